What follows belongs to an exercise in optimizing a design on an open flow for small area, a short achievable clock period and few clock cycles per item; a production flow would make more cautious choices.
RTL that was checked went through simulation tests only; none was proved equivalent to the original.
Runs are listed by start time; runs that overlapped did not see each other's results, and the first one shown may already differ from the original design.
Not every run is shown, and edits may drop behaviour that the tests do not exercise.
The RTL of runs 2, 5 to 12, 14, 15, 25, 30 and 38 was laid out without a check of its function.

$ cat flow/config.mk
export PLATFORM = sky130hd
export DESIGN_NAME = MD5
export DESIGN_NICKNAME = MD5
export VERILOG_FILES = /design/flow/design.v
export SDC_FILE = /design/flow/constraint.sdc
export NUM_CORES = 8
export LEC_CHECK = 0
export CAP_MARGIN = 20
export CORE_MARGIN = 2
export CORE_UTILIZATION = 40
export SLEW_MARGIN = 20
$ cat flow/run.sh
#!/bin/bash
# synth_recipe.tcl (not shown) runs the flow's synth.tcl, then flattens the netlist and writes it again
# the make line also repeats each setting of config.mk as NAME=value (left out here)
make -C /OpenROAD-flow-scripts/flow DESIGN_CONFIG=/design/flow/config.mk WORK_HOME=/design/flow/orfs CLKGATE_MAP_FILE= SYNTH_SCRIPT=/design/flow/synth_recipe.tcl finish
$ cat flow/design.v
module MD5_core(
    input wire clk,
    input wire reset_n,
    input wire init,
    input wire next,
    input wire [511:0] block,
    output wire [127:0] digest,
    output wire ready
);
localparam A0 = 32'h67452301;
localparam B0 = 32'hefcdab89;
localparam C0 = 32'h98badcfe;
localparam D0 = 32'h10325476;
localparam CTRL_IDLE = 3'h0;
localparam CTRL_PIPE = 3'h1;
localparam CTRL_LOOP = 3'h2;
localparam CTRL_FINISH = 3'h3;
localparam NUM_ROUNDS = 64;
reg [31:0] h0_reg;
reg [31:0] h0_new;
reg [31:0] h1_reg;
reg [31:0] h1_new;
reg [31:0] h2_reg;
reg [31:0] h2_new;
reg [31:0] h3_reg;
reg [31:0] h3_new;
reg h_we;
reg [31:0] a_reg;
reg [31:0] a_new;
reg [31:0] b_reg;
reg [31:0] b_new;
reg [31:0] c_reg;
reg [31:0] c_new;
reg [31:0] d_reg;
reg [31:0] d_new;
reg a_d_we;
reg [31:0] pipe_b_reg;
reg [31:0] pipe_b_new;
reg ready_reg;
reg ready_new;
reg ready_we;
reg [31:0] block_reg [0:15];
reg block_we;
reg [6:0] round_ctr_reg;
reg [6:0] round_ctr_new;
reg round_ctr_inc;
reg round_ctr_rst;
reg round_ctr_we;
reg [2:0] MD5_core_ctrl_reg;
reg [2:0] MD5_core_ctrl_new;
reg MD5_core_ctrl_we;
reg init_state;
reg update_state;
reg init_round;
reg update_round;
function [31:0] F(
    input [31:0] b,
    input [31:0] c,
    input [31:0] d,
    input [5:0] round
);
    begin
        if (round < 16)
            F = (b & c) | ((~b) & d);
        else if ((round >= 16) && (round < 32))
            F = (d & b) | ((~d) & c);
        else if ((round >= 32) && (round < 48))
            F = b ^ c ^ d;
        else  
            F = c ^ (b | (~d));
    end
endfunction
function [31:0] K(
    input [5:0] round
);
    begin
        case (round)
            6'h00: K = 32'hd76aa478;
            6'h01: K = 32'he8c7b756;
            6'h02: K = 32'h242070db;
            6'h03: K = 32'hc1bdceee;
            6'h04: K = 32'hf57c0faf;
            6'h05: K = 32'h4787c62a;
            6'h06: K = 32'ha8304613;
            6'h07: K = 32'hfd469501;
            6'h08: K = 32'h698098d8;
            6'h09: K = 32'h8b44f7af;
            6'h0a: K = 32'hffff5bb1;
            6'h0b: K = 32'h895cd7be;
            6'h0c: K = 32'h6b901122;
            6'h0d: K = 32'hfd987193;
            6'h0e: K = 32'ha679438e;
            6'h0f: K = 32'h49b40821;
            6'h10: K = 32'hf61e2562;
            6'h11: K = 32'hc040b340;
            6'h12: K = 32'h265e5a51;
            6'h13: K = 32'he9b6c7aa;
            6'h14: K = 32'hd62f105d;
            6'h15: K = 32'h02441453;
            6'h16: K = 32'hd8a1e681;
            6'h17: K = 32'he7d3fbc8;
            6'h18: K = 32'h21e1cde6;
            6'h19: K = 32'hc33707d6;
            6'h1a: K = 32'hf4d50d87;
            6'h1b: K = 32'h455a14ed;
            6'h1c: K = 32'ha9e3e905;
            6'h1d: K = 32'hfcefa3f8;
            6'h1e: K = 32'h676f02d9;
            6'h1f: K = 32'h8d2a4c8a;
            6'h20: K = 32'hfffa3942;
            6'h21: K = 32'h8771f681;
            6'h22: K = 32'h6d9d6122;
            6'h23: K = 32'hfde5380c;
            6'h24: K = 32'ha4beea44;
            6'h25: K = 32'h4bdecfa9;
            6'h26: K = 32'hf6bb4b60;
            6'h27: K = 32'hbebfbc70;
            6'h28: K = 32'h289b7ec6;
            6'h29: K = 32'heaa127fa;
            6'h2a: K = 32'hd4ef3085;
            6'h2b: K = 32'h04881d05;
            6'h2c: K = 32'hd9d4d039;
            6'h2d: K = 32'he6db99e5;
            6'h2e: K = 32'h1fa27cf8;
            6'h2f: K = 32'hc4ac5665;
            6'h30: K = 32'hf4292244;
            6'h31: K = 32'h432aff97;
            6'h32: K = 32'hab9423a7;
            6'h33: K = 32'hfc93a039;
            6'h34: K = 32'h655b59c3;
            6'h35: K = 32'h8f0ccc92;
            6'h36: K = 32'hffeff47d;
            6'h37: K = 32'h85845dd1;
            6'h38: K = 32'h6fa87e4f;
            6'h39: K = 32'hfe2ce6e0;
            6'h3a: K = 32'ha3014314;
            6'h3b: K = 32'h4e0811a1;
            6'h3c: K = 32'hf7537e82;
            6'h3d: K = 32'hbd3af235;
            6'h3e: K = 32'h2ad7d2bb;
            6'h3f: K = 32'heb86d391;
        endcase
    end
endfunction
function [31:0] rotate(
    input [31:0] x,
    input [5:0] round
);
    begin
        if (round < 16)
            case (round[1:0])
                0: rotate = {x[24:0], x[31:25]};     
                1: rotate = {x[19:0], x[31:20]};     
                2: rotate = {x[14:0], x[31:15]};     
                3: rotate = {x[09:0], x[31:10]};     
            endcase
        else if ((round >= 16) && (round < 32))
            case (round[1:0])
                0: rotate = {x[26:0], x[31:27]};     
                1: rotate = {x[22:0], x[31:23]};     
                2: rotate = {x[17:0], x[31:18]};     
                3: rotate = {x[11:0], x[31:12]};     
            endcase
        else if ((round >= 32) && (round < 48))
            case (round[1:0])
                0: rotate = {x[27:0], x[31:28]};     
                1: rotate = {x[20:0], x[31:21]};     
                2: rotate = {x[15:0], x[31:16]};     
                3: rotate = {x[08:0], x[31:09]};     
            endcase
        else   
            case (round[1:0])
                0: rotate = {x[25:0], x[31:26]};     
                1: rotate = {x[21:0], x[31:22]};     
                2: rotate = {x[16:0], x[31:17]};     
                3: rotate = {x[10:0], x[31:11]};     
            endcase
    end
endfunction
function [3:0] G(
    input [5:0] round
);
    begin
        case (round)
            6'h00: G = 0;
            6'h01: G = 1;
            6'h02: G = 2;
            6'h03: G = 3;
            6'h04: G = 4;
            6'h05: G = 5;
            6'h06: G = 6;
            6'h07: G = 7;
            6'h08: G = 8;
            6'h09: G = 9;
            6'h0a: G = 10;
            6'h0b: G = 11;
            6'h0c: G = 12;
            6'h0d: G = 13;
            6'h0e: G = 14;
            6'h0f: G = 15;
            6'h10: G = 1;
            6'h11: G = 6;
            6'h12: G = 11;
            6'h13: G = 0;
            6'h14: G = 5;
            6'h15: G = 10;
            6'h16: G = 15;
            6'h17: G = 4;
            6'h18: G = 9;
            6'h19: G = 14;
            6'h1a: G = 3;
            6'h1b: G = 8;
            6'h1c: G = 13;
            6'h1d: G = 2;
            6'h1e: G = 7;
            6'h1f: G = 12;
            6'h20: G = 5;
            6'h21: G = 8;
            6'h22: G = 11;
            6'h23: G = 14;
            6'h24: G = 1;
            6'h25: G = 4;
            6'h26: G = 7;
            6'h27: G = 10;
            6'h28: G = 13;
            6'h29: G = 0;
            6'h2a: G = 3;
            6'h2b: G = 6;
            6'h2c: G = 9;
            6'h2d: G = 12;
            6'h2e: G = 15;
            6'h2f: G = 2;
            6'h30: G = 0;
            6'h31: G = 7;
            6'h32: G = 14;
            6'h33: G = 5;
            6'h34: G = 12;
            6'h35: G = 3;
            6'h36: G = 10;
            6'h37: G = 1;
            6'h38: G = 8;
            6'h39: G = 15;
            6'h3a: G = 6;
            6'h3b: G = 13;
            6'h3c: G = 4;
            6'h3d: G = 11;
            6'h3e: G = 2;
            6'h3f: G = 9;
        endcase
    end
endfunction
function [31:0] byteflip(
    input [31:0] w
);
    begin
        byteflip = {w[7:0], w[15:8], w[23:16], w[31:24]};
    end
endfunction
assign ready = ready_reg;
assign digest = {byteflip(h0_reg), byteflip(h1_reg),
                 byteflip(h2_reg), byteflip(h3_reg)};
always @(posedge clk or negedge reset_n) begin: reg_update
    integer i;
    if (!reset_n) begin
        for (i = 0; i < 16; i = i + 1) 
            block_reg[i] <= 32'h0;
        h0_reg <= 32'h0;
        h1_reg <= 32'h0;
        h2_reg <= 32'h0;
        h3_reg <= 32'h0;
        a_reg <= 32'h0;
        b_reg <= 32'h0;
        c_reg <= 32'h0;
        d_reg <= 32'h0;
        pipe_b_reg <= 32'h0;
        ready_reg <= 1'h1;
        round_ctr_reg <= 7'h0;
        MD5_core_ctrl_reg <= CTRL_IDLE;
    end
    else begin
        pipe_b_reg <= pipe_b_new;
        if (ready_we)
            ready_reg <= ready_new;
        if (block_we) begin
            block_reg[00] <= block[511:480];
            block_reg[01] <= block[479:448];
            block_reg[02] <= block[447:416];
            block_reg[03] <= block[415:384];
            block_reg[04] <= block[383:352];
            block_reg[05] <= block[351:320];
            block_reg[06] <= block[319:288];
            block_reg[07] <= block[287:256];
            block_reg[08] <= block[255:224];
            block_reg[09] <= block[223:192];
            block_reg[10] <= block[191:160];
            block_reg[11] <= block[159:128];
            block_reg[12] <= block[127:096];
            block_reg[13] <= block[095:064];
            block_reg[14] <= block[063:032];
            block_reg[15] <= block[031:000];
        end
        if (h_we) begin
            h0_reg <= h0_new;
            h1_reg <= h1_new;
            h2_reg <= h2_new;
            h3_reg <= h3_new;
        end
        if (a_d_we) begin
            a_reg <= a_new;
            b_reg <= b_new;
            c_reg <= c_new;
            d_reg <= d_new;
        end
        if (round_ctr_we)
            round_ctr_reg <= round_ctr_new;
        if (MD5_core_ctrl_we)
            MD5_core_ctrl_reg <= MD5_core_ctrl_new;
    end
end
always @(*) begin: MD5_dp
    reg [31:0] f;
    reg [31:0] k;
    reg [3:0] g;
    reg [31:0] w;
    reg [31:0] tmp_b0;
    reg [31:0] lr;
    reg [31:0] tmp_b2;
    h0_new = 32'h0;
    h1_new = 32'h0;
    h2_new = 32'h0;
    h3_new = 32'h0;
    h_we = 1'h0;
    a_new = 32'h0;
    b_new = 32'h0;
    c_new = 32'h0;
    d_new = 32'h0;
    a_d_we = 1'h0;
    f = F(b_reg, c_reg, d_reg, round_ctr_reg[5:0]);
    g = G(round_ctr_reg[5:0]);
    w = block_reg[g];
    k = K(round_ctr_reg[5:0]);
    tmp_b0 = a_reg + f + w + k;
    pipe_b_new = tmp_b0;
    lr = rotate(pipe_b_reg, round_ctr_reg[5:0]);
    tmp_b2 = lr + b_reg;
    if (init_state) begin
        h0_new = A0;
        h1_new = B0;
        h2_new = C0;
        h3_new = D0;
        h_we = 1'h1;
    end
    if (update_state) begin
        h0_new = h0_reg + a_reg;
        h1_new = h1_reg + b_reg;
        h2_new = h2_reg + c_reg;
        h3_new = h3_reg + d_reg;
        h_we = 1'h1;
    end
    if (init_round) begin
        a_new = h0_reg;
        b_new = h1_reg;
        c_new = h2_reg;
        d_new = h3_reg;
        a_d_we = 1'h1;
    end
    if (update_round) begin
        a_new = d_reg;
        b_new = tmp_b2;
        c_new = b_reg;
        d_new = c_reg;
        a_d_we = 1'h1;
    end
end
always @(*) begin: round_ctr
    round_ctr_new = 7'h0;
    round_ctr_we = 1'h0;
    if (round_ctr_rst) begin
        round_ctr_new = 7'h0;
        round_ctr_we = 1'h1;
    end
    if (round_ctr_inc) begin
        round_ctr_new = round_ctr_reg + 1'h1;
        round_ctr_we = 1'h1;
    end
end
always @(*) begin: MD5_core_ctrl
    ready_new = 1'h0;
    ready_we = 1'h0;
    block_we = 1'h0;
    round_ctr_inc = 1'h0;
    round_ctr_rst = 1'h0;
    init_state = 1'h0;
    update_state = 1'h0;
    init_round = 1'h0;
    update_round = 1'h0;
    MD5_core_ctrl_new = CTRL_IDLE;
    MD5_core_ctrl_we = 1'h0;
    case (MD5_core_ctrl_reg) 
        CTRL_IDLE: begin
            if (init) begin
                init_state = 1'h1;
            end
            if (next) begin
                init_round = 1'h1;
                block_we = 1'h1;
                round_ctr_rst = 1'h1;
                ready_new = 1'h0;
                ready_we = 1'h1;
                MD5_core_ctrl_new = CTRL_PIPE;
                MD5_core_ctrl_we = 1'h1;
            end
        end
        CTRL_PIPE: begin
            MD5_core_ctrl_new = CTRL_LOOP;
            MD5_core_ctrl_we = 1'h1;
        end
        CTRL_LOOP: begin
            if (round_ctr_reg < 64) begin
                update_round = 1'h1;
                round_ctr_inc = 1'h1;
                MD5_core_ctrl_new = CTRL_PIPE;
                MD5_core_ctrl_we = 1'h1;
            end
            else begin
                update_state = 1'h1;
                ready_new = 1'h1;
                ready_we = 1'h1;
                MD5_core_ctrl_new = CTRL_IDLE;
                MD5_core_ctrl_we = 1'h1;
            end
        end
        default: begin
        end
    endcase
end
endmodule
module MD5(
    input wire clk,
    input wire reset_n,
    input wire cs,
    input wire we,
    input wire [7:0] address,
    input wire [31:0] write_data,
    output wire [31:0] read_data
);
localparam ADDR_NAME0 = 8'h00;
localparam ADDR_NAME1 = 8'h01;
localparam ADDR_VERSION = 8'h02;
localparam ADDR_CTRL = 8'h08;
localparam CTRL_INIT_BIT = 0;
localparam CTRL_NEXT_BIT = 1;
localparam ADDR_STATUS = 8'h09;
localparam STATUS_READY_BIT = 0;
localparam ADDR_BLOCK0 = 8'h20;
localparam ADDR_BLOCK15 = 8'h2f;
localparam ADDR_DIGEST0 = 8'h40;
localparam ADDR_DIGEST3 = 8'h43;
localparam CORE_NAME0 = 32'h6d643520;    
localparam CORE_NAME1 = 32'h68617368;    
localparam CORE_VERSION = 32'h302e3120;  
reg init_reg;
reg init_new;
reg next_reg;
reg next_new;
reg [31:0] block_reg [0:15];
reg block_we;
reg [31:0] tmp_read_data;
wire core_ready;
wire [511:0] core_block;
wire [127:0] core_digest;
assign read_data = tmp_read_data;
assign core_block = {block_reg[0],  block_reg[1],  block_reg[2],  block_reg[3],
                     block_reg[4],  block_reg[5],  block_reg[6],  block_reg[7],
                     block_reg[8],  block_reg[9],  block_reg[10], block_reg[11],
                     block_reg[12], block_reg[13], block_reg[14], block_reg[15]};
MD5_core core(
    .clk(clk),
    .reset_n(reset_n),
    .init(init_reg),
    .next(next_reg),
    .block(core_block),
    .digest(core_digest),
    .ready(core_ready)
);
always @(posedge clk or negedge reset_n) begin: reg_update
    integer i;
    if (!reset_n) begin
        for (i = 0; i < 16; i = i + 1) 
            block_reg[i] <= 32'h0;
        init_reg <= 1'h0;
        next_reg <= 1'h0;
    end
    else begin
        init_reg <= init_new;
        next_reg <= next_new;
        if (block_we)
            block_reg[address[3:0]] <= write_data;
    end
end  
always @(*) begin: api
    init_new = 1'h0;
    next_new = 1'h0;
    block_we = 1'h0;
    tmp_read_data = 32'h0;
    if (cs) begin
        if (we) begin
            if (core_ready) begin
                if (address == ADDR_CTRL) begin
                    init_new = write_data[CTRL_INIT_BIT];
                    next_new = write_data[CTRL_NEXT_BIT];
                end
                if ((address >= ADDR_BLOCK0) && (address <= ADDR_BLOCK15))
                    block_we = 1'h1;
            end
        end
        else begin
            case (address)
                ADDR_NAME0: tmp_read_data = CORE_NAME0;
                ADDR_NAME1: tmp_read_data = CORE_NAME1;
                ADDR_VERSION: tmp_read_data = CORE_VERSION;
                ADDR_STATUS: tmp_read_data = {31'h0, core_ready};
                default: begin
                end
            endcase  
            if ((address >= ADDR_DIGEST0) && (address <= ADDR_DIGEST3))
                tmp_read_data = core_digest[(3 - (address - ADDR_DIGEST0))*32 +: 32];
        end
    end
end  
endmodule    
$ cat flow/constraint.sdc
create_clock -name core_clock -period 9.0 [get_ports {clk}]
set_input_delay 1.8000 -clock core_clock [delete_from_list [all_inputs] [get_ports {clk}]]
set_output_delay 1.8000 -clock core_clock [all_outputs]
set_load 0.01 [all_outputs]
==> flow_summary_export.csv, run 1 <==
group,metric,value,unit
finish,drive_gt1_share,13.4,%
route,top_layer_used,"met5",
placed_design,portBuffers,75,
timing,fin_crit_sh,95.1,%
setup_path,arrival,9.24,ns
logic_synthesis,syn_area,70700,µm²
route,drt_wl_total,249000,µm
finish,final_util,44.8,%
grt,grt_usage,27.3,%
grt,grt_first_pass_wirelength,374000,µm
floorplan,core,176000,µm²
finish,areaGrowthSynthToFinish,11.6,%
setup_path,slowest_delay,0.82,ns
grt,antenna_found_initial,5,
setup_path,crit_top_cell,"buf_4",
setup_path,worstPathRequired,9.68,ns
hold_path,hold_path_class,"reg2reg",
clock_network,clk_pin_slew,0.06,ns
timing,grt_setup_unrepaired,"no",
logic_synthesis,synth_top_area_share,46.8,%
logic_synthesis,yosysWarnings,4,
logic_synthesis,ys_top_cells_by_area,"dfrtp_1 47%, nand2_1 11%, mux2_2 8.2%, ha_1 3.8%, a21oi_1 2.6%",
placed_design,dp_hpwl,161000,µm
grt,gr-total-overflow,0,
clock_network,cts_setup_buffers,0,
grt,grt_pass1_vias,56800,
status,outcome,"no timing/DRC/antenna violations",
floorplan,dieArea,180000,µm²
finish,fill_cells,16800,
timing,holdWs,0.410,ns
logic_synthesis,yosysUniqueCellTypes,94,
clock_network,root_buffer,"clkbuf_16",
grt,grt_max_degree,211,
timing,min_period,8.56,ns
setup_path,cpMaxStageDelayCell,"nor3_4",
route,wl_met1,106000,µm
logic_synthesis,synth-main-ff-cell,"dfrtp_1",
finish,regArea,33100,µm²
logic_synthesis,async_flop_share,100,%
logic_synthesis,seq_area_frac_synth,46.9,%
route,drc,0,
timing,slew_viol_final,0,
route,ant_nets,0,
clock_network,cts_resized,0,
floorplan,die_x,424,µm
logic_synthesis,ys_ff_latch,1324,
route,avgRoutedWirePerCell,25.1,µm
timing,skew,0.0725,ns
logic_synthesis,synthTopCellsByCount,"2140 x nand2_1, 1323 x dfrtp_1, 513 x mux2_2, 434 x nor2_1, 369 x clkbuf_1",
route,dr_total_vias,58300,
floorplan,ioPinCount,76,
finish,layout.nets,7761,
logic_synthesis,synth_top_cell_by_area,"dfrtp_1",
run,maxCapViolCount,0,
clock_network,cts_hold_buf,0,
timing,worstMarginPinSlew,1.24,ns
logic_synthesis,syn_avg_cell_area,9.34,µm²
placed_design,gp_routability_congestion,0.969,
logic_synthesis,synthesis.nets,7889,
logic_synthesis,synth_most_common_cell,"nand2_1",
route,drt_iter0_drc,6880,
floorplan,initial_core_util,40.2,%
route,wl_met2,116000,µm
clock_network,cts.sinks,1324,
finish,multi_input_area,35400,µm²
clock_network,cts_buffers,147,
clock_network,cts.path.max_buffers,3,
setup_path,worstSetupPathType,"reg2reg",
route,vias_per_cell,5.89,
timing,tns,0,ns
clock_network,cts_tree,"built",
setup_path,startpoint_type,"flip-flop",
floorplan,rows,154,
floorplan,die_h,424,µm
route,met3_length,16400,µm
clock_network,htreeDepth,4,
route,dr.pass1.iters,10,
setup_path,crit_path_end_kind,"flip-flop",
setup_path,path_max_fanout,14,
timing,fmax,0.117,GHz
clock_network,clock_latency,0.82,ns
logic_synthesis,synth_cells,7564,
timing,hold_viol,0,
logic_synthesis,synth_edf_count,0,
timing,relSlewSlack,17.1,%
timing,setup_viol,0,
-- placed cells by master (no fill, tap or decap), types with 149 or more instances in the layout --
master / count
ha_1: 214
a21oi_1: 362
inv_1: 152
o21ai_0: 297
nand2_1: 2125
dfrtp_1: 1319
mux2_2: 513
a31oi_1: 175
nor2_1: 421
clkbuf_16: 149
-- worst paths after layout --
path / startpoint / endpoint / slack (ns) / cells past startpoint
min: block_reg[12][7] / core.block_reg[12][7] / 0.41 / 2
min reg2reg: block_reg[12][7] / core.block_reg[12][7] / 0.41 / 2
max reg2reg: core.round_ctr_reg[1] / core.pipe_b_reg[28] / 0.44 / 28
min in group asynchronous: reset_n / core.h3_reg[18] / 0.88 / 1
max: core.round_ctr_reg[1] / core.pipe_b_reg[28] / 0.44 / 28
max in group asynchronous: reset_n / core.block_reg[10][22] / 5.88 / 3
-- metrics by stage --
step	worst slack, ns	cells	area (µm²)
2_1_floorplan	2.00	7564	70700
3_3_place_gp	0.852	9624	73800
3_5_place_dp	0.724	9625	73800
4_1_cts	0.666	9886	78900
5_1_grt	0.138	9889	78900
6_report	0.441	9892	78900
-- critical path, delay by kind of cell, from the launching register on --
family | cells | cell delay [ns]
adder cells (fa/ha/maj) | 4 | 2.05
AO/OA/AOI/OAI | 10 | 2.39
flip-flops | 1 | 0.34
buffers and inverters | 5 | 1.02
AND/OR/NAND/NOR | 9 | 2.66
-- per-layer routing --
| layer | GRT usage, % | vias to the layer above |
|---|---|---|
| met5 | 0 | - |
| met4 | 11.1 | 4 |
| met3 | 4.21 | 508 |
| met2 | 43.5 | 2261 |
| met1 | 37.2 | 29400 |
| li1 | - | 26100 |
-- layout make-up --
class                   count  share of cell area, %
diodes                      4                 0.0127
clock buffers             215                   5.47
clock inverters            46                  0.899
inverters                 156                  0.742
multi-input cells        5609                   44.9
flip-flops and latches   1324                   42.0
well taps                2340                   3.71
repair buffers            198                   2.30
-- logic make-up after synthesis --
kind of cell,Yosys count,synth area share [%]
and+or+nand+nor,3003,17.3
DFF,1324,46.9
buffers and inverters,631,3.39
AOI/OAI and AO/OA,1559,14.6
xor gates and xnor gates,192,2.38
muxes,571,9.70
adders and majority gates,284,5.73
Testbench counts, summed over its fixed seeds: cycles 29,631, blocks 192.
Power of run 1 is not shown: the default activity estimate is doubtful for this run.
==> run 2: changes to the inputs <==
==> flow/design.v (replaced) <==
module MD5_core(
    input wire clk,
    input wire reset_n,
    input wire init,
    input wire next,
    input wire block_wr,
    input wire block_sel,
    input wire [3:0] block_addr,
    input wire [31:0] block_data,
    output wire [127:0] digest,
    output wire ready
);
localparam A0 = 32'h67452301;
localparam B0 = 32'hefcdab89;
localparam C0 = 32'h98badcfe;
localparam D0 = 32'h10325476;
function [31:0] K(input [5:0] i);
    begin
        case (i)
            6'd0: K = 32'hd76aa478;
            6'd1: K = 32'he8c7b756;
            6'd2: K = 32'h242070db;
            6'd3: K = 32'hc1bdceee;
            6'd4: K = 32'hf57c0faf;
            6'd5: K = 32'h4787c62a;
            6'd6: K = 32'ha8304613;
            6'd7: K = 32'hfd469501;
            6'd8: K = 32'h698098d8;
            6'd9: K = 32'h8b44f7af;
            6'd10: K = 32'hffff5bb1;
            6'd11: K = 32'h895cd7be;
            6'd12: K = 32'h6b901122;
            6'd13: K = 32'hfd987193;
            6'd14: K = 32'ha679438e;
            6'd15: K = 32'h49b40821;
            6'd16: K = 32'hf61e2562;
            6'd17: K = 32'hc040b340;
            6'd18: K = 32'h265e5a51;
            6'd19: K = 32'he9b6c7aa;
            6'd20: K = 32'hd62f105d;
            6'd21: K = 32'h02441453;
            6'd22: K = 32'hd8a1e681;
            6'd23: K = 32'he7d3fbc8;
            6'd24: K = 32'h21e1cde6;
            6'd25: K = 32'hc33707d6;
            6'd26: K = 32'hf4d50d87;
            6'd27: K = 32'h455a14ed;
            6'd28: K = 32'ha9e3e905;
            6'd29: K = 32'hfcefa3f8;
            6'd30: K = 32'h676f02d9;
            6'd31: K = 32'h8d2a4c8a;
            6'd32: K = 32'hfffa3942;
            6'd33: K = 32'h8771f681;
            6'd34: K = 32'h6d9d6122;
            6'd35: K = 32'hfde5380c;
            6'd36: K = 32'ha4beea44;
            6'd37: K = 32'h4bdecfa9;
            6'd38: K = 32'hf6bb4b60;
            6'd39: K = 32'hbebfbc70;
            6'd40: K = 32'h289b7ec6;
            6'd41: K = 32'heaa127fa;
            6'd42: K = 32'hd4ef3085;
            6'd43: K = 32'h04881d05;
            6'd44: K = 32'hd9d4d039;
            6'd45: K = 32'he6db99e5;
            6'd46: K = 32'h1fa27cf8;
            6'd47: K = 32'hc4ac5665;
            6'd48: K = 32'hf4292244;
            6'd49: K = 32'h432aff97;
            6'd50: K = 32'hab9423a7;
            6'd51: K = 32'hfc93a039;
            6'd52: K = 32'h655b59c3;
            6'd53: K = 32'h8f0ccc92;
            6'd54: K = 32'hffeff47d;
            6'd55: K = 32'h85845dd1;
            6'd56: K = 32'h6fa87e4f;
            6'd57: K = 32'hfe2ce6e0;
            6'd58: K = 32'ha3014314;
            6'd59: K = 32'h4e0811a1;
            6'd60: K = 32'hf7537e82;
            6'd61: K = 32'hbd3af235;
            6'd62: K = 32'h2ad7d2bb;
            6'd63: K = 32'heb86d391;
        endcase
    end
endfunction
function [3:0] G(input [5:0] i);
    begin
        case (i)
            6'd0: G = 4'd0;
            6'd1: G = 4'd1;
            6'd2: G = 4'd2;
            6'd3: G = 4'd3;
            6'd4: G = 4'd4;
            6'd5: G = 4'd5;
            6'd6: G = 4'd6;
            6'd7: G = 4'd7;
            6'd8: G = 4'd8;
            6'd9: G = 4'd9;
            6'd10: G = 4'd10;
            6'd11: G = 4'd11;
            6'd12: G = 4'd12;
            6'd13: G = 4'd13;
            6'd14: G = 4'd14;
            6'd15: G = 4'd15;
            6'd16: G = 4'd1;
            6'd17: G = 4'd6;
            6'd18: G = 4'd11;
            6'd19: G = 4'd0;
            6'd20: G = 4'd5;
            6'd21: G = 4'd10;
            6'd22: G = 4'd15;
            6'd23: G = 4'd4;
            6'd24: G = 4'd9;
            6'd25: G = 4'd14;
            6'd26: G = 4'd3;
            6'd27: G = 4'd8;
            6'd28: G = 4'd13;
            6'd29: G = 4'd2;
            6'd30: G = 4'd7;
            6'd31: G = 4'd12;
            6'd32: G = 4'd5;
            6'd33: G = 4'd8;
            6'd34: G = 4'd11;
            6'd35: G = 4'd14;
            6'd36: G = 4'd1;
            6'd37: G = 4'd4;
            6'd38: G = 4'd7;
            6'd39: G = 4'd10;
            6'd40: G = 4'd13;
            6'd41: G = 4'd0;
            6'd42: G = 4'd3;
            6'd43: G = 4'd6;
            6'd44: G = 4'd9;
            6'd45: G = 4'd12;
            6'd46: G = 4'd15;
            6'd47: G = 4'd2;
            6'd48: G = 4'd0;
            6'd49: G = 4'd7;
            6'd50: G = 4'd14;
            6'd51: G = 4'd5;
            6'd52: G = 4'd12;
            6'd53: G = 4'd3;
            6'd54: G = 4'd10;
            6'd55: G = 4'd1;
            6'd56: G = 4'd8;
            6'd57: G = 4'd15;
            6'd58: G = 4'd6;
            6'd59: G = 4'd13;
            6'd60: G = 4'd4;
            6'd61: G = 4'd11;
            6'd62: G = 4'd2;
            6'd63: G = 4'd9;
        endcase
    end
endfunction
function [31:0] rotl(input [31:0] x, input [3:0] j);
    begin
        case (j)
            4'd0: rotl = {x[24:0], x[31:25]};    
            4'd1: rotl = {x[19:0], x[31:20]};    
            4'd2: rotl = {x[14:0], x[31:15]};    
            4'd3: rotl = {x[9:0], x[31:10]};    
            4'd4: rotl = {x[26:0], x[31:27]};    
            4'd5: rotl = {x[22:0], x[31:23]};    
            4'd6: rotl = {x[17:0], x[31:18]};    
            4'd7: rotl = {x[11:0], x[31:12]};    
            4'd8: rotl = {x[27:0], x[31:28]};    
            4'd9: rotl = {x[20:0], x[31:21]};    
            4'd10: rotl = {x[15:0], x[31:16]};    
            4'd11: rotl = {x[8:0], x[31:9]};    
            4'd12: rotl = {x[25:0], x[31:26]};    
            4'd13: rotl = {x[21:0], x[31:22]};    
            4'd14: rotl = {x[16:0], x[31:17]};    
            4'd15: rotl = {x[10:0], x[31:11]};    
        endcase
    end
endfunction
function [31:0] F(input [31:0] b, input [31:0] c, input [31:0] d, input [1:0] t);
    begin
        case (t)
            2'd0: F = d ^ (b & (c ^ d));
            2'd1: F = c ^ (d & (b ^ c));
            2'd2: F = b ^ c ^ d;
            2'd3: F = c ^ (b | ~d);
        endcase
    end
endfunction
function [31:0] bswap(input [31:0] w);
    begin
        bswap = {w[7:0], w[15:8], w[23:16], w[31:24]};
    end
endfunction
reg [31:0] blk [0:15];
reg [31:0] h0_reg, h1_reg, h2_reg, h3_reg;   
reg [31:0] a_reg, b_reg, c_reg, d_reg;
reg [31:0] pre_reg;      
reg [5:0]  ri_reg;
reg        pstep_reg;    
reg        plast_reg;    
reg        pv_reg;       
reg [6:0]  cnt_reg;      
reg        busy_reg;
reg        fin_reg;      
reg        reload_reg;   
wire idle    = ~busy_reg;
wire go      = next & idle;
wire do_init = init & idle;
wire bwe     = block_wr & idle;
wire cnt_lo  = ~cnt_reg[6] & ~cnt_reg[5] & ~cnt_reg[4];    
wire match   = bwe & cnt_lo & ~reload_reg & (block_addr == cnt_reg[3:0]);
wire inval   = bwe & (cnt_reg[4] | (cnt_lo & (block_addr < cnt_reg[3:0])));
wire prep    = match | ((busy_reg | go) & ~cnt_reg[6] & ~reload_reg);
wire step    = (pv_reg & pstep_reg) | fin_reg;
wire [31:0] w_sel  = (block_sel & idle) ? block_data : blk[G(cnt_reg[5:0])];
wire [31:0] pre_new = (pv_reg ? d_reg : a_reg) + K(cnt_reg[5:0]) + w_sel;
wire [31:0] f_val  = F(b_reg, c_reg, d_reg, ri_reg[5:4]);
wire [31:0] b_new  = b_reg + rotl(pre_reg + f_val, {ri_reg[5:4], ri_reg[1:0]});
wire [31:0] h_sum  = h0_reg + b_reg;
assign ready  = idle;
assign digest = {bswap(h0_reg), bswap(h1_reg), bswap(h2_reg), bswap(h3_reg)};
always @(posedge clk or negedge reset_n) begin
    if (!reset_n) begin
        busy_reg   <= 1'b0;
        pv_reg     <= 1'b0;
        cnt_reg    <= 7'd0;
        fin_reg    <= 1'b0;
        reload_reg <= 1'b0;
    end
    else begin
        fin_reg    <= pv_reg & plast_reg;
        reload_reg <= fin_reg | do_init | inval;
        if (go)
            busy_reg <= 1'b1;
        else if (pv_reg & plast_reg)
            busy_reg <= 1'b0;
        if (do_init | inval | reload_reg) begin
            cnt_reg <= 7'd0;
            pv_reg  <= 1'b0;
        end
        else begin
            pv_reg <= prep;
            if (prep)
                cnt_reg <= cnt_reg + 7'd1;
        end
    end
end
always @(posedge clk) begin
    if (bwe)
        blk[block_addr] <= block_data;
    if (prep) begin
        pre_reg   <= pre_new;
        ri_reg    <= cnt_reg[5:0];
        pstep_reg <= (cnt_reg[5:0] >= 6'd61);
        plast_reg <= (cnt_reg[5:0] == 6'd63);
    end
    if (reload_reg) begin
        a_reg <= h0_reg;
        b_reg <= h1_reg;
        c_reg <= h2_reg;
        d_reg <= h3_reg;
    end
    else if (pv_reg) begin
        a_reg <= d_reg;
        b_reg <= b_new;
        c_reg <= b_reg;
        d_reg <= c_reg;
    end
    if (do_init) begin
        h0_reg <= A0;
        h1_reg <= B0;
        h2_reg <= C0;
        h3_reg <= D0;
    end
    else if (step) begin
        h0_reg <= h3_reg;
        h1_reg <= h_sum;
        h2_reg <= h1_reg;
        h3_reg <= h2_reg;
    end
end
endmodule
module MD5(
    input wire clk,
    input wire reset_n,
    input wire cs,
    input wire we,
    input wire [7:0] address,
    input wire [31:0] write_data,
    output wire [31:0] read_data
);
localparam CORE_NAME0   = 32'h6d643520;    
localparam CORE_NAME1   = 32'h68617368;    
localparam CORE_VERSION = 32'h302e3120;    
wire         ready;
wire [127:0] digest;
wire wr       = cs & we;
wire ctrl_wr  = wr & (address == 8'h08);
wire block_wr = wr & (address[7:4] == 4'h2);
MD5_core core(
    .clk(clk),
    .reset_n(reset_n),
    .init(ctrl_wr & write_data[0] & ~write_data[1]),
    .next(ctrl_wr & write_data[1] & ~write_data[0]),
    .block_wr(block_wr),
    .block_sel(address[5]),
    .block_addr(address[3:0]),
    .block_data(write_data),
    .digest(digest),
    .ready(ready)
);
reg [31:0] rd;
always @(*) begin
    rd = 32'h0;
    case (address)
        8'h00: rd = CORE_NAME0;
        8'h01: rd = CORE_NAME1;
        8'h02: rd = CORE_VERSION;
        8'h09: rd = {31'h0, ready};
        8'h40: rd = digest[127:96];
        8'h41: rd = digest[95:64];
        8'h42: rd = digest[63:32];
        8'h43: rd = digest[31:0];
        default: rd = 32'h0;
    endcase
end
assign read_data = rd;
endmodule
==> flow_summary_export.csv, run 2 <==
group,metric,value,unit
finish,final_cell_mix,"745 x nand2_1, 646 x edfxtp_1, 394 x a21oi_1",
route,avgRoutedWirePerCell,25.2,µm
floorplan,core,120000,µm²
logic_synthesis,yosysWarnings,2,
floorplan,ioPinCount,76,
clock_network,clock_latency,0.68,ns
route,met3_length,12900,µm
logic_synthesis,synth-main-ff-cell,"edfxtp_1",
setup_path,worstSetupPathType,"reg2reg",
finish,layout.nets,5092,
logic_synthesis,ys_top_cells_by_area,"edfxtp_1 40%, dfxtp_1 6.7%, nand2_1 5.8%, a21oi_1 4.1%, ha_1 4.0%",
floorplan,die_h,351,µm
timing,setup_viol,0,
timing,slew_viol_final,0,
floorplan,dieArea,123000,µm²
clock_network,root_buffer,"clkbuf_16",
logic_synthesis,synth_most_common_cell,"nand2_1",
timing,relSlewSlack,13.7,%
logic_synthesis,synthesis.nets,5145,
route,wl_met1,71300,µm
finish,drive_gt1_share,9.29,%
timing,worstMarginPinSlew,1.28,ns
logic_synthesis,async_flop_share,1.35,%
logic_synthesis,synth_edf_count,646,
clock_network,htreeDepth,3,
timing,tns,0,ns
finish,areaGrowthSynthToFinish,12.0,%
setup_path,crit_top_cell,"o21ai_0",
logic_synthesis,seq_area_frac_synth,47.5,%
clock_network,cts.sinks,817,
clock_network,cts_hold_buf,0,
route,ant_nets,0,
logic_synthesis,yosysUniqueCellTypes,89,
placed_design,gp_routability_congestion,0.976,
hold_path,hold_path_class,"reg2reg",
logic_synthesis,syn_avg_cell_area,9.81,µm²
grt,grt_usage,26.3,%
logic_synthesis,synth_cells,4911,
run,maxCapViolCount,0,
timing,fmax,0.120,GHz
route,wl_met2,73200,µm
route,dr_total_vias,40000,
grt,gr-total-overflow,0,
grt,antenna_found_initial,13,
floorplan,initial_core_util,40.3,%
setup_path,worstPathRequired,9.39,ns
floorplan,rows,127,
route,drt_iter0_drc,4795,
timing,grt_setup_unrepaired,"no",
setup_path,slowest_delay,0.66,ns
placed_design,portBuffers,75,
clock_network,clk_pin_slew,0.06,ns
timing,fin_crit_sh,92.8,%
timing,hold_viol,0,
route,drc,0,
finish,largest_reg_flops,512,
route,dr.pass1.iters,9,
placed_design,dp_hpwl,111000,µm
finish,top_register,"core.blk",
logic_synthesis,synth_top_area_share,40.3,%
setup_path,cpMaxStageDelayCell,"edfxtp_1",
setup_path,arrival,8.74,ns
logic_synthesis,synth_top_cell_by_area,"edfxtp_1",
setup_path,startpoint_type,"flip-flop",
route,vias_per_cell,6.12,
clock_network,cts_resized,0,
setup_path,crit_path_end_kind,"flip-flop",
logic_synthesis,syn_area,48200,µm²
logic_synthesis,synthTopCellsByCount,"745 x nand2_1, 646 x edfxtp_1, 396 x a21oi_1, 300 x clkbuf_1, 277 x o21ai_0",
clock_network,cts_setup_buffers,0,
timing,skew,0.0333,ns
clock_network,cts_tree,"built",
status,outcome,"no timing/DRC/antenna violations",
clock_network,cts.path.max_buffers,3,
route,top_layer_used,"met5",
route,drt_wl_total,165000,µm
grt,grt_pass1_vias,37300,
setup_path,path_max_fanout,28,
finish,final_common_cell,"nand2_1",
clock_network,cts_buffers,87,
grt,grt_first_pass_wirelength,246000,µm
timing,min_period,8.35,ns
logic_synthesis,ys_ff_latch,817,
grt,grt_max_degree,100,
floorplan,die_x,351,µm
## run 2: changes by cell type after synthesis, moves of 59 or more
cell	previous run	this run
nand2_1	2140	745
dfrtp_1	1323	11
edfxtp_1	0	646
mux2_2	513	75
nor2_1	434	257
dfxtp_1	0	160
a211oi_1	82	236
and2_1	16	146
clkbuf_1	369	300
mux2i_1	17	85
a222oi_1	71	8
a311oi_1	14	75
ha_1	214	155
## run 2: cell type report
cell class                      count  area (µm²)
Fill cell                       11400       65700
Multi-Input combinational cell   3592       23600
Sequential cell                   817       22900
Clock buffer                      112        2360
Tap cell                         1612        2020
Timing Repair Buffer              220        1870
Clock inverter                     51         634
Inverter                          140         526
Antenna cell                        2        5.00
## run 2: worst max-delay path, delay by kind of cell (launching register included)
| kind | cells | cell delay, ns |
|---|---|---|
| xor+xnor | 3 | 0.60 |
| simple gates | 3 | 0.36 |
| flops | 1 | 0.66 |
| compound gates | 19 | 4.55 |
| fa+ha+maj | 2 | 0.75 |
| buf+inv | 3 | 1.13 |
## run 2: path summary, 6_finish.rpt
check                                from  cells after the start  slack (ns)         endpoint
max                        core.ri_reg[4]                     30        0.65   core.b_reg[30]
max reg2reg                core.ri_reg[4]                     30        0.65   core.b_reg[30]
min reg2reg                core.h0_reg[6]                      2        0.48   core.h0_reg[6]
min                        core.h0_reg[6]                      2        0.48   core.h0_reg[6]
min in group asynchronous         reset_n                      1        1.53    core.busy_reg
max in group asynchronous         reset_n                      1        7.01  core.cnt_reg[2]
## run 2: metrics by stage
stage / utilization (%) / setup slack, ns / hold slack, ns / std cells / cell area [µm²]
global route: 45.1 / 0.113 / 0.496 / 6546 / 53900
finish: 45.1 / 0.647 / 0.482 / 6546 / 53900
CTS: 45.1 / 0.823 / 0.471 / 6544 / 53900
global placement: 42.5 / 0.957 / 0.465 / 6380 / 50900
detailed placement: 42.6 / 0.850 / 0.469 / 6381 / 50900
floorplan: - / 1.10 / 0.449 / 4911 / 48200
## run 2: cell families (layout without fill, tap and decap cells)
logic type | Yosys count | in the layout | synth area share [%]
compound gates | 1566 | 1566 | 21.6
buf+inv | 502 | 523 | 4.02
fa+ha+maj | 192 | 192 | 5.52
other cells | 0 | 2 | 0
mux | 177 | 177 | 4.31
flops | 817 | 817 | 47.5
xor+xnor | 188 | 188 | 3.47
simple gates | 1469 | 1469 | 13.6
## run 2: per-layer routing
metal | vias to the layer above | global-route usage (%)
met5 | - | 0
met2 | 1855 | 40.7
met4 | 14 | 10.0
met3 | 347 | 4.31
met1 | 19600 | 36.8
li1 | 18300 | -
Power of run 2 is not shown: the default activity estimate is doubtful for this run.
==> run 3: changes to the inputs <==
--- a/flow/design.v
+++ b/flow/design.v
@@ -85,104 +85,92 @@
     end
 endfunction
-function [3:0] G(input [5:0] i);
+function [15:0] G1H(input [5:0] i);
     begin
         case (i)
-            6'd0: G = 4'd0;
-            6'd1: G = 4'd1;
-            6'd2: G = 4'd2;
-            6'd3: G = 4'd3;
-            6'd4: G = 4'd4;
-            6'd5: G = 4'd5;
-            6'd6: G = 4'd6;
-            6'd7: G = 4'd7;
-            6'd8: G = 4'd8;
-            6'd9: G = 4'd9;
-            6'd10: G = 4'd10;
-            6'd11: G = 4'd11;
-            6'd12: G = 4'd12;
-            6'd13: G = 4'd13;
-            6'd14: G = 4'd14;
-            6'd15: G = 4'd15;
-            6'd16: G = 4'd1;
-            6'd17: G = 4'd6;
-            6'd18: G = 4'd11;
-            6'd19: G = 4'd0;
-            6'd20: G = 4'd5;
-            6'd21: G = 4'd10;
-            6'd22: G = 4'd15;
-            6'd23: G = 4'd4;
-            6'd24: G = 4'd9;
-            6'd25: G = 4'd14;
-            6'd26: G = 4'd3;
-            6'd27: G = 4'd8;
-            6'd28: G = 4'd13;
-            6'd29: G = 4'd2;
-            6'd30: G = 4'd7;
-            6'd31: G = 4'd12;
-            6'd32: G = 4'd5;
-            6'd33: G = 4'd8;
-            6'd34: G = 4'd11;
-            6'd35: G = 4'd14;
-            6'd36: G = 4'd1;
-            6'd37: G = 4'd4;
-            6'd38: G = 4'd7;
-            6'd39: G = 4'd10;
-            6'd40: G = 4'd13;
-            6'd41: G = 4'd0;
-            6'd42: G = 4'd3;
-            6'd43: G = 4'd6;
-            6'd44: G = 4'd9;
-            6'd45: G = 4'd12;
-            6'd46: G = 4'd15;
-            6'd47: G = 4'd2;
-            6'd48: G = 4'd0;
-            6'd49: G = 4'd7;
-            6'd50: G = 4'd14;
-            6'd51: G = 4'd5;
-            6'd52: G = 4'd12;
-            6'd53: G = 4'd3;
-            6'd54: G = 4'd10;
-            6'd55: G = 4'd1;
-            6'd56: G = 4'd8;
-            6'd57: G = 4'd15;
-            6'd58: G = 4'd6;
-            6'd59: G = 4'd13;
-            6'd60: G = 4'd4;
-            6'd61: G = 4'd11;
-            6'd62: G = 4'd2;
-            6'd63: G = 4'd9;
+            6'd0: G1H = 16'h0001;
+            6'd1: G1H = 16'h0002;
+            6'd2: G1H = 16'h0004;
+            6'd3: G1H = 16'h0008;
+            6'd4: G1H = 16'h0010;
+            6'd5: G1H = 16'h0020;
+            6'd6: G1H = 16'h0040;
+            6'd7: G1H = 16'h0080;
+            6'd8: G1H = 16'h0100;
+            6'd9: G1H = 16'h0200;
+            6'd10: G1H = 16'h0400;
+            6'd11: G1H = 16'h0800;
+            6'd12: G1H = 16'h1000;
+            6'd13: G1H = 16'h2000;
+            6'd14: G1H = 16'h4000;
+            6'd15: G1H = 16'h8000;
+            6'd16: G1H = 16'h0002;
+            6'd17: G1H = 16'h0040;
+            6'd18: G1H = 16'h0800;
+            6'd19: G1H = 16'h0001;
+            6'd20: G1H = 16'h0020;
+            6'd21: G1H = 16'h0400;
+            6'd22: G1H = 16'h8000;
+            6'd23: G1H = 16'h0010;
+            6'd24: G1H = 16'h0200;
+            6'd25: G1H = 16'h4000;
+            6'd26: G1H = 16'h0008;
+            6'd27: G1H = 16'h0100;
+            6'd28: G1H = 16'h2000;
+            6'd29: G1H = 16'h0004;
+            6'd30: G1H = 16'h0080;
+            6'd31: G1H = 16'h1000;
+            6'd32: G1H = 16'h0020;
+            6'd33: G1H = 16'h0100;
+            6'd34: G1H = 16'h0800;
+            6'd35: G1H = 16'h4000;
+            6'd36: G1H = 16'h0002;
+            6'd37: G1H = 16'h0010;
+            6'd38: G1H = 16'h0080;
+            6'd39: G1H = 16'h0400;
+            6'd40: G1H = 16'h2000;
+            6'd41: G1H = 16'h0001;
+            6'd42: G1H = 16'h0008;
+            6'd43: G1H = 16'h0040;
+            6'd44: G1H = 16'h0200;
+            6'd45: G1H = 16'h1000;
+            6'd46: G1H = 16'h8000;
+            6'd47: G1H = 16'h0004;
+            6'd48: G1H = 16'h0001;
+            6'd49: G1H = 16'h0080;
+            6'd50: G1H = 16'h4000;
+            6'd51: G1H = 16'h0020;
+            6'd52: G1H = 16'h1000;
+            6'd53: G1H = 16'h0008;
+            6'd54: G1H = 16'h0400;
+            6'd55: G1H = 16'h0002;
+            6'd56: G1H = 16'h0100;
+            6'd57: G1H = 16'h8000;
+            6'd58: G1H = 16'h0040;
+            6'd59: G1H = 16'h2000;
+            6'd60: G1H = 16'h0010;
+            6'd61: G1H = 16'h0800;
+            6'd62: G1H = 16'h0004;
+            6'd63: G1H = 16'h0200;
         endcase
     end
 endfunction
-function [31:0] rotl(input [31:0] x, input [3:0] j);
+function [31:0] rotl(input [31:0] x, input [15:0] s);
     begin
-        case (j)
-            4'd0: rotl = {x[24:0], x[31:25]};    
-            4'd1: rotl = {x[19:0], x[31:20]};    
-            4'd2: rotl = {x[14:0], x[31:15]};    
-            4'd3: rotl = {x[9:0], x[31:10]};    
-            4'd4: rotl = {x[26:0], x[31:27]};    
-            4'd5: rotl = {x[22:0], x[31:23]};    
-            4'd6: rotl = {x[17:0], x[31:18]};    
-            4'd7: rotl = {x[11:0], x[31:12]};    
-            4'd8: rotl = {x[27:0], x[31:28]};    
-            4'd9: rotl = {x[20:0], x[31:21]};    
-            4'd10: rotl = {x[15:0], x[31:16]};    
-            4'd11: rotl = {x[8:0], x[31:9]};    
-            4'd12: rotl = {x[25:0], x[31:26]};    
-            4'd13: rotl = {x[21:0], x[31:22]};    
-            4'd14: rotl = {x[16:0], x[31:17]};    
-            4'd15: rotl = {x[10:0], x[31:11]};    
-        endcase
-    end
-endfunction
-function [31:0] F(input [31:0] b, input [31:0] c, input [31:0] d, input [1:0] t);
-    begin
-        case (t)
-            2'd0: F = d ^ (b & (c ^ d));
-            2'd1: F = c ^ (d & (b ^ c));
-            2'd2: F = b ^ c ^ d;
-            2'd3: F = c ^ (b | ~d);
-        endcase
+        rotl = ({32{s[0]}} & {x[24:0], x[31:25]}) |
+        ({32{s[1]}} & {x[19:0], x[31:20]}) |
+        ({32{s[2]}} & {x[14:0], x[31:15]}) |
+        ({32{s[3]}} & {x[9:0], x[31:10]}) |
+        ({32{s[4]}} & {x[26:0], x[31:27]}) |
+        ({32{s[5]}} & {x[22:0], x[31:23]}) |
+        ({32{s[6]}} & {x[17:0], x[31:18]}) |
+        ({32{s[7]}} & {x[11:0], x[31:12]}) |
+        ({32{s[8]}} & {x[27:0], x[31:28]}) |
+        ({32{s[9]}} & {x[20:0], x[31:21]}) |
+        ({32{s[10]}} & {x[15:0], x[31:16]}) |
+        ({32{s[11]}} & {x[8:0], x[31:9]}) |
+        ({32{s[12]}} & {x[25:0], x[31:26]}) |
+        ({32{s[13]}} & {x[21:0], x[31:22]}) |
+        ({32{s[14]}} & {x[16:0], x[31:17]}) |
+        ({32{s[15]}} & {x[10:0], x[31:11]});
     end
 endfunction
@@ -195,8 +183,10 @@
 reg [31:0] h0_reg, h1_reg, h2_reg, h3_reg;   
 reg [31:0] a_reg, b_reg, c_reg, d_reg;
+reg [31:0] x1_reg, x0_reg;   
 reg [31:0] pre_reg;      
-reg [5:0]  ri_reg;
+reg [15:0] rsel_reg;     
 reg        pstep_reg;    
 reg        plast_reg;    
+reg [15:0] gsel_reg;     
 reg        pv_reg;       
 reg [6:0]  cnt_reg;      
@@ -212,10 +202,30 @@
 wire inval   = bwe & (cnt_reg[4] | (cnt_lo & (block_addr < cnt_reg[3:0])));
 wire prep    = match | ((busy_reg | go) & ~cnt_reg[6] & ~reload_reg);
+wire clear   = do_init | inval | reload_reg;
 wire step    = (pv_reg & pstep_reg) | fin_reg;
-wire [31:0] w_sel  = (block_sel & idle) ? block_data : blk[G(cnt_reg[5:0])];
+wire [6:0] cnt_inc = cnt_reg + 7'd1;
+reg [31:0] w_mem;
+integer i;
+always @(*) begin
+    w_mem = 32'h0;
+    for (i = 0; i < 16; i = i + 1)
+        w_mem = w_mem | ({32{gsel_reg[i]}} & blk[i]);
+end
+wire [31:0] w_sel   = (block_sel & idle) ? block_data : w_mem;
 wire [31:0] pre_new = (pv_reg ? d_reg : a_reg) + K(cnt_reg[5:0]) + w_sel;
-wire [31:0] f_val  = F(b_reg, c_reg, d_reg, ri_reg[5:4]);
-wire [31:0] b_new  = b_reg + rotl(pre_reg + f_val, {ri_reg[5:4], ri_reg[1:0]});
-wire [31:0] h_sum  = h0_reg + b_reg;
+wire [31:0] f_val   = (b_reg & x1_reg) | (~b_reg & x0_reg);
+wire [31:0] b_new   = b_reg + rotl(pre_reg + f_val, rsel_reg);
+wire [31:0] h_sum   = h0_reg + b_reg;
+wire [31:0] c_nx = reload_reg ? h2_reg : (pv_reg ? b_reg : c_reg);
+wire [31:0] d_nx = reload_reg ? h3_reg : (pv_reg ? c_reg : d_reg);
+reg  [31:0] x1_new, x0_new;
+always @(*) begin
+    case (cnt_reg[5:4])
+        2'd0: begin x1_new = c_nx;           x0_new = d_nx;          end
+        2'd1: begin x1_new = c_nx | d_nx;    x0_new = c_nx & ~d_nx;  end
+        2'd2: begin x1_new = ~(c_nx ^ d_nx); x0_new = c_nx ^ d_nx;   end
+        2'd3: begin x1_new = ~c_nx;          x0_new = ~(c_nx ^ d_nx); end
+    endcase
+end
 assign ready  = idle;
 assign digest = {bswap(h0_reg), bswap(h1_reg), bswap(h2_reg), bswap(h3_reg)};
@@ -225,4 +235,5 @@
         pv_reg     <= 1'b0;
         cnt_reg    <= 7'd0;
+        gsel_reg   <= 16'h0001;
         fin_reg    <= 1'b0;
         reload_reg <= 1'b0;
@@ -235,12 +246,15 @@
         else if (pv_reg & plast_reg)
             busy_reg <= 1'b0;
-        if (do_init | inval | reload_reg) begin
-            cnt_reg <= 7'd0;
-            pv_reg  <= 1'b0;
+        if (clear) begin
+            cnt_reg  <= 7'd0;
+            gsel_reg <= 16'h0001;
+            pv_reg   <= 1'b0;
         end
         else begin
             pv_reg <= prep;
-            if (prep)
-                cnt_reg <= cnt_reg + 7'd1;
+            if (prep) begin
+                cnt_reg  <= cnt_inc;
+                gsel_reg <= G1H(cnt_inc[5:0]);
+            end
         end
     end
@@ -251,8 +265,10 @@
     if (prep) begin
         pre_reg   <= pre_new;
-        ri_reg    <= cnt_reg[5:0];
+        rsel_reg  <= 16'h0001 << {cnt_reg[5:4], cnt_reg[1:0]};
         pstep_reg <= (cnt_reg[5:0] >= 6'd61);
         plast_reg <= (cnt_reg[5:0] == 6'd63);
     end
+    x1_reg <= x1_new;
+    x0_reg <= x0_new;
     if (reload_reg) begin
         a_reg <= h0_reg;
==> flow_summary_export.csv, run 3 <==
group,metric,value,unit
finish,areaGrowthSynthToFinish,12.3,%
timing,setup_viol,0,
hold_path,holdPathStages,2,
floorplan,rows,128,
finish,fill_cells,11500,
placed_design,dp_hpwl,111000,µm
finish,final_cell_mix,"597 x nand2_1, 594 x edfxtp_1, 378 x o21ai_0",
clock_network,cts_buffers,100,
placed_design,portBuffers,75,
grt,grt_use_met1,36.9,%
clock_network,cts_resized,0,
clock_network,cts.sinks,909,
timing,skew,0.0869,ns
setup_path,startpoint_type,"flip-flop",
logic_synthesis,ys_ff_latch,909,
logic_synthesis,synth_top_area_share,36.2,%
floorplan,die_h,355,µm
setup_path,path_max_fanout,8,
logic_synthesis,yosysUniqueCellTypes,86,
logic_synthesis,synth-main-ff-cell,"edfxtp_1",
hold_path,hold_path_startpoint,"core.h3_reg[0]",
logic_synthesis,async_flop_share,2.97,%
setup_path,critPathBufInv,0,
logic_synthesis,syn_area,49300,µm²
setup_path,crit_family,"compound AO/OA/AOI/OAI gates",
floorplan,dieArea,126000,µm²
floorplan,core,122000,µm²
logic_synthesis,synthTopCellsByCount,"597 x nand2_1, 594 x edfxtp_1, 379 x o21ai_0, 318 x clkbuf_1, 293 x a21oi_1",
clock_network,htreeDepth,3,
logic_synthesis,synth_most_common_cell,"nand2_1",
logic_synthesis,synth_cells,4822,
route,dr_total_vias,39800,
clock_network,cts.path.max_buffers,3,
clock_network,cts_hold_buf,0,
setup_path,crit_path_cell_trace,"mux2_2 > ha_1 > a211oi_2 > o211ai_1 > and4bb_1 > a21bo_2 > a2111oi_0 > or3b_1 > a21oi_1 > o21a_1 > nor2_1 > xor2_1 > o2111ai_1 > ha_1 > nor3_1 > o21ai_0 > a311oi_1 > o31ai_1 > a311oi_1 > o2111ai_1 > a21boi_0 > o21bai_1 > mux2i_1 > o21ai_0",
timing,relSlewSlack,22.1,%
setup_path,path_depth,24,
grt,met3_usage,4.10,%
setup_path,slowest_delay,0.79,ns
clock_network,clk_pin_slew,0.06,ns
setup_path,cpMaxStageDelayCell,"a311oi_1",
grt,antenna_found_initial,7,
route,drc,0,
setup_path,timing.rr.start,"core.b_reg[1]",
route,vias_per_cell,6.14,
grt,grtUsageMet2,42.4,%
clock_network,cts_tree,"built",
route,dr.pass1.iters,9,
logic_synthesis,yosysWarnings,2,
logic_synthesis,synth_edf_count,594,
setup_path,worstPathRequired,9.45,ns
floorplan,die_x,355,µm
status,outcome,"no timing/DRC/antenna violations",
grt,grt_pass1_vias,37300,
finish,drive_gt1_share,8.47,%
grt,grt_first_pass_wirelength,251000,µm
grt,gr-total-overflow,0,
floorplan,ioPinCount,76,
setup_path,crit_path_start,"core.b_reg[1]",
clock_network,cts_setup_buffers,0,
floorplan,initial_core_util,40.4,%
logic_synthesis,synth_top_cell_by_area,"edfxtp_1",
finish,regArea,24300,µm²
logic_synthesis,syn_avg_cell_area,10.2,µm²
timing,slew_viol_final,0,
timing,worstMarginPinSlew,1.16,ns
finish,stdcell_area,55400,µm²
setup_path,reg2regPathDepth,24,
run,maxCapViolCount,0,
route,drt_wl_total,171000,µm
clock_network,root_buffer,"clkbuf_16",
timing,min_period,8.22,ns
route,ant_nets,0,
finish,layout.nets,5057,
setup_path,arrival,8.68,ns
logic_synthesis,ys_top_cells_by_area,"edfxtp_1 36%, dfxtp_1 12%, ha_1 5.4%, nand2_1 4.5%, o21ai_0 3.8%",
logic_synthesis,seq_area_frac_synth,49.2,%
timing,grt_setup_unrepaired,"no",
grt,grt_busiest_layer,"met2",
finish,top_register,"core.blk",
placed_design,gp_routability_congestion,0.957,
finish,largest_reg_flops,512,
clock_network,clock_latency,0.77,ns
timing,hold_viol,0,
logic_synthesis,synthesis.nets,5115,
timing,fmax,0.122,GHz
placed_design,dpl_cell_area,51900,µm²
finish,multi_input_area,23100,µm²
grt,grt_max_degree,191,
setup_path,crit_path_end_kind,"flip-flop",
route,drt_iter0_drc,4625,
hold_path,hold_path_class,"reg2reg",
timing,tns,0,ns
timing,fin_crit_sh,91.4,%
route,avgRoutedWirePerCell,26.4,µm
finish,final_common_cell,"nand2_1",
grt,grt_usage,26.5,%
setup_path,worstSetupPathType,"reg2reg",
## run 3: cell types whose count changed after synthesis, moves of 102 or more
cell,previous run,this run
a211oi_1,236,27
nand2_1,745,597
dfxtp_1,160,288
and2_1,146,26
a22oi_1,35,147
a21oi_1,396,293
o21ai_0,277,379
## run 3: area by class of cell
cell class	instances	area share, %
diodes	2	0.00904
clock buffers	133	4.91
clock inverters	57	1.34
inverters	206	1.40
multi-input cells	3344	41.7
flip-flops and latches	909	43.9
well taps	1625	3.67
repair buffers	203	3.13
## run 3: path summary, 6_finish.rpt
check,to,slack (ns)
setup / recovery,core.b_reg[30],0.78
hold / removal,core.h3_reg[0],0.49
setup reg to reg,core.b_reg[30],0.78
hold reg to reg,core.h3_reg[0],0.49
max in group asynchronous,core.reload_reg,7.13
min in group asynchronous,core.gsel_reg[12],1.44
## run 3: logic make-up after synthesis
logic type | synth area share [%]
AOI/OAI and AO/OA | 20.8
xor gates and xnor gates | 2.05
adders and majority gates | 6.85
buffers and inverters | 4.35
DFF | 49.2
muxes | 5.31
and+or+nand+nor | 11.4
## run 3: worst register-to-register path, delay by kind of cell (launching register included)
family	cells	cell delay, ns
XOR/XNOR	1	0.68
flip-flops	1	0.50
adder cells (fa/ha/maj)	2	0.61
AND/OR/NAND/NOR	4	1.15
AO/OA/AOI/OAI	15	4.46
multiplexers	2	0.56
## run 3: metrics by stage
step	utilization (%)	std cells	setup slack (ns)	hold WS, ns
floorplan	-	4822	2.26	0.455
global placement	42.5	6286	0.814	0.460
detailed placement	42.5	6286	0.886	0.476
CTS	45.3	6476	0.880	0.486
global route	45.4	6477	0.217	0.511
finish	45.4	6479	0.776	0.489
## run 3: routing by layer
layer / routed length, µm / vias up
met5: 48 / -
met4: 5190 / 8
met3: 12200 / 266
met2: 79000 / 1679
met1: 74200 / 19800
li1: - / 18000
Testbench counts for the RTL of run 3, summed over its fixed seeds: cycles 13,695, blocks 192.
Power of run 3 is not shown: the default activity estimate is doubtful for this run.
==> run 4: changes to the inputs <==
--- a/flow/config.mk
+++ b/flow/config.mk
@@ -9,3 +9,4 @@
 export CORE_MARGIN = 2
 export CORE_UTILIZATION = 40
+export SETUP_SLACK_MARGIN = 3.5
 export SLEW_MARGIN = 20
==> flow_summary_export.csv, run 4 <==
group,metric,value,unit
clock_network,cts.sinks,909,
floorplan,initial_core_util,40.4,%
finish,final_common_cell,"edfxtp_1",
finish,top_register,"core.blk",
finish,drive_gt1_share,13.8,%
timing,hold_viol,0,
finish,largest_reg_flops,512,
route,drt_wl_total,170000,µm
floorplan,dieArea,126000,µm²
run,maxCapViolCount,0,
logic_synthesis,synth_edf_count,594,
logic_synthesis,synth_top_area_share,36.2,%
timing,fin_crit_sh,74.5,%
timing,fmax,0.149,GHz
timing,skew,0.0279,ns
grt,grt_max_degree,131,
setup_path,crit_path_start,"core.b_reg[0]",
route,avgRoutedWirePerCell,25.8,µm
logic_synthesis,yosysUniqueCellTypes,86,
setup_path,startpoint_type,"flip-flop",
placed_design,place_ws,1.71,ns
floorplan,die_x,355,µm
logic_synthesis,synth_cells,4822,
logic_synthesis,ys_top_cells_by_area,"edfxtp_1 36%, dfxtp_1 12%, ha_1 5.4%, nand2_1 4.5%, o21ai_0 3.8%",
setup_path,crit_family,"compound AO/OA/AOI/OAI gates",
logic_synthesis,syn_area,49300,µm²
finish,fill_cells,11200,
logic_synthesis,seq_area_frac_synth,49.2,%
grt,gr-total-overflow,0,
route,ant_nets,0,
clock_network,cts.path.max_buffers,3,
hold_path,hold_path_startpoint,"core.plast_reg",
timing,slew_viol_final,0,
route,drc,0,
grt,grt_busiest_layer,"met2",
finish,areaGrowthSynthToFinish,16.6,%
finish,layout.nets,5182,
finish,final_cell_mix,"594 x edfxtp_1, 589 x nand2_1, 341 x o21ai_0",
clock_network,clk_pin_slew,0.06,ns
clock_network,clock_latency,0.71,ns
setup_path,arrival,7.13,ns
timing,fin_ws,2.30,ns
grt,grt_first_pass_wirelength,249000,µm
grt,grt_pass1_vias,37500,
finish,multi_input_area,24200,µm²
grt,met3_usage,4.47,%
setup_path,worstSetupPathType,"reg2reg",
setup_path,crit_path_end_kind,"flip-flop",
logic_synthesis,yosysWarnings,2,
timing,relSlewSlack,17.9,%
route,dr.pass1.iters,10,
status,outcome,"no timing/DRC/antenna violations",
placed_design,dp_hpwl,107000,µm
clock_network,htreeDepth,3,
clock_network,cts_tree,"built",
logic_synthesis,synth_most_common_cell,"nand2_1",
clock_network,root_buffer,"clkbuf_16",
timing,tns,0,ns
placed_design,gp_routability_congestion,0.968,
logic_synthesis,synthTopCellsByCount,"597 x nand2_1, 594 x edfxtp_1, 379 x o21ai_0, 318 x clkbuf_1, 293 x a21oi_1",
setup_path,critPathBufInv,3,
grt,grt_use_met1,35.8,%
floorplan,die_h,355,µm
floorplan,rows,128,
grt,antenna_found_initial,9,
logic_synthesis,synth-main-ff-cell,"edfxtp_1",
setup_path,timing.rr.start,"core.b_reg[0]",
setup_path,worstPathRequired,9.43,ns
route,vias_per_cell,6.14,
floorplan,core,122000,µm²
clock_network,cts_hold_buf,0,
grt,grt_usage,26.0,%
timing,grt_setup_unrepaired,"yes",
logic_synthesis,async_flop_share,2.97,%
logic_synthesis,ys_ff_latch,909,
route,dr_total_vias,40500,
finish,regArea,24300,µm²
placed_design,portBuffers,75,
floorplan,ioPinCount,76,
logic_synthesis,synthesis.nets,5115,
setup_path,cpMaxStageDelayCell,"edfxtp_1",
hold_path,hold_path_class,"reg2reg",
timing,setup_viol,0,
timing,min_period,6.70,ns
clock_network,cts_buffers,99,
setup_path,path_max_fanout,6,
setup_path,slowest_delay,0.45,ns
logic_synthesis,synth_top_cell_by_area,"edfxtp_1",
grt,grtUsageMet2,41.0,%
logic_synthesis,syn_avg_cell_area,10.2,µm²
route,drt_iter0_drc,4967,
timing,worstMarginPinSlew,1.20,ns
run 4: cell count changes in the layout (fill, tap and decap cells not counted), moves of 12 or more:
cell             change
ha_2                +12
o21ai_1             +31
ha_1                -30
buf_4               +93
a21oi_2             +16
a21oi_1             -21
ha_4                +18
o21ai_0             -37
dlygate4sd2_1       +21
buf_6               +18
clkdlybuf4s50_1     -35
run 4: per-stage QoR:
stage / util [%] / area, µm² / instances / hold slack, ns
3_3_place_gp: 42.6 / 52000 / 6283 / 0.462
2_1_floorplan: - / 49500 / 4822 / 0.455
3_5_place_dp: 42.6 / 52000 / 6283 / 0.467
4_1_cts: 46.4 / 56600 / 6540 / 0.481
5_1_grt: 47.1 / 57500 / 6597 / 0.500
6_report: 47.1 / 57500 / 6599 / 0.480
run 4: cell type report:
class	instances	share of cell area (%)
clock inverter	54	0.899
multi-input combinational	3345	42.1
clock buffer	130	4.75
tap	1625	3.54
antenna	2	0.00871
sequential	909	42.3
timing repair buffer	328	5.08
inverter	206	1.37
run 4: kinds of logic (layout without fill, tap and decap cells):
kind of cell             after synthesis  count (layout)  share of synthesized area [%]
other                                  0               2                              0
XOR/XNOR                             113             113                           2.05
flip-flops                           909             909                           49.2
AO/OA/AOI/OAI                       1502            1502                           20.8
AND/OR/NAND/NOR                     1257            1258                           11.4
buffers and inverters                569             718                           4.35
multiplexers                         223             223                           5.31
adder cells (fa/ha/maj)              249             249                           6.85
run 4: what timing repair did:
action	4_1_cts	5_1_grt
pin swaps	62	53
setup buffers	70	55
setup endpoints to repair	96	46
gates cloned	3	2
gates resized for setup	225	105
run 4: final timing paths:
kind	to	slack, ns	depth (start not counted)
max reg2reg	core.b_reg[23]	2.30	28
max	core.b_reg[23]	2.30	28
min	core.fin_reg	0.48	1
min reg2reg	core.fin_reg	0.48	1
min in group asynchronous	core.gsel_reg[6]	1.53	2
max in group asynchronous	core.pv_reg	7.12	2
run 4: worst register-to-register path, delay by kind of cell (launching register included):
family,cells,cell delay (ns)
AND/OR/NAND/NOR,3,0.39
buffers and inverters,3,0.50
flip-flops,1,0.45
adder cells (fa/ha/maj),3,0.87
XOR/XNOR,2,0.24
multiplexers,1,0.35
AO/OA/AOI/OAI,16,3.61
run 4: per-layer routing:
layer	part of all wire, %	routed length (µm)
met1	43	72300
met2	45	76900
met3	7.9	13500
met4	4.3	7280
met5	0.052	88
Power of run 4 is not shown: the default activity estimate is doubtful for this run.
==> run 5: changes to the inputs <==
--- a/flow/design.v
+++ b/flow/design.v
@@ -5,5 +5,4 @@
     input wire next,
     input wire block_wr,
-    input wire block_sel,
     input wire [3:0] block_addr,
     input wire [31:0] block_data,
@@ -201,5 +200,5 @@
 wire match   = bwe & cnt_lo & ~reload_reg & (block_addr == cnt_reg[3:0]);
 wire inval   = bwe & (cnt_reg[4] | (cnt_lo & (block_addr < cnt_reg[3:0])));
-wire prep    = match | ((busy_reg | go) & ~cnt_reg[6] & ~reload_reg);
+wire prep    = match | ((busy_reg | (go & ~cnt_lo)) & ~cnt_reg[6] & ~reload_reg);
 wire clear   = do_init | inval | reload_reg;
 wire step    = (pv_reg & pstep_reg) | fin_reg;
@@ -212,5 +211,6 @@
         w_mem = w_mem | ({32{gsel_reg[i]}} & blk[i]);
 end
-wire [31:0] w_sel   = (block_sel & idle) ? block_data : w_mem;
+wire        w_bus   = idle & cnt_lo;
+wire [31:0] w_sel   = w_bus ? block_data : w_mem;
 wire [31:0] pre_new = (pv_reg ? d_reg : a_reg) + K(cnt_reg[5:0]) + w_sel;
 wire [31:0] f_val   = (b_reg & x1_reg) | (~b_reg & x0_reg);
@@ -320,5 +320,4 @@
     .next(ctrl_wr & write_data[1] & ~write_data[0]),
     .block_wr(block_wr),
-    .block_sel(address[5]),
     .block_addr(address[3:0]),
     .block_data(write_data),
--- a/flow/config.mk
+++ b/flow/config.mk
@@ -6,7 +6,8 @@
 export NUM_CORES = 8
 export LEC_CHECK = 0
+export ABC_AREA = 1
 export CAP_MARGIN = 20
 export CORE_MARGIN = 2
 export CORE_UTILIZATION = 40
-export SETUP_SLACK_MARGIN = 3.5
+export SETUP_SLACK_MARGIN = 4.0
 export SLEW_MARGIN = 20
==> flow_summary_export.csv, run 5 <==
group,metric,value,unit
finish,areaGrowthSynthToFinish,24.2,%
clock_network,cts.path.max_buffers,3,
logic_synthesis,synthTopCellsByCount,"1295 x nand2_1, 594 x edfxtp_1, 526 x inv_1, 392 x a21oi_1, 344 x o21ai_0",
timing,setup_viol,0,
placed_design,gp_routability_congestion,1.03,
clock_network,cts_buffers,99,
logic_synthesis,synth-xor-area-share,1.00,%
floorplan,rows,129,
route,drt_iter0_drc,5459,
logic_synthesis,synth_cells,5649,
hold_path,holdPathStages,2,
grt,antenna_found_initial,10,
clock_network,cts_hold_buf,0,
finish,fill_cells,11500,
timing,relSlewSlack,25.7,%
floorplan,initial_core_util,40.3,%
logic_synthesis,synth_compound_area_share,17.2,%
timing,skew,0.0519,ns
route,ant_nets,0,
timing,slew_viol_final,0,
timing,min_period,5.32,ns
run,maxCapViolCount,0,
logic_synthesis,seq_area_frac_synth,48.7,%
logic_synthesis,synthMuxAreaShare,1.56,%
clock_network,clock_latency,0.73,ns
logic_synthesis,syn_avg_cell_area,8.83,µm²
finish,final_cell_mix,"1190 x nand2_1, 594 x edfxtp_1, 468 x inv_1",
timing,grt_setup_unrepaired,"yes",
clock_network,cts.sinks,909,
floorplan,ioPinCount,76,
logic_synthesis,yosysWarnings,2,
timing,fmax,0.188,GHz
floorplan,die_x,357,µm
finish,multi_input_area,25700,µm²
grt,grt_first_pass_wirelength,286000,µm
timing,tns,0,ns
setup_path,crit_path_end_kind,"output pin",
logic_synthesis,synth-main-ff-cell,"edfxtp_1",
logic_synthesis,synth_top_cell_by_area,"edfxtp_1",
route,vias_per_cell,5.96,
placed_design,dp_hpwl,130000,µm
logic_synthesis,ys_ff_latch,909,
floorplan,die_h,357,µm
setup_path,startpoint_type,"input pin",
clock_network,clk_pin_slew,0.06,ns
clock_network,cts_tree,"built",
route,drt_wl_total,201000,µm
route,avgRoutedWirePerCell,26.3,µm
clock_network,root_buffer,"clkbuf_16",
logic_synthesis,synth_top_family_by_area,"simple AND/OR/NAND/NOR gates",
setup_path,arrival,3.52,ns
logic_synthesis,ys_top_cells_by_area,"edfxtp_1 36%, dfxtp_1 12%, nand2_1 9.7%, ha_1 5.4%, inv_1 4.0%",
logic_synthesis,async_flop_share,2.97,%
setup_path,reg2regPathDepth,28,
grt,grt_max_degree,87,
clock_network,htreeDepth,3,
grt,grt_usage,30.3,%
finish,layout.nets,6242,
grt,grt_pass1_vias,42100,
logic_synthesis,syn_area,49900,µm²
logic_synthesis,synth_top_area_share,35.8,%
setup_path,path_max_fanout,5,
logic_synthesis,synth-simple-area-share,18.2,%
status,outcome,"no timing/DRC/antenna violations",
placed_design,portBuffers,75,
grt,gr-total-overflow,0,
logic_synthesis,synth_edf_count,594,
floorplan,dieArea,128000,µm²
floorplan,core,124000,µm²
route,dr_total_vias,45700,
timing,fin_crit_sh,59.1,%
logic_synthesis,yosysUniqueCellTypes,77,
logic_synthesis,synthesis.nets,5942,
timing,hold_viol,0,
hold_path,hold_path_class,"reg2reg",
route,drc,0,
finish,drive_gt1_share,21.5,%
setup_path,worstSetupPathType,"in2out",
finish,largest_reg_flops,512,
finish,top_register,"core.blk",
finish,final_common_cell,"nand2_1",
finish,regArea,24300,µm²
route,dr.pass1.iters,7,
setup_path,worstPathRequired,7.20,ns
logic_synthesis,synthAdderAreaFrac,6.77,%
timing,worstMarginPinSlew,1.08,ns
logic_synthesis,synth_most_common_cell,"nand2_1",
-- run 5: layout make-up --
cell class,instances,area share [%]
antenna,2,0.00808
clock buffer,134,4.55
clock inverter,50,0.752
inverter,560,3.59
multi-input combinational,3892,41.4
sequential,909,39.2
tap,1637,3.31
timing repair buffer,483,7.08
timing repair inverter,4,0.0525
-- run 5: kinds of logic (layout without fill, tap and decap cells) --
logic type      after synthesis  in the layout
simple gates               2145           2147
compound gates             1365           1365
fa+ha+maj                   249            249
other cells                   0              2
buf+inv                     850           1231
xor+xnor                     57             57
flops                       909            909
mux                          74             74
-- run 5: worst max-delay path: stages --
cell and delay (ns):
buf_8 0.10, nor2_4 0.18, clkinv_4 0.10, nor2_4 0.09, inv_2 0.06, buf_6 0.11
nor2_4 0.10, buf_12 0.13, clkinvlp_4 0.18, buf_12 0.19, o22ai_2 0.15, a21oi_1 0.06
o211ai_1 0.10, buf_2 0.16
-- run 5: final timing paths --
kind,startpoint,end,slack (ns)
worst max-delay path,address[3],read_data[5],3.68
worst min-delay path,core.h2_reg[31],core.h3_reg[31],0.46
worst max register to register,core.b_reg[7],core.b_reg[18],3.80
worst min register to register,core.h2_reg[31],core.h3_reg[31],0.46
max in group asynchronous,reset_n,core.pv_reg,7.19
min in group asynchronous,reset_n,core.cnt_reg[0],1.48
-- run 5: per-stage QoR --
| step | hold slack [ns] | cells | cell area, µm² | setup slack (ns) | utilization (%) |
|---|---|---|---|---|---|
| 2_1_floorplan | 0.426 | 5649 | 49900 | 4.04 | - |
| 3_3_place_gp | 0.444 | 7167 | 52400 | 1.58 | 42.3 |
| 3_5_place_dp | 0.457 | 7167 | 52400 | 1.39 | 42.3 |
| 4_1_cts | 0.465 | 7541 | 58900 | 3.76 | 47.6 |
| 5_1_grt | 0.489 | 7669 | 61900 | 3.60 | 50.1 |
| 6_report | 0.460 | 7671 | 61900 | 3.68 | 50.1 |
-- run 5: metal layers --
layer,wire (µm),part of all wire [%],GRT usage [%],vias to the layer above
met5,80,0.040,0,-
met4,11700,5.8,14.3,14
met3,18600,9.2,6.18,635
met2,91300,45,48.5,2364
met1,79700,40,39.3,22200
li1,-,-,-,20500
-- run 5: what timing repair did --
item                       CTS  global route
setup endpoints to repair   91            67
gates resized for setup    555           533
pin swaps                  101           226
gates cloned                10             5
setup buffers              180           123
Power of run 5 is not shown: the default activity estimate is doubtful for this run.
==> run 6: changes to the inputs <==
--- a/flow/design.v
+++ b/flow/design.v
@@ -154,4 +154,14 @@
     end
 endfunction
+function [31:0] rot2(input [31:0] x, input [3:0] sr, input [4:0] sq);
+    reg [31:0] t;
+    begin
+        t = ({32{sr[0]}} & x) | ({32{sr[1]}} & {x[30:0], x[31]}) |
+            ({32{sr[2]}} & {x[29:0], x[31:30]}) | ({32{sr[3]}} & {x[28:0], x[31:29]});
+        rot2 = ({32{sq[0]}} & {t[27:0], t[31:28]}) | ({32{sq[1]}} & {t[23:0], t[31:24]}) |
+               ({32{sq[2]}} & {t[19:0], t[31:20]}) | ({32{sq[3]}} & {t[15:0], t[31:16]}) |
+               ({32{sq[4]}} & {t[11:0], t[31:12]});
+    end
+endfunction
 function [31:0] rotl(input [31:0] x, input [15:0] s);
     begin
@@ -174,4 +184,26 @@
     end
 endfunction
+function [4:0] rot_amt(input [5:0] i);
+    begin
+        case ({i[5:4], i[1:0]})
+            4'd0: rot_amt = 5'd7;
+            4'd1: rot_amt = 5'd12;
+            4'd2: rot_amt = 5'd17;
+            4'd3: rot_amt = 5'd22;
+            4'd4: rot_amt = 5'd5;
+            4'd5: rot_amt = 5'd9;
+            4'd6: rot_amt = 5'd14;
+            4'd7: rot_amt = 5'd20;
+            4'd8: rot_amt = 5'd4;
+            4'd9: rot_amt = 5'd11;
+            4'd10: rot_amt = 5'd16;
+            4'd11: rot_amt = 5'd23;
+            4'd12: rot_amt = 5'd6;
+            4'd13: rot_amt = 5'd10;
+            4'd14: rot_amt = 5'd15;
+            4'd15: rot_amt = 5'd21;
+        endcase
+    end
+endfunction
 function [31:0] bswap(input [31:0] w);
     begin
@@ -182,7 +214,8 @@
 reg [31:0] h0_reg, h1_reg, h2_reg, h3_reg;   
 reg [31:0] a_reg, b_reg, c_reg, d_reg;
-reg [31:0] x1_reg, x0_reg;   
+reg [3:0]  fsel_reg;     
 reg [31:0] pre_reg;      
-reg [15:0] rsel_reg;     
+reg [3:0]  rlo_reg;      
+reg [4:0]  rhi_reg;      
 reg        pstep_reg;    
 reg        plast_reg;    
@@ -214,18 +247,10 @@
 wire [31:0] w_sel   = w_bus ? block_data : w_mem;
 wire [31:0] pre_new = (pv_reg ? d_reg : a_reg) + K(cnt_reg[5:0]) + w_sel;
-wire [31:0] f_val   = (b_reg & x1_reg) | (~b_reg & x0_reg);
-wire [31:0] b_new   = b_reg + rotl(pre_reg + f_val, rsel_reg);
+wire [31:0] f_val   = ({32{fsel_reg[0]}} & (d_reg ^ (b_reg & (c_reg ^ d_reg)))) |
+                      ({32{fsel_reg[1]}} & (c_reg ^ (d_reg & (b_reg ^ c_reg)))) |
+                      ({32{fsel_reg[2]}} & (b_reg ^ c_reg ^ d_reg)) |
+                      ({32{fsel_reg[3]}} & (c_reg ^ (b_reg | ~d_reg)));
+wire [31:0] b_new   = b_reg + rot2(pre_reg + f_val, rlo_reg, rhi_reg);
 wire [31:0] h_sum   = h0_reg + b_reg;
-wire [31:0] c_nx = reload_reg ? h2_reg : (pv_reg ? b_reg : c_reg);
-wire [31:0] d_nx = reload_reg ? h3_reg : (pv_reg ? c_reg : d_reg);
-reg  [31:0] x1_new, x0_new;
-always @(*) begin
-    case (cnt_reg[5:4])
-        2'd0: begin x1_new = c_nx;           x0_new = d_nx;          end
-        2'd1: begin x1_new = c_nx | d_nx;    x0_new = c_nx & ~d_nx;  end
-        2'd2: begin x1_new = ~(c_nx ^ d_nx); x0_new = c_nx ^ d_nx;   end
-        2'd3: begin x1_new = ~c_nx;          x0_new = ~(c_nx ^ d_nx); end
-    endcase
-end
 assign ready  = idle;
 assign digest = {bswap(h0_reg), bswap(h1_reg), bswap(h2_reg), bswap(h3_reg)};
@@ -265,10 +290,10 @@
     if (prep) begin
         pre_reg   <= pre_new;
-        rsel_reg  <= 16'h0001 << {cnt_reg[5:4], cnt_reg[1:0]};
+        fsel_reg  <= 4'h1 << cnt_reg[5:4];
+        rlo_reg   <= 4'h1 << (rot_amt(cnt_reg[5:0]) & 5'd3);
+        rhi_reg   <= 5'h1 << ((rot_amt(cnt_reg[5:0]) >> 2) - 5'd1);
         pstep_reg <= (cnt_reg[5:0] >= 6'd61);
         plast_reg <= (cnt_reg[5:0] == 6'd63);
     end
-    x1_reg <= x1_new;
-    x0_reg <= x0_new;
     if (reload_reg) begin
         a_reg <= h0_reg;
==> flow_summary_export.csv, run 6 <==
group,metric,value,unit
finish,areaGrowthSynthToFinish,24.6,%
clock_network,htreeDepth,3,
timing,skew,0.0517,ns
clock_network,cts_tree,"built",
logic_synthesis,async_flop_share,3.21,%
grt,grt_usage,30.1,%
setup_path,cpMaxStageDelayCell,"edfxtp_1",
run,maxCapViolCount,0,
route,dr_total_vias,43100,
clock_network,cts.sinks,842,
finish,largest_reg_flops,512,
floorplan,core,118000,µm²
grt,grt_max_degree,96,
floorplan,die_h,348,µm
logic_synthesis,ys_ff_latch,842,
timing,fin_ws,3.38,ns
setup_path,worstSetupPathType,"reg2reg",
timing,relSlewSlack,16.6,%
logic_synthesis,synth_top_cell_by_area,"edfxtp_1",
grt,gr-total-overflow,0,
setup_path,arrival,6.04,ns
timing,setup_viol,0,
floorplan,initial_core_util,40.2,%
finish,final_util,50.0,%
setup_path,worstPathRequired,9.41,ns
logic_synthesis,synthesis.nets,5708,
floorplan,rows,126,
placed_design,place_ws,1.32,ns
setup_path,startpoint_type,"flip-flop",
finish,layout.nets,6031,
logic_synthesis,synth_most_common_cell,"nand2_1",
route,avgRoutedWirePerCell,25.4,µm
timing,hold_viol,0,
finish,top_register,"core.blk",
clock_network,root_buffer,"clkbuf_16",
logic_synthesis,synth_cells,5475,
finish,final_cell_mix,"1430 x nand2_1, 655 x edfxtp_1, 571 x inv_1",
placed_design,dp_hpwl,124000,µm
floorplan,die_x,348,µm
timing,tns,0,ns
clock_network,cts_buffers,90,
route,drt_wl_total,189000,µm
hold_path,hold_path_class,"reg2reg",
timing,grt_setup_unrepaired,"yes",
setup_path,crit_top_cell,"nand2_2",
logic_synthesis,yosysWarnings,2,
route,drc,0,
logic_synthesis,seq_area_frac_synth,49.8,%
timing,slew_viol_final,0,
floorplan,ioPinCount,76,
finish,drive_gt1_share,19.9,%
logic_synthesis,synthTopCellsByCount,"1515 x nand2_1, 655 x edfxtp_1, 610 x inv_1, 352 x a21oi_1, 350 x o21ai_0",
status,outcome,"no timing/DRC/antenna violations",
setup_path,critPathBufInv,6,
timing,min_period,5.62,ns
floorplan,dieArea,121000,µm²
grt,grt_pass1_vias,39900,
logic_synthesis,synth_edf_count,655,
setup_path,path_max_fanout,4,
placed_design,portBuffers,75,
setup_path,crit_path_end_kind,"flip-flop",
logic_synthesis,syn_avg_cell_area,8.63,µm²
logic_synthesis,synth_top_area_share,41.6,%
finish,final_common_cell,"nand2_1",
clock_network,clock_latency,0.70,ns
route,dr.pass1.iters,8,
route,drt_iter0_drc,5057,
logic_synthesis,synth-main-ff-cell,"edfxtp_1",
logic_synthesis,yosysUniqueCellTypes,77,
clock_network,cts.path.max_buffers,3,
setup_path,crit_family,"simple AND/OR/NAND/NOR gates",
timing,fin_crit_sh,62.5,%
placed_design,gp_routability_congestion,0.962,
clock_network,cts_hold_buf,0,
setup_path,slowest_delay,0.49,ns
route,vias_per_cell,5.81,
route,ant_nets,0,
clock_network,clk_pin_slew,0.07,ns
timing,worstMarginPinSlew,1.24,ns
logic_synthesis,ys_top_cells_by_area,"edfxtp_1 42%, nand2_1 12%, dfxtp_1 6.8%, inv_1 4.8%, ha_1 4.1%",
grt,antenna_found_initial,8,
timing,fmax,0.178,GHz
finish,fill_cells,10900,
grt,grt_first_pass_wirelength,270000,µm
logic_synthesis,syn_area,47200,µm²
[run 6: changes by cell type in the layout (fill, tap and decap cells not counted), sizes merged, moves of 55 or more]
cell / change
nand2: +211
edfxtp: +61
o22ai: -55
dfxtp: -128
ha: -60
inv: +95
[run 6: layout make-up]
type                    count  area [µm²]  share of cell area, %
repair inverters            4        50.0                 0.0850
multi-input cells        3782       23600                   40.1
clock buffers             126        2500                   4.25
inverters                 631        2450                   4.17
well taps                1536        1920                   3.27
clock inverters            39         480                  0.816
diodes                      4        10.0                 0.0170
repair buffers            447        4230                   7.20
flip-flops and latches    842       23600                   40.1
[run 6: final timing paths]
check                           startpoint                end  slack (ns)  depth (start not counted)
hold / removal             core.h1_reg[13]    core.h2_reg[13]        0.47                          2
setup reg to reg             core.d_reg[0]     core.b_reg[30]        3.38                         39
hold reg to reg            core.h1_reg[13]    core.h2_reg[13]        0.47                          2
max in group asynchronous          reset_n   core.gsel_reg[9]        7.11                          2
min in group asynchronous          reset_n  core.gsel_reg[12]        1.52                          2
setup / recovery             core.d_reg[0]     core.b_reg[30]        3.38                         39
[run 6: cell families (layout without fill, tap and decap cells)]
logic type	Yosys count	in the layout	synth area share, %
simple gates	2312	2312	20.6
mux	14	14	0.299
buf+inv	851	1247	6.85
flops	842	842	49.8
compound gates	1210	1210	15.8
fa+ha+maj	189	189	5.56
xor+xnor	57	57	1.06
other cells	0	4	0
[run 6: metrics by stage]
stage | area (µm²) | std cells | hold WS, ns
final | 58800 | 7411 | 0.473
after global routing | 58800 | 7408 | 0.488
after CTS | 57000 | 7334 | 0.467
after detailed placement | 49800 | 6950 | 0.454
after global placement | 49800 | 6950 | 0.447
after floorplan | 47300 | 5475 | 0.426
[run 6: metal layers]
layer | GRT usage, % | routed length (µm) | vias to the layer above
met4 | 15.1 | 10800 | 12
met5 | 0 | 78 | -
met3 | 6.38 | 18300 | 463
li1 | - | - | 19600
met2 | 46.6 | 83500 | 2155
met1 | 40.0 | 76000 | 20800
[run 6: worst register-to-register path, delay by kind of cell (launching register included)]
family	cells	cell delay (ns)
simple gates	20	1.96
fa+ha+maj	4	1.17
compound gates	8	0.98
buf+inv	6	0.55
flops	1	0.49
xor+xnor	1	0.20
[run 6: repair_timing]
action | CTS | global route
gates resized for setup | 706 | 289
pin swaps | 139 | 125
gates cloned | 10 | 3
buffers inserted | 209 | 70
endpoints found under the setup margin | 90 | 74
Power of run 6 is not shown: the default activity estimate is doubtful for this run.
==> run 7: changes to the inputs <==
--- a/flow/design.v
+++ b/flow/design.v
@@ -214,5 +214,5 @@
 reg [31:0] h0_reg, h1_reg, h2_reg, h3_reg;   
 reg [31:0] a_reg, b_reg, c_reg, d_reg;
-reg [3:0]  fsel_reg;     
+reg [31:0] x1_reg, x0_reg;   
 reg [31:0] pre_reg;      
 reg [3:0]  rlo_reg;      
@@ -247,10 +247,18 @@
 wire [31:0] w_sel   = w_bus ? block_data : w_mem;
 wire [31:0] pre_new = (pv_reg ? d_reg : a_reg) + K(cnt_reg[5:0]) + w_sel;
-wire [31:0] f_val   = ({32{fsel_reg[0]}} & (d_reg ^ (b_reg & (c_reg ^ d_reg)))) |
-                      ({32{fsel_reg[1]}} & (c_reg ^ (d_reg & (b_reg ^ c_reg)))) |
-                      ({32{fsel_reg[2]}} & (b_reg ^ c_reg ^ d_reg)) |
-                      ({32{fsel_reg[3]}} & (c_reg ^ (b_reg | ~d_reg)));
+wire [31:0] f_val   = (b_reg & x1_reg) | (~b_reg & x0_reg);
 wire [31:0] b_new   = b_reg + rot2(pre_reg + f_val, rlo_reg, rhi_reg);
 wire [31:0] h_sum   = h0_reg + b_reg;
+wire [31:0] c_nx = reload_reg ? h2_reg : (pv_reg ? b_reg : c_reg);
+wire [31:0] d_nx = reload_reg ? h3_reg : (pv_reg ? c_reg : d_reg);
+reg  [31:0] x1_new, x0_new;
+always @(*) begin
+    case (cnt_reg[5:4])
+        2'd0: begin x1_new = c_nx;           x0_new = d_nx;          end
+        2'd1: begin x1_new = c_nx | d_nx;    x0_new = c_nx & ~d_nx;  end
+        2'd2: begin x1_new = ~(c_nx ^ d_nx); x0_new = c_nx ^ d_nx;   end
+        2'd3: begin x1_new = ~c_nx;          x0_new = ~(c_nx ^ d_nx); end
+    endcase
+end
 assign ready  = idle;
 assign digest = {bswap(h0_reg), bswap(h1_reg), bswap(h2_reg), bswap(h3_reg)};
@@ -290,5 +298,4 @@
     if (prep) begin
         pre_reg   <= pre_new;
-        fsel_reg  <= 4'h1 << cnt_reg[5:4];
         rlo_reg   <= 4'h1 << (rot_amt(cnt_reg[5:0]) & 5'd3);
         rhi_reg   <= 5'h1 << ((rot_amt(cnt_reg[5:0]) >> 2) - 5'd1);
@@ -296,4 +303,6 @@
         plast_reg <= (cnt_reg[5:0] == 6'd63);
     end
+    x1_reg <= x1_new;
+    x0_reg <= x0_new;
     if (reload_reg) begin
         a_reg <= h0_reg;
==> flow_summary_export.csv, run 7 <==
group,metric,value,unit
setup_path,timing.rr.start,"core.b_reg[29]",
clock_network,clk_pin_slew,0.06,ns
setup_path,worstPathRequired,7.20,ns
hold_path,hold_path_class,"reg2reg",
logic_synthesis,seq_area_frac_synth,49.3,%
logic_synthesis,synth_top_area_share,36.1,%
logic_synthesis,synth-main-ff-cell,"edfxtp_1",
clock_network,cts_buffers,98,
floorplan,ioPinCount,76,
finish,drive_gt1_share,19.6,%
grt,grt_first_pass_wirelength,272000,µm
timing,min_period,5.29,ns
setup_path,r2r-end,"core.b_reg[2]",
logic_synthesis,synth_cells,5497,
finish,top_register,"core.blk",
timing,worstMarginPinSlew,1.17,ns
finish,largest_reg_flops,512,
placed_design,placed_cells,7035,
grt,grt_max_degree,90,
finish,regArea,24100,µm²
logic_synthesis,yosysUniqueCellTypes,79,
route,dr_total_vias,43000,
setup_path,crit_path_end_kind,"output pin",
status,outcome,"no timing/DRC/antenna violations",
logic_synthesis,synth_edf_count,587,
placed_design,dp_hpwl,128000,µm
finish,final_common_cell,"nand2_1",
finish,areaGrowthSynthToFinish,22.5,%
route,drc,0,
floorplan,dieArea,125000,µm²
setup_path,startpoint_type,"input pin",
logic_synthesis,synthesis.nets,5790,
clock_network,cts_tree,"built",
logic_synthesis,ys_top_cells_by_area,"edfxtp_1 36%, dfxtp_1 12%, nand2_1 10%, ha_1 5.5%, inv_1 4.7%",
route,drt_iter0_drc,4750,
hold_path,hold_path_startpoint,"core.plast_reg",
timing,skew,0.0630,ns
clock_network,cts.path.max_buffers,3,
clock_network,cts.sinks,902,
floorplan,die_h,353,µm
logic_synthesis,synthTopCellsByCount,"1313 x nand2_1, 607 x inv_1, 587 x edfxtp_1, 366 x o21ai_0, 292 x nor2_1",
finish,multi_input_area,24400,µm²
logic_synthesis,async_flop_share,2.99,%
clock_network,htreeDepth,3,
timing,fin_crit_sh,58.7,%
floorplan,core,121000,µm²
logic_synthesis,syn_area,48800,µm²
finish,layout.nets,6039,
placed_design,portBuffers,75,
floorplan,die_x,353,µm
setup_path,r2r_slack,3.77,ns
hold_path,holdPathStages,2,
timing,relSlewSlack,22.3,%
hold_path,whs_endpoint,"core.fin_reg",
route,dr.pass1.iters,6,
logic_synthesis,synth_most_common_cell,"nand2_1",
timing,fmax,0.189,GHz
route,vias_per_cell,5.77,
floorplan,rows,128,
grt,grt_pass1_vias,39900,
grt,gr-total-overflow,0,
setup_path,reg2regPathDepth,27,
logic_synthesis,ys_ff_latch,902,
grt,antenna_found_initial,7,
grt,grt_usage,29.4,%
setup_path,arrival,3.49,ns
setup_path,worstSetupPathType,"in2out",
setup_path,path_max_fanout,8,
finish,final_cell_mix,"1207 x nand2_1, 587 x edfxtp_1, 574 x inv_1",
finish,instances_no_fill,7460,
run,maxCapViolCount,0,
route,drt_wl_total,192000,µm
timing,grt_setup_unrepaired,"yes",
route,ant_nets,0,
placed_design,gp_routability_congestion,1.03,
timing,slew_viol_final,0,
route,avgRoutedWirePerCell,25.8,µm
clock_network,root_buffer,"clkbuf_16",
logic_synthesis,yosysWarnings,2,
timing,hold_viol,0,
timing,tns,0,ns
clock_network,clock_latency,0.72,ns
finish,fill_cells,11300,
floorplan,initial_core_util,40.2,%
timing,setup_viol,0,
logic_synthesis,syn_avg_cell_area,8.88,µm²
logic_synthesis,synth_top_cell_by_area,"edfxtp_1",
[run 7: cell types whose count changed after synthesis, moves of 22 or more]
cell / delta
nand2_1: -202
dfxtp_1: +128
a21oi_1: -78
edfxtp_1: -68
ha_1: +60
o2111ai_1: -36
o211ai_1: +34
a221oi_1: +31
mux2_2: +29
mux2i_1: +26
clkbuf_1: +24
o221ai_1: +22
[run 7: layout make-up]
type	count	share of cell area, %
multi-input combinational	3711	40.7
sequential	902	40.3
timing repair buffer	395	5.94
clock buffer	122	4.42
inverter	638	4.09
tap	1625	3.40
clock inverter	60	1.11
antenna	7	0.0293
[run 7: how the worst max path moves through the flow]
stage	start	to	slack, ns	cells past startpoint
detailed placement	address[3]	read_data[18]	1.99	9
global placement	address[3]	read_data[18]	2.05	9
global route	core.b_reg[23]	core.b_reg[22]	3.63	33
floorplan	address[5]	read_data[14]	4.01	7
CTS	core.b_reg[0]	core.b_reg[18]	3.73	32
finish	address[4]	read_data[11]	3.71	13
[run 7: what timing repair did]
item | CTS | global route
hold buffers | 0 | 0
gates cloned | 8 | 4
endpoints found under the setup margin | 85 | 74
pin swaps | 74 | 146
resized for setup | 522 | 409
buffers inserted | 134 | 90
[run 7: cell families (layout without fill, tap and decap cells)]
kind of cell	Yosys count	after routing	share of synthesized area [%]
buf+inv	888	1215	7.00
other cells	0	7	0
simple gates	2103	2107	18.3
compound gates	1225	1225	15.9
fa+ha+maj	249	249	6.92
mux	69	69	1.49
xor+xnor	61	61	1.14
flops	902	902	49.3
[run 7: metrics by stage]
step | hold slack, ns | worst slack [ns] | cell area [µm²] | util, %
after global routing | 0.486 | 3.63 | 59800 | 49.2
final | 0.470 | 3.71 | 59800 | 49.3
after CTS | 0.467 | 3.73 | 57300 | 47.2
after global placement | 0.466 | 2.05 | 51400 | 42.4
after floorplan | 0.426 | 4.01 | 48800 | -
after detailed placement | 0.464 | 1.99 | 51400 | 42.4
[run 7: layer usage]
metal	track usage [%]	vias to the layer above	share of wire (%)
met3	5.95	444	8.1
li1	-	19700	-
met1	37.1	21000	40
met4	14.7	2	5.5
met5	0	-	0.0068
met2	48.0	1897	47
[run 7: critical path, stage by stage]
cell,delay [ns]
buf_6,0.10
nor2_4,0.12
inv_2,0.05
nor3_4,0.13
buf_4,0.14
buf_6,0.08
buf_6,0.09
nand4_1,0.15
buf_6,0.19
buf_12,0.15
buf_4,0.15
o21ai_1,0.17
buf_2,0.17
Power of run 7 is not shown: the default activity estimate is doubtful for this run.
==> run 8: changes to the inputs <==
--- a/flow/config.mk
+++ b/flow/config.mk
@@ -10,4 +10,5 @@
 export CORE_MARGIN = 2
 export CORE_UTILIZATION = 40
+export CTS_BUF_LIST = sky130_fd_sc_hd__clkbuf_8
 export SETUP_SLACK_MARGIN = 4.0
 export SLEW_MARGIN = 20
==> flow_summary_export.csv, run 8 <==
group,metric,value,unit
finish,final_util,48.9,%
route,drt_wl_total,192000,µm
clock_network,cts_tree,"built",
route,met3_length,16400,µm
timing,min_period,5.33,ns
setup_path,arrival,3.53,ns
finish,final_common_cell,"nand2_1",
finish,top_register,"core.blk",
clock_network,cts.sinks,902,
timing,fin_crit_sh,59.2,%
setup_path,reg2regPathDepth,27,
setup_path,path_max_fanout,6,
setup_path,r2r_slack,3.76,ns
setup_path,worstSetupPathType,"in2out",
logic_synthesis,ys_ff_latch,902,
timing,skew,0.0669,ns
grt,grt_pass1_vias,40000,
setup_path,worstPathRequired,7.20,ns
route,drt_iter0_drc,4910,
floorplan,die_h,353,µm
logic_synthesis,ys_top_cells_by_area,"edfxtp_1 36%, dfxtp_1 12%, nand2_1 10%, ha_1 5.5%, inv_1 4.7%",
route,top_layer_used,"met5",
placed_design,portBuffers,75,
clock_network,cts_hold_buf,0,
floorplan,core,121000,µm²
route,vias_per_cell,5.74,
clock_network,cts_buffers,153,
hold_path,hold_path_startpoint,"core.plast_reg",
grt,grt_first_pass_wirelength,271000,µm
run,maxCapViolCount,0,
status,outcome,"no timing/DRC/antenna violations",
logic_synthesis,synth_top_area_share,36.1,%
route,avgRoutedWirePerCell,25.4,µm
logic_synthesis,syn_area,48800,µm²
timing,grt_setup_unrepaired,"yes",
placed_design,place_ws,1.99,ns
finish,layout.nets,6096,
timing,fin_ws,3.67,ns
route,wl_met2,89100,µm
timing,hold_viol,0,
logic_synthesis,syn_avg_cell_area,8.88,µm²
placed_design,gp_routability_congestion,1.03,
placed_design,dpl_cell_area,51400,µm²
logic_synthesis,synth_edf_count,587,
setup_path,crit_family,"buffers and inverters",
route,ant_nets,0,
logic_synthesis,async_flop_share,2.99,%
timing,relSlewSlack,25.4,%
clock_network,cts.path.max_buffers,3,
finish,areaGrowthSynthToFinish,21.5,%
placed_design,dp_hpwl,128000,µm
finish,fill_cells,11400,
setup_path,critPathBufInv,9,
finish,drive_gt1_share,20.1,%
setup_path,crit_top_cell,"buf_6",
finish,final_cell_mix,"1207 x nand2_1, 635 x inv_1, 587 x edfxtp_1",
timing,worstMarginPinSlew,1.09,ns
logic_synthesis,yosysWarnings,2,
logic_synthesis,synthesis.nets,5790,
timing,fmax,0.188,GHz
setup_path,r2r-end,"core.b_reg[2]",
route,wl_met1,75400,µm
finish,regArea,24100,µm²
finish,largest_reg_flops,512,
floorplan,ioPinCount,76,
finish,multi_input_area,24300,µm²
route,dr_total_vias,43300,
logic_synthesis,yosysUniqueCellTypes,79,
setup_path,crit_path_end_kind,"output pin",
logic_synthesis,synth_cells,5497,
timing,slew_viol_final,0,
setup_path,timing.rr.start,"core.b_reg[28]",
clock_network,root_buffer,"clkbuf_8",
hold_path,whs_endpoint,"core.fin_reg",
setup_path,slowest_delay,0.18,ns
grt,antenna_found_initial,9,
hold_path,hold_path_class,"reg2reg",
setup_path,cpMaxStageDelayCell,"buf_2",
logic_synthesis,synthTopCellsByCount,"1313 x nand2_1, 607 x inv_1, 587 x edfxtp_1, 366 x o21ai_0, 292 x nor2_1",
grt,grt_usage,29.4,%
setup_path,path_depth,14,
timing,tns,0,ns
finish,stdcell_area,59300,µm²
floorplan,dieArea,125000,µm²
floorplan,rows,128,
logic_synthesis,synth-main-ff-cell,"edfxtp_1",
setup_path,crit_path_cell_trace,"buf_8 > nor2_4 > inv_2 > nor3_4 > buf_6 > clkinvlp_4 > buf_8 > buf_6 > nor2_4 > buf_12 > buf_6 > a221oi_1 > o21ai_1 > buf_2",
setup_path,startpoint_type,"input pin",
route,dr.pass1.iters,6,
hold_path,holdPathStages,2,
floorplan,initial_core_util,40.2,%
clock_network,htreeDepth,4,
grt,gr-total-overflow,0,
logic_synthesis,synth_top_cell_by_area,"edfxtp_1",
floorplan,die_x,353,µm
clock_network,clk_pin_slew,0.06,ns
timing,setup_viol,0,
clock_network,clock_latency,0.88,ns
grt,grt_max_degree,90,
logic_synthesis,synth_most_common_cell,"nand2_1",
route,drc,0,
logic_synthesis,seq_area_frac_synth,49.3,%
run 8: cell type report:
cell class / instances / area share [%]
clock buffers: 168 / 3.90
flip-flops and latches: 902 / 40.6
multi-input cells: 3711 / 41.0
inverters: 638 / 4.13
clock inverters: 99 / 0.953
diodes: 3 / 0.0127
repair buffers: 397 / 5.96
well taps: 1625 / 3.43
run 8: worst max path at each step:
stage,from,endpoint,slack [ns]
floorplan,address[5],read_data[14],4.01
global placement,address[3],read_data[18],2.05
detailed placement,address[3],read_data[18],1.99
CTS,core.b_reg[0],core.b_reg[18],3.73
global route,core.b_reg[5],core.b_reg[26],3.57
finish,address[5],read_data[1],3.67
run 8: cell families after synthesis:
| logic type | share of synthesized area (%) |
|---|---|
| simple gates | 18.3 |
| mux | 1.49 |
| buf+inv | 7.00 |
| compound gates | 15.9 |
| fa+ha+maj | 6.92 |
| flops | 49.3 |
| xor+xnor | 1.14 |
run 8: per-layer routing:
metal / track usage [%] / vias to the layer above
met4: 15.2 / 6
met3: 6.08 / 447
met2: 47.6 / 1988
met5: 0 / -
li1: - / 19800
met1: 37.2 / 21100
run 8: worst reg2reg max path, cell delays in order, from the launching register on:
cell and delay, ns:
edfxtp_1 0.64, mux2_2 0.48, ha_1 0.38, nand3_1 0.18, o221ai_1 0.17, nor2_1 0.19, nand2_2 0.08, or2_4 0.29
nand3_1 0.09, nand2_2 0.09, o21ai_2 0.18, o2111ai_4 0.19, ha_4 0.33, nand2_2 0.07, buf_4 0.13, buf_4 0.12
buf_4 0.12, buf_4 0.12, buf_4 0.12, buf_4 0.13, buf_4 0.13, buf_4 0.12, buf_4 0.12, buf_4 0.12
buf_4 0.12, buf_4 0.12, nand2_1 0.05, o22ai_1 0.07
run 8: through the flow:
| stage | cells | hold WS, ns |
|---|---|---|
| floorplan | 5497 | 0.426 |
| global placement | 7035 | 0.466 |
| detailed placement | 7035 | 0.464 |
| CTS | 7442 | 0.479 |
| global route | 7541 | 0.499 |
| finish | 7543 | 0.480 |
run 8: timing repair:
item,4_1_cts,5_1_grt
cloned,8,2
buffers inserted,132,96
resized for setup,489,426
pin swaps,62,161
setup endpoints to repair,85,74
Power of run 8 is not shown: the default activity estimate is doubtful for this run.
==> run 9: changes to the inputs <==
==> flow/flow/run.sh (new file) <==
#!/bin/bash
# The standard layout (standard.sh), with one change to synthesis: Yosys does not map
# adders to the library's full/half-adder cells (ADDER_MAP_FILE is empty), so ABC maps the
# adders' logic together with the rest. Registers are mapped exactly as in the standard synthesis.
# make's full output goes to flow_make.log; ORFS keeps each step's log under orfs/logs/.
set -euo pipefail
bash standard.sh ADDER_MAP_FILE= finish > flow_make.log 2>&1
==> flow/standard.sh (new file) <==
#!/bin/bash
# synth_recipe.tcl (not shown) runs the flow's synth.tcl, then flattens the netlist and writes it again
# the make line also repeats each setting of config.mk as NAME=value (left out here)
make -C /OpenROAD-flow-scripts/flow DESIGN_CONFIG=/design/flow/config.mk WORK_HOME=/design/flow/orfs CLKGATE_MAP_FILE= SYNTH_SCRIPT=/design/flow/synth_recipe.tcl "${@:-finish}"
--- a/flow/config.mk
+++ b/flow/config.mk
@@ -10,5 +10,4 @@
 export CORE_MARGIN = 2
 export CORE_UTILIZATION = 40
-export CTS_BUF_LIST = sky130_fd_sc_hd__clkbuf_8
 export SETUP_SLACK_MARGIN = 4.0
 export SLEW_MARGIN = 20
removed: flow/run.sh
==> flow_summary_export.csv, run 9 <==
group,metric,value,unit
logic_synthesis,ys_ff_latch,902,
finish,final_cell_mix,"1977 x nand2_1, 623 x inv_1, 587 x edfxtp_1",
setup_path,path_max_fanout,6,
logic_synthesis,syn_area,49400,µm²
logic_synthesis,async_flop_share,2.99,%
floorplan,initial_core_util,40.4,%
timing,min_period,5.14,ns
setup_path,worstPathRequired,7.20,ns
route,avgRoutedWirePerCell,24.9,µm
timing,setup_viol,0,
logic_synthesis,synthTopCellsByCount,"2003 x nand2_1, 646 x inv_1, 587 x edfxtp_1, 554 x nor2_1, 447 x o21ai_0",
timing,fmax,0.195,GHz
route,drt_iter0_drc,5461,
grt,grt_usage,31.3,%
setup_path,timing.rr.start,"core.b_reg[2]",
setup_path,r2r-end,"core.b_reg[22]",
route,dr_total_vias,46900,
grt,antenna_found_initial,4,
clock_network,cts_tree,"built",
timing,holdWs,0.471,ns
logic_synthesis,yosysUniqueCellTypes,78,
status,outcome,"no timing/DRC/antenna violations",
logic_synthesis,synth_cells,6366,
hold_path,holdPathStages,2,
clock_network,htreeDepth,3,
floorplan,dieArea,126000,µm²
route,vias_per_cell,5.72,
hold_path,hold_path_class,"reg2reg",
floorplan,rows,128,
clock_network,cts_buffers,94,
timing,worstMarginPinSlew,1.09,ns
finish,areaGrowthSynthToFinish,15.4,%
finish,stdcell_area,57000,µm²
finish,largest_reg_flops,512,
floorplan,ioPinCount,76,
route,ant_nets,0,
placed_design,dpl_cell_area,52000,µm²
logic_synthesis,synth_edf_count,587,
clock_network,root_buffer,"clkbuf_16",
logic_synthesis,yosysWarnings,2,
floorplan,die_x,356,µm
timing,tns,0,ns
setup_path,worstSetupPathType,"in2out",
clock_network,cts_hold_buf,0,
route,dr.pass1.iters,7,
timing,grt_setup_unrepaired,"yes",
timing,fin_crit_sh,57.1,%
placed_design,portBuffers,75,
timing,skew,0.0548,ns
timing,relSlewSlack,26.4,%
timing,hold_viol,0,
run,maxCapViolCount,0,
setup_path,arrival,3.34,ns
logic_synthesis,ys_top_cells_by_area,"edfxtp_1 36%, nand2_1 15%, dfxtp_1 12%, inv_1 4.9%, o21ai_0 4.5%",
finish,layout.nets,6543,
grt,grt_pass1_vias,42500,
placed_design,gp_routability_congestion,1.06,
finish,drive_gt1_share,10.7,%
placed_design,dp_hpwl,144000,µm
floorplan,core,122000,µm²
logic_synthesis,synth_most_common_cell,"nand2_1",
logic_synthesis,synthesis.nets,6410,
finish,final_common_cell,"nand2_1",
clock_network,cts.path.max_buffers,3,
logic_synthesis,synth_top_area_share,35.7,%
logic_synthesis,syn_avg_cell_area,7.76,µm²
setup_path,startpoint_type,"input pin",
setup_path,r2r_slack,4.13,ns
timing,slew_viol_final,0,
grt,grt_first_pass_wirelength,290000,µm
setup_path,reg2regPathDepth,29,
hold_path,whs_endpoint,"core.fin_reg",
grt,grt_max_degree,102,
floorplan,die_h,356,µm
setup_path,crit_path_end_kind,"output pin",
route,drc,0,
clock_network,cts.sinks,902,
route,drt_wl_total,204000,µm
finish,top_register,"core.blk",
grt,gr-total-overflow,0,
hold_path,hold_path_startpoint,"core.plast_reg",
clock_network,clk_pin_slew,0.06,ns
logic_synthesis,synth-main-ff-cell,"edfxtp_1",
logic_synthesis,synth_top_cell_by_area,"edfxtp_1",
logic_synthesis,seq_area_frac_synth,48.7,%
clock_network,clock_latency,0.70,ns
run 9: changes by cell type after synthesis, moves of 30 or more:
cell and delta:
o21ai_0 +81, a21oi_1 -68, mux2_2 -30, xor2_1 +49
nand2_1 +690, inv_1 +39, fa_1 -35, mux2i_1 -39
o22ai_1 -36, ha_1 -214, nor2_1 +262, nand3_1 +199
run 9: worst max path at each step:
stage                    start            end  slack [ns]  cells past startpoint
detailed placement  address[5]  read_data[23]        1.77                     10
finish              address[5]  read_data[26]        3.86                     12
floorplan           address[5]  read_data[26]        4.01                      8
CTS                 address[4]  read_data[23]        3.86                     12
global placement    address[5]  read_data[10]        1.72                      6
global route        address[5]  read_data[26]        3.78                     12
run 9: logic make-up (layout without fill, tap and decap cells):
family          after synthesis  after routing  synth area share, %
compound gates             1149           1149                 14.4
flops                       902            902                 48.7
buf+inv                     915           1120                 7.10
fa+ha+maj                     1              1               0.0203
simple gates               3278           3282                 27.6
xor+xnor                    121            121                 2.21
other cells                   0              3                    0
run 9: layer usage:
metal | global-route usage [%] | part of all wire [%] | up-vias
met5 | 0 | 0.0064 | -
met4 | 16.2 | 5.7 | 2
met3 | 4.68 | 8.6 | 497
met2 | 50.4 | 46 | 2361
met1 | 40.9 | 40 | 22300
li1 | - | - | 21800
run 9: worst max-delay path, cell delays in order:
cell and delay [ns]:
buf_6 0.09, or2_4 0.25, nor3_4 0.17, buf_6 0.15, inv_8 0.04, nor2_4 0.20
buf_12 0.18, a21oi_2 0.05, o21ai_1 0.10, a21oi_1 0.07, o21ai_1 0.08, buf_2 0.14
run 9: through the flow:
stage / instances / worst slack (ns) / util (%)
after global placement: 7905 / 1.72 / 42.6
after CTS: 8137 / 3.86 / 45.8
final: 8203 / 3.86 / 46.7
after detailed placement: 7906 / 1.77 / 42.6
after floorplan: 6366 / 4.01 / -
after global routing: 8200 / 3.78 / 46.7
run 9: cell type report:
class	count	area [µm²]
inverters	681	2600
well taps	1625	2030
repair buffers	267	2340
diodes	3	7.51
flip-flops and latches	902	24100
multi-input cells	4553	22900
clock buffers	134	2660
clock inverters	38	400
fillers	12000	65200
run 9: repair_timing:
action / 4_1_cts / 5_1_grt
resized for setup: 280 / 156
cloned: 7 / 2
pin swaps: 32 / 26
setup endpoints to repair: 74 / 79
setup buffers: 52 / 61
Power of run 9 is not shown: the default activity estimate is doubtful for this run.
==> run 10: changes to the inputs <==
==> flow/run.sh (new file) <==
#!/bin/bash
# synth_recipe.tcl (not shown) runs the flow's synth.tcl, then flattens the netlist and writes it again
# the make line also repeats each setting of config.mk as NAME=value (left out here)
make -C /OpenROAD-flow-scripts/flow DESIGN_CONFIG=/design/flow/config.mk WORK_HOME=/design/flow/orfs CLKGATE_MAP_FILE= SYNTH_SCRIPT=/design/flow/synth_recipe.tcl finish
--- a/flow/config.mk
+++ b/flow/config.mk
@@ -10,4 +10,5 @@
 export CORE_MARGIN = 2
 export CORE_UTILIZATION = 40
-export SETUP_SLACK_MARGIN = 4.0
+export CTS_BUF_LIST = sky130_fd_sc_hd__clkbuf_8
+export SETUP_SLACK_MARGIN = 3.6
 export SLEW_MARGIN = 20
removed: flow/flow/run.sh
removed: flow/standard.sh
==> flow_summary_export.csv, run 10 <==
group,metric,value,unit
logic_synthesis,seq_area_frac_synth,49.3,%
route,drt_wl_total,186000,µm
logic_synthesis,async_flop_share,2.99,%
setup_path,worstSetupPathType,"reg2reg",
route,drc,0,
logic_synthesis,syn_avg_cell_area,8.88,µm²
clock_network,cts_buffers,153,
clock_network,clk_pin_slew,0.08,ns
timing,hold_viol,0,
logic_synthesis,synth_cells,5497,
logic_synthesis,synth-simple-area-share,18.3,%
floorplan,rows,128,
logic_synthesis,yosysWarnings,2,
floorplan,initial_core_util,40.2,%
finish,final_cell_mix,"1274 x nand2_1, 651 x inv_1, 587 x edfxtp_1",
logic_synthesis,synth_most_common_cell,"nand2_1",
setup_path,slowest_delay,0.58,ns
hold_path,hold_path_startpoint,"core.plast_reg",
finish,fill_cells,11700,
logic_synthesis,synthesis.nets,5790,
logic_synthesis,synth_top_family_by_area,"simple AND/OR/NAND/NOR gates",
clock_network,htreeDepth,4,
route,wl_met1,75300,µm
grt,antenna_found_initial,12,
placed_design,dp_hpwl,128000,µm
clock_network,cts.sinks,902,
grt,grt_usage,29.0,%
placed_design,portBuffers,75,
setup_path,crit_path_start,"core.cnt_reg[1]",
setup_path,arrival,5.92,ns
grt,grt_pass1_vias,39200,
status,outcome,"no timing/DRC/antenna violations",
setup_path,crit_path_end_kind,"flip-flop",
floorplan,die_x,353,µm
setup_path,path_max_fanout,16,
route,avgRoutedWirePerCell,25.2,µm
floorplan,dieArea,125000,µm²
logic_synthesis,yosysUniqueCellTypes,79,
clock_network,cts_tree,"built",
clock_network,root_buffer,"clkbuf_8",
route,drt_iter0_drc,4855,
setup_path,startpoint_type,"flip-flop",
logic_synthesis,synth_top_cell_by_area,"edfxtp_1",
setup_path,worstPathRequired,9.58,ns
timing,slew_viol_final,0,
hold_path,hold_path_class,"reg2reg",
clock_network,clock_latency,0.88,ns
logic_synthesis,synth-main-ff-cell,"edfxtp_1",
clock_network,cts.path.max_buffers,3,
grt,gr-total-overflow,0,
finish,layout.nets,5960,
grt,grt_max_degree,90,
timing,fin_crit_sh,59.4,%
route,dr_total_vias,42400,
setup_path,cpMaxStageDelayCell,"fa_1",
grt,grt_first_pass_wirelength,267000,µm
logic_synthesis,synthTopCellsByCount,"1313 x nand2_1, 607 x inv_1, 587 x edfxtp_1, 366 x o21ai_0, 292 x nor2_1",
route,met3_length,14300,µm
logic_synthesis,synthAdderAreaFrac,6.92,%
logic_synthesis,ys_top_cells_by_area,"edfxtp_1 36%, dfxtp_1 12%, nand2_1 10%, ha_1 5.5%, inv_1 4.7%",
timing,skew,0.0562,ns
floorplan,core,121000,µm²
finish,final_common_cell,"nand2_1",
timing,relSlewSlack,26.9,%
route,ant_nets,0,
timing,min_period,5.34,ns
logic_synthesis,synth_compound_area_share,15.9,%
route,top_layer_used,"met5",
logic_synthesis,synth-xor-area-share,1.14,%
route,wl_met2,86300,µm
timing,setup_viol,0,
floorplan,ioPinCount,76,
finish,drive_gt1_share,13.8,%
logic_synthesis,synthMuxAreaShare,1.49,%
logic_synthesis,synth_top_area_share,36.1,%
timing,worstMarginPinSlew,1.10,ns
placed_design,gp_routability_congestion,1.03,
setup_path,crit_top_cell,"nand2_1",
floorplan,die_h,353,µm
route,vias_per_cell,5.73,
timing,fmax,0.187,GHz
finish,largest_reg_flops,512,
timing,grt_setup_unrepaired,"yes",
finish,top_register,"core.blk",
timing,tns,0,ns
setup_path,timing.rr.start,"core.cnt_reg[1]",
logic_synthesis,synth_edf_count,587,
logic_synthesis,ys_ff_latch,902,
logic_synthesis,syn_area,48800,µm²
finish,areaGrowthSynthToFinish,15.5,%
route,dr.pass1.iters,9,
run,maxCapViolCount,0,
run 10: area by class of cell:
cell class | instances | area [µm²] | area share [%]
Sequential cell | 902 | 24100 | 42.7
Clock buffer | 168 | 2310 | 4.10
Inverter | 638 | 2420 | 4.30
Timing Repair inverter | 1 | 5.00 | 0.00888
Clock inverter | 99 | 566 | 1.00
Timing Repair Buffer | 262 | 2190 | 3.88
Multi-Input combinational cell | 3709 | 22800 | 40.4
Tap cell | 1625 | 2030 | 3.61
Antenna cell | 4 | 10.0 | 0.0178
run 10: path summary, 6_finish.rpt:
check	to	slack, ns	cells after the start
min	core.fin_reg	0.48	2
max reg2reg	core.pre_reg[26]	3.66	28
max in group asynchronous	core.gsel_reg[0]	7.36	2
max	core.pre_reg[26]	3.66	28
min in group asynchronous	core.cnt_reg[2]	1.31	2
min reg2reg	core.fin_reg	0.48	2
run 10: worst max-delay path, delay by kind of cell (launching register included):
kind                       cells  cell delay, ns
DFF                            1            0.38
AOI/OAI and AO/OA              6            1.11
adders and majority gates      3            1.23
buffers and inverters          7            0.87
and+or+nand+nor               12            1.44
run 10: routing by layer:
metal,GRT usage (%),up-vias
met2,47.1,1864
met5,0,-
li1,-,19500
met4,14.4,8
met3,5.74,418
met1,36.9,20600
run 10: cells by family after synthesis:
group / count (synthesis)
and+or+nand+nor: 2103
AOI/OAI and AO/OA: 1225
DFF: 902
buffers and inverters: 888
adders and majority gates: 249
muxes: 69
xor gates and xnor gates: 61
run 10: what timing repair did:
| action | in CTS | in global routing |
|---|---|---|
| gates cloned | 3 | 1 |
| hold buffers | 0 | 0 |
| setup endpoints to repair | 76 | 69 |
| buffers inserted | 68 | 30 |
| pin swaps | 21 | 49 |
| resized for setup | 238 | 175 |
run 10: through the flow:
step	hold WS [ns]	area, µm²	setup WS, ns	cells	utilization (%)
finish	0.476	56400	3.66	7408	46.4
global route	0.500	56400	3.44	7406	46.4
CTS	0.479	55500	3.59	7373	45.7
detailed placement	0.464	51400	1.99	7035	42.4
global placement	0.466	51400	2.05	7035	42.4
floorplan	0.426	48800	4.01	5497	-
Power of run 10 is not shown: the default activity estimate is doubtful for this run.
==> run 11: changes to the inputs <==
--- a/flow/config.mk
+++ b/flow/config.mk
@@ -9,6 +9,6 @@
 export CAP_MARGIN = 20
 export CORE_MARGIN = 2
-export CORE_UTILIZATION = 40
+export CORE_UTILIZATION = 55
 export CTS_BUF_LIST = sky130_fd_sc_hd__clkbuf_8
-export SETUP_SLACK_MARGIN = 3.6
+export SETUP_SLACK_MARGIN = 4.0
 export SLEW_MARGIN = 20
==> flow_summary_export.csv, run 11 <==
group,metric,value,unit
floorplan,rows,109,
floorplan,die_x,302,µm
route,drc,0,
floorplan,core,88200,µm²
timing,grt_setup_unrepaired,"yes",
grt,grt_usage,40.4,%
grt,grt_busiest_layer,"met2",
setup_path,worstPathRequired,9.60,ns
clock_network,clock_latency,0.87,ns
floorplan,die_h,302,µm
route,vias_per_cell,6.19,
finish,final_cell_mix,"1251 x nand2_1, 637 x inv_1, 587 x edfxtp_1",
timing,skew,0.0658,ns
setup_path,path_max_fanout,4,
logic_synthesis,synth_top_area_share,36.1,%
logic_synthesis,async_flop_share,2.99,%
placed_design,portBuffers,75,
finish,areaGrowthSynthToFinish,18.0,%
hold_path,hold_path_class,"reg2reg",
route,drt_iter0_drc,5196,
logic_synthesis,yosysWarnings,2,
logic_synthesis,seq_area_frac_synth,49.3,%
route,ant_nets,0,
setup_path,startpoint_type,"flip-flop",
timing,fmax,0.182,GHz
clock_network,clk_pin_slew,0.07,ns
route,drt_wl_total,188000,µm
logic_synthesis,synth-main-ff-cell,"edfxtp_1",
route,dr.pass1.iters,6,
finish,top_register,"core.blk",
setup_path,crit_path_end_kind,"flip-flop",
timing,fin_crit_sh,61.1,%
floorplan,ioPinCount,76,
finish,final_common_cell,"nand2_1",
timing,fin_ws,3.50,ns
logic_synthesis,ys_ff_latch,902,
setup_path,worstSetupPathType,"reg2reg",
grt,grt_pass1_vias,40500,
timing,slew_viol_final,0,
floorplan,initial_core_util,55.3,%
logic_synthesis,yosysUniqueCellTypes,79,
floorplan,dieArea,91200,µm²
placed_design,place_ws,2.15,ns
setup_path,cpMaxStageDelayCell,"edfxtp_1",
clock_network,cts.sinks,902,
finish,largest_reg_flops,512,
logic_synthesis,synthTopCellsByCount,"1313 x nand2_1, 607 x inv_1, 587 x edfxtp_1, 366 x o21ai_0, 292 x nor2_1",
finish,layout.nets,6036,
logic_synthesis,synth_top_cell_by_area,"edfxtp_1",
grt,grt_use_met1,49.5,%
timing,setup_viol,0,
logic_synthesis,synth_most_common_cell,"nand2_1",
logic_synthesis,synth_edf_count,587,
grt,grtUsageMet2,62.6,%
logic_synthesis,syn_avg_cell_area,8.88,µm²
logic_synthesis,ys_top_cells_by_area,"edfxtp_1 36%, dfxtp_1 12%, nand2_1 10%, ha_1 5.5%, inv_1 4.7%",
timing,min_period,5.50,ns
run,maxCapViolCount,0,
logic_synthesis,synth_cells,5497,
clock_network,cts.path.max_buffers,3,
timing,relSlewSlack,27.5,%
logic_synthesis,syn_area,48800,µm²
clock_network,cts_buffers,149,
grt,gr-total-overflow,0,
grt,grt_max_degree,90,
setup_path,slowest_delay,0.57,ns
grt,met3_usage,9.03,%
clock_network,cts_tree,"built",
setup_path,arrival,6.11,ns
grt,grt_first_pass_wirelength,267000,µm
placed_design,dp_hpwl,124000,µm
placed_design,gp_routability_congestion,1.03,
status,outcome,"no timing/DRC/antenna violations",
clock_network,root_buffer,"clkbuf_8",
timing,hold_viol,0,
finish,drive_gt1_share,17.6,%
grt,antenna_found_initial,6,
timing,worstMarginPinSlew,1.08,ns
logic_synthesis,synthesis.nets,5790,
timing,tns,0,ns
clock_network,htreeDepth,4,
route,avgRoutedWirePerCell,26.7,µm
route,dr_total_vias,43500,
[run 11: worst paths after layout]
check                                from                to  slack (ns)  cells past startpoint
setup reg to reg            core.b_reg[5]    core.b_reg[10]        3.50                     32
min in group asynchronous         reset_n  core.gsel_reg[5]        1.35                      2
max in group asynchronous         reset_n  core.gsel_reg[0]        7.33                      2
hold reg to reg            core.h2_reg[1]    core.h3_reg[1]        0.48                      2
hold / removal             core.h2_reg[1]    core.h3_reg[1]        0.48                      2
setup / recovery            core.b_reg[5]    core.b_reg[10]        3.50                     32
[run 11: kinds of logic after synthesis]
logic type / synth area share [%]
flip-flops: 49.3
buffers and inverters: 7.00
AO/OA/AOI/OAI: 15.9
adder cells (fa/ha/maj): 6.92
AND/OR/NAND/NOR: 18.3
XOR/XNOR: 1.14
multiplexers: 1.49
[run 11: metrics by stage]
step | hold slack [ns] | area [µm²] | instances | utilization (%)
4_1_cts | 0.489 | 56300 | 6957 | 63.8
2_1_floorplan | 0.426 | 48800 | 5497 | -
3_5_place_dp | 0.475 | 50700 | 6560 | 57.5
6_report | 0.483 | 57600 | 7027 | 65.3
5_1_grt | 0.508 | 57600 | 7023 | 65.3
3_3_place_gp | 0.464 | 50700 | 6560 | 57.5
[run 11: layer usage]
layer | up-vias | wire length [µm]
met3 | 688 | 17500
met5 | - | 26
met4 | 4 | 16200
met1 | 20700 | 70100
met2 | 2436 | 84000
li1 | 19700 | -
[run 11: layout make-up]
| cell class | count | area [µm²] |
|---|---|---|
| sequential | 902 | 24100 |
| multi-input combinational | 3710 | 23600 |
| antenna | 6 | 15.0 |
| fill | 7270 | 30600 |
| timing repair inverter | 2 | 17.5 |
| timing repair buffer | 340 | 3100 |
| clock buffer | 167 | 2300 |
| tap | 1165 | 1460 |
| inverter | 638 | 2440 |
| clock inverter | 97 | 613 |
[run 11: repair_timing]
action,CTS,global route
hold buffers,0,0
resized for setup,533,197
cloned,8,4
pin swaps,87,94
endpoints found under the setup margin,87,74
setup buffers,125,60
[run 11: worst max-delay path, delay by kind of cell (launching register included)]
family                     cells  cell delay, ns
buffers and inverters          3            0.23
AOI/OAI and AO/OA              4            0.51
and+or+nand+nor               21            2.54
adders and majority gates      3            0.99
muxes                          1            0.38
DFF                            1            0.57
Power of run 11 is not shown: the default activity estimate is doubtful for this run.
==> run 12: changes to the inputs <==
--- a/flow/design.v
+++ b/flow/design.v
@@ -84,4 +84,137 @@
     end
 endfunction
+function [31:0] rot2(input [31:0] x, input [3:0] sr, input [4:0] sq);
+    reg [31:0] t;
+    begin
+        t = ({32{sr[0]}} & x) | ({32{sr[1]}} & {x[30:0], x[31]}) |
+            ({32{sr[2]}} & {x[29:0], x[31:30]}) | ({32{sr[3]}} & {x[28:0], x[31:29]});
+        rot2 = ({32{sq[0]}} & {t[27:0], t[31:28]}) | ({32{sq[1]}} & {t[23:0], t[31:24]}) |
+               ({32{sq[2]}} & {t[19:0], t[31:20]}) | ({32{sq[3]}} & {t[15:0], t[31:16]}) |
+               ({32{sq[4]}} & {t[11:0], t[31:12]});
+    end
+endfunction
+function [31:0] rotl(input [31:0] x, input [15:0] s);
+    begin
+        rotl = ({32{s[0]}} & {x[24:0], x[31:25]}) |
+        ({32{s[1]}} & {x[19:0], x[31:20]}) |
+        ({32{s[2]}} & {x[14:0], x[31:15]}) |
+        ({32{s[3]}} & {x[9:0], x[31:10]}) |
+        ({32{s[4]}} & {x[26:0], x[31:27]}) |
+        ({32{s[5]}} & {x[22:0], x[31:23]}) |
+        ({32{s[6]}} & {x[17:0], x[31:18]}) |
+        ({32{s[7]}} & {x[11:0], x[31:12]}) |
+        ({32{s[8]}} & {x[27:0], x[31:28]}) |
+        ({32{s[9]}} & {x[20:0], x[31:21]}) |
+        ({32{s[10]}} & {x[15:0], x[31:16]}) |
+        ({32{s[11]}} & {x[8:0], x[31:9]}) |
+        ({32{s[12]}} & {x[25:0], x[31:26]}) |
+        ({32{s[13]}} & {x[21:0], x[31:22]}) |
+        ({32{s[14]}} & {x[16:0], x[31:17]}) |
+        ({32{s[15]}} & {x[10:0], x[31:11]});
+    end
+endfunction
+function [31:0] bswap(input [31:0] w);
+    begin
+        bswap = {w[7:0], w[15:8], w[23:16], w[31:24]};
+    end
+endfunction
+reg [31:0] blk [0:15];
+reg [31:0] h0_reg, h1_reg, h2_reg, h3_reg;   
+reg [31:0] a_reg, b_reg, c_reg, d_reg;
+reg [31:0] pre_reg;      
+wire        prep, pv, reload, step, do_init, bwe, w_bus;
+wire [5:0]  rnd;
+wire [15:0] gsel;
+wire [3:0]  fsel, rlo;
+wire [4:0]  rhi;
+md5_ctl ctl(
+    .clk(clk),
+    .reset_n(reset_n),
+    .init(init),
+    .next(next),
+    .block_wr(block_wr),
+    .block_addr(block_addr),
+    .ready(ready),
+    .prep(prep),
+    .pv(pv),
+    .reload(reload),
+    .step(step),
+    .do_init(do_init),
+    .bwe(bwe),
+    .w_bus(w_bus),
+    .rnd(rnd),
+    .gsel(gsel),
+    .fsel(fsel),
+    .rlo(rlo),
+    .rhi(rhi)
+);
+reg [31:0] w_mem;
+integer i;
+always @(*) begin
+    w_mem = 32'h0;
+    for (i = 0; i < 16; i = i + 1)
+        w_mem = w_mem | ({32{gsel[i]}} & blk[i]);
+end
+wire [31:0] w_sel   = w_bus ? block_data : w_mem;
+wire [31:0] pre_new = (pv ? d_reg : a_reg) + K(rnd) + w_sel;
+wire [31:0] f_val   = ({32{fsel[0]}} & (d_reg ^ (b_reg & (c_reg ^ d_reg)))) |
+                      ({32{fsel[1]}} & (c_reg ^ (d_reg & (b_reg ^ c_reg)))) |
+                      ({32{fsel[2]}} & (b_reg ^ c_reg ^ d_reg)) |
+                      ({32{fsel[3]}} & (c_reg ^ (b_reg | ~d_reg)));
+wire [31:0] b_new   = b_reg + rot2(pre_reg + f_val, rlo, rhi);
+wire [31:0] h_sum   = h0_reg + b_reg;
+assign digest = {bswap(h0_reg), bswap(h1_reg), bswap(h2_reg), bswap(h3_reg)};
+always @(posedge clk) begin
+    if (bwe)
+        blk[block_addr] <= block_data;
+    if (prep)
+        pre_reg <= pre_new;
+    if (reload) begin
+        a_reg <= h0_reg;
+        b_reg <= h1_reg;
+        c_reg <= h2_reg;
+        d_reg <= h3_reg;
+    end
+    else if (pv) begin
+        a_reg <= d_reg;
+        b_reg <= b_new;
+        c_reg <= b_reg;
+        d_reg <= c_reg;
+    end
+    if (do_init) begin
+        h0_reg <= A0;
+        h1_reg <= B0;
+        h2_reg <= C0;
+        h3_reg <= D0;
+    end
+    else if (step) begin
+        h0_reg <= h3_reg;
+        h1_reg <= h_sum;
+        h2_reg <= h1_reg;
+        h3_reg <= h2_reg;
+    end
+end
+endmodule
+module md5_ctl(
+    input wire clk,
+    input wire reset_n,
+    input wire init,
+    input wire next,
+    input wire block_wr,
+    input wire [3:0] block_addr,
+    output wire ready,
+    output wire prep,        
+    output wire pv,          
+    output wire reload,      
+    output wire step,        
+    output wire do_init,     
+    output wire bwe,         
+    output wire w_bus,       
+    output wire [5:0] rnd,   
+    output wire [15:0] gsel,
+    output wire [3:0] fsel,
+    output wire [3:0] rlo,
+    output wire [4:0] rhi
+);
 function [15:0] G1H(input [5:0] i);
     begin
@@ -154,34 +287,4 @@
     end
 endfunction
-function [31:0] rot2(input [31:0] x, input [3:0] sr, input [4:0] sq);
-    reg [31:0] t;
-    begin
-        t = ({32{sr[0]}} & x) | ({32{sr[1]}} & {x[30:0], x[31]}) |
-            ({32{sr[2]}} & {x[29:0], x[31:30]}) | ({32{sr[3]}} & {x[28:0], x[31:29]});
-        rot2 = ({32{sq[0]}} & {t[27:0], t[31:28]}) | ({32{sq[1]}} & {t[23:0], t[31:24]}) |
-               ({32{sq[2]}} & {t[19:0], t[31:20]}) | ({32{sq[3]}} & {t[15:0], t[31:16]}) |
-               ({32{sq[4]}} & {t[11:0], t[31:12]});
-    end
-endfunction
-function [31:0] rotl(input [31:0] x, input [15:0] s);
-    begin
-        rotl = ({32{s[0]}} & {x[24:0], x[31:25]}) |
-        ({32{s[1]}} & {x[19:0], x[31:20]}) |
-        ({32{s[2]}} & {x[14:0], x[31:15]}) |
-        ({32{s[3]}} & {x[9:0], x[31:10]}) |
-        ({32{s[4]}} & {x[26:0], x[31:27]}) |
-        ({32{s[5]}} & {x[22:0], x[31:23]}) |
-        ({32{s[6]}} & {x[17:0], x[31:18]}) |
-        ({32{s[7]}} & {x[11:0], x[31:12]}) |
-        ({32{s[8]}} & {x[27:0], x[31:28]}) |
-        ({32{s[9]}} & {x[20:0], x[31:21]}) |
-        ({32{s[10]}} & {x[15:0], x[31:16]}) |
-        ({32{s[11]}} & {x[8:0], x[31:9]}) |
-        ({32{s[12]}} & {x[25:0], x[31:26]}) |
-        ({32{s[13]}} & {x[21:0], x[31:22]}) |
-        ({32{s[14]}} & {x[16:0], x[31:17]}) |
-        ({32{s[15]}} & {x[10:0], x[31:11]});
-    end
-endfunction
 function [4:0] rot_amt(input [5:0] i);
     begin
@@ -206,14 +309,5 @@
     end
 endfunction
-function [31:0] bswap(input [31:0] w);
-    begin
-        bswap = {w[7:0], w[15:8], w[23:16], w[31:24]};
-    end
-endfunction
-reg [31:0] blk [0:15];
-reg [31:0] h0_reg, h1_reg, h2_reg, h3_reg;   
-reg [31:0] a_reg, b_reg, c_reg, d_reg;
-reg [31:0] x1_reg, x0_reg;   
-reg [31:0] pre_reg;      
+reg [3:0]  fsel_reg;     
 reg [3:0]  rlo_reg;      
 reg [4:0]  rhi_reg;      
@@ -225,42 +319,25 @@
 reg        busy_reg;
 reg        fin_reg;      
-reg        reload_reg;   
+reg        reload_reg;
 wire idle    = ~busy_reg;
 wire go      = next & idle;
-wire do_init = init & idle;
-wire bwe     = block_wr & idle;
 wire cnt_lo  = ~cnt_reg[6] & ~cnt_reg[5] & ~cnt_reg[4];    
 wire match   = bwe & cnt_lo & ~reload_reg & (block_addr == cnt_reg[3:0]);
 wire inval   = bwe & (cnt_reg[4] | (cnt_lo & (block_addr < cnt_reg[3:0])));
-wire prep    = match | ((busy_reg | (go & ~cnt_lo)) & ~cnt_reg[6] & ~reload_reg);
 wire clear   = do_init | inval | reload_reg;
-wire step    = (pv_reg & pstep_reg) | fin_reg;
 wire [6:0] cnt_inc = cnt_reg + 7'd1;
-reg [31:0] w_mem;
-integer i;
-always @(*) begin
-    w_mem = 32'h0;
-    for (i = 0; i < 16; i = i + 1)
-        w_mem = w_mem | ({32{gsel_reg[i]}} & blk[i]);
-end
-wire        w_bus   = idle & cnt_lo;
-wire [31:0] w_sel   = w_bus ? block_data : w_mem;
-wire [31:0] pre_new = (pv_reg ? d_reg : a_reg) + K(cnt_reg[5:0]) + w_sel;
-wire [31:0] f_val   = (b_reg & x1_reg) | (~b_reg & x0_reg);
-wire [31:0] b_new   = b_reg + rot2(pre_reg + f_val, rlo_reg, rhi_reg);
-wire [31:0] h_sum   = h0_reg + b_reg;
-wire [31:0] c_nx = reload_reg ? h2_reg : (pv_reg ? b_reg : c_reg);
-wire [31:0] d_nx = reload_reg ? h3_reg : (pv_reg ? c_reg : d_reg);
-reg  [31:0] x1_new, x0_new;
-always @(*) begin
-    case (cnt_reg[5:4])
-        2'd0: begin x1_new = c_nx;           x0_new = d_nx;          end
-        2'd1: begin x1_new = c_nx | d_nx;    x0_new = c_nx & ~d_nx;  end
-        2'd2: begin x1_new = ~(c_nx ^ d_nx); x0_new = c_nx ^ d_nx;   end
-        2'd3: begin x1_new = ~c_nx;          x0_new = ~(c_nx ^ d_nx); end
-    endcase
-end
-assign ready  = idle;
-assign digest = {bswap(h0_reg), bswap(h1_reg), bswap(h2_reg), bswap(h3_reg)};
+assign ready   = idle;
+assign do_init = init & idle;
+assign bwe     = block_wr & idle;
+assign prep    = match | ((busy_reg | (go & ~cnt_lo)) & ~cnt_reg[6] & ~reload_reg);
+assign step    = (pv_reg & pstep_reg) | fin_reg;
+assign w_bus   = idle & cnt_lo;
+assign pv      = pv_reg;
+assign reload  = reload_reg;
+assign rnd     = cnt_reg[5:0];
+assign gsel    = gsel_reg;
+assign fsel    = fsel_reg;
+assign rlo     = rlo_reg;
+assign rhi     = rhi_reg;
 always @(posedge clk or negedge reset_n) begin
     if (!reset_n) begin
@@ -294,8 +371,6 @@
 end
 always @(posedge clk) begin
-    if (bwe)
-        blk[block_addr] <= block_data;
     if (prep) begin
-        pre_reg   <= pre_new;
+        fsel_reg  <= 4'h1 << cnt_reg[5:4];
         rlo_reg   <= 4'h1 << (rot_amt(cnt_reg[5:0]) & 5'd3);
         rhi_reg   <= 5'h1 << ((rot_amt(cnt_reg[5:0]) >> 2) - 5'd1);
@@ -303,30 +378,4 @@
         plast_reg <= (cnt_reg[5:0] == 6'd63);
     end
-    x1_reg <= x1_new;
-    x0_reg <= x0_new;
-    if (reload_reg) begin
-        a_reg <= h0_reg;
-        b_reg <= h1_reg;
-        c_reg <= h2_reg;
-        d_reg <= h3_reg;
-    end
-    else if (pv_reg) begin
-        a_reg <= d_reg;
-        b_reg <= b_new;
-        c_reg <= b_reg;
-        d_reg <= c_reg;
-    end
-    if (do_init) begin
-        h0_reg <= A0;
-        h1_reg <= B0;
-        h2_reg <= C0;
-        h3_reg <= D0;
-    end
-    else if (step) begin
-        h0_reg <= h3_reg;
-        h1_reg <= h_sum;
-        h2_reg <= h1_reg;
-        h3_reg <= h2_reg;
-    end
 end
 endmodule
@@ -340,7 +389,4 @@
     output wire [31:0] read_data
 );
-localparam CORE_NAME0   = 32'h6d643520;    
-localparam CORE_NAME1   = 32'h68617368;    
-localparam CORE_VERSION = 32'h302e3120;    
 wire         ready;
 wire [127:0] digest;
@@ -359,19 +405,32 @@
     .ready(ready)
 );
-reg [31:0] rd;
+MD5_read rd_mux(
+    .address(address),
+    .ready(ready),
+    .digest(digest),
+    .read_data(read_data)
+);
+endmodule
+module MD5_read(
+    input wire [7:0] address,
+    input wire ready,
+    input wire [127:0] digest,
+    output reg [31:0] read_data
+);
+localparam CORE_NAME0   = 32'h6d643520;    
+localparam CORE_NAME1   = 32'h68617368;    
+localparam CORE_VERSION = 32'h302e3120;    
 always @(*) begin
-    rd = 32'h0;
     case (address)
-        8'h00: rd = CORE_NAME0;
-        8'h01: rd = CORE_NAME1;
-        8'h02: rd = CORE_VERSION;
-        8'h09: rd = {31'h0, ready};
-        8'h40: rd = digest[127:96];
-        8'h41: rd = digest[95:64];
-        8'h42: rd = digest[63:32];
-        8'h43: rd = digest[31:0];
-        default: rd = 32'h0;
+        8'h00: read_data = CORE_NAME0;
+        8'h01: read_data = CORE_NAME1;
+        8'h02: read_data = CORE_VERSION;
+        8'h09: read_data = {31'h0, ready};
+        8'h40: read_data = digest[127:96];
+        8'h41: read_data = digest[95:64];
+        8'h42: read_data = digest[63:32];
+        8'h43: read_data = digest[31:0];
+        default: read_data = 32'h0;
     endcase
 end
-assign read_data = rd;
 endmodule
==> flow/flow/run.sh (new file) <==
#!/bin/bash
# The standard layout (standard.sh), with one change to synthesis: Yosys does not map
# adders to the library's full/half-adder cells (ADDER_MAP_FILE is empty), so ABC maps the
# adders' logic together with the rest. Registers are mapped exactly as in the standard synthesis.
# make's full output goes to flow_make.log; ORFS keeps each step's log under orfs/logs/.
set -euo pipefail
bash standard.sh ADDER_MAP_FILE= finish > flow_make.log 2>&1
==> flow/standard.sh (new file) <==
#!/bin/bash
# synth_recipe.tcl (not shown) runs the flow's synth.tcl, then flattens the netlist and writes it again
# the make line also repeats each setting of config.mk as NAME=value (left out here)
make -C /OpenROAD-flow-scripts/flow DESIGN_CONFIG=/design/flow/config.mk WORK_HOME=/design/flow/orfs CLKGATE_MAP_FILE= SYNTH_SCRIPT=/design/flow/synth_recipe.tcl "${@:-finish}"
--- a/flow/config.mk
+++ b/flow/config.mk
@@ -9,6 +9,7 @@
 export CAP_MARGIN = 20
 export CORE_MARGIN = 2
-export CORE_UTILIZATION = 55
-export CTS_BUF_LIST = sky130_fd_sc_hd__clkbuf_8
+export CORE_UTILIZATION = 40
+export CTS_CLUSTER_SIZE = 20
 export SETUP_SLACK_MARGIN = 4.0
 export SLEW_MARGIN = 20
+export SYNTH_HIERARCHICAL = 1
removed: flow/run.sh
==> flow_summary_export.csv, run 12 <==
group,metric,value,unit
status,outcome,"no timing/DRC/antenna violations",
clock_network,cts.sinks,842,
timing,fin_ws,4.00,ns
logic_synthesis,ys_top_cells_by_area,"edfxtp_1 39%, nand2_1 16%, nand3_1 6.5%, dfxtp_1 6.4%, nor2_1 4.6%",
run,maxCapViolCount,0,
timing,fin_crit_sh,55.6,%
finish,top_register,"core.blk",
floorplan,dieArea,128000,µm²
timing,grt_setup_unrepaired,"yes",
logic_synthesis,seq_area_frac_synth,47.2,%
setup_path,crit_path_end_kind,"output pin",
setup_path,crit_path_cell_trace,"dlygate4sd2_1 > inv_2 > nand2_4 > nor2_4 > buf_8 > clkbuf_16 > nand3_1 > nand2_2 > nor2_2 > nand2_1 > buf_2",
timing,min_period,5.00,ns
finish,final_cell_mix,"2013 x nand2_1, 655 x edfxtp_1, 622 x nand3_1",
timing,setup_viol,0,
logic_synthesis,syn_avg_cell_area,7.68,µm²
logic_synthesis,synthesis.nets,6538,
floorplan,rows,129,
setup_path,worstSetupPathType,"in2out",
clock_network,cts_tree,"built",
setup_path,worstPathRequired,7.20,ns
clock_network,clock_latency,0.72,ns
logic_synthesis,yosysWarnings,9,
grt,antenna_found_initial,4,
timing,skew,0.0698,ns
route,vias_per_cell,5.66,
logic_synthesis,syn_area,49900,µm²
grt,grt_max_degree,183,
finish,largest_reg_flops,512,
floorplan,initial_core_util,40.3,%
clock_network,root_buffer,"clkbuf_16",
route,drc,0,
setup_path,path_max_fanout,6,
finish,layout.nets,6688,
route,dr.pass1.iters,8,
placed_design,gp_routability_congestion,1.02,
placed_design,placed_cells,8044,
placed_design,place_ws,2.23,ns
logic_synthesis,ys_ff_latch,842,
timing,hold_viol,0,
route,drt_iter0_drc,5349,
finish,final_util,46.4,%
setup_path,cpMaxStageDelayCell,"dlygate4sd2_1",
finish,final_common_cell,"nand2_1",
clock_network,cts.path.max_buffers,3,
clock_network,htreeDepth,3,
setup_path,slowest_delay,0.25,ns
clock_network,clk_pin_slew,0.05,ns
floorplan,die_x,357,µm
finish,drive_gt1_share,14.6,%
logic_synthesis,yosysUniqueCellTypes,77,
hold_path,hold_path_class,"reg2reg",
setup_path,startpoint_type,"input pin",
route,dr_total_vias,47300,
grt,grt_usage,31.3,%
logic_synthesis,synth_cells,6494,
timing,fmax,0.200,GHz
finish,instances_no_fill,8363,
finish,areaGrowthSynthToFinish,15.1,%
timing,worstMarginPinSlew,1.18,ns
timing,tns,0,ns
floorplan,die_h,357,µm
logic_synthesis,synth_top_area_share,39.4,%
floorplan,core,124000,µm²
floorplan,ioPinCount,76,
logic_synthesis,synth_top_cell_by_area,"edfxtp_1",
setup_path,arrival,3.20,ns
timing,slew_viol_final,0,
logic_synthesis,synth-main-ff-cell,"edfxtp_1",
placed_design,dp_hpwl,143000,µm
grt,gr-total-overflow,0,
route,drt_wl_total,204000,µm
placed_design,portBuffers,75,
logic_synthesis,synth_edf_count,655,
clock_network,cts_buffers,92,
logic_synthesis,async_flop_share,3.21,%
logic_synthesis,synth_most_common_cell,"nand2_1",
route,avgRoutedWirePerCell,24.4,µm
route,ant_nets,0,
logic_synthesis,synthTopCellsByCount,"2061 x nand2_1, 655 x edfxtp_1, 646 x nand3_1, 610 x nor2_1, 492 x inv_1",
grt,grt_pass1_vias,43200,
grt,grt_first_pass_wirelength,293000,µm
timing,relSlewSlack,20.5,%
==> run 12: cell types whose count changed in the layout (fill, tap and decap cells not counted), sizes merged, moves of 40 or more <==
cell    delta
nand2    +866
nand3    +407
nor2     +405
ha       -214
dfxtp    -128
inv      -112
o211ai   -105
edfxtp    +68
o21ai     +63
o22ai     -58
buf       -57
a21oi     -53
a221oi    -53
clkbuf    -40
==> run 12: worst paths after layout <==
check	startpoint	endpoint	slack (ns)	cells past startpoint
max	address[7]	read_data[5]	4.00	11
min in group asynchronous	reset_n	core.ctl.gsel_reg[4]	1.49	2
min reg2reg	core.ctl.plast_reg	core.ctl.fin_reg	0.49	2
max in group asynchronous	reset_n	core.ctl.gsel_reg[0]	7.15	2
min	core.ctl.plast_reg	core.ctl.fin_reg	0.49	2
max reg2reg	core.ctl.fsel_reg[2]	core.b_reg[31]	4.12	25
==> run 12: cell families (layout without fill, tap and decap cells) <==
family	after synthesis	after routing	synth area share (%)
AO/OA/AOI/OAI	954	954	11.4
adder cells (fa/ha/maj)	4	4	0.0802
flip-flops	842	842	47.2
XOR/XNOR	98	98	1.72
other	0	3	0
AND/OR/NAND/NOR	3773	3780	32.7
buffers and inverters	823	1045	6.84
==> run 12: critical path: cells and delay by family <==
family                 cells  cell delay [ns]
and+or+nand+nor            6             0.58
buffers and inverters      5             0.81
==> run 12: metal layers <==
| metal | wire length (µm) | global-route usage [%] |
|---|---|---|
| met5 | 25 | 0 |
| met4 | 12300 | 16.6 |
| met3 | 16800 | 4.40 |
| met2 | 92100 | 49.4 |
| met1 | 83100 | 41.8 |
==> run 12: what timing repair did <==
| item | in CTS | in global routing |
|---|---|---|
| gates cloned | 9 | 5 |
| setup endpoints to repair | 179 | 82 |
| pin swaps | 29 | 45 |
| gates resized for setup | 232 | 230 |
| buffers inserted | 78 | 50 |
| hold buffers | 0 | 0 |
==> run 12: metrics by stage <==
step	instance area (µm²)	hold WS (ns)
5_1_grt	57400	0.511
2_1_floorplan	49900	0.421
4_1_cts	56300	0.486
6_report	57400	0.490
3_5_place_dp	52200	0.477
3_3_place_gp	52200	0.469
==> run 12: final cells by class <==
class / instances / area [µm²]
Inverter: 582 / 2220
Antenna cell: 3 / 7.51
Timing Repair Buffer: 290 / 2610
Multi-Input combinational cell: 4836 / 24000
Clock inverter: 53 / 538
Tap cell: 1637 / 2050
Fill cell: 12300 / 66400
Sequential cell: 842 / 23600
Clock buffer: 120 / 2490
==> run 12: modules after synthesis (local to each module, per instance) <==
| module | cell area, µm² | cells | flops+latches |
|---|---|---|---|
| MD5 | 71.3 | 15 | 0 |
| md5_ctl | 2660 | 335 | 42 |
| MD5_read | 1490 | 314 | 0 |
| MD5_core | 45700 | 5830 | 800 |
Power of run 12 is not shown: the default activity estimate is doubtful for this run.
==> run 13: changes to the inputs <==
--- a/flow/design.v
+++ b/flow/design.v
@@ -84,137 +84,4 @@
     end
 endfunction
-function [31:0] rot2(input [31:0] x, input [3:0] sr, input [4:0] sq);
-    reg [31:0] t;
-    begin
-        t = ({32{sr[0]}} & x) | ({32{sr[1]}} & {x[30:0], x[31]}) |
-            ({32{sr[2]}} & {x[29:0], x[31:30]}) | ({32{sr[3]}} & {x[28:0], x[31:29]});
-        rot2 = ({32{sq[0]}} & {t[27:0], t[31:28]}) | ({32{sq[1]}} & {t[23:0], t[31:24]}) |
-               ({32{sq[2]}} & {t[19:0], t[31:20]}) | ({32{sq[3]}} & {t[15:0], t[31:16]}) |
-               ({32{sq[4]}} & {t[11:0], t[31:12]});
-    end
-endfunction
-function [31:0] rotl(input [31:0] x, input [15:0] s);
-    begin
-        rotl = ({32{s[0]}} & {x[24:0], x[31:25]}) |
-        ({32{s[1]}} & {x[19:0], x[31:20]}) |
-        ({32{s[2]}} & {x[14:0], x[31:15]}) |
-        ({32{s[3]}} & {x[9:0], x[31:10]}) |
-        ({32{s[4]}} & {x[26:0], x[31:27]}) |
-        ({32{s[5]}} & {x[22:0], x[31:23]}) |
-        ({32{s[6]}} & {x[17:0], x[31:18]}) |
-        ({32{s[7]}} & {x[11:0], x[31:12]}) |
-        ({32{s[8]}} & {x[27:0], x[31:28]}) |
-        ({32{s[9]}} & {x[20:0], x[31:21]}) |
-        ({32{s[10]}} & {x[15:0], x[31:16]}) |
-        ({32{s[11]}} & {x[8:0], x[31:9]}) |
-        ({32{s[12]}} & {x[25:0], x[31:26]}) |
-        ({32{s[13]}} & {x[21:0], x[31:22]}) |
-        ({32{s[14]}} & {x[16:0], x[31:17]}) |
-        ({32{s[15]}} & {x[10:0], x[31:11]});
-    end
-endfunction
-function [31:0] bswap(input [31:0] w);
-    begin
-        bswap = {w[7:0], w[15:8], w[23:16], w[31:24]};
-    end
-endfunction
-reg [31:0] blk [0:15];
-reg [31:0] h0_reg, h1_reg, h2_reg, h3_reg;   
-reg [31:0] a_reg, b_reg, c_reg, d_reg;
-reg [31:0] pre_reg;      
-wire        prep, pv, reload, step, do_init, bwe, w_bus;
-wire [5:0]  rnd;
-wire [15:0] gsel;
-wire [3:0]  fsel, rlo;
-wire [4:0]  rhi;
-md5_ctl ctl(
-    .clk(clk),
-    .reset_n(reset_n),
-    .init(init),
-    .next(next),
-    .block_wr(block_wr),
-    .block_addr(block_addr),
-    .ready(ready),
-    .prep(prep),
-    .pv(pv),
-    .reload(reload),
-    .step(step),
-    .do_init(do_init),
-    .bwe(bwe),
-    .w_bus(w_bus),
-    .rnd(rnd),
-    .gsel(gsel),
-    .fsel(fsel),
-    .rlo(rlo),
-    .rhi(rhi)
-);
-reg [31:0] w_mem;
-integer i;
-always @(*) begin
-    w_mem = 32'h0;
-    for (i = 0; i < 16; i = i + 1)
-        w_mem = w_mem | ({32{gsel[i]}} & blk[i]);
-end
-wire [31:0] w_sel   = w_bus ? block_data : w_mem;
-wire [31:0] pre_new = (pv ? d_reg : a_reg) + K(rnd) + w_sel;
-wire [31:0] f_val   = ({32{fsel[0]}} & (d_reg ^ (b_reg & (c_reg ^ d_reg)))) |
-                      ({32{fsel[1]}} & (c_reg ^ (d_reg & (b_reg ^ c_reg)))) |
-                      ({32{fsel[2]}} & (b_reg ^ c_reg ^ d_reg)) |
-                      ({32{fsel[3]}} & (c_reg ^ (b_reg | ~d_reg)));
-wire [31:0] b_new   = b_reg + rot2(pre_reg + f_val, rlo, rhi);
-wire [31:0] h_sum   = h0_reg + b_reg;
-assign digest = {bswap(h0_reg), bswap(h1_reg), bswap(h2_reg), bswap(h3_reg)};
-always @(posedge clk) begin
-    if (bwe)
-        blk[block_addr] <= block_data;
-    if (prep)
-        pre_reg <= pre_new;
-    if (reload) begin
-        a_reg <= h0_reg;
-        b_reg <= h1_reg;
-        c_reg <= h2_reg;
-        d_reg <= h3_reg;
-    end
-    else if (pv) begin
-        a_reg <= d_reg;
-        b_reg <= b_new;
-        c_reg <= b_reg;
-        d_reg <= c_reg;
-    end
-    if (do_init) begin
-        h0_reg <= A0;
-        h1_reg <= B0;
-        h2_reg <= C0;
-        h3_reg <= D0;
-    end
-    else if (step) begin
-        h0_reg <= h3_reg;
-        h1_reg <= h_sum;
-        h2_reg <= h1_reg;
-        h3_reg <= h2_reg;
-    end
-end
-endmodule
-module md5_ctl(
-    input wire clk,
-    input wire reset_n,
-    input wire init,
-    input wire next,
-    input wire block_wr,
-    input wire [3:0] block_addr,
-    output wire ready,
-    output wire prep,        
-    output wire pv,          
-    output wire reload,      
-    output wire step,        
-    output wire do_init,     
-    output wire bwe,         
-    output wire w_bus,       
-    output wire [5:0] rnd,   
-    output wire [15:0] gsel,
-    output wire [3:0] fsel,
-    output wire [3:0] rlo,
-    output wire [4:0] rhi
-);
 function [15:0] G1H(input [5:0] i);
     begin
@@ -287,4 +154,34 @@
     end
 endfunction
+function [31:0] rot2(input [31:0] x, input [3:0] sr, input [4:0] sq);
+    reg [31:0] t;
+    begin
+        t = ({32{sr[0]}} & x) | ({32{sr[1]}} & {x[30:0], x[31]}) |
+            ({32{sr[2]}} & {x[29:0], x[31:30]}) | ({32{sr[3]}} & {x[28:0], x[31:29]});
+        rot2 = ({32{sq[0]}} & {t[27:0], t[31:28]}) | ({32{sq[1]}} & {t[23:0], t[31:24]}) |
+               ({32{sq[2]}} & {t[19:0], t[31:20]}) | ({32{sq[3]}} & {t[15:0], t[31:16]}) |
+               ({32{sq[4]}} & {t[11:0], t[31:12]});
+    end
+endfunction
+function [31:0] rotl(input [31:0] x, input [15:0] s);
+    begin
+        rotl = ({32{s[0]}} & {x[24:0], x[31:25]}) |
+        ({32{s[1]}} & {x[19:0], x[31:20]}) |
+        ({32{s[2]}} & {x[14:0], x[31:15]}) |
+        ({32{s[3]}} & {x[9:0], x[31:10]}) |
+        ({32{s[4]}} & {x[26:0], x[31:27]}) |
+        ({32{s[5]}} & {x[22:0], x[31:23]}) |
+        ({32{s[6]}} & {x[17:0], x[31:18]}) |
+        ({32{s[7]}} & {x[11:0], x[31:12]}) |
+        ({32{s[8]}} & {x[27:0], x[31:28]}) |
+        ({32{s[9]}} & {x[20:0], x[31:21]}) |
+        ({32{s[10]}} & {x[15:0], x[31:16]}) |
+        ({32{s[11]}} & {x[8:0], x[31:9]}) |
+        ({32{s[12]}} & {x[25:0], x[31:26]}) |
+        ({32{s[13]}} & {x[21:0], x[31:22]}) |
+        ({32{s[14]}} & {x[16:0], x[31:17]}) |
+        ({32{s[15]}} & {x[10:0], x[31:11]});
+    end
+endfunction
 function [4:0] rot_amt(input [5:0] i);
     begin
@@ -309,5 +206,14 @@
     end
 endfunction
-reg [3:0]  fsel_reg;     
+function [31:0] bswap(input [31:0] w);
+    begin
+        bswap = {w[7:0], w[15:8], w[23:16], w[31:24]};
+    end
+endfunction
+reg [31:0] blk [0:15];
+reg [31:0] h0_reg, h1_reg, h2_reg, h3_reg;   
+reg [31:0] a_reg, b_reg, c_reg, d_reg;
+reg [31:0] x1_reg, x0_reg;   
+reg [31:0] pre_reg;      
 reg [3:0]  rlo_reg;      
 reg [4:0]  rhi_reg;      
@@ -319,25 +225,42 @@
 reg        busy_reg;
 reg        fin_reg;      
-reg        reload_reg;
+reg        reload_reg;   
 wire idle    = ~busy_reg;
 wire go      = next & idle;
+wire do_init = init & idle;
+wire bwe     = block_wr & idle;
 wire cnt_lo  = ~cnt_reg[6] & ~cnt_reg[5] & ~cnt_reg[4];    
 wire match   = bwe & cnt_lo & ~reload_reg & (block_addr == cnt_reg[3:0]);
 wire inval   = bwe & (cnt_reg[4] | (cnt_lo & (block_addr < cnt_reg[3:0])));
+wire prep    = match | ((busy_reg | (go & ~cnt_lo)) & ~cnt_reg[6] & ~reload_reg);
 wire clear   = do_init | inval | reload_reg;
+wire step    = (pv_reg & pstep_reg) | fin_reg;
 wire [6:0] cnt_inc = cnt_reg + 7'd1;
-assign ready   = idle;
-assign do_init = init & idle;
-assign bwe     = block_wr & idle;
-assign prep    = match | ((busy_reg | (go & ~cnt_lo)) & ~cnt_reg[6] & ~reload_reg);
-assign step    = (pv_reg & pstep_reg) | fin_reg;
-assign w_bus   = idle & cnt_lo;
-assign pv      = pv_reg;
-assign reload  = reload_reg;
-assign rnd     = cnt_reg[5:0];
-assign gsel    = gsel_reg;
-assign fsel    = fsel_reg;
-assign rlo     = rlo_reg;
-assign rhi     = rhi_reg;
+reg [31:0] w_mem;
+integer i;
+always @(*) begin
+    w_mem = 32'h0;
+    for (i = 0; i < 16; i = i + 1)
+        w_mem = w_mem | ({32{gsel_reg[i]}} & blk[i]);
+end
+wire        w_bus   = idle & cnt_lo;
+wire [31:0] w_sel   = w_bus ? block_data : w_mem;
+wire [31:0] pre_new = (pv_reg ? d_reg : a_reg) + K(cnt_reg[5:0]) + w_sel;
+wire [31:0] f_val   = (b_reg & x1_reg) | (~b_reg & x0_reg);
+wire [31:0] b_new   = b_reg + rot2(pre_reg + f_val, rlo_reg, rhi_reg);
+wire [31:0] h_sum   = h0_reg + b_reg;
+wire [31:0] c_nx = reload_reg ? h2_reg : (pv_reg ? b_reg : c_reg);
+wire [31:0] d_nx = reload_reg ? h3_reg : (pv_reg ? c_reg : d_reg);
+reg  [31:0] x1_new, x0_new;
+always @(*) begin
+    case (cnt_reg[5:4])
+        2'd0: begin x1_new = c_nx;           x0_new = d_nx;          end
+        2'd1: begin x1_new = c_nx | d_nx;    x0_new = c_nx & ~d_nx;  end
+        2'd2: begin x1_new = ~(c_nx ^ d_nx); x0_new = c_nx ^ d_nx;   end
+        2'd3: begin x1_new = ~c_nx;          x0_new = ~(c_nx ^ d_nx); end
+    endcase
+end
+assign ready  = idle;
+assign digest = {bswap(h0_reg), bswap(h1_reg), bswap(h2_reg), bswap(h3_reg)};
 always @(posedge clk or negedge reset_n) begin
     if (!reset_n) begin
@@ -371,6 +294,8 @@
 end
 always @(posedge clk) begin
+    if (bwe)
+        blk[block_addr] <= block_data;
     if (prep) begin
-        fsel_reg  <= 4'h1 << cnt_reg[5:4];
+        pre_reg   <= pre_new;
         rlo_reg   <= 4'h1 << (rot_amt(cnt_reg[5:0]) & 5'd3);
         rhi_reg   <= 5'h1 << ((rot_amt(cnt_reg[5:0]) >> 2) - 5'd1);
@@ -378,4 +303,30 @@
         plast_reg <= (cnt_reg[5:0] == 6'd63);
     end
+    x1_reg <= x1_new;
+    x0_reg <= x0_new;
+    if (reload_reg) begin
+        a_reg <= h0_reg;
+        b_reg <= h1_reg;
+        c_reg <= h2_reg;
+        d_reg <= h3_reg;
+    end
+    else if (pv_reg) begin
+        a_reg <= d_reg;
+        b_reg <= b_new;
+        c_reg <= b_reg;
+        d_reg <= c_reg;
+    end
+    if (do_init) begin
+        h0_reg <= A0;
+        h1_reg <= B0;
+        h2_reg <= C0;
+        h3_reg <= D0;
+    end
+    else if (step) begin
+        h0_reg <= h3_reg;
+        h1_reg <= h_sum;
+        h2_reg <= h1_reg;
+        h3_reg <= h2_reg;
+    end
 end
 endmodule
--- a/flow/config.mk
+++ b/flow/config.mk
@@ -10,5 +10,4 @@
 export CORE_MARGIN = 2
 export CORE_UTILIZATION = 40
-export CTS_CLUSTER_SIZE = 20
 export SETUP_SLACK_MARGIN = 4.0
 export SLEW_MARGIN = 20
==> flow_summary_export.csv, run 13 <==
group,metric,value,unit
status,outcome,"no timing/DRC/antenna violations",
finish,largest_reg_flops,512,
floorplan,ioPinCount,76,
setup_path,arrival,3.16,ns
placed_design,portBuffers,75,
finish,final_cell_mix,"1850 x nand2_1, 587 x edfxtp_1, 568 x inv_1",
finish,final_common_cell,"nand2_1",
setup_path,slowest_delay,0.30,ns
route,dr_total_vias,46400,
floorplan,die_h,359,µm
route,drt_iter0_drc,4957,
logic_synthesis,yosysWarnings,8,
setup_path,crit_path_cell_trace,"buf_2 > inv_2 > nand2_8 > nor2_4 > bufbuf_16 > buf_4 > nand3_1 > nand2_1 > inv_1 > nand2_1 > buf_2",
timing,setup_viol,0,
timing,fin_crit_sh,55.1,%
logic_synthesis,synth_most_common_cell,"nand2_1",
setup_path,worstSetupPathType,"in2out",
hold_path,holdPathStages,2,
setup_path,r2r_slack,4.22,ns
logic_synthesis,synth-simple-area-share,29.0,%
timing,min_period,4.96,ns
logic_synthesis,synthesis.nets,6488,
logic_synthesis,synth-xor-area-share,2.24,%
logic_synthesis,synth_top_area_share,35.0,%
finish,regArea,24100,µm²
placed_design,dp_hpwl,146000,µm
clock_network,cts_tree,"built",
setup_path,crit_family,"buffers and inverters",
clock_network,clock_latency,0.74,ns
clock_network,cts.sinks,902,
clock_network,cts_hold_buf,0,
setup_path,timing.rr.start,"core.b_reg[28]",
clock_network,clk_pin_slew,0.06,ns
route,drc,0,
setup_path,reg2regPathDepth,30,
logic_synthesis,syn_area,50400,µm²
timing,relSlewSlack,16.7,%
logic_synthesis,synthMuxAreaShare,0,%
logic_synthesis,synthAdderAreaFrac,0.0819,%
setup_path,critPathBufInv,6,
logic_synthesis,synth_top_cell_by_area,"edfxtp_1",
placed_design,gp_routability_congestion,1.02,
grt,grt_max_degree,98,
logic_synthesis,synth_top_family_by_area,"simple AND/OR/NAND/NOR gates",
grt,grt_usage,30.9,%
hold_path,hold_path_class,"reg2reg",
grt,gr-total-overflow,0,
setup_path,worstPathRequired,7.20,ns
timing,tns,0,ns
logic_synthesis,async_flop_share,2.99,%
clock_network,root_buffer,"clkbuf_16",
floorplan,core,125000,µm²
floorplan,dieArea,129000,µm²
logic_synthesis,synth_edf_count,587,
finish,layout.nets,6588,
finish,top_register,"core.blk",
logic_synthesis,synthTopCellsByCount,"1861 x nand2_1, 587 x edfxtp_1, 576 x inv_1, 539 x nand3_1, 528 x nor2_1",
timing,slew_viol_final,0,
logic_synthesis,ys_ff_latch,902,
run,maxCapViolCount,0,
grt,grt_first_pass_wirelength,293000,µm
timing,hold_viol,0,
hold_path,hold_path_startpoint,"core.plast_reg",
finish,areaGrowthSynthToFinish,13.7,%
floorplan,die_x,359,µm
route,vias_per_cell,5.60,
finish,fill_cells,12500,
floorplan,rows,130,
route,dr.pass1.iters,10,
timing,worstMarginPinSlew,1.24,ns
logic_synthesis,seq_area_frac_synth,47.7,%
timing,grt_setup_unrepaired,"yes",
clock_network,cts.path.max_buffers,3,
route,ant_nets,0,
grt,antenna_found_initial,6,
hold_path,whs_endpoint,"core.fin_reg",
logic_synthesis,synth_cells,6444,
route,avgRoutedWirePerCell,24.8,µm
logic_synthesis,synth_compound_area_share,13.7,%
clock_network,htreeDepth,3,
finish,drive_gt1_share,12.0,%
logic_synthesis,ys_top_cells_by_area,"edfxtp_1 35%, nand2_1 14%, dfxtp_1 11%, nand3_1 5.4%, o21ai_0 4.4%",
setup_path,crit_path_end_kind,"output pin",
logic_synthesis,yosysUniqueCellTypes,84,
setup_path,path_max_fanout,7,
timing,fmax,0.202,GHz
route,drt_wl_total,205000,µm
floorplan,initial_core_util,40.2,%
setup_path,startpoint_type,"input pin",
finish,multi_input_area,23200,µm²
setup_path,r2r-end,"core.b_reg[28]",
grt,grt_pass1_vias,42900,
timing,skew,0.0585,ns
setup_path,cpMaxStageDelayCell,"bufbuf_16",
logic_synthesis,syn_avg_cell_area,7.82,µm²
clock_network,cts_buffers,97,
logic_synthesis,synth-main-ff-cell,"edfxtp_1",
[run 13: changes by cell type after synthesis, sizes merged, moves of 29 or more]
cell	previous run	this run
nand2	2202	1981
dfxtp	160	288
nand3	657	558
nor2	705	617
inv	572	658
edfxtp	655	587
clkbuf	103	164
o211ai	32	91
buf	137	81
a21oi	227	271
xor2	59	93
o21ai	461	493
o22ai	19	48
[run 13: kinds of logic (layout without fill, tap and decap cells)]
group | Yosys count | in the layout
compound gates | 1143 | 1143
xor+xnor | 124 | 124
fa+ha+maj | 4 | 4
buf+inv | 916 | 1089
flops | 902 | 902
other cells | 0 | 2
simple gates | 3355 | 3363
[run 13: area by class of cell]
cell class,instances,area share [%]
Sequential cell,902,42.0
Multi-Input combinational cell,4634,40.4
Clock buffer,135,4.79
Inverter,670,4.43
Timing Repair Buffer,239,3.84
Tap cell,1650,3.60
Clock inverter,45,0.871
Antenna cell,2,0.00873
[run 13: how the worst max path moves through the flow]
stage          slack, ns             to       start  cells past startpoint
2_1_floorplan       4.64  read_data[15]  address[3]                      7
3_3_place_gp        2.54   read_data[0]  address[4]                     10
3_5_place_dp        2.56  read_data[24]  address[5]                     10
4_1_cts             3.97  read_data[24]  address[3]                     11
5_1_grt             3.99   read_data[8]  address[0]                     11
6_report            4.04  read_data[24]  address[2]                     11
[run 13: through the flow]
stage / instance area [µm²] / worst slack [ns] / utilization, % / hold WS [ns] / std cells
2_1_floorplan: 50400 / 4.64 / - / 0.426 / 6444
3_3_place_gp: 52800 / 2.54 / 42.1 / 0.473 / 7995
3_5_place_dp: 52800 / 2.56 / 42.1 / 0.488 / 7995
4_1_cts: 56700 / 3.97 / 45.2 / 0.478 / 8215
5_1_grt: 57300 / 3.99 / 45.7 / 0.525 / 8275
6_report: 57300 / 4.04 / 45.7 / 0.488 / 8277
[run 13: worst register-to-register path: cells and delay by family (launching register included)]
kind / cells / cell delay [ns]
and+or+nand+nor: 25 / 2.83
DFF: 1 / 0.77
AOI/OAI and AO/OA: 1 / 0.29
buffers and inverters: 4 / 0.63
[run 13: repair_timing]
action / in CTS / in global routing
hold endpoints to repair: 0 / 0
pin swaps: 23 / 14
setup buffers: 28 / 58
endpoints found under the setup margin: 54 / 89
cloned: 12 / 2
gates resized for setup: 181 / 59
[run 13: layer usage]
| layer | wire length, µm | vias up | GRT usage, % |
|---|---|---|---|
| met5 | 34 | - | 0 |
| met4 | 11300 | 4 | 15.5 |
| met3 | 14900 | 451 | 5.07 |
| met2 | 96100 | 2011 | 51.4 |
| met1 | 82700 | 22000 | 39.0 |
| li1 | - | 21900 | - |
[run 13: Yosys stat by module (local to each module, per instance)]
module    times used  flip-flops and latches
MD5_core           1                     902
MD5_read           1                       0
MD5                1                       0
Testbench counts for the RTL of run 13, summed over its fixed seeds: cycles 13,695, blocks 192.
Power of run 13 is not shown: the default activity estimate is doubtful for this run.
==> run 14: changes to the inputs <==
--- a/flow/design.v
+++ b/flow/design.v
@@ -84,4 +84,139 @@
     end
 endfunction
+function [31:0] rot2(input [31:0] x, input [3:0] sr, input [4:0] sq);
+    reg [31:0] t;
+    begin
+        t = ({32{sr[0]}} & x) | ({32{sr[1]}} & {x[30:0], x[31]}) |
+            ({32{sr[2]}} & {x[29:0], x[31:30]}) | ({32{sr[3]}} & {x[28:0], x[31:29]});
+        rot2 = ({32{sq[0]}} & {t[27:0], t[31:28]}) | ({32{sq[1]}} & {t[23:0], t[31:24]}) |
+               ({32{sq[2]}} & {t[19:0], t[31:20]}) | ({32{sq[3]}} & {t[15:0], t[31:16]}) |
+               ({32{sq[4]}} & {t[11:0], t[31:12]});
+    end
+endfunction
+function [31:0] rotl(input [31:0] x, input [15:0] s);
+    begin
+        rotl = ({32{s[0]}} & {x[24:0], x[31:25]}) |
+        ({32{s[1]}} & {x[19:0], x[31:20]}) |
+        ({32{s[2]}} & {x[14:0], x[31:15]}) |
+        ({32{s[3]}} & {x[9:0], x[31:10]}) |
+        ({32{s[4]}} & {x[26:0], x[31:27]}) |
+        ({32{s[5]}} & {x[22:0], x[31:23]}) |
+        ({32{s[6]}} & {x[17:0], x[31:18]}) |
+        ({32{s[7]}} & {x[11:0], x[31:12]}) |
+        ({32{s[8]}} & {x[27:0], x[31:28]}) |
+        ({32{s[9]}} & {x[20:0], x[31:21]}) |
+        ({32{s[10]}} & {x[15:0], x[31:16]}) |
+        ({32{s[11]}} & {x[8:0], x[31:9]}) |
+        ({32{s[12]}} & {x[25:0], x[31:26]}) |
+        ({32{s[13]}} & {x[21:0], x[31:22]}) |
+        ({32{s[14]}} & {x[16:0], x[31:17]}) |
+        ({32{s[15]}} & {x[10:0], x[31:11]});
+    end
+endfunction
+function [31:0] bswap(input [31:0] w);
+    begin
+        bswap = {w[7:0], w[15:8], w[23:16], w[31:24]};
+    end
+endfunction
+reg [31:0] blk [0:15];
+reg [31:0] h0_reg, h1_reg, h2_reg, h3_reg;   
+reg [31:0] b_reg, c_reg, d_reg;
+reg [31:0] pre_reg;
+wire        prep, pv, reload, step, do_init, bwe, w_bus;
+wire [5:0]  rnd;
+wire [15:0] gsel;
+wire [3:0]  fsel, rlo;
+wire [4:0]  rhi;
+md5_ctl ctl(
+    .clk(clk),
+    .reset_n(reset_n),
+    .init(init),
+    .next(next),
+    .block_wr(block_wr),
+    .block_addr(block_addr),
+    .ready(ready),
+    .prep(prep),
+    .pv(pv),
+    .reload(reload),
+    .step(step),
+    .do_init(do_init),
+    .bwe(bwe),
+    .w_bus(w_bus),
+    .rnd(rnd),
+    .gsel(gsel),
+    .fsel(fsel),
+    .rlo(rlo),
+    .rhi(rhi)
+);
+reg [31:0] w_mem;
+integer i;
+always @(*) begin
+    w_mem = 32'h0;
+    for (i = 0; i < 16; i = i + 1)
+        w_mem = w_mem | ({32{gsel[i]}} & blk[i]);
+end
+wire [31:0] w_sel   = w_bus ? block_data : w_mem;
+wire [31:0] pre_new = (pv ? d_reg : pre_reg) + K(rnd) + w_sel;
+wire [31:0] f_val   = ({32{fsel[0]}} & (d_reg ^ (b_reg & (c_reg ^ d_reg)))) |
+                      ({32{fsel[1]}} & (c_reg ^ (d_reg & (b_reg ^ c_reg)))) |
+                      ({32{fsel[2]}} & (b_reg ^ c_reg ^ d_reg)) |
+                      ({32{fsel[3]}} & (c_reg ^ (b_reg | ~d_reg)));
+wire [31:0] b_new   = b_reg + rot2(pre_reg + f_val, rlo, rhi);
+wire [31:0] h_sum   = h0_reg + b_reg;
+assign digest = {bswap(h0_reg), bswap(h1_reg), bswap(h2_reg), bswap(h3_reg)};
+always @(posedge clk) begin
+    if (bwe)
+        blk[block_addr] <= block_data;
+    if (reload)
+        pre_reg <= h0_reg;
+    else if (prep)
+        pre_reg <= pre_new;
+    else if (pv)
+        pre_reg <= d_reg;
+    if (reload) begin
+        b_reg <= h1_reg;
+        c_reg <= h2_reg;
+        d_reg <= h3_reg;
+    end
+    else if (pv) begin
+        b_reg <= b_new;
+        c_reg <= b_reg;
+        d_reg <= c_reg;
+    end
+    if (do_init) begin
+        h0_reg <= A0;
+        h1_reg <= B0;
+        h2_reg <= C0;
+        h3_reg <= D0;
+    end
+    else if (step) begin
+        h0_reg <= h3_reg;
+        h1_reg <= h_sum;
+        h2_reg <= h1_reg;
+        h3_reg <= h2_reg;
+    end
+end
+endmodule
+module md5_ctl(
+    input wire clk,
+    input wire reset_n,
+    input wire init,
+    input wire next,
+    input wire block_wr,
+    input wire [3:0] block_addr,
+    output wire ready,
+    output wire prep,        
+    output wire pv,          
+    output wire reload,      
+    output wire step,        
+    output wire do_init,     
+    output wire bwe,         
+    output wire w_bus,       
+    output wire [5:0] rnd,   
+    output wire [15:0] gsel,
+    output wire [3:0] fsel,
+    output wire [3:0] rlo,
+    output wire [4:0] rhi
+);
 function [15:0] G1H(input [5:0] i);
     begin
@@ -154,34 +289,4 @@
     end
 endfunction
-function [31:0] rot2(input [31:0] x, input [3:0] sr, input [4:0] sq);
-    reg [31:0] t;
-    begin
-        t = ({32{sr[0]}} & x) | ({32{sr[1]}} & {x[30:0], x[31]}) |
-            ({32{sr[2]}} & {x[29:0], x[31:30]}) | ({32{sr[3]}} & {x[28:0], x[31:29]});
-        rot2 = ({32{sq[0]}} & {t[27:0], t[31:28]}) | ({32{sq[1]}} & {t[23:0], t[31:24]}) |
-               ({32{sq[2]}} & {t[19:0], t[31:20]}) | ({32{sq[3]}} & {t[15:0], t[31:16]}) |
-               ({32{sq[4]}} & {t[11:0], t[31:12]});
-    end
-endfunction
-function [31:0] rotl(input [31:0] x, input [15:0] s);
-    begin
-        rotl = ({32{s[0]}} & {x[24:0], x[31:25]}) |
-        ({32{s[1]}} & {x[19:0], x[31:20]}) |
-        ({32{s[2]}} & {x[14:0], x[31:15]}) |
-        ({32{s[3]}} & {x[9:0], x[31:10]}) |
-        ({32{s[4]}} & {x[26:0], x[31:27]}) |
-        ({32{s[5]}} & {x[22:0], x[31:23]}) |
-        ({32{s[6]}} & {x[17:0], x[31:18]}) |
-        ({32{s[7]}} & {x[11:0], x[31:12]}) |
-        ({32{s[8]}} & {x[27:0], x[31:28]}) |
-        ({32{s[9]}} & {x[20:0], x[31:21]}) |
-        ({32{s[10]}} & {x[15:0], x[31:16]}) |
-        ({32{s[11]}} & {x[8:0], x[31:9]}) |
-        ({32{s[12]}} & {x[25:0], x[31:26]}) |
-        ({32{s[13]}} & {x[21:0], x[31:22]}) |
-        ({32{s[14]}} & {x[16:0], x[31:17]}) |
-        ({32{s[15]}} & {x[10:0], x[31:11]});
-    end
-endfunction
 function [4:0] rot_amt(input [5:0] i);
     begin
@@ -206,14 +311,5 @@
     end
 endfunction
-function [31:0] bswap(input [31:0] w);
-    begin
-        bswap = {w[7:0], w[15:8], w[23:16], w[31:24]};
-    end
-endfunction
-reg [31:0] blk [0:15];
-reg [31:0] h0_reg, h1_reg, h2_reg, h3_reg;   
-reg [31:0] a_reg, b_reg, c_reg, d_reg;
-reg [31:0] x1_reg, x0_reg;   
-reg [31:0] pre_reg;      
+reg [3:0]  fsel_reg;     
 reg [3:0]  rlo_reg;      
 reg [4:0]  rhi_reg;      
@@ -225,42 +321,25 @@
 reg        busy_reg;
 reg        fin_reg;      
-reg        reload_reg;   
+reg        reload_reg;
 wire idle    = ~busy_reg;
 wire go      = next & idle;
-wire do_init = init & idle;
-wire bwe     = block_wr & idle;
 wire cnt_lo  = ~cnt_reg[6] & ~cnt_reg[5] & ~cnt_reg[4];    
 wire match   = bwe & cnt_lo & ~reload_reg & (block_addr == cnt_reg[3:0]);
 wire inval   = bwe & (cnt_reg[4] | (cnt_lo & (block_addr < cnt_reg[3:0])));
-wire prep    = match | ((busy_reg | (go & ~cnt_lo)) & ~cnt_reg[6] & ~reload_reg);
 wire clear   = do_init | inval | reload_reg;
-wire step    = (pv_reg & pstep_reg) | fin_reg;
 wire [6:0] cnt_inc = cnt_reg + 7'd1;
-reg [31:0] w_mem;
-integer i;
-always @(*) begin
-    w_mem = 32'h0;
-    for (i = 0; i < 16; i = i + 1)
-        w_mem = w_mem | ({32{gsel_reg[i]}} & blk[i]);
-end
-wire        w_bus   = idle & cnt_lo;
-wire [31:0] w_sel   = w_bus ? block_data : w_mem;
-wire [31:0] pre_new = (pv_reg ? d_reg : a_reg) + K(cnt_reg[5:0]) + w_sel;
-wire [31:0] f_val   = (b_reg & x1_reg) | (~b_reg & x0_reg);
-wire [31:0] b_new   = b_reg + rot2(pre_reg + f_val, rlo_reg, rhi_reg);
-wire [31:0] h_sum   = h0_reg + b_reg;
-wire [31:0] c_nx = reload_reg ? h2_reg : (pv_reg ? b_reg : c_reg);
-wire [31:0] d_nx = reload_reg ? h3_reg : (pv_reg ? c_reg : d_reg);
-reg  [31:0] x1_new, x0_new;
-always @(*) begin
-    case (cnt_reg[5:4])
-        2'd0: begin x1_new = c_nx;           x0_new = d_nx;          end
-        2'd1: begin x1_new = c_nx | d_nx;    x0_new = c_nx & ~d_nx;  end
-        2'd2: begin x1_new = ~(c_nx ^ d_nx); x0_new = c_nx ^ d_nx;   end
-        2'd3: begin x1_new = ~c_nx;          x0_new = ~(c_nx ^ d_nx); end
-    endcase
-end
-assign ready  = idle;
-assign digest = {bswap(h0_reg), bswap(h1_reg), bswap(h2_reg), bswap(h3_reg)};
+assign ready   = idle;
+assign do_init = init & idle;
+assign bwe     = block_wr & idle;
+assign prep    = match | ((busy_reg | (go & ~cnt_lo)) & ~cnt_reg[6] & ~reload_reg);
+assign step    = (pv_reg & pstep_reg) | fin_reg;
+assign w_bus   = idle & cnt_lo;
+assign pv      = pv_reg;
+assign reload  = reload_reg;
+assign rnd     = cnt_reg[5:0];
+assign gsel    = gsel_reg;
+assign fsel    = fsel_reg;
+assign rlo     = rlo_reg;
+assign rhi     = rhi_reg;
 always @(posedge clk or negedge reset_n) begin
     if (!reset_n) begin
@@ -294,8 +373,6 @@
 end
 always @(posedge clk) begin
-    if (bwe)
-        blk[block_addr] <= block_data;
     if (prep) begin
-        pre_reg   <= pre_new;
+        fsel_reg  <= 4'h1 << cnt_reg[5:4];
         rlo_reg   <= 4'h1 << (rot_amt(cnt_reg[5:0]) & 5'd3);
         rhi_reg   <= 5'h1 << ((rot_amt(cnt_reg[5:0]) >> 2) - 5'd1);
@@ -303,30 +380,4 @@
         plast_reg <= (cnt_reg[5:0] == 6'd63);
     end
-    x1_reg <= x1_new;
-    x0_reg <= x0_new;
-    if (reload_reg) begin
-        a_reg <= h0_reg;
-        b_reg <= h1_reg;
-        c_reg <= h2_reg;
-        d_reg <= h3_reg;
-    end
-    else if (pv_reg) begin
-        a_reg <= d_reg;
-        b_reg <= b_new;
-        c_reg <= b_reg;
-        d_reg <= c_reg;
-    end
-    if (do_init) begin
-        h0_reg <= A0;
-        h1_reg <= B0;
-        h2_reg <= C0;
-        h3_reg <= D0;
-    end
-    else if (step) begin
-        h0_reg <= h3_reg;
-        h1_reg <= h_sum;
-        h2_reg <= h1_reg;
-        h3_reg <= h2_reg;
-    end
 end
 endmodule
==> flow_summary_export.csv, run 14 <==
group,metric,value,unit
logic_synthesis,synth_top_area_share,38.0,%
placed_design,gp_routability_congestion,0.991,
setup_path,arrival,3.19,ns
run,maxCapViolCount,0,
clock_network,cts_buffers,89,
finish,layout.nets,6750,
finish,areaGrowthSynthToFinish,15.4,%
clock_network,cts.sinks,810,
setup_path,crit_path_end_kind,"output pin",
placed_design,portBuffers,75,
clock_network,cts.path.max_buffers,3,
logic_synthesis,synth_edf_count,623,
logic_synthesis,seq_area_frac_synth,45.9,%
timing,setup_viol,0,
setup_path,cpMaxStageDelayCell,"nor2_4",
grt,grt_usage,30.9,%
grt,grt_pass1_vias,43800,
setup_path,startpoint_type,"input pin",
floorplan,core,122000,µm²
floorplan,ioPinCount,76,
timing,relSlewSlack,21.3,%
logic_synthesis,ys_ff_latch,810,
route,avgRoutedWirePerCell,23.8,µm
timing,hold_viol,0,
status,outcome,"no timing/DRC/antenna violations",
finish,largest_reg_flops,512,
clock_network,clock_latency,0.73,ns
finish,final_common_cell,"nand2_1",
setup_path,crit_family,"simple AND/OR/NAND/NOR gates",
grt,antenna_found_initial,6,
route,vias_per_cell,5.65,
logic_synthesis,yosysUniqueCellTypes,73,
route,dr.pass1.iters,7,
clock_network,cts_tree,"built",
logic_synthesis,async_flop_share,3.33,%
logic_synthesis,syn_area,49200,µm²
logic_synthesis,synth_most_common_cell,"nand2_1",
finish,final_cell_mix,"2001 x nand2_1, 638 x nand3_1, 623 x edfxtp_1",
timing,grt_setup_unrepaired,"yes",
setup_path,worstSetupPathType,"in2out",
logic_synthesis,ys_top_cells_by_area,"edfxtp_1 38%, nand2_1 16%, nand3_1 6.7%, dfxtp_1 6.5%, nor2_1 4.8%",
logic_synthesis,synth_cells,6565,
grt,gr-total-overflow,0,
route,drt_iter0_drc,5543,
grt,grt_first_pass_wirelength,289000,µm
finish,fill_cells,12200,
route,dr_total_vias,47500,
logic_synthesis,synth_top_cell_by_area,"edfxtp_1",
placed_design,dp_hpwl,140000,µm
logic_synthesis,synthTopCellsByCount,"2051 x nand2_1, 654 x nand3_1, 628 x nor2_1, 623 x edfxtp_1, 583 x inv_1",
finish,drive_gt1_share,13.9,%
hold_path,hold_path_class,"reg2reg",
timing,tns,0,ns
logic_synthesis,yosysWarnings,9,
floorplan,rows,128,
clock_network,root_buffer,"clkbuf_16",
clock_network,htreeDepth,3,
timing,min_period,4.99,ns
timing,skew,0.0521,ns
setup_path,slowest_delay,0.27,ns
clock_network,cts_hold_buf,0,
logic_synthesis,synth-main-ff-cell,"edfxtp_1",
floorplan,die_h,355,µm
grt,grt_max_degree,107,
finish,top_register,"core.blk",
clock_network,clk_pin_slew,0.06,ns
floorplan,initial_core_util,40.4,%
timing,fin_crit_sh,55.5,%
timing,worstMarginPinSlew,1.17,ns
timing,slew_viol_final,0,
setup_path,crit_path_cell_trace,"clkbuf_4 > inv_2 > nand2_2 > nor2_4 > nand2_1 > nand2_1 > inv_1 > nand3_1 > dlygate4sd2_1",
route,ant_nets,0,
floorplan,die_x,355,µm
timing,fmax,0.200,GHz
setup_path,crit_top_cell,"nand2_1",
setup_path,worstPathRequired,7.20,ns
floorplan,dieArea,126000,µm²
logic_synthesis,syn_avg_cell_area,7.49,µm²
logic_synthesis,synthesis.nets,6609,
setup_path,critPathBufInv,4,
setup_path,path_max_fanout,9,
route,drc,0,
route,drt_wl_total,200000,µm
-- run 14: cell types whose count changed after synthesis, moves of 42 or more --
cell      before   now
nand2_1     1861  2051
o21ai_0      445   403
o211ai_1      91    49
nand3_1      539   654
nor2_1       528   628
dfxtp_1      288   160
-- run 14: tightest hold or removal path: stages, from the launching register on --
cell and delay [ns]:
dfrtp_1 0.32, inv_1 0.06, nand2_1 0.07
-- run 14: per-layer routing --
metal | track usage [%] | vias up | routed length [µm] | share of wire, %
met3 | 4.20 | 430 | 15600 | 7.8
li1 | - | 22300 | - | -
met4 | 15.3 | 4 | 10700 | 5.3
met5 | 0 | - | 26 | 0.013
met2 | 49.9 | 2134 | 91600 | 46
met1 | 40.8 | 22600 | 82600 | 41
-- run 14: layout make-up --
class / count / area (µm²) / area share [%]
Antenna cell: 3 / 7.51 / 0.0132
Clock buffer: 113 / 2350 / 4.14
Clock inverter: 52 / 494 / 0.870
Inverter: 649 / 2470 / 4.36
Multi-Input combinational cell: 4861 / 24100 / 42.4
Sequential cell: 810 / 22600 / 39.8
Tap cell: 1625 / 2030 / 3.58
Timing Repair Buffer: 295 / 2760 / 4.86
-- run 14: what timing repair did --
action / CTS / global route
resized for setup: 198 / 309
pin swaps: 25 / 52
buffers inserted: 47 / 86
cloned: 11 / 4
setup endpoints to repair: 69 / 82
endpoints found under the hold margin: 0 / 0
-- run 14: metrics by stage --
stage          util, %  setup WS, ns  instance area (µm²)  instances  hold WS, ns
6_report          46.6          4.01                56800       8408        0.481
5_1_grt           46.6          3.88                56800       8407        0.490
4_1_cts           45.2          3.97                55100       8315        0.482
3_5_place_dp      42.2          2.79                51500       8092        0.463
3_3_place_gp      42.2          2.82                51500       8092        0.463
2_1_floorplan        -          3.56                49200       6565        0.421
-- run 14: cells by family after synthesis --
| logic type | after synthesis | share of synthesized area [%] |
|---|---|---|
| and+or+nand+nor | 3749 | 32.7 |
| AOI/OAI and AO/OA | 1019 | 12.4 |
| buffers and inverters | 898 | 7.43 |
| DFF | 810 | 45.9 |
| xor gates and xnor gates | 86 | 1.53 |
| adders and majority gates | 2 | 0.0407 |
| muxes | 1 | 0.0203 |
-- run 14: worst paths after layout --
kind	startpoint	to	slack [ns]	cells after the start
worst max-delay path	address[0]	read_data[28]	4.01	9
worst min-delay path	core.ctl.fin_reg	core.ctl.reload_reg	0.48	2
worst max register to register	core.ctl.cnt_reg[1]	core.pre_reg[28]	4.16	27
worst min register to register	core.ctl.fin_reg	core.ctl.reload_reg	0.48	2
max in group asynchronous	reset_n	core.ctl.gsel_reg[0]	7.19	2
min in group asynchronous	reset_n	core.ctl.busy_reg	1.49	2
-- run 14: per-module statistics from Yosys (local to each module, per instance) --
module	cell area (µm²)	cells inside
MD5_core	45000	5901
md5_ctl	2660	335
MD5_read	1490	314
MD5	71.3	15
Power of run 14 is not shown: the default activity estimate is doubtful for this run.
==> run 15: changes to the inputs <==
--- a/flow/config.mk
+++ b/flow/config.mk
@@ -10,5 +10,5 @@
 export CORE_MARGIN = 2
 export CORE_UTILIZATION = 40
-export SETUP_SLACK_MARGIN = 4.0
+export SETUP_SLACK_MARGIN = 4.3
 export SLEW_MARGIN = 20
 export SYNTH_HIERARCHICAL = 1
==> flow_summary_export.csv, run 15 <==
group,metric,value,unit
floorplan,die_x,355,µm
finish,layout.nets,6876,
timing,relSlewSlack,15.8,%
setup_path,crit_path_cell_trace,"buf_8 > inv_6 > nand2_4 > nor2_4 > buf_12 > buf_12 > buf_16 > nand3_2 > nand2_2 > inv_1 > nand2_1 > buf_2",
grt,gr-total-overflow,0,
timing,slew_viol_final,0,
route,dr_total_vias,48500,
finish,drive_gt1_share,22.8,%
logic_synthesis,synth_cells,6565,
route,drt_wl_total,207000,µm
finish,instances_no_fill,8533,
logic_synthesis,synth-main-ff-cell,"edfxtp_1",
floorplan,ioPinCount,76,
setup_path,cpMaxStageDelayCell,"buf_16",
clock_network,htreeDepth,3,
route,dr.pass1.iters,8,
floorplan,die_h,355,µm
clock_network,cts.sinks,810,
logic_synthesis,synthTopCellsByCount,"2051 x nand2_1, 654 x nand3_1, 628 x nor2_1, 623 x edfxtp_1, 583 x inv_1",
timing,setup_viol,0,
finish,final_common_cell,"nand2_1",
setup_path,crit_path_end_kind,"output pin",
setup_path,arrival,3.06,ns
timing,grt_setup_unrepaired,"yes",
placed_design,portBuffers,75,
route,drt_iter0_drc,5530,
logic_synthesis,synth_edf_count,623,
logic_synthesis,synthesis.nets,6609,
setup_path,crit_top_cell,"buf_12",
route,drc,0,
logic_synthesis,yosysUniqueCellTypes,73,
grt,grt_first_pass_wirelength,293000,µm
timing,tns,0,ns
timing,fmax,0.206,GHz
route,avgRoutedWirePerCell,24.2,µm
grt,grt_pass1_vias,44300,
floorplan,dieArea,126000,µm²
setup_path,worstSetupPathType,"in2out",
setup_path,startpoint_type,"input pin",
floorplan,core,122000,µm²
clock_network,clk_pin_slew,0.06,ns
grt,grt_usage,31.3,%
floorplan,rows,128,
timing,hold_viol,0,
clock_network,root_buffer,"clkbuf_16",
clock_network,cts_tree,"built",
logic_synthesis,async_flop_share,3.33,%
status,outcome,"no timing/DRC/antenna violations",
logic_synthesis,syn_area,49200,µm²
placed_design,placed_cells,8092,
clock_network,cts.path.max_buffers,3,
placed_design,place_ws,2.79,ns
clock_network,cts_hold_buf,0,
logic_synthesis,seq_area_frac_synth,45.9,%
timing,min_period,4.86,ns
logic_synthesis,ys_top_cells_by_area,"edfxtp_1 38%, nand2_1 16%, nand3_1 6.7%, dfxtp_1 6.5%, nor2_1 4.8%",
placed_design,gp_routability_congestion,0.991,
grt,antenna_found_initial,6,
floorplan,initial_core_util,40.4,%
finish,final_cell_mix,"1774 x nand2_1, 623 x edfxtp_1, 543 x inv_1",
finish,largest_reg_flops,512,
logic_synthesis,synth_top_area_share,38.0,%
setup_path,slowest_delay,0.16,ns
hold_path,hold_path_class,"reg2reg",
timing,fin_ws,4.14,ns
clock_network,clock_latency,0.73,ns
route,ant_nets,0,
finish,areaGrowthSynthToFinish,23.8,%
timing,fin_crit_sh,54.0,%
timing,worstMarginPinSlew,1.26,ns
grt,grt_max_degree,107,
logic_synthesis,yosysWarnings,9,
logic_synthesis,synth_most_common_cell,"nand2_1",
logic_synthesis,synth_top_cell_by_area,"edfxtp_1",
logic_synthesis,syn_avg_cell_area,7.49,µm²
finish,top_register,"core.blk",
timing,skew,0.0517,ns
clock_network,cts_buffers,89,
run,maxCapViolCount,0,
placed_design,dp_hpwl,140000,µm
setup_path,path_max_fanout,7,
logic_synthesis,ys_ff_latch,810,
setup_path,worstPathRequired,7.20,ns
route,vias_per_cell,5.68,
## run 15: changes by cell type in the layout (fill, tap and decap cells not counted), moves of 28 or more
cell,delta
nand3_1,-111
nand3_2,+100
nand2_1,-227
nor2_1,-80
nor2_4,+65
o21ai_0,-28
nand2_4,+93
nand2_2,+130
buf_4,+88
## run 15: cells by family (layout without fill, tap and decap cells)
group           Yosys count  count (layout)  synth area share, %
buf+inv                 898            1234                 7.43
xor+xnor                 86              86                 1.53
simple gates           3749            3754                 32.7
flops                   810             810                 45.9
compound gates         1019            1019                 12.4
fa+ha+maj                 2               2               0.0407
mux                       1               1               0.0203
other cells               0               2                    0
## run 15: worst paths after layout
kind / slack (ns) / cells after the start / endpoint / from
min reg2reg: 0.48 / 2 / core.ctl.reload_reg / core.ctl.fin_reg
min in group asynchronous: 1.48 / 2 / core.ctl.busy_reg / reset_n
max reg2reg: 4.30 / 36 / core.b_reg[27] / core.b_reg[15]
max in group asynchronous: 7.20 / 2 / core.ctl.gsel_reg[0] / reset_n
min: 0.48 / 2 / core.ctl.reload_reg / core.ctl.fin_reg
max: 4.14 / 12 / read_data[14] / address[7]
## run 15: worst max-delay path: cells and delay by family
kind / cells / cell delay (ns)
simple gates: 5 / 0.43
buf+inv: 7 / 0.80
## run 15: layer usage
| metal | wire length (µm) | global-route usage, % | vias up |
|---|---|---|---|
| met2 | 94700 | 50.6 | 2165 |
| met3 | 16100 | 4.12 | 489 |
| met1 | 83600 | 41.3 | 23300 |
| met5 | 26 | 0 | - |
| li1 | - | - | 22600 |
| met4 | 12400 | 15.8 | 4 |
## run 15: Yosys stat by module, one instance, submodules excluded
module | cell area, µm² | times used | flip-flops and latches
MD5 | 71.3 | 1 | 0
MD5_core | 45000 | 1 | 768
md5_ctl | 2660 | 1 | 42
MD5_read | 1490 | 1 | 0
## run 15: what timing repair did
| action | CTS | global route |
|---|---|---|
| gates cloned | 17 | 9 |
| endpoints found under the setup margin | 80 | 93 |
| pin swaps | 65 | 314 |
| buffers inserted | 98 | 150 |
| gates resized for setup | 438 | 909 |
## run 15: cell type report
| cell class | instances | area [µm²] |
|---|---|---|
| clock inverters | 52 | 494 |
| well taps | 1625 | 2030 |
| inverters | 649 | 2520 |
| repair buffers | 420 | 4110 |
| clock buffers | 113 | 2350 |
| diodes | 2 | 5.00 |
| multi-input cells | 4862 | 26800 |
| fillers | 11800 | 61000 |
| flip-flops and latches | 810 | 22600 |
## run 15: metrics by stage
stage               util [%]  area (µm²)  hold WS, ns
global placement        42.2       51500        0.463
detailed placement      42.2       51500        0.463
finish                  50.0       60900        0.481
floorplan                  -       49200        0.421
global route            50.0       60900        0.490
CTS                     46.2       56300        0.482
Power of run 15 is not shown: the default activity estimate is doubtful for this run.
==> run 16: changes to the inputs <==
--- a/flow/design.v
+++ b/flow/design.v
@@ -219,71 +219,71 @@
     output wire [4:0] rhi
 );
-function [15:0] G1H(input [5:0] i);
+function [3:0] GIX(input [5:0] i);
     begin
         case (i)
-            6'd0: G1H = 16'h0001;
-            6'd1: G1H = 16'h0002;
-            6'd2: G1H = 16'h0004;
-            6'd3: G1H = 16'h0008;
-            6'd4: G1H = 16'h0010;
-            6'd5: G1H = 16'h0020;
-            6'd6: G1H = 16'h0040;
-            6'd7: G1H = 16'h0080;
-            6'd8: G1H = 16'h0100;
-            6'd9: G1H = 16'h0200;
-            6'd10: G1H = 16'h0400;
-            6'd11: G1H = 16'h0800;
-            6'd12: G1H = 16'h1000;
-            6'd13: G1H = 16'h2000;
-            6'd14: G1H = 16'h4000;
-            6'd15: G1H = 16'h8000;
-            6'd16: G1H = 16'h0002;
-            6'd17: G1H = 16'h0040;
-            6'd18: G1H = 16'h0800;
-            6'd19: G1H = 16'h0001;
-            6'd20: G1H = 16'h0020;
-            6'd21: G1H = 16'h0400;
-            6'd22: G1H = 16'h8000;
-            6'd23: G1H = 16'h0010;
-            6'd24: G1H = 16'h0200;
-            6'd25: G1H = 16'h4000;
-            6'd26: G1H = 16'h0008;
-            6'd27: G1H = 16'h0100;
-            6'd28: G1H = 16'h2000;
-            6'd29: G1H = 16'h0004;
-            6'd30: G1H = 16'h0080;
-            6'd31: G1H = 16'h1000;
-            6'd32: G1H = 16'h0020;
-            6'd33: G1H = 16'h0100;
-            6'd34: G1H = 16'h0800;
-            6'd35: G1H = 16'h4000;
-            6'd36: G1H = 16'h0002;
-            6'd37: G1H = 16'h0010;
-            6'd38: G1H = 16'h0080;
-            6'd39: G1H = 16'h0400;
-            6'd40: G1H = 16'h2000;
-            6'd41: G1H = 16'h0001;
-            6'd42: G1H = 16'h0008;
-            6'd43: G1H = 16'h0040;
-            6'd44: G1H = 16'h0200;
-            6'd45: G1H = 16'h1000;
-            6'd46: G1H = 16'h8000;
-            6'd47: G1H = 16'h0004;
-            6'd48: G1H = 16'h0001;
-            6'd49: G1H = 16'h0080;
-            6'd50: G1H = 16'h4000;
-            6'd51: G1H = 16'h0020;
-            6'd52: G1H = 16'h1000;
-            6'd53: G1H = 16'h0008;
-            6'd54: G1H = 16'h0400;
-            6'd55: G1H = 16'h0002;
-            6'd56: G1H = 16'h0100;
-            6'd57: G1H = 16'h8000;
-            6'd58: G1H = 16'h0040;
-            6'd59: G1H = 16'h2000;
-            6'd60: G1H = 16'h0010;
-            6'd61: G1H = 16'h0800;
-            6'd62: G1H = 16'h0004;
-            6'd63: G1H = 16'h0200;
+            6'd0: GIX = 4'd0;
+            6'd1: GIX = 4'd1;
+            6'd2: GIX = 4'd2;
+            6'd3: GIX = 4'd3;
+            6'd4: GIX = 4'd4;
+            6'd5: GIX = 4'd5;
+            6'd6: GIX = 4'd6;
+            6'd7: GIX = 4'd7;
+            6'd8: GIX = 4'd8;
+            6'd9: GIX = 4'd9;
+            6'd10: GIX = 4'd10;
+            6'd11: GIX = 4'd11;
+            6'd12: GIX = 4'd12;
+            6'd13: GIX = 4'd13;
+            6'd14: GIX = 4'd14;
+            6'd15: GIX = 4'd15;
+            6'd16: GIX = 4'd1;
+            6'd17: GIX = 4'd6;
+            6'd18: GIX = 4'd11;
+            6'd19: GIX = 4'd0;
+            6'd20: GIX = 4'd5;
+            6'd21: GIX = 4'd10;
+            6'd22: GIX = 4'd15;
+            6'd23: GIX = 4'd4;
+            6'd24: GIX = 4'd9;
+            6'd25: GIX = 4'd14;
+            6'd26: GIX = 4'd3;
+            6'd27: GIX = 4'd8;
+            6'd28: GIX = 4'd13;
+            6'd29: GIX = 4'd2;
+            6'd30: GIX = 4'd7;
+            6'd31: GIX = 4'd12;
+            6'd32: GIX = 4'd5;
+            6'd33: GIX = 4'd8;
+            6'd34: GIX = 4'd11;
+            6'd35: GIX = 4'd14;
+            6'd36: GIX = 4'd1;
+            6'd37: GIX = 4'd4;
+            6'd38: GIX = 4'd7;
+            6'd39: GIX = 4'd10;
+            6'd40: GIX = 4'd13;
+            6'd41: GIX = 4'd0;
+            6'd42: GIX = 4'd3;
+            6'd43: GIX = 4'd6;
+            6'd44: GIX = 4'd9;
+            6'd45: GIX = 4'd12;
+            6'd46: GIX = 4'd15;
+            6'd47: GIX = 4'd2;
+            6'd48: GIX = 4'd0;
+            6'd49: GIX = 4'd7;
+            6'd50: GIX = 4'd14;
+            6'd51: GIX = 4'd5;
+            6'd52: GIX = 4'd12;
+            6'd53: GIX = 4'd3;
+            6'd54: GIX = 4'd10;
+            6'd55: GIX = 4'd1;
+            6'd56: GIX = 4'd8;
+            6'd57: GIX = 4'd15;
+            6'd58: GIX = 4'd6;
+            6'd59: GIX = 4'd13;
+            6'd60: GIX = 4'd4;
+            6'd61: GIX = 4'd11;
+            6'd62: GIX = 4'd2;
+            6'd63: GIX = 4'd9;
         endcase
     end
@@ -316,5 +316,5 @@
 reg        pstep_reg;    
 reg        plast_reg;    
-reg [15:0] gsel_reg;     
+reg [3:0]  gidx_reg;     
 reg        pv_reg;       
 reg [6:0]  cnt_reg;      
@@ -338,5 +338,5 @@
 assign reload  = reload_reg;
 assign rnd     = cnt_reg[5:0];
-assign gsel    = gsel_reg;
+assign gsel    = 16'h0001 << gidx_reg;
 assign fsel    = fsel_reg;
 assign rlo     = rlo_reg;
@@ -347,5 +347,5 @@
         pv_reg     <= 1'b0;
         cnt_reg    <= 7'd0;
-        gsel_reg   <= 16'h0001;
+        gidx_reg   <= 4'd0;
         fin_reg    <= 1'b0;
         reload_reg <= 1'b0;
@@ -360,5 +360,5 @@
         if (clear) begin
             cnt_reg  <= 7'd0;
-            gsel_reg <= 16'h0001;
+            gidx_reg <= 4'd0;
             pv_reg   <= 1'b0;
         end
@@ -367,5 +367,5 @@
             if (prep) begin
                 cnt_reg  <= cnt_inc;
-                gsel_reg <= G1H(cnt_inc[5:0]);
+                gidx_reg <= GIX(cnt_inc[5:0]);
             end
         end
--- a/flow/config.mk
+++ b/flow/config.mk
@@ -10,5 +10,5 @@
 export CORE_MARGIN = 2
 export CORE_UTILIZATION = 40
-export SETUP_SLACK_MARGIN = 4.3
+export SETUP_SLACK_MARGIN = 3.7
 export SLEW_MARGIN = 20
 export SYNTH_HIERARCHICAL = 1
==> flow_summary_export.csv, run 16 <==
group,metric,value,unit
status,outcome,"no timing/DRC/antenna violations",
grt,grt_pass1_vias,42800,
clock_network,cts.path.max_buffers,3,
setup_path,path_max_fanout,8,
logic_synthesis,synth_top_cell_by_area,"edfxtp_1",
route,drt_iter0_drc,5414,
setup_path,worstPathRequired,7.20,ns
clock_network,cts_buffers,87,
run,maxCapViolCount,0,
finish,largest_reg_flops,512,
floorplan,rows,127,
setup_path,worstSetupPathType,"in2out",
floorplan,die_h,351,µm
timing,worstMarginPinSlew,1.14,ns
floorplan,ioPinCount,76,
timing,hold_viol,0,
floorplan,core,120000,µm²
logic_synthesis,synth_most_common_cell,"nand2_1",
timing,fin_crit_sh,58.5,%
timing,skew,0.0789,ns
clock_network,root_buffer,"clkbuf_16",
clock_network,htreeDepth,3,
finish,top_register,"core.blk",
clock_network,clock_latency,0.71,ns
logic_synthesis,ys_ff_latch,798,
floorplan,dieArea,123000,µm²
placed_design,dpl_cell_area,50700,µm²
timing,min_period,5.27,ns
clock_network,clk_pin_slew,0.06,ns
logic_synthesis,yosysWarnings,9,
grt,grt_max_degree,102,
timing,fmax,0.190,GHz
logic_synthesis,synth_edf_count,623,
grt,antenna_found_initial,6,
logic_synthesis,synth_top_area_share,38.8,%
setup_path,startpoint_type,"input pin",
route,drt_wl_total,195000,µm
timing,setup_viol,0,
finish,layout.nets,6599,
logic_synthesis,synth_cells,6464,
setup_path,crit_path_end_kind,"output pin",
placed_design,dp_hpwl,138000,µm
hold_path,hold_path_class,"reg2reg",
route,vias_per_cell,5.64,
logic_synthesis,synthesis.nets,6508,
grt,grt_first_pass_wirelength,283000,µm
grt,gr-total-overflow,0,
route,drc,0,
timing,grt_setup_unrepaired,"yes",
finish,drive_gt1_share,10.4,%
logic_synthesis,syn_area,48300,µm²
finish,final_cell_mix,"2011 x nand2_1, 632 x nand3_1, 623 x edfxtp_1",
finish,final_common_cell,"nand2_1",
floorplan,die_x,351,µm
clock_network,cts.sinks,798,
finish,areaGrowthSynthToFinish,13.9,%
route,dr_total_vias,46500,
logic_synthesis,syn_avg_cell_area,7.47,µm²
logic_synthesis,async_flop_share,1.88,%
logic_synthesis,synthTopCellsByCount,"2018 x nand2_1, 643 x nor2_1, 633 x nand3_1, 623 x edfxtp_1, 586 x inv_1",
logic_synthesis,synth-main-ff-cell,"edfxtp_1",
clock_network,cts_tree,"built",
timing,tns,0,ns
timing,slew_viol_final,0,
logic_synthesis,ys_top_cells_by_area,"edfxtp_1 39%, nand2_1 16%, dfxtp_1 6.6%, nand3_1 6.6%, nor2_1 5.0%",
setup_path,arrival,3.47,ns
finish,stdcell_area,55000,µm²
timing,relSlewSlack,23.5,%
placed_design,place_ws,2.57,ns
placed_design,portBuffers,75,
route,dr.pass1.iters,6,
floorplan,initial_core_util,40.3,%
placed_design,gp_routability_congestion,1.02,
logic_synthesis,yosysUniqueCellTypes,66,
route,avgRoutedWirePerCell,23.6,µm
grt,grt_usage,31.0,%
route,ant_nets,0,
timing,fin_ws,3.73,ns
logic_synthesis,seq_area_frac_synth,46.2,%
[run 16: cell types whose count changed after synthesis, moves of 7 or more]
cell,delta
nand2_1,-33
nand3_1,-21
o21ai_2,-20
nor2_1,+15
dfrtp_1,-11
nand2_2,-7
[run 16: per-module statistics from Yosys (local to each module, per instance)]
module	area, µm²	cells inside	times used	flip-flops and latches
MD5_read	1490	314	1	0
MD5	71.3	15	1	0
md5_ctl	1730	234	1	30
MD5_core	45000	5901	1	768
[run 16: per-stage QoR]
stage	utilization, %	instances	hold slack, ns
CTS	45.4	8198	0.489
global placement	42.3	7985	0.473
global route	45.9	8242	0.516
finish	45.9	8245	0.483
detailed placement	42.3	7985	0.475
floorplan	-	6464	0.427
[run 16: repair_timing]
item | CTS | global route
cloned | 9 | 0
buffers inserted | 42 | 41
hold buffers | 0 | 0
pin swaps | 18 | 16
resized for setup | 123 | 92
setup endpoints to repair | 84 | 79
[run 16: logic make-up (layout without fill, tap and decap cells)]
kind of cell	count (synthesis)	after routing	synth area share (%)
compound gates	1001	1001	12.2
xor+xnor	87	87	1.58
fa+ha+maj	2	2	0.0415
buf+inv	885	1043	7.31
flops	798	798	46.2
mux	1	1	0.0207
other cells	0	5	0
simple gates	3690	3696	32.6
[run 16: path summary, 6_finish.rpt]
check                                     from                   end  slack, ns  cells after the start
hold / removal              core.ctl.plast_reg      core.ctl.fin_reg       0.48                      2
setup reg to reg           core.ctl.cnt_reg[4]      core.pre_reg[24]       3.75                     21
hold reg to reg             core.ctl.plast_reg      core.ctl.fin_reg       0.48                      2
setup / recovery                    address[1]         read_data[10]       3.73                     12
max in group asynchronous              reset_n   core.ctl.reload_reg       6.67                      1
min in group asynchronous              reset_n  core.ctl.gidx_reg[3]       1.63                      1
[run 16: critical path: stages]
cell,delay [ns]
clkdlybuf4s18_2,0.32
inv_1,0.21
nand2_4,0.13
nor2_4,0.15
buf_12,0.14
buf_4,0.11
buf_6,0.12
nand3_1,0.07
nand2_1,0.08
nor2_1,0.04
nand2_1,0.05
clkdlybuf4s15_1,0.23
[run 16: area by class of cell]
class                   instances  area [µm²]
fillers                     12000       64800
multi-input cells            4787       23100
flip-flops and latches        798       22300
inverters                     645        2430
clock buffers                 115        2390
repair buffers                236        2220
well taps                    1612        2020
clock inverters                47         549
diodes                          5        12.5
[run 16: layer usage]
metal | part of all wire (%) | GRT usage (%)
met1 | 41 | 40.8
met2 | 46 | 50.0
met3 | 8.3 | 4.79
met4 | 5.4 | 15.1
met5 | 0 | 0
Testbench counts for the RTL of run 16, summed over its fixed seeds: cycles 13,695, blocks 192.
Power of run 16 is not shown: the default activity estimate is doubtful for this run.
==> run 17: changes to the inputs <==
--- a/flow/config.mk
+++ b/flow/config.mk
@@ -10,5 +10,5 @@
 export CORE_MARGIN = 2
 export CORE_UTILIZATION = 40
-export SETUP_SLACK_MARGIN = 3.7
+export SETUP_SLACK_MARGIN = 4.0
 export SLEW_MARGIN = 20
 export SYNTH_HIERARCHICAL = 1
==> flow_summary_export.csv, run 17 <==
group,metric,value,unit
setup_path,critPathBufInv,7,
logic_synthesis,yosysWarnings,9,
setup_path,path_max_fanout,9,
clock_network,clk_pin_slew,0.06,ns
route,drc,0,
status,outcome,"no timing/DRC/antenna violations",
grt,grt_max_degree,102,
grt,gr-total-overflow,0,
finish,final_common_cell,"nand2_1",
grt,antenna_found_initial,9,
setup_path,crit_family,"buffers and inverters",
finish,fill_cells,11900,
route,dr.pass1.iters,10,
logic_synthesis,syn_avg_cell_area,7.47,µm²
route,avgRoutedWirePerCell,23.7,µm
setup_path,cpMaxStageDelayCell,"buf_4",
logic_synthesis,synth_top_area_share,38.8,%
logic_synthesis,synth_cells,6464,
logic_synthesis,syn_area,48300,µm²
timing,grt_setup_unrepaired,"yes",
setup_path,crit_path_cell_trace,"clkbuf_2 > inv_2 > nand2_8 > buf_4 > buf_4 > nor2_4 > buf_4 > buf_4 > nand3_1 > nand4_1 > buf_2",
timing,fin_crit_sh,54.8,%
setup_path,arrival,3.13,ns
logic_synthesis,synthTopCellsByCount,"2018 x nand2_1, 643 x nor2_1, 633 x nand3_1, 623 x edfxtp_1, 586 x inv_1",
logic_synthesis,async_flop_share,1.88,%
logic_synthesis,seq_area_frac_synth,46.2,%
logic_synthesis,ys_ff_latch,798,
finish,areaGrowthSynthToFinish,16.8,%
logic_synthesis,synth-main-ff-cell,"edfxtp_1",
logic_synthesis,synth_edf_count,623,
grt,grtUsageMet2,50.1,%
setup_path,worstPathRequired,7.20,ns
grt,grt_busiest_layer,"met2",
floorplan,dieArea,123000,µm²
clock_network,clock_latency,0.71,ns
floorplan,die_h,351,µm
route,drt_iter0_drc,5286,
route,dr_total_vias,46900,
finish,drive_gt1_share,13.4,%
finish,final_cell_mix,"1969 x nand2_1, 623 x edfxtp_1, 621 x nand3_1",
finish,layout.nets,6675,
floorplan,ioPinCount,76,
floorplan,rows,127,
placed_design,portBuffers,75,
run,maxCapViolCount,0,
floorplan,initial_core_util,40.3,%
placed_design,dp_hpwl,138000,µm
hold_path,hold_path_class,"reg2reg",
timing,setup_viol,0,
logic_synthesis,yosysUniqueCellTypes,66,
clock_network,cts.path.max_buffers,3,
clock_network,root_buffer,"clkbuf_16",
timing,fmax,0.203,GHz
timing,tns,0,ns
setup_path,crit_top_cell,"buf_4",
timing,worstMarginPinSlew,1.11,ns
floorplan,die_x,351,µm
logic_synthesis,synth_most_common_cell,"nand2_1",
route,vias_per_cell,5.64,
setup_path,worstSetupPathType,"in2out",
timing,hold_viol,0,
timing,skew,0.0780,ns
clock_network,cts_buffers,87,
logic_synthesis,synthesis.nets,6508,
timing,slew_viol_final,0,
finish,largest_reg_flops,512,
route,ant_nets,0,
grt,grt_use_met1,40.9,%
floorplan,core,120000,µm²
finish,top_register,"core.blk",
placed_design,gp_routability_congestion,1.02,
clock_network,cts.sinks,798,
grt,grt_pass1_vias,43100,
logic_synthesis,synth_top_cell_by_area,"edfxtp_1",
timing,min_period,4.93,ns
clock_network,htreeDepth,3,
grt,grt_usage,31.3,%
route,drt_wl_total,197000,µm
timing,relSlewSlack,26.2,%
grt,grt_first_pass_wirelength,286000,µm
setup_path,slowest_delay,0.17,ns
clock_network,cts_tree,"built",
grt,met3_usage,4.92,%
setup_path,startpoint_type,"input pin",
logic_synthesis,ys_top_cells_by_area,"edfxtp_1 39%, nand2_1 16%, dfxtp_1 6.6%, nand3_1 6.6%, nor2_1 5.0%",
setup_path,crit_path_end_kind,"output pin",
## run 17: cell counts after synthesis
No cell type changed its count.
## run 17: area by class of cell
class	instances	area, µm²	share of cell area, %
Clock buffer	115	2390	4.23
Tap cell	1612	2020	3.58
Sequential cell	798	22300	39.6
Inverter	645	2460	4.36
Antenna cell	4	10.0	0.0178
Clock inverter	47	549	0.975
Timing Repair Buffer	312	3000	5.33
Multi-Input combinational cell	4787	23600	41.9
## run 17: per-layer routing
metal	routed length (µm)	part of all wire [%]
met4	11900	6.0
met5	45	0.023
met2	89500	45
met1	79600	40
met3	16300	8.3
## run 17: cells by family (layout without fill, tap and decap cells)
group	after synthesis	after routing	synth area share, %
adder cells (fa/ha/maj)	2	2	0.0415
AND/OR/NAND/NOR	3690	3696	32.6
XOR/XNOR	87	87	1.58
buffers and inverters	885	1119	7.31
AO/OA/AOI/OAI	1001	1001	12.2
flip-flops	798	798	46.2
other	0	4	0
multiplexers	1	1	0.0207
## run 17: modules after synthesis, one instance, submodules excluded
module / times used / cells / flip-flops and latches / cell area [µm²]
MD5_core: 1 / 5901 / 768 / 45000
md5_ctl: 1 / 234 / 30 / 1730
MD5_read: 1 / 314 / 0 / 1490
MD5: 1 / 15 / 0 / 71.3
## run 17: tightest hold or removal path, cell delays in order, from the launching register on
cell and delay (ns):
edfxtp_1 0.33, nand2_1 0.07, inv_1 0.05
## run 17: path summary, 6_finish.rpt
kind	from	endpoint	slack (ns)	depth (start not counted)
worst max-delay path	address[5]	read_data[31]	4.07	11
worst min-delay path	core.ctl.plast_reg	core.ctl.fin_reg	0.48	2
worst max register to register	core.b_reg[18]	core.b_reg[25]	4.15	31
worst min register to register	core.ctl.plast_reg	core.ctl.fin_reg	0.48	2
max in group asynchronous	reset_n	core.ctl.reload_reg	6.66	1
min in group asynchronous	reset_n	core.ctl.gidx_reg[3]	1.63	1
## run 17: what timing repair did
action / in CTS / in global routing
gates resized for setup: 226 / 266
buffers inserted: 62 / 89
pin swaps: 28 / 46
endpoints found under the setup margin: 89 / 83
hold buffers: 0 / 0
gates cloned: 13 / 3
## run 17: metrics by stage
stage | cell area [µm²] | hold slack, ns | instances | utilization (%) | worst slack, ns
floorplan | 48300 | 0.427 | 6464 | - | 3.58
finish | 56400 | 0.480 | 8320 | 47.0 | 4.07
detailed placement | 50700 | 0.475 | 7985 | 42.3 | 2.57
global route | 56400 | 0.516 | 8318 | 47.0 | 3.96
CTS | 54700 | 0.489 | 8222 | 45.7 | 3.93
global placement | 50700 | 0.473 | 7985 | 42.3 | 2.64
Power of run 17 is not shown: the default activity estimate is doubtful for this run.
==> run 18: changes to the inputs <==
--- a/flow/config.mk
+++ b/flow/config.mk
@@ -10,4 +10,5 @@
 export CORE_MARGIN = 2
 export CORE_UTILIZATION = 40
+export PLACE_DENSITY = 0.72
 export SETUP_SLACK_MARGIN = 4.0
 export SLEW_MARGIN = 20
==> flow_summary_export.csv, run 18 <==
group,metric,value,unit
timing,min_period,4.95,ns
timing,worstMarginPinSlew,1.07,ns
floorplan,die_h,351,µm
clock_network,clock_latency,0.73,ns
finish,drive_gt1_share,13.3,%
grt,grt_first_pass_wirelength,277000,µm
timing,fin_crit_sh,55.0,%
route,avgRoutedWirePerCell,23.1,µm
route,wl_met1,73900,µm
logic_synthesis,syn_avg_cell_area,7.47,µm²
logic_synthesis,syn_area,48300,µm²
floorplan,dieArea,123000,µm²
finish,layout.nets,6640,
logic_synthesis,synth_top_family_by_area,"simple AND/OR/NAND/NOR gates",
floorplan,initial_core_util,40.3,%
grt,antenna_found_initial,5,
setup_path,cpMaxStageDelayCell,"clkdlybuf4s15_2",
setup_path,worstSetupPathType,"in2out",
grt,gr-total-overflow,0,
grt,grt_usage,30.2,%
route,drc,0,
setup_path,crit_family,"buffers and inverters",
route,ant_nets,0,
timing,skew,0.0382,ns
floorplan,die_x,351,µm
setup_path,arrival,3.15,ns
clock_network,clk_pin_slew,0.06,ns
setup_path,path_depth,10,
timing,hold_viol,0,
logic_synthesis,synth_cells,6464,
grt,grt_pass1_vias,43400,
setup_path,reg2regPathDepth,33,
logic_synthesis,synthMuxAreaShare,0.0207,%
finish,largest_reg_flops,512,
floorplan,ioPinCount,76,
placed_design,dp_hpwl,132000,µm
setup_path,critPathBufInv,6,
timing,fmax,0.202,GHz
clock_network,cts.sinks,798,
clock_network,cts_tree,"built",
finish,final_cell_mix,"1966 x nand2_1, 623 x edfxtp_1, 617 x nand3_1",
logic_synthesis,synth-main-ff-cell,"edfxtp_1",
timing,tns,0,ns
finish,top_register,"core.blk",
grt,grt_max_degree,106,
placed_design,gp_routability_congestion,1.03,
logic_synthesis,ys_top_cells_by_area,"edfxtp_1 39%, nand2_1 16%, dfxtp_1 6.6%, nand3_1 6.6%, nor2_1 5.0%",
clock_network,cts_buffers,85,
route,drt_wl_total,191000,µm
route,top_layer_used,"met5",
floorplan,rows,127,
setup_path,path_max_fanout,16,
setup_path,crit_path_cell_trace,"clkbuf_2 > inv_2 > nand2_8 > nor2_4 > buf_12 > buf_12 > buf_16 > nand3_1 > nand4_1 > clkdlybuf4s15_2",
hold_path,holdPathStages,2,
route,wl_met2,85400,µm
logic_synthesis,synthAdderAreaFrac,0.0415,%
setup_path,crit_top_cell,"buf_12",
finish,stdcell_area,55900,µm²
route,met3_length,20300,µm
route,dr_total_vias,47400,
timing,relSlewSlack,26.6,%
timing,setup_viol,0,
setup_path,startpoint_type,"input pin",
route,drt_iter0_drc,6589,
logic_synthesis,synthesis.nets,6508,
floorplan,core,120000,µm²
run,maxCapViolCount,0,
finish,areaGrowthSynthToFinish,15.9,%
logic_synthesis,yosysUniqueCellTypes,66,
clock_network,cts.path.max_buffers,3,
logic_synthesis,async_flop_share,1.88,%
route,vias_per_cell,5.73,
timing,grt_setup_unrepaired,"yes",
timing,slew_viol_final,0,
status,outcome,"no timing/DRC/antenna violations",
route,dr.pass1.iters,8,
placed_design,dpl_cell_area,50700,µm²
logic_synthesis,synth_compound_area_share,12.2,%
clock_network,root_buffer,"clkbuf_16",
logic_synthesis,ys_ff_latch,798,
setup_path,slowest_delay,0.24,ns
clock_network,htreeDepth,3,
finish,final_common_cell,"nand2_1",
logic_synthesis,synth-simple-area-share,32.6,%
setup_path,worstPathRequired,7.20,ns
logic_synthesis,synth_top_cell_by_area,"edfxtp_1",
logic_synthesis,synth_most_common_cell,"nand2_1",
logic_synthesis,seq_area_frac_synth,46.2,%
timing,fin_ws,4.05,ns
logic_synthesis,yosysWarnings,9,
hold_path,hold_path_class,"reg2reg",
placed_design,place_ws,2.68,ns
placed_design,portBuffers,75,
logic_synthesis,synthTopCellsByCount,"2018 x nand2_1, 643 x nor2_1, 633 x nand3_1, 623 x edfxtp_1, 586 x inv_1",
logic_synthesis,synth-xor-area-share,1.58,%
logic_synthesis,synth_top_area_share,38.8,%
setup_path,crit_path_end_kind,"output pin",
logic_synthesis,synth_edf_count,623,
run 18: cell counts after synthesis:
Identical to the previous run, type by type.
run 18: final timing paths:
| path | slack [ns] | startpoint | endpoint |
|---|---|---|---|
| max | 4.05 | address[7] | read_data[23] |
| min | 0.49 | core.ctl.plast_reg | core.ctl.fin_reg |
| max reg2reg | 4.12 | core.b_reg[19] | core.b_reg[28] |
| min reg2reg | 0.49 | core.ctl.plast_reg | core.ctl.fin_reg |
| max in group asynchronous | 6.91 | reset_n | core.ctl.cnt_reg[0] |
| min in group asynchronous | 1.54 | reset_n | core.ctl.reload_reg |
run 18: stage by stage:
step           hold WS, ns  instances  util (%)
2_1_floorplan        0.427       6464         -
6_report             0.491       8281      46.7
3_5_place_dp         0.478       7981      42.3
5_1_grt              0.516       8279      46.7
3_3_place_gp         0.460       7981      42.3
4_1_cts              0.493       8203      45.4
run 18: routing by layer:
layer,up-vias,global-route usage (%)
met5,-,0
met4,2,16.8
met3,542,6.11
met2,2677,47.2
met1,22300,39.0
li1,21900,-
run 18: cells by family after synthesis:
kind of cell	Yosys count
AOI/OAI and AO/OA	1001
muxes	1
adders and majority gates	2
and+or+nand+nor	3690
buffers and inverters	885
DFF	798
xor gates and xnor gates	87
run 18: what timing repair did:
action / in CTS / in global routing
endpoints found under the hold margin: 0 / 0
pin swaps: 26 / 35
hold buffers: 0 / 0
cloned: 10 / 3
gates resized for setup: 220 / 290
setup buffers: 56 / 71
endpoints found under the setup margin: 88 / 84
run 18: worst register-to-register path, delay by kind of cell, from the launching register on:
kind            cells  cell delay (ns)
flops               1             0.49
simple gates       26             3.24
buf+inv             5             0.55
compound gates      2             0.35
run 18: per-module statistics from Yosys (local to each module, per instance):
module	cell area [µm²]	cells	copies in the design
MD5_read	1490	314	1
MD5_core	45000	5901	1
md5_ctl	1730	234	1
MD5	71.3	15	1
run 18: area by class of cell:
type	count	area, µm²
clock inverters	49	517
well taps	1612	2020
flip-flops and latches	798	22300
inverters	645	2470
multi-input cells	4787	23700
clock buffers	107	2260
fillers	11800	63900
diodes	4	10.0
repair buffers	279	2640
Power of run 18 is not shown: the default activity estimate is doubtful for this run.
==> run 19: changes to the inputs <==
--- a/flow/config.mk
+++ b/flow/config.mk
@@ -7,9 +7,8 @@
 export LEC_CHECK = 0
 export ABC_AREA = 1
-export CAP_MARGIN = 20
+export CAP_MARGIN = 8
 export CORE_MARGIN = 2
 export CORE_UTILIZATION = 40
-export PLACE_DENSITY = 0.72
 export SETUP_SLACK_MARGIN = 4.0
-export SLEW_MARGIN = 20
+export SLEW_MARGIN = 8
 export SYNTH_HIERARCHICAL = 1
==> flow_summary_export.csv, run 19 <==
group,metric,value,unit
floorplan,dieArea,123000,µm²
setup_path,critPathBufInv,7,
floorplan,die_h,351,µm
logic_synthesis,ys_ff_latch,798,
grt,antenna_found_initial,10,
logic_synthesis,synth_cells,6464,
setup_path,slowest_delay,0.17,ns
timing,skew,0.0765,ns
route,drt_wl_total,198000,µm
route,ant_nets,0,
finish,layout.nets,6667,
setup_path,worstSetupPathType,"in2out",
clock_network,cts.sinks,798,
floorplan,die_x,351,µm
route,dr_total_vias,47100,
timing,relSlewSlack,16.8,%
placed_design,portBuffers,75,
route,dr.pass1.iters,9,
clock_network,cts_buffers,87,
logic_synthesis,syn_avg_cell_area,7.47,µm²
setup_path,path_max_fanout,9,
grt,grt_usage,31.3,%
clock_network,htreeDepth,3,
setup_path,startpoint_type,"input pin",
placed_design,dpl_cell_area,50700,µm²
logic_synthesis,yosysWarnings,9,
timing,worstMarginPinSlew,1.25,ns
timing,grt_setup_unrepaired,"yes",
timing,hold_viol,0,
placed_design,dp_hpwl,138000,µm
setup_path,cpMaxStageDelayCell,"buf_4",
logic_synthesis,synthTopCellsByCount,"2018 x nand2_1, 643 x nor2_1, 633 x nand3_1, 623 x edfxtp_1, 586 x inv_1",
setup_path,arrival,3.13,ns
logic_synthesis,synth_edf_count,623,
grt,grt_max_degree,102,
floorplan,rows,127,
grt,gr-total-overflow,0,
clock_network,clock_latency,0.71,ns
route,vias_per_cell,5.67,
timing,fmax,0.203,GHz
logic_synthesis,async_flop_share,1.88,%
floorplan,initial_core_util,40.3,%
finish,fill_cells,11900,
logic_synthesis,yosysUniqueCellTypes,66,
setup_path,crit_top_cell,"buf_4",
timing,setup_viol,0,
logic_synthesis,syn_area,48300,µm²
logic_synthesis,synth_top_cell_by_area,"edfxtp_1",
logic_synthesis,synth_most_common_cell,"nand2_1",
run,maxCapViolCount,0,
timing,fin_crit_sh,54.8,%
logic_synthesis,synthesis.nets,6508,
finish,areaGrowthSynthToFinish,16.6,%
grt,grt_pass1_vias,43100,
status,outcome,"no timing/DRC/antenna violations",
route,avgRoutedWirePerCell,23.8,µm
timing,min_period,4.93,ns
floorplan,core,120000,µm²
logic_synthesis,seq_area_frac_synth,46.2,%
logic_synthesis,synth-main-ff-cell,"edfxtp_1",
floorplan,ioPinCount,76,
clock_network,clk_pin_slew,0.06,ns
placed_design,gp_routability_congestion,1.02,
setup_path,worstPathRequired,7.20,ns
timing,slew_viol_final,0,
timing,tns,0,ns
finish,final_common_cell,"nand2_1",
clock_network,root_buffer,"clkbuf_16",
route,drt_iter0_drc,5228,
clock_network,cts_tree,"built",
clock_network,cts.path.max_buffers,3,
route,drc,0,
logic_synthesis,ys_top_cells_by_area,"edfxtp_1 39%, nand2_1 16%, dfxtp_1 6.6%, nand3_1 6.6%, nor2_1 5.0%",
finish,stdcell_area,56300,µm²
finish,drive_gt1_share,13.2,%
setup_path,crit_path_cell_trace,"clkbuf_2 > inv_2 > nand2_8 > buf_4 > buf_4 > nor2_4 > buf_4 > buf_4 > nand3_1 > nand4_1 > buf_2",
setup_path,crit_family,"buffers and inverters",
setup_path,crit_path_end_kind,"output pin",
hold_path,hold_path_class,"reg2reg",
finish,top_register,"core.blk",
grt,grt_first_pass_wirelength,286000,µm
logic_synthesis,synth_top_area_share,38.8,%
finish,final_cell_mix,"1974 x nand2_1, 623 x edfxtp_1, 622 x nand3_1",
finish,largest_reg_flops,512,
## run 19: per-module statistics from Yosys (local to each module, per instance)
module	cells inside	cell area [µm²]
MD5_core	5901	45000
md5_ctl	234	1730
MD5	15	71.3
MD5_read	314	1490
## run 19: worst min-delay path, delay by kind of cell (launching register included)
| family | cells | cell delay, ns |
|---|---|---|
| AND/OR/NAND/NOR | 1 | 0.07 |
| buffers and inverters | 1 | 0.05 |
| flip-flops | 1 | 0.33 |
## run 19: worst paths after layout
| check | cells past startpoint | to | slack [ns] | from |
|---|---|---|---|---|
| worst max register to register | 28 | core.b_reg[25] | 4.15 | core.ctl.fsel_reg[3] |
| min in group asynchronous | 1 | core.ctl.gidx_reg[3] | 1.64 | reset_n |
| worst min register to register | 2 | core.ctl.fin_reg | 0.48 | core.ctl.plast_reg |
| worst min-delay path | 2 | core.ctl.fin_reg | 0.48 | core.ctl.plast_reg |
| worst max-delay path | 11 | read_data[31] | 4.07 | address[5] |
| max in group asynchronous | 1 | core.ctl.reload_reg | 6.66 | reset_n |
## run 19: area by class of cell
class | instances | area [µm²] | area share, %
Tap cell | 1612 | 2020 | 3.58
Inverter | 645 | 2460 | 4.37
Sequential cell | 798 | 22300 | 39.6
Clock inverter | 47 | 549 | 0.976
Antenna cell | 6 | 15.0 | 0.0267
Timing Repair Buffer | 304 | 2940 | 5.22
Clock buffer | 115 | 2390 | 4.24
Multi-Input combinational cell | 4787 | 23600 | 42.0
## run 19: stage by stage
| step | util [%] | hold WS, ns | std cells | setup slack [ns] |
|---|---|---|---|---|
| floorplan | - | 0.427 | 6464 | 3.58 |
| global placement | 42.3 | 0.473 | 7985 | 2.64 |
| detailed placement | 42.3 | 0.475 | 7985 | 2.57 |
| CTS | 45.7 | 0.489 | 8222 | 3.93 |
| global route | 47.0 | 0.516 | 8310 | 3.97 |
| finish | 47.0 | 0.479 | 8314 | 4.07 |
## run 19: metal layers
| layer | track usage (%) | vias to the layer above | share of wire (%) |
|---|---|---|---|
| li1 | - | 22000 | - |
| met1 | 40.9 | 22500 | 40 |
| met2 | 50.1 | 2167 | 45 |
| met3 | 4.92 | 451 | 8.8 |
| met4 | 16.2 | 8 | 6.1 |
| met5 | 0 | - | 0.022 |
## run 19: cells by family (layout without fill, tap and decap cells)
logic type / count (synthesis) / in the layout / synth area share, %
XOR/XNOR: 87 / 87 / 1.58
AO/OA/AOI/OAI: 1001 / 1001 / 12.2
flip-flops: 798 / 798 / 46.2
AND/OR/NAND/NOR: 3690 / 3696 / 32.6
other: 0 / 6 / 0
multiplexers: 1 / 1 / 0.0207
buffers and inverters: 885 / 1111 / 7.31
adder cells (fa/ha/maj): 2 / 2 / 0.0415
## run 19: what timing repair did
action / 4_1_cts / 5_1_grt
pin swaps: 28 / 42
hold buffers: 0 / 0
endpoints found under the setup margin: 89 / 83
cloned: 13 / 3
buffers inserted: 62 / 83
resized for setup: 226 / 259
Power of run 19 is not shown: the default activity estimate is doubtful for this run.
==> run 20: changes to the inputs <==
--- a/flow/config.mk
+++ b/flow/config.mk
@@ -7,8 +7,10 @@
 export LEC_CHECK = 0
 export ABC_AREA = 1
-export CAP_MARGIN = 8
+export CAP_MARGIN = 20
 export CORE_MARGIN = 2
 export CORE_UTILIZATION = 40
+export CTS_CLUSTER_DIAMETER = 250
+export CTS_CLUSTER_SIZE = 16
 export SETUP_SLACK_MARGIN = 4.0
-export SLEW_MARGIN = 8
+export SLEW_MARGIN = 20
 export SYNTH_HIERARCHICAL = 1
==> flow_summary_export.csv, run 20 <==
group,metric,value,unit
status,outcome,"no timing/DRC/antenna violations",
clock_network,root_buffer,"clkbuf_16",
setup_path,reg2regPathDepth,31,
finish,layout.nets,6646,
route,ant_nets,0,
route,drt_wl_total,197000,µm
grt,grt_max_degree,102,
grt,gr-total-overflow,0,
timing,min_period,4.95,ns
setup_path,worstSetupPathType,"in2out",
logic_synthesis,synth_top_area_share,38.8,%
setup_path,timing.rr.start,"core.ctl.fsel_reg[3]",
setup_path,startpoint_type,"input pin",
hold_path,hold_path_startpoint,"core.ctl.plast_reg",
clock_network,clk_pin_slew,0.09,ns
setup_path,arrival,3.15,ns
timing,tns,0,ns
finish,areaGrowthSynthToFinish,14.0,%
clock_network,cts_hold_buf,0,
timing,relSlewSlack,25.7,%
timing,grt_setup_unrepaired,"yes",
grt,grt_pass1_vias,42700,
floorplan,die_x,351,µm
setup_path,crit_path_end_kind,"output pin",
route,avgRoutedWirePerCell,23.8,µm
run,maxCapViolCount,0,
timing,worstMarginPinSlew,1.11,ns
logic_synthesis,synth-main-ff-cell,"edfxtp_1",
floorplan,rows,127,
clock_network,cts.sinks,798,
clock_network,cts.path.max_buffers,3,
logic_synthesis,synthTopCellsByCount,"2018 x nand2_1, 643 x nor2_1, 633 x nand3_1, 623 x edfxtp_1, 586 x inv_1",
grt,antenna_found_initial,6,
route,dr.pass1.iters,6,
setup_path,path_max_fanout,5,
logic_synthesis,yosysWarnings,9,
logic_synthesis,synthesis.nets,6508,
placed_design,gp_routability_congestion,1.02,
setup_path,worstPathRequired,7.20,ns
logic_synthesis,syn_area,48300,µm²
clock_network,htreeDepth,2,
placed_design,dp_hpwl,138000,µm
logic_synthesis,ys_ff_latch,798,
logic_synthesis,ys_top_cells_by_area,"edfxtp_1 39%, nand2_1 16%, dfxtp_1 6.6%, nand3_1 6.6%, nor2_1 5.0%",
route,vias_per_cell,5.66,
floorplan,core,120000,µm²
finish,top_register,"core.blk",
logic_synthesis,synth_top_cell_by_area,"edfxtp_1",
logic_synthesis,synth_cells,6464,
hold_path,whs_endpoint,"core.ctl.fin_reg",
finish,final_common_cell,"nand2_1",
timing,slew_viol_final,0,
clock_network,cts_buffers,55,
grt,grt_usage,31.2,%
timing,fin_crit_sh,55.0,%
floorplan,ioPinCount,76,
clock_network,clock_latency,0.72,ns
finish,final_cell_mix,"1972 x nand2_1, 623 x edfxtp_1, 622 x nand3_1",
clock_network,cts_tree,"built",
logic_synthesis,syn_avg_cell_area,7.47,µm²
route,dr_total_vias,46800,
timing,fin_ws,4.05,ns
hold_path,holdPathStages,2,
setup_path,r2r_slack,4.12,ns
timing,setup_viol,0,
setup_path,r2r-end,"core.b_reg[28]",
finish,drive_gt1_share,12.7,%
logic_synthesis,synth_edf_count,623,
logic_synthesis,synth_most_common_cell,"nand2_1",
logic_synthesis,yosysUniqueCellTypes,66,
setup_path,crit_path_start,"address[4]",
hold_path,hold_path_class,"reg2reg",
floorplan,initial_core_util,40.3,%
timing,hold_viol,0,
finish,largest_reg_flops,512,
route,drt_iter0_drc,5427,
route,drc,0,
timing,fmax,0.202,GHz
floorplan,die_h,351,µm
logic_synthesis,async_flop_share,1.88,%
placed_design,place_ws,2.57,ns
floorplan,dieArea,123000,µm²
grt,grt_first_pass_wirelength,285000,µm
logic_synthesis,seq_area_frac_synth,46.2,%
timing,skew,0.0583,ns
placed_design,portBuffers,75,
==> run 20: routing by layer <==
metal / share of wire [%] / routed length [µm] / track usage [%]
met5: 0.0056 / 11 / 0
met3: 8.6 / 16800 / 5.21
met1: 40 / 79300 / 40.8
met4: 6.1 / 11900 / 15.5
met2: 45 / 88500 / 50.0
==> run 20: worst max-delay path by stage <==
stage	slack, ns	to
3_5_place_dp	2.57	core.pre_reg[24]
2_1_floorplan	3.58	core.blk[0][0]
5_1_grt	3.96	core.b_reg[26]
4_1_cts	3.90	read_data[1]
3_3_place_gp	2.64	core.pre_reg[24]
6_report	4.05	read_data[22]
==> run 20: kinds of logic after synthesis <==
logic type | after synthesis | share of synthesized area [%]
fa+ha+maj | 2 | 0.0415
simple gates | 3690 | 32.6
flops | 798 | 46.2
buf+inv | 885 | 7.31
compound gates | 1001 | 12.2
mux | 1 | 0.0207
xor+xnor | 87 | 1.58
==> run 20: timing repair <==
item / CTS / global route
resized for setup: 238 / 259
setup buffers: 65 / 90
endpoints found under the setup margin: 89 / 81
pin swaps: 32 / 52
gates cloned: 14 / 2
==> run 20: cell type report <==
cell class	instances	area, µm²
tap	1612	2020
clock buffer	101	1600
inverter	645	2450
sequential	798	22300
fill	12100	64800
timing repair buffer	315	2990
antenna	4	10.0
multi-input combinational	4787	23600
clock inverter	1	20.0
==> run 20: modules after synthesis, one instance, submodules excluded <==
module | cells | flip-flops and latches | copies in the design | area, µm²
md5_ctl | 234 | 30 | 1 | 1730
MD5_read | 314 | 0 | 1 | 1490
MD5_core | 5901 | 768 | 1 | 45000
MD5 | 15 | 0 | 1 | 71.3
==> run 20: critical path, cell delays in order <==
cell      delay, ns
clkbuf_2       0.11
inv_2          0.10
nand2_8        0.07
nor2_4         0.11
buf_12         0.15
buf_12         0.13
buf_12         0.11
buf_16         0.11
nand3_1        0.10
nand2_2        0.09
nor2_1         0.04
nand2_1        0.07
buf_2          0.13
==> run 20: per-stage QoR <==
step / hold slack (ns) / utilization (%) / instances / cell area, µm²
floorplan: 0.427 / - / 6464 / 48300
global placement: 0.473 / 42.3 / 7985 / 50700
detailed placement: 0.475 / 42.3 / 7985 / 50700
CTS: 0.481 / 44.6 / 8166 / 53500
global route: 0.526 / 45.9 / 8261 / 55000
finish: 0.469 / 45.9 / 8263 / 55000
Power of run 20 is not shown: the default activity estimate is doubtful for this run.
==> run 21: changes to the inputs <==
--- a/flow/config.mk
+++ b/flow/config.mk
@@ -12,5 +12,5 @@
 export CTS_CLUSTER_DIAMETER = 250
 export CTS_CLUSTER_SIZE = 16
-export SETUP_SLACK_MARGIN = 4.0
+export SETUP_SLACK_MARGIN = 4.1
 export SLEW_MARGIN = 20
 export SYNTH_HIERARCHICAL = 1
==> flow_summary_export.csv, run 21 <==
group,metric,value,unit
logic_synthesis,ys_ff_latch,798,
logic_synthesis,synthTopCellsByCount,"2018 x nand2_1, 643 x nor2_1, 633 x nand3_1, 623 x edfxtp_1, 586 x inv_1",
timing,worstMarginPinSlew,1.11,ns
logic_synthesis,async_flop_share,1.88,%
clock_network,cts.sinks,798,
logic_synthesis,synthAdderAreaFrac,0.0415,%
timing,fin_ws,4.16,ns
clock_network,cts_buffers,55,
placed_design,place_ws,2.57,ns
logic_synthesis,ys_top_cells_by_area,"edfxtp_1 39%, nand2_1 16%, dfxtp_1 6.6%, nand3_1 6.6%, nor2_1 5.0%",
floorplan,core,120000,µm²
logic_synthesis,synth_top_cell_by_area,"edfxtp_1",
logic_synthesis,yosysUniqueCellTypes,66,
setup_path,crit_path_cell_trace,"buf_6 > inv_4 > nand2_8 > nor2_4 > buf_12 > buf_12 > buf_12 > buf_16 > nand3_1 > nand2_1 > nor2_1 > nand2_1 > buf_2",
setup_path,path_max_fanout,8,
clock_network,clk_pin_slew,0.09,ns
setup_path,arrival,3.04,ns
finish,layout.nets,6664,
logic_synthesis,syn_area,48300,µm²
timing,holdWs,0.471,ns
logic_synthesis,synth_compound_area_share,12.2,%
finish,largest_reg_flops,512,
floorplan,initial_core_util,40.3,%
hold_path,hold_path_class,"reg2reg",
floorplan,rows,127,
clock_network,cts_tree,"built",
finish,drive_gt1_share,14.0,%
logic_synthesis,synth-main-ff-cell,"edfxtp_1",
route,vias_per_cell,5.68,
route,dr.pass1.iters,7,
timing,fin_crit_sh,53.8,%
logic_synthesis,synth_cells,6464,
grt,grt_first_pass_wirelength,285000,µm
floorplan,ioPinCount,76,
route,dr_total_vias,47100,
setup_path,crit_top_cell,"buf_12",
logic_synthesis,synth_most_common_cell,"nand2_1",
setup_path,cpMaxStageDelayCell,"buf_12",
grt,grt_max_degree,102,
clock_network,clock_latency,0.72,ns
logic_synthesis,synthMuxAreaShare,0.0207,%
grt,grt_usage,31.3,%
finish,areaGrowthSynthToFinish,15.4,%
clock_network,cts.path.max_buffers,3,
timing,fmax,0.207,GHz
logic_synthesis,yosysWarnings,9,
grt,grt_pass1_vias,42700,
timing,skew,0.0620,ns
setup_path,crit_path_end_kind,"output pin",
route,avgRoutedWirePerCell,23.9,µm
floorplan,die_x,351,µm
setup_path,worstPathRequired,7.20,ns
setup_path,critPathBufInv,7,
floorplan,die_h,351,µm
finish,top_register,"core.blk",
route,drc,0,
logic_synthesis,synthesis.nets,6508,
logic_synthesis,seq_area_frac_synth,46.2,%
timing,setup_viol,0,
timing,grt_setup_unrepaired,"yes",
finish,final_util,46.5,%
finish,final_cell_mix,"1942 x nand2_1, 623 x edfxtp_1, 603 x nand3_1",
clock_network,cts_hold_buf,0,
grt,antenna_found_initial,7,
setup_path,crit_family,"buffers and inverters",
floorplan,dieArea,123000,µm²
clock_network,root_buffer,"clkbuf_16",
setup_path,worstSetupPathType,"in2out",
grt,gr-total-overflow,0,
run,maxCapViolCount,0,
logic_synthesis,synth-xor-area-share,1.58,%
finish,final_common_cell,"nand2_1",
logic_synthesis,synth_top_family_by_area,"simple AND/OR/NAND/NOR gates",
logic_synthesis,synth-simple-area-share,32.6,%
clock_network,htreeDepth,2,
timing,relSlewSlack,25.9,%
route,drt_wl_total,198000,µm
timing,hold_viol,0,
timing,slew_viol_final,0,
timing,min_period,4.84,ns
status,outcome,"no timing/DRC/antenna violations",
logic_synthesis,syn_avg_cell_area,7.47,µm²
logic_synthesis,synth_edf_count,623,
placed_design,portBuffers,75,
placed_design,dp_hpwl,138000,µm
logic_synthesis,synth_top_area_share,38.8,%
setup_path,startpoint_type,"input pin",
placed_design,gp_routability_congestion,1.02,
route,ant_nets,0,
setup_path,slowest_delay,0.18,ns
timing,tns,0,ns
route,drt_iter0_drc,5267,
-- run 21: stage by stage --
step | std cells | instance area [µm²]
CTS | 8168 | 53600
global route | 8279 | 55700
finish | 8284 | 55700
detailed placement | 7985 | 50700
floorplan | 6464 | 48300
global placement | 7985 | 50700
-- run 21: cell families (layout without fill, tap and decap cells) --
| group | after synthesis | count (layout) |
|---|---|---|
| compound gates | 1001 | 1001 |
| xor+xnor | 87 | 87 |
| fa+ha+maj | 2 | 2 |
| buf+inv | 885 | 1080 |
| flops | 798 | 798 |
| mux | 1 | 1 |
| other cells | 0 | 7 |
| simple gates | 3690 | 3696 |
-- run 21: timing repair --
action	CTS	global route
endpoints found under the setup margin	90	81
gates resized for setup	266	373
cloned	14	3
buffers inserted	67	105
pin swaps	40	74
hold endpoints to repair	0	0
-- run 21: worst register-to-register path, delay by kind of cell (launching register included) --
kind | cells | cell delay [ns]
buffers and inverters | 4 | 0.54
AOI/OAI and AO/OA | 1 | 0.08
and+or+nand+nor | 26 | 3.55
DFF | 1 | 0.44
-- run 21: layer usage --
layer,up-vias,wire (µm),track usage [%]
met2,2240,89700,50.3
li1,22000,-,-
met4,2,11700,15.2
met1,22400,78600,40.8
met5,-,13,0
met3,446,18100,5.31
-- run 21: cell type report --
cell class	count	area, µm²
inverter	645	2470
sequential	798	22300
clock inverter	1	20.0
timing repair buffer	333	3230
tap	1612	2020
clock buffer	101	1600
antenna	7	17.5
fill	12000	64100
multi-input combinational	4787	24000
-- run 21: final timing paths --
| kind | depth (start not counted) | end | startpoint | slack (ns) |
|---|---|---|---|---|
| max in group asynchronous | 1 | core.ctl.gidx_reg[3] | reset_n | 6.69 |
| worst min register to register | 2 | core.ctl.fin_reg | core.ctl.plast_reg | 0.47 |
| worst max-delay path | 13 | read_data[8] | address[4] | 4.16 |
| min in group asynchronous | 1 | core.ctl.cnt_reg[4] | reset_n | 1.63 |
| worst min-delay path | 2 | core.ctl.fin_reg | core.ctl.plast_reg | 0.47 |
| worst max register to register | 31 | core.b_reg[28] | core.ctl.fsel_reg[3] | 4.17 |
-- run 21: modules after synthesis, one instance, submodules excluded --
| module | flip-flops and latches | copies in the design |
|---|---|---|
| MD5_read | 0 | 1 |
| MD5 | 0 | 1 |
| md5_ctl | 30 | 1 |
| MD5_core | 768 | 1 |
Power of run 21 is not shown: the default activity estimate is doubtful for this run.
==> run 22: changes to the inputs <==
--- a/flow/config.mk
+++ b/flow/config.mk
@@ -10,7 +10,7 @@
 export CORE_MARGIN = 2
 export CORE_UTILIZATION = 40
-export CTS_CLUSTER_DIAMETER = 250
-export CTS_CLUSTER_SIZE = 16
-export SETUP_SLACK_MARGIN = 4.1
+export CTS_CLUSTER_DIAMETER = 220
+export CTS_CLUSTER_SIZE = 18
+export SETUP_SLACK_MARGIN = 4.0
 export SLEW_MARGIN = 20
 export SYNTH_HIERARCHICAL = 1
==> flow_summary_export.csv, run 22 <==
group,metric,value,unit
grt,grt_first_pass_wirelength,284000,µm
placed_design,dp_hpwl,138000,µm
hold_path,holdPathStages,2,
timing,fmax,0.204,GHz
grt,grt_pass1_vias,42600,
grt,gr-total-overflow,0,
clock_network,htreeDepth,2,
clock_network,cts_tree,"built",
logic_synthesis,synth_top_area_share,38.8,%
route,avgRoutedWirePerCell,23.9,µm
finish,instances_no_fill,8249,
floorplan,die_x,351,µm
logic_synthesis,yosysWarnings,9,
setup_path,crit_path_end_kind,"output pin",
finish,layout.nets,6633,
clock_network,clock_latency,0.72,ns
finish,drive_gt1_share,12.9,%
logic_synthesis,synthTopCellsByCount,"2018 x nand2_1, 643 x nor2_1, 633 x nand3_1, 623 x edfxtp_1, 586 x inv_1",
setup_path,critPathBufInv,6,
clock_network,cts_hold_buf,0,
placed_design,placed_cells,7985,
finish,regArea,22300,µm²
finish,areaGrowthSynthToFinish,13.7,%
placed_design,gp_routability_congestion,1.02,
timing,min_period,4.91,ns
timing,fin_crit_sh,54.6,%
floorplan,initial_core_util,40.3,%
floorplan,ioPinCount,76,
timing,slew_viol_final,0,
setup_path,path_depth,11,
clock_network,cts.sinks,798,
route,dr.pass1.iters,7,
status,outcome,"no timing/DRC/antenna violations",
logic_synthesis,synth_top_cell_by_area,"edfxtp_1",
logic_synthesis,async_flop_share,1.88,%
setup_path,r2r_slack,4.14,ns
grt,grt_max_degree,102,
floorplan,dieArea,123000,µm²
floorplan,core,120000,µm²
logic_synthesis,syn_avg_cell_area,7.47,µm²
setup_path,path_max_fanout,8,
setup_path,worstSetupPathType,"in2out",
timing,setup_viol,0,
floorplan,rows,127,
finish,top_register,"core.blk",
finish,largest_reg_flops,512,
floorplan,die_h,351,µm
clock_network,cts.path.max_buffers,3,
setup_path,crit_path_cell_trace,"clkbuf_4 > inv_4 > nand2_8 > nor2_4 > buf_6 > buf_12 > nand3_1 > nand2_1 > inv_1 > nand2_1 > clkdlybuf4s15_2",
clock_network,cts_buffers,50,
logic_synthesis,synth_edf_count,623,
finish,multi_input_area,23700,µm²
setup_path,arrival,3.11,ns
finish,fill_cells,12100,
logic_synthesis,ys_top_cells_by_area,"edfxtp_1 39%, nand2_1 16%, dfxtp_1 6.6%, nand3_1 6.6%, nor2_1 5.0%",
grt,grt_usage,31.1,%
logic_synthesis,yosysUniqueCellTypes,66,
timing,grt_setup_unrepaired,"no",
route,vias_per_cell,5.67,
logic_synthesis,seq_area_frac_synth,46.2,%
timing,worstMarginPinSlew,1.14,ns
setup_path,worstPathRequired,7.20,ns
finish,final_cell_mix,"1952 x nand2_1, 623 x edfxtp_1, 614 x nand3_1",
placed_design,portBuffers,75,
timing,skew,0.0872,ns
timing,hold_viol,0,
clock_network,clk_pin_slew,0.08,ns
route,ant_nets,0,
setup_path,slowest_delay,0.22,ns
hold_path,hold_path_class,"reg2reg",
logic_synthesis,syn_area,48300,µm²
timing,tns,0,ns
setup_path,reg2regPathDepth,32,
setup_path,startpoint_type,"input pin",
logic_synthesis,synth-main-ff-cell,"edfxtp_1",
timing,relSlewSlack,24.1,%
logic_synthesis,synth_most_common_cell,"nand2_1",
finish,final_common_cell,"nand2_1",
setup_path,cpMaxStageDelayCell,"clkdlybuf4s15_2",
logic_synthesis,ys_ff_latch,798,
logic_synthesis,synthesis.nets,6508,
timing,holdWs,0.487,ns
route,drt_wl_total,197000,µm
clock_network,root_buffer,"clkbuf_16",
run,maxCapViolCount,0,
route,drt_iter0_drc,5568,
logic_synthesis,synth_cells,6464,
setup_path,crit_family,"buffers and inverters",
route,drc,0,
grt,antenna_found_initial,6,
setup_path,crit_top_cell,"nand2_1",
route,dr_total_vias,46800,
## run 22: repair_timing
item / 4_1_cts / 5_1_grt
setup buffers: 62 / 87
cloned: 12 / 2
pin swaps: 32 / 60
endpoints found under the setup margin: 89 / 79
gates resized for setup: 219 / 292
endpoints found under the hold margin: 0 / 0
## run 22: path summary, 6_finish.rpt
path,startpoint,endpoint
setup / recovery,address[3],read_data[10]
hold / removal,core.ctl.plast_reg,core.ctl.fin_reg
setup reg to reg,core.b_reg[21],core.b_reg[28]
hold reg to reg,core.ctl.plast_reg,core.ctl.fin_reg
max in group asynchronous,reset_n,core.ctl.cnt_reg[1]
min in group asynchronous,reset_n,core.ctl.reload_reg
## run 22: kinds of logic (layout without fill, tap and decap cells)
| group | count (synthesis) | after routing | share of synthesized area (%) |
|---|---|---|---|
| buf+inv | 885 | 1046 | 7.31 |
| xor+xnor | 87 | 87 | 1.58 |
| flops | 798 | 798 | 46.2 |
| other cells | 0 | 6 | 0 |
| fa+ha+maj | 2 | 2 | 0.0415 |
| simple gates | 3690 | 3696 | 32.6 |
| compound gates | 1001 | 1001 | 12.2 |
| mux | 1 | 1 | 0.0207 |
## run 22: worst min-delay path, cell delays in order (launching register included)
cell and delay (ns):
edfxtp_1 0.34, nand2_1 0.07, inv_1 0.05
## run 22: modules after synthesis, one instance, submodules excluded
module	times used	flip-flops and latches	cell area [µm²]	cells
md5_ctl	1	30	1730	234
MD5_read	1	0	1490	314
MD5	1	0	71.3	15
MD5_core	1	768	45000	5901
## run 22: final cells by class
type                    instances  share of cell area [%]
well taps                    1612                    3.67
inverters                     645                    4.45
clock inverters                 4                   0.175
multi-input cells            4787                    43.2
diodes                          6                  0.0273
repair buffers                307                    5.27
clock buffers                  90                    2.55
flip-flops and latches        798                    40.6
## run 22: stage by stage
step                worst slack, ns  cell area, µm²  utilization (%)
detailed placement             2.57           50700             42.3
global route                   3.93           54900             45.8
global placement               2.64           50700             42.3
floorplan                      3.58           48300                -
CTS                            3.96           53200             44.4
finish                         4.09           54900             45.8
## run 22: metal layers
layer	global-route usage, %	share of wire, %	vias to the layer above
met5	0	0	-
met2	50.0	46	2148
li1	-	-	21900
met3	5.40	8.7	403
met4	14.9	5.6	0
met1	40.5	40	22300
Power of run 22 is not shown: the default activity estimate is doubtful for this run.
==> run 23: changes to the inputs <==
==> flow/flow/run.sh (replaced) <==
#!/bin/bash
# The standard layout (standard.sh) with two changes to synthesis:
# - Yosys does not map adders to the library's full/half-adder cells
#   (ADDER_MAP_FILE is empty), so ABC maps the adders' logic with the rest;
# - flow/synth.tcl runs synth_recipe.tcl with ABC mapping MD5_core with
#   flow/core_abc.script.
# Registers are mapped exactly as in the standard synthesis.
# make's full output goes to flow_make.log; ORFS keeps each step's log under orfs/logs/.
set -euo pipefail
bash standard.sh ADDER_MAP_FILE= SYNTH_SCRIPT="$PWD/flow/synth.tcl" finish > flow_make.log 2>&1
==> flow/flow/core_abc.script (new file) <==
strash
dc2
dch
map -B 0.9
topo
stime -c
buffer -c
upsize -c
dnsize -c
==> flow/flow/synth.tcl (new file) <==
# The standard flow's synthesis (synth_recipe.tcl, run unchanged), with one change: ABC maps
# the module MD5_core with the script core_abc.script (logic rewriting for area
# with dc2 before the mapping of ORFS's area script). Every other module is
# mapped with the script that the flow settings choose. ABC maps only
# combinational logic; registers are mapped by synth.tcl as in the standard
# synthesis.
set flow_dir [file dirname [file normalize [info script]]]
proc abc {args} {
  global flow_dir
  set i [lsearch -exact $args -script]
  set core [lreplace $args [expr {$i + 1}] [expr {$i + 1}] $flow_dir/core_abc.script]
  yosys abc {*}$core MD5_core
  yosys abc {*}$args * MD5_core %d
}
source [file dirname $flow_dir]/synth_recipe.tcl
--- a/flow/config.mk
+++ b/flow/config.mk
@@ -10,6 +10,6 @@
 export CORE_MARGIN = 2
 export CORE_UTILIZATION = 40
-export CTS_CLUSTER_DIAMETER = 220
-export CTS_CLUSTER_SIZE = 18
+export CTS_CLUSTER_DIAMETER = 250
+export CTS_CLUSTER_SIZE = 16
 export SETUP_SLACK_MARGIN = 4.0
 export SLEW_MARGIN = 20
==> flow_summary_export.csv, run 23 <==
group,metric,value,unit
grt,grt_usage,29.3,%
logic_synthesis,seq_area_frac_synth,50.3,%
route,dr.pass1.iters,10,
grt,grt_pass1_vias,38700,
finish,layout.nets,5901,
timing,worstMarginPinSlew,1.15,ns
finish,largest_reg_flops,512,
setup_path,startpoint_type,"flip-flop",
route,drt_iter0_drc,4971,
finish,final_util,50.4,%
finish,top_register,"core.blk",
route,dr_total_vias,42500,
finish,stdcell_area,55600,µm²
setup_path,slowest_delay,0.46,ns
timing,skew,0.0798,ns
timing,min_period,6.90,ns
route,avgRoutedWirePerCell,23.8,µm
route,drt_wl_total,176000,µm
logic_synthesis,synth_top_area_share,42.2,%
setup_path,worstPathRequired,9.43,ns
clock_network,cts.path.max_buffers,3,
clock_network,cts.sinks,798,
timing,tns,0,ns
floorplan,initial_core_util,40.2,%
logic_synthesis,ys_top_cells_by_area,"edfxtp_1 42%, nand2_1 12%, dfxtp_1 7.2%, o21ai_0 5.1%, inv_1 4.6%",
floorplan,dieArea,113000,µm²
floorplan,rows,122,
grt,grt_first_pass_wirelength,250000,µm
logic_synthesis,synth_edf_count,623,
hold_path,hold_path_class,"reg2reg",
route,drc,0,
floorplan,die_x,337,µm
clock_network,htreeDepth,2,
logic_synthesis,yosysWarnings,9,
placed_design,portBuffers,75,
setup_path,reg2regPathDepth,63,
logic_synthesis,synth_most_common_cell,"nand2_1",
grt,grt_max_degree,88,
logic_synthesis,synth-main-ff-cell,"edfxtp_1",
timing,slew_viol_final,0,
logic_synthesis,synth_top_cell_by_area,"edfxtp_1",
hold_path,holdPathStages,2,
logic_synthesis,async_flop_share,1.88,%
grt,gr-total-overflow,0,
setup_path,path_depth,63,
timing,grt_setup_unrepaired,"yes",
placed_design,dpl_cell_area,46900,µm²
grt,antenna_found_initial,4,
clock_network,cts_buffers,55,
finish,final_common_cell,"nand2_1",
finish,areaGrowthSynthToFinish,25.4,%
setup_path,crit_top_cell,"nand2_2",
setup_path,worstSetupPathType,"reg2reg",
logic_synthesis,syn_area,44300,µm²
finish,final_cell_mix,"1268 x nand2_1, 623 x edfxtp_1, 516 x inv_1",
logic_synthesis,synthesis.nets,5395,
timing,fmax,0.145,GHz
setup_path,crit_path_end_kind,"flip-flop",
timing,relSlewSlack,23.4,%
setup_path,critPathBufInv,13,
clock_network,clock_latency,0.72,ns
placed_design,dp_hpwl,108000,µm
floorplan,die_h,337,µm
logic_synthesis,syn_avg_cell_area,8.28,µm²
logic_synthesis,synth_cells,5351,
timing,setup_viol,0,
floorplan,core,110000,µm²
logic_synthesis,synthTopCellsByCount,"1366 x nand2_1, 623 x edfxtp_1, 538 x inv_1, 449 x o21ai_0, 404 x nor2_1",
status,outcome,"no timing/DRC/antenna violations",
setup_path,arrival,7.33,ns
route,vias_per_cell,5.76,
floorplan,ioPinCount,76,
setup_path,cpMaxStageDelayCell,"edfxtp_1",
route,ant_nets,0,
logic_synthesis,ys_ff_latch,798,
logic_synthesis,yosysUniqueCellTypes,75,
timing,fin_crit_sh,76.7,%
run,maxCapViolCount,0,
finish,drive_gt1_share,23.0,%
clock_network,cts_tree,"built",
timing,hold_viol,0,
placed_design,gp_routability_congestion,0.979,
clock_network,root_buffer,"clkbuf_16",
setup_path,crit_family,"simple AND/OR/NAND/NOR gates",
clock_network,clk_pin_slew,0.10,ns
setup_path,path_max_fanout,5,
==> run 23: what timing repair did <==
item | in CTS | in global routing
gates cloned | 7 | 10
pin swaps | 126 | 207
setup buffers | 387 | 118
hold buffers | 0 | 0
setup endpoints to repair | 91 | 94
gates resized for setup | 421 | 445
==> run 23: worst paths after layout <==
| path | slack (ns) | startpoint | to |
|---|---|---|---|
| worst max-delay path | 2.10 | core.ctl.fsel_reg[3] | core.b_reg[7] |
| worst min-delay path | 0.48 | core.ctl.plast_reg | core.ctl.fin_reg |
| worst max register to register | 2.10 | core.ctl.fsel_reg[3] | core.b_reg[7] |
| worst min register to register | 0.48 | core.ctl.plast_reg | core.ctl.fin_reg |
| max in group asynchronous | 6.85 | reset_n | core.ctl.cnt_reg[4] |
| min in group asynchronous | 1.55 | reset_n | core.ctl.fin_reg |
==> run 23: layout make-up <==
cell class | count | area, µm²
fillers | 10200 | 54600
clock inverters | 4 | 93.8
multi-input cells | 3740 | 21200
flip-flops and latches | 798 | 22300
repair buffers | 689 | 6340
diodes | 1 | 2.50
well taps | 1488 | 1860
inverters | 573 | 2240
clock buffers | 83 | 1480
==> run 23: per-module statistics from Yosys (local to each module, per instance) <==
module	flip-flops and latches	copies in the design
md5_ctl	30	1
MD5_core	768	1
MD5_read	0	1
MD5	0	1
==> run 23: logic make-up (layout without fill, tap and decap cells) <==
logic type / Yosys count / count (layout) / share of synthesized area, %
AND/OR/NAND/NOR: 2462 / 2463 / 24.2
XOR/XNOR: 92 / 92 / 1.87
AO/OA/AOI/OAI: 1183 / 1183 / 16.2
flip-flops: 798 / 798 / 50.3
adder cells (fa/ha/maj): 2 / 2 / 0.0452
other: 0 / 1 / 0
buffers and inverters: 814 / 1349 / 7.43
==> run 23: per-layer routing <==
layer | part of all wire, % | track usage (%)
met3 | 8.6 | 4.30
met1 | 42 | 41.0
met4 | 3.8 | 9.77
met5 | 0.13 | 1.06
met2 | 45 | 46.4
==> run 23: worst reg2reg max path: cells and delay by family, from the launching register on <==
family | cells | cell delay (ns)
AO/OA/AOI/OAI | 6 | 0.90
buffers and inverters | 13 | 1.76
AND/OR/NAND/NOR | 43 | 3.31
XOR/XNOR | 1 | 0.18
flip-flops | 1 | 0.46
==> run 23: per-stage QoR <==
step | setup WS (ns) | hold slack, ns | cells
2_1_floorplan | 2.92 | 0.427 | 5351
3_3_place_gp | 1.59 | 0.443 | 6766
3_5_place_dp | 1.50 | 0.460 | 6766
4_1_cts | 2.32 | 0.468 | 7247
5_1_grt | 1.73 | 0.496 | 7375
6_report | 2.10 | 0.475 | 7376
Power of run 23 is not shown: the default activity estimate is doubtful for this run.
==> run 24: changes to the inputs <==
--- a/flow/design.v
+++ b/flow/design.v
@@ -94,24 +94,4 @@
     end
 endfunction
-function [31:0] rotl(input [31:0] x, input [15:0] s);
-    begin
-        rotl = ({32{s[0]}} & {x[24:0], x[31:25]}) |
-        ({32{s[1]}} & {x[19:0], x[31:20]}) |
-        ({32{s[2]}} & {x[14:0], x[31:15]}) |
-        ({32{s[3]}} & {x[9:0], x[31:10]}) |
-        ({32{s[4]}} & {x[26:0], x[31:27]}) |
-        ({32{s[5]}} & {x[22:0], x[31:23]}) |
-        ({32{s[6]}} & {x[17:0], x[31:18]}) |
-        ({32{s[7]}} & {x[11:0], x[31:12]}) |
-        ({32{s[8]}} & {x[27:0], x[31:28]}) |
-        ({32{s[9]}} & {x[20:0], x[31:21]}) |
-        ({32{s[10]}} & {x[15:0], x[31:16]}) |
-        ({32{s[11]}} & {x[8:0], x[31:9]}) |
-        ({32{s[12]}} & {x[25:0], x[31:26]}) |
-        ({32{s[13]}} & {x[21:0], x[31:22]}) |
-        ({32{s[14]}} & {x[16:0], x[31:17]}) |
-        ({32{s[15]}} & {x[10:0], x[31:11]});
-    end
-endfunction
 function [31:0] bswap(input [31:0] w);
     begin
==> flow/flow/run.sh (replaced) <==
#!/bin/bash
# The standard layout (standard.sh), with one change to synthesis: Yosys does not map
# adders to the library's full/half-adder cells (ADDER_MAP_FILE is empty), so ABC maps the
# adders' logic together with the rest. Registers are mapped exactly as in the standard synthesis.
# make's full output goes to flow_make.log; ORFS keeps each step's log under orfs/logs/.
set -euo pipefail
bash standard.sh ADDER_MAP_FILE= finish > flow_make.log 2>&1
--- a/flow/config.mk
+++ b/flow/config.mk
@@ -10,6 +10,7 @@
 export CORE_MARGIN = 2
 export CORE_UTILIZATION = 40
-export CTS_CLUSTER_DIAMETER = 250
-export CTS_CLUSTER_SIZE = 16
+export CTS_CLUSTER_DIAMETER = 220
+export CTS_CLUSTER_SIZE = 18
+export GPL_ROUTABILITY_DRIVEN = 0
 export SETUP_SLACK_MARGIN = 4.0
 export SLEW_MARGIN = 20
removed: flow/flow/core_abc.script
removed: flow/flow/synth.tcl
==> flow_summary_export.csv, run 24 <==
group,metric,value,unit
status,outcome,"no timing/DRC/antenna violations",
setup_path,slowest_delay,0.26,ns
floorplan,rows,127,
floorplan,die_x,351,µm
floorplan,dieArea,123000,µm²
logic_synthesis,synth_top_area_share,38.8,%
route,drc,0,
setup_path,critPathBufInv,5,
logic_synthesis,syn_avg_cell_area,7.47,µm²
finish,final_cell_mix,"1984 x nand2_1, 623 x edfxtp_1, 616 x nand3_1",
setup_path,crit_path_end_kind,"output pin",
timing,fmax,0.202,GHz
setup_path,path_max_fanout,8,
clock_network,cts_tree,"built",
logic_synthesis,async_flop_share,1.88,%
timing,worstMarginPinSlew,1.19,ns
finish,largest_reg_flops,512,
clock_network,root_buffer,"clkbuf_16",
setup_path,startpoint_type,"input pin",
route,drt_wl_total,189000,µm
hold_path,hold_path_class,"reg2reg",
route,dr.pass1.iters,11,
setup_path,crit_family,"buffers and inverters",
timing,slew_viol_final,0,
grt,grt_first_pass_wirelength,273000,µm
grt,gr-total-overflow,0,
placed_design,dp_hpwl,130000,µm
logic_synthesis,seq_area_frac_synth,46.2,%
setup_path,arrival,3.16,ns
grt,antenna_found_initial,7,
placed_design,place_ws,2.49,ns
setup_path,worstSetupPathType,"in2out",
logic_synthesis,syn_area,48300,µm²
setup_path,cpMaxStageDelayCell,"nor2_4",
clock_network,htreeDepth,2,
finish,fill_cells,11900,
clock_network,clk_pin_slew,0.09,ns
finish,instances_no_fill,8250,
clock_network,cts_buffers,50,
timing,fin_crit_sh,55.1,%
timing,min_period,4.96,ns
setup_path,crit_path_cell_trace,"buf_4 > inv_2 > nand2_4 > nor2_4 > buf_12 > nand2_8 > nand2_4 > a21oi_4 > buf_12 > nand2_1 > clkbuf_2",
timing,tns,0,ns
logic_synthesis,ys_top_cells_by_area,"edfxtp_1 39%, nand2_1 16%, dfxtp_1 6.6%, nand3_1 6.6%, nor2_1 5.0%",
clock_network,cts.sinks,798,
clock_network,cts.path.max_buffers,3,
logic_synthesis,ys_ff_latch,798,
timing,fin_ws,4.04,ns
route,drt_iter0_drc,6190,
logic_synthesis,synthTopCellsByCount,"2018 x nand2_1, 643 x nor2_1, 633 x nand3_1, 623 x edfxtp_1, 586 x inv_1",
logic_synthesis,synth_top_cell_by_area,"edfxtp_1",
route,ant_nets,0,
timing,setup_viol,0,
grt,grt_usage,29.6,%
timing,skew,0.0365,ns
logic_synthesis,synthesis.nets,6508,
floorplan,core,120000,µm²
logic_synthesis,yosysWarnings,9,
floorplan,ioPinCount,76,
route,avgRoutedWirePerCell,22.9,µm
logic_synthesis,yosysUniqueCellTypes,66,
finish,final_common_cell,"nand2_1",
clock_network,clock_latency,0.69,ns
logic_synthesis,synth_cells,6464,
grt,grt_max_degree,106,
timing,hold_viol,0,
finish,top_register,"core.blk",
logic_synthesis,synth_edf_count,623,
finish,areaGrowthSynthToFinish,13.5,%
floorplan,initial_core_util,40.3,%
route,vias_per_cell,5.70,
placed_design,placed_cells,7985,
placed_design,portBuffers,75,
finish,stdcell_area,54800,µm²
grt,grt_pass1_vias,42100,
finish,drive_gt1_share,12.3,%
finish,layout.nets,6637,
placed_design,dpl_cell_area,50700,µm²
run,maxCapViolCount,0,
timing,relSlewSlack,20.8,%
route,dr_total_vias,47100,
setup_path,worstPathRequired,7.20,ns
logic_synthesis,synth-main-ff-cell,"edfxtp_1",
floorplan,die_h,351,µm
timing,grt_setup_unrepaired,"yes",
logic_synthesis,synth_most_common_cell,"nand2_1",
clock_network,cts_hold_buf,0,
==> run 24: worst min-delay path, delay by kind of cell, from the launching register on <==
kind          cells  cell delay [ns]
simple gates      1             0.07
flops             1             0.34
buf+inv           1             0.05
==> run 24: worst paths after layout <==
path,startpoint,to,slack [ns],depth (start not counted)
setup / recovery,address[1],read_data[13],4.04,11
hold / removal,core.ctl.plast_reg,core.ctl.fin_reg,0.49,2
setup reg to reg,core.ctl.fsel_reg[3],core.b_reg[26],4.16,32
hold reg to reg,core.ctl.plast_reg,core.ctl.fin_reg,0.49,2
max in group asynchronous,reset_n,core.ctl.reload_reg,6.85,1
min in group asynchronous,reset_n,core.ctl.cnt_reg[3],1.57,1
==> run 24: area by class of cell <==
| type | count | area [µm²] | share of cell area (%) |
|---|---|---|---|
| antenna | 5 | 12.5 | 0.0228 |
| clock buffer | 88 | 1390 | 2.55 |
| clock inverter | 4 | 96.3 | 0.176 |
| inverter | 645 | 2460 | 4.49 |
| multi-input combinational | 4793 | 23600 | 43.1 |
| sequential | 798 | 22300 | 40.7 |
| tap | 1612 | 2020 | 3.68 |
| timing repair buffer | 304 | 2880 | 5.26 |
| timing repair inverter | 1 | 7.51 | 0.0137 |
==> run 24: per-stage QoR <==
stage / hold WS [ns] / utilization [%]
after CTS: 0.497 / 44.4
after floorplan: 0.427 / -
final: 0.490 / 45.7
after global placement: 0.475 / 42.3
after detailed placement: 0.476 / 42.3
after global routing: 0.507 / 45.7
==> run 24: Yosys stat by module, one instance, submodules excluded <==
module / cell area (µm²) / times used / cells
MD5_core: 45000 / 1 / 5901
MD5: 71.3 / 1 / 15
md5_ctl: 1730 / 1 / 234
MD5_read: 1490 / 1 / 314
==> run 24: cell families (layout without fill, tap and decap cells) <==
logic type / Yosys count / in the layout / share of synthesized area [%]
simple gates: 3690 / 3702 / 32.6
compound gates: 1001 / 1001 / 12.2
other cells: 0 / 5 / 0
flops: 798 / 798 / 46.2
xor+xnor: 87 / 87 / 1.58
buf+inv: 885 / 1042 / 7.31
mux: 1 / 1 / 0.0207
fa+ha+maj: 2 / 2 / 0.0415
==> run 24: per-layer routing <==
metal	part of all wire, %	GRT usage (%)	vias to the layer above
li1	-	-	21900
met2	44	46.7	2462
met4	5.9	14.7	4
met5	0.016	0	-
met3	9.7	5.30	482
met1	40	39.2	22200
==> run 24: repair_timing <==
action                                  CTS  global route
cloned                                   17             5
endpoints found under the setup margin   88            78
buffers inserted                         55            89
pin swaps                                27            45
resized for setup                       195           255
Testbench counts for the RTL of run 24, summed over its fixed seeds: cycles 13,695, blocks 192.
Power of run 24 is not shown: the default activity estimate is doubtful for this run.
==> run 25: changes to the inputs <==
--- a/flow/design.v
+++ b/flow/design.v
@@ -296,5 +296,6 @@
 reg        pstep_reg;    
 reg        plast_reg;    
-reg [3:0]  gidx_reg;     
+reg [3:0]  ghi_reg;      
+reg [3:0]  glo_reg;      
 reg        pv_reg;       
 reg [6:0]  cnt_reg;      
@@ -309,4 +310,5 @@
 wire clear   = do_init | inval | reload_reg;
 wire [6:0] cnt_inc = cnt_reg + 7'd1;
+wire [3:0] gix_inc = GIX(cnt_inc[5:0]);
 assign ready   = idle;
 assign do_init = init & idle;
@@ -318,5 +320,10 @@
 assign reload  = reload_reg;
 assign rnd     = cnt_reg[5:0];
-assign gsel    = 16'h0001 << gidx_reg;
+genvar gi;
+generate
+    for (gi = 0; gi < 16; gi = gi + 1) begin: g_sel
+        assign gsel[gi] = ghi_reg[gi / 4] & glo_reg[gi % 4];
+    end
+endgenerate
 assign fsel    = fsel_reg;
 assign rlo     = rlo_reg;
@@ -327,5 +334,6 @@
         pv_reg     <= 1'b0;
         cnt_reg    <= 7'd0;
-        gidx_reg   <= 4'd0;
+        ghi_reg    <= 4'h1;
+        glo_reg    <= 4'h1;
         fin_reg    <= 1'b0;
         reload_reg <= 1'b0;
@@ -340,5 +348,6 @@
         if (clear) begin
             cnt_reg  <= 7'd0;
-            gidx_reg <= 4'd0;
+            ghi_reg  <= 4'h1;
+            glo_reg  <= 4'h1;
             pv_reg   <= 1'b0;
         end
@@ -347,5 +356,6 @@
             if (prep) begin
                 cnt_reg  <= cnt_inc;
-                gidx_reg <= GIX(cnt_inc[5:0]);
+                ghi_reg  <= 4'h1 << gix_inc[3:2];
+                glo_reg  <= 4'h1 << gix_inc[1:0];
             end
         end
--- a/flow/config.mk
+++ b/flow/config.mk
@@ -9,8 +9,7 @@
 export CAP_MARGIN = 20
 export CORE_MARGIN = 2
-export CORE_UTILIZATION = 40
+export CORE_UTILIZATION = 45
 export CTS_CLUSTER_DIAMETER = 220
 export CTS_CLUSTER_SIZE = 18
-export GPL_ROUTABILITY_DRIVEN = 0
 export SETUP_SLACK_MARGIN = 4.0
 export SLEW_MARGIN = 20
==> flow_summary_export.csv, run 25 <==
group,metric,value,unit
logic_synthesis,synth_edf_count,623,
logic_synthesis,syn_area,48600,µm²
timing,relSlewSlack,19.1,%
clock_network,cts.sinks,802,
logic_synthesis,synthTopCellsByCount,"2036 x nand2_1, 641 x nand3_1, 625 x nor2_1, 623 x edfxtp_1, 592 x inv_1",
finish,drive_gt1_share,13.0,%
finish,final_cell_mix,"1965 x nand2_1, 623 x edfxtp_1, 618 x nand3_1",
grt,grt_usage,34.5,%
floorplan,die_h,333,µm
timing,fin_ws,4.07,ns
floorplan,initial_core_util,45.4,%
placed_design,dpl_cell_area,50600,µm²
timing,min_period,4.93,ns
logic_synthesis,ys_ff_latch,802,
logic_synthesis,seq_area_frac_synth,46.1,%
finish,top_register,"core.blk",
route,drc,0,
setup_path,crit_path_end_kind,"output pin",
setup_path,worstPathRequired,7.20,ns
setup_path,path_max_fanout,9,
hold_path,hold_path_class,"reg2reg",
finish,final_common_cell,"nand2_1",
finish,instances_no_fill,8043,
floorplan,ioPinCount,76,
setup_path,worstSetupPathType,"in2out",
setup_path,startpoint_type,"input pin",
clock_network,cts_buffers,50,
route,drt_iter0_drc,5290,
placed_design,placed_cells,7802,
placed_design,dp_hpwl,139000,µm
route,ant_nets,0,
placed_design,portBuffers,75,
floorplan,die_x,333,µm
logic_synthesis,yosysUniqueCellTypes,68,
floorplan,core,107000,µm²
finish,largest_reg_flops,512,
setup_path,crit_top_cell,"nor2_1",
grt,antenna_found_initial,3,
timing,fmax,0.203,GHz
route,avgRoutedWirePerCell,24.6,µm
timing,hold_viol,0,
logic_synthesis,synth_most_common_cell,"nand2_1",
clock_network,clk_pin_slew,0.08,ns
status,outcome,"no timing/DRC/antenna violations",
clock_network,cts_hold_buf,0,
timing,fin_crit_sh,54.7,%
timing,worstMarginPinSlew,1.20,ns
timing,tns,0,ns
finish,multi_input_area,24000,µm²
route,vias_per_cell,5.82,
logic_synthesis,synth_top_cell_by_area,"edfxtp_1",
route,dr_total_vias,46800,
timing,slew_viol_final,0,
clock_network,root_buffer,"clkbuf_16",
setup_path,critPathBufInv,5,
route,dr.pass1.iters,6,
logic_synthesis,yosysWarnings,9,
placed_design,place_ws,2.57,ns
finish,fill_cells,10500,
logic_synthesis,async_flop_share,2.37,%
timing,setup_viol,0,
finish,layout.nets,6640,
logic_synthesis,synth_cells,6500,
finish,stdcell_area,54800,µm²
logic_synthesis,ys_top_cells_by_area,"edfxtp_1 39%, nand2_1 16%, nand3_1 6.6%, dfxtp_1 6.6%, nor2_1 4.8%",
grt,grt_pass1_vias,42600,
grt,gr-total-overflow,0,
floorplan,dieArea,111000,µm²
clock_network,htreeDepth,2,
finish,regArea,22400,µm²
setup_path,crit_family,"buffers and inverters",
finish,areaGrowthSynthToFinish,12.8,%
run,maxCapViolCount,0,
setup_path,arrival,3.13,ns
clock_network,cts.path.max_buffers,3,
clock_network,cts_tree,"built",
logic_synthesis,synthesis.nets,6544,
route,drt_wl_total,198000,µm
timing,grt_setup_unrepaired,"yes",
grt,grt_max_degree,91,
logic_synthesis,syn_avg_cell_area,7.47,µm²
grt,grt_first_pass_wirelength,284000,µm
logic_synthesis,synth_top_area_share,38.5,%
floorplan,rows,120,
setup_path,crit_path_cell_trace,"dlygate4sd2_1 > inv_2 > nand2_4 > nor2_4 > buf_12 > buf_6 > nand2_8 > nor2_1 > nor2_1 > nand2_1 > clkdlybuf4s15_1",
setup_path,slowest_delay,0.25,ns
setup_path,cpMaxStageDelayCell,"dlygate4sd2_1",
placed_design,gp_routability_congestion,1.00,
clock_network,clock_latency,0.71,ns
logic_synthesis,synth-main-ff-cell,"edfxtp_1",
timing,skew,0.0600,ns
run 25: what timing repair did:
action | CTS | global route
resized for setup | 195 | 360
buffers inserted | 40 | 94
pin swaps | 17 | 66
cloned | 8 | 3
setup endpoints to repair | 83 | 80
run 25: cells by family (layout without fill, tap and decap cells):
family,after synthesis,count (layout),synth area share [%]
AO/OA/AOI/OAI,996,996,12.1
XOR/XNOR,88,88,1.59
adder cells (fa/ha/maj),2,2,0.0412
buffers and inverters,896,1027,7.39
flip-flops,802,802,46.1
multiplexers,1,1,0.0206
other,0,3,0
AND/OR/NAND/NOR,3715,3721,32.8
run 25: per-module statistics from Yosys (local to each module, per instance):
module | flops+latches | cells
MD5_core | 768 | 5901
MD5_read | 0 | 314
md5_ctl | 34 | 270
MD5 | 0 | 15
run 25: cell type report:
cell class / instances / area share (%)
Multi-Input combinational cell: 4808 / 43.8
Sequential cell: 802 / 40.9
Timing Repair Buffer: 278 / 4.82
Inverter: 656 / 4.56
Tap cell: 1403 / 3.20
Clock buffer: 89 / 2.55
Clock inverter: 4 / 0.162
Antenna cell: 3 / 0.0137
run 25: worst min-delay path, cell delays in order, from the launching register on:
cell and delay (ns):
edfxtp_1 0.33, nand2_1 0.06, inv_1 0.05
run 25: final timing paths:
| kind | cells after the start | startpoint | slack (ns) | endpoint |
|---|---|---|---|---|
| worst min register to register | 2 | core.ctl.plast_reg | 0.47 | core.ctl.fin_reg |
| max in group asynchronous | 1 | reset_n | 6.69 | core.ctl.reload_reg |
| worst max register to register | 30 | core.ctl.fsel_reg[2] | 4.17 | core.b_reg[28] |
| worst min-delay path | 2 | core.ctl.plast_reg | 0.47 | core.ctl.fin_reg |
| worst max-delay path | 11 | address[7] | 4.07 | read_data[26] |
| min in group asynchronous | 1 | reset_n | 1.64 | core.ctl.cnt_reg[5] |
run 25: routing by layer:
| layer | vias up | wire length, µm | global-route usage (%) | part of all wire, % |
|---|---|---|---|---|
| met3 | 453 | 14400 | 4.40 | 7.3 |
| met2 | 2025 | 92400 | 57.2 | 47 |
| met1 | 22400 | 77800 | 43.5 | 39 |
| met5 | - | 11 | 0 | 0.0056 |
| li1 | 21900 | - | - | - |
| met4 | 2 | 13400 | 19.7 | 6.8 |
run 25: stage by stage:
step	hold WS (ns)	utilization, %
after floorplan	0.427	-
after global placement	0.446	47.2
after detailed placement	0.451	47.2
after CTS	0.471	49.4
after global routing	0.480	51.2
final	0.470	51.2
Power of run 25 is not shown: the default activity estimate is doubtful for this run.
==> run 26: changes to the inputs <==
--- a/flow/design.v
+++ b/flow/design.v
@@ -296,6 +296,5 @@
 reg        pstep_reg;    
 reg        plast_reg;    
-reg [3:0]  ghi_reg;      
-reg [3:0]  glo_reg;      
+reg [3:0]  gidx_reg;     
 reg        pv_reg;       
 reg [6:0]  cnt_reg;      
@@ -310,5 +309,4 @@
 wire clear   = do_init | inval | reload_reg;
 wire [6:0] cnt_inc = cnt_reg + 7'd1;
-wire [3:0] gix_inc = GIX(cnt_inc[5:0]);
 assign ready   = idle;
 assign do_init = init & idle;
@@ -320,10 +318,5 @@
 assign reload  = reload_reg;
 assign rnd     = cnt_reg[5:0];
-genvar gi;
-generate
-    for (gi = 0; gi < 16; gi = gi + 1) begin: g_sel
-        assign gsel[gi] = ghi_reg[gi / 4] & glo_reg[gi % 4];
-    end
-endgenerate
+assign gsel    = 16'h0001 << gidx_reg;
 assign fsel    = fsel_reg;
 assign rlo     = rlo_reg;
@@ -334,6 +327,5 @@
         pv_reg     <= 1'b0;
         cnt_reg    <= 7'd0;
-        ghi_reg    <= 4'h1;
-        glo_reg    <= 4'h1;
+        gidx_reg   <= 4'd0;
         fin_reg    <= 1'b0;
         reload_reg <= 1'b0;
@@ -348,6 +340,5 @@
         if (clear) begin
             cnt_reg  <= 7'd0;
-            ghi_reg  <= 4'h1;
-            glo_reg  <= 4'h1;
+            gidx_reg <= 4'd0;
             pv_reg   <= 1'b0;
         end
@@ -356,6 +347,5 @@
             if (prep) begin
                 cnt_reg  <= cnt_inc;
-                ghi_reg  <= 4'h1 << gix_inc[3:2];
-                glo_reg  <= 4'h1 << gix_inc[1:0];
+                gidx_reg <= GIX(cnt_inc[5:0]);
             end
         end
--- a/flow/config.mk
+++ b/flow/config.mk
@@ -15,2 +15,3 @@
 export SLEW_MARGIN = 20
 export SYNTH_HIERARCHICAL = 1
+export TNS_END_PERCENT = 5
==> flow_summary_export.csv, run 26 <==
group,metric,value,unit
run,maxCapViolCount,0,
logic_synthesis,synth-main-ff-cell,"edfxtp_1",
route,dr.pass1.iters,6,
logic_synthesis,syn_area,48300,µm²
setup_path,cpMaxStageDelayCell,"dlygate4sd2_1",
timing,setup_viol,0,
timing,hold_viol,0,
logic_synthesis,ys_ff_latch,798,
setup_path,startpoint_type,"input pin",
logic_synthesis,synth_most_common_cell,"nand2_1",
route,drc,0,
route,avgRoutedWirePerCell,23.7,µm
status,outcome,"no timing/DRC/antenna violations",
logic_synthesis,synth_edf_count,623,
timing,fin_crit_sh,55.9,%
finish,top_register,"core.blk",
grt,antenna_found_initial,5,
setup_path,worstPathRequired,7.20,ns
grt,gr-total-overflow,0,
setup_path,reg2regPathDepth,31,
placed_design,portBuffers,75,
clock_network,cts_buffers,50,
grt,grt_first_pass_wirelength,273000,µm
floorplan,die_h,332,µm
floorplan,dieArea,110000,µm²
clock_network,cts_hold_buf,0,
floorplan,initial_core_util,45.2,%
route,dr_total_vias,45900,
finish,layout.nets,6574,
route,vias_per_cell,5.76,
floorplan,ioPinCount,76,
route,drt_iter0_drc,5200,
finish,final_cell_mix,"1993 x nand2_1, 625 x nand3_1, 623 x edfxtp_1",
floorplan,core,107000,µm²
logic_synthesis,synth_top_cell_by_area,"edfxtp_1",
logic_synthesis,syn_avg_cell_area,7.47,µm²
finish,regArea,22300,µm²
timing,grt_setup_unrepaired,"yes",
timing,worstMarginPinSlew,1.21,ns
logic_synthesis,synthMuxAreaShare,0.0207,%
finish,fill_cells,10400,
finish,final_common_cell,"nand2_1",
logic_synthesis,synth_top_area_share,38.8,%
logic_synthesis,synth-xor-area-share,1.58,%
hold_path,whs_endpoint,"core.ctl.fin_reg",
setup_path,path_max_fanout,19,
finish,drive_gt1_share,10.7,%
route,ant_nets,0,
timing,tns,0,ns
setup_path,r2r-end,"core.b_reg[26]",
logic_synthesis,synth_top_family_by_area,"simple AND/OR/NAND/NOR gates",
timing,fmax,0.199,GHz
grt,grt_pass1_vias,41400,
timing,relSlewSlack,18.5,%
logic_synthesis,ys_top_cells_by_area,"edfxtp_1 39%, nand2_1 16%, dfxtp_1 6.6%, nand3_1 6.6%, nor2_1 5.0%",
clock_network,htreeDepth,2,
finish,multi_input_area,23300,µm²
placed_design,gp_routability_congestion,1.01,
placed_design,dp_hpwl,132000,µm
finish,largest_reg_flops,512,
finish,areaGrowthSynthToFinish,11.1,%
logic_synthesis,synthTopCellsByCount,"2018 x nand2_1, 643 x nor2_1, 633 x nand3_1, 623 x edfxtp_1, 586 x inv_1",
clock_network,cts.path.max_buffers,3,
logic_synthesis,synth_compound_area_share,12.2,%
logic_synthesis,yosysUniqueCellTypes,66,
hold_path,holdPathStages,2,
setup_path,crit_path_end_kind,"output pin",
setup_path,worstSetupPathType,"in2out",
setup_path,r2r_slack,4.12,ns
clock_network,cts.sinks,798,
setup_path,crit_top_cell,"buf_12",
logic_synthesis,synthAdderAreaFrac,0.0415,%
grt,grt_usage,33.2,%
setup_path,slowest_delay,0.26,ns
logic_synthesis,seq_area_frac_synth,46.2,%
logic_synthesis,synth-simple-area-share,32.6,%
timing,skew,0.0438,ns
hold_path,hold_path_class,"reg2reg",
hold_path,hold_path_startpoint,"core.ctl.plast_reg",
clock_network,clock_latency,0.70,ns
floorplan,die_x,332,µm
floorplan,rows,120,
setup_path,arrival,3.23,ns
logic_synthesis,synth_cells,6464,
logic_synthesis,async_flop_share,1.88,%
setup_path,crit_path_cell_trace,"dlygate4sd2_1 > inv_2 > nand2_2 > nor2_4 > buf_12 > buf_12 > buf_16 > nand3_1 > nand4_1 > clkdlybuf4s15_1",
timing,slew_viol_final,0,
clock_network,clk_pin_slew,0.09,ns
clock_network,root_buffer,"clkbuf_16",
logic_synthesis,synthesis.nets,6508,
setup_path,timing.rr.start,"core.ctl.fsel_reg[3]",
grt,grt_max_degree,107,
logic_synthesis,yosysWarnings,9,
clock_network,cts_tree,"built",
timing,min_period,5.03,ns
route,drt_wl_total,189000,µm
==> run 26: kinds of logic after synthesis <==
logic type / count (synthesis)
compound gates: 1001
fa+ha+maj: 2
flops: 798
mux: 1
xor+xnor: 87
buf+inv: 885
simple gates: 3690
==> run 26: timing repair <==
item	4_1_cts	5_1_grt
hold endpoints to repair	0	0
buffers inserted	29	75
endpoints found under the setup margin	84	84
gates cloned	7	3
pin swaps	16	20
gates resized for setup	128	201
==> run 26: worst max-delay path by stage <==
stage                          from          endpoint  slack, ns  cells past startpoint
2_1_floorplan            address[7]    core.blk[0][0]       3.58                      7
3_3_place_gp   core.ctl.gidx_reg[3]  core.pre_reg[24]       2.61                     26
3_5_place_dp   core.ctl.gidx_reg[3]  core.pre_reg[24]       2.64                     26
4_1_cts               write_data[3]  core.pre_reg[26]       3.91                     22
5_1_grt                  address[5]     read_data[10]       3.89                     12
6_report                 address[4]      read_data[4]       3.97                     10
==> run 26: layout make-up <==
class                           count  area share (%)
Inverter                          645            4.58
Clock inverter                      4           0.180
Tap cell                         1403            3.27
Antenna cell                        1         0.00467
Clock buffer                       87            2.59
Timing Repair inverter              1         0.00933
Sequential cell                   798            41.6
Multi-Input combinational cell   4785            43.5
Timing Repair Buffer              249            4.32
==> run 26: Yosys stat by module (local to each module, per instance) <==
| module | area (µm²) | flops+latches |
|---|---|---|
| MD5_read | 1490 | 0 |
| MD5_core | 45000 | 768 |
| MD5 | 71.3 | 0 |
| md5_ctl | 1730 | 30 |
==> run 26: metrics by stage <==
stage	worst slack, ns	std cells	area [µm²]	hold WS [ns]	util (%)
6_report	3.97	7973	53600	0.511	50.2
5_1_grt	3.89	7973	53600	0.541	50.2
4_1_cts	3.91	7894	52400	0.519	49.1
3_5_place_dp	2.64	7767	50400	0.502	47.2
3_3_place_gp	2.61	7767	50400	0.484	47.2
2_1_floorplan	3.58	6464	48300	0.427	-
==> run 26: routing by layer <==
metal / vias up / routed length (µm) / track usage, %
li1: 21800 / - / -
met1: 21500 / 73600 / 42.2
met2: 2190 / 87500 / 54.5
met3: 470 / 15100 / 4.33
met4: 8 / 12800 / 18.8
met5: - / 45 / 0
==> run 26: critical path: cells and delay by family <==
| kind | cells | cell delay, ns |
|---|---|---|
| buffers and inverters | 6 | 0.99 |
| AND/OR/NAND/NOR | 4 | 0.42 |
Testbench counts for the RTL of run 26, summed over its fixed seeds: cycles 13,695, blocks 192.
Power of run 26 is not shown: the default activity estimate is doubtful for this run.
==> run 27: changes to the inputs <==
--- a/flow/config.mk
+++ b/flow/config.mk
@@ -15,3 +15,2 @@
 export SLEW_MARGIN = 20
 export SYNTH_HIERARCHICAL = 1
-export TNS_END_PERCENT = 5
==> flow_summary_export.csv, run 27 <==
group,metric,value,unit
status,outcome,"no timing/DRC/antenna violations",
timing,hold_viol,0,
clock_network,cts.sinks,798,
timing,relSlewSlack,23.3,%
logic_synthesis,synth_top_cell_by_area,"edfxtp_1",
logic_synthesis,synth_top_area_share,38.8,%
grt,grt_usage,33.2,%
logic_synthesis,seq_area_frac_synth,46.2,%
placed_design,gp_routability_congestion,1.01,
logic_synthesis,synth_edf_count,623,
clock_network,root_buffer,"clkbuf_16",
logic_synthesis,ys_top_cells_by_area,"edfxtp_1 39%, nand2_1 16%, dfxtp_1 6.6%, nand3_1 6.6%, nor2_1 5.0%",
logic_synthesis,syn_avg_cell_area,7.47,µm²
logic_synthesis,synth_most_common_cell,"nand2_1",
setup_path,r2r_slack,4.17,ns
hold_path,holdPathStages,2,
finish,top_register,"core.blk",
floorplan,die_h,332,µm
timing,min_period,4.97,ns
setup_path,r2r-end,"core.b_reg[25]",
logic_synthesis,synthesis.nets,6508,
route,drt_wl_total,190000,µm
setup_path,endpoint,"read_data[9]",
finish,fill_cells,10400,
placed_design,dp_hpwl,132000,µm
clock_network,cts_tree,"built",
setup_path,arrival,3.17,ns
setup_path,crit_path_start,"address[7]",
route,dr_total_vias,46000,
timing,skew,0.0420,ns
grt,grt_max_degree,107,
logic_synthesis,yosysUniqueCellTypes,66,
setup_path,startpoint_type,"input pin",
timing,slew_viol_final,0,
floorplan,dieArea,110000,µm²
finish,largest_reg_flops,512,
setup_path,worstPathRequired,7.20,ns
timing,tns,0,ns
run,maxCapViolCount,0,
floorplan,ioPinCount,76,
setup_path,timing.rr.start,"core.b_reg[18]",
route,ant_nets,0,
setup_path,worstSetupPathType,"in2out",
logic_synthesis,synth_cells,6464,
route,drc,0,
floorplan,core,107000,µm²
floorplan,rows,120,
route,avgRoutedWirePerCell,23.7,µm
floorplan,initial_core_util,45.2,%
logic_synthesis,async_flop_share,1.88,%
route,drt_iter0_drc,5383,
finish,layout.nets,6597,
grt,grt_pass1_vias,41400,
clock_network,htreeDepth,2,
clock_network,clock_latency,0.69,ns
clock_network,clk_pin_slew,0.09,ns
clock_network,cts_hold_buf,0,
logic_synthesis,yosysWarnings,9,
placed_design,portBuffers,75,
logic_synthesis,ys_ff_latch,798,
finish,areaGrowthSynthToFinish,12.2,%
timing,grt_setup_unrepaired,"yes",
route,dr.pass1.iters,7,
clock_network,cts.path.max_buffers,3,
grt,antenna_found_initial,5,
route,vias_per_cell,5.76,
timing,worstMarginPinSlew,1.14,ns
floorplan,die_x,332,µm
grt,grt_first_pass_wirelength,273000,µm
timing,setup_viol,0,
timing,fmax,0.201,GHz
finish,drive_gt1_share,11.7,%
setup_path,path_max_fanout,19,
finish,final_common_cell,"nand2_1",
logic_synthesis,syn_area,48300,µm²
grt,gr-total-overflow,0,
setup_path,reg2regPathDepth,34,
finish,final_cell_mix,"1987 x nand2_1, 623 x edfxtp_1, 618 x nand3_1",
clock_network,cts_buffers,50,
logic_synthesis,synth-main-ff-cell,"edfxtp_1",
logic_synthesis,synthTopCellsByCount,"2018 x nand2_1, 643 x nor2_1, 633 x nand3_1, 623 x edfxtp_1, 586 x inv_1",
setup_path,crit_path_end_kind,"output pin",
timing,fin_crit_sh,55.2,%
hold_path,hold_path_class,"reg2reg",
==> run 27: cell count changes in the layout (fill, tap and decap cells not counted), moves of 7 or more <==
cell             delta
nand3_1             -7
buf_2               +9
buf_12              +7
buf_4               +8
clkdlybuf4s15_1     -8
nor2_4              +7
dlygate4sd2_1       -9
==> run 27: kinds of logic (layout without fill, tap and decap cells) <==
family / count (synthesis) / after routing / synth area share, %
AOI/OAI and AO/OA: 1001 / 1001 / 12.2
DFF: 798 / 798 / 46.2
other: 0 / 1 / 0
buffers and inverters: 885 / 1009 / 7.31
muxes: 1 / 1 / 0.0207
adders and majority gates: 2 / 2 / 0.0415
xor gates and xnor gates: 87 / 87 / 1.58
and+or+nand+nor: 3690 / 3694 / 32.6
==> run 27: repair_timing <==
action | in CTS | in global routing
setup endpoints to repair | 84 | 83
resized for setup | 150 | 292
cloned | 7 | 5
pin swaps | 16 | 42
buffers inserted | 32 | 93
==> run 27: how the worst min path moves through the flow <==
stage                             startpoint                to  slack [ns]
after floorplan           core.ctl.plast_reg  core.ctl.fin_reg        0.43
after global placement    core.ctl.plast_reg  core.ctl.fin_reg        0.48
after detailed placement  core.ctl.plast_reg  core.ctl.fin_reg        0.50
after CTS                 core.ctl.plast_reg  core.ctl.fin_reg        0.52
after global routing          core.h2_reg[4]    core.h2_reg[4]        0.54
final                     core.ctl.plast_reg  core.ctl.fin_reg        0.51
==> run 27: per-layer routing <==
metal	global-route usage, %	vias to the layer above	share of wire, %
met4	19.0	8	7.0
met2	54.5	2209	46
met1	42.3	21600	39
met3	4.26	476	8.1
li1	-	21800	-
met5	0	-	0.030
==> run 27: metrics by stage <==
step | instance area, µm² | cells | worst slack [ns] | utilization (%) | hold WS, ns
2_1_floorplan | 48300 | 6464 | 3.58 | - | 0.427
3_3_place_gp | 50400 | 7767 | 2.61 | 47.2 | 0.484
3_5_place_dp | 50400 | 7767 | 2.64 | 47.2 | 0.502
4_1_cts | 52500 | 7897 | 3.96 | 49.1 | 0.519
5_1_grt | 54100 | 7996 | 3.95 | 50.7 | 0.541
6_report | 54100 | 7996 | 4.03 | 50.7 | 0.514
==> run 27: area by class of cell <==
| type | count | area (µm²) | area share [%] |
|---|---|---|---|
| multi-input combinational | 4785 | 23500 | 43.5 |
| sequential | 798 | 22300 | 41.2 |
| timing repair buffer | 272 | 2590 | 4.79 |
| inverter | 645 | 2460 | 4.54 |
| tap | 1403 | 1760 | 3.24 |
| clock buffer | 87 | 1390 | 2.57 |
| clock inverter | 4 | 96.3 | 0.178 |
| timing repair inverter | 1 | 5.00 | 0.00925 |
| antenna | 1 | 2.50 | 0.00462 |
==> run 27: critical path, cell delays in order <==
cell and delay, ns:
dlygate4sd2_1 0.25, inv_2 0.06, nand2_2 0.05, nor2_4 0.12
buf_12 0.16, buf_12 0.12, buf_16 0.14, nand3_1 0.07
nand2_1 0.08, nor2_1 0.04, nand2_1 0.05, clkdlybuf4s15_2 0.21
==> run 27: modules after synthesis, one instance, submodules excluded <==
module | area (µm²) | times used | cells | flops+latches
md5_ctl | 1730 | 1 | 234 | 30
MD5 | 71.3 | 1 | 15 | 0
MD5_core | 45000 | 1 | 5901 | 768
MD5_read | 1490 | 1 | 314 | 0
Power of run 27 is not shown: the default activity estimate is doubtful for this run.
==> run 28: changes to the inputs <==
--- a/flow/config.mk
+++ b/flow/config.mk
@@ -12,5 +12,5 @@
 export CTS_CLUSTER_DIAMETER = 220
 export CTS_CLUSTER_SIZE = 18
-export SETUP_SLACK_MARGIN = 4.0
+export SETUP_SLACK_MARGIN = 3.9
 export SLEW_MARGIN = 20
 export SYNTH_HIERARCHICAL = 1
==> flow_summary_export.csv, run 28 <==
group,metric,value,unit
timing,hold_viol,0,
setup_path,path_max_fanout,15,
timing,setup_viol,0,
finish,top_register,"core.blk",
logic_synthesis,seq_area_frac_synth,46.2,%
clock_network,clk_pin_slew,0.09,ns
finish,layout.nets,6572,
clock_network,cts.sinks,798,
finish,regArea,22300,µm²
floorplan,core,107000,µm²
placed_design,dp_hpwl,132000,µm
finish,fill_cells,10400,
logic_synthesis,async_flop_share,1.88,%
route,dr_total_vias,45900,
setup_path,reg2regPathDepth,34,
logic_synthesis,ys_ff_latch,798,
placed_design,gp_routability_congestion,1.01,
setup_path,crit_path_end_kind,"output pin",
setup_path,worstSetupPathType,"in2out",
grt,grt_pass1_vias,41300,
placed_design,dpl_cell_area,50400,µm²
setup_path,r2r_slack,4.09,ns
logic_synthesis,synth_cells,6464,
finish,largest_reg_flops,512,
logic_synthesis,synth-main-ff-cell,"edfxtp_1",
setup_path,endpoint,"read_data[25]",
route,avgRoutedWirePerCell,23.7,µm
clock_network,cts_hold_buf,0,
setup_path,arrival,3.25,ns
timing,slew_viol_final,0,
status,outcome,"no timing/DRC/antenna violations",
clock_network,root_buffer,"clkbuf_16",
logic_synthesis,syn_area,48300,µm²
logic_synthesis,yosysUniqueCellTypes,66,
floorplan,dieArea,110000,µm²
logic_synthesis,synth_top_area_share,38.8,%
clock_network,htreeDepth,2,
grt,grt_first_pass_wirelength,273000,µm
setup_path,worstPathRequired,7.20,ns
timing,worstMarginPinSlew,1.15,ns
clock_network,cts_buffers,50,
finish,final_cell_mix,"1999 x nand2_1, 628 x nand3_1, 623 x edfxtp_1",
finish,instances_no_fill,7971,
grt,grt_max_degree,107,
hold_path,hold_path_class,"reg2reg",
finish,drive_gt1_share,10.4,%
timing,min_period,5.05,ns
placed_design,portBuffers,75,
logic_synthesis,synth_most_common_cell,"nand2_1",
placed_design,placed_cells,7767,
clock_network,cts_tree,"built",
timing,relSlewSlack,22.5,%
timing,fmax,0.198,GHz
floorplan,rows,120,
placed_design,place_ws,2.64,ns
timing,skew,0.0406,ns
logic_synthesis,synthTopCellsByCount,"2018 x nand2_1, 643 x nor2_1, 633 x nand3_1, 623 x edfxtp_1, 586 x inv_1",
finish,areaGrowthSynthToFinish,11.0,%
route,vias_per_cell,5.76,
timing,fin_ws,3.95,ns
logic_synthesis,syn_avg_cell_area,7.47,µm²
route,drt_iter0_drc,5355,
logic_synthesis,yosysWarnings,9,
timing,grt_setup_unrepaired,"yes",
setup_path,startpoint_type,"input pin",
logic_synthesis,synth_edf_count,623,
floorplan,ioPinCount,76,
floorplan,die_x,332,µm
setup_path,timing.rr.start,"core.b_reg[4]",
setup_path,r2r-end,"core.b_reg[25]",
run,maxCapViolCount,0,
finish,final_common_cell,"nand2_1",
clock_network,clock_latency,0.69,ns
timing,tns,0,ns
logic_synthesis,ys_top_cells_by_area,"edfxtp_1 39%, nand2_1 16%, dfxtp_1 6.6%, nand3_1 6.6%, nor2_1 5.0%",
grt,grt_usage,33.2,%
route,ant_nets,0,
floorplan,die_h,332,µm
grt,gr-total-overflow,0,
timing,fin_crit_sh,56.2,%
clock_network,cts.path.max_buffers,3,
route,dr.pass1.iters,9,
finish,stdcell_area,53600,µm²
setup_path,crit_path_start,"address[2]",
grt,antenna_found_initial,5,
floorplan,initial_core_util,45.2,%
route,drc,0,
logic_synthesis,synth_top_cell_by_area,"edfxtp_1",
finish,multi_input_area,23300,µm²
logic_synthesis,synthesis.nets,6508,
route,drt_wl_total,189000,µm
## run 28: cell types whose count changed in the layout (fill, tap and decap cells not counted), moves of 6 or more
cell,change
buf_4,-12
nand3_1,+10
nor2_1,+13
buf_8,-6
nand2_2,-11
clkdlybuf4s15_1,+7
dlygate4sd2_1,+10
nor2_4,-10
o21ai_0,+7
clkbuf_2,-6
nand2_1,+12
nand3_2,-9
buf_2,-9
## run 28: layer usage
metal  GRT usage [%]  up-vias  part of all wire (%)
li1                -    21800                     -
met1            42.2    21600                    39
met2            54.5     2106                    46
met3            4.33      440                   7.8
met4            18.8        8                   6.7
met5               0        -                 0.024
## run 28: repair_timing
| action | in CTS | in global routing |
|---|---|---|
| cloned | 7 | 2 |
| buffers inserted | 28 | 75 |
| pin swaps | 16 | 20 |
| setup endpoints to repair | 76 | 73 |
| endpoints found under the hold margin | 0 | 0 |
| gates resized for setup | 125 | 180 |
## run 28: cells by family after synthesis
logic type | Yosys count | share of synthesized area [%]
xor+xnor | 87 | 1.58
mux | 1 | 0.0207
compound gates | 1001 | 12.2
fa+ha+maj | 2 | 0.0415
buf+inv | 885 | 7.31
simple gates | 3690 | 32.6
flops | 798 | 46.2
## run 28: metrics by stage
step | utilization (%) | hold WS, ns
finish | 50.2 | 0.512
global route | 50.2 | 0.541
CTS | 49.0 | 0.519
detailed placement | 47.2 | 0.502
global placement | 47.2 | 0.484
floorplan | - | 0.427
## run 28: worst min-delay path by stage
stage,slack (ns),depth (start not counted),start,endpoint
after floorplan,0.43,2,core.ctl.plast_reg,core.ctl.fin_reg
after global placement,0.48,2,core.ctl.plast_reg,core.ctl.fin_reg
after detailed placement,0.50,2,core.ctl.plast_reg,core.ctl.fin_reg
after CTS,0.52,2,core.ctl.plast_reg,core.ctl.fin_reg
after global routing,0.54,2,core.h2_reg[4],core.h2_reg[4]
final,0.51,2,core.ctl.plast_reg,core.ctl.fin_reg
## run 28: critical path: stages
cell           delay, ns
buf_2               0.15
inv_2               0.11
nand2_8             0.09
buf_12              0.15
nor2_4              0.37
nand3_1             0.12
nand4_1             0.17
dlygate4sd2_1       0.29
## run 28: layout make-up
class                   instances  area share (%)
inverters                     645            4.58
repair inverters                1         0.00934
diodes                          1         0.00467
clock inverters                 4           0.180
clock buffers                  87            2.60
well taps                    1403            3.28
flip-flops and latches        798            41.6
repair buffers                247            4.31
multi-input cells            4785            43.4
## run 28: Yosys stat by module, one instance, submodules excluded
| module | flip-flops and latches | times used |
|---|---|---|
| MD5 | 0 | 1 |
| MD5_core | 768 | 1 |
| md5_ctl | 30 | 1 |
| MD5_read | 0 | 1 |
Power of run 28 is not shown: the default activity estimate is doubtful for this run.
==> run 29: changes to the inputs <==
--- a/flow/config.mk
+++ b/flow/config.mk
@@ -9,8 +9,8 @@
 export CAP_MARGIN = 20
 export CORE_MARGIN = 2
-export CORE_UTILIZATION = 45
+export CORE_UTILIZATION = 50
 export CTS_CLUSTER_DIAMETER = 220
 export CTS_CLUSTER_SIZE = 18
-export SETUP_SLACK_MARGIN = 3.9
+export SETUP_SLACK_MARGIN = 4.0
 export SLEW_MARGIN = 20
 export SYNTH_HIERARCHICAL = 1
==> flow_summary_export.csv, run 29 <==
group,metric,value,unit
logic_synthesis,synth_cells,6464,
logic_synthesis,ys_ff_latch,798,
finish,final_common_cell,"nand2_1",
finish,layout.nets,6634,
logic_synthesis,synth-main-ff-cell,"edfxtp_1",
logic_synthesis,yosysWarnings,9,
setup_path,r2r_slack,4.20,ns
grt,grt_busiest_layer,"met2",
logic_synthesis,synth_top_family_by_area,"simple AND/OR/NAND/NOR gates",
floorplan,core,95300,µm²
floorplan,die_x,315,µm
route,drc,0,
clock_network,root_buffer,"clkbuf_16",
run,maxCapViolCount,0,
logic_synthesis,synth_most_common_cell,"nand2_1",
logic_synthesis,syn_avg_cell_area,7.47,µm²
logic_synthesis,synth_top_cell_by_area,"edfxtp_1",
placed_design,gp_routability_congestion,1.03,
finish,fill_cells,9043,
floorplan,die_h,315,µm
setup_path,timing.rr.start,"core.ctl.fsel_reg[3]",
grt,grtUsageMet2,61.8,%
timing,fin_crit_sh,54.8,%
route,dr.pass1.iters,8,
logic_synthesis,syn_area,48300,µm²
timing,grt_setup_unrepaired,"yes",
route,vias_per_cell,5.95,
logic_synthesis,ys_top_cells_by_area,"edfxtp_1 39%, nand2_1 16%, dfxtp_1 6.6%, nand3_1 6.6%, nor2_1 5.0%",
logic_synthesis,async_flop_share,1.88,%
logic_synthesis,synth-simple-area-share,32.6,%
logic_synthesis,synthAdderAreaFrac,0.0415,%
grt,grt_usage,38.0,%
logic_synthesis,yosysUniqueCellTypes,66,
grt,grt_max_degree,132,
setup_path,crit_path_end_kind,"output pin",
route,drt_wl_total,193000,µm
route,avgRoutedWirePerCell,24.4,µm
timing,setup_viol,0,
finish,areaGrowthSynthToFinish,12.7,%
logic_synthesis,synthesis.nets,6508,
route,ant_nets,0,
setup_path,r2r-end,"core.b_reg[26]",
timing,worstMarginPinSlew,1.15,ns
clock_network,cts.path.max_buffers,3,
setup_path,worstSetupPathType,"in2out",
timing,fmax,0.203,GHz
logic_synthesis,synthTopCellsByCount,"2018 x nand2_1, 643 x nor2_1, 633 x nand3_1, 623 x edfxtp_1, 586 x inv_1",
finish,final_cell_mix,"1960 x nand2_1, 623 x edfxtp_1, 614 x nand3_1",
setup_path,reg2regPathDepth,32,
grt,grt_use_met1,46.4,%
placed_design,dp_hpwl,135000,µm
timing,hold_viol,0,
hold_path,holdPathStages,2,
setup_path,startpoint_type,"input pin",
logic_synthesis,synth_edf_count,623,
floorplan,ioPinCount,76,
logic_synthesis,synthMuxAreaShare,0.0207,%
grt,antenna_found_initial,7,
setup_path,path_max_fanout,7,
logic_synthesis,synth-xor-area-share,1.58,%
hold_path,hold_path_class,"reg2reg",
clock_network,clk_pin_slew,0.08,ns
clock_network,cts_buffers,50,
hold_path,whs_endpoint,"core.ctl.fin_reg",
setup_path,worstPathRequired,7.20,ns
finish,largest_reg_flops,512,
clock_network,cts.sinks,798,
timing,min_period,4.93,ns
grt,met3_usage,5.25,%
logic_synthesis,synth_compound_area_share,12.2,%
timing,skew,0.0547,ns
route,dr_total_vias,46900,
clock_network,clock_latency,0.69,ns
finish,multi_input_area,23700,µm²
placed_design,portBuffers,75,
hold_path,hold_path_startpoint,"core.ctl.plast_reg",
finish,drive_gt1_share,12.9,%
timing,relSlewSlack,22.8,%
finish,regArea,22300,µm²
floorplan,initial_core_util,50.6,%
route,drt_iter0_drc,5382,
grt,grt_pass1_vias,42700,
grt,grt_first_pass_wirelength,278000,µm
setup_path,arrival,3.13,ns
status,outcome,"no timing/DRC/antenna violations",
clock_network,htreeDepth,2,
grt,gr-total-overflow,0,
finish,top_register,"core.blk",
clock_network,cts_tree,"built",
timing,tns,0,ns
logic_synthesis,seq_area_frac_synth,46.2,%
logic_synthesis,synth_top_area_share,38.8,%
timing,slew_viol_final,0,
floorplan,rows,113,
floorplan,dieArea,99000,µm²
-- run 29: cell counts after synthesis --
No cell type changed its count.
-- run 29: logic make-up (layout without fill, tap and decap cells) --
group / count (synthesis) / count (layout)
compound gates: 1001 / 1001
xor+xnor: 87 / 87
fa+ha+maj: 2 / 2
buf+inv: 885 / 1044
flops: 798 / 798
mux: 1 / 1
other cells: 0 / 1
simple gates: 3690 / 3697
-- run 29: what timing repair did --
item | in CTS | in global routing
cloned | 12 | 3
pin swaps | 28 | 46
hold buffers | 0 | 0
setup buffers | 58 | 100
resized for setup | 223 | 278
setup endpoints to repair | 89 | 77
-- run 29: final cells by class --
| cell class | instances | area share, % |
|---|---|---|
| Antenna cell | 1 | 0.00460 |
| Clock buffer | 88 | 2.56 |
| Clock inverter | 4 | 0.156 |
| Inverter | 645 | 4.52 |
| Multi-Input combinational cell | 4788 | 43.7 |
| Sequential cell | 798 | 41.0 |
| Tap cell | 1265 | 2.91 |
| Timing Repair Buffer | 307 | 5.18 |
-- run 29: worst max-delay path: stages --
cell	delay (ns)
clkbuf_4	0.17
inv_4	0.09
nand2_8	0.08
buf_12	0.15
nor2_4	0.16
buf_4	0.19
nand3_1	0.07
nand2_1	0.09
inv_1	0.04
nand2_1	0.06
clkdlybuf4s15_1	0.23
-- run 29: how the worst max path moves through the flow --
stage,from,to,depth (start not counted),slack (ns)
floorplan,address[7],core.blk[0][0],7,3.58
global route,core.b_reg[3],core.b_reg[29],29,3.92
CTS,address[5],read_data[13],11,3.97
global placement,address[4],read_data[13],11,2.61
finish,address[3],read_data[24],11,4.07
detailed placement,address[4],read_data[13],11,2.57
-- run 29: metrics by stage --
step                      setup WS (ns)  instance area [µm²]  hold WS [ns]  cells  utilization, %
after floorplan                    3.58                48300         0.427   6464               -
after global placement             2.61                50200         0.482   7630            52.7
after detailed placement           2.57                50200         0.486   7630            52.7
after CTS                          3.97                52600         0.504   7792            55.2
after global routing               3.92                54400         0.522   7895            57.1
final                              4.07                54400         0.493   7896            57.1
-- run 29: modules after synthesis, one instance, submodules excluded --
module / area (µm²) / cells / copies in the design
MD5: 71.3 / 15 / 1
MD5_read: 1490 / 314 / 1
md5_ctl: 1730 / 234 / 1
MD5_core: 45000 / 5901 / 1
-- run 29: routing by layer --
layer  vias to the layer above  routed length [µm]
met4                        10               16000
met2                      2337               88900
met5                         -                  67
met3                       584               15800
met1                     22100               71800
li1                      21900                   -
Power of run 29 is not shown: the default activity estimate is doubtful for this run.
==> run 30: changes to the inputs <==
--- a/flow/design.v
+++ b/flow/design.v
@@ -102,9 +102,10 @@
 reg [31:0] h0_reg, h1_reg, h2_reg, h3_reg;   
 reg [31:0] b_reg, c_reg, d_reg;
+reg [31:0] x1_reg, x0_reg;   
 reg [31:0] pre_reg;
 wire        prep, pv, reload, step, do_init, bwe, w_bus;
 wire [5:0]  rnd;
 wire [15:0] gsel;
-wire [3:0]  fsel, rlo;
+wire [3:0]  rlo;
 wire [4:0]  rhi;
 md5_ctl ctl(
@@ -125,5 +126,4 @@
     .rnd(rnd),
     .gsel(gsel),
-    .fsel(fsel),
     .rlo(rlo),
     .rhi(rhi)
@@ -138,12 +138,22 @@
 wire [31:0] w_sel   = w_bus ? block_data : w_mem;
 wire [31:0] pre_new = (pv ? d_reg : pre_reg) + K(rnd) + w_sel;
-wire [31:0] f_val   = ({32{fsel[0]}} & (d_reg ^ (b_reg & (c_reg ^ d_reg)))) |
-                      ({32{fsel[1]}} & (c_reg ^ (d_reg & (b_reg ^ c_reg)))) |
-                      ({32{fsel[2]}} & (b_reg ^ c_reg ^ d_reg)) |
-                      ({32{fsel[3]}} & (c_reg ^ (b_reg | ~d_reg)));
+wire [31:0] f_val   = (b_reg & x1_reg) | (~b_reg & x0_reg);
+wire [31:0] c_nx = reload ? h2_reg : (pv ? b_reg : c_reg);
+wire [31:0] d_nx = reload ? h3_reg : (pv ? c_reg : d_reg);
+reg  [31:0] x1_new, x0_new;
+always @(*) begin
+    case (rnd[5:4])
+        2'd0: begin x1_new = c_nx;           x0_new = d_nx;          end
+        2'd1: begin x1_new = c_nx | d_nx;    x0_new = c_nx & ~d_nx;  end
+        2'd2: begin x1_new = ~(c_nx ^ d_nx); x0_new = c_nx ^ d_nx;   end
+        2'd3: begin x1_new = ~c_nx;          x0_new = ~(c_nx ^ d_nx); end
+    endcase
+end
 wire [31:0] b_new   = b_reg + rot2(pre_reg + f_val, rlo, rhi);
 wire [31:0] h_sum   = h0_reg + b_reg;
 assign digest = {bswap(h0_reg), bswap(h1_reg), bswap(h2_reg), bswap(h3_reg)};
 always @(posedge clk) begin
+    x1_reg <= x1_new;
+    x0_reg <= x0_new;
     if (bwe)
         blk[block_addr] <= block_data;
@@ -195,5 +205,4 @@
     output wire [5:0] rnd,   
     output wire [15:0] gsel,
-    output wire [3:0] fsel,
     output wire [3:0] rlo,
     output wire [4:0] rhi
@@ -291,5 +300,4 @@
     end
 endfunction
-reg [3:0]  fsel_reg;     
 reg [3:0]  rlo_reg;      
 reg [4:0]  rhi_reg;      
@@ -319,5 +327,4 @@
 assign rnd     = cnt_reg[5:0];
 assign gsel    = 16'h0001 << gidx_reg;
-assign fsel    = fsel_reg;
 assign rlo     = rlo_reg;
 assign rhi     = rhi_reg;
@@ -354,5 +361,4 @@
 always @(posedge clk) begin
     if (prep) begin
-        fsel_reg  <= 4'h1 << cnt_reg[5:4];
         rlo_reg   <= 4'h1 << (rot_amt(cnt_reg[5:0]) & 5'd3);
         rhi_reg   <= 5'h1 << ((rot_amt(cnt_reg[5:0]) >> 2) - 5'd1);
--- a/flow/config.mk
+++ b/flow/config.mk
@@ -9,5 +9,5 @@
 export CAP_MARGIN = 20
 export CORE_MARGIN = 2
-export CORE_UTILIZATION = 50
+export CORE_UTILIZATION = 45
 export CTS_CLUSTER_DIAMETER = 220
 export CTS_CLUSTER_SIZE = 18
==> flow_summary_export.csv, run 30 <==
group,metric,value,unit
clock_network,htreeDepth,2,
timing,grt_setup_unrepaired,"yes",
logic_synthesis,ys_ff_latch,858,
timing,relSlewSlack,10.7,%
timing,fin_crit_sh,55.6,%
logic_synthesis,syn_area,49300,µm²
finish,areaGrowthSynthToFinish,11.3,%
logic_synthesis,synth_edf_count,555,
finish,antenna-diode-count,0,
hold_path,hold_path_class,"reg2reg",
logic_synthesis,synthesis.nets,6679,
floorplan,dieArea,112000,µm²
setup_path,worstPathRequired,7.20,ns
placed_design,portBuffers,75,
route,drc,0,
finish,instances_no_fill,8181,
grt,grt_first_pass_wirelength,290000,µm
route,drt_wl_total,202000,µm
floorplan,initial_core_util,45.3,%
timing,skew,0.0622,ns
timing,worstMarginPinSlew,1.33,ns
clock_network,cts_buffers,53,
grt,antenna_found_initial,5,
timing,setup_viol,0,
logic_synthesis,seq_area_frac_synth,46.3,%
route,avgRoutedWirePerCell,24.8,µm
run,maxCapViolCount,0,
setup_path,path_max_fanout,7,
setup_path,startpoint_type,"input pin",
route,dr_total_vias,48100,
grt,grt_pass1_vias,43700,
logic_synthesis,yosysWarnings,9,
finish,fill_cells,10600,
logic_synthesis,yosysUniqueCellTypes,70,
finish,final_cell_mix,"1958 x nand2_1, 729 x inv_1, 557 x nand3_1",
timing,tns,0,ns
timing,fmax,0.200,GHz
grt,grt_max_degree,107,
clock_network,clk_pin_slew,0.09,ns
floorplan,rows,121,
route,drt_iter0_drc,6040,
logic_synthesis,synth_top_area_share,33.8,%
logic_synthesis,ys_top_cells_by_area,"edfxtp_1 34%, nand2_1 15%, dfxtp_1 12%, nand3_1 5.8%, inv_1 5.6%",
status,outcome,"no timing/DRC/antenna violations",
logic_synthesis,synthTopCellsByCount,"1977 x nand2_1, 737 x inv_1, 594 x nor2_1, 569 x nand3_1, 555 x edfxtp_1",
logic_synthesis,synth_most_common_cell,"nand2_1",
placed_design,placed_cells,7925,
clock_network,cts_tree,"built",
route,ant_nets,0,
logic_synthesis,async_flop_share,1.75,%
finish,layout.nets,6769,
clock_network,clock_latency,0.71,ns
clock_network,cts.sinks,858,
floorplan,die_x,335,µm
hold_path,holdPathStages,2,
route,dr.pass1.iters,6,
finish,final_util,50.5,%
route,vias_per_cell,5.88,
grt,gr-total-overflow,0,
logic_synthesis,synth_top_cell_by_area,"edfxtp_1",
logic_synthesis,synth-main-ff-cell,"edfxtp_1",
floorplan,core,109000,µm²
grt,grt_usage,35.0,%
clock_network,root_buffer,"clkbuf_16",
clock_network,cts.path.max_buffers,3,
timing,slew_viol_final,0,
placed_design,dp_hpwl,140000,µm
setup_path,arrival,3.20,ns
logic_synthesis,syn_avg_cell_area,7.42,µm²
logic_synthesis,synth_cells,6635,
finish,top_register,"core.blk",
finish,largest_reg_flops,512,
floorplan,die_h,335,µm
finish,drive_gt1_share,8.91,%
timing,hold_viol,0,
setup_path,reg2regPathDepth,29,
clock_network,cts_hold_buf,0,
setup_path,crit_path_end_kind,"output pin",
placed_design,gp_routability_congestion,1.08,
timing,min_period,5.00,ns
setup_path,worstSetupPathType,"in2out",
floorplan,ioPinCount,76,
finish,final_common_cell,"nand2_1",
## run 30: cell types whose count changed after synthesis, sizes merged, moves of 17 or more
cell and delta:
clkbuf +42, edfxtp -68, nand2 -121, a22oi +33, a21oi +104, o211ai +41, buf -17, dfxtp +128
o22ai +34, nand3 -71, xnor2 +24, or2 +32, nor2 -90, inv +125
## run 30: worst max-delay path: stages
cell and delay (ns):
buf_2 0.25, inv_2 0.11, nand2_8 0.14, nor2_4 0.05
buf_12 0.13, buf_6 0.12, nand3_1 0.09, nand2_1 0.08
nor2_1 0.13, nand2_1 0.11, buf_2 0.16
## run 30: layout make-up
| cell class | count | area, µm² | area share [%] |
|---|---|---|---|
| multi-input cells | 4751 | 23100 | 42.1 |
| flip-flops and latches | 858 | 22800 | 41.6 |
| inverters | 770 | 2910 | 5.31 |
| repair buffers | 290 | 2700 | 4.93 |
| well taps | 1414 | 1770 | 3.23 |
| clock buffers | 93 | 1480 | 2.69 |
| clock inverters | 4 | 46.3 | 0.0844 |
| repair inverters | 1 | 5.00 | 0.00913 |
## run 30: per-module statistics from Yosys, one instance, submodules excluded
module	copies in the design	area [µm²]
MD5	1	71.3
MD5_read	1	1490
md5_ctl	1	1650
MD5_core	1	46100
## run 30: what timing repair did
item	in CTS	in global routing
gates resized for setup	208	125
gates cloned	12	4
setup buffers	87	54
setup endpoints to repair	80	81
pin swaps	30	28
## run 30: final timing paths
| kind | end | from | slack, ns |
|---|---|---|---|
| worst min-delay path | core.h3_reg[10] | core.h2_reg[10] | 0.52 |
| worst max-delay path | read_data[0] | address[2] | 4.00 |
| worst max register to register | core.b_reg[26] | core.b_reg[4] | 4.15 |
| max in group asynchronous | core.ctl.cnt_reg[5] | reset_n | 6.84 |
| min in group asynchronous | core.ctl.cnt_reg[6] | reset_n | 1.57 |
| worst min register to register | core.h3_reg[10] | core.h2_reg[10] | 0.52 |
## run 30: metrics by stage
stage	hold slack [ns]	setup WS (ns)	area, µm²
2_1_floorplan	0.427	3.67	49300
3_3_place_gp	0.479	2.48	51400
3_5_place_dp	0.503	2.43	51400
4_1_cts	0.522	3.97	54000
5_1_grt	0.564	3.91	54800
6_report	0.516	4.00	54800
## run 30: cells by family (layout without fill, tap and decap cells)
family                     after synthesis  after routing  share of synthesized area, %
xor gates and xnor gates               115            115                          2.06
adders and majority gates                1              1                        0.0203
DFF                                    858            858                          46.3
buffers and inverters                 1034           1158                          8.23
AOI/OAI and AO/OA                     1174           1174                          13.9
muxes                                    1              1                        0.0229
and+or+nand+nor                       3452           3460                          29.5
## run 30: layer usage
metal	vias to the layer above	track usage (%)	share of wire, %
li1	22300	-	-
met2	2569	55.8	45
met5	-	0	0.018
met4	6	22.9	7.9
met1	22600	43.8	38
met3	625	6.30	9.6
Power of run 30 is not shown: the default activity estimate is doubtful for this run.
==> run 31: changes to the inputs <==
--- a/flow/design.v
+++ b/flow/design.v
@@ -102,10 +102,9 @@
 reg [31:0] h0_reg, h1_reg, h2_reg, h3_reg;   
 reg [31:0] b_reg, c_reg, d_reg;
-reg [31:0] x1_reg, x0_reg;   
 reg [31:0] pre_reg;
 wire        prep, pv, reload, step, do_init, bwe, w_bus;
 wire [5:0]  rnd;
 wire [15:0] gsel;
-wire [3:0]  rlo;
+wire [3:0]  fsel, rlo;
 wire [4:0]  rhi;
 md5_ctl ctl(
@@ -126,4 +125,5 @@
     .rnd(rnd),
     .gsel(gsel),
+    .fsel(fsel),
     .rlo(rlo),
     .rhi(rhi)
@@ -138,22 +138,12 @@
 wire [31:0] w_sel   = w_bus ? block_data : w_mem;
 wire [31:0] pre_new = (pv ? d_reg : pre_reg) + K(rnd) + w_sel;
-wire [31:0] f_val   = (b_reg & x1_reg) | (~b_reg & x0_reg);
-wire [31:0] c_nx = reload ? h2_reg : (pv ? b_reg : c_reg);
-wire [31:0] d_nx = reload ? h3_reg : (pv ? c_reg : d_reg);
-reg  [31:0] x1_new, x0_new;
-always @(*) begin
-    case (rnd[5:4])
-        2'd0: begin x1_new = c_nx;           x0_new = d_nx;          end
-        2'd1: begin x1_new = c_nx | d_nx;    x0_new = c_nx & ~d_nx;  end
-        2'd2: begin x1_new = ~(c_nx ^ d_nx); x0_new = c_nx ^ d_nx;   end
-        2'd3: begin x1_new = ~c_nx;          x0_new = ~(c_nx ^ d_nx); end
-    endcase
-end
+wire [31:0] f_val   = ({32{fsel[0]}} & (d_reg ^ (b_reg & (c_reg ^ d_reg)))) |
+                      ({32{fsel[1]}} & (c_reg ^ (d_reg & (b_reg ^ c_reg)))) |
+                      ({32{fsel[2]}} & (b_reg ^ c_reg ^ d_reg)) |
+                      ({32{fsel[3]}} & (c_reg ^ (b_reg | ~d_reg)));
 wire [31:0] b_new   = b_reg + rot2(pre_reg + f_val, rlo, rhi);
 wire [31:0] h_sum   = h0_reg + b_reg;
 assign digest = {bswap(h0_reg), bswap(h1_reg), bswap(h2_reg), bswap(h3_reg)};
 always @(posedge clk) begin
-    x1_reg <= x1_new;
-    x0_reg <= x0_new;
     if (bwe)
         blk[block_addr] <= block_data;
@@ -205,4 +195,5 @@
     output wire [5:0] rnd,   
     output wire [15:0] gsel,
+    output wire [3:0] fsel,
     output wire [3:0] rlo,
     output wire [4:0] rhi
@@ -300,4 +291,5 @@
     end
 endfunction
+reg [3:0]  fsel_reg;     
 reg [3:0]  rlo_reg;      
 reg [4:0]  rhi_reg;      
@@ -327,4 +319,5 @@
 assign rnd     = cnt_reg[5:0];
 assign gsel    = 16'h0001 << gidx_reg;
+assign fsel    = fsel_reg;
 assign rlo     = rlo_reg;
 assign rhi     = rhi_reg;
@@ -361,4 +354,5 @@
 always @(posedge clk) begin
     if (prep) begin
+        fsel_reg  <= 4'h1 << cnt_reg[5:4];
         rlo_reg   <= 4'h1 << (rot_amt(cnt_reg[5:0]) & 5'd3);
         rhi_reg   <= 5'h1 << ((rot_amt(cnt_reg[5:0]) >> 2) - 5'd1);
==> flow/flow/run.sh (replaced) <==
#!/bin/bash
# The standard layout (standard.sh) with two changes:
# - synthesis: Yosys does not map adders to the library's full/half-adder cells
#   (ADDER_MAP_FILE is empty), so ABC maps the adders' logic together with the
#   rest. Registers are mapped exactly as in the standard synthesis.
# - placement: every input and output port is still given a buffer, but the
#   buffer is sky130_fd_sc_hd__buf_4 instead of the delay cell that
#   buffer_ports picks by default.
# make's full output goes to flow_make.log; ORFS keeps each step's log under orfs/logs/.
set -euo pipefail
bash standard.sh ADDER_MAP_FILE= "BUFFER_PORTS_ARGS=-buffer_cell sky130_fd_sc_hd__buf_4" finish > flow_make.log 2>&1
--- a/flow/config.mk
+++ b/flow/config.mk
@@ -12,5 +12,5 @@
 export CTS_CLUSTER_DIAMETER = 220
 export CTS_CLUSTER_SIZE = 18
-export SETUP_SLACK_MARGIN = 4.0
+export SETUP_SLACK_MARGIN = 4.2
 export SLEW_MARGIN = 20
 export SYNTH_HIERARCHICAL = 1
==> flow_summary_export.csv, run 31 <==
group,metric,value,unit
logic_synthesis,syn_avg_cell_area,7.47,µm²
route,avgRoutedWirePerCell,24.4,µm
setup_path,r2r_slack,4.33,ns
clock_network,clock_latency,0.70,ns
grt,antenna_found_initial,4,
logic_synthesis,yosysWarnings,9,
logic_synthesis,synth_top_area_share,38.8,%
route,dr_total_vias,47000,
route,drc,0,
timing,skew,0.0562,ns
logic_synthesis,ys_top_cells_by_area,"edfxtp_1 39%, nand2_1 16%, dfxtp_1 6.6%, nand3_1 6.6%, nor2_1 5.0%",
clock_network,cts_hold_buf,0,
timing,hold_viol,0,
setup_path,path_max_fanout,9,
placed_design,gp_routability_congestion,1.01,
setup_path,startpoint_type,"input pin",
timing,fmax,0.204,GHz
clock_network,cts.sinks,798,
timing,slew_viol_final,0,
logic_synthesis,syn_area,48300,µm²
placed_design,dp_hpwl,136000,µm
clock_network,htreeDepth,2,
floorplan,core,107000,µm²
logic_synthesis,seq_area_frac_synth,46.2,%
grt,gr-total-overflow,0,
floorplan,die_x,332,µm
hold_path,hold_path_startpoint,"core.ctl.plast_reg",
status,outcome,"no timing/DRC/antenna violations",
finish,layout.nets,6649,
clock_network,cts_buffers,50,
timing,holdWs,0.469,ns
logic_synthesis,synthesis.nets,6508,
floorplan,die_h,332,µm
route,dr.pass1.iters,8,
route,drt_wl_total,196000,µm
finish,fill_cells,10200,
timing,setup_viol,0,
setup_path,r2r-end,"core.b_reg[24]",
logic_synthesis,synth_top_cell_by_area,"edfxtp_1",
setup_path,timing.rr.start,"core.b_reg[11]",
route,vias_per_cell,5.83,
finish,largest_reg_flops,512,
logic_synthesis,async_flop_share,1.88,%
timing,tns,0,ns
timing,min_period,4.91,ns
setup_path,arrival,3.11,ns
placed_design,portBuffers,75,
setup_path,worstSetupPathType,"in2out",
floorplan,initial_core_util,45.2,%
logic_synthesis,synth_edf_count,623,
timing,relSlewSlack,21.3,%
finish,areaGrowthSynthToFinish,15.1,%
logic_synthesis,ys_ff_latch,798,
timing,fin_crit_sh,54.6,%
grt,grt_first_pass_wirelength,279000,µm
grt,grt_usage,33.8,%
timing,grt_setup_unrepaired,"yes",
hold_path,holdPathStages,2,
setup_path,reg2regPathDepth,33,
grt,grt_pass1_vias,42700,
finish,top_register,"core.blk",
logic_synthesis,yosysUniqueCellTypes,66,
floorplan,ioPinCount,76,
setup_path,crit_path_end_kind,"output pin",
run,maxCapViolCount,0,
clock_network,cts_tree,"built",
logic_synthesis,synth-main-ff-cell,"edfxtp_1",
floorplan,rows,120,
floorplan,dieArea,110000,µm²
placed_design,placed_cells,7768,
logic_synthesis,synthTopCellsByCount,"2018 x nand2_1, 643 x nor2_1, 633 x nand3_1, 623 x edfxtp_1, 586 x inv_1",
clock_network,root_buffer,"clkbuf_16",
route,ant_nets,0,
grt,grt_max_degree,118,
finish,final_common_cell,"nand2_1",
logic_synthesis,synth_most_common_cell,"nand2_1",
clock_network,cts.path.max_buffers,3,
clock_network,clk_pin_slew,0.09,ns
finish,final_cell_mix,"1905 x nand2_1, 623 x edfxtp_1, 581 x nand3_1",
route,drt_iter0_drc,5225,
hold_path,hold_path_class,"reg2reg",
timing,worstMarginPinSlew,1.17,ns
finish,drive_gt1_share,15.7,%
hold_path,whs_endpoint,"core.ctl.fin_reg",
logic_synthesis,synth_cells,6464,
setup_path,worstPathRequired,7.20,ns
finish,instances_no_fill,8052,
-- run 31: stage by stage --
stage | util [%] | area (µm²) | worst slack, ns
detailed placement | 47.0 | 50200 | 3.21
floorplan | - | 48300 | 3.58
CTS | 49.4 | 52800 | 4.17
finish | 52.1 | 55600 | 4.09
global route | 52.1 | 55600 | 4.10
global placement | 47.0 | 50200 | 3.31
-- run 31: per-layer routing --
metal  track usage (%)  vias to the layer above  share of wire (%)
li1                  -                    21900                  -
met1              41.6                    22300                 39
met2              56.4                     2210                 46
met3              5.17                      521                8.2
met4              20.1                        2                7.0
met5                 0                        -             0.0056
-- run 31: repair_timing --
action / 4_1_cts / 5_1_grt
gates resized for setup: 110 / 465
buffers inserted: 59 / 111
cloned: 7 / 10
pin swaps: 20 / 116
setup endpoints to repair: 91 / 86
-- run 31: kinds of logic (layout without fill, tap and decap cells) --
| group | count (synthesis) | after routing | synth area share [%] |
|---|---|---|---|
| other cells | 0 | 3 | 0 |
| xor+xnor | 87 | 87 | 1.58 |
| simple gates | 3690 | 3693 | 32.6 |
| compound gates | 1001 | 1001 | 12.2 |
| buf+inv | 885 | 1064 | 7.31 |
| flops | 798 | 798 | 46.2 |
| mux | 1 | 1 | 0.0207 |
| fa+ha+maj | 2 | 2 | 0.0415 |
-- run 31: layout make-up --
cell class | instances | area [µm²] | share of cell area [%]
diodes | 3 | 7.51 | 0.0135
clock buffers | 89 | 1400 | 2.51
flip-flops and latches | 798 | 22300 | 40.1
clock inverters | 4 | 96.3 | 0.173
multi-input cells | 4784 | 24300 | 43.8
well taps | 1403 | 1760 | 3.16
repair buffers | 326 | 3220 | 5.80
inverters | 645 | 2480 | 4.46
-- run 31: worst max-delay path by stage --
stage | depth (start not counted) | slack [ns] | startpoint | endpoint
after CTS | 11 | 4.17 | address[4] | read_data[9]
after detailed placement | 21 | 3.21 | core.ctl.gidx_reg[3] | core.pre_reg[29]
final | 10 | 4.09 | address[4] | read_data[25]
after global placement | 25 | 3.31 | core.ctl.gidx_reg[3] | core.pre_reg[26]
after floorplan | 7 | 3.58 | address[7] | core.blk[0][0]
after global routing | 11 | 4.10 | address[4] | read_data[14]
-- run 31: critical path: stages --
cell and delay [ns]:
buf_6 0.10, inv_4 0.05, nand2_4 0.06, nor2_4 0.15, buf_12 0.13, clkbuf_16 0.16, buf_6 0.20, nand3_1 0.09
nand4_1 0.18, buf_4 0.16
-- run 31: modules after synthesis (local to each module, per instance) --
| module | times used | area, µm² | cells inside | flops+latches |
|---|---|---|---|---|
| MD5_read | 1 | 1490 | 314 | 0 |
| MD5 | 1 | 71.3 | 15 | 0 |
| md5_ctl | 1 | 1730 | 234 | 30 |
| MD5_core | 1 | 45000 | 5901 | 768 |
Testbench counts for the RTL of run 31, summed over its fixed seeds: cycles 13,695, blocks 192.
Power of run 31 is not shown: the default activity estimate is doubtful for this run.
==> run 32: changes to the inputs <==
--- a/flow/config.mk
+++ b/flow/config.mk
@@ -12,5 +12,5 @@
 export CTS_CLUSTER_DIAMETER = 220
 export CTS_CLUSTER_SIZE = 18
-export SETUP_SLACK_MARGIN = 4.2
+export SETUP_SLACK_MARGIN = 4.4
 export SLEW_MARGIN = 20
 export SYNTH_HIERARCHICAL = 1
==> flow_summary_export.csv, run 32 <==
group,metric,value,unit
clock_network,cts.sinks,798,
route,dr_total_vias,48000,
setup_path,endpoint,"read_data[22]",
floorplan,core,107000,µm²
timing,slew_viol_final,0,
clock_network,cts_hold_buf,0,
timing,fmax,0.204,GHz
logic_synthesis,synthesis.nets,6508,
placed_design,portBuffers,75,
hold_path,hold_path_class,"reg2reg",
setup_path,r2r-end,"core.b_reg[22]",
route,dr.pass1.iters,10,
floorplan,rows,120,
timing,fin_crit_sh,54.3,%
clock_network,clock_latency,0.71,ns
setup_path,worstPathRequired,7.20,ns
setup_path,arrival,3.09,ns
hold_path,holdPathStages,2,
setup_path,r2r_slack,4.38,ns
clock_network,htreeDepth,2,
timing,skew,0.0648,ns
setup_path,reg2regPathDepth,34,
floorplan,die_x,332,µm
status,outcome,"no timing/DRC/antenna violations",
timing,hold_viol,0,
logic_synthesis,synth_top_area_share,38.8,%
floorplan,die_h,332,µm
timing,grt_setup_unrepaired,"yes",
logic_synthesis,yosysWarnings,9,
timing,min_period,4.89,ns
route,drt_iter0_drc,5215,
timing,worstMarginPinSlew,1.27,ns
logic_synthesis,synthTopCellsByCount,"2018 x nand2_1, 643 x nor2_1, 633 x nand3_1, 623 x edfxtp_1, 586 x inv_1",
grt,grt_max_degree,118,
route,drt_wl_total,201000,µm
placed_design,dp_hpwl,136000,µm
logic_synthesis,ys_top_cells_by_area,"edfxtp_1 39%, nand2_1 16%, dfxtp_1 6.6%, nand3_1 6.6%, nor2_1 5.0%",
finish,final_common_cell,"nand2_1",
setup_path,path_max_fanout,6,
finish,drive_gt1_share,22.8,%
clock_network,cts_buffers,50,
setup_path,timing.rr.start,"core.b_reg[5]",
logic_synthesis,yosysUniqueCellTypes,66,
grt,gr-total-overflow,0,
logic_synthesis,synth_edf_count,623,
setup_path,crit_path_end_kind,"output pin",
clock_network,root_buffer,"clkbuf_16",
floorplan,initial_core_util,45.2,%
setup_path,crit_path_start,"address[7]",
floorplan,dieArea,110000,µm²
logic_synthesis,syn_avg_cell_area,7.47,µm²
clock_network,clk_pin_slew,0.08,ns
timing,setup_viol,0,
finish,largest_reg_flops,512,
grt,antenna_found_initial,7,
finish,fill_cells,9861,
finish,final_cell_mix,"1723 x nand2_1, 623 x edfxtp_1, 543 x inv_1",
route,ant_nets,0,
route,vias_per_cell,5.88,
clock_network,cts.path.max_buffers,3,
logic_synthesis,syn_area,48300,µm²
timing,tns,0,ns
grt,grt_first_pass_wirelength,283000,µm
finish,top_register,"core.blk",
finish,layout.nets,6754,
placed_design,gp_routability_congestion,1.01,
logic_synthesis,synth_top_cell_by_area,"edfxtp_1",
finish,stdcell_area,59000,µm²
grt,grt_pass1_vias,43500,
logic_synthesis,seq_area_frac_synth,46.2,%
finish,areaGrowthSynthToFinish,22.3,%
grt,grt_usage,34.4,%
timing,relSlewSlack,15.6,%
logic_synthesis,ys_ff_latch,798,
placed_design,dpl_cell_area,50200,µm²
logic_synthesis,synth_most_common_cell,"nand2_1",
route,avgRoutedWirePerCell,24.7,µm
logic_synthesis,async_flop_share,1.88,%
floorplan,ioPinCount,76,
setup_path,startpoint_type,"input pin",
route,drc,0,
setup_path,worstSetupPathType,"in2out",
clock_network,cts_tree,"built",
logic_synthesis,synth-main-ff-cell,"edfxtp_1",
run,maxCapViolCount,0,
logic_synthesis,synth_cells,6464,
==> run 32: how the worst min path moves through the flow <==
stage	startpoint	end	slack, ns
3_5_place_dp	core.h1_reg[20]	core.h1_reg[20]	0.49
2_1_floorplan	core.ctl.plast_reg	core.ctl.fin_reg	0.43
5_1_grt	core.ctl.plast_reg	core.ctl.fin_reg	0.51
4_1_cts	core.ctl.plast_reg	core.ctl.fin_reg	0.49
3_3_place_gp	core.ctl.plast_reg	core.ctl.fin_reg	0.48
6_report	core.ctl.plast_reg	core.ctl.fin_reg	0.47
==> run 32: area by class of cell <==
type | count | area [µm²] | area share [%]
Clock buffer | 89 | 1400 | 2.37
Multi-Input combinational cell | 4785 | 26500 | 44.9
Antenna cell | 1 | 2.50 | 0.00424
Timing Repair Buffer | 430 | 4460 | 7.56
Tap cell | 1403 | 1760 | 2.97
Clock inverter | 4 | 96.3 | 0.163
Inverter | 645 | 2480 | 4.21
Sequential cell | 798 | 22300 | 37.8
==> run 32: worst max-delay path: stages <==
cell	delay, ns
buf_8	0.10
inv_6	0.05
nand2_4	0.04
nor2_4	0.13
buf_12	0.17
buf_12	0.14
buf_16	0.16
nand2_4	0.09
nor2_1	0.17
nor2_2	0.07
nand2_1	0.06
buf_4	0.11
==> run 32: per-layer routing <==
layer,vias up,track usage [%],part of all wire (%)
met2,2321,57.1,46
li1,22100,-,-
met4,4,21.1,7.6
met3,597,5.16,8.5
met5,-,0,0.011
met1,22900,42.4,38
==> run 32: per-stage QoR <==
step                utilization [%]  worst slack [ns]  cells  hold slack, ns
floorplan                         -              3.58   6464           0.427
global placement               47.0              3.31   7768           0.477
detailed placement             47.0              3.21   7768           0.490
CTS                            50.8              4.19   7986           0.487
global route                   55.3              4.09   8154           0.507
finish                         55.3              4.11   8155           0.469
==> run 32: timing repair <==
item | in CTS | in global routing
endpoints found under the hold margin | 0 | 0
endpoints found under the setup margin | 92 | 87
setup buffers | 111 | 154
pin swaps | 79 | 349
resized for setup | 321 | 883
cloned | 14 | 13
==> run 32: modules after synthesis, one instance, submodules excluded <==
| module | times used | cells inside | cell area, µm² | flip-flops and latches |
|---|---|---|---|---|
| md5_ctl | 1 | 234 | 1730 | 30 |
| MD5_read | 1 | 314 | 1490 | 0 |
| MD5_core | 1 | 5901 | 45000 | 768 |
| MD5 | 1 | 15 | 71.3 | 0 |
==> run 32: cells by family (layout without fill, tap and decap cells) <==
logic type / Yosys count / in the layout / share of synthesized area [%]
xor+xnor: 87 / 87 / 1.58
flops: 798 / 798 / 46.2
other cells: 0 / 1 / 0
simple gates: 3690 / 3694 / 32.6
buf+inv: 885 / 1168 / 7.31
mux: 1 / 1 / 0.0207
fa+ha+maj: 2 / 2 / 0.0415
compound gates: 1001 / 1001 / 12.2
Power of run 32 is not shown: the default activity estimate is doubtful for this run.
==> run 33: changes to the inputs <==
--- a/flow/config.mk
+++ b/flow/config.mk
@@ -12,5 +12,5 @@
 export CTS_CLUSTER_DIAMETER = 220
 export CTS_CLUSTER_SIZE = 18
-export SETUP_SLACK_MARGIN = 4.4
+export SETUP_SLACK_MARGIN = 4.0
 export SLEW_MARGIN = 20
 export SYNTH_HIERARCHICAL = 1
==> flow_summary_export.csv, run 33 <==
group,metric,value,unit
status,outcome,"no timing/DRC/antenna violations",
timing,worstMarginPinSlew,1.23,ns
setup_path,crit_path_cell_trace,"buf_4 > inv_2 > nand2_8 > nor2_2 > clkbuf_8 > nand3_1 > nand2_1 > nor2_2 > nand2_1 > buf_4",
timing,fmax,0.202,GHz
hold_path,whs_endpoint,"core.ctl.fin_reg",
logic_synthesis,synthTopCellsByCount,"2018 x nand2_1, 643 x nor2_1, 633 x nand3_1, 623 x edfxtp_1, 586 x inv_1",
logic_synthesis,synth_top_family_by_area,"simple AND/OR/NAND/NOR gates",
logic_synthesis,synth_cells,6464,
logic_synthesis,async_flop_share,1.88,%
logic_synthesis,syn_avg_cell_area,7.47,µm²
timing,skew,0.0526,ns
logic_synthesis,yosysUniqueCellTypes,66,
timing,grt_setup_unrepaired,"yes",
timing,relSlewSlack,17.3,%
setup_path,crit_family,"simple AND/OR/NAND/NOR gates",
hold_path,holdPathStages,2,
floorplan,initial_core_util,45.2,%
route,drc,0,
finish,final_cell_mix,"1967 x nand2_1, 623 x edfxtp_1, 617 x nand3_1",
timing,min_period,4.95,ns
route,avgRoutedWirePerCell,24.0,µm
setup_path,critPathBufInv,4,
route,ant_nets,0,
setup_path,crit_path_end_kind,"output pin",
grt,grt_pass1_vias,42400,
logic_synthesis,synth_edf_count,623,
logic_synthesis,seq_area_frac_synth,46.2,%
logic_synthesis,synth_top_area_share,38.8,%
finish,fill_cells,10400,
logic_synthesis,yosysWarnings,9,
run,maxCapViolCount,0,
timing,slew_viol_final,0,
finish,top_register,"core.blk",
logic_synthesis,synth-xor-area-share,1.58,%
logic_synthesis,synthesis.nets,6508,
setup_path,arrival,3.15,ns
floorplan,die_x,332,µm
setup_path,slowest_delay,0.24,ns
placed_design,dp_hpwl,136000,µm
logic_synthesis,synthAdderAreaFrac,0.0415,%
timing,fin_crit_sh,55.0,%
route,dr.pass1.iters,6,
logic_synthesis,synthMuxAreaShare,0.0207,%
timing,setup_viol,0,
route,drt_wl_total,191000,µm
logic_synthesis,synth-simple-area-share,32.6,%
grt,antenna_found_initial,6,
timing,tns,0,ns
clock_network,cts_buffers,50,
floorplan,dieArea,110000,µm²
clock_network,htreeDepth,2,
setup_path,r2r-end,"core.pre_reg[29]",
setup_path,reg2regPathDepth,23,
finish,layout.nets,6582,
setup_path,timing.rr.start,"core.ctl.cnt_reg[2]",
finish,largest_reg_flops,512,
hold_path,hold_path_startpoint,"core.ctl.plast_reg",
logic_synthesis,synth_most_common_cell,"nand2_1",
grt,grt_max_degree,118,
route,dr_total_vias,46200,
placed_design,portBuffers,75,
floorplan,rows,120,
grt,grt_usage,33.5,%
clock_network,cts.sinks,798,
clock_network,root_buffer,"clkbuf_16",
setup_path,r2r_slack,4.14,ns
grt,gr-total-overflow,0,
timing,hold_viol,0,
setup_path,path_max_fanout,32,
logic_synthesis,syn_area,48300,µm²
clock_network,cts.path.max_buffers,3,
logic_synthesis,synth_compound_area_share,12.2,%
finish,drive_gt1_share,12.2,%
logic_synthesis,ys_top_cells_by_area,"edfxtp_1 39%, nand2_1 16%, dfxtp_1 6.6%, nand3_1 6.6%, nor2_1 5.0%",
finish,areaGrowthSynthToFinish,11.1,%
clock_network,clk_pin_slew,0.09,ns
route,vias_per_cell,5.78,
setup_path,worstSetupPathType,"in2out",
grt,grt_first_pass_wirelength,276000,µm
clock_network,cts_tree,"built",
clock_network,clock_latency,0.70,ns
setup_path,startpoint_type,"input pin",
placed_design,gp_routability_congestion,1.01,
hold_path,hold_path_class,"reg2reg",
floorplan,core,107000,µm²
finish,final_common_cell,"nand2_1",
route,drt_iter0_drc,5028,
floorplan,die_h,332,µm
logic_synthesis,ys_ff_latch,798,
setup_path,worstPathRequired,7.20,ns
logic_synthesis,synth-main-ff-cell,"edfxtp_1",
floorplan,ioPinCount,76,
setup_path,cpMaxStageDelayCell,"clkbuf_8",
logic_synthesis,synth_top_cell_by_area,"edfxtp_1",
==> run 33: cell counts after synthesis <==
Identical to the previous run, type by type.
==> run 33: how the worst max path moves through the flow <==
stage / cells after the start / to / slack, ns / start
after floorplan: 7 / core.blk[0][0] / 3.58 / address[7]
after global placement: 25 / core.pre_reg[26] / 3.31 / core.ctl.gidx_reg[3]
after detailed placement: 21 / core.pre_reg[29] / 3.21 / core.ctl.gidx_reg[3]
after CTS: 22 / core.pre_reg[29] / 3.97 / core.ctl.cnt_reg[5]
after global routing: 34 / core.b_reg[16] / 3.96 / core.b_reg[14]
final: 10 / read_data[12] / 4.05 / address[3]
==> run 33: repair_timing <==
action                                  in CTS  in global routing
gates resized for setup                     33                228
hold buffers                                 0                  0
pin swaps                                    9                 32
endpoints found under the setup margin      87                 86
buffers inserted                            19                 96
endpoints found under the hold margin        0                  0
gates cloned                                 3                  2
==> run 33: kinds of logic (layout without fill, tap and decap cells) <==
| logic type | count (synthesis) | in the layout |
|---|---|---|
| compound gates | 1001 | 1001 |
| xor+xnor | 87 | 87 |
| fa+ha+maj | 2 | 2 |
| buf+inv | 885 | 997 |
| flops | 798 | 798 |
| mux | 1 | 1 |
| other cells | 0 | 1 |
| simple gates | 3690 | 3693 |
==> run 33: worst min-delay path, delay by kind of cell (launching register included) <==
kind / cells / cell delay, ns
DFF: 1 / 0.33
and+or+nand+nor: 1 / 0.08
buffers and inverters: 1 / 0.06
==> run 33: cell type report <==
class / count / area [µm²] / area share, %
diodes: 1 / 2.50 / 0.00467
clock buffers: 89 / 1400 / 2.61
clock inverters: 4 / 96.3 / 0.180
inverters: 645 / 2440 / 4.55
multi-input cells: 4784 / 23400 / 43.7
flip-flops and latches: 798 / 22300 / 41.6
well taps: 1403 / 1760 / 3.27
repair buffers: 259 / 2220 / 4.14
==> run 33: metal layers <==
layer  up-vias  global-route usage [%]  routed length [µm]
met1     21800                    41.4               74300
li1      21700                       -                   -
met2      2087                    55.3               88800
met5         -                       0                  25
met4         4                    20.6               13700
met3       511                    4.85               14500
==> run 33: per-stage QoR <==
stage	util (%)	area, µm²	hold slack [ns]	setup WS [ns]	instances
floorplan	-	48300	0.427	3.58	6464
global placement	47.0	50200	0.477	3.31	7768
detailed placement	47.0	50200	0.490	3.21	7768
CTS	48.7	52000	0.487	3.97	7883
global route	50.2	53600	0.513	3.96	7982
finish	50.2	53600	0.484	4.05	7983
==> run 33: Yosys stat by module, one instance, submodules excluded <==
module | area [µm²] | copies in the design | cells inside
MD5_read | 1490 | 1 | 314
md5_ctl | 1730 | 1 | 234
MD5 | 71.3 | 1 | 15
MD5_core | 45000 | 1 | 5901
Power of run 33 is not shown: the default activity estimate is doubtful for this run.
==> run 34: changes to the inputs <==
--- a/flow/flow/run.sh
+++ b/flow/flow/run.sh
@@ -6,6 +6,7 @@
 # - placement: every input and output port is still given a buffer, but the
 #   buffer is sky130_fd_sc_hd__buf_4 instead of the delay cell that
-#   buffer_ports picks by default.
+#   buffer_ports picks by default; flow/io.tcl keeps the read path's ports
+#   together on the top edge.
 # make's full output goes to flow_make.log; ORFS keeps each step's log under orfs/logs/.
 set -euo pipefail
-bash standard.sh ADDER_MAP_FILE= "BUFFER_PORTS_ARGS=-buffer_cell sky130_fd_sc_hd__buf_4" finish > flow_make.log 2>&1
+bash standard.sh ADDER_MAP_FILE= "BUFFER_PORTS_ARGS=-buffer_cell sky130_fd_sc_hd__buf_4" IO_CONSTRAINTS="$PWD/flow/io.tcl" finish > flow_make.log 2>&1
==> flow/flow/io.tcl (new file) <==
# Keep the read path's ports (address, cs, we, read_data) together on the
# top edge, so that the read multiplexer and its ports sit close together.
set_io_pin_constraint -region top:110-190 -pin_names {address[0] address[1] address[2] address[3] address[4] address[5] address[6] address[7] cs we read_data[0] read_data[1] read_data[2] read_data[3] read_data[4] read_data[5] read_data[6] read_data[7] read_data[8] read_data[9] read_data[10] read_data[11] read_data[12] read_data[13] read_data[14] read_data[15] read_data[16] read_data[17] read_data[18] read_data[19] read_data[20] read_data[21] read_data[22] read_data[23] read_data[24] read_data[25] read_data[26] read_data[27] read_data[28] read_data[29] read_data[30] read_data[31]}
==> flow_summary_export.csv, run 34 <==
group,metric,value,unit
hold_path,hold_path_class,"reg2reg",
setup_path,r2r-end,"core.pre_reg[31]",
status,outcome,"no timing/DRC/antenna violations",
logic_synthesis,yosysWarnings,9,
finish,drive_gt1_share,12.6,%
setup_path,timing.rr.start,"core.ctl.cnt_reg[5]",
setup_path,r2r_slack,4.21,ns
route,drt_wl_total,195000,µm
grt,grt_pass1_vias,41900,
logic_synthesis,synth_most_common_cell,"nand2_1",
logic_synthesis,synth_top_area_share,38.8,%
setup_path,worstSetupPathType,"in2out",
finish,layout.nets,6599,
finish,fill_cells,10400,
grt,antenna_found_initial,4,
route,vias_per_cell,5.83,
floorplan,die_x,332,µm
clock_network,cts.sinks,798,
timing,worstMarginPinSlew,1.27,ns
logic_synthesis,synth_edf_count,623,
timing,skew,0.0701,ns
finish,final_common_cell,"nand2_1",
logic_synthesis,syn_avg_cell_area,7.47,µm²
setup_path,worstPathRequired,7.20,ns
route,drc,0,
route,dr.pass1.iters,8,
route,ant_nets,0,
floorplan,initial_core_util,45.2,%
finish,top_register,"core.blk",
logic_synthesis,synth_top_cell_by_area,"edfxtp_1",
setup_path,arrival,3.16,ns
finish,largest_reg_flops,512,
route,dr_total_vias,46600,
clock_network,root_buffer,"clkbuf_16",
logic_synthesis,synthTopCellsByCount,"2018 x nand2_1, 643 x nor2_1, 633 x nand3_1, 623 x edfxtp_1, 586 x inv_1",
logic_synthesis,synthesis.nets,6508,
timing,relSlewSlack,14.5,%
hold_path,holdPathStages,2,
timing,tns,0,ns
finish,final_cell_mix,"1974 x nand2_1, 623 x edfxtp_1, 620 x nand3_1",
run,maxCapViolCount,0,
timing,hold_viol,0,
logic_synthesis,synth-main-ff-cell,"edfxtp_1",
placed_design,portBuffers,75,
grt,grt_usage,33.9,%
grt,grt_max_degree,90,
route,drt_iter0_drc,5536,
hold_path,whs_endpoint,"core.ctl.fin_reg",
logic_synthesis,ys_ff_latch,798,
clock_network,clk_pin_slew,0.09,ns
clock_network,cts_tree,"built",
logic_synthesis,ys_top_cells_by_area,"edfxtp_1 39%, nand2_1 16%, dfxtp_1 6.6%, nand3_1 6.6%, nor2_1 5.0%",
grt,grt_first_pass_wirelength,278000,µm
logic_synthesis,synth_cells,6464,
route,avgRoutedWirePerCell,24.4,µm
hold_path,hold_path_startpoint,"core.ctl.plast_reg",
logic_synthesis,async_flop_share,1.88,%
clock_network,cts_hold_buf,0,
placed_design,gp_routability_congestion,1.03,
logic_synthesis,syn_area,48300,µm²
grt,gr-total-overflow,0,
setup_path,reg2regPathDepth,29,
timing,fmax,0.202,GHz
floorplan,dieArea,110000,µm²
timing,setup_viol,0,
floorplan,die_h,332,µm
placed_design,dp_hpwl,136000,µm
setup_path,path_max_fanout,32,
clock_network,cts_buffers,50,
timing,slew_viol_final,0,
logic_synthesis,seq_area_frac_synth,46.2,%
timing,min_period,4.96,ns
floorplan,rows,120,
timing,grt_setup_unrepaired,"yes",
logic_synthesis,yosysUniqueCellTypes,66,
setup_path,startpoint_type,"input pin",
clock_network,clock_latency,0.70,ns
timing,fin_crit_sh,55.1,%
finish,areaGrowthSynthToFinish,11.6,%
floorplan,ioPinCount,76,
clock_network,cts.path.max_buffers,3,
clock_network,htreeDepth,2,
floorplan,core,107000,µm²
setup_path,crit_path_end_kind,"output pin",
[run 34: cell counts after synthesis]
No cell type changed its count.
[run 34: layout make-up]
class	count	area, µm²	area share, %
inverter	645	2450	4.54
clock buffer	87	1390	2.58
tap	1403	1760	3.26
sequential	798	22300	41.4
timing repair buffer	274	2330	4.33
multi-input combinational	4786	23500	43.7
antenna	1	2.50	0.00465
clock inverter	5	97.6	0.181
[run 34: logic make-up (layout without fill, tap and decap cells)]
kind of cell,Yosys count,after routing,synth area share (%)
compound gates,1001,1001,12.2
xor+xnor,87,87,1.58
simple gates,3690,3695,32.6
buf+inv,885,1011,7.31
mux,1,1,0.0207
fa+ha+maj,2,2,0.0415
other cells,0,1,0
flops,798,798,46.2
[run 34: how the worst max path moves through the flow]
stage,from,to,slack [ns],cells after the start
finish,address[3],read_data[29],4.04,10
global route,core.b_reg[30],core.b_reg[26],3.83,32
CTS,core.b_reg[1],core.b_reg[14],3.99,31
detailed placement,core.ctl.gidx_reg[3],core.pre_reg[24],3.10,25
global placement,core.ctl.gidx_reg[3],core.pre_reg[24],3.14,25
floorplan,address[7],core.blk[0][0],3.58,7
[run 34: per-stage QoR]
stage	setup WS (ns)	cell area, µm²	utilization (%)	hold WS (ns)	std cells
after global placement	3.14	50200	47.0	0.459	7764
after CTS	3.99	52100	48.8	0.472	7897
after floorplan	3.58	48300	-	0.427	6464
final	4.04	53900	50.4	0.467	7999
after global routing	3.83	53800	50.4	0.519	7998
after detailed placement	3.10	50200	47.0	0.451	7764
[run 34: per-module statistics from Yosys (local to each module, per instance)]
module    copies in the design  flip-flops and latches  area (µm²)  cells inside
MD5                          1                       0        71.3            15
MD5_core                     1                     768       45000          5901
md5_ctl                      1                      30        1730           234
MD5_read                     1                       0        1490           314
[run 34: per-layer routing]
layer	track usage (%)	vias up	share of wire, %
met5	0	-	0.025
met4	18.9	6	6.7
met3	4.53	468	8.3
met2	54.8	2298	46
met1	43.9	22000	39
li1	-	21800	-
[run 34: critical path: stages]
cell and delay (ns):
buf_4 0.16, inv_2 0.07, nand2_4 0.20, nor2_2 0.06, buf_6 0.20, nand3_1 0.12, nand2_1 0.06, nor2_1 0.24
nand2_1 0.09, buf_4 0.15
[run 34: timing repair]
action,in CTS,in global routing
pin swaps,10,32
setup buffers,35,94
cloned,6,7
resized for setup,34,245
endpoints found under the setup margin,85,81
Power of run 34 is not shown: the default activity estimate is doubtful for this run.
==> run 35: changes to the inputs <==
==> flow/flow/run.sh (replaced) <==
#!/bin/bash
# The standard layout (standard.sh) with two changes:
# - synthesis: Yosys does not map adders to the library's full/half-adder cells
#   (ADDER_MAP_FILE is empty), so ABC maps the adders' logic together with the
#   rest. Registers are mapped exactly as in the standard synthesis.
# - placement: every input and output port is still given a buffer, but the
#   buffer is sky130_fd_sc_hd__buf_4 instead of the delay cell that
#   buffer_ports picks by default.
# make's full output goes to flow_make.log; ORFS keeps each step's log under orfs/logs/.
set -euo pipefail
bash standard.sh ADDER_MAP_FILE= "BUFFER_PORTS_ARGS=-buffer_cell sky130_fd_sc_hd__buf_4" finish > flow_make.log 2>&1
--- a/flow/config.mk
+++ b/flow/config.mk
@@ -10,6 +10,6 @@
 export CORE_MARGIN = 2
 export CORE_UTILIZATION = 45
-export CTS_CLUSTER_DIAMETER = 220
-export CTS_CLUSTER_SIZE = 18
+export CTS_CLUSTER_DIAMETER = 240
+export CTS_CLUSTER_SIZE = 20
 export SETUP_SLACK_MARGIN = 4.0
 export SLEW_MARGIN = 20
removed: flow/flow/io.tcl
==> flow_summary_export.csv, run 35 <==
group,metric,value,unit
logic_synthesis,synth-main-ff-cell,"edfxtp_1",
route,dr_total_vias,46100,
hold_path,hold_path_class,"reg2reg",
finish,final_cell_mix,"1968 x nand2_1, 623 x edfxtp_1, 615 x nand3_1",
logic_synthesis,synthesis.nets,6508,
clock_network,cts.path.max_buffers,3,
logic_synthesis,ys_top_cells_by_area,"edfxtp_1 39%, nand2_1 16%, dfxtp_1 6.6%, nand3_1 6.6%, nor2_1 5.0%",
timing,tns,0,ns
timing,setup_viol,0,
logic_synthesis,ys_ff_latch,798,
clock_network,clk_pin_slew,0.09,ns
clock_network,root_buffer,"clkbuf_16",
timing,grt_setup_unrepaired,"yes",
timing,hold_viol,0,
grt,grt_max_degree,118,
finish,final_common_cell,"nand2_1",
setup_path,r2r-end,"core.b_reg[14]",
run,maxCapViolCount,0,
finish,top_register,"core.blk",
finish,drive_gt1_share,12.1,%
route,drc,0,
timing,min_period,4.96,ns
setup_path,worstPathRequired,7.20,ns
floorplan,core,107000,µm²
clock_network,htreeDepth,2,
route,drt_wl_total,191000,µm
timing,worstMarginPinSlew,1.25,ns
clock_network,cts.sinks,798,
setup_path,arrival,3.16,ns
finish,stdcell_area,53400,µm²
placed_design,portBuffers,75,
setup_path,crit_path_start,"address[1]",
logic_synthesis,yosysUniqueCellTypes,66,
setup_path,endpoint,"read_data[0]",
floorplan,ioPinCount,76,
grt,grt_usage,33.4,%
logic_synthesis,yosysWarnings,9,
placed_design,gp_routability_congestion,1.01,
placed_design,place_ws,3.21,ns
setup_path,crit_path_end_kind,"output pin",
logic_synthesis,synth_most_common_cell,"nand2_1",
status,outcome,"no timing/DRC/antenna violations",
clock_network,cts_hold_buf,0,
setup_path,crit_top_cell,"buf_4",
grt,grt_first_pass_wirelength,275000,µm
finish,fill_cells,10400,
setup_path,path_depth,11,
timing,fin_crit_sh,55.1,%
timing,fmax,0.202,GHz
logic_synthesis,syn_area,48300,µm²
timing,relSlewSlack,16.0,%
setup_path,cpMaxStageDelayCell,"nor2_4",
clock_network,clock_latency,0.67,ns
clock_network,cts_buffers,45,
logic_synthesis,seq_area_frac_synth,46.2,%
setup_path,crit_path_cell_trace,"buf_4 > inv_1 > nand2_4 > nor2_4 > buf_12 > buf_4 > nand3_1 > nand2_2 > nor2_1 > nand2_1 > buf_4",
clock_network,cts_tree,"built",
logic_synthesis,async_flop_share,1.88,%
grt,antenna_found_initial,3,
timing,skew,0.0307,ns
route,dr.pass1.iters,6,
floorplan,die_h,332,µm
timing,slew_viol_final,0,
route,avgRoutedWirePerCell,24.0,µm
setup_path,worstSetupPathType,"in2out",
finish,largest_reg_flops,512,
logic_synthesis,synth_edf_count,623,
timing,fin_ws,4.04,ns
route,ant_nets,0,
grt,gr-total-overflow,0,
setup_path,r2r_slack,4.17,ns
placed_design,dpl_cell_area,50200,µm²
floorplan,initial_core_util,45.2,%
setup_path,reg2regPathDepth,29,
floorplan,die_x,332,µm
setup_path,path_max_fanout,8,
setup_path,slowest_delay,0.30,ns
finish,final_util,50.0,%
logic_synthesis,synth_cells,6464,
floorplan,rows,120,
grt,grt_pass1_vias,42300,
logic_synthesis,synth_top_cell_by_area,"edfxtp_1",
setup_path,startpoint_type,"input pin",
route,vias_per_cell,5.79,
finish,areaGrowthSynthToFinish,10.6,%
placed_design,dp_hpwl,136000,µm
setup_path,crit_family,"simple AND/OR/NAND/NOR gates",
logic_synthesis,synthTopCellsByCount,"2018 x nand2_1, 643 x nor2_1, 633 x nand3_1, 623 x edfxtp_1, 586 x inv_1",
finish,layout.nets,6575,
logic_synthesis,syn_avg_cell_area,7.47,µm²
setup_path,timing.rr.start,"core.ctl.fsel_reg[3]",
setup_path,critPathBufInv,5,
logic_synthesis,synth_top_area_share,38.8,%
route,drt_iter0_drc,4937,
floorplan,dieArea,110000,µm²
-- run 35: changes by cell type in the layout (fill, tap and decap cells not counted), sizes merged --
cell and delta:
clkbuf -33, buf -13, nor2 -2, clkinv -1, clkinvlp -1, inv +1
-- run 35: final cells by class --
cell class	count	area, µm²	share of cell area, %
well taps	1403	1760	3.29
inverters	645	2440	4.57
diodes	1	2.50	0.00469
repair buffers	257	2210	4.14
flip-flops and latches	798	22300	41.8
clock inverters	4	83.8	0.157
multi-input cells	4784	23400	43.8
clock buffers	58	1170	2.20
-- run 35: modules after synthesis, one instance, submodules excluded --
module / flip-flops and latches / cells inside / area, µm²
md5_ctl: 30 / 234 / 1730
MD5_read: 0 / 314 / 1490
MD5: 0 / 15 / 71.3
MD5_core: 768 / 5901 / 45000
-- run 35: worst min path at each step --
stage	start	endpoint	slack [ns]	cells past startpoint
after floorplan	core.ctl.plast_reg	core.ctl.fin_reg	0.43	2
after global placement	core.ctl.plast_reg	core.ctl.fin_reg	0.48	2
after detailed placement	core.h1_reg[20]	core.h1_reg[20]	0.49	2
after CTS	core.h3_reg[14]	core.h3_reg[14]	0.50	2
after global routing	core.ctl.fin_reg	core.ctl.reload_reg	0.51	1
final	core.ctl.plast_reg	core.ctl.fin_reg	0.50	2
-- run 35: worst min-delay path, stage by stage, from the launching register on --
cell and delay (ns):
edfxtp_1 0.34, nand2_1 0.08, inv_1 0.06
-- run 35: logic make-up (layout without fill, tap and decap cells) --
kind of cell    count (synthesis)  after routing  share of synthesized area [%]
simple gates                 3690           3693                           32.6
compound gates               1001           1001                           12.2
buf+inv                       885            964                           7.31
flops                         798            798                           46.2
xor+xnor                       87             87                           1.58
fa+ha+maj                       2              2                         0.0415
mux                             1              1                         0.0207
other cells                     0              1                              0
-- run 35: metal layers --
layer / global-route usage (%) / wire [µm]
met1: 41.1 / 73700
met2: 55.5 / 88900
met3: 4.96 / 14500
met4: 20.2 / 13300
met5: 0 / 47
-- run 35: through the flow --
step | std cells | hold WS (ns)
2_1_floorplan | 6464 | 0.427
3_3_place_gp | 7768 | 0.477
3_5_place_dp | 7768 | 0.490
4_1_cts | 7850 | 0.505
5_1_grt | 7949 | 0.513
6_report | 7950 | 0.504
-- run 35: what timing repair did --
action                     CTS  global route
cloned                       3             2
gates resized for setup     34           223
setup endpoints to repair   87            85
pin swaps                    7            34
buffers inserted            17            96
Power of run 35 is not shown: the default activity estimate is doubtful for this run.
==> run 36: changes to the inputs <==
--- a/flow/config.mk
+++ b/flow/config.mk
@@ -10,7 +10,7 @@
 export CORE_MARGIN = 2
 export CORE_UTILIZATION = 45
-export CTS_CLUSTER_DIAMETER = 240
-export CTS_CLUSTER_SIZE = 20
-export SETUP_SLACK_MARGIN = 4.0
+export CTS_CLUSTER_DIAMETER = 220
+export CTS_CLUSTER_SIZE = 18
+export SETUP_SLACK_MARGIN = 4.1
 export SLEW_MARGIN = 20
 export SYNTH_HIERARCHICAL = 1
==> flow_summary_export.csv, run 36 <==
group,metric,value,unit
logic_synthesis,seq_area_frac_synth,46.2,%
setup_path,crit_path_end_kind,"output pin",
logic_synthesis,synthTopCellsByCount,"2018 x nand2_1, 643 x nor2_1, 633 x nand3_1, 623 x edfxtp_1, 586 x inv_1",
logic_synthesis,synth_cells,6464,
hold_path,hold_path_class,"reg2reg",
setup_path,arrival,3.09,ns
placed_design,portBuffers,75,
finish,largest_reg_flops,512,
timing,slew_viol_final,0,
finish,final_common_cell,"nand2_1",
finish,layout.nets,6606,
route,ant_nets,0,
clock_network,cts.sinks,798,
logic_synthesis,synth_top_area_share,38.8,%
timing,hold_viol,0,
logic_synthesis,ys_ff_latch,798,
logic_synthesis,synth_edf_count,623,
timing,relSlewSlack,17.0,%
grt,gr-total-overflow,0,
timing,fmax,0.205,GHz
logic_synthesis,synth_most_common_cell,"nand2_1",
timing,fin_crit_sh,54.3,%
logic_synthesis,yosysWarnings,9,
grt,antenna_found_initial,5,
route,dr_total_vias,46400,
finish,final_cell_mix,"1950 x nand2_1, 623 x edfxtp_1, 611 x nand3_1",
floorplan,core,107000,µm²
clock_network,cts.path.max_buffers,3,
logic_synthesis,synth-simple-area-share,32.6,%
logic_synthesis,synthAdderAreaFrac,0.0415,%
setup_path,r2r_slack,4.25,ns
setup_path,endpoint,"read_data[11]",
clock_network,htreeDepth,2,
setup_path,worstPathRequired,7.20,ns
floorplan,initial_core_util,45.2,%
timing,setup_viol,0,
setup_path,crit_path_start,"address[4]",
route,drt_wl_total,193000,µm
placed_design,dp_hpwl,136000,µm
route,drc,0,
logic_synthesis,ys_top_cells_by_area,"edfxtp_1 39%, nand2_1 16%, dfxtp_1 6.6%, nand3_1 6.6%, nor2_1 5.0%",
logic_synthesis,synth_top_cell_by_area,"edfxtp_1",
setup_path,path_max_fanout,9,
clock_network,cts_hold_buf,0,
clock_network,cts_buffers,50,
floorplan,dieArea,110000,µm²
grt,grt_first_pass_wirelength,277000,µm
route,drt_iter0_drc,5122,
setup_path,worstSetupPathType,"in2out",
logic_synthesis,syn_area,48300,µm²
logic_synthesis,yosysUniqueCellTypes,66,
logic_synthesis,synth_compound_area_share,12.2,%
timing,skew,0.0550,ns
floorplan,die_x,332,µm
clock_network,root_buffer,"clkbuf_16",
timing,tns,0,ns
route,dr.pass1.iters,5,
finish,areaGrowthSynthToFinish,12.4,%
finish,drive_gt1_share,13.4,%
logic_synthesis,synth_top_family_by_area,"simple AND/OR/NAND/NOR gates",
grt,grt_pass1_vias,42400,
route,avgRoutedWirePerCell,24.1,µm
clock_network,clock_latency,0.70,ns
logic_synthesis,synthMuxAreaShare,0.0207,%
logic_synthesis,synthesis.nets,6508,
logic_synthesis,syn_avg_cell_area,7.47,µm²
setup_path,startpoint_type,"input pin",
setup_path,r2r-end,"core.pre_reg[20]",
setup_path,timing.rr.start,"core.ctl.cnt_reg[4]",
logic_synthesis,synth-xor-area-share,1.58,%
setup_path,reg2regPathDepth,18,
grt,grt_max_degree,118,
placed_design,gp_routability_congestion,1.01,
logic_synthesis,synth-main-ff-cell,"edfxtp_1",
floorplan,rows,120,
run,maxCapViolCount,0,
status,outcome,"no timing/DRC/antenna violations",
logic_synthesis,async_flop_share,1.88,%
route,vias_per_cell,5.80,
floorplan,die_h,332,µm
clock_network,cts_tree,"built",
finish,top_register,"core.blk",
timing,grt_setup_unrepaired,"yes",
grt,grt_usage,33.6,%
timing,worstMarginPinSlew,1.23,ns
timing,min_period,4.89,ns
floorplan,ioPinCount,76,
clock_network,clk_pin_slew,0.09,ns
-- run 36: cell counts after synthesis --
No cell type changed its count.
-- run 36: critical path, cell delays in order --
cell	delay, ns
buf_4	0.12
inv_2	0.05
nand2_2	0.08
nor2_4	0.20
buf_8	0.20
clkbuf_16	0.19
nand3_1	0.08
nand4_1	0.18
buf_4	0.17
-- run 36: per-module statistics from Yosys (local to each module, per instance) --
module    area (µm²)  copies in the design  flops+latches  cells
MD5_read        1490                     1              0    314
md5_ctl         1730                     1             30    234
MD5_core       45000                     1            768   5901
MD5             71.3                     1              0     15
-- run 36: through the flow --
step / hold slack [ns] / cell area [µm²] / utilization (%) / instances / worst slack [ns]
2_1_floorplan: 0.427 / 48300 / - / 6464 / 3.58
3_3_place_gp: 0.477 / 50200 / 47.0 / 7768 / 3.31
3_5_place_dp: 0.490 / 50200 / 47.0 / 7768 / 3.21
4_1_cts: 0.487 / 52300 / 49.0 / 7897 / 4.10
5_1_grt: 0.514 / 54300 / 50.8 / 8006 / 4.04
6_report: 0.481 / 54300 / 50.8 / 8007 / 4.11
-- run 36: timing repair --
item | in CTS | in global routing
resized for setup | 58 | 308
setup buffers | 33 | 100
cloned | 3 | 8
pin swaps | 12 | 53
endpoints found under the setup margin | 89 | 81
-- run 36: cells by family (layout without fill, tap and decap cells) --
logic type,Yosys count,in the layout
compound gates,1001,1001
xor+xnor,87,87
fa+ha+maj,2,2
buf+inv,885,1021
flops,798,798
mux,1,1
other cells,0,1
simple gates,3690,3693
-- run 36: worst min path at each step --
| stage | from | end | cells past startpoint |
|---|---|---|---|
| global route | core.ctl.plast_reg | core.ctl.fin_reg | 2 |
| detailed placement | core.h1_reg[20] | core.h1_reg[20] | 2 |
| CTS | core.ctl.plast_reg | core.ctl.fin_reg | 2 |
| finish | core.ctl.plast_reg | core.ctl.fin_reg | 2 |
| floorplan | core.ctl.plast_reg | core.ctl.fin_reg | 2 |
| global placement | core.ctl.plast_reg | core.ctl.fin_reg | 2 |
-- run 36: layer usage --
layer  global-route usage (%)  wire, µm  vias to the layer above  share of wire, %
met5                        0        31                        -             0.016
met4                     19.7     13300                        4               6.9
met3                     4.85     15700                      492               8.1
met2                     56.0     89900                     2144                47
met1                     41.5     74300                    22000                38
li1                         -         -                    21800                 -
-- run 36: layout make-up --
cell class / instances / area (µm²)
diodes: 1 / 2.50
clock buffers: 89 / 1400
clock inverters: 4 / 96.3
fillers: 10300 / 52500
inverters: 645 / 2440
multi-input cells: 4784 / 23700
flip-flops and latches: 798 / 22300
well taps: 1403 / 1760
repair buffers: 283 / 2530
Power of run 36 is not shown: the default activity estimate is doubtful for this run.
==> run 37: changes to the inputs <==
--- a/flow/flow/run.sh
+++ b/flow/flow/run.sh
@@ -9,3 +9,3 @@
 # make's full output goes to flow_make.log; ORFS keeps each step's log under orfs/logs/.
 set -euo pipefail
-bash standard.sh ADDER_MAP_FILE= "BUFFER_PORTS_ARGS=-buffer_cell sky130_fd_sc_hd__buf_4" finish > flow_make.log 2>&1
+bash standard.sh ADDER_MAP_FILE= "BUFFER_PORTS_ARGS=-buffer_cell sky130_fd_sc_hd__buf_4" SYNTH_SCRIPT="$PWD/flow/synth.tcl" finish > flow_make.log 2>&1
==> flow/flow/core_abc.script (new file) <==
strash
dch
map -a
topo
stime -c
buffer -c
upsize -c
dnsize -c
==> flow/flow/synth.tcl (new file) <==
# The standard flow's synthesis (synth_recipe.tcl, run unchanged), with one change: ABC maps
# the module MD5_core with the script core_abc.script (ORFS's area script with
# area-oriented mapping, map -a). Every other module is
# mapped with the script that the flow settings choose. ABC maps only
# combinational logic; registers are mapped by synth.tcl as in the standard
# synthesis.
set flow_dir [file dirname [file normalize [info script]]]
proc abc {args} {
  global flow_dir
  set i [lsearch -exact $args -script]
  set core [lreplace $args [expr {$i + 1}] [expr {$i + 1}] $flow_dir/core_abc.script]
  yosys abc {*}$core MD5_core
  yosys abc {*}$args * MD5_core %d
}
source [file dirname $flow_dir]/synth_recipe.tcl
==> flow_summary_export.csv, run 37 <==
group,metric,value,unit
finish,antenna-diode-count,0,
logic_synthesis,synthAdderAreaFrac,0,%
timing,slew_viol_final,0,
setup_path,arrival,6.43,ns
logic_synthesis,synth_most_common_cell,"nand2_1",
logic_synthesis,synth_compound_area_share,19.2,%
finish,largest_reg_flops,512,
timing,tns,0,ns
logic_synthesis,synth-main-ff-cell,"edfxtp_1",
timing,min_period,6.00,ns
logic_synthesis,ys_top_cells_by_area,"edfxtp_1 41%, nand2_1 8.8%, dfxtp_1 7.1%, nor2_1 6.6%, o21ai_0 5.1%",
setup_path,critPathBufInv,10,
finish,regArea,22300,µm²
logic_synthesis,yosysUniqueCellTypes,83,
timing,fin_crit_sh,66.7,%
grt,grt_max_degree,88,
timing,setup_viol,0,
clock_network,htreeDepth,2,
route,avgRoutedWirePerCell,25.9,µm
clock_network,cts_buffers,50,
logic_synthesis,synth-xor-area-share,2.53,%
route,vias_per_cell,6.02,
finish,multi_input_area,23300,µm²
finish,fill_cells,9023,
floorplan,dieArea,103000,µm²
logic_synthesis,synthesis.nets,5600,
clock_network,root_buffer,"clkbuf_16",
run,maxCapViolCount,0,
route,drt_wl_total,188000,µm
logic_synthesis,synth_cells,5556,
timing,holdWs,0.488,ns
setup_path,path_max_fanout,4,
grt,grt_first_pass_wirelength,266000,µm
hold_path,hold_path_class,"reg2reg",
route,dr.pass1.iters,19,
timing,fmax,0.167,GHz
timing,grt_setup_unrepaired,"yes",
setup_path,worstSetupPathType,"reg2reg",
timing,worstMarginPinSlew,1.18,ns
finish,areaGrowthSynthToFinish,23.9,%
setup_path,cpMaxStageDelayCell,"edfxtp_1",
grt,grt_pass1_vias,40300,
clock_network,clk_pin_slew,0.10,ns
logic_synthesis,ys_ff_latch,798,
logic_synthesis,async_flop_share,1.88,%
logic_synthesis,syn_area,45400,µm²
floorplan,core,100000,µm²
placed_design,portBuffers,75,
placed_design,dp_hpwl,124000,µm
finish,final_common_cell,"nand2_1",
route,ant_nets,0,
clock_network,cts_tree,"built",
route,drt_iter0_drc,4960,
grt,antenna_found_initial,3,
grt,grt_usage,34.8,%
timing,relSlewSlack,21.1,%
timing,hold_viol,0,
route,dr_total_vias,43700,
placed_design,gp_routability_congestion,1.04,
logic_synthesis,synthMuxAreaShare,0.0221,%
finish,final_cell_mix,"993 x nand2_1, 623 x edfxtp_1, 610 x nor2_1",
logic_synthesis,yosysWarnings,9,
logic_synthesis,synth_edf_count,623,
clock_network,cts.sinks,798,
floorplan,die_x,322,µm
grt,gr-total-overflow,0,
setup_path,crit_path_end_kind,"flip-flop",
status,outcome,"no timing/DRC/antenna violations",
clock_network,clock_latency,0.71,ns
finish,drive_gt1_share,24.0,%
placed_design,place_ws,2.31,ns
setup_path,crit_path_start,"core.b_reg[3]",
floorplan,die_h,322,µm
setup_path,worstPathRequired,9.43,ns
setup_path,startpoint_type,"flip-flop",
floorplan,ioPinCount,76,
floorplan,initial_core_util,45.4,%
logic_synthesis,synth_top_cell_by_area,"edfxtp_1",
clock_network,cts.path.max_buffers,3,
finish,top_register,"core.blk",
logic_synthesis,seq_area_frac_synth,49.1,%
route,drc,0,
hold_path,hold_path_startpoint,"core.h2_reg[21]",
logic_synthesis,synth_top_family_by_area,"simple AND/OR/NAND/NOR gates",
floorplan,rows,116,
logic_synthesis,synth-simple-area-share,21.4,%
logic_synthesis,synthTopCellsByCount,"1059 x nand2_1, 797 x nor2_1, 623 x edfxtp_1, 572 x inv_1, 464 x o21ai_0",
setup_path,slowest_delay,0.51,ns
timing,fin_ws,3.00,ns
timing,skew,0.0504,ns
setup_path,crit_family,"simple AND/OR/NAND/NOR gates",
finish,layout.nets,5957,
logic_synthesis,syn_avg_cell_area,8.17,µm²
setup_path,timing.rr.start,"core.b_reg[3]",
logic_synthesis,synth_top_area_share,41.2,%
[run 37: cell types whose count changed after synthesis, moves of 23 or more]
cell	change
a22o_1	-29
nand3_1	-343
nand4_1	-49
a32oi_1	+23
nand2_1	-959
nand2_2	-93
nor2_1	+154
nor2_2	-44
a22oi_1	+73
o221ai_1	+27
a221oi_1	+49
o21ai_0	+56
a21oi_1	+121
[run 37: worst min-delay path: stages, from the launching register on]
cell,delay [ns]
dfxtp_1,0.34
nand2_1,0.07
nand2_1,0.04
[run 37: kinds of logic after synthesis]
logic type | count (synthesis)
buf+inv | 885
flops | 798
compound gates | 1401
xor+xnor | 127
simple gates | 2344
mux | 1
[run 37: final timing paths]
path                                             end  slack [ns]  depth (start not counted)
worst max-delay path                  core.b_reg[29]        3.00                         40
worst min-delay path                 core.h2_reg[21]        0.49                          2
worst max register to register        core.b_reg[29]        3.00                         40
worst min register to register       core.h2_reg[21]        0.49                          2
max in group asynchronous        core.ctl.cnt_reg[4]        7.75                          1
min in group asynchronous       core.ctl.gidx_reg[1]        0.97                          1
[run 37: per-module statistics from Yosys (local to each module, per instance)]
module | copies in the design | cell area, µm² | flip-flops and latches
MD5_core | 1 | 42100 | 768
md5_ctl | 1 | 1730 | 30
MD5_read | 1 | 1490 | 0
MD5 | 1 | 71.3 | 0
[run 37: cell type report]
class / count / area share, %
Timing Repair inverter: 1 / 0.00890
Sequential cell: 798 / 39.7
Clock buffer: 89 / 2.49
Tap cell: 1298 / 2.89
Clock inverter: 5 / 0.149
Inverter: 647 / 4.48
Multi-Input combinational cell: 3877 / 41.4
Timing Repair Buffer: 538 / 8.92
[run 37: routing by layer]
layer | track usage, % | share of wire [%] | vias to the layer above
met1 | 44.9 | 39 | 21000
met4 | 20.7 | 7.0 | 4
li1 | - | - | 19900
met5 | 0 | 0.015 | -
met3 | 6.07 | 8.9 | 515
met2 | 54.8 | 45 | 2220
[run 37: through the flow]
| stage | area (µm²) | cells | utilization (%) |
|---|---|---|---|
| 6_report | 56200 | 7253 | 56.2 |
| 5_1_grt | 56200 | 7253 | 56.2 |
| 4_1_cts | 53600 | 7128 | 53.6 |
| 3_5_place_dp | 47400 | 6771 | 47.4 |
| 3_3_place_gp | 47300 | 6771 | 47.3 |
| 2_1_floorplan | 45400 | 5556 | - |
[run 37: timing repair]
item | CTS | global route
setup endpoints to repair | 93 | 95
gates cloned | 14 | 5
resized for setup | 640 | 396
hold endpoints to repair | 0 | 0
pin swaps | 188 | 218
hold buffers | 0 | 0
buffers inserted | 249 | 120
Power of run 37 is not shown: the default activity estimate is doubtful for this run.
==> run 38: changes to the inputs <==
--- a/flow/design.v
+++ b/flow/design.v
@@ -102,9 +102,10 @@
 reg [31:0] h0_reg, h1_reg, h2_reg, h3_reg;   
 reg [31:0] b_reg, c_reg, d_reg;
+reg [31:0] x1_reg, x0_reg;   
 reg [31:0] pre_reg;
 wire        prep, pv, reload, step, do_init, bwe, w_bus;
 wire [5:0]  rnd;
 wire [15:0] gsel;
-wire [3:0]  fsel, rlo;
+wire [3:0]  rlo;
 wire [4:0]  rhi;
 md5_ctl ctl(
@@ -125,5 +126,4 @@
     .rnd(rnd),
     .gsel(gsel),
-    .fsel(fsel),
     .rlo(rlo),
     .rhi(rhi)
@@ -138,12 +138,22 @@
 wire [31:0] w_sel   = w_bus ? block_data : w_mem;
 wire [31:0] pre_new = (pv ? d_reg : pre_reg) + K(rnd) + w_sel;
-wire [31:0] f_val   = ({32{fsel[0]}} & (d_reg ^ (b_reg & (c_reg ^ d_reg)))) |
-                      ({32{fsel[1]}} & (c_reg ^ (d_reg & (b_reg ^ c_reg)))) |
-                      ({32{fsel[2]}} & (b_reg ^ c_reg ^ d_reg)) |
-                      ({32{fsel[3]}} & (c_reg ^ (b_reg | ~d_reg)));
+wire [31:0] f_val   = (b_reg & x1_reg) | (~b_reg & x0_reg);
+wire [31:0] c_nx = reload ? h2_reg : (pv ? b_reg : c_reg);
+wire [31:0] d_nx = reload ? h3_reg : (pv ? c_reg : d_reg);
+reg  [31:0] x1_new, x0_new;
+always @(*) begin
+    case (rnd[5:4])
+        2'd0: begin x1_new = c_nx;           x0_new = d_nx;          end
+        2'd1: begin x1_new = c_nx | d_nx;    x0_new = c_nx & ~d_nx;  end
+        2'd2: begin x1_new = ~(c_nx ^ d_nx); x0_new = c_nx ^ d_nx;   end
+        2'd3: begin x1_new = ~c_nx;          x0_new = ~(c_nx ^ d_nx); end
+    endcase
+end
 wire [31:0] b_new   = b_reg + rot2(pre_reg + f_val, rlo, rhi);
 wire [31:0] h_sum   = h0_reg + b_reg;
 assign digest = {bswap(h0_reg), bswap(h1_reg), bswap(h2_reg), bswap(h3_reg)};
 always @(posedge clk) begin
+    x1_reg <= x1_new;
+    x0_reg <= x0_new;
     if (bwe)
         blk[block_addr] <= block_data;
@@ -195,5 +205,4 @@
     output wire [5:0] rnd,   
     output wire [15:0] gsel,
-    output wire [3:0] fsel,
     output wire [3:0] rlo,
     output wire [4:0] rhi
@@ -291,5 +300,4 @@
     end
 endfunction
-reg [3:0]  fsel_reg;     
 reg [3:0]  rlo_reg;      
 reg [4:0]  rhi_reg;      
@@ -319,5 +327,4 @@
 assign rnd     = cnt_reg[5:0];
 assign gsel    = 16'h0001 << gidx_reg;
-assign fsel    = fsel_reg;
 assign rlo     = rlo_reg;
 assign rhi     = rhi_reg;
@@ -354,5 +361,4 @@
 always @(posedge clk) begin
     if (prep) begin
-        fsel_reg  <= 4'h1 << cnt_reg[5:4];
         rlo_reg   <= 4'h1 << (rot_amt(cnt_reg[5:0]) & 5'd3);
         rhi_reg   <= 5'h1 << ((rot_amt(cnt_reg[5:0]) >> 2) - 5'd1);
--- a/flow/flow/run.sh
+++ b/flow/flow/run.sh
@@ -9,3 +9,3 @@
 # make's full output goes to flow_make.log; ORFS keeps each step's log under orfs/logs/.
 set -euo pipefail
-bash standard.sh ADDER_MAP_FILE= "BUFFER_PORTS_ARGS=-buffer_cell sky130_fd_sc_hd__buf_4" SYNTH_SCRIPT="$PWD/flow/synth.tcl" finish > flow_make.log 2>&1
+bash standard.sh ADDER_MAP_FILE= "BUFFER_PORTS_ARGS=-buffer_cell sky130_fd_sc_hd__buf_4" finish > flow_make.log 2>&1
removed: flow/flow/core_abc.script
removed: flow/flow/synth.tcl
==> flow_summary_export.csv, run 38 <==
group,metric,value,unit
setup_path,crit_path_cell_trace,"buf_4 > inv_2 > nand2_2 > nor2_4 > buf_12 > buf_12 > clkbuf_16 > nand3_1 > nand2_1 > inv_1 > nand2_1 > buf_4",
timing,hold_viol,0,
timing,relSlewSlack,26.4,%
timing,worstMarginPinSlew,1.09,ns
finish,layout.nets,6762,
status,outcome,"no timing/DRC/antenna violations",
route,dr_total_vias,47700,
logic_synthesis,synthesis.nets,6679,
logic_synthesis,synth_top_area_share,33.8,%
grt,grt_usage,37.7,%
route,drt_iter0_drc,5570,
grt,gr-total-overflow,0,
route,avgRoutedWirePerCell,26.6,µm
setup_path,startpoint_type,"input pin",
floorplan,rows,121,
clock_network,clock_latency,0.69,ns
timing,slew_viol_final,0,
logic_synthesis,synth-main-ff-cell,"edfxtp_1",
route,vias_per_cell,5.84,
logic_synthesis,synth_most_common_cell,"nand2_1",
route,ant_nets,0,
timing,fmax,0.204,GHz
timing,min_period,4.89,ns
floorplan,die_x,335,µm
finish,drive_gt1_share,11.2,%
grt,grt_max_degree,103,
floorplan,ioPinCount,76,
logic_synthesis,synth_edf_count,555,
setup_path,slowest_delay,0.19,ns
finish,top_register,"core.blk",
hold_path,hold_path_class,"reg2reg",
setup_path,cpMaxStageDelayCell,"buf_12",
logic_synthesis,yosysWarnings,9,
grt,antenna_found_initial,10,
grt,grt_first_pass_wirelength,306000,µm
logic_synthesis,yosysUniqueCellTypes,70,
setup_path,worstPathRequired,7.20,ns
route,drt_wl_total,217000,µm
logic_synthesis,syn_area,49300,µm²
floorplan,die_h,335,µm
clock_network,htreeDepth,2,
grt,grt_pass1_vias,43800,
floorplan,core,109000,µm²
placed_design,portBuffers,75,
setup_path,crit_path_end_kind,"output pin",
placed_design,dp_hpwl,158000,µm
logic_synthesis,synth_cells,6635,
clock_network,cts.sinks,858,
clock_network,cts_tree,"built",
timing,tns,0,ns
clock_network,clk_pin_slew,0.08,ns
logic_synthesis,async_flop_share,1.75,%
logic_synthesis,syn_avg_cell_area,7.42,µm²
run,maxCapViolCount,0,
timing,skew,0.0472,ns
logic_synthesis,synthTopCellsByCount,"1977 x nand2_1, 737 x inv_1, 594 x nor2_1, 569 x nand3_1, 555 x edfxtp_1",
floorplan,dieArea,112000,µm²
logic_synthesis,seq_area_frac_synth,46.3,%
finish,largest_reg_flops,512,
route,dr.pass1.iters,6,
setup_path,worstSetupPathType,"in2out",
logic_synthesis,ys_top_cells_by_area,"edfxtp_1 34%, nand2_1 15%, dfxtp_1 12%, nand3_1 5.8%, inv_1 5.6%",
timing,grt_setup_unrepaired,"yes",
logic_synthesis,synth_top_cell_by_area,"edfxtp_1",
logic_synthesis,ys_ff_latch,858,
finish,final_common_cell,"nand2_1",
finish,final_cell_mix,"1904 x nand2_1, 724 x inv_1, 555 x edfxtp_1",
timing,fin_crit_sh,54.3,%
setup_path,path_max_fanout,13,
placed_design,gp_routability_congestion,1.03,
route,drc,0,
floorplan,initial_core_util,45.3,%
timing,setup_viol,0,
setup_path,arrival,3.09,ns
clock_network,cts.path.max_buffers,3,
finish,areaGrowthSynthToFinish,12.2,%
clock_network,root_buffer,"clkbuf_16",
clock_network,cts_buffers,53,
## run 38: repair_timing
item | 4_1_cts | 5_1_grt
setup endpoints to repair | 92 | 89
pin swaps | 13 | 31
resized for setup | 91 | 238
cloned | 5 | 7
hold buffers | 0 | 0
setup buffers | 74 | 51
## run 38: worst paths after layout
kind	from	endpoint	slack [ns]	cells after the start
max in group asynchronous	reset_n	core.ctl.cnt_reg[4]	7.77	1
max reg2reg	core.b_reg[31]	core.b_reg[20]	4.25	19
min reg2reg	core.ctl.plast_reg	core.ctl.fin_reg	0.50	2
min in group asynchronous	reset_n	core.ctl.gidx_reg[0]	0.95	1
min	core.ctl.plast_reg	core.ctl.fin_reg	0.50	2
max	address[4]	read_data[17]	4.11	12
## run 38: final cells by class
type | instances | area (µm²)
Fill cell | 10700 | 53500
Tap cell | 1414 | 1770
Multi-Input combinational cell | 4747 | 23600
Antenna cell | 4 | 10.0
Clock inverter | 4 | 62.6
Inverter | 770 | 2930
Clock buffer | 83 | 1440
Sequential cell | 858 | 22800
Timing Repair Buffer | 288 | 2600
## run 38: modules after synthesis, one instance, submodules excluded
| module | flip-flops and latches | times used | cell area (µm²) |
|---|---|---|---|
| MD5 | 0 | 1 | 71.3 |
| MD5_core | 832 | 1 | 46100 |
| MD5_read | 0 | 1 | 1490 |
| md5_ctl | 26 | 1 | 1650 |
## run 38: stage by stage
step / instances / instance area (µm²) / hold WS, ns / util [%] / worst slack [ns]
global route: 8164 / 55200 / 0.526 / 50.8 / 4.04
floorplan: 6635 / 49300 / 0.427 / - / 3.67
detailed placement: 7939 / 51300 / 0.484 / 47.2 / 3.18
finish: 8168 / 55300 / 0.500 / 50.8 / 4.11
global placement: 7939 / 51300 / 0.458 / 47.2 / 3.22
CTS: 8105 / 53800 / 0.499 / 49.5 / 4.04
## run 38: per-layer routing
metal	GRT usage (%)	part of all wire [%]	vias to the layer above
li1	-	-	22200
met1	47.4	39	22700
met2	60.7	45	2253
met3	5.81	7.8	543
met4	23.5	7.7	8
met5	0.608	0.064	-
## run 38: logic make-up after synthesis
logic type,after synthesis,share of synthesized area [%]
AO/OA/AOI/OAI,1174,13.9
XOR/XNOR,115,2.06
adder cells (fa/ha/maj),1,0.0203
buffers and inverters,1034,8.23
flip-flops,858,46.3
multiplexers,1,0.0229
AND/OR/NAND/NOR,3452,29.5
## run 38: worst max-delay path: cells and delay by family
kind                   cells  cell delay (ns)
buffers and inverters      7             0.85
and+or+nand+nor            5             0.42
Power of run 38 is not shown: the default activity estimate is doubtful for this run.
==> run 39: changes to the inputs <==
--- a/flow/design.v
+++ b/flow/design.v
@@ -102,10 +102,9 @@
 reg [31:0] h0_reg, h1_reg, h2_reg, h3_reg;   
 reg [31:0] b_reg, c_reg, d_reg;
-reg [31:0] x1_reg, x0_reg;   
 reg [31:0] pre_reg;
 wire        prep, pv, reload, step, do_init, bwe, w_bus;
 wire [5:0]  rnd;
 wire [15:0] gsel;
-wire [3:0]  rlo;
+wire [3:0]  fsel, rlo;
 wire [4:0]  rhi;
 md5_ctl ctl(
@@ -126,4 +125,5 @@
     .rnd(rnd),
     .gsel(gsel),
+    .fsel(fsel),
     .rlo(rlo),
     .rhi(rhi)
@@ -138,22 +138,12 @@
 wire [31:0] w_sel   = w_bus ? block_data : w_mem;
 wire [31:0] pre_new = (pv ? d_reg : pre_reg) + K(rnd) + w_sel;
-wire [31:0] f_val   = (b_reg & x1_reg) | (~b_reg & x0_reg);
-wire [31:0] c_nx = reload ? h2_reg : (pv ? b_reg : c_reg);
-wire [31:0] d_nx = reload ? h3_reg : (pv ? c_reg : d_reg);
-reg  [31:0] x1_new, x0_new;
-always @(*) begin
-    case (rnd[5:4])
-        2'd0: begin x1_new = c_nx;           x0_new = d_nx;          end
-        2'd1: begin x1_new = c_nx | d_nx;    x0_new = c_nx & ~d_nx;  end
-        2'd2: begin x1_new = ~(c_nx ^ d_nx); x0_new = c_nx ^ d_nx;   end
-        2'd3: begin x1_new = ~c_nx;          x0_new = ~(c_nx ^ d_nx); end
-    endcase
-end
+wire [31:0] f_val   = ({32{fsel[0]}} & (d_reg ^ (b_reg & (c_reg ^ d_reg)))) |
+                      ({32{fsel[1]}} & (c_reg ^ (d_reg & (b_reg ^ c_reg)))) |
+                      ({32{fsel[2]}} & (b_reg ^ c_reg ^ d_reg)) |
+                      ({32{fsel[3]}} & (c_reg ^ (b_reg | ~d_reg)));
 wire [31:0] b_new   = b_reg + rot2(pre_reg + f_val, rlo, rhi);
 wire [31:0] h_sum   = h0_reg + b_reg;
 assign digest = {bswap(h0_reg), bswap(h1_reg), bswap(h2_reg), bswap(h3_reg)};
 always @(posedge clk) begin
-    x1_reg <= x1_new;
-    x0_reg <= x0_new;
     if (bwe)
         blk[block_addr] <= block_data;
@@ -205,4 +195,5 @@
     output wire [5:0] rnd,   
     output wire [15:0] gsel,
+    output wire [3:0] fsel,
     output wire [3:0] rlo,
     output wire [4:0] rhi
@@ -300,4 +291,5 @@
     end
 endfunction
+reg [3:0]  fsel_reg;     
 reg [3:0]  rlo_reg;      
 reg [4:0]  rhi_reg;      
@@ -327,4 +319,5 @@
 assign rnd     = cnt_reg[5:0];
 assign gsel    = 16'h0001 << gidx_reg;
+assign fsel    = fsel_reg;
 assign rlo     = rlo_reg;
 assign rhi     = rhi_reg;
@@ -361,4 +354,5 @@
 always @(posedge clk) begin
     if (prep) begin
+        fsel_reg  <= 4'h1 << cnt_reg[5:4];
         rlo_reg   <= 4'h1 << (rot_amt(cnt_reg[5:0]) & 5'd3);
         rhi_reg   <= 5'h1 << ((rot_amt(cnt_reg[5:0]) >> 2) - 5'd1);
==> flow/run.sh (new file) <==
#!/bin/bash
# synth_recipe.tcl (not shown) runs the flow's synth.tcl, then flattens the netlist and writes it again
# the make line also repeats each setting of config.mk as NAME=value (left out here)
make -C /OpenROAD-flow-scripts/flow DESIGN_CONFIG=/design/flow/config.mk WORK_HOME=/design/flow/orfs CLKGATE_MAP_FILE= SYNTH_SCRIPT=/design/flow/synth_recipe.tcl finish
--- a/flow/config.mk
+++ b/flow/config.mk
@@ -12,5 +12,5 @@
 export CTS_CLUSTER_DIAMETER = 220
 export CTS_CLUSTER_SIZE = 18
-export SETUP_SLACK_MARGIN = 4.1
+export SETUP_SLACK_MARGIN = 3.8
 export SLEW_MARGIN = 20
 export SYNTH_HIERARCHICAL = 1
removed: flow/flow/run.sh
removed: flow/standard.sh
==> flow_summary_export.csv, run 39 <==
group,metric,value,unit
status,outcome,"no timing/DRC/antenna violations",
logic_synthesis,synth_edf_count,623,
finish,areaGrowthSynthToFinish,21.3,%
floorplan,die_h,326,µm
logic_synthesis,synth-simple-area-share,23.6,%
finish,final_util,54.9,%
route,vias_per_cell,5.99,
clock_network,htreeDepth,2,
setup_path,startpoint_type,"flip-flop",
grt,grt_pass1_vias,40600,
timing,hold_viol,0,
timing,grt_setup_unrepaired,"yes",
clock_network,cts_buffers,50,
route,avgRoutedWirePerCell,25.0,µm
clock_network,root_buffer,"clkbuf_16",
grt,gr-total-overflow,0,
setup_path,cpMaxStageDelayCell,"edfxtp_1",
run,maxCapViolCount,0,
floorplan,ioPinCount,76,
timing,tns,0,ns
clock_network,cts.sinks,798,
grt,antenna_found_initial,4,
grt,grt_max_degree,99,
logic_synthesis,synth_top_family_by_area,"simple AND/OR/NAND/NOR gates",
logic_synthesis,syn_avg_cell_area,8.31,µm²
grt,grt_usage,33.2,%
logic_synthesis,yosysWarnings,9,
logic_synthesis,synth_top_cell_by_area,"edfxtp_1",
setup_path,path_max_fanout,4,
logic_synthesis,syn_area,46800,µm²
hold_path,hold_path_class,"reg2reg",
placed_design,dp_hpwl,122000,µm
floorplan,core,103000,µm²
route,drt_iter0_drc,4974,
logic_synthesis,synth_most_common_cell,"nand2_1",
logic_synthesis,synthesis.nets,5862,
logic_synthesis,async_flop_share,1.88,%
clock_network,cts_hold_buf,0,
timing,holdWs,0.487,ns
logic_synthesis,synth_compound_area_share,15.2,%
finish,final_common_cell,"nand2_1",
logic_synthesis,synthTopCellsByCount,"1460 x nand2_1, 623 x edfxtp_1, 550 x inv_1, 435 x nor2_1, 418 x o21ai_0",
clock_network,cts.path.max_buffers,3,
logic_synthesis,synthAdderAreaFrac,5.67,%
logic_synthesis,ys_top_cells_by_area,"edfxtp_1 40%, nand2_1 12%, dfxtp_1 6.8%, o21ai_0 4.5%, inv_1 4.4%",
finish,drive_gt1_share,19.8,%
setup_path,worstSetupPathType,"reg2reg",
floorplan,rows,118,
finish,instances_no_fill,7351,
clock_network,clk_pin_slew,0.08,ns
route,dr_total_vias,44000,
placed_design,portBuffers,75,
timing,relSlewSlack,22.8,%
logic_synthesis,synth_top_area_share,40.0,%
route,drt_wl_total,183000,µm
route,drc,0,
setup_path,worstPathRequired,9.45,ns
route,ant_nets,0,
logic_synthesis,seq_area_frac_synth,47.7,%
finish,largest_reg_flops,512,
finish,top_register,"core.blk",
logic_synthesis,yosysUniqueCellTypes,78,
setup_path,arrival,5.93,ns
placed_design,gp_routability_congestion,1.01,
timing,fin_crit_sh,60.9,%
clock_network,clock_latency,0.70,ns
floorplan,die_x,326,µm
logic_synthesis,ys_ff_latch,798,
timing,min_period,5.48,ns
finish,layout.nets,6164,
floorplan,initial_core_util,45.3,%
route,dr.pass1.iters,7,
finish,final_cell_mix,"1349 x nand2_1, 623 x edfxtp_1, 498 x inv_1",
placed_design,placed_cells,6930,
floorplan,dieArea,107000,µm²
logic_synthesis,synth-main-ff-cell,"edfxtp_1",
timing,setup_viol,0,
logic_synthesis,synthMuxAreaShare,0.214,%
clock_network,cts_tree,"built",
timing,slew_viol_final,0,
timing,worstMarginPinSlew,1.16,ns
setup_path,slowest_delay,0.52,ns
logic_synthesis,synth-xor-area-share,0.840,%
timing,skew,0.0480,ns
timing,fmax,0.182,GHz
logic_synthesis,synth_cells,5627,
setup_path,crit_path_end_kind,"flip-flop",
grt,grt_first_pass_wirelength,266000,µm
[run 39: changes by cell type after synthesis, moves of 31 or more]
| cell | change |
|---|---|
| o21ai_1 | -41 |
| o2111ai_1 | +38 |
| inv_1 | -187 |
| o22ai_1 | -31 |
| nand3_1 | -157 |
| fa_1 | +35 |
| ha_1 | +156 |
| nand2_1 | -517 |
| dfxtp_1 | -128 |
| xor2_1 | -44 |
| edfxtp_1 | +68 |
| nor2_1 | -159 |
[run 39: metal layers]
metal	up-vias	GRT usage [%]	routed length (µm)
met5	-	0	42
met4	6	19.6	12700
met3	472	4.21	14900
met2	2209	52.2	82900
met1	21300	44.0	72800
li1	20100	-	-
[run 39: layout make-up]
type,instances,area (µm²)
fill,9515,46600
multi-input combinational,4020,24600
sequential,798,22300
timing repair buffer,476,4320
inverter,581,2220
tap,1380,1730
clock buffer,89,1400
clock inverter,4,96.3
timing repair inverter,2,12.5
antenna,1,2.50
[run 39: worst max-delay path, delay by kind of cell, from the launching register on]
| kind | cells | cell delay (ns) |
|---|---|---|
| and+or+nand+nor | 21 | 2.16 |
| buffers and inverters | 5 | 0.51 |
| adders and majority gates | 3 | 0.85 |
| AOI/OAI and AO/OA | 8 | 1.18 |
| DFF | 1 | 0.52 |
[run 39: cell families after synthesis]
group / count (synthesis)
and+or+nand+nor: 2587
AOI/OAI and AO/OA: 1177
buffers and inverters: 820
DFF: 798
muxes: 10
xor gates and xnor gates: 44
adders and majority gates: 191
[run 39: path summary, 6_finish.rpt]
check | from | slack [ns] | cells past startpoint | endpoint
max in group asynchronous | reset_n | 6.78 | 1 | core.ctl.reload_reg
worst max register to register | core.b_reg[5] | 3.52 | 37 | core.b_reg[26]
min in group asynchronous | reset_n | 1.58 | 1 | core.ctl.cnt_reg[3]
worst min-delay path | core.ctl.fin_reg | 0.49 | 2 | core.ctl.reload_reg
worst min register to register | core.ctl.fin_reg | 0.49 | 2 | core.ctl.reload_reg
worst max-delay path | core.b_reg[5] | 3.52 | 37 | core.b_reg[26]
[run 39: repair_timing]
action / in CTS / in global routing
setup endpoints to repair: 86 / 68
pin swaps: 149 / 168
resized for setup: 475 / 451
buffers inserted: 213 / 94
cloned: 19 / 1
[run 39: stage by stage]
stage	setup slack, ns	cell area, µm²
finish	3.52	56700
floorplan	3.67	46800
CTS	3.58	54400
global placement	2.44	49100
detailed placement	2.38	49100
global route	3.24	56700
[run 39: modules after synthesis (local to each module, per instance)]
| module | cells inside | cell area [µm²] | copies in the design | flip-flops and latches |
|---|---|---|---|---|
| MD5_read | 314 | 1490 | 1 | 0 |
| MD5 | 15 | 71.3 | 1 | 0 |
| MD5_core | 5027 | 43200 | 1 | 768 |
| md5_ctl | 271 | 2000 | 1 | 30 |
Testbench counts for the RTL of run 39, summed over its fixed seeds: cycles 13,695, blocks 192.
Power of run 39 is not shown: the default activity estimate is doubtful for this run.
==> run 40: changes to the inputs <==
--- a/flow/config.mk
+++ b/flow/config.mk
@@ -12,5 +12,5 @@
 export CTS_CLUSTER_DIAMETER = 220
 export CTS_CLUSTER_SIZE = 18
-export SETUP_SLACK_MARGIN = 3.8
+export SETUP_SLACK_MARGIN = 4.0
 export SLEW_MARGIN = 20
 export SYNTH_HIERARCHICAL = 1
==> flow_summary_export.csv, run 40 <==
group,metric,value,unit
floorplan,die_x,326,µm
clock_network,clk_pin_slew,0.09,ns
timing,worstMarginPinSlew,1.09,ns
timing,setup_viol,0,
floorplan,initial_core_util,45.3,%
logic_synthesis,synth_top_cell_by_area,"edfxtp_1",
grt,grt_pass1_vias,40400,
setup_path,startpoint_type,"flip-flop",
finish,top_register,"core.blk",
logic_synthesis,yosysWarnings,9,
clock_network,htreeDepth,2,
finish,layout.nets,6093,
logic_synthesis,syn_avg_cell_area,8.31,µm²
setup_path,crit_path_end_kind,"flip-flop",
logic_synthesis,synth_edf_count,623,
placed_design,dp_hpwl,125000,µm
logic_synthesis,syn_area,46800,µm²
finish,multi_input_area,24600,µm²
logic_synthesis,synthesis.nets,5862,
logic_synthesis,synth-main-ff-cell,"edfxtp_1",
placed_design,portBuffers,75,
route,dr.pass1.iters,8,
finish,drive_gt1_share,18.9,%
floorplan,ioPinCount,76,
route,vias_per_cell,5.96,
timing,skew,0.0453,ns
setup_path,crit_top_cell,"nand2_1",
setup_path,worstSetupPathType,"reg2reg",
clock_network,cts.path.max_buffers,3,
timing,fin_crit_sh,60.9,%
floorplan,rows,118,
status,outcome,"no timing/DRC/antenna violations",
route,drc,0,
finish,largest_reg_flops,512,
timing,grt_setup_unrepaired,"yes",
logic_synthesis,seq_area_frac_synth,47.7,%
timing,hold_viol,0,
setup_path,worstPathRequired,9.43,ns
hold_path,hold_path_class,"reg2reg",
timing,min_period,5.48,ns
route,avgRoutedWirePerCell,25.4,µm
clock_network,clock_latency,0.69,ns
logic_synthesis,synth_cells,5627,
setup_path,path_max_fanout,4,
finish,fill_cells,9491,
timing,slew_viol_final,0,
floorplan,die_h,326,µm
floorplan,core,103000,µm²
clock_network,cts_tree,"built",
route,drt_iter0_drc,4890,
timing,fmax,0.182,GHz
logic_synthesis,ys_ff_latch,798,
logic_synthesis,synth_most_common_cell,"nand2_1",
placed_design,gp_routability_congestion,0.985,
finish,final_common_cell,"nand2_1",
run,maxCapViolCount,0,
finish,regArea,22300,µm²
clock_network,cts.sinks,798,
clock_network,cts_buffers,50,
clock_network,root_buffer,"clkbuf_16",
clock_network,cts_hold_buf,0,
finish,final_cell_mix,"1371 x nand2_1, 623 x edfxtp_1, 500 x inv_1",
route,drt_wl_total,185000,µm
timing,relSlewSlack,27.4,%
logic_synthesis,ys_top_cells_by_area,"edfxtp_1 40%, nand2_1 12%, dfxtp_1 6.8%, o21ai_0 4.5%, inv_1 4.4%",
floorplan,dieArea,107000,µm²
logic_synthesis,synth_top_area_share,40.0,%
grt,gr-total-overflow,0,
setup_path,slowest_delay,0.42,ns
setup_path,cpMaxStageDelayCell,"edfxtp_1",
grt,grt_usage,33.4,%
finish,areaGrowthSynthToFinish,20.5,%
timing,tns,0,ns
setup_path,arrival,5.91,ns
grt,grt_first_pass_wirelength,267000,µm
route,ant_nets,0,
logic_synthesis,yosysUniqueCellTypes,78,
logic_synthesis,async_flop_share,1.88,%
grt,antenna_found_initial,5,
grt,grt_max_degree,85,
route,dr_total_vias,43400,
logic_synthesis,synthTopCellsByCount,"1460 x nand2_1, 623 x edfxtp_1, 550 x inv_1, 435 x nor2_1, 418 x o21ai_0",
-- run 40: cells by family after synthesis --
family                     after synthesis  share of synthesized area (%)
adders and majority gates              191                           5.67
and+or+nand+nor                       2587                           23.6
DFF                                    798                           47.7
xor gates and xnor gates                44                          0.840
buffers and inverters                  820                           6.84
AOI/OAI and AO/OA                     1177                           15.2
muxes                                   10                          0.214
-- run 40: path summary, 6_finish.rpt --
path / startpoint / end / slack (ns) / cells past startpoint
setup / recovery: core.d_reg[5] / core.b_reg[10] / 3.52 / 37
hold / removal: core.ctl.plast_reg / core.ctl.fin_reg / 0.48 / 2
setup reg to reg: core.d_reg[5] / core.b_reg[10] / 3.52 / 37
hold reg to reg: core.ctl.plast_reg / core.ctl.fin_reg / 0.48 / 2
max in group asynchronous: reset_n / core.ctl.reload_reg / 6.65 / 1
min in group asynchronous: reset_n / core.ctl.cnt_reg[0] / 1.63 / 1
-- run 40: per-stage QoR --
stage / utilization (%) / hold slack (ns) / cell area (µm²) / instances / setup WS (ns)
after CTS: 52.5 / 0.481 / 54200 / 7205 / 3.54
after detailed placement: 47.5 / 0.459 / 49100 / 6921 / 2.51
after floorplan: - / 0.422 / 46800 / 5627 / 3.67
after global routing: 54.5 / 0.507 / 56400 / 7280 / 3.25
after global placement: 47.4 / 0.457 / 49000 / 6920 / 2.52
final: 54.5 / 0.479 / 56400 / 7283 / 3.52
-- run 40: per-module statistics from Yosys (local to each module, per instance) --
module | copies in the design | cell area, µm² | flops+latches
MD5_core | 1 | 43200 | 768
md5_ctl | 1 | 2000 | 30
MD5_read | 1 | 1490 | 0
MD5 | 1 | 71.3 | 0
-- run 40: repair_timing --
item                                    in CTS  in global routing
resized for setup                          568                411
hold endpoints to repair                     0                  0
pin swaps                                  150                166
gates cloned                                16                  4
endpoints found under the setup margin      91                 78
setup buffers                              175                 70
-- run 40: area by class of cell --
class | instances | share of cell area (%)
Clock inverter | 4 | 0.171
Antenna cell | 4 | 0.0178
Sequential cell | 798 | 39.6
Timing Repair Buffer | 413 | 7.05
Multi-Input combinational cell | 4014 | 43.7
Inverter | 581 | 3.95
Tap cell | 1380 | 3.06
Clock buffer | 89 | 2.48
-- run 40: critical path, delay by kind of cell (launching register included) --
family | cells | cell delay (ns)
simple gates | 17 | 1.84
compound gates | 9 | 1.33
fa+ha+maj | 3 | 0.89
buf+inv | 8 | 0.77
flops | 1 | 0.42
-- run 40: metal layers --
| layer | part of all wire [%] | wire length [µm] | up-vias | global-route usage, % |
|---|---|---|---|---|
| met1 | 40 | 74100 | 21100 | 43.4 |
| met5 | 0.017 | 31 | - | 0 |
| met2 | 46 | 85100 | 1934 | 53.5 |
| met3 | 7.9 | 14600 | 419 | 6.08 |
| met4 | 6.0 | 11200 | 6 | 17.3 |
| li1 | - | - | 19900 | - |
Power of run 40 is not shown: the default activity estimate is doubtful for this run.

[port drivers added, routing unchanged]
Ports are ideal in the flow. The routed layouts listed here were re-timed in OpenROAD. Step 1: set_driving_cell puts a clkbuf_16 on clk and a buf_2 on each other input, an assumption about the parent block. Step 2 times the ports against the registers' clock, not the clock port: input delays grow and output delays shrink by t, the midpoint of the rising clock arrivals with the driver on. Slacks: ideal / step 1 / step 2; pairs: ideal / step 1.
run	t, ns	setup slack, ns	hold slack, ns
run 1	0.879	0.441 / 0.441 / 0.441	0.410 / 0.410 / 0.410
run 2	0.732	0.647 / 0.647 / 0.647	0.482 / 0.482 / 0.482
run 3	0.811	0.776 / 0.776 / 0.776	0.489 / 0.489 / 0.489
run 4	0.770	2.295 / 2.295 / 2.295	0.480 / 0.480 / 0.480
run 5	0.784	3.683 / 3.603 / 3.416	0.460 / 0.460 / 0.460
run 6	0.750	3.379 / 3.379 / 3.379	0.473 / 0.473 / 0.473
run 7	0.770	3.714 / 3.623 / 3.393	0.470 / 0.470 / 0.470
run 8	0.922	3.669 / 3.611 / 3.225	0.480 / 0.480 / 0.480
run 9	0.748	3.863 / 3.761 / 3.498	0.471 / 0.471 / 0.471
run 10	0.929	3.658 / 3.513 / 2.904	0.476 / 0.476 / 0.476
run 11	0.914	3.497 / 3.497 / 3.261	0.483 / 0.483 / 0.483
run 12	0.766	4.000 / 3.982 / 3.328	0.490 / 0.490 / 0.490
run 13	0.788	4.043 / 3.936 / 3.524	0.488 / 0.488 / 0.488
run 14	0.780	4.008 / 3.986 / 3.489	0.481 / 0.481 / 0.481
run 15	0.781	4.141 / 4.095 / 3.671	0.481 / 0.481 / 0.481
run 16	0.746	3.733 / 3.711 / 3.080	0.483 / 0.483 / 0.483
run 17	0.748	4.072 / 4.039 / 3.515	0.480 / 0.480 / 0.480
run 18	0.782	4.050 / 4.025 / 3.370	0.491 / 0.491 / 0.491
run 19	0.748	4.070 / 4.037 / 3.502	0.479 / 0.479 / 0.479
run 20	0.768	4.047 / 4.013 / 3.526	0.469 / 0.469 / 0.469
run 21	0.770	4.158 / 4.118 / 3.544	0.471 / 0.471 / 0.471
run 22	0.764	4.088 / 4.056 / 3.523	0.487 / 0.487 / 0.487
run 23	0.754	2.098 / 2.098 / 1.735	0.475 / 0.475 / 0.475
run 24	0.742	4.040 / 4.018 / 3.461	0.490 / 0.490 / 0.490
run 25	0.756	4.074 / 4.053 / 3.575	0.470 / 0.470 / 0.470
run 26	0.752	3.965 / 3.947 / 3.373	0.511 / 0.511 / 0.511
run 27	0.747	4.031 / 4.014 / 3.504	0.514 / 0.514 / 0.514
run 28	0.748	3.946 / 3.927 / 3.400	0.512 / 0.512 / 0.512
run 29	0.738	4.070 / 3.966 / 3.515	0.493 / 0.493 / 0.493
run 30	0.754	4.000 / 3.966 / 3.465	0.516 / 0.516 / 0.516
run 31	0.748	4.086 / 4.046 / 3.825	0.469 / 0.469 / 0.469
run 32	0.750	4.110 / 4.068 / 4.043	0.469 / 0.469 / 0.469
run 33	0.744	4.047 / 4.023 / 3.616	0.484 / 0.484 / 0.484
run 34	0.738	4.042 / 4.012 / 4.012	0.467 / 0.467 / 0.467
run 35	0.734	4.040 / 4.016 / 3.643	0.504 / 0.504 / 0.504
run 36	0.746	4.112 / 4.087 / 3.618	0.481 / 0.481 / 0.481
run 37	0.758	2.997 / 2.997 / 2.997	0.488 / 0.488 / 0.488
run 38	0.744	4.110 / 4.055 / 3.622	0.500 / 0.500 / 0.500
run 39	0.750	3.519 / 3.519 / 3.289	0.487 / 0.487 / 0.487
run 40	0.747	3.518 / 3.518 / 3.440	0.479 / 0.479 / 0.479
After both steps every run listed still meets setup and hold. For run 10, which loses most, drivers alone change the setup slack by -0.145 ns; drivers and shift together by -0.754 ns.
